What follows belongs to an exercise in optimizing a design on an open flow for small area, a short achievable clock period and few clock cycles; a production flow would make more cautious choices. Where RTL was checked, it was by simulation tests only, not by an equivalence proof against the original. The runs stand in the order in which they began. Some may have run side by side, so a run need not build on the results above it, and the first need not be the original design. The series may have gaps, and a smaller design here may also do less where the tests do not look. Only the layout flow was run in runs 2 to 14, 17 to 19, 21 and 24 to 35; the RTL was not checked for function there.

===== flow/run.sh =====
#!/bin/bash
# synth_recipe.tcl (not shown) runs the flow's synth.tcl, then flattens the netlist and writes it again
# the make line also repeats each setting of config.mk as NAME=value (left out here)
make -C /OpenROAD-flow-scripts/flow DESIGN_CONFIG=/design/flow/config.mk WORK_HOME=/design/flow/orfs CLKGATE_MAP_FILE= SYNTH_SCRIPT=/design/flow/synth_recipe.tcl finish

===== flow/config.mk =====
export PLATFORM = sky130hd
export DESIGN_NAME = top
export DESIGN_NICKNAME = top
export VERILOG_FILES = /design/flow/design.v
export SDC_FILE = /design/flow/constraint.sdc
export NUM_CORES = 4
export LEC_CHECK = 0
export CAP_MARGIN = 20
export CORE_MARGIN = 2
export CORE_UTILIZATION = 40
export SLEW_MARGIN = 20

===== flow/constraint.sdc =====
create_clock -name core_clock -period 10.0 [get_ports {clk}]
set_input_delay 2.0000 -clock core_clock [delete_from_list [all_inputs] [get_ports {clk}]]
set_output_delay 2.0000 -clock core_clock [all_outputs]
set_load 0.01 [all_outputs]

===== flow/design.v =====
module matrix_mult
    (   input Clock,
        input reset,  
        input Enable,     
        input [71:0] A,
        input [71:0] B,
        output reg [71:0] C,
        output reg done      
    );
reg signed [7:0] matA [2:0][2:0];
reg signed [7:0] matB [2:0][2:0];
reg signed [7:0] matC [2:0][2:0];
integer i,j,k;   
reg first_cycle;     
reg end_of_mult;     
reg signed [15:0] temp;  
always @(posedge Clock or posedge reset)
begin
    if(reset == 1) begin     
        i = 0;
        j = 0;
        k = 0;
        temp = 0;
        first_cycle = 1;
        end_of_mult = 0;
        done = 0;
        for(i=0;i<=2;i=i+1) begin
            for(j=0;j<=2;j=j+1) begin
                matA[i][j] = 8'd0;
                matB[i][j] = 8'd0;
                matC[i][j] = 8'd0;
            end
        end
    end
    else begin   
        if(Enable == 1)      
            if(first_cycle == 1) begin      
                for(i=0;i<=2;i=i+1) begin
                    for(j=0;j<=2;j=j+1) begin
                        matA[i][j] = A[(i*3+j)*8+:8];
                        matB[i][j] = B[(i*3+j)*8+:8];
                        matC[i][j] = 8'd0;
                    end
                end
                first_cycle = 0;
                end_of_mult = 0;
                temp = 0;
                i = 0;
                j = 0;
                k = 0;
            end
            else if(end_of_mult == 0) begin      
                temp = matA[i][k]*matB[k][j];
                matC[i][j] = matC[i][j] + temp[7:0];     
                if(k == 2) begin
                    k = 0;
                    if(j == 2) begin
                        j = 0;
                        if (i == 2) begin
                            i = 0;
                            end_of_mult = 1;
                        end
                        else
                            i = i + 1;
                    end
                    else
                        j = j+1;
                end
                else
                    k = k+1;
            end
            else if(end_of_mult == 1) begin      
                for(i=0;i<=2;i=i+1) begin    
                    for(j=0;j<=2;j=j+1) begin     
                        C[(i*3+j)*8+:8] = matC[i][j];
                    end
                end
                done = 1;    
            end
    end
end
endmodule
module top(
    input clk,              
    input rst,              
    input cyc,              
    input stb,              
    input we,               
	input [3:0] wb_sel,     
    input [31:0] adr,       
    input [31:0] dat_mosi,  
    output reg [31:0] dat_miso,  
    output reg ack,             
    output reg err              
);
parameter A_OFFSET = 0;     
parameter B_OFFSET = 9;     
parameter C_OFFSET = 18;    
parameter MAT_SIZE = 9;     
parameter INT_WIDTH = 8;  
reg [71:0] A, B;
reg Enable;
reg reset_matrix;
wire [71:0] C;
wire done;
matrix_mult mm_inst(
    .Clock(clk),
    .reset(reset_matrix),
    .Enable(Enable),
    .A(A),
    .B(B),
    .C(C),
    .done(done)
);
always @(posedge clk or posedge rst) begin
    if (rst) begin
        dat_miso <= 32'b0;
        ack <= 0;
        err <= 0;
        reset_matrix <= 1;
        Enable <= 0;
        A <= 72'b0;
        B <= 72'b0;
    end else if (cyc && stb) begin
        ack <= 0;
        err <= 0;
        reset_matrix <= 0;
        if (we && wb_sel[0]) begin
            reset_matrix <= 1;
            if (adr < A_OFFSET+MAT_SIZE) begin
                A[((adr-A_OFFSET)*INT_WIDTH)+:INT_WIDTH] <= dat_mosi[7:0];
                ack <= 1;
            end else if (adr >=B_OFFSET && adr < B_OFFSET+MAT_SIZE) begin
                B[((adr-B_OFFSET)*INT_WIDTH)+:INT_WIDTH] <= dat_mosi[7:0];
                ack <= 1;
            end else begin
                err <= 1;
            end
        end else if (!we) begin
            if (adr >= C_OFFSET && adr < C_OFFSET+MAT_SIZE) begin
                Enable <= 1;
                if (done) begin
                    dat_miso[7:0] <= C[(adr-C_OFFSET)*INT_WIDTH+:INT_WIDTH];
                    ack <= 1;
                    Enable <= 0;
                end
            end else begin
                err <= 1;
            end
        end
    end else begin
        ack <= 0;
        err <= 0;
    end
end
endmodule

==> results of run 1 <==
## placed cells by master, fill, tap and decap left out, drive strengths merged, types with 22 or more instances in the layout
cell type	n
nand3	66
clkbuf	80
xnor2	65
nor2	164
inv	58
nor2b	22
or3	24
nand4	30
conb	24
nor4	33
clkdlybuf4s50	54
o21ai	73
xor2	67
nand2	155
dfrtp	465
nor3	48
mux2	358
buf	32
edfxtp	72
ha	45
mux4	28
fa	22
and3	29
a21oi	57
## flip-flops by register name (all words and copies together) (netlist names)
register and flops:
reset_matrix 1, mm_inst.done 1, mm_inst.C 72, dat_miso 8, B 72, mm_inst.j 32
mm_inst.matA 72, ack 1, mm_inst.i 32, A 72, mm_inst.matC 72, mm_inst.first_cycle 1
Enable 1, mm_inst.end_of_mult 1, err 1, mm_inst.k 32, mm_inst.matB 72
## final timing paths
check,from,endpoint,slack [ns]
setup / recovery,mm_inst.k[0],mm_inst.matC[4][7],1.06
hold / removal,reset_matrix,mm_inst.matC[1][6],0.37
setup reg to reg,mm_inst.k[0],mm_inst.matC[4][7],1.06
hold reg to reg,reset_matrix,mm_inst.matC[1][6],0.37
max in group asynchronous,rst,B[6],6.85
min in group core_clock,mm_inst.matC[0][2],mm_inst.C[66],0.47
## metrics by stage
step / std cells / util / hold slack [ns] / setup WS (ns)
4_1_cts: 3243 / 0.4532 / 0.4633 / 1.049
5_1_grt: 3243 / 0.4533 / 0.4814 / 0.5240
3_5_place_dp: 3141 / 0.4260 / 0.4492 / 1.072
2_1_floorplan: 2311 / - / 0.4351 / 0.9486
3_3_place_gp: 3141 / 0.4260 / 0.4459 / 1.191
6_report: 3243 / 0.4533 / 0.3684 / 1.065
## synthesized netlist by cell type, drive strengths merged (5+ instances only)
master,count,area share
nor2,164,0.023
dfrtp,465,0.43
nor4,33,0.0081
nor3b,6,0.0017
or3,24,0.0057
dfstp,6,0.0058
nand3,66,0.012
nand2,155,0.021
mux2i,20,0.0073
buf,44,0.010
or4,10,0.0030
xnor2,65,0.021
or2,8,0.0018
nand4,30,0.0074
o41ai,11,0.0035
nor3,48,0.0088
xor2,67,0.022
o221ai,14,0.0045
edfxtp,72,0.079
o31ai,18,0.0050
o2111ai,10,0.0032
o21ai,73,0.013
clkbuf,85,0.012
a21oi,57,0.011
nor4b,6,0.0019
nand2b,16,0.0037
inv,58,0.0080
mux2,358,0.15
and2,13,0.0030
and3,29,0.0067
nor2b,22,0.0050
a22oi,9,0.0025
ha,45,0.021
o22ai,11,0.0025
a211oi,5,0.0023
and4,7,0.0022
a22o,6,0.0019
a31oi,21,0.0048
o211ai,9,0.0025
fa,22,0.016
xnor3,7,0.0058
nand3b,12,0.0033
mux4,28,0.023
## worst register-to-register path, cell delays in order (launching register included)
cell,delay [ns]
dfrtp_1,0.49
ha_1,0.32
xnor2_1,0.29
inv_1,0.11
ha_1,0.32
fa_1,0.48
inv_1,0.06
fa_1,0.43
xnor3_1,0.35
xor2_1,0.22
xor3_1,0.46
xnor2_1,0.28
buf_4,0.20
o221ai_1,0.22
or2_2,0.37
fa_1,0.47
fa_1,0.55
inv_1,0.05
fa_1,0.48
fa_1,0.49
ha_1,0.32
ha_1,0.33
a21oi_1,0.22
xnor2_1,0.17
xnor2_1,0.14
xnor3_1,0.24
xnor3_1,0.39
o41ai_1,0.37
## cells by family after synthesis
family / Yosys count / share of synthesized area
buffers and inverters: 187 / 0.02993
other: 1 / 0.0001376
XOR/XNOR: 140 / 0.04940
multiplexers: 406 / 0.1784
AO/OA/AOI/OAI: 290 / 0.07300
AND/OR/NAND/NOR: 654 / 0.1202
adder cells (fa/ha/maj): 67 / 0.03682
flip-flops: 543 / 0.5121
## routing by layer
metal  track usage  vias up  part of all wire
met3       0.02509       94             0.044
met2        0.3031      433              0.48
met1        0.2608     9319              0.45
met4       0.05436        0             0.024
li1              -     8331                 -
met5             0        -                 0
## final cells by class
cell class                 count  area [sq um]
clock buffer                  80          1582
clock inverter                22         247.7
fill                        6118         36780
inverter                      58         230.2
multi-input combinational   1581         12590
sequential                   543         13960
tap                          873          1092
timing repair buffer          86         798.3
==> results.txt, run 1 <==
Status:
- The flow ran to the end and the layout has no timing, DRC or antenna violations.

Synth:
- The most common flop cell mapped by yosys is dfrtp_1.
- Synthesis instantiated 85 different standard cells from the library.
- For this run, asynchronously set or reset flops after synthesis account for 0.8674.
- The Yosys step of the flow raised 5 warnings.
- The post-synthesis average cell area is approximately 12 sq um.
- Counting flops and latches in the post-synthesis netlist gives 543.
- The number of flops mapped to enable cells by yosys is 72.
- The post-synthesis cell count is about 2300.
- After synthesis the cells add up to between 20000 and 30000 sq um.
- The share of the Yosys chip area taken by registers is 0.5121.

Clock tree:
- The clock latency on the worst-skew pair is around 0.61 ns.
- Hold repair after CTS inserted 0 buffers.
- The register clock-pin slew on the reported worst setup and hold paths is 0.06 ns.
- The maximum root-to-sink buffer count is 3.
- Once the clock tree was built, the resizer swapped 0 gates to a different size.
- The count of clock tree sinks is roughly 540.
- TritonCTS built the clock tree.
- In this run the number of H-tree levels came out at 2.
- The cell at the root of the clock tree is clkbuf_16.
- The total CTS buffers is between 50 and 60.
- In this run the post-CTS setup repair buffer count came out at 0.

Critical path:
- The most used cell along the critical path is fa_1.
- The cell type group with the largest total delay on the critical path is adder cells.
- The arrival time reported for the critical path endpoint is between 9 and 10 ns.
- Among all stages on the critical path, the largest delay is contributed by fa_1.
- The largest stage delay on the critical path is 0.55 ns.
- For the worst setup path, the data required time is ~10 ns.
- Measured in cells, the most critical reg-to-reg path has a length of 27.
- The kind of end point of the critical path is a flop.
- The startpoint kind of the worst setup timing path is a flop.
- Together, buffers and inverters on the worst path number 4.
- The type of the setup path with the least slack is reg -> reg.
- The number of gates on the worst path with buffers counted is 27.
- The largest fanout on the critical path is 10.

Drt:
- Across all layers, the routed design uses approximately 18000 vias.
- The remaining routing DRC violations is 0.
- The number of design-rule violations left by the first detailed-router iteration is approximately 1500.
- Using the TritonRoute via totals, the vias-per-cell ratio works out to ~5.6.
- The routed wire length per instance is between 20 and 25 um.
- The first TritonRoute pass finished after 5 iterations.
- The wire length reported by the detailed router is approximately 65000 um.
- The count of nets left with antenna violations once routing finished came out at 0.

Finish:
- The final net count is roughly 2500.
- Summing all non-filler instances in the final layout gives an area of 30500 sq um.
- 0 antenna diodes ended up in the layout.
- The post-synthesis to final-layout area growth is 11.90%.
- Of the cells placed in the final design, the portion with a size suffix greater than 1 is 0.2283.

Global route:
- The first global-routing pass estimated about 100000 um of wire.
- The initial antenna violation count came to 0.
- Across every metal layer, demand over resource in global routing totals 0.1862.
- Summed over all layers, the global routing overflow is 0.
- The number of global-route vias before repair came to 18576.
- Entering global routing, the biggest net connects between 100 and 150 pins.

Die:
- In this run the vertical extent of the chip is between 200 and 300 um.
- The initial core utilization is 0.4051.
- The die area is between 70000 and 80000 sq um.
- The row count is 95.
- The total core area is about 67000 sq um.
- The count of pins on the block boundary is between 100 and 150.
- From left edge to right edge, the die measures between 200 and 300 um.

Placement:
- After legalization and detailed placement, the total HPWL measured ~43000 um.
- Input and output buffers added on the ports amount to 55.
- Summing all placed instances gives a cell area of 28660 sq um.
- The routability congestion estimate from global placement is between 0.8 and 0.9.

Timing:
- On the final layout, the worst clock skew is between 0.015 and 0.02 ns.
- The count of final hold-check violations came to 0.
- At the pin with the least slew margin, the transition time is 1.144 ns.
- The count of final setup violators is 0.
- Setup repair after global routing left no endpoint under its margin.
- For the finished layout, the period the worst path requires is 8.935 ns.
- The maximum operating frequency is 0.1119 GHz.
- Headroom to the max-slew limit came out at 0.2351.
- The number of max-slew violations in the final report is 0.
- The final critical-path share of the clock period is 0.8935.
- The post-route setup TNS is 0 ns.

Min path:
- The worst hold path class is reg -> async.

Run:
- Max-cap violations in this run came to 0.
Testbench counts, summed over its fixed seeds: cycles 18,240.
Power of run 1 is not shown: the default activity estimate is doubtful for this run.
==> inputs of run 2 (changes only) <==
==> flow/design.v (replaced) <==
module matrix_mult (
    input  [71:0] A,
    input  [71:0] B,
    input  [2:0]  row,    
    input  [2:0]  col,    
    output [7:0]  c
);
    wire [7:0] a0 = ({8{row[0]}} & A[0*8+:8]) | ({8{row[1]}} & A[3*8+:8]) | ({8{row[2]}} & A[6*8+:8]);
    wire [7:0] a1 = ({8{row[0]}} & A[1*8+:8]) | ({8{row[1]}} & A[4*8+:8]) | ({8{row[2]}} & A[7*8+:8]);
    wire [7:0] a2 = ({8{row[0]}} & A[2*8+:8]) | ({8{row[1]}} & A[5*8+:8]) | ({8{row[2]}} & A[8*8+:8]);
    wire [7:0] b0 = ({8{col[0]}} & B[0*8+:8]) | ({8{col[1]}} & B[1*8+:8]) | ({8{col[2]}} & B[2*8+:8]);
    wire [7:0] b1 = ({8{col[0]}} & B[3*8+:8]) | ({8{col[1]}} & B[4*8+:8]) | ({8{col[2]}} & B[5*8+:8]);
    wire [7:0] b2 = ({8{col[0]}} & B[6*8+:8]) | ({8{col[1]}} & B[7*8+:8]) | ({8{col[2]}} & B[8*8+:8]);
    assign c = a0 * b0 + a1 * b1 + a2 * b2;
endmodule
module top(
    input clk,              
    input rst,              
    input cyc,              
    input stb,              
    input we,               
    input [3:0] wb_sel,     
    input [31:0] adr,       
    input [31:0] dat_mosi,  
    output [31:0] dat_miso,  
    output reg ack,             
    output reg err              
);
reg [71:0] A, B;
reg [7:0] rdata;
reg [2:0] nxt_row, nxt_col;
assign dat_miso = {24'b0, rdata};
wire req      = cyc & stb;
wire adr_hi0  = ~|adr[31:5];
wire [4:0] a5 = adr[4:0];
wire in_ab    = adr_hi0 & (a5 < 5'd18);
wire in_c     = adr_hi0 & (a5 >= 5'd18) & (a5 < 5'd27);
wire wr       = req & we & wb_sel[0];
wire rd       = req & ~we;
reg [2:0] r_row, r_col;
always @(*) begin
    case (a5)
        5'd18: begin r_row = 3'b001; r_col = 3'b001; end
        5'd19: begin r_row = 3'b001; r_col = 3'b010; end
        5'd20: begin r_row = 3'b001; r_col = 3'b100; end
        5'd21: begin r_row = 3'b010; r_col = 3'b001; end
        5'd22: begin r_row = 3'b010; r_col = 3'b010; end
        5'd23: begin r_row = 3'b010; r_col = 3'b100; end
        5'd24: begin r_row = 3'b100; r_col = 3'b001; end
        5'd25: begin r_row = 3'b100; r_col = 3'b010; end
        default: begin r_row = 3'b100; r_col = 3'b100; end
    endcase
end
wire hit = (r_row == nxt_row) & (r_col == nxt_col);
wire [7:0] c;
matrix_mult mm_inst(.A(A), .B(B), .row(nxt_row), .col(nxt_col), .c(c));
always @(posedge clk or posedge rst) begin
    if (rst) begin
        ack <= 1'b0;
        err <= 1'b0;
        nxt_row <= 3'b001;
        nxt_col <= 3'b001;
    end else begin
        ack <= (wr & in_ab) | (rd & in_c & hit);
        err <= (wr & ~in_ab) | (rd & ~in_c);
        if (wr) begin
            nxt_row <= 3'b001;
            nxt_col <= 3'b001;
        end else if (rd & in_c) begin
            if (hit) begin
                nxt_col <= {r_col[1:0], r_col[2]};
                nxt_row <= r_col[2] ? {r_row[1:0], r_row[2]} : r_row;
            end else begin
                nxt_row <= r_row;
                nxt_col <= r_col;
            end
        end
    end
end
always @(posedge clk)
    rdata <= c;
wire [7:0] wdata = rst ? 8'b0 : dat_mosi[7:0];
integer e;
always @(posedge clk) begin
    for (e = 0; e < 9; e = e + 1) begin
        if (rst | (wr & in_ab & (a5 == e)))     A[e*8+:8] <= wdata;
        if (rst | (wr & in_ab & (a5 == e + 9))) B[e*8+:8] <= wdata;
    end
end
endmodule
==> results.txt, run 2 <==
Timing:
- The worst-case hold slack is 0.7801 ns (was 0.3684 ns).
- RSZ-0062 raised after global routing: no (unchanged).
- The shortest clock period the worst path allows after layout came to 7.153 ns (was 8.935 ns).
- The count of final setup violators is 0 (unchanged).
- The clock skew is 0.01918 ns (was 0.01803 ns).
- The pin slew with the least headroom to its limit is 1.045 ns (was 1.144 ns).
- The post-route setup TNS is 0 ns (unchanged).
- The number of max-slew violations in the final report is 0 (unchanged).
- The headroom to the max-slew limit is 0.3036 (was 0.2351).
- The final critical-path share of the clock period is 0.7153 (was 0.8935).
- The count of final hold-check violations is 0 (unchanged).
- The maximum operating frequency is 0.1398 GHz (was 0.1119 GHz).

Drt:
- The routed via count is 5773 (was 18177).
- The wire length reported by the detailed router came to 20570 um (was 65210 um).
- The remaining routing DRC violations came to 0 (unchanged).
- The number of design-rule violations left by the first detailed-router iteration is 512 (was 1505).
- The routed via count divided by cell count was 5.164 (was 5.605).
- The first-pass iteration count of the detailed router is 7 (was 5).
- The routed wire length per instance is 18.40 um (was 20.11 um).
- The number of nets with antenna violations after detailed routing is 0 (unchanged).

Synth:
- The number of warnings issued by yosys came to 1 (was 5).
- The post-synthesis sequential element count is 160 (was 543).
- The distinct cell type count after synthesis is 41 (was 85).
- The mapped cell area was 9235 sq um (was 27250 sq um).
- The post-synthesis cell count is 733 (was 2288).
- The async set-or-reset flop fraction in the synthesized netlist is 0.05000 (was 0.8674).
- The post-synthesis average cell area was 12.60 sq um (was 11.91 sq um).
- Largest cells by area after synthesis: edfxtp_1 47%, fa_1 11%, ha_1 7.5% (was dfrtp_1 43%, mux2_2 15%, edfxtp_1 7.9%).
- The post-synthesis sequential area ratio is 0.5075 (was 0.5121).
- The number of flops mapped to enable cells by yosys is 144 (was 72).
- The cell type with the largest total area after synthesis is edfxtp_1 (was dfrtp_1).
- The most common flop cell mapped by yosys was edfxtp_1 (was dfrtp_1).
- The most instantiated library cell after synthesis is edfxtp_1 (was dfrtp_1).
- The portion of synthesized cell area occupied by the leading cell type is 0.4682 (was 0.4270).
- Most numerous cell types in the synthesized netlist: 144 x edfxtp_1, 85 x inv_1, 78 x nor2_1 (was 465 x dfrtp_1, 358 x mux2_2, 164 x nor2_1).

Finish:
- The utilization after layout is 0.4768 (was 0.4533).
- Leading cell types in the layout, fill and taps excluded: 144 x edfxtp_1, 85 x inv_1, 78 x nor2_1, 55 x ha_1, 55 x clkdlybuf4s50_1 (was 465 x dfrtp_1, 358 x mux2_2, 163 x nor2_1, 153 x nand2_1).
- In the final layout, the registers with the most flip-flops are A (72), B (72), rdata (8).
- The fraction of layout instances using a drive strength above 1 is 0.1236 (was 0.2283).
- The post-synthesis to final-layout area growth came to 16.88% (was 11.90%).
- The count of inserted antenna diode cells is 0 (unchanged).
- The final net count is 1000 (was 2466).
- The cell area after layout came to 10790 sq um (was 30500 sq um).
- The most common cell after layout, fill and taps aside is edfxtp_1 (was dfrtp_1).

Clock tree:
- The buffers inserted during post-CTS setup optimization is 0 (unchanged).
- The number of H-tree levels is 4 (was 2).
- The clock latency on the worst-skew pair was 0.44 ns (was 0.61 ns).
- The number of hold-repair buffers added at the cts stage came to 0 (unchanged).
- The count of clock tree sinks is 160 (was 543).
- The total CTS buffers was 17 (was 56).
- The cell at the root of the clock tree is clkbuf_16 (unchanged).
- The post-cts gate resize count is 0 (unchanged).
- The maximum root-to-sink buffer count is 2 (was 3).
- The clock tree from TritonCTS is yes (unchanged).
- The register clock-pin slew on the reported worst setup and hold paths was 0.08 ns (was 0.06 ns).

Die:
- The total core area is 22640 sq um (was 67280 sq um).
- The initial core utilization is 0.4079 (was 0.4051).
- The die outline height is 155.9 um (was 265.0 um).
- The count of pins on the block boundary is 107 (unchanged).
- The row count is 55 (was 95).
- The die area came to 24320 sq um (was 70240 sq um).
- The overall die width is 155.9 um (was 265.0 um).

Critical path:
- The critical path data required time is 10.36 ns (was 10.48 ns).
- The largest stage delay on the critical path is 1.00 ns (was 0.55 ns).
- The terminus of the critical flop-to-flop path is rdata[7] (was mm_inst.matC[4][7]).
- The type of the setup path with the least slack is reg -> reg (unchanged).
- The worst reg-to-reg setup slack came to 2.85 ns (was 1.06 ns).
- The kind of end point of the critical path is a flop (unchanged).
- The source of the worst register-to-register timing path is nxt_col[1] (was mm_inst.k[0]).
- The critical path goes through a222oi_1, nand2b_1, fa_1, fa_1, fa_1, inv_1, fa_1, fa_1, fa_1, inv_1, fa_1, inv_1, ha_1, a21o_1, a21oi_1, xnor2_1, xnor2_1, xnor2_1, xnor2_1, xnor2_1.
- The number of cells on the worst reg-to-reg path is 20 (was 27).
- The arrival time reported for the critical path endpoint is 7.51 ns (was 9.42 ns).
- The library cell contributing the largest single delay on the critical path is a222oi_1 (was fa_1).
- The largest fanout on the critical path is 15 (was 10).
- The startpoint kind of the worst setup timing path was a flop (unchanged).
- The most used cell along the critical path is fa_1 (unchanged).

Min path:
- The worst hold path begins at nxt_row[2].
- The worst hold path class is reg -> reg (was reg -> async).
- The worst hold path was traced through 2 stages.
- The worst hold endpoint is nxt_row[2].

Global route:
- The overall global routing resource usage came to 0.1760 (was 0.1862).
- The initial antenna violation count is 0 (unchanged).
- The number of global-route vias before repair is 5833 (was 18576).
- The total overflow reported by the global router came to 0 (unchanged).
- The first-pass GRT wire length is 32060 um (was 104500 um).
- The largest net degree at the start of global routing is 29 (was 147).

Status:
- Status: finished clean (unchanged).

Placement:
- The routability congestion estimate from global placement is 0.7897 (was 0.8905).
- The detailed placer's ending HPWL is 14590 um (was 42900 um).
- The number of I/O port buffers is 55 (unchanged).
- The placement-stage cell area is 10180 sq um (was 28660 sq um).

Run:
- The number of max-capacitance violations reported came to 0 (unchanged).
[run 2: worst max path at each step]
| stage | from | cells past startpoint | to | slack (ns) |
|---|---|---|---|---|
| floorplan | nxt_col[0] | 22 | rdata[7] | 3.64 |
| global placement | nxt_row[2] | 20 | rdata[7] | 2.82 |
| detailed placement | nxt_row[2] | 22 | rdata[7] | 2.75 |
| CTS | nxt_row[2] | 22 | rdata[7] | 2.71 |
| global route | nxt_col[1] | 20 | rdata[7] | 2.49 |
| finish | nxt_col[1] | 20 | rdata[7] | 2.85 |
[run 2: final cells by class]
cell class	count	area [sq um]
Fill cell	2045	11850
Sequential cell	160	4687
Multi-Input combinational cell	461	3994
Timing Repair Buffer	95	843.3
Clock buffer	17	425.4
Tap cell	285	356.6
Inverter	85	319.1
Clock inverter	15	168.9
[run 2: cells by family (layout without fill, tap and decap cells)]
family | Yosys count | count (layout) | share of synthesized area
buffers and inverters | 135 | 212 | 0.06964
xor gates and xnor gates | 55 | 55 | 0.05460
and+or+nand+nor | 178 | 178 | 0.09227
DFF | 160 | 160 | 0.5075
AOI/OAI and AO/OA | 85 | 85 | 0.07533
muxes | 12 | 12 | 0.01301
adders and majority gates | 107 | 107 | 0.1872
other | 1 | 24 | 0.0004061
[run 2: stage by stage]
step | setup WS [ns] | instances
final | 2.847 | 1118
after global routing | 2.486 | 1118
after CTS | 2.713 | 1114
after detailed placement | 2.747 | 1082
after global placement | 2.824 | 1082
after floorplan | 3.642 | 756
[run 2: routing by layer]
layer	up-vias	global-route usage	wire length [um]
met4	0	0.04325	243
met3	19	0.03194	1083
met1	2847	0.2400	9383
met2	187	0.2933	9859
met5	-	0	0
li1	2720	-	-
[run 2: critical path: cells and delay by family, from the launching register on]
family | cells | cell delay (ns)
compound gates | 3 | 1.42
xor+xnor | 5 | 0.84
fa+ha+maj | 8 | 3.80
buf+inv | 3 | 0.15
flops | 1 | 0.63
simple gates | 1 | 0.23
Power of run 2 is not shown: the default activity estimate is doubtful for this run.
==> inputs of run 3 (changes only) <==
--- a/flow/config.mk
+++ b/flow/config.mk
@@ -7,2 +7,3 @@
 export LEC_CHECK = 0
+export ABC_CLOCK_PERIOD_IN_PS = 4000
 export CAP_MARGIN = 20
@@ -10,2 +11,3 @@
 export CORE_UTILIZATION = 40
+export SETUP_SLACK_MARGIN = 4
 export SLEW_MARGIN = 20
==> results.txt, run 3 <==
Timing:
- RSZ-0062 raised after global routing: yes (was no).
- The number of max-slew violations in the final report came to 0 (unchanged).
- The pin slew with the least headroom to its limit is 0.9325 ns (was 1.045 ns).
- The headroom to the max-slew limit came to 0.3755 (was 0.3036).
- The clock skew is 0.009299 ns (was 0.01918 ns).
- The count of final setup violators came to 0 (unchanged).
- The shortest clock period the worst path allows after layout is 6.363 ns (was 7.153 ns).
- The final critical-path share of the clock period came to 0.6363 (was 0.7153).
- The maximum operating frequency is 0.1572 GHz (was 0.1398 GHz).
- The count of final hold-check violations was 0 (unchanged).
- The post-route setup TNS is 0 ns (unchanged).

Placement:
- The number of I/O port buffers is 55 (unchanged).
- The detailed placer's ending HPWL was 14260 um (was 14590 um).
- The routability congestion estimate from global placement was 0.7638 (was 0.7897).

Synth:
- The portion of synthesized cell area occupied by the leading cell type is 0.4682 (unchanged).
- The post-synthesis sequential area ratio came to 0.5075 (unchanged).
- The post-synthesis sequential element count is 160 (unchanged).
- Largest cells by area after synthesis: edfxtp_1 47%, fa_1 11%, ha_1 7.5% (unchanged).
- Most numerous cell types in the synthesized netlist: 144 x edfxtp_1, 85 x inv_1, 78 x nor2_1 (unchanged).
- The largest family of logic cells by synthesized area was adder cells (unchanged).
- The distinct cell type count after synthesis is 41 (unchanged).
- The post-synthesis average cell area came to 12.60 sq um (unchanged).
- The simple-gate share of the synthesized area is 0.09226 (unchanged).
- The cell type with the largest total area after synthesis is edfxtp_1 (unchanged).
- The share of the synthesized netlist area taken by xor and xnor gates is 0.05460 (unchanged).
- The most common flop cell mapped by yosys is edfxtp_1 (unchanged).
- The mapped cell area is 9235 sq um (unchanged).
- The post-synthesis cell count is 733 (unchanged).
- The number of warnings issued by yosys came to 1 (unchanged).
- The fraction of synthesized area in multiplexers was 0.01301 (unchanged).
- The post-synthesis compound-gate area fraction was 0.07533 (unchanged).
- The adder and majority gate portion of the synthesized area was 0.1872 (unchanged).
- The number of flops mapped to enable cells by yosys is 144 (unchanged).
- The async set-or-reset flop fraction in the synthesized netlist is 0.05000 (unchanged).
- The most instantiated library cell after synthesis is edfxtp_1 (unchanged).

Die:
- The die outline height is 155.9 um (unchanged).
- The total core area is 22640 sq um (unchanged).
- The count of pins on the block boundary was 107 (unchanged).
- The row count is 55 (unchanged).
- The die area is 24320 sq um (unchanged).
- The initial core utilization came to 0.4079 (unchanged).
- The overall die width is 155.9 um (unchanged).

Drt:
- The routed via count is 6004 (was 5773).
- The first-pass iteration count of the detailed router came to 7 (unchanged).
- The number of nets with antenna violations after detailed routing is 0 (unchanged).
- The number of design-rule violations left by the first detailed-router iteration is 590 (was 512).
- The wire length reported by the detailed router is 21610 um (was 20570 um).
- The routed via count divided by cell count came to 5.140 (was 5.164).
- The remaining routing DRC violations is 0 (unchanged).
- The routed wire length per instance is 18.50 um (was 18.40 um).

Global route:
- The overall global routing resource usage is 0.1902 (was 0.1760).
- The total overflow reported by the global router is 0 (unchanged).
- The number of global-route vias before repair was 6271 (was 5833).
- The first-pass GRT wire length is 34420 um (was 32060 um).
- The largest net degree at the start of global routing is 29 (unchanged).
- The initial antenna violation count is 0 (unchanged).

Min path:
- The instance count along the most critical hold path is 2 (unchanged).
- The start point of the worst min-delay path is nxt_col[2] (was nxt_row[2]).
- The worst hold path class is reg -> reg (unchanged).

Critical path:
- The arrival time reported for the critical path endpoint was 6.70 ns (was 7.51 ns).
- The number of cells on the worst reg-to-reg path is 21 (was 20).
- The most used cell along the critical path is fa_1 (unchanged).
- The number of gates on the worst path with buffers counted is 21 (was 20).
- The startpoint kind of the worst setup timing path was a flop (unchanged).
- The cell type group with the largest total delay on the critical path was adder cells (unchanged).
- The source of the worst register-to-register timing path is nxt_col[0] (was nxt_col[1]).
- The library cell contributing the largest single delay on the critical path is dfstp_4 (was a222oi_1).
- The largest fanout on the critical path is 7 (was 15).
- The combined buffer and inverter count along the critical path came to 5 (was 3).
- The largest stage delay on the critical path is 0.71 ns (was 1.00 ns).
- Worst-path cell chain: a222oi_1, buf_4, buf_4, or2_2, fa_1, fa_1, fa_1, inv_1, fa_1, fa_1, fa_1, inv_1, fa_1, inv_1, ha_4, a21oi_4, xnor2_2, xnor2_1, xnor2_1, xnor2_1, xnor2_1 (was a222oi_1, nand2b_1, fa_1, fa_1, fa_1, inv_1, fa_1, fa_1, fa_1, inv_1, fa_1, inv_1, ha_1, a21o_1, a21oi_1, xnor2_1, xnor2_1, xnor2_1, xnor2_1, xnor2_1).
- The kind of end point of the critical path is a flop (unchanged).
- The first element of the critical path is nxt_col[0] (was nxt_col[1]).
- The type of the setup path with the least slack was reg -> reg (unchanged).
- The critical path data required time came to 10.34 ns (was 10.36 ns).

Clock tree:
- The register clock-pin slew on the reported worst setup and hold paths is 0.07 ns (was 0.08 ns).
- The number of H-tree levels is 4 (unchanged).
- The maximum root-to-sink buffer count is 2 (unchanged).
- The cell at the root of the clock tree was clkbuf_16 (unchanged).
- The count of clock tree sinks is 160 (unchanged).
- The number of hold-repair buffers added at the cts stage is 0 (unchanged).
- The clock latency on the worst-skew pair is 0.43 ns (was 0.44 ns).
- The total CTS buffers came to 17 (unchanged).
- The clock tree from TritonCTS was yes (unchanged).

Finish:
- The fill cell total of the finished layout was 2004 (was 2045).
- The utilization after layout was 0.4988 (was 0.4768).
- The most common cell after layout, fill and taps aside was edfxtp_1 (unchanged).
- Leading cell types in the layout, fill and taps excluded: 144 x edfxtp_1, 83 x inv_1, 80 x buf_4, 78 x nor2_1, 55 x clkdlybuf4s50_1 (was 144 x edfxtp_1, 85 x inv_1, 78 x nor2_1, 55 x ha_1, 55 x clkdlybuf4s50_1).
- The fraction of layout instances using a drive strength above 1 is 0.1880 (was 0.1236).
- The final net count is 1050 (was 1000).
- The count of inserted antenna diode cells is 0 (unchanged).
- The area taken by flip-flops and latches is 4695 sq um (was 4687 sq um).
- The area used by multi-input combinational logic was 4070 sq um (was 3994 sq um).
- Leading registers by flop count: A (72), B (72), rdata (8) (unchanged).
- The post-synthesis to final-layout area growth is 22.29% (was 16.88%).

Status:
- Status: finished clean (unchanged).

Run:
- The number of max-capacitance violations reported is 0 (unchanged).
==> run 3: cell count changes in the layout (fill, tap and decap cells not counted), sizes merged <==
cell	previous run	this run
buf	38	90
clkbuf	19	18
clkinv	8	5
clkinvlp	0	1
inv	92	93
==> run 3: timing repair <==
| action | CTS | global route |
|---|---|---|
| gates resized for setup | 27 | 6 |
| pin swaps | 45 | 10 |
| endpoints found under the hold margin | 0 | 0 |
| buffers inserted | 50 | 4 |
| setup endpoints to repair | 2 | 1 |
==> run 3: tightest hold or removal path, cell delays in order, from the launching register on <==
cell	delay, ns
dfrtp_1	0.45
nand2_1	0.08
mux2i_1	0.06
==> run 3: cell families (layout without fill, tap and decap cells) <==
group                    after synthesis  in the layout
other                                  1             24
adder cells (fa/ha/maj)              107            107
AO/OA/AOI/OAI                         85             85
multiplexers                          12             12
XOR/XNOR                              55             55
flip-flops                           160            160
AND/OR/NAND/NOR                      178            178
buffers and inverters                135            262
==> run 3: final cells by class <==
cell class                 instances  share of cell area
multi-input combinational        461              0.3604
sequential                       160              0.4157
timing repair buffer             145              0.1149
clock inverter                    14             0.01119
tap                              285             0.03158
inverter                          85             0.02825
clock buffer                      18             0.03800
==> run 3: worst paths after layout <==
check	end	slack, ns
worst min-delay path	nxt_col[2]	0.64
worst max-delay path	rdata[7]	3.64
worst min register to register	nxt_col[2]	0.64
min in group asynchronous	ack	2.27
max in group asynchronous	nxt_row[1]	7.27
worst max register to register	rdata[7]	3.64
==> run 3: through the flow <==
stage | std cells | setup slack, ns | hold WS (ns) | instance area [sq um]
2_1_floorplan | 756 | 3.890 | 0.7724 | 9345
3_3_place_gp | 1082 | 3.039 | 0.5690 | 10200
3_5_place_dp | 1082 | 3.055 | 0.5819 | 10200
4_1_cts | 1164 | 3.556 | 0.6048 | 11230
5_1_grt | 1168 | 3.405 | 0.6772 | 11290
6_report | 1168 | 3.637 | 0.6365 | 11290
==> run 3: per-layer routing <==
layer / vias to the layer above / share of wire / global-route usage
met5: - / 0 / 0
met3: 21 / 0.060 / 0.03778
met2: 206 / 0.49 / 0.3194
met1: 2953 / 0.44 / 0.2527
met4: 0 / 0.017 / 0.05242
li1: 2824 / - / -
Power of run 3 is not shown: the default activity estimate is doubtful for this run.
==> inputs of run 4 (changes only) <==
--- a/flow/design.v
+++ b/flow/design.v
@@ -13,3 +13,147 @@
     wire [7:0] b2 = ({8{col[0]}} & B[6*8+:8]) | ({8{col[1]}} & B[7*8+:8]) | ({8{col[2]}} & B[8*8+:8]);
-    assign c = a0 * b0 + a1 * b1 + a2 * b2;
+    wire s1 = (a0[0] & b0[6]) ^ (a0[1] & b0[5]) ^ (a0[2] & b0[4]);
+    wire k2 = ((a0[0] & b0[6]) & (a0[1] & b0[5])) | ((a0[0] & b0[6]) & (a0[2] & b0[4])) | ((a0[1] & b0[5]) & (a0[2] & b0[4]));
+    wire s3 = (a0[0] & b0[7]) ^ (a0[1] & b0[6]) ^ (a0[2] & b0[5]);
+    wire s4 = (a0[3] & b0[4]) ^ (a0[4] & b0[3]) ^ (a0[5] & b0[2]);
+    wire s5 = (a0[6] & b0[1]) ^ (a0[7] & b0[0]) ^ (a1[0] & b1[7]);
+    wire s6 = (a0[0] & b0[4]) ^ (a0[1] & b0[3]) ^ (a0[2] & b0[2]);
+    wire k7 = ((a0[0] & b0[4]) & (a0[1] & b0[3])) | ((a0[0] & b0[4]) & (a0[2] & b0[2])) | ((a0[1] & b0[3]) & (a0[2] & b0[2]));
+    wire s8 = (a0[0] & b0[5]) ^ (a0[1] & b0[4]) ^ (a0[2] & b0[3]);
+    wire k9 = ((a0[0] & b0[5]) & (a0[1] & b0[4])) | ((a0[0] & b0[5]) & (a0[2] & b0[3])) | ((a0[1] & b0[4]) & (a0[2] & b0[3]));
+    wire s10 = (a0[3] & b0[2]) ^ (a0[4] & b0[1]) ^ (a0[5] & b0[0]);
+    wire k11 = ((a0[3] & b0[2]) & (a0[4] & b0[1])) | ((a0[3] & b0[2]) & (a0[5] & b0[0])) | ((a0[4] & b0[1]) & (a0[5] & b0[0]));
+    wire s12 = (a1[0] & b1[5]) ^ (a1[1] & b1[4]) ^ (a1[2] & b1[3]);
+    wire k13 = ((a1[0] & b1[5]) & (a1[1] & b1[4])) | ((a1[0] & b1[5]) & (a1[2] & b1[3])) | ((a1[1] & b1[4]) & (a1[2] & b1[3]));
+    wire s14 = (a0[3] & b0[3]) ^ (a0[4] & b0[2]) ^ (a0[5] & b0[1]);
+    wire k15 = ((a0[3] & b0[3]) & (a0[4] & b0[2])) | ((a0[3] & b0[3]) & (a0[5] & b0[1])) | ((a0[4] & b0[2]) & (a0[5] & b0[1]));
+    wire s16 = (a0[6] & b0[0]) ^ (a1[0] & b1[6]) ^ (a1[1] & b1[5]);
+    wire k17 = ((a0[6] & b0[0]) & (a1[0] & b1[6])) | ((a0[6] & b0[0]) & (a1[1] & b1[5])) | ((a1[0] & b1[6]) & (a1[1] & b1[5]));
+    wire s18 = (a1[2] & b1[4]) ^ (a1[3] & b1[3]) ^ (a1[4] & b1[2]);
+    wire k19 = ((a1[2] & b1[4]) & (a1[3] & b1[3])) | ((a1[2] & b1[4]) & (a1[4] & b1[2])) | ((a1[3] & b1[3]) & (a1[4] & b1[2]));
+    wire s20 = (a1[5] & b1[1]) ^ (a1[6] & b1[0]) ^ (a2[0] & b2[6]);
+    wire k21 = ((a1[5] & b1[1]) & (a1[6] & b1[0])) | ((a1[5] & b1[1]) & (a2[0] & b2[6])) | ((a1[6] & b1[0]) & (a2[0] & b2[6]));
+    wire s22 = (a2[1] & b2[5]) ^ (a2[2] & b2[4]);
+    wire k23 = (a2[1] & b2[5]) & (a2[2] & b2[4]);
+    wire s24 = k2 ^ (a1[1] & b1[6]) ^ (a1[2] & b1[5]);
+    wire s25 = (a1[3] & b1[4]) ^ (a1[4] & b1[3]) ^ (a1[5] & b1[2]);
+    wire s26 = (a1[6] & b1[1]) ^ (a1[7] & b1[0]) ^ (a2[0] & b2[7]);
+    wire s27 = (a2[1] & b2[6]) ^ (a2[2] & b2[5]) ^ (a2[3] & b2[4]);
+    wire s28 = (a2[4] & b2[3]) ^ (a2[5] & b2[2]) ^ (a2[6] & b2[1]);
+    wire s29 = (a2[7] & b2[0]) ^ s3;
+    wire s30 = (a0[0] & b0[3]) ^ (a0[1] & b0[2]) ^ (a0[2] & b0[1]);
+    wire k31 = ((a0[0] & b0[3]) & (a0[1] & b0[2])) | ((a0[0] & b0[3]) & (a0[2] & b0[1])) | ((a0[1] & b0[2]) & (a0[2] & b0[1]));
+    wire s32 = (a0[3] & b0[0]) ^ (a1[0] & b1[3]);
+    wire k33 = (a0[3] & b0[0]) & (a1[0] & b1[3]);
+    wire s34 = (a0[3] & b0[1]) ^ (a0[4] & b0[0]) ^ (a1[0] & b1[4]);
+    wire k35 = ((a0[3] & b0[1]) & (a0[4] & b0[0])) | ((a0[3] & b0[1]) & (a1[0] & b1[4])) | ((a0[4] & b0[0]) & (a1[0] & b1[4]));
+    wire s36 = (a1[1] & b1[3]) ^ (a1[2] & b1[2]) ^ (a1[3] & b1[1]);
+    wire k37 = ((a1[1] & b1[3]) & (a1[2] & b1[2])) | ((a1[1] & b1[3]) & (a1[3] & b1[1])) | ((a1[2] & b1[2]) & (a1[3] & b1[1]));
+    wire s38 = (a1[4] & b1[0]) ^ (a2[0] & b2[4]) ^ (a2[1] & b2[3]);
+    wire k39 = ((a1[4] & b1[0]) & (a2[0] & b2[4])) | ((a1[4] & b1[0]) & (a2[1] & b2[3])) | ((a2[0] & b2[4]) & (a2[1] & b2[3]));
+    wire s40 = k7 ^ (a1[3] & b1[2]) ^ (a1[4] & b1[1]);
+    wire k41 = (k7 & (a1[3] & b1[2])) | (k7 & (a1[4] & b1[1])) | ((a1[3] & b1[2]) & (a1[4] & b1[1]));
+    wire s42 = (a1[5] & b1[0]) ^ (a2[0] & b2[5]) ^ (a2[1] & b2[4]);
+    wire k43 = ((a1[5] & b1[0]) & (a2[0] & b2[5])) | ((a1[5] & b1[0]) & (a2[1] & b2[4])) | ((a2[0] & b2[5]) & (a2[1] & b2[4]));
+    wire s44 = (a2[2] & b2[3]) ^ (a2[3] & b2[2]) ^ (a2[4] & b2[1]);
+    wire k45 = ((a2[2] & b2[3]) & (a2[3] & b2[2])) | ((a2[2] & b2[3]) & (a2[4] & b2[1])) | ((a2[3] & b2[2]) & (a2[4] & b2[1]));
+    wire s46 = (a2[5] & b2[0]) ^ s8;
+    wire k47 = (a2[5] & b2[0]) & s8;
+    wire s48 = k9 ^ k11 ^ k13;
+    wire k49 = (k9 & k11) | (k9 & k13) | (k11 & k13);
+    wire s50 = (a2[3] & b2[3]) ^ (a2[4] & b2[2]) ^ (a2[5] & b2[1]);
+    wire k51 = ((a2[3] & b2[3]) & (a2[4] & b2[2])) | ((a2[3] & b2[3]) & (a2[5] & b2[1])) | ((a2[4] & b2[2]) & (a2[5] & b2[1]));
+    wire s52 = (a2[6] & b2[0]) ^ s1 ^ s14;
+    wire k53 = ((a2[6] & b2[0]) & s1) | ((a2[6] & b2[0]) & s14) | (s1 & s14);
+    wire s54 = s16 ^ s18 ^ s20;
+    wire k55 = (s16 & s18) | (s16 & s20) | (s18 & s20);
+    wire s56 = k15 ^ k17 ^ k19;
+    wire s57 = k21 ^ k23 ^ s4;
+    wire s58 = s5 ^ s24 ^ s25;
+    wire s59 = s26 ^ s27 ^ s28;
+    wire s60 = (a0[0] & b0[2]) ^ (a0[1] & b0[1]) ^ (a0[2] & b0[0]);
+    wire k61 = ((a0[0] & b0[2]) & (a0[1] & b0[1])) | ((a0[0] & b0[2]) & (a0[2] & b0[0])) | ((a0[1] & b0[1]) & (a0[2] & b0[0]));
+    wire s62 = (a1[0] & b1[2]) ^ (a1[1] & b1[1]);
+    wire k63 = (a1[0] & b1[2]) & (a1[1] & b1[1]);
+    wire s64 = (a1[1] & b1[2]) ^ (a1[2] & b1[1]) ^ (a1[3] & b1[0]);
+    wire k65 = ((a1[1] & b1[2]) & (a1[2] & b1[1])) | ((a1[1] & b1[2]) & (a1[3] & b1[0])) | ((a1[2] & b1[1]) & (a1[3] & b1[0]));
+    wire s66 = (a2[0] & b2[3]) ^ (a2[1] & b2[2]) ^ (a2[2] & b2[1]);
+    wire k67 = ((a2[0] & b2[3]) & (a2[1] & b2[2])) | ((a2[0] & b2[3]) & (a2[2] & b2[1])) | ((a2[1] & b2[2]) & (a2[2] & b2[1]));
+    wire s68 = (a2[3] & b2[0]) ^ s30;
+    wire k69 = (a2[3] & b2[0]) & s30;
+    wire s70 = k31 ^ k33 ^ (a2[2] & b2[2]);
+    wire k71 = (k31 & k33) | (k31 & (a2[2] & b2[2])) | (k33 & (a2[2] & b2[2]));
+    wire s72 = (a2[3] & b2[1]) ^ (a2[4] & b2[0]) ^ s6;
+    wire k73 = ((a2[3] & b2[1]) & (a2[4] & b2[0])) | ((a2[3] & b2[1]) & s6) | ((a2[4] & b2[0]) & s6);
+    wire s74 = s34 ^ s36 ^ s38;
+    wire k75 = (s34 & s36) | (s34 & s38) | (s36 & s38);
+    wire s76 = k35 ^ k37 ^ k39;
+    wire k77 = (k35 & k37) | (k35 & k39) | (k37 & k39);
+    wire s78 = s10 ^ s12 ^ s40;
+    wire k79 = (s10 & s12) | (s10 & s40) | (s12 & s40);
+    wire s80 = s42 ^ s44 ^ s46;
+    wire k81 = (s42 & s44) | (s42 & s46) | (s44 & s46);
+    wire s82 = k41 ^ k43 ^ k45;
+    wire k83 = (k41 & k43) | (k41 & k45) | (k43 & k45);
+    wire s84 = k47 ^ s22 ^ s48;
+    wire k85 = (k47 & s22) | (k47 & s48) | (s22 & s48);
+    wire s86 = s50 ^ s52 ^ s54;
+    wire k87 = (s50 & s52) | (s50 & s54) | (s52 & s54);
+    wire s88 = k49 ^ k51 ^ k53;
+    wire s89 = k55 ^ s29 ^ s56;
+    wire s90 = s57 ^ s58 ^ s59;
+    wire s91 = (a0[0] & b0[1]) ^ (a0[1] & b0[0]) ^ (a1[0] & b1[1]);
+    wire k92 = ((a0[0] & b0[1]) & (a0[1] & b0[0])) | ((a0[0] & b0[1]) & (a1[0] & b1[1])) | ((a0[1] & b0[0]) & (a1[0] & b1[1]));
+    wire s93 = (a1[2] & b1[0]) ^ (a2[0] & b2[2]) ^ (a2[1] & b2[1]);
+    wire k94 = ((a1[2] & b1[0]) & (a2[0] & b2[2])) | ((a1[2] & b1[0]) & (a2[1] & b2[1])) | ((a2[0] & b2[2]) & (a2[1] & b2[1]));
+    wire s95 = (a2[2] & b2[0]) ^ s60;
+    wire k96 = (a2[2] & b2[0]) & s60;
+    wire s97 = k61 ^ k63 ^ s32;
+    wire k98 = (k61 & k63) | (k61 & s32) | (k63 & s32);
+    wire s99 = s64 ^ s66 ^ s68;
+    wire k100 = (s64 & s66) | (s64 & s68) | (s66 & s68);
+    wire s101 = k65 ^ k67 ^ k69;
+    wire k102 = (k65 & k67) | (k65 & k69) | (k67 & k69);
+    wire s103 = s70 ^ s72 ^ s74;
+    wire k104 = (s70 & s72) | (s70 & s74) | (s72 & s74);
+    wire s105 = k71 ^ k73 ^ k75;
+    wire k106 = (k71 & k73) | (k71 & k75) | (k73 & k75);
+    wire s107 = s76 ^ s78 ^ s80;
+    wire k108 = (s76 & s78) | (s76 & s80) | (s78 & s80);
+    wire s109 = k77 ^ k79 ^ k81;
+    wire k110 = (k77 & k79) | (k77 & k81) | (k79 & k81);
+    wire s111 = s82 ^ s84 ^ s86;
+    wire k112 = (s82 & s84) | (s82 & s86) | (s84 & s86);
+    wire s113 = k83 ^ k85 ^ k87;
+    wire s114 = s88 ^ s89 ^ s90;
+    wire s115 = (a1[1] & b1[0]) ^ (a2[0] & b2[1]);
+    wire k116 = (a1[1] & b1[0]) & (a2[0] & b2[1]);
+    wire s117 = k92 ^ s62 ^ s93;
+    wire k118 = (k92 & s62) | (k92 & s93) | (s62 & s93);
+    wire s119 = k94 ^ k96 ^ s97;
+    wire k120 = (k94 & k96) | (k94 & s97) | (k96 & s97);
+    wire s121 = k98 ^ k100 ^ s101;
+    wire k122 = (k98 & k100) | (k98 & s101) | (k100 & s101);
+    wire s123 = k102 ^ k104 ^ s105;
+    wire k124 = (k102 & k104) | (k102 & s105) | (k104 & s105);
+    wire s125 = k106 ^ k108 ^ s109;
+    wire k126 = (k106 & k108) | (k106 & s109) | (k108 & s109);
+    wire s127 = k110 ^ k112 ^ s113;
+    wire s128 = (a0[0] & b0[0]) ^ (a1[0] & b1[0]);
+    wire k129 = (a0[0] & b0[0]) & (a1[0] & b1[0]);
+    wire s130 = (a2[1] & b2[0]) ^ s91 ^ s115;
+    wire k131 = ((a2[1] & b2[0]) & s91) | ((a2[1] & b2[0]) & s115) | (s91 & s115);
+    wire s132 = k116 ^ s95 ^ s117;
+    wire k133 = (k116 & s95) | (k116 & s117) | (s95 & s117);
+    wire s134 = k118 ^ s99 ^ s119;
+    wire k135 = (k118 & s99) | (k118 & s119) | (s99 & s119);
+    wire s136 = k120 ^ s103 ^ s121;
+    wire k137 = (k120 & s103) | (k120 & s121) | (s103 & s121);
+    wire s138 = k122 ^ s107 ^ s123;
+    wire k139 = (k122 & s107) | (k122 & s123) | (s107 & s123);
+    wire s140 = k124 ^ s111 ^ s125;
+    wire k141 = (k124 & s111) | (k124 & s125) | (s111 & s125);
+    wire s142 = k126 ^ s114 ^ s127;
+    wire [7:0] x = {k141, k139, k137, k135, k133, k131, k129, (a2[0] & b2[0])};
+    wire [7:0] y = {s142, s140, s138, s136, s134, s132, s130, s128};
+    assign c = x + y;
 endmodule
--- a/flow/config.mk
+++ b/flow/config.mk
@@ -7,3 +7,2 @@
 export LEC_CHECK = 0
-export ABC_CLOCK_PERIOD_IN_PS = 4000
 export CAP_MARGIN = 20
@@ -11,3 +10,2 @@
 export CORE_UTILIZATION = 40
-export SETUP_SLACK_MARGIN = 4
 export SLEW_MARGIN = 20
==> results.txt, run 4 <==
Status:
- Status: finished clean (unchanged).

Finish:
- The most common cell after layout, fill and taps aside is edfxtp_1 (unchanged).
- Leading registers by flop count: A (72), B (72), rdata (8) (unchanged).
- The cell area after layout is 10230 sq um (was 11290 sq um).
- The area taken by flip-flops and latches is 4687 sq um (was 4695 sq um).
- The post-synthesis to final-layout area growth is 17.20% (was 22.29%).
- The final net count was 898 (was 1050).
- Leading cell types in the layout, fill and taps excluded: 144 x edfxtp_1, 84 x nor2_1, 55 x clkdlybuf4s50_1, 54 x inv_1, 53 x fa_1 (was 144 x edfxtp_1, 83 x inv_1, 80 x buf_4, 78 x nor2_1, 55 x clkdlybuf4s50_1).
- The count of inserted antenna diode cells came to 0 (unchanged).
- The fill cell total of the finished layout is 1939 (was 2004).
- The area used by multi-input combinational logic came to 3588 sq um (was 4070 sq um).
- The fraction of layout instances using a drive strength above 1 is 0.1376 (was 0.1880).

Timing:
- The maximum operating frequency came to 0.1645 GHz (was 0.1572 GHz).
- The number of max-slew violations in the final report was 0 (unchanged).
- RSZ-0062 raised after global routing: no (was yes).
- The shortest clock period the worst path allows after layout is 6.078 ns (was 6.363 ns).
- The pin slew with the least headroom to its limit is 1.130 ns (was 0.9325 ns).
- The clock skew was 0.008999 ns (was 0.009299 ns).
- The count of final hold-check violations is 0 (unchanged).
- The post-route setup TNS is 0 ns (unchanged).
- The count of final setup violators is 0 (unchanged).
- The final critical-path share of the clock period is 0.6078 (was 0.6363).
- The headroom to the max-slew limit came to 0.2465 (was 0.3755).

Critical path:
- The combined buffer and inverter count along the critical path is 2 (was 5).
- Worst-path cell chain: a222oi_1, nor2_1, fa_1, inv_1, fa_1, fa_1, fa_1, inv_1, fa_1, xor2_1, xnor2_1, xnor2_1, xnor2_1, xnor2_1, xnor2_1, xnor3_1 (was a222oi_1, buf_4, buf_4, or2_2, fa_1, fa_1, fa_1, inv_1, fa_1, fa_1, fa_1, inv_1, fa_1, inv_1, ha_4, a21oi_4, xnor2_2, xnor2_1, xnor2_1, xnor2_1, xnor2_1).
- The critical path data required time was 10.31 ns (was 10.34 ns).
- The largest stage delay on the critical path is 1.11 ns (was 0.71 ns).
- The arrival time reported for the critical path endpoint is 6.39 ns (was 6.70 ns).
- The largest fanout on the critical path was 26 (was 7).
- The cell type group with the largest total delay on the critical path is adder cells (unchanged).
- The type of the setup path with the least slack is reg -> reg (unchanged).
- The startpoint kind of the worst setup timing path is a flop (unchanged).
- The library cell contributing the largest single delay on the critical path was a222oi_1 (was dfstp_4).
- The kind of end point of the critical path is a flop (unchanged).

Synth:
- The cell type with the largest total area after synthesis is edfxtp_1 (unchanged).
- The mapped cell area is 8727 sq um (was 9235 sq um).
- The post-synthesis average cell area is 13.12 sq um (was 12.60 sq um).
- Largest cells by area after synthesis: edfxtp_1 50%, fa_1 12%, a222oi_1 5.3% (was edfxtp_1 47%, fa_1 11%, ha_1 7.5%).
- The number of warnings issued by yosys is 1 (unchanged).
- The post-synthesis sequential area ratio is 0.5371 (was 0.5075).
- The async set-or-reset flop fraction in the synthesized netlist was 0.05000 (unchanged).
- The number of flops mapped to enable cells by yosys is 144 (unchanged).
- The post-synthesis sequential element count came to 160 (unchanged).
- Most numerous cell types in the synthesized netlist: 144 x edfxtp_1, 84 x nor2_1, 54 x inv_1 (was 144 x edfxtp_1, 85 x inv_1, 78 x nor2_1).
- The most instantiated library cell after synthesis is edfxtp_1 (unchanged).
- The post-synthesis cell count was 665 (was 733).
- The most common flop cell mapped by yosys is edfxtp_1 (unchanged).
- The portion of synthesized cell area occupied by the leading cell type came to 0.4955 (was 0.4682).
- The distinct cell type count after synthesis is 48 (was 41).

Global route:
- The met2 demand-to-capacity share in global routing is 0.3205 (was 0.3194).
- The total overflow reported by the global router is 0 (unchanged).
- The overall global routing resource usage is 0.1914 (was 0.1902).
- The met1 capacity usage during global routing is 0.2458 (was 0.2527).
- The first-pass GRT wire length was 32320 um (was 34420 um).
- The met3 track demand over resource in global routing is 0.03413 (was 0.03778).
- The initial antenna violation count is 0 (unchanged).
- The routing layer with the top usage in global route is met2 (unchanged).
- The number of global-route vias before repair is 5810 (was 6271).
- The largest net degree at the start of global routing came to 28 (was 29).

Min path:
- The worst hold path class was reg -> reg (unchanged).

Die:
- The initial core utilization is 0.4036 (was 0.4079).
- The count of pins on the block boundary is 107 (unchanged).
- The overall die width is 151.7 um (was 155.9 um).
- The row count came to 54 (was 55).
- The total core area was 21620 sq um (was 22640 sq um).
- The die outline height is 151.7 um (was 155.9 um).
- The die area came to 23020 sq um (was 24320 sq um).

Run:
- The number of max-capacitance violations reported is 0 (unchanged).

Clock tree:
- The count of clock tree sinks is 160 (unchanged).
- The clock tree from TritonCTS is yes (unchanged).
- The total CTS buffers is 17 (unchanged).
- The number of hold-repair buffers added at the cts stage is 0 (unchanged).
- The register clock-pin slew on the reported worst setup and hold paths is 0.07 ns (about the same).
- The clock latency on the worst-skew pair is 0.43 ns (about the same).
- The buffers inserted during post-CTS setup optimization is 0 (was 50).
- The maximum root-to-sink buffer count is 2 (unchanged).
- The post-cts gate resize count is 0 (was 27).
- The cell at the root of the clock tree is clkbuf_16 (unchanged).
- The number of H-tree levels came to 4 (unchanged).

Placement:
- The placement-stage cell area came to 9676 sq um (was 10200 sq um).
- The routability congestion estimate from global placement is 0.8881 (was 0.7638).
- The detailed placer's ending HPWL is 14660 um (was 14260 um).
- The number of I/O port buffers is 55 (unchanged).

Drt:
- The routed via count is 5641 (was 6004).
- The first-pass iteration count of the detailed router came to 6 (was 7).
- The routed wire length per instance is 20.10 um (was 18.50 um).
- The number of design-rule violations left by the first detailed-router iteration came to 509 (was 590).
- The remaining routing DRC violations is 0 (unchanged).
- The routed via count divided by cell count is 5.408 (was 5.140).
- The number of nets with antenna violations after detailed routing is 0 (unchanged).
- The wire length reported by the detailed router is 20960 um (was 21610 um).
[run 4: changes by cell type after synthesis, moves of 6 or more]
| cell | delta |
|---|---|
| nand2_1 | -10 |
| ha_1 | -34 |
| xnor2_1 | -8 |
| nor2_1 | +6 |
| a31o_2 | +7 |
| inv_1 | -31 |
[run 4: cell families after synthesis]
logic type	Yosys count	synth area share
other cells	1	0.0004297
buf+inv	105	0.06193
compound gates	97	0.09376
fa+ha+maj	74	0.1517
xor+xnor	51	0.05448
flops	160	0.5371
simple gates	168	0.09032
mux	9	0.01032
[run 4: layout make-up]
cell class | count | area share
Sequential cell | 160 | 0.4582
Multi-Input combinational cell | 423 | 0.3508
Timing Repair Buffer | 94 | 0.08245
Clock buffer | 17 | 0.04159
Tap cell | 280 | 0.03425
Inverter | 55 | 0.02018
Clock inverter | 14 | 0.01248
[run 4: final timing paths]
path / startpoint / slack, ns / depth (start not counted) / end
min: nxt_col[2] / 0.62 / 2 / nxt_col[2]
max in group asynchronous: rst / 7.20 / 2 / nxt_row[1]
min in group asynchronous: rst / 2.39 / 2 / ack
min reg2reg: nxt_col[2] / 0.62 / 2 / nxt_col[2]
max: nxt_col[1] / 3.92 / 16 / rdata[7]
max reg2reg: nxt_col[1] / 3.92 / 16 / rdata[7]
[run 4: metrics by stage]
stage	hold slack (ns)	util	instances	setup WS, ns
2_1_floorplan	0.7130	-	688	4.792
3_3_place_gp	0.6175	0.4475	1012	4.041
3_5_place_dp	0.6139	0.4475	1012	3.982
4_1_cts	0.6229	0.4731	1043	3.973
5_1_grt	0.6330	0.4731	1043	3.644
6_report	0.6167	0.4731	1043	3.922
[run 4: worst min-delay path, stage by stage, from the launching register on]
cell and delay (ns):
dfrtp_1 0.44, nand2_1 0.08, mux2i_1 0.06
[run 4: metal layers]
layer	vias up	wire [um]
met5	-	0
li1	2523	-
met2	269	10210
met1	2800	8679
met4	0	704
met3	49	1362
Power of run 4 is not shown: the default activity estimate is doubtful for this run.
==> inputs of run 5 (changes only) <==
--- a/flow/design.v
+++ b/flow/design.v
@@ -1,2 +1,3 @@
 module matrix_mult (
+    input         clk,
     input  [71:0] A,
@@ -155,4 +156,38 @@
     wire s142 = k126 ^ s114 ^ s127;
-    wire [7:0] x = {k141, k139, k137, k135, k133, k131, k129, (a2[0] & b2[0])};
-    wire [7:0] y = {s142, s140, s138, s136, s134, s132, s130, s128};
+    reg p0_0;
+    reg p0_1;
+    reg p1_0;
+    reg p1_1;
+    reg p2_0;
+    reg p2_1;
+    reg p3_0;
+    reg p3_1;
+    reg p4_0;
+    reg p4_1;
+    reg p5_0;
+    reg p5_1;
+    reg p6_0;
+    reg p6_1;
+    reg p7_0;
+    reg p7_1;
+    always @(posedge clk) begin
+        p0_0 <= (a2[0] & b2[0]);
+        p0_1 <= s128;
+        p1_0 <= k129;
+        p1_1 <= s130;
+        p2_0 <= k131;
+        p2_1 <= s132;
+        p3_0 <= k133;
+        p3_1 <= s134;
+        p4_0 <= k135;
+        p4_1 <= s136;
+        p5_0 <= k137;
+        p5_1 <= s138;
+        p6_0 <= k139;
+        p6_1 <= s140;
+        p7_0 <= k141;
+        p7_1 <= s142;
+    end
+    wire [7:0] x = {p7_0, p6_0, p5_0, p4_0, p3_0, p2_0, p1_0, p0_0};
+    wire [7:0] y = {p7_1, p6_1, p5_1, p4_1, p3_1, p2_1, p1_1, p0_1};
     assign c = x + y;
@@ -174,3 +209,5 @@
 reg [7:0] rdata;
-reg [2:0] nxt_row, nxt_col;
+reg [2:0] tgt_row, tgt_col;    
+reg [4:0] tag;                 
+reg stale;
 assign dat_miso = {24'b0, rdata};
@@ -183,2 +220,19 @@
 wire rd       = req & ~we;
+wire wr_ab    = wr & in_ab;
+wire rd_c     = rd & in_c;
+wire hit = (a5 == tag) & ~stale;
+reg [4:0] tgt_adr;
+always @(*) begin
+    case ({tgt_row, tgt_col})
+        6'b001_001: tgt_adr = 5'd18;
+        6'b001_010: tgt_adr = 5'd19;
+        6'b001_100: tgt_adr = 5'd20;
+        6'b010_001: tgt_adr = 5'd21;
+        6'b010_010: tgt_adr = 5'd22;
+        6'b010_100: tgt_adr = 5'd23;
+        6'b100_001: tgt_adr = 5'd24;
+        6'b100_010: tgt_adr = 5'd25;
+        default:    tgt_adr = 5'd26;
+    endcase
+end
 reg [2:0] r_row, r_col;
@@ -197,5 +251,17 @@
 end
-wire hit = (r_row == nxt_row) & (r_col == nxt_col);
+wire [2:0] n_col = {r_col[1:0], r_col[2]};
+wire [2:0] n_row = r_col[2] ? {r_row[1:0], r_row[2]} : r_row;
+wire [2:0] p_row = hit ? n_row : r_row;
+wire [2:0] p_col = hit ? n_col : r_col;
+wire p_in_stage1 = (p_row == tgt_row) & (p_col == tgt_col);
+wire [2:0] q_col = {p_col[1:0], p_col[2]};
+wire [2:0] q_row = p_col[2] ? {p_row[1:0], p_row[2]} : p_row;
+wire [2:0] w_row = (a5 < 5'd3) ? 3'b001 : (a5 < 5'd6) ? 3'b010 : 3'b100;
+wire [1:0] b_idx = (a5 == 5'd9 || a5 == 5'd12 || a5 == 5'd15) ? 2'd0 :
+                   (a5 == 5'd10 || a5 == 5'd13 || a5 == 5'd16) ? 2'd1 : 2'd2;
+wire [2:0] w_col = 3'b001 << b_idx;
+wire w_is_a = a5 < 5'd9;
+wire touch = w_is_a ? |(w_row & tgt_row) : |(w_col & tgt_col);
 wire [7:0] c;
-matrix_mult mm_inst(.A(A), .B(B), .row(nxt_row), .col(nxt_col), .c(c));
+matrix_mult mm_inst(.clk(clk), .A(A), .B(B), .row(tgt_row), .col(tgt_col), .c(c));
 always @(posedge clk or posedge rst) begin
@@ -204,18 +270,17 @@
         err <= 1'b0;
-        nxt_row <= 3'b001;
-        nxt_col <= 3'b001;
+        tgt_row <= 3'b001;
+        tgt_col <= 3'b001;
+        tag <= 5'd18;
+        stale <= 1'b1;
     end else begin
-        ack <= (wr & in_ab) | (rd & in_c & hit);
+        ack <= wr_ab | (rd_c & hit);
         err <= (wr & ~in_ab) | (rd & ~in_c);
+        tag <= tgt_adr;
+        stale <= wr_ab & touch;
         if (wr) begin
-            nxt_row <= 3'b001;
-            nxt_col <= 3'b001;
-        end else if (rd & in_c) begin
-            if (hit) begin
-                nxt_col <= {r_col[1:0], r_col[2]};
-                nxt_row <= r_col[2] ? {r_row[1:0], r_row[2]} : r_row;
-            end else begin
-                nxt_row <= r_row;
-                nxt_col <= r_col;
-            end
+            tgt_row <= 3'b001;
+            tgt_col <= (a5 == 5'd17) ? 3'b010 : 3'b001;
+        end else if (rd_c) begin
+            tgt_row <= p_in_stage1 ? q_row : p_row;
+            tgt_col <= p_in_stage1 ? q_col : p_col;
         end
@@ -229,4 +294,4 @@
     for (e = 0; e < 9; e = e + 1) begin
-        if (rst | (wr & in_ab & (a5 == e)))     A[e*8+:8] <= wdata;
-        if (rst | (wr & in_ab & (a5 == e + 9))) B[e*8+:8] <= wdata;
+        if (rst | (wr_ab & (a5 == e)))     A[e*8+:8] <= wdata;
+        if (rst | (wr_ab & (a5 == e + 9))) B[e*8+:8] <= wdata;
     end
==> results.txt, run 5 <==
Finish:
- Leading cell types in the layout, fill and taps excluded: 144 x edfxtp_1, 77 x nor2_1, 67 x nand2_1, 55 x clkdlybuf4s50_1, 54 x fa_1 (was 144 x edfxtp_1, 84 x nor2_1, 55 x clkdlybuf4s50_1, 54 x inv_1, 53 x fa_1).
- The most common cell after layout, fill and taps aside is edfxtp_1 (unchanged).
- The post-synthesis to final-layout area growth came to 17.56% (was 17.20%).
- The final net count is 1012 (was 898).
- The area taken by flip-flops and latches is 5135 sq um (was 4687 sq um).
- The area used by multi-input combinational logic is 4053 sq um (was 3588 sq um).
- The count of inserted antenna diode cells is 0 (unchanged).
- The fraction of layout instances using a drive strength above 1 was 0.1207 (was 0.1376).
- Leading registers by flop count: A (72), B (72), rdata (8) (unchanged).
- The fill cell total of the finished layout is 2145 (was 1939).

Synth:
- The number of flops mapped to enable cells by yosys is 144 (unchanged).
- The mapped cell area is 9563 sq um (was 8727 sq um).
- The fraction of synthesized area in multiplexers is 0.01047 (was 0.01032).
- The post-synthesis cell count is 780 (was 665).
- The adder and majority gate portion of the synthesized area is 0.1392 (was 0.1517).
- The distinct cell type count after synthesis is 54 (was 48).
- The most instantiated library cell after synthesis is edfxtp_1 (unchanged).
- The post-synthesis compound-gate area fraction is 0.09826 (was 0.09376).
- Largest cells by area after synthesis: edfxtp_1 45%, fa_1 11%, dfxtp_1 5.0% (was edfxtp_1 50%, fa_1 12%, a222oi_1 5.3%).
- The most common flop cell mapped by yosys is edfxtp_1 (unchanged).
- The post-synthesis sequential area ratio was 0.5370 (was 0.5371).
- The portion of synthesized cell area occupied by the leading cell type is 0.4522 (was 0.4955).
- The simple-gate share of the synthesized area came to 0.1145 (was 0.09032).
- The number of warnings issued by yosys was 2 (was 1).
- Most numerous cell types in the synthesized netlist: 144 x edfxtp_1, 77 x nor2_1, 67 x nand2_1 (was 144 x edfxtp_1, 84 x nor2_1, 54 x inv_1).
- The cell type with the largest total area after synthesis is edfxtp_1 (unchanged).
- The async set-or-reset flop fraction in the synthesized netlist came to 0.07182 (was 0.05000).
- The post-synthesis sequential element count is 181 (was 160).
- The post-synthesis average cell area is 12.26 sq um (was 13.12 sq um).
- The largest family of logic cells by synthesized area is adder cells (unchanged).
- The share of the synthesized netlist area taken by xor and xnor gates is 0.04946 (was 0.05448).

Global route:
- The total overflow reported by the global router is 0 (unchanged).
- The first-pass GRT wire length is 34270 um (was 32320 um).
- The met3 track demand over resource in global routing came to 0.03321 (was 0.03413).
- The met2 demand-to-capacity share in global routing is 0.3210 (was 0.3205).
- The routing layer with the top usage in global route is met2 (unchanged).
- The initial antenna violation count came to 0 (unchanged).
- The met1 capacity usage during global routing came to 0.2482 (was 0.2458).
- The largest net degree at the start of global routing is 35 (was 28).
- The overall global routing resource usage is 0.1868 (was 0.1914).
- The number of global-route vias before repair is 6115 (was 5810).

Timing:
- The count of final hold-check violations came to 0 (unchanged).
- The final critical-path share of the clock period is 0.5277 (was 0.6078).
- The shortest clock period the worst path allows after layout was 5.277 ns (was 6.078 ns).
- The post-route setup TNS was 0 ns (unchanged).
- The pin slew with the least headroom to its limit came to 1.021 ns (was 1.130 ns).
- The number of max-slew violations in the final report came to 0 (unchanged).
- The maximum operating frequency is 0.1895 GHz (was 0.1645 GHz).
- The count of final setup violators is 0 (unchanged).
- The clock skew came to 0.01489 ns (was 0.008999 ns).
- The headroom to the max-slew limit is 0.3147 (was 0.2465).
- RSZ-0062 raised after global routing: no (unchanged).

Critical path:
- The arrival time reported for the critical path endpoint is 5.61 ns (was 6.39 ns).
- The critical path data required time is 10.33 ns (was 10.31 ns).
- The type of the setup path with the least slack is reg -> reg (unchanged).
- The worst reg-to-reg setup slack was 4.72 ns (was 3.92 ns).
- The startpoint kind of the worst setup timing path was a flop (unchanged).
- The number of cells on the worst reg-to-reg path is 18 (was 16).
- The largest fanout on the critical path is 32 (was 26).
- The kind of end point of the critical path is a flop (unchanged).

Die:
- The total core area was 23470 sq um (was 21620 sq um).
- The initial core utilization was 0.4074 (was 0.4036).
- The row count came to 56 (was 54).
- The die outline height is 158.6 um (was 151.7 um).
- The overall die width is 158.6 um (was 151.7 um).
- The count of pins on the block boundary is 107 (unchanged).
- The die area came to 25160 sq um (was 23020 sq um).

Min path:
- The worst hold path class is reg -> reg (unchanged).
- The instance count along the most critical hold path is 1 (was 2).

Placement:
- The detailed placer's ending HPWL is 15470 um (was 14660 um).
- The routability congestion estimate from global placement is 0.9041 (was 0.8881).
- The number of I/O port buffers is 55 (unchanged).

Clock tree:
- The cell at the root of the clock tree was clkbuf_16 (unchanged).
- The clock tree from TritonCTS is yes (unchanged).
- The buffers inserted during post-CTS setup optimization is 0 (unchanged).
- The clock latency on the worst-skew pair was 0.44 ns (was 0.43 ns).
- The number of hold-repair buffers added at the cts stage is 0 (unchanged).
- The count of clock tree sinks was 181 (was 160).
- The register clock-pin slew on the reported worst setup and hold paths came to 0.08 ns (was 0.07 ns).
- The total CTS buffers is 17 (unchanged).
- The number of H-tree levels was 4 (unchanged).
- The maximum root-to-sink buffer count is 2 (unchanged).
- The post-cts gate resize count is 0 (unchanged).

Drt:
- The number of nets with antenna violations after detailed routing is 0 (unchanged).
- The number of design-rule violations left by the first detailed-router iteration is 670 (was 509).
- The routed via count divided by cell count is 5.170 (was 5.408).
- The wire length reported by the detailed router is 22290 um (was 20960 um).
- The routed wire length per instance is 18.62 um (was 20.10 um).
- The remaining routing DRC violations is 0 (unchanged).
- The first-pass iteration count of the detailed router is 6 (unchanged).
- The routed via count was 6188 (was 5641).

Status:
- Status: finished clean (unchanged).

Run:
- The number of max-capacitance violations reported is 0 (unchanged).
run 5: changes by cell type after synthesis, moves of 7 or more:
cell,delta
a31o_2,-7
a222oi_1,-9
dfxtp_1,+16
nand2_1,+47
o21ai_0,+8
clkbuf_1,+14
nand3_1,+9
nor2_1,-7
xnor2_1,+9
a22oi_1,+12
run 5: layout make-up:
class	instances	area share
clock buffers	17	0.03784
clock inverters	15	0.01625
inverters	51	0.01703
multi-input cells	518	0.3605
flip-flops and latches	181	0.4568
well taps	319	0.03550
repair buffers	96	0.07613
run 5: cell families (layout without fill, tap and decap cells):
kind of cell / count (synthesis) / count (layout)
AND/OR/NAND/NOR: 232 / 232
flip-flops: 181 / 181
AO/OA/AOI/OAI: 124 / 124
buffers and inverters: 104 / 179
adder cells (fa/ha/maj): 74 / 74
XOR/XNOR: 54 / 54
multiplexers: 10 / 10
other: 1 / 24
run 5: critical path: stages, from the launching register on:
cell,delay [ns]
dfstp_2,1.01
a222oi_1,0.21
buf_4,0.23
or2_2,0.30
fa_1,0.48
inv_1,0.05
ha_1,0.27
inv_1,0.04
fa_1,0.47
inv_1,0.05
fa_1,0.39
fa_1,0.43
xnor2_1,0.22
xnor2_1,0.16
xnor2_1,0.17
xnor2_1,0.16
xnor2_1,0.15
xnor2_1,0.16
xnor2_1,0.18
run 5: worst paths after layout:
kind	endpoint	startpoint
setup / recovery	mm_inst.p7_1	tgt_col[0]
hold / removal	rdata[0]	mm_inst.p0_0
setup reg to reg	mm_inst.p7_1	tgt_col[0]
hold reg to reg	rdata[0]	mm_inst.p0_0
max in group asynchronous	tag[0]	rst
min in group asynchronous	tgt_col[1]	rst
run 5: routing by layer:
metal,part of all wire,vias to the layer above
met3,0.048,12
met4,0.0070,0
met2,0.51,204
met5,0,-
li1,-,2912
met1,0.44,3060
run 5: metrics by stage:
stage / worst slack, ns / utilization / hold slack, ns / std cells / cell area, sq um
after CTS: 4.712 / 0.4785 / 0.4616 / 1197 / 11230
after global routing: 4.470 / 0.4789 / 0.4760 / 1197 / 11240
after detailed placement: 4.351 / 0.4526 / 0.4401 / 1165 / 10620
after global placement: 4.380 / 0.4523 / 0.4416 / 1164 / 10620
after floorplan: 5.078 / - / 0.4200 / 803 / 9649
final: 4.723 / 0.4789 / 0.4582 / 1197 / 11240
Power of run 5 is not shown: the default activity estimate is doubtful for this run.
==> inputs of run 6 (changes only) <==
--- a/flow/config.mk
+++ b/flow/config.mk
@@ -7,2 +7,3 @@
 export LEC_CHECK = 0
+export ABC_CLOCK_PERIOD_IN_PS = 3000
 export CAP_MARGIN = 20
@@ -10,2 +11,3 @@
 export CORE_UTILIZATION = 40
+export SETUP_SLACK_MARGIN = 5
 export SLEW_MARGIN = 20
==> results.txt, run 6 <==
Drt:
- The total routed wire length on the met1 layer is 9842 um (was 9762 um).
- The routed via count divided by cell count is 5.182 (was 5.170).
- The number of nets with antenna violations after detailed routing is 0 (unchanged).
- The number of design-rule violations left by the first detailed-router iteration came to 663 (was 670).
- The routed wire length per instance is 19.04 um (was 18.62 um).
- The routed via count came to 6224 (was 6188).
- The met2 routed wirelength was 11440 um (was 11290 um).
- The wire length reported by the detailed router came to 22870 um (was 22290 um).
- The first-pass iteration count of the detailed router is 6 (unchanged).
- The remaining routing DRC violations is 0 (unchanged).
- The wire length on met3 is 1326 um (was 1078 um).
- The top routing layer in use was met4 (unchanged).

Timing:
- The final critical-path share of the clock period is 0.4869 (was 0.5277).
- The post-route setup TNS is 0 ns (unchanged).
- RSZ-0062 raised after global routing: yes (was no).
- The maximum operating frequency is 0.2054 GHz (was 0.1895 GHz).
- The count of final setup violators is 0 (unchanged).
- The shortest clock period the worst path allows after layout came to 4.869 ns (was 5.277 ns).
- The clock skew was 0.01556 ns (was 0.01489 ns).
- The headroom to the max-slew limit is 0.3231 (was 0.3147).
- The count of final hold-check violations was 0 (unchanged).
- The number of max-slew violations in the final report is 0 (unchanged).
- The post-layout worst setup margin is 5.131 ns (was 4.723 ns).
- The pin slew with the least headroom to its limit is 1.015 ns (was 1.021 ns).

Synth:
- Most numerous cell types in the synthesized netlist: 144 x edfxtp_1, 77 x nor2_1, 67 x nand2_1 (unchanged).
- The mapped cell area is 9563 sq um (unchanged).
- The post-synthesis average cell area was 12.26 sq um (unchanged).
- The portion of synthesized cell area occupied by the leading cell type is 0.4522 (unchanged).
- The number of flops mapped to enable cells by yosys is 144 (unchanged).
- The distinct cell type count after synthesis is 54 (unchanged).
- The most instantiated library cell after synthesis is edfxtp_1 (unchanged).
- The post-synthesis sequential area ratio was 0.5370 (unchanged).
- The async set-or-reset flop fraction in the synthesized netlist was 0.07182 (unchanged).
- The post-synthesis sequential element count came to 181 (unchanged).
- Largest cells by area after synthesis: edfxtp_1 45%, fa_1 11%, dfxtp_1 5.0% (unchanged).
- The post-synthesis cell count is 780 (unchanged).
- The most common flop cell mapped by yosys was edfxtp_1 (unchanged).
- The number of warnings issued by yosys is 2 (unchanged).
- The cell type with the largest total area after synthesis was edfxtp_1 (unchanged).

Min path:
- The instance count along the most critical hold path is 1 (unchanged).
- The start point of the worst min-delay path is mm_inst.p0_0 (unchanged).
- The worst hold endpoint was rdata[0] (unchanged).
- The worst hold path class was reg -> reg (unchanged).

Die:
- The die outline height is 158.6 um (unchanged).
- The overall die width was 158.6 um (unchanged).
- The total core area is 23470 sq um (unchanged).
- The row count is 56 (unchanged).
- The die area is 25160 sq um (unchanged).
- The initial core utilization was 0.4074 (unchanged).
- The count of pins on the block boundary is 107 (unchanged).

Critical path:
- The library cell contributing the largest single delay on the critical path is dfstp_4 (was dfstp_2).
- The kind of end point of the critical path is a flop (unchanged).
- The startpoint kind of the worst setup timing path was a flop (unchanged).
- The terminus of the critical flop-to-flop path is mm_inst.p7_1 (unchanged).
- The arrival time reported for the critical path endpoint is 5.21 ns (was 5.61 ns).
- The number of gates on the worst path with buffers counted is 18 (unchanged).
- The most used cell along the critical path is xnor2_1 (unchanged).
- The cell type group with the largest total delay on the critical path is adder cells (unchanged).
- The number of cells on the worst reg-to-reg path is 18 (unchanged).
- The largest fanout on the critical path is 13 (was 32).
- The combined buffer and inverter count along the critical path is 4 (unchanged).
- The worst reg-to-reg setup slack came to 5.13 ns (was 4.72 ns).
- Worst-path cell chain: a222oi_1, buf_4, or2_2, fa_1, inv_1, ha_1, inv_1, fa_1, fa_1, inv_1, fa_2, xnor2_2, xnor2_1, xnor2_1, xnor2_1, xnor2_1, xnor2_1, xnor2_1 (was a222oi_1, buf_4, or2_2, fa_1, inv_1, ha_1, inv_1, fa_1, inv_1, fa_1, fa_1, xnor2_1, xnor2_1, xnor2_1, xnor2_1, xnor2_1, xnor2_1, xnor2_1).
- The largest stage delay on the critical path was 0.74 ns (was 1.01 ns).
- The critical path data required time is 10.34 ns (was 10.33 ns).
- The source of the worst register-to-register timing path is tgt_row[0] (was tgt_col[0]).
- The type of the setup path with the least slack is reg -> reg (unchanged).

Clock tree:
- The clock tree from TritonCTS was yes (unchanged).
- The register clock-pin slew on the reported worst setup and hold paths is 0.08 ns (about the same).
- The maximum root-to-sink buffer count is 2 (unchanged).
- The cell at the root of the clock tree is clkbuf_16 (unchanged).
- The total CTS buffers is 17 (unchanged).
- The number of H-tree levels is 4 (unchanged).
- The count of clock tree sinks is 181 (unchanged).
- The clock latency on the worst-skew pair is 0.44 ns (about the same).

Finish:
- Leading cell types in the layout, fill and taps excluded: 144 x edfxtp_1, 77 x nor2_1, 67 x nand2_1, 51 x clkdlybuf4s50_1, 50 x fa_1 (was 144 x edfxtp_1, 77 x nor2_1, 67 x nand2_1, 55 x clkdlybuf4s50_1, 54 x fa_1).
- The fraction of layout instances using a drive strength above 1 came to 0.1349 (was 0.1207).
- The most common cell after layout, fill and taps aside is edfxtp_1 (unchanged).
- The count of inserted antenna diode cells is 0 (unchanged).
- Leading registers by flop count: A (72), B (72), rdata (8) (unchanged).
- The cell area after layout came to 11360 sq um (was 11240 sq um).
- The post-synthesis to final-layout area growth is 18.83% (was 17.56%).
- The fill cell total of the finished layout came to 2129 (was 2145).
- The final net count is 1016 (was 1012).

Global route:
- The first-pass GRT wire length is 34760 um (was 34270 um).
- The number of global-route vias before repair is 6180 (was 6115).
- The largest net degree at the start of global routing is 35 (unchanged).
- The total overflow reported by the global router came to 0 (unchanged).
- The overall global routing resource usage was 0.1899 (was 0.1868).
- The initial antenna violation count came to 0 (unchanged).

Placement:
- The detailed placer's ending HPWL came to 15470 um (unchanged).
- The worst slack at placement is 4.351 ns (unchanged).
- The number of I/O port buffers is 55 (unchanged).
- The placement-stage cell area is 10620 sq um (unchanged).
- The routability congestion estimate from global placement is 0.9041 (unchanged).

Status:
- Status: finished clean (unchanged).

Run:
- The number of max-capacitance violations reported was 0 (unchanged).
[run 6: changes by cell type in the layout (fill, tap and decap cells not counted), sizes merged]
cell,change
bufbuf,+1
clkdlybuf4s15,+1
buf,+3
clkdlybuf4s50,-4
dlymetal6s2s,+2
clkbuf,+1
[run 6: worst max path at each step]
stage | slack [ns] | from | end
after global placement | 4.38 | adr[3] | tgt_row[1]
after CTS | 4.94 | tgt_col[1] | mm_inst.p7_1
final | 5.13 | tgt_row[0] | mm_inst.p7_1
after floorplan | 5.08 | tgt_row[0] | mm_inst.p7_1
after global routing | 4.98 | tgt_row[0] | mm_inst.p7_1
after detailed placement | 4.35 | adr[3] | tgt_row[1]
[run 6: cell families after synthesis]
family / Yosys count / share of synthesized area
XOR/XNOR: 54 / 0.04946
AO/OA/AOI/OAI: 124 / 0.09826
other: 1 / 0.0003921
multiplexers: 10 / 0.01047
AND/OR/NAND/NOR: 232 / 0.1145
flip-flops: 181 / 0.5370
buffers and inverters: 104 / 0.05076
adder cells (fa/ha/maj): 74 / 0.1392
[run 6: area by class of cell]
class,instances,area (sq um),area share
multi-input combinational,518,4075,0.3586
clock buffer,17,425.4,0.03744
clock inverter,15,182.7,0.01608
inverter,51,191.4,0.01685
tap,319,399.1,0.03512
sequential,181,5144,0.4527
timing repair buffer,100,945.9,0.08324
[run 6: worst reg2reg max path, stage by stage (launching register included)]
cell	delay, ns
dfstp_4	0.74
a222oi_1	0.14
buf_4	0.21
or2_2	0.34
fa_1	0.54
inv_1	0.05
ha_1	0.27
inv_1	0.05
fa_1	0.39
fa_1	0.49
inv_1	0.05
fa_2	0.36
xnor2_2	0.15
xnor2_1	0.14
xnor2_1	0.21
xnor2_1	0.16
xnor2_1	0.15
xnor2_1	0.16
xnor2_1	0.18
[run 6: metal layers]
layer	vias up	track usage
li1	2922	-
met1	3051	0.2518
met2	234	0.3261
met3	17	0.03375
met4	0	0.04290
met5	-	0
[run 6: through the flow]
stage	hold WS [ns]	instances	utilization
floorplan	0.4200	803	-
global placement	0.4416	1164	0.4523
detailed placement	0.4401	1165	0.4526
CTS	0.4616	1199	0.4816
global route	0.4760	1201	0.4841
finish	0.4580	1201	0.4841
[run 6: timing repair]
action | CTS | global route
hold endpoints to repair | 0 | 0
cloned | 1 | 0
setup buffers | 1 | 2
hold buffers | 0 | 0
setup endpoints to repair | 7 | 7
pin swaps | 8 | 10
resized for setup | 12 | 13
Power of run 6 is not shown: the default activity estimate is doubtful for this run.
==> inputs of run 7 (changes only) <==
==> flow/design.v: back to that of run 4 <==
==> results.txt, run 7 <==
Timing:
- The count of final hold-check violations came to 0 (unchanged).
- The headroom to the max-slew limit is 0.4484 (was 0.3231).
- The post-route setup TNS is 0 ns (unchanged).
- The worst-case hold slack came to 0.6561 ns (was 0.4580 ns).
- The shortest clock period the worst path allows after layout is 5.318 ns (was 4.869 ns).
- The count of final setup violators is 0 (unchanged).
- The maximum operating frequency is 0.1880 GHz (was 0.2054 GHz).
- The pin slew with the least headroom to its limit is 0.8236 ns (was 1.015 ns).
- The final critical-path share of the clock period is 0.5318 (was 0.4869).
- The clock skew is 0.01087 ns (was 0.01556 ns).
- RSZ-0062 raised after global routing: yes (unchanged).
- The number of max-slew violations in the final report is 0 (unchanged).

Synth:
- The distinct cell type count after synthesis is 48 (was 54).
- The number of flops mapped to enable cells by yosys was 144 (unchanged).
- The most common flop cell mapped by yosys is edfxtp_1 (unchanged).
- The portion of synthesized cell area occupied by the leading cell type is 0.4955 (was 0.4522).
- The number of warnings issued by yosys was 1 (was 2).
- The post-synthesis sequential area ratio was 0.5371 (was 0.5370).
- The post-synthesis sequential element count is 160 (was 181).
- The post-synthesis cell count is 665 (was 780).
- The post-synthesis average cell area is 13.12 sq um (was 12.26 sq um).
- The cell type with the largest total area after synthesis is edfxtp_1 (unchanged).
- The most instantiated library cell after synthesis was edfxtp_1 (unchanged).
- Largest cells by area after synthesis: edfxtp_1 50%, fa_1 12%, a222oi_1 5.3% (was edfxtp_1 45%, fa_1 11%, dfxtp_1 5.0%).
- Most numerous cell types in the synthesized netlist: 144 x edfxtp_1, 84 x nor2_1, 54 x inv_1 (was 144 x edfxtp_1, 77 x nor2_1, 67 x nand2_1).
- The async set-or-reset flop fraction in the synthesized netlist came to 0.05000 (was 0.07182).
- The mapped cell area is 8727 sq um (was 9563 sq um).

Critical path:
- The worst reg-to-reg setup slack came to 4.68 ns (was 5.13 ns).
- The type of the setup path with the least slack is reg -> reg (unchanged).
- The number of cells on the worst reg-to-reg path is 17 (was 18).
- The startpoint kind of the worst setup timing path is a flop (unchanged).
- The arrival time reported for the critical path endpoint is 5.63 ns (was 5.21 ns).
- The critical path data required time is 10.31 ns (was 10.34 ns).
- The largest fanout on the critical path is 8 (was 13).
- The kind of end point of the critical path is a flop (unchanged).

Clock tree:
- The register clock-pin slew on the reported worst setup and hold paths is 0.07 ns (was 0.08 ns).
- The maximum root-to-sink buffer count is 2 (unchanged).
- The clock tree from TritonCTS is yes (unchanged).
- The count of clock tree sinks is 160 (was 181).
- The cell at the root of the clock tree is clkbuf_16 (unchanged).
- The total CTS buffers is 17 (unchanged).
- The number of hold-repair buffers added at the cts stage is 0 (unchanged).
- The number of H-tree levels was 4 (unchanged).
- The clock latency on the worst-skew pair is 0.42 ns (was 0.44 ns).

Die:
- The die area is 23020 sq um (was 25160 sq um).
- The initial core utilization came to 0.4036 (was 0.4074).
- The total core area was 21620 sq um (was 23470 sq um).
- The row count came to 54 (was 56).
- The count of pins on the block boundary is 107 (unchanged).
- The overall die width was 151.7 um (was 158.6 um).
- The die outline height came to 151.7 um (was 158.6 um).

Finish:
- The post-synthesis to final-layout area growth was 24.37% (was 18.83%).
- The fill cell total of the finished layout is 1892 (was 2129).
- Leading cell types in the layout, fill and taps excluded: 144 x edfxtp_1, 82 x nor2_1, 82 x buf_4, 55 x clkdlybuf4s50_1 (was 144 x edfxtp_1, 77 x nor2_1, 67 x nand2_1, 51 x clkdlybuf4s50_1, 50 x fa_1).
- The final net count is 955 (was 1016).
- The count of inserted antenna diode cells was 0 (unchanged).
- The most common cell after layout, fill and taps aside is edfxtp_1 (unchanged).
- The fraction of layout instances using a drive strength above 1 is 0.2302 (was 0.1349).
- Leading registers by flop count: A (72), B (72), rdata (8) (unchanged).

Drt:
- The remaining routing DRC violations is 0 (unchanged).
- The routed wire length per instance is 20.34 um (was 19.04 um).
- The routed via count divided by cell count was 5.422 (was 5.182).
- The wire length reported by the detailed router is 22390 um (was 22870 um).
- The number of nets with antenna violations after detailed routing is 0 (unchanged).
- The routed via count is 5970 (was 6224).
- The number of design-rule violations left by the first detailed-router iteration is 584 (was 663).
- The first-pass iteration count of the detailed router is 6 (unchanged).

Global route:
- The largest net degree at the start of global routing is 21 (was 35).
- The number of global-route vias before repair is 6214 (was 6180).
- The initial antenna violation count came to 0 (unchanged).
- The total overflow reported by the global router is 0 (unchanged).
- The first-pass GRT wire length is 34170 um (was 34760 um).
- The overall global routing resource usage was 0.2032 (was 0.1899).

Status:
- Status: finished clean (unchanged).

Placement:
- The detailed placer's ending HPWL was 14670 um (was 15470 um).
- The routability congestion estimate from global placement was 0.8509 (was 0.9041).
- The number of I/O port buffers is 55 (unchanged).

Min path:
- The worst hold path class was reg -> reg (unchanged).
- The instance count along the most critical hold path is 2 (was 1).

Run:
- The number of max-capacitance violations reported is 0 (unchanged).
run 7: cell count changes in the layout (fill, tap and decap cells not counted), sizes merged, moves of 12 or more:
cell | before | now
a22oi | 14 | 2
buf | 44 | 95
dfxtp | 24 | 8
nand2 | 67 | 20
o21ai | 28 | 15
run 7: through the flow:
step                worst slack [ns]  std cells    util  area [sq um]
global placement               3.958       1008  0.4462          9648
detailed placement             3.947       1009  0.4466          9656
CTS                            4.773       1090  0.4938         10680
floorplan                      4.998        688       -          8828
global route                   4.505       1101  0.5020         10850
finish                         4.682       1101  0.5020         10850
run 7: cell families (layout without fill, tap and decap cells):
family	Yosys count	after routing	share of synthesized area
adders and majority gates	74	74	0.1517
buffers and inverters	105	238	0.06193
xor gates and xnor gates	51	51	0.05448
and+or+nand+nor	168	168	0.09032
other	1	24	0.0004297
AOI/OAI and AO/OA	97	97	0.09376
DFF	160	160	0.5371
muxes	9	9	0.01032
run 7: final cells by class:
class                      instances  area, sq um  share of cell area
multi-input combinational        423         3656              0.3368
timing repair buffer             151         1376              0.1268
tap                              280        350.3             0.03228
clock buffer                      17        425.4             0.03919
clock inverter                    15        132.6             0.01222
sequential                       160         4707              0.4337
inverter                          55        206.4             0.01902
run 7: repair_timing:
action | CTS | global route
setup buffers | 49 | 10
endpoints found under the setup margin | 3 | 1
resized for setup | 20 | 23
pin swaps | 25 | 25
gates cloned | 0 | 1
run 7: worst paths after layout:
path,from,end
worst max-delay path,nxt_row[0],rdata[7]
min in group asynchronous,rst,nxt_col[2]
worst max register to register,nxt_row[0],rdata[7]
worst min register to register,nxt_col[2],nxt_col[2]
max in group asynchronous,rst,nxt_row[2]
worst min-delay path,nxt_col[2],nxt_col[2]
run 7: critical path, cell delays in order, from the launching register on:
cell and delay [ns]:
dfstp_4 0.69, buf_6 0.13, a222oi_1 0.07, buf_4 0.18
or2_2 0.32, fa_1 0.51, fa_1 0.58, fa_1 0.46
fa_1 0.53, inv_2 0.04, fa_2 0.38, xor2_2 0.18
xnor2_1 0.19, xnor2_1 0.11, xnor2_1 0.29, xnor2_1 0.18
xnor2_1 0.15, xnor3_1 0.22
run 7: metal layers:
metal / global-route usage / vias to the layer above / wire [um]
met2: 0.3480 / 284 / 11140
met3: 0.03503 / 45 / 1560
met4: 0.06852 / 0 / 626
li1: - / 2643 / -
met1: 0.2623 / 2998 / 9068
met5: 0 / - / 0
Power of run 7 is not shown: the default activity estimate is doubtful for this run.
==> inputs of run 8 (changes only) <==
--- a/flow/design.v
+++ b/flow/design.v
@@ -1,2 +1,3 @@
 module matrix_mult (
+    input         clk,
     input  [71:0] A,
@@ -103,30 +104,122 @@
     wire s90 = s57 ^ s58 ^ s59;
-    wire s91 = (a0[0] & b0[1]) ^ (a0[1] & b0[0]) ^ (a1[0] & b1[1]);
-    wire k92 = ((a0[0] & b0[1]) & (a0[1] & b0[0])) | ((a0[0] & b0[1]) & (a1[0] & b1[1])) | ((a0[1] & b0[0]) & (a1[0] & b1[1]));
-    wire s93 = (a1[2] & b1[0]) ^ (a2[0] & b2[2]) ^ (a2[1] & b2[1]);
-    wire k94 = ((a1[2] & b1[0]) & (a2[0] & b2[2])) | ((a1[2] & b1[0]) & (a2[1] & b2[1])) | ((a2[0] & b2[2]) & (a2[1] & b2[1]));
-    wire s95 = (a2[2] & b2[0]) ^ s60;
-    wire k96 = (a2[2] & b2[0]) & s60;
-    wire s97 = k61 ^ k63 ^ s32;
-    wire k98 = (k61 & k63) | (k61 & s32) | (k63 & s32);
-    wire s99 = s64 ^ s66 ^ s68;
-    wire k100 = (s64 & s66) | (s64 & s68) | (s66 & s68);
-    wire s101 = k65 ^ k67 ^ k69;
-    wire k102 = (k65 & k67) | (k65 & k69) | (k67 & k69);
-    wire s103 = s70 ^ s72 ^ s74;
-    wire k104 = (s70 & s72) | (s70 & s74) | (s72 & s74);
-    wire s105 = k71 ^ k73 ^ k75;
-    wire k106 = (k71 & k73) | (k71 & k75) | (k73 & k75);
-    wire s107 = s76 ^ s78 ^ s80;
-    wire k108 = (s76 & s78) | (s76 & s80) | (s78 & s80);
-    wire s109 = k77 ^ k79 ^ k81;
-    wire k110 = (k77 & k79) | (k77 & k81) | (k79 & k81);
-    wire s111 = s82 ^ s84 ^ s86;
-    wire k112 = (s82 & s84) | (s82 & s86) | (s84 & s86);
-    wire s113 = k83 ^ k85 ^ k87;
-    wire s114 = s88 ^ s89 ^ s90;
-    wire s115 = (a1[1] & b1[0]) ^ (a2[0] & b2[1]);
-    wire k116 = (a1[1] & b1[0]) & (a2[0] & b2[1]);
-    wire s117 = k92 ^ s62 ^ s93;
-    wire k118 = (k92 & s62) | (k92 & s93) | (s62 & s93);
+    reg p0_0;
+    reg p0_1;
+    reg p0_2;
+    reg p1_0;
+    reg p1_1;
+    reg p1_2;
+    reg p1_3;
+    reg p1_4;
+    reg p1_5;
+    reg p2_0;
+    reg p2_1;
+    reg p2_2;
+    reg p2_3;
+    reg p2_4;
+    reg p2_5;
+    reg p3_0;
+    reg p3_1;
+    reg p3_2;
+    reg p3_3;
+    reg p3_4;
+    reg p3_5;
+    reg p4_0;
+    reg p4_1;
+    reg p4_2;
+    reg p4_3;
+    reg p4_4;
+    reg p4_5;
+    reg p5_0;
+    reg p5_1;
+    reg p5_2;
+    reg p5_3;
+    reg p5_4;
+    reg p5_5;
+    reg p6_0;
+    reg p6_1;
+    reg p6_2;
+    reg p6_3;
+    reg p6_4;
+    reg p6_5;
+    reg p7_0;
+    reg p7_1;
+    reg p7_2;
+    reg p7_3;
+    reg p7_4;
+    reg p7_5;
+    always @(posedge clk) begin
+        p0_0 <= (a0[0] & b0[0]);
+        p0_1 <= (a1[0] & b1[0]);
+        p0_2 <= (a2[0] & b2[0]);
+        p1_0 <= (a0[0] & b0[1]);
+        p1_1 <= (a0[1] & b0[0]);
+        p1_2 <= (a1[0] & b1[1]);
+        p1_3 <= (a1[1] & b1[0]);
+        p1_4 <= (a2[0] & b2[1]);
+        p1_5 <= (a2[1] & b2[0]);
+        p2_0 <= (a1[2] & b1[0]);
+        p2_1 <= (a2[0] & b2[2]);
+        p2_2 <= (a2[1] & b2[1]);
+        p2_3 <= (a2[2] & b2[0]);
+        p2_4 <= s60;
+        p2_5 <= s62;
+        p3_0 <= k61;
+        p3_1 <= k63;
+        p3_2 <= s32;
+        p3_3 <= s64;
+        p3_4 <= s66;
+        p3_5 <= s68;
+        p4_0 <= k65;
+        p4_1 <= k67;
+        p4_2 <= k69;
+        p4_3 <= s70;
+        p4_4 <= s72;
+        p4_5 <= s74;
+        p5_0 <= k71;
+        p5_1 <= k73;
+        p5_2 <= k75;
+        p5_3 <= s76;
+        p5_4 <= s78;
+        p5_5 <= s80;
+        p6_0 <= k77;
+        p6_1 <= k79;
+        p6_2 <= k81;
+        p6_3 <= s82;
+        p6_4 <= s84;
+        p6_5 <= s86;
+        p7_0 <= k83;
+        p7_1 <= k85;
+        p7_2 <= k87;
+        p7_3 <= s88;
+        p7_4 <= s89;
+        p7_5 <= s90;
+    end
+    wire s91 = p1_0 ^ p1_1 ^ p1_2;
+    wire k92 = (p1_0 & p1_1) | (p1_0 & p1_2) | (p1_1 & p1_2);
+    wire s93 = p2_0 ^ p2_1 ^ p2_2;
+    wire k94 = (p2_0 & p2_1) | (p2_0 & p2_2) | (p2_1 & p2_2);
+    wire s95 = p2_3 ^ p2_4;
+    wire k96 = p2_3 & p2_4;
+    wire s97 = p3_0 ^ p3_1 ^ p3_2;
+    wire k98 = (p3_0 & p3_1) | (p3_0 & p3_2) | (p3_1 & p3_2);
+    wire s99 = p3_3 ^ p3_4 ^ p3_5;
+    wire k100 = (p3_3 & p3_4) | (p3_3 & p3_5) | (p3_4 & p3_5);
+    wire s101 = p4_0 ^ p4_1 ^ p4_2;
+    wire k102 = (p4_0 & p4_1) | (p4_0 & p4_2) | (p4_1 & p4_2);
+    wire s103 = p4_3 ^ p4_4 ^ p4_5;
+    wire k104 = (p4_3 & p4_4) | (p4_3 & p4_5) | (p4_4 & p4_5);
+    wire s105 = p5_0 ^ p5_1 ^ p5_2;
+    wire k106 = (p5_0 & p5_1) | (p5_0 & p5_2) | (p5_1 & p5_2);
+    wire s107 = p5_3 ^ p5_4 ^ p5_5;
+    wire k108 = (p5_3 & p5_4) | (p5_3 & p5_5) | (p5_4 & p5_5);
+    wire s109 = p6_0 ^ p6_1 ^ p6_2;
+    wire k110 = (p6_0 & p6_1) | (p6_0 & p6_2) | (p6_1 & p6_2);
+    wire s111 = p6_3 ^ p6_4 ^ p6_5;
+    wire k112 = (p6_3 & p6_4) | (p6_3 & p6_5) | (p6_4 & p6_5);
+    wire s113 = p7_0 ^ p7_1 ^ p7_2;
+    wire s114 = p7_3 ^ p7_4 ^ p7_5;
+    wire s115 = p1_3 ^ p1_4;
+    wire k116 = p1_3 & p1_4;
+    wire s117 = k92 ^ p2_5 ^ s93;
+    wire k118 = (k92 & p2_5) | (k92 & s93) | (p2_5 & s93);
     wire s119 = k94 ^ k96 ^ s97;
@@ -140,6 +233,6 @@
     wire s127 = k110 ^ k112 ^ s113;
-    wire s128 = (a0[0] & b0[0]) ^ (a1[0] & b1[0]);
-    wire k129 = (a0[0] & b0[0]) & (a1[0] & b1[0]);
-    wire s130 = (a2[1] & b2[0]) ^ s91 ^ s115;
-    wire k131 = ((a2[1] & b2[0]) & s91) | ((a2[1] & b2[0]) & s115) | (s91 & s115);
+    wire s128 = p0_0 ^ p0_1;
+    wire k129 = p0_0 & p0_1;
+    wire s130 = p1_5 ^ s91 ^ s115;
+    wire k131 = (p1_5 & s91) | (p1_5 & s115) | (s91 & s115);
     wire s132 = k116 ^ s95 ^ s117;
@@ -155,3 +248,3 @@
     wire s142 = k126 ^ s114 ^ s127;
-    wire [7:0] x = {k141, k139, k137, k135, k133, k131, k129, (a2[0] & b2[0])};
+    wire [7:0] x = {k141, k139, k137, k135, k133, k131, k129, p0_2};
     wire [7:0] y = {s142, s140, s138, s136, s134, s132, s130, s128};
@@ -174,3 +267,6 @@
 reg [7:0] rdata;
-reg [2:0] nxt_row, nxt_col;
+reg [2:0] tgt_row, tgt_col;    
+reg [4:0] tgt_adr;             
+reg [4:0] tag;                 
+reg fresh;                     
 assign dat_miso = {24'b0, rdata};
@@ -183,2 +279,5 @@
 wire rd       = req & ~we;
+wire wr_ab    = wr & in_ab;
+wire rd_c     = rd & in_c;
+wire hit = adr_hi0 & (a5 == tag) & fresh;
 reg [2:0] r_row, r_col;
@@ -197,5 +296,16 @@
 end
-wire hit = (r_row == nxt_row) & (r_col == nxt_col);
+wire [2:0] n_col = {tgt_col[1:0], tgt_col[2]};
+wire [2:0] n_row = tgt_col[2] ? {tgt_row[1:0], tgt_row[2]} : tgt_row;
+wire [4:0] n_adr = (tgt_adr == 5'd26) ? 5'd18 : tgt_adr + 5'd1;
+wire w_is_a = a5 < 5'd9;
+wire w_row0 = a5 < 5'd3;
+wire w_row1 = ~w_row0 & (a5 < 5'd6);
+wire w_row2 = ~w_row0 & ~w_row1;
+wire w_col0 = (a5 == 5'd9) | (a5 == 5'd12) | (a5 == 5'd15);
+wire w_col1 = (a5 == 5'd10) | (a5 == 5'd13) | (a5 == 5'd16);
+wire w_col2 = ~w_col0 & ~w_col1;
+wire touch = w_is_a ? |({w_row2, w_row1, w_row0} & tgt_row)
+                    : |({w_col2, w_col1, w_col0} & tgt_col);
 wire [7:0] c;
-matrix_mult mm_inst(.A(A), .B(B), .row(nxt_row), .col(nxt_col), .c(c));
+matrix_mult mm_inst(.clk(clk), .A(A), .B(B), .row(tgt_row), .col(tgt_col), .c(c));
 always @(posedge clk or posedge rst) begin
@@ -204,18 +314,20 @@
         err <= 1'b0;
-        nxt_row <= 3'b001;
-        nxt_col <= 3'b001;
+        tgt_row <= 3'b000;
+        tgt_col <= 3'b000;
+        tgt_adr <= 5'd0;
+        tag <= 5'd0;
+        fresh <= 1'b0;
     end else begin
-        ack <= (wr & in_ab) | (rd & in_c & hit);
+        ack <= wr_ab | (rd_c & hit);
         err <= (wr & ~in_ab) | (rd & ~in_c);
+        tag <= tgt_adr;
+        fresh <= ~(wr_ab & touch);
         if (wr) begin
-            nxt_row <= 3'b001;
-            nxt_col <= 3'b001;
-        end else if (rd & in_c) begin
-            if (hit) begin
-                nxt_col <= {r_col[1:0], r_col[2]};
-                nxt_row <= r_col[2] ? {r_row[1:0], r_row[2]} : r_row;
-            end else begin
-                nxt_row <= r_row;
-                nxt_col <= r_col;
-            end
+            tgt_row <= 3'b001;
+            tgt_col <= (a5 == 5'd17) ? 3'b010 : 3'b001;
+            tgt_adr <= (a5 == 5'd17) ? 5'd19 : 5'd18;
+        end else if (rd_c) begin
+            tgt_row <= hit ? n_row : r_row;
+            tgt_col <= hit ? n_col : r_col;
+            tgt_adr <= hit ? n_adr : a5;
         end
@@ -229,4 +341,4 @@
     for (e = 0; e < 9; e = e + 1) begin
-        if (rst | (wr & in_ab & (a5 == e)))     A[e*8+:8] <= wdata;
-        if (rst | (wr & in_ab & (a5 == e + 9))) B[e*8+:8] <= wdata;
+        if (rst | (wr_ab & (a5 == e)))     A[e*8+:8] <= wdata;
+        if (rst | (wr_ab & (a5 == e + 9))) B[e*8+:8] <= wdata;
     end
--- a/flow/config.mk
+++ b/flow/config.mk
@@ -7,3 +7,3 @@
 export LEC_CHECK = 0
-export ABC_CLOCK_PERIOD_IN_PS = 3000
+export ABC_CLOCK_PERIOD_IN_PS = 4000
 export CAP_MARGIN = 20
==> results.txt, run 8 <==
Clock tree:
- The clock latency on the worst-skew pair came to 0.52 ns (was 0.42 ns).
- The number of H-tree levels is 1 (was 4).
- The count of clock tree sinks was 216 (was 160).
- The register clock-pin slew on the reported worst setup and hold paths is 0.06 ns (was 0.07 ns).
- The clock tree from TritonCTS is yes (unchanged).
- The maximum root-to-sink buffer count is 3 (was 2).
- The post-cts gate resize count is 0 (was 20).
- The total CTS buffers was 23 (was 17).
- The buffers inserted during post-CTS setup optimization was 0 (was 49).
- The number of hold-repair buffers added at the cts stage came to 0 (unchanged).
- The cell at the root of the clock tree is clkbuf_16 (unchanged).

Critical path:
- The kind of end point of the critical path is a flop (unchanged).
- The source of the worst register-to-register timing path is tgt_col[0] (was nxt_row[0]).
- The startpoint kind of the worst setup timing path is a primary input (was flop).
- The arrival time reported for the critical path endpoint is 4.70 ns (was 5.63 ns).
- The type of the setup path with the least slack was in -> reg (was reg -> reg).
- The critical path data required time is 10.16 ns (was 10.31 ns).
- The first element of the critical path is we (was nxt_row[0]).
- The largest fanout on the critical path came to 10 (was 8).
- The terminus of the critical flop-to-flop path is mm_inst.p7_4 (was rdata[7]).
- The number of cells on the worst reg-to-reg path is 9 (was 17).
- The worst reg-to-reg setup slack was 6.21 ns (was 4.68 ns).

Global route:
- The overall global routing resource usage was 0.1709 (was 0.2032).
- The largest net degree at the start of global routing is 37 (was 21).
- The number of global-route vias before repair is 6187 (was 6214).
- The first-pass GRT wire length is 34980 um (was 34170 um).
- The initial antenna violation count is 0 (unchanged).
- The total overflow reported by the global router was 0 (unchanged).

Timing:
- The shortest clock period the worst path allows after layout is 4.535 ns (was 5.318 ns).
- The post-route setup TNS is 0 ns (unchanged).
- The count of final setup violators came to 0 (unchanged).
- The pin slew with the least headroom to its limit came to 1.055 ns (was 0.8236 ns).
- The headroom to the max-slew limit is 0.2887 (was 0.4484).
- RSZ-0062 raised after global routing: no (was yes).
- The count of final hold-check violations is 0 (unchanged).
- The final critical-path share of the clock period came to 0.4535 (was 0.5318).
- The clock skew is 0.01598 ns (was 0.01087 ns).
- The number of max-slew violations in the final report is 0 (unchanged).
- The maximum operating frequency is 0.2205 GHz (was 0.1880 GHz).

Synth:
- The distinct cell type count after synthesis came to 50 (was 48).
- The portion of synthesized cell area occupied by the leading cell type is 0.4249 (was 0.4955).
- The number of flops mapped to enable cells by yosys came to 144 (unchanged).
- The most common flop cell mapped by yosys is edfxtp_1 (unchanged).
- The post-synthesis sequential element count is 216 (was 160).
- The mapped cell area came to 10180 sq um (was 8727 sq um).
- Largest cells by area after synthesis: edfxtp_1 42%, fa_1 11%, dfxtp_1 10% (was edfxtp_1 50%, fa_1 12%, a222oi_1 5.3%).
- The number of warnings issued by yosys is 2 (was 1).
- The cell type with the largest total area after synthesis is edfxtp_1 (unchanged).
- The post-synthesis average cell area came to 12.96 sq um (was 13.12 sq um).
- The most instantiated library cell after synthesis is edfxtp_1 (unchanged).
- The async set-or-reset flop fraction in the synthesized netlist is 0.08796 (was 0.05000).
- The post-synthesis sequential area ratio is 0.5759 (was 0.5371).
- Most numerous cell types in the synthesized netlist: 144 x edfxtp_1, 103 x nor2_1, 54 x fa_1, 54 x inv_1, 53 x dfxtp_1 (was 144 x edfxtp_1, 84 x nor2_1, 54 x inv_1).
- The post-synthesis cell count was 785 (was 665).

Min path:
- The instance count along the most critical hold path is 1 (was 2).
- The worst hold endpoint was rdata[0] (was nxt_col[2]).
- The start point of the worst min-delay path is mm_inst.p0_2 (was nxt_col[2]).
- The worst hold path class is reg -> reg (unchanged).

Die:
- The overall die width came to 163.5 um (was 151.7 um).
- The count of pins on the block boundary came to 107 (unchanged).
- The row count came to 58 (was 54).
- The die area is 26730 sq um (was 23020 sq um).
- The total core area is 25110 sq um (was 21620 sq um).
- The initial core utilization is 0.4053 (was 0.4036).
- The die outline height is 163.5 um (was 151.7 um).

Drt:
- The routed via count divided by cell count was 5.153 (was 5.422).
- The number of design-rule violations left by the first detailed-router iteration is 598 (was 584).
- The number of nets with antenna violations after detailed routing is 0 (unchanged).
- The wire length reported by the detailed router was 22060 um (was 22390 um).
- The first-pass iteration count of the detailed router was 6 (unchanged).
- The remaining routing DRC violations was 0 (unchanged).
- The routed wire length per instance is 18.19 um (was 20.34 um).
- The routed via count was 6251 (was 5970).

Finish:
- The fraction of layout instances using a drive strength above 1 is 0.1133 (was 0.2302).
- The cell area after layout was 11870 sq um (was 10850 sq um).
- The utilization after layout is 0.4725 (was 0.5020).
- The fill cell total of the finished layout is 2283 (was 1892).
- The count of inserted antenna diode cells is 0 (unchanged).
- Leading registers by flop count: A (72), B (72), rdata (8) (unchanged).
- The most common cell after layout, fill and taps aside is edfxtp_1 (unchanged).
- Leading cell types in the layout, fill and taps excluded: 144 x edfxtp_1, 103 x nor2_1, 55 x clkdlybuf4s50_1, 54 x inv_1, 54 x fa_1 (was 144 x edfxtp_1, 82 x nor2_1, 82 x buf_4, 55 x clkdlybuf4s50_1).
- The post-synthesis to final-layout area growth is 16.60% (was 24.37%).
- The final net count is 1016 (was 955).

Status:
- Status: finished clean (unchanged).

Placement:
- The detailed placer's ending HPWL is 15240 um (was 14670 um).
- The placement-stage cell area is 11150 sq um (was 9656 sq um).
- The routability congestion estimate from global placement is 0.8211 (was 0.8509).
- The number of I/O port buffers is 55 (unchanged).

Run:
- The number of max-capacitance violations reported is 0 (unchanged).
-- run 8: cell types whose count changed in the layout (fill, tap and decap cells not counted), sizes merged, moves of 6 or more --
cell	delta
nand3	+11
a21oi	+6
xnor2	+6
nand2	+12
dfrtp	+13
nor2	+19
o31ai	+6
dfxtp	+45
clkbuf	+11
a31o	-7
buf	-61
-- run 8: area by class of cell --
| class | count | area, sq um | area share |
|---|---|---|---|
| Clock buffer | 28 | 594.3 | 0.05009 |
| Timing Repair Buffer | 90 | 803.3 | 0.06770 |
| Sequential cell | 216 | 5861 | 0.4939 |
| Clock inverter | 13 | 95.09 | 0.008014 |
| Tap cell | 330 | 412.9 | 0.03480 |
| Multi-Input combinational cell | 481 | 3892 | 0.3281 |
| Inverter | 55 | 206.4 | 0.01740 |
-- run 8: routing by layer --
metal | wire [um] | vias to the layer above | global-route usage
met2 | 10900 | 190 | 0.2927
met4 | 400 | 0 | 0.03748
met3 | 1173 | 33 | 0.02489
li1 | - | 2918 | -
met5 | 0 | - | 0
met1 | 9594 | 3110 | 0.2315
-- run 8: worst max path at each step --
stage / to / slack, ns / cells after the start
4_1_cts: A[53] / 5.49 / 6
3_5_place_dp: A[52] / 4.95 / 6
5_1_grt: A[53] / 5.13 / 7
3_3_place_gp: A[52] / 4.93 / 6
2_1_floorplan: A[0] / 5.71 / 5
6_report: A[53] / 5.46 / 6
-- run 8: worst max-delay path: stages --
cell and delay (ns):
clkdlybuf4s50_1 0.50, nand2_1 0.06, nor2_1 0.59, nand2_1 0.43
nor3_1 0.59, a41o_1 0.52
-- run 8: cell families after synthesis --
kind of cell / Yosys count / synth area share
AOI/OAI and AO/OA: 112 / 0.08804
xor gates and xnor gates: 51 / 0.04537
adders and majority gates: 76 / 0.1333
buffers and inverters: 111 / 0.05385
DFF: 216 / 0.5759
muxes: 8 / 0.007869
other: 1 / 0.0003685
and+or+nand+nor: 210 / 0.09529
-- run 8: metrics by stage --
step	cells	hold WS (ns)	worst slack, ns
finish	1213	0.4521	5.465
detailed placement	1170	0.4397	4.951
floorplan	808	0.3519	5.715
global placement	1168	0.4343	4.934
global route	1213	0.4700	5.127
CTS	1211	0.4508	5.489
Power of run 8 is not shown: the default activity estimate is doubtful for this run.
==> inputs of run 9 (changes only) <==
--- a/flow/config.mk
+++ b/flow/config.mk
@@ -7,3 +7,3 @@
 export LEC_CHECK = 0
-export ABC_CLOCK_PERIOD_IN_PS = 4000
+export ABC_CLOCK_PERIOD_IN_PS = 1500
 export CAP_MARGIN = 20
==> results.txt, run 9 <==
Clock tree:
- The clock latency on the worst-skew pair came to 0.52 ns (about the same).
- The maximum root-to-sink buffer count is 3 (unchanged).
- The cell at the root of the clock tree is clkbuf_16 (unchanged).
- The number of H-tree levels came to 1 (unchanged).
- The number of hold-repair buffers added at the cts stage came to 0 (unchanged).
- The post-cts gate resize count came to 0 (unchanged).
- The buffers inserted during post-CTS setup optimization is 0 (unchanged).
- The clock tree from TritonCTS is yes (unchanged).
- The count of clock tree sinks was 216 (unchanged).
- The register clock-pin slew on the reported worst setup and hold paths was 0.06 ns (about the same).
- The total CTS buffers is 23 (unchanged).

Critical path:
- The worst reg-to-reg setup slack is 6.21 ns (about the same).
- The endpoint of the worst setup timing path is A[53] (unchanged).
- The number of cells on the worst reg-to-reg path is 9 (unchanged).
- Worst-path cell chain: clkdlybuf4s50_1, nand2_1, nor2_1, nand2_1, nor3_1, a41o_1 (unchanged).
- The arrival time reported for the critical path endpoint came to 4.70 ns (about the same).
- The most used cell along the critical path is nand2_1 (unchanged).
- The startpoint kind of the worst setup timing path was a primary input (unchanged).
- The largest stage delay on the critical path is 0.59 ns (about the same).
- The critical path data required time is 10.16 ns (about the same).
- The type of the setup path with the least slack was in -> reg (unchanged).
- The largest fanout on the critical path is 10 (unchanged).
- The terminus of the critical flop-to-flop path is mm_inst.p7_4 (unchanged).
- The number of gates on the worst path with buffers counted came to 6 (unchanged).
- The combined buffer and inverter count along the critical path came to 1 (unchanged).
- The library cell contributing the largest single delay on the critical path is nor2_1 (unchanged).
- The source of the worst register-to-register timing path was tgt_col[0] (unchanged).
- The kind of end point of the critical path is a flop (unchanged).
- The first element of the critical path was we (unchanged).
- The cell type group with the largest total delay on the critical path is simple AND/OR/NAND/NOR gates (unchanged).

Synth:
- The cell type with the largest total area after synthesis is edfxtp_1 (unchanged).
- The mapped cell area is 10180 sq um (unchanged).
- The number of flops mapped to enable cells by yosys is 144 (unchanged).
- The distinct cell type count after synthesis was 50 (unchanged).
- The post-synthesis sequential element count was 216 (unchanged).
- The number of warnings issued by yosys was 2 (unchanged).
- The post-synthesis sequential area ratio is 0.5759 (unchanged).
- Largest cells by area after synthesis: edfxtp_1 42%, fa_1 11%, dfxtp_1 10% (unchanged).
- The portion of synthesized cell area occupied by the leading cell type is 0.4249 (unchanged).
- The post-synthesis average cell area was 12.96 sq um (unchanged).
- Most numerous cell types in the synthesized netlist: 144 x edfxtp_1, 103 x nor2_1, 54 x fa_1, 54 x inv_1, 53 x dfxtp_1 (unchanged).
- The most common flop cell mapped by yosys is edfxtp_1 (unchanged).
- The post-synthesis cell count was 785 (unchanged).
- The async set-or-reset flop fraction in the synthesized netlist was 0.08796 (unchanged).
- The most instantiated library cell after synthesis is edfxtp_1 (unchanged).

Global route:
- The total overflow reported by the global router is 0 (unchanged).
- The initial antenna violation count was 0 (unchanged).
- The overall global routing resource usage was 0.1709 (unchanged).
- The largest net degree at the start of global routing came to 37 (unchanged).
- The number of global-route vias before repair is 6187 (unchanged).
- The first-pass GRT wire length was 34980 um (unchanged).

Placement:
- The post-placement cell count is 1170 (unchanged).
- The number of I/O port buffers was 55 (unchanged).
- The detailed placer's ending HPWL is 15240 um (unchanged).
- The routability congestion estimate from global placement came to 0.8211 (unchanged).

Finish:
- The fraction of layout instances using a drive strength above 1 is 0.1133 (unchanged).
- The final net count is 1016 (unchanged).
- Leading registers by flop count: A (72), B (72), rdata (8) (unchanged).
- The most common cell after layout, fill and taps aside is edfxtp_1 (unchanged).
- Leading cell types in the layout, fill and taps excluded: 144 x edfxtp_1, 103 x nor2_1, 55 x clkdlybuf4s50_1, 54 x inv_1, 54 x fa_1 (unchanged).
- The post-synthesis to final-layout area growth came to 16.60% (unchanged).
- The count of inserted antenna diode cells is 0 (unchanged).
- The count of non-filler cells in the finished layout is 1213 (unchanged).

Drt:
- The remaining routing DRC violations is 0 (unchanged).
- The number of nets with antenna violations after detailed routing is 0 (unchanged).
- The routed via count divided by cell count is 5.153 (unchanged).
- The wire length reported by the detailed router is 22060 um (unchanged).
- The number of design-rule violations left by the first detailed-router iteration was 598 (unchanged).
- The routed wire length per instance came to 18.19 um (unchanged).
- The first-pass iteration count of the detailed router is 6 (unchanged).
- The routed via count is 6251 (unchanged).

Min path:
- The start point of the worst min-delay path is mm_inst.p0_2 (unchanged).
- The worst hold path class is reg -> reg (unchanged).

Run:
- The number of max-capacitance violations reported is 0 (unchanged).

Timing:
- The headroom to the max-slew limit is 0.2887 (unchanged).
- The pin slew with the least headroom to its limit is 1.055 ns (unchanged).
- The maximum operating frequency is 0.2205 GHz (unchanged).
- The clock skew is 0.01598 ns (unchanged).
- The count of final hold-check violations was 0 (unchanged).
- The number of max-slew violations in the final report is 0 (unchanged).
- The shortest clock period the worst path allows after layout was 4.535 ns (unchanged).
- The final critical-path share of the clock period came to 0.4535 (unchanged).
- RSZ-0062 raised after global routing: no (unchanged).
- The count of final setup violators is 0 (unchanged).
- The post-route setup TNS is 0 ns (unchanged).

Status:
- Status: finished clean (unchanged).

Die:
- The initial core utilization is 0.4053 (unchanged).
- The overall die width was 163.5 um (unchanged).
- The die outline height was 163.5 um (unchanged).
- The row count was 58 (unchanged).
- The count of pins on the block boundary was 107 (unchanged).
- The total core area is 25110 sq um (unchanged).
- The die area is 26730 sq um (unchanged).
run 9: final cells by class:
| class | instances | area (sq um) |
|---|---|---|
| Fill cell | 2283 | 13240 |
| Timing Repair Buffer | 90 | 803.3 |
| Clock inverter | 13 | 95.09 |
| Inverter | 55 | 206.4 |
| Sequential cell | 216 | 5861 |
| Tap cell | 330 | 412.9 |
| Clock buffer | 28 | 594.3 |
| Multi-Input combinational cell | 481 | 3892 |
run 9: cell families after synthesis:
logic type / share of synthesized area
other: 0.0003685
xor gates and xnor gates: 0.04537
adders and majority gates: 0.1333
DFF: 0.5759
and+or+nand+nor: 0.09529
muxes: 0.007869
AOI/OAI and AO/OA: 0.08804
buffers and inverters: 0.05385
run 9: worst min path at each step:
stage / endpoint / slack [ns] / cells after the start
2_1_floorplan: tag[2] / 0.35 / 0
3_3_place_gp: rdata[0] / 0.43 / 1
3_5_place_dp: tag[4] / 0.44 / 0
4_1_cts: tag[4] / 0.45 / 0
5_1_grt: tag[4] / 0.47 / 0
6_report: rdata[0] / 0.45 / 1
run 9: routing by layer:
layer | part of all wire | up-vias | GRT usage
li1 | - | 2918 | -
met1 | 0.43 | 3110 | 0.2315
met2 | 0.49 | 190 | 0.2927
met3 | 0.053 | 33 | 0.02489
met4 | 0.018 | 0 | 0.03748
met5 | 0 | - | 0
run 9: per-stage QoR:
step / setup slack [ns] / hold WS (ns) / util / cell area (sq um)
5_1_grt: 5.127 / 0.4700 / 0.4725 / 11870
2_1_floorplan: 5.715 / 0.3519 / - / 10260
3_5_place_dp: 4.951 / 0.4397 / 0.4441 / 11150
3_3_place_gp: 4.934 / 0.4343 / 0.4437 / 11140
4_1_cts: 5.489 / 0.4508 / 0.4716 / 11840
6_report: 5.465 / 0.4521 / 0.4725 / 11870
Power of run 9 is not shown: the default activity estimate is doubtful for this run.
==> inputs of run 10 (changes only) <==
--- a/flow/config.mk
+++ b/flow/config.mk
@@ -7,4 +7,3 @@
 export LEC_CHECK = 0
-export ABC_CLOCK_PERIOD_IN_PS = 1500
-export CAP_MARGIN = 20
+export CAP_MARGIN = 50
 export CORE_MARGIN = 2
@@ -12,2 +11,2 @@
 export SETUP_SLACK_MARGIN = 5
-export SLEW_MARGIN = 20
+export SLEW_MARGIN = 70
==> results.txt, run 10 <==
Status:
- Status: finished clean (unchanged).

Synth:
- The fraction of synthesized area in multiplexers is 0.007869 (unchanged).
- The adder and majority gate portion of the synthesized area was 0.1333 (unchanged).
- The share of the synthesized netlist area taken by xor and xnor gates is 0.04537 (unchanged).
- The post-synthesis cell count was 785 (unchanged).
- The mapped cell area is 10180 sq um (unchanged).
- The cell type with the largest total area after synthesis is edfxtp_1 (unchanged).
- The post-synthesis compound-gate area fraction is 0.08804 (unchanged).
- The post-synthesis sequential element count is 216 (unchanged).
- The portion of synthesized cell area occupied by the leading cell type is 0.4249 (unchanged).
- The number of warnings issued by yosys is 2 (unchanged).
- The simple-gate share of the synthesized area is 0.09529 (unchanged).
- Most numerous cell types in the synthesized netlist: 144 x edfxtp_1, 103 x nor2_1, 54 x fa_1, 54 x inv_1, 53 x dfxtp_1 (unchanged).
- The number of flops mapped to enable cells by yosys was 144 (unchanged).
- The most instantiated library cell after synthesis was edfxtp_1 (unchanged).
- The distinct cell type count after synthesis is 50 (unchanged).
- The post-synthesis average cell area is 12.96 sq um (unchanged).
- Largest cells by area after synthesis: edfxtp_1 42%, fa_1 11%, dfxtp_1 10% (unchanged).
- The async set-or-reset flop fraction in the synthesized netlist is 0.08796 (unchanged).
- The most common flop cell mapped by yosys is edfxtp_1 (unchanged).
- The largest family of logic cells by synthesized area is adder cells (unchanged).
- The post-synthesis sequential area ratio came to 0.5759 (unchanged).

Finish:
- Leading cell types in the layout, fill and taps excluded: 144 x edfxtp_1, 101 x nor2_1, 73 x clkdlybuf4s50_1, 54 x inv_1, 54 x fa_1 (was 144 x edfxtp_1, 103 x nor2_1, 55 x clkdlybuf4s50_1, 54 x inv_1, 54 x fa_1).
- The post-synthesis to final-layout area growth is 22.66% (was 16.60%).
- The count of inserted antenna diode cells came to 0 (unchanged).
- The fraction of layout instances using a drive strength above 1 is 0.1306 (was 0.1133).
- The final net count was 1089 (was 1016).
- Leading registers by flop count: A (72), B (72), rdata (8) (unchanged).
- The most common cell after layout, fill and taps aside is edfxtp_1 (unchanged).

Placement:
- The worst slack at placement is 5.038 ns (was 4.951 ns).
- The number of I/O port buffers is 55 (unchanged).
- The detailed placer's ending HPWL is 15710 um (was 15240 um).
- The routability congestion estimate from global placement is 0.8211 (unchanged).

Drt:
- The routed via count came to 6511 (was 6251).
- The routed via count divided by cell count is 5.059 (was 5.153).
- The wire length reported by the detailed router came to 22430 um (was 22060 um).
- The remaining routing DRC violations came to 0 (unchanged).
- The number of nets with antenna violations after detailed routing is 0 (unchanged).
- The routed wire length per instance is 17.43 um (was 18.19 um).
- The number of design-rule violations left by the first detailed-router iteration came to 547 (was 598).
- The first-pass iteration count of the detailed router is 5 (was 6).

Die:
- The initial core utilization is 0.4053 (unchanged).
- The row count is 58 (unchanged).
- The die area is 26730 sq um (unchanged).
- The die outline height is 163.5 um (unchanged).
- The overall die width was 163.5 um (unchanged).
- The count of pins on the block boundary is 107 (unchanged).
- The total core area is 25110 sq um (unchanged).

Clock tree:
- The count of clock tree sinks is 216 (unchanged).
- The cell at the root of the clock tree is clkbuf_16 (unchanged).
- The number of hold-repair buffers added at the cts stage is 0 (unchanged).
- The register clock-pin slew on the reported worst setup and hold paths came to 0.06 ns (about the same).
- The clock latency on the worst-skew pair is 0.52 ns (about the same).
- The clock tree from TritonCTS is yes (unchanged).
- The buffers inserted during post-CTS setup optimization came to 0 (unchanged).
- The number of H-tree levels is 1 (unchanged).
- The post-cts gate resize count is 0 (unchanged).
- The total CTS buffers is 23 (unchanged).
- The maximum root-to-sink buffer count is 3 (unchanged).

Global route:
- The number of global-route vias before repair is 6673 (was 6187).
- The total overflow reported by the global router was 0 (unchanged).
- The first-pass GRT wire length was 36140 um (was 34980 um).
- The overall global routing resource usage is 0.1747 (was 0.1709).
- The initial antenna violation count is 0 (unchanged).
- The largest net degree at the start of global routing was 37 (unchanged).

Critical path:
- The type of the setup path with the least slack is reg -> reg (was in -> reg).
- The kind of end point of the critical path is a flop (unchanged).
- The arrival time reported for the critical path endpoint was 4.71 ns (was 4.70 ns).
- The startpoint kind of the worst setup timing path is a flop (was primary input).
- The largest fanout on the critical path is 27 (was 10).
- The critical path data required time is 10.39 ns (was 10.16 ns).

Timing:
- The final critical-path share of the clock period came to 0.4316 (was 0.4535).
- The post-route setup TNS is 0 ns (unchanged).
- The maximum operating frequency is 0.2317 GHz (was 0.2205 GHz).
- RSZ-0062 raised after global routing: no (unchanged).
- The shortest clock period the worst path allows after layout is 4.316 ns (was 4.535 ns).
- The post-layout worst setup margin is 5.684 ns (was 5.465 ns).
- The clock skew was 0.009088 ns (was 0.01598 ns).
- The worst-case hold slack was 0.4515 ns (was 0.4521 ns).
- The count of final setup violators is 0 (unchanged).
- The number of max-slew violations in the final report is 0 (unchanged).
- The count of final hold-check violations is 0 (unchanged).

Run:
- The number of max-capacitance violations reported came to 0 (unchanged).

Min path:
- The worst hold path class is reg -> reg (unchanged).
==> run 10: critical path, cell delays in order, from the launching register on <==
cell             delay, ns
dfrtp_4               0.63
a222oi_1              0.51
clkdlybuf4s50_1       0.63
clkdlybuf4s25_1       0.32
clkdlybuf4s50_1       0.54
nor2_1                0.07
fa_1                  0.53
fa_1                  0.45
fa_1                  0.49
==> run 10: routing by layer <==
metal | vias to the layer above | part of all wire | routed length [um] | GRT usage
met4 | 0 | 0.018 | 406 | 0.04466
met1 | 3202 | 0.43 | 9751 | 0.2308
li1 | 3068 | - | - | -
met5 | - | 0 | 0 | 0
met3 | 31 | 0.052 | 1166 | 0.02362
met2 | 210 | 0.50 | 11100 | 0.3044
==> run 10: worst paths after layout <==
| kind | startpoint | endpoint | slack [ns] | cells after the start |
|---|---|---|---|---|
| setup / recovery | tgt_col[0] | mm_inst.p6_5 | 5.68 | 8 |
| hold / removal | mm_inst.p0_2 | rdata[0] | 0.45 | 1 |
| setup reg to reg | tgt_col[0] | mm_inst.p6_5 | 5.68 | 8 |
| hold reg to reg | mm_inst.p0_2 | rdata[0] | 0.45 | 1 |
| max in group asynchronous | rst | tgt_col[0] | 8.08 | 3 |
| min in group asynchronous | rst | tgt_row[1] | 1.64 | 3 |
==> run 10: area by class of cell <==
class / instances / area [sq um]
clock inverter: 16 / 167.7
fill: 2231 / 12630
tap: 330 / 412.9
sequential: 216 / 5864
inverter: 55 / 206.4
timing repair buffer: 163 / 1266
clock buffer: 26 / 606.8
multi-input combinational: 481 / 3958
==> run 10: metrics by stage <==
stage / cells / area (sq um) / utilization
global placement: 1168 / 11140 / 0.4437
CTS: 1284 / 12450 / 0.4957
floorplan: 808 / 10260 / -
finish: 1287 / 12480 / 0.4971
detailed placement: 1242 / 11670 / 0.4648
global route: 1287 / 12480 / 0.4971
==> run 10: cells by family after synthesis <==
logic type               Yosys count
multiplexers                       8
buffers and inverters            111
other                              1
AND/OR/NAND/NOR                  210
adder cells (fa/ha/maj)           76
XOR/XNOR                          51
flip-flops                       216
AO/OA/AOI/OAI                    112
Power of run 10 is not shown: the default activity estimate is doubtful for this run.
==> inputs of run 11 (changes only) <==
==> flow/flow/run.sh (new file) <==
#!/bin/bash
bash standard.sh SETUP_SLACK_MARGIN=6.5 finish > standard.log 2>&1
==> flow/standard.sh (new file) <==
#!/bin/bash
# synth_recipe.tcl (not shown) runs the flow's synth.tcl, then flattens the netlist and writes it again
# the make line also repeats each setting of config.mk as NAME=value (left out here)
make -C /OpenROAD-flow-scripts/flow DESIGN_CONFIG=/design/flow/config.mk WORK_HOME=/design/flow/orfs CLKGATE_MAP_FILE= SYNTH_SCRIPT=/design/flow/synth_recipe.tcl "${@:-finish}"
--- a/flow/config.mk
+++ b/flow/config.mk
@@ -7,6 +7,5 @@
 export LEC_CHECK = 0
-export CAP_MARGIN = 50
+export CAP_MARGIN = 20
 export CORE_MARGIN = 2
 export CORE_UTILIZATION = 40
-export SETUP_SLACK_MARGIN = 5
-export SLEW_MARGIN = 70
+export SLEW_MARGIN = 20
removed: flow/run.sh
==> results.txt, run 11 <==
Status:
- Status: finished clean (unchanged).

Critical path:
- The type of the setup path with the least slack is in -> reg (was reg -> reg).
- The worst reg-to-reg setup slack is 6.68 ns (was 5.68 ns).
- The kind of end point of the critical path is a flop (unchanged).
- The startpoint kind of the worst setup timing path is a primary input (was flop).
- The largest fanout on the critical path came to 8 (was 27).
- The arrival time reported for the critical path endpoint is 3.56 ns (was 4.71 ns).
- The critical path data required time is 10.15 ns (was 10.39 ns).

Synth:
- Most numerous cell types in the synthesized netlist: 144 x edfxtp_1, 103 x nor2_1, 54 x fa_1, 54 x inv_1, 53 x dfxtp_1 (unchanged).
- The cell type with the largest total area after synthesis is edfxtp_1 (unchanged).
- The most common flop cell mapped by yosys is edfxtp_1 (unchanged).
- The post-synthesis average cell area is 12.96 sq um (unchanged).
- The portion of synthesized cell area occupied by the leading cell type is 0.4249 (unchanged).
- The distinct cell type count after synthesis is 50 (unchanged).
- The post-synthesis sequential area ratio is 0.5759 (unchanged).
- The post-synthesis cell count is 785 (unchanged).
- The async set-or-reset flop fraction in the synthesized netlist is 0.08796 (unchanged).
- The most instantiated library cell after synthesis was edfxtp_1 (unchanged).
- The post-synthesis sequential element count is 216 (unchanged).
- Largest cells by area after synthesis: edfxtp_1 42%, fa_1 11%, dfxtp_1 10% (unchanged).
- The number of warnings issued by yosys was 2 (unchanged).
- The number of flops mapped to enable cells by yosys was 144 (unchanged).
- The mapped cell area is 10180 sq um (unchanged).

Drt:
- The routed via count divided by cell count was 5.196 (was 5.059).
- The first-pass iteration count of the detailed router is 7 (was 5).
- The routed via count is 6495 (was 6511).
- The wire length reported by the detailed router was 23650 um (was 22430 um).
- The routed wire length per instance is 18.92 um (was 17.43 um).
- The remaining routing DRC violations came to 0 (unchanged).
- The number of nets with antenna violations after detailed routing is 0 (unchanged).
- The number of design-rule violations left by the first detailed-router iteration is 576 (was 547).

Timing:
- The number of max-slew violations in the final report is 0 (unchanged).
- The post-layout worst setup margin was 6.595 ns (was 5.684 ns).
- For the pin with the worst max-slew slack, the measured transition is about 1.1 ns.
- The count of final setup violators came to 0 (unchanged).
- The headroom to the max-slew limit is 0.2550.
- The post-route setup TNS came to 0 ns (unchanged).
- The shortest clock period the worst path allows after layout is 3.405 ns (was 4.316 ns).
- RSZ-0062 raised after global routing: yes (was no).
- The final critical-path share of the clock period was 0.3405 (was 0.4316).
- The maximum operating frequency is 0.2937 GHz (was 0.2317 GHz).
- The clock skew is 0.01269 ns (was 0.009088 ns).
- The count of final hold-check violations is 0 (unchanged).

Run:
- The number of max-capacitance violations reported is 0 (unchanged).

Global route:
- The routing layer with the top usage in global route was met2 (unchanged).
- The first-pass GRT wire length is 37610 um (was 36140 um).
- The initial antenna violation count is 1 (was 0).
- The largest net degree at the start of global routing came to 37 (unchanged).
- The met2 demand-to-capacity share in global routing is 0.3159 (was 0.3044).
- The total overflow reported by the global router came to 0 (unchanged).
- The met3 track demand over resource in global routing is 0.02387 (was 0.02362).
- The overall global routing resource usage is 0.1834 (was 0.1747).
- The met1 capacity usage during global routing was 0.2484 (was 0.2308).
- The number of global-route vias before repair was 6652 (was 6673).

Placement:
- The number of I/O port buffers is 55 (unchanged).
- The placement-stage cell area is 11330 sq um (was 11670 sq um).
- The detailed placer's ending HPWL is 15640 um (was 15710 um).
- The routability congestion estimate from global placement came to 0.8447 (was 0.8211).
- The post-placement cell count is 1166 (was 1242).
- The worst slack at placement is 4.994 ns (was 5.038 ns).

Clock tree:
- The count of clock tree sinks is 216 (unchanged).
- The number of H-tree levels is 1 (unchanged).
- The register clock-pin slew on the reported worst setup and hold paths is 0.06 ns (about the same).
- The total CTS buffers is 24 (was 23).
- The cell at the root of the clock tree is clkbuf_16 (unchanged).
- The clock latency on the worst-skew pair is 0.51 ns (was 0.52 ns).
- The clock tree from TritonCTS was yes (unchanged).
- The number of hold-repair buffers added at the cts stage was 0 (unchanged).
- The maximum root-to-sink buffer count was 3 (unchanged).

Finish:
- The final net count is 1053 (was 1089).
- The fraction of layout instances using a drive strength above 1 is 0.2065 (was 0.1306).
- The fill cell total of the finished layout came to 2237 (was 2231).
- The count of inserted antenna diode cells is 0 (unchanged).
- The count of non-filler cells in the finished layout is 1250 (was 1287).
- The most common cell after layout, fill and taps aside is edfxtp_1 (unchanged).
- The cell area after layout is 12640 sq um (was 12480 sq um).
- Leading cell types in the layout, fill and taps excluded: 144 x edfxtp_1, 100 x nor2_1, 61 x buf_4, 54 x fa_1 (was 144 x edfxtp_1, 101 x nor2_1, 73 x clkdlybuf4s50_1, 54 x inv_1, 54 x fa_1).
- The post-synthesis to final-layout area growth is 24.23% (was 22.66%).
- Leading registers by flop count: A (72), B (72), rdata (8) (unchanged).

Die:
- The die area is 26730 sq um (unchanged).
- The overall die width was 163.5 um (unchanged).
- The initial core utilization is 0.4053 (unchanged).
- The row count is 58 (unchanged).
- The total core area is 25110 sq um (unchanged).
- The die outline height is 163.5 um (unchanged).
- The count of pins on the block boundary came to 107 (unchanged).

Min path:
- The worst hold path class was reg -> reg (unchanged).
[run 11: cell counts after synthesis]
No cell type changed its count.
[run 11: area by class of cell]
type	instances	area, sq um	area share
Inverter	55	219.0	0.01732
Clock buffer	39	730.7	0.05780
Sequential cell	216	5863	0.4638
Tap cell	330	412.9	0.03266
Clock inverter	3	12.51	0.0009897
Multi-Input combinational cell	481	4280	0.3386
Timing Repair Buffer	126	1124	0.08888
[run 11: worst paths after layout]
path / start / endpoint / depth (start not counted)
min in group asynchronous: rst / tgt_row[2] / 2
max in group asynchronous: rst / tgt_col[0] / 2
worst min register to register: mm_inst.p0_2 / rdata[0] / 1
worst max register to register: tgt_row[1] / mm_inst.p6_5 / 5
worst max-delay path: adr[13] / B[24] / 6
worst min-delay path: mm_inst.p0_2 / rdata[0] / 1
[run 11: logic make-up (layout without fill, tap and decap cells)]
kind of cell / Yosys count / count (layout) / synth area share
other: 1 / 24 / 0.0003685
adder cells (fa/ha/maj): 76 / 76 / 0.1333
AO/OA/AOI/OAI: 112 / 112 / 0.08804
buffers and inverters: 111 / 223 / 0.05385
flip-flops: 216 / 216 / 0.5759
AND/OR/NAND/NOR: 210 / 210 / 0.09529
XOR/XNOR: 51 / 51 / 0.04537
multiplexers: 8 / 8 / 0.007869
[run 11: metrics by stage]
step	hold WS, ns	utilization
after global placement	0.4284	0.4511
after CTS	0.4513	0.5008
after global routing	0.4501	0.5035
after detailed placement	0.4377	0.4511
final	0.4428	0.5035
after floorplan	0.3519	-
[run 11: what timing repair did]
action                     4_1_cts  5_1_grt
pin swaps                       29       17
gates resized for setup         76       37
setup endpoints to repair      162      150
cloned                           0        1
buffers inserted                36        4
[run 11: metal layers]
metal / up-vias / share of wire
met4: 0 / 0.023
met5: - / 0
li1: 3001 / -
met1: 3267 / 0.43
met2: 185 / 0.50
met3: 42 / 0.045
[run 11: critical path, stage by stage]
cell,delay [ns]
dlygate4sd2_1,0.24
nor4_2,0.29
nand3_2,0.16
nor2_4,0.20
nand2_8,0.13
o31ai_4,0.53
Power of run 11 is not shown: the default activity estimate is doubtful for this run.
==> inputs of run 12 (changes only) <==
==> flow/flow/run.sh (replaced) <==
#!/bin/bash
bash standard.sh SETUP_SLACK_MARGIN=7 finish > standard.log 2>&1
==> results.txt, run 12 <==
Status:
- Status: finished clean (unchanged).

Drt:
- The number of nets with antenna violations after detailed routing is 0 (unchanged).
- The number of design-rule violations left by the first detailed-router iteration is 673 (was 576).
- The routed via count is 6668 (was 6495).
- The remaining routing DRC violations is 0 (unchanged).
- The routed via count divided by cell count was 5.125 (was 5.196).
- The wire length reported by the detailed router was 23860 um (was 23650 um).
- The routed wire length per instance is 18.34 um (was 18.92 um).
- The first-pass iteration count of the detailed router is 6 (was 7).

Synth:
- The most common flop cell mapped by yosys is edfxtp_1 (unchanged).
- The adder and majority gate portion of the synthesized area is 0.1333 (unchanged).
- The cell type with the largest total area after synthesis is edfxtp_1 (unchanged).
- The distinct cell type count after synthesis is 50 (unchanged).
- The post-synthesis average cell area is 12.96 sq um (unchanged).
- The portion of synthesized cell area occupied by the leading cell type was 0.4249 (unchanged).
- The post-synthesis cell count is 785 (unchanged).
- The post-synthesis sequential area ratio is 0.5759 (unchanged).
- The number of flops mapped to enable cells by yosys is 144 (unchanged).
- The most instantiated library cell after synthesis is edfxtp_1 (unchanged).
- The largest family of logic cells by synthesized area is adder cells (unchanged).
- Largest cells by area after synthesis: edfxtp_1 42%, fa_1 11%, dfxtp_1 10% (unchanged).
- The fraction of synthesized area in multiplexers is 0.007869 (unchanged).
- Most numerous cell types in the synthesized netlist: 144 x edfxtp_1, 103 x nor2_1, 54 x fa_1, 54 x inv_1, 53 x dfxtp_1 (unchanged).
- The simple-gate share of the synthesized area is 0.09529 (unchanged).
- The post-synthesis compound-gate area fraction is 0.08804 (unchanged).
- The number of warnings issued by yosys is 2 (unchanged).
- The async set-or-reset flop fraction in the synthesized netlist is 0.08796 (unchanged).
- The post-synthesis sequential element count was 216 (unchanged).
- The mapped cell area was 10180 sq um (unchanged).
- The share of the synthesized netlist area taken by xor and xnor gates is 0.04537 (unchanged).

Placement:
- The worst slack at placement was 4.964 ns (was 4.994 ns).
- The detailed placer's ending HPWL is 15700 um (was 15640 um).
- The number of I/O port buffers is 55 (unchanged).
- The placement-stage cell area is 11360 sq um (was 11330 sq um).
- The routability congestion estimate from global placement is 0.8292 (was 0.8447).

Die:
- The die outline height was 163.5 um (unchanged).
- The overall die width was 163.5 um (unchanged).
- The row count came to 58 (unchanged).
- The count of pins on the block boundary is 107 (unchanged).
- The initial core utilization is 0.4053 (unchanged).
- The die area is 26730 sq um (unchanged).
- The total core area is 25110 sq um (unchanged).

Global route:
- The largest net degree at the start of global routing was 37 (unchanged).
- The total overflow reported by the global router came to 0 (unchanged).
- The first-pass GRT wire length is 37230 um (was 37610 um).
- The initial antenna violation count is 0 (was 1).
- The number of global-route vias before repair is 6757 (was 6652).
- The overall global routing resource usage is 0.1822 (was 0.1834).

Clock tree:
- The maximum root-to-sink buffer count is 3 (unchanged).
- The register clock-pin slew on the reported worst setup and hold paths is 0.06 ns (about the same).
- The clock tree from TritonCTS is yes (unchanged).
- The count of clock tree sinks came to 216 (unchanged).
- The clock latency on the worst-skew pair is 0.52 ns (was 0.51 ns).
- The number of hold-repair buffers added at the cts stage was 0 (unchanged).
- The total CTS buffers is 24 (unchanged).
- The cell at the root of the clock tree is clkbuf_16 (unchanged).
- The number of H-tree levels is 1 (unchanged).

Critical path:
- The cell type group with the largest total delay on the critical path is simple AND/OR/NAND/NOR gates (unchanged).
- The largest stage delay on the critical path was 0.28 ns (was 0.53 ns).
- The terminus of the critical flop-to-flop path is mm_inst.p6_5 (unchanged).
- The kind of end point of the critical path is a flop (unchanged).
- The critical path data required time is 10.21 ns (was 10.15 ns).
- The worst reg-to-reg setup slack is 6.97 ns (was 6.68 ns).
- The library cell contributing the largest single delay on the critical path is nor4_2 (was o31ai_4).
- The startpoint kind of the worst setup timing path is a primary input (unchanged).
- The type of the setup path with the least slack is in -> reg (unchanged).
- The source of the worst register-to-register timing path is tgt_col[0] (was tgt_row[1]).
- Worst-path cell chain: clkdlybuf4s15_1, nor4_2, nand3_2, nor2_4, nand2_8, nor3_4, buf_6, a41o_4 (was dlygate4sd2_1, nor4_2, nand3_2, nor2_4, nand2_8, o31ai_4).
- The combined buffer and inverter count along the critical path is 2 (was 1).
- The largest fanout on the critical path is 8 (unchanged).
- The number of cells on the worst reg-to-reg path is 9 (was 5).
- The first element of the critical path is adr[12] (was adr[13]).
- The arrival time reported for the critical path endpoint is 3.56 ns (about the same).

Finish:
- The fill cell total of the finished layout is 2146 (was 2237).
- The cell area after layout is 13510 sq um (was 12640 sq um).
- Leading cell types in the layout, fill and taps excluded: 144 x edfxtp_1, 98 x nor2_1, 82 x buf_4, 52 x dfxtp_1 (was 144 x edfxtp_1, 100 x nor2_1, 61 x buf_4, 54 x fa_1).
- The post-synthesis to final-layout area growth is 32.74% (was 24.23%).
- The fraction of layout instances using a drive strength above 1 is 0.3193 (was 0.2065).
- The final net count is 1103 (was 1053).
- The utilization after layout came to 0.5380 (was 0.5035).
- Leading registers by flop count: A (72), B (72), rdata (8) (unchanged).
- The most common cell after layout, fill and taps aside is edfxtp_1 (unchanged).
- The count of inserted antenna diode cells was 0 (unchanged).

Timing:
- The headroom to the max-slew limit is 0.3798 (was 0.2550).
- The clock skew is 0.01805 ns (was 0.01269 ns).
- The pin slew with the least headroom to its limit is 0.9303 ns (was 1.117 ns).
- The final critical-path share of the clock period is 0.3354 (was 0.3405).
- The count of final hold-check violations is 0 (unchanged).
- The post-route setup TNS is 0 ns (unchanged).
- RSZ-0062 raised after global routing: yes (unchanged).
- The shortest clock period the worst path allows after layout came to 3.354 ns (was 3.405 ns).
- The maximum operating frequency is 0.2981 GHz (was 0.2937 GHz).
- The number of max-slew violations in the final report is 0 (unchanged).
- The post-layout worst setup margin was 6.646 ns (was 6.595 ns).
- The count of final setup violators is 0 (unchanged).

Min path:
- The worst hold path class was reg -> reg (unchanged).
- The worst hold endpoint is rdata[0] (unchanged).
- The instance count along the most critical hold path is 1 (unchanged).
- The start point of the worst min-delay path is mm_inst.p0_2 (unchanged).

Run:
- The number of max-capacitance violations reported is 0 (unchanged).
-- run 12: metal layers --
metal,part of all wire,wire [um],up-vias,track usage
met2,0.50,11880,180,0.3126
met3,0.047,1116,34,0.02336
met5,0,0,-,0
li1,-,-,3107,-
met4,0.024,568,0,0.04785
met1,0.43,10300,3347,0.2449
-- run 12: worst reg2reg max path, stage by stage, from the launching register on --
cell and delay [ns]:
dfrtp_2 0.44, buf_4 0.16, buf_6 0.11, buf_4 0.12
a222oi_1 0.31, buf_4 0.18, nor2_1 0.05, fa_1 0.53
fa_1 0.58, fa_2 0.43
-- run 12: area by class of cell --
cell class	instances	area, sq um	area share
multi-input combinational	481	4537	0.3359
tap	330	412.9	0.03057
inverter	55	221.5	0.01639
sequential	216	5871	0.4346
clock buffer	28	636.9	0.04715
timing repair buffer	176	1625	0.1203
clock inverter	15	203.9	0.01510
-- run 12: worst max path at each step --
stage | to | slack, ns | depth (start not counted)
4_1_cts | A[3] | 6.68 | 8
5_1_grt | A[55] | 6.56 | 8
6_report | A[52] | 6.65 | 8
3_5_place_dp | tgt_adr[0] | 4.96 | 8
3_3_place_gp | tgt_adr[0] | 4.96 | 8
2_1_floorplan | A[48] | 6.31 | 6
-- run 12: cells by family (layout without fill, tap and decap cells) --
group	after synthesis	count (layout)
AO/OA/AOI/OAI	112	112
XOR/XNOR	51	51
adder cells (fa/ha/maj)	76	76
buffers and inverters	111	274
flip-flops	216	216
multiplexers	8	8
other	1	24
AND/OR/NAND/NOR	210	210
-- run 12: stage by stage --
stage                     hold WS, ns  std cells
after floorplan                0.3519        808
after global placement         0.4300       1165
after detailed placement       0.4342       1166
after CTS                      0.4481       1283
after global routing           0.4549       1301
final                          0.4430       1301
-- run 12: repair_timing --
| item | 4_1_cts | 5_1_grt |
|---|---|---|
| setup endpoints to repair | 205 | 170 |
| setup buffers | 73 | 16 |
| pin swaps | 63 | 57 |
| cloned | 1 | 1 |
| gates resized for setup | 226 | 67 |
Power of run 12 is not shown: the default activity estimate is doubtful for this run.
==> inputs of run 13 (changes only) <==
--- a/flow/design.v
+++ b/flow/design.v
@@ -271,2 +271,6 @@
 reg fresh;                     
+reg wv;                        
+reg [4:0] wa;
+reg [7:0] wd;
+reg rst_q;
 assign dat_miso = {24'b0, rdata};
@@ -281,3 +285,3 @@
 wire rd_c     = rd & in_c;
-wire hit = adr_hi0 & (a5 == tag) & fresh;
+wire hit = (a5 == tag) & fresh;
 reg [2:0] r_row, r_col;
@@ -299,11 +303,18 @@
 wire [4:0] n_adr = (tgt_adr == 5'd26) ? 5'd18 : tgt_adr + 5'd1;
-wire w_is_a = a5 < 5'd9;
-wire w_row0 = a5 < 5'd3;
-wire w_row1 = ~w_row0 & (a5 < 5'd6);
-wire w_row2 = ~w_row0 & ~w_row1;
-wire w_col0 = (a5 == 5'd9) | (a5 == 5'd12) | (a5 == 5'd15);
-wire w_col1 = (a5 == 5'd10) | (a5 == 5'd13) | (a5 == 5'd16);
-wire w_col2 = ~w_col0 & ~w_col1;
-wire touch = w_is_a ? |({w_row2, w_row1, w_row0} & tgt_row)
-                    : |({w_col2, w_col1, w_col0} & tgt_col);
+function touches;
+    input [4:0] x;
+    input [2:0] row, col;
+    begin
+        if (x < 5'd9)
+            touches = (x < 5'd3) ? row[0] : (x < 5'd6) ? row[1] : row[2];
+        else if (x == 5'd9 || x == 5'd12 || x == 5'd15)
+            touches = col[0];
+        else if (x == 5'd10 || x == 5'd13 || x == 5'd16)
+            touches = col[1];
+        else
+            touches = col[2];
+    end
+endfunction
+wire touch_now = wr_ab & touches(a5, tgt_row, tgt_col);
+wire touch_pend = wv & touches(wa, tgt_row, tgt_col);
 wire [7:0] c;
@@ -319,2 +330,3 @@
         fresh <= 1'b0;
+        wv <= 1'b0;
     end else begin
@@ -323,3 +335,4 @@
         tag <= tgt_adr;
-        fresh <= ~(wr_ab & touch);
+        fresh <= ~(touch_now | touch_pend | rst_q);
+        wv <= wr_ab;
         if (wr) begin
@@ -335,5 +348,15 @@
 end
+always @(posedge clk or posedge rst) begin
+    if (rst)
+        rst_q <= 1'b1;
+    else
+        rst_q <= 1'b0;
+end
+always @(posedge clk) begin
+    wa <= a5;
+    wd <= dat_mosi[7:0];
+end
 always @(posedge clk)
     rdata <= c;
-wire [7:0] wdata = rst ? 8'b0 : dat_mosi[7:0];
+wire [7:0] sdata = rst_q ? 8'b0 : wd;
 integer e;
@@ -341,4 +364,4 @@
     for (e = 0; e < 9; e = e + 1) begin
-        if (rst | (wr_ab & (a5 == e)))     A[e*8+:8] <= wdata;
-        if (rst | (wr_ab & (a5 == e + 9))) B[e*8+:8] <= wdata;
+        if (rst_q | (wv & (wa == e)))     A[e*8+:8] <= sdata;
+        if (rst_q | (wv & (wa == e + 9))) B[e*8+:8] <= sdata;
     end
==> flow/flow/run.sh (replaced) <==
#!/bin/bash
bash standard.sh SETUP_SLACK_MARGIN=6.5 finish > standard.log 2>&1
==> results.txt, run 13 <==
Synth:
- The number of flops mapped to enable cells by yosys is 144 (unchanged).
- Most numerous cell types in the synthesized netlist: 144 x edfxtp_1, 96 x nor2_1, 66 x dfxtp_1 (was 144 x edfxtp_1, 103 x nor2_1, 54 x fa_1, 54 x inv_1, 53 x dfxtp_1).
- The number of warnings issued by yosys is 2 (unchanged).
- The post-synthesis sequential area ratio was 0.5823 (was 0.5759).
- The most common flop cell mapped by yosys is edfxtp_1 (unchanged).
- The async set-or-reset flop fraction in the synthesized netlist came to 0.09091 (was 0.08796).
- The cell type with the largest total area after synthesis is edfxtp_1 (unchanged).
- The post-synthesis sequential element count is 231 (was 216).
- The portion of synthesized cell area occupied by the leading cell type is 0.4079 (was 0.4249).
- The post-synthesis average cell area was 13.15 sq um (was 12.96 sq um).
- The mapped cell area is 10600 sq um (was 10180 sq um).
- The most instantiated library cell after synthesis was edfxtp_1 (unchanged).
- Largest cells by area after synthesis: edfxtp_1 41%, dfxtp_1 12%, fa_1 10% (was edfxtp_1 42%, fa_1 11%, dfxtp_1 10%).
- The distinct cell type count after synthesis is 53 (was 50).
- The post-synthesis cell count is 806 (was 785).

Die:
- The overall die width came to 166.8 um (was 163.5 um).
- The die outline height is 166.8 um (was 163.5 um).
- The initial core utilization is 0.4068 (was 0.4053).
- The row count is 59 (was 58).
- The count of pins on the block boundary is 107 (unchanged).
- The total core area is 26060 sq um (was 25110 sq um).
- The die area is 27820 sq um (was 26730 sq um).

Run:
- The number of max-capacitance violations reported came to 0 (unchanged).

Finish:
- The post-synthesis to final-layout area growth is 18.92% (was 32.74%).
- Leading registers by flop count: A (72), B (72) (was A (72), B (72), rdata (8)).
- The final net count is 1051 (was 1103).
- The fraction of layout instances using a drive strength above 1 is 0.1520 (was 0.3193).
- The count of inserted antenna diode cells is 0 (unchanged).
- The utilization after layout came to 0.4837 (was 0.5380).
- Leading cell types in the layout, fill and taps excluded: 144 x edfxtp_1, 96 x nor2_1, 66 x dfxtp_1, 54 x fa_1, 51 x inv_1 (was 144 x edfxtp_1, 98 x nor2_1, 82 x buf_4, 52 x dfxtp_1).
- The most common cell after layout, fill and taps aside is edfxtp_1 (unchanged).

Timing:
- RSZ-0062 raised after global routing: no (was yes).
- The final critical-path share of the clock period is 0.3401 (was 0.3354).
- The worst-case hold slack came to 0.4477 ns (was 0.4430 ns).
- The clock skew is 0.01984 ns (was 0.01805 ns).
- The shortest clock period the worst path allows after layout came to 3.401 ns (was 3.354 ns).
- The number of max-slew violations in the final report was 0 (unchanged).
- The count of final setup violators is 0 (unchanged).
- The pin slew with the least headroom to its limit is 1.043 ns (was 0.9303 ns).
- The count of final hold-check violations came to 0 (unchanged).
- The headroom to the max-slew limit is 0.3048 (was 0.3798).
- The maximum operating frequency is 0.2941 GHz (was 0.2981 GHz).
- The post-route setup TNS was 0 ns (unchanged).

Clock tree:
- The number of H-tree levels is 1 (unchanged).
- The total CTS buffers came to 25 (was 24).
- The maximum root-to-sink buffer count is 3 (unchanged).
- The register clock-pin slew on the reported worst setup and hold paths came to 0.06 ns (about the same).
- The count of clock tree sinks is 231 (was 216).
- The number of hold-repair buffers added at the cts stage is 0 (unchanged).
- The clock tree from TritonCTS is yes (unchanged).
- The cell at the root of the clock tree is clkbuf_16 (unchanged).
- The clock latency on the worst-skew pair is 0.54 ns (was 0.52 ns).

Critical path:
- The largest fanout on the critical path is 5 (was 8).
- The critical path data required time came to 10.39 ns (was 10.21 ns).
- The type of the setup path with the least slack is in -> reg (unchanged).
- The startpoint kind of the worst setup timing path is a primary input (unchanged).
- The arrival time reported for the critical path endpoint was 3.79 ns (was 3.56 ns).
- The worst reg-to-reg setup slack is 6.65 ns (was 6.97 ns).
- The kind of end point of the critical path is a flop (unchanged).

Drt:
- The routed via count divided by cell count was 5.185 (was 5.125).
- The routed wire length per instance came to 18.12 um (was 18.34 um).
- The number of nets with antenna violations after detailed routing is 0 (unchanged).
- The first-pass iteration count of the detailed router came to 5 (was 6).
- The number of design-rule violations left by the first detailed-router iteration is 671 (was 673).
- The remaining routing DRC violations was 0 (unchanged).
- The routed via count is 6512 (was 6668).
- The wire length reported by the detailed router came to 22750 um (was 23860 um).

Placement:
- The number of I/O port buffers is 55 (unchanged).
- The detailed placer's ending HPWL is 15640 um (was 15700 um).
- The routability congestion estimate from global placement was 0.8423 (was 0.8292).

Global route:
- The initial antenna violation count is 0 (unchanged).
- The overall global routing resource usage was 0.1649 (was 0.1822).
- The number of global-route vias before repair is 6373 (was 6757).
- The largest net degree at the start of global routing is 29 (was 37).
- The first-pass GRT wire length was 35920 um (was 37230 um).
- The total overflow reported by the global router came to 0 (unchanged).

Min path:
- The worst hold path class is reg -> reg (unchanged).

Status:
- Status: finished clean (unchanged).
## run 13: cell families after synthesis
group | count (synthesis) | synth area share
multiplexers | 16 | 0.01534
flip-flops | 231 | 0.5823
AND/OR/NAND/NOR | 191 | 0.08404
adder cells (fa/ha/maj) | 76 | 0.1280
AO/OA/AOI/OAI | 128 | 0.09514
other | 1 | 0.0003538
buffers and inverters | 110 | 0.05040
XOR/XNOR | 53 | 0.04450
## run 13: worst max-delay path, stage by stage
cell	delay, ns
clkdlybuf4s50_1	0.41
nor4_2	0.25
nand4_1	0.20
a2111oi_4	0.28
nand2_2	0.18
a21oi_4	0.23
mux2i_1	0.21
nor2_1	0.05
## run 13: area by class of cell
type	instances	area, sq um
Clock buffer	39	748.2
Timing Repair Buffer	102	889.6
Inverter	53	198.9
Tap cell	335	419.2
Multi-Input combinational cell	489	4095
Sequential cell	231	6173
Clock inverter	7	81.33
Fill cell	2308	13450
## run 13: timing repair
| item | CTS | global route |
|---|---|---|
| cloned | 0 | 0 |
| pin swaps | 11 | 14 |
| gates resized for setup | 29 | 20 |
| setup endpoints to repair | 18 | 14 |
| setup buffers | 9 | 11 |
## run 13: final timing paths
check                                   from            to  cells after the start
worst max-delay path                 adr[18]    tgt_row[2]                      8
worst min-delay path            mm_inst.p0_2      rdata[0]                      1
worst max register to register    tgt_col[0]  mm_inst.p6_5                      6
worst min register to register  mm_inst.p0_2      rdata[0]                      1
max in group asynchronous                rst    tgt_row[2]                      2
min in group asynchronous                rst    tgt_adr[4]                      2
## run 13: metal layers
metal	vias up	wire [um]	global-route usage
met5	-	0	0
met3	30	1418	0.02471
met1	3217	9831	0.2269
li1	3041	-	-
met2	224	11080	0.2760
met4	0	427	0.04160
## run 13: per-stage QoR
step	worst slack, ns	area (sq um)	std cells
finish	6.599	12610	1256
floorplan	6.472	10730	830
global placement	5.119	11550	1189
CTS	6.477	12500	1245
global route	6.499	12610	1256
detailed placement	5.086	11560	1190
Power of run 13 is not shown: the default activity estimate is doubtful for this run.
==> inputs of run 14 (changes only) <==
==> flow/flow/run.sh (replaced) <==
#!/bin/bash
bash standard.sh SETUP_SLACK_MARGIN=7 finish > standard.log 2>&1
==> results.txt, run 14 <==
Placement:
- The detailed placer's ending HPWL is 15460 um (was 15640 um).
- The post-placement cell count came to 1189 (was 1190).
- The routability congestion estimate from global placement is 0.7823 (was 0.8423).
- The placement-stage cell area is 11630 sq um (was 11560 sq um).
- The number of I/O port buffers is 55 (unchanged).

Global route:
- The number of global-route vias before repair was 6761 (was 6373).
- The first-pass GRT wire length was 37530 um (was 35920 um).
- The overall global routing resource usage was 0.1723 (was 0.1649).
- The total overflow reported by the global router is 0 (unchanged).
- The largest net degree at the start of global routing is 30 (was 29).
- The initial antenna violation count came to 0 (unchanged).

Synth:
- The largest family of logic cells by synthesized area is adder cells (unchanged).
- The number of warnings issued by yosys is 2 (unchanged).
- The share of the synthesized netlist area taken by xor and xnor gates is 0.04450 (unchanged).
- The most instantiated library cell after synthesis is edfxtp_1 (unchanged).
- The cell type with the largest total area after synthesis is edfxtp_1 (unchanged).
- The fraction of synthesized area in multiplexers came to 0.01534 (unchanged).
- The adder and majority gate portion of the synthesized area is 0.1280 (unchanged).
- The number of flops mapped to enable cells by yosys was 144 (unchanged).
- The mapped cell area is 10600 sq um (unchanged).
- Largest cells by area after synthesis: edfxtp_1 41%, dfxtp_1 12%, fa_1 10% (unchanged).
- The most common flop cell mapped by yosys is edfxtp_1 (unchanged).
- The portion of synthesized cell area occupied by the leading cell type is 0.4079 (unchanged).
- The post-synthesis sequential area ratio is 0.5823 (unchanged).
- The post-synthesis cell count is 806 (unchanged).
- The distinct cell type count after synthesis came to 53 (unchanged).
- The post-synthesis sequential element count is 231 (unchanged).
- The post-synthesis compound-gate area fraction is 0.09514 (unchanged).
- Most numerous cell types in the synthesized netlist: 144 x edfxtp_1, 96 x nor2_1, 66 x dfxtp_1 (unchanged).
- The async set-or-reset flop fraction in the synthesized netlist is 0.09091 (unchanged).
- The simple-gate share of the synthesized area is 0.08404 (unchanged).
- The post-synthesis average cell area is 13.15 sq um (unchanged).

Die:
- The overall die width is 166.8 um (unchanged).
- The count of pins on the block boundary is 107 (unchanged).
- The total core area is 26060 sq um (unchanged).
- The initial core utilization is 0.4068 (unchanged).
- The die area was 27820 sq um (unchanged).
- The die outline height is 166.8 um (unchanged).
- The row count is 59 (unchanged).

Drt:
- The routed via count came to 6691 (was 6512).
- The number of nets with antenna violations after detailed routing was 0 (unchanged).
- The number of design-rule violations left by the first detailed-router iteration came to 529 (was 671).
- The first-pass iteration count of the detailed router is 6 (was 5).
- The routed via count divided by cell count is 5.159 (was 5.185).
- The wire length reported by the detailed router is 23800 um (was 22750 um).
- The remaining routing DRC violations is 0 (unchanged).
- The routed wire length per instance is 18.35 um (was 18.12 um).

Finish:
- Leading registers by flop count: A (72), B (72) (unchanged).
- The count of non-filler cells in the finished layout is 1297 (was 1256).
- The final net count was 1093 (was 1051).
- The post-synthesis to final-layout area growth is 23.64% (was 18.92%).
- The count of inserted antenna diode cells came to 0 (unchanged).
- Leading cell types in the layout, fill and taps excluded: 144 x edfxtp_1, 94 x nor2_1, 81 x buf_4, 64 x dfxtp_1, 52 x fa_1 (was 144 x edfxtp_1, 96 x nor2_1, 66 x dfxtp_1, 54 x fa_1, 51 x inv_1).
- The most common cell after layout, fill and taps aside is edfxtp_1 (unchanged).
- The cell area after layout came to 13110 sq um (was 12610 sq um).
- The fraction of layout instances using a drive strength above 1 is 0.2484 (was 0.1520).
- The utilization after layout is 0.5030 (was 0.4837).

Timing:
- The count of final setup violators is 0 (unchanged).
- RSZ-0062 raised after global routing: yes (was no).
- The number of max-slew violations in the final report was 0 (unchanged).
- The post-route setup TNS was 0 ns (unchanged).
- The headroom to the max-slew limit is 0.3748 (was 0.3048).
- The final critical-path share of the clock period is 0.3148 (was 0.3401).
- The pin slew with the least headroom to its limit was 0.9358 ns (was 1.043 ns).
- The clock skew is 0.01304 ns (was 0.01984 ns).
- The count of final hold-check violations is 0 (unchanged).
- The shortest clock period the worst path allows after layout is 3.148 ns (was 3.401 ns).
- The maximum operating frequency came to 0.3177 GHz (was 0.2941 GHz).

Clock tree:
- The clock latency on the worst-skew pair is 0.51 ns (was 0.54 ns).
- The total CTS buffers is 25 (unchanged).
- The cell at the root of the clock tree is clkbuf_16 (unchanged).
- The number of H-tree levels was 1 (unchanged).
- The register clock-pin slew on the reported worst setup and hold paths is 0.06 ns (about the same).
- The maximum root-to-sink buffer count was 3 (unchanged).
- The clock tree from TritonCTS is yes (unchanged).
- The count of clock tree sinks is 231 (unchanged).

Run:
- The number of max-capacitance violations reported was 0 (unchanged).

Critical path:
- The arrival time reported for the critical path endpoint is 3.51 ns (was 3.79 ns).
- The type of the setup path with the least slack is in -> reg (unchanged).
- The largest fanout on the critical path is 5 (unchanged).
- The kind of end point of the critical path was a flop (unchanged).
- The startpoint kind of the worst setup timing path was a primary input (unchanged).
- The critical path data required time is 10.37 ns (was 10.39 ns).

Status:
- Status: finished clean (unchanged).

Min path:
- The worst hold path class is reg -> reg (unchanged).
[run 14: through the flow]
stage | setup slack (ns) | hold WS, ns
2_1_floorplan | 6.580 | 0.4059
3_3_place_gp | 5.376 | 0.4292
3_5_place_dp | 5.319 | 0.4324
4_1_cts | 6.844 | 0.4542
5_1_grt | 6.783 | 0.4767
6_report | 6.852 | 0.4563
[run 14: layout make-up]
class,count,area (sq um)
clock buffers,34,683.2
clock inverters,11,185.2
fillers,2262,12950
inverters,53,206.4
multi-input cells,492,4293
flip-flops and latches,231,6182
well taps,335,419.2
repair buffers,141,1137
[run 14: path summary, 6_finish.rpt]
kind,from,cells after the start,to,slack (ns)
setup reg to reg,tgt_row[0],9,mm_inst.p7_4,6.94
max in group asynchronous,rst,2,tgt_col[1],7.42
hold reg to reg,mm_inst.p0_2,1,rdata[0],0.46
setup / recovery,adr[27],8,tgt_row[2],6.85
min in group asynchronous,rst,2,tgt_adr[0],1.97
hold / removal,mm_inst.p0_2,1,rdata[0],0.46
[run 14: timing repair]
action / CTS / global route
hold buffers: 0 / 0
resized for setup: 172 / 40
gates cloned: 2 / 1
pin swaps: 42 / 34
setup buffers: 42 / 18
setup endpoints to repair: 45 / 25
[run 14: worst max-delay path: stages]
cell	delay (ns)
dlygate4sd2_1	0.23
nor3_2	0.18
nand3_2	0.14
a2111oi_4	0.37
nand2_4	0.14
a21oi_4	0.20
mux2i_1	0.20
nor2_1	0.05
[run 14: per-layer routing]
| layer | track usage | wire, um | vias to the layer above |
|---|---|---|---|
| met3 | 0.02662 | 1354 | 28 |
| met4 | 0.04385 | 419 | 0 |
| met1 | 0.2313 | 10600 | 3335 |
| li1 | - | - | 3125 |
| met5 | 0 | 0 | - |
| met2 | 0.2943 | 11430 | 203 |
[run 14: cell families (layout without fill, tap and decap cells)]
logic type,after synthesis,count (layout)
mux,16,16
flops,231,231
other cells,1,25
compound gates,128,128
xor+xnor,53,53
fa+ha+maj,76,76
buf+inv,110,239
simple gates,191,194
Power of run 14 is not shown: the default activity estimate is doubtful for this run.
==> inputs of run 15 (changes only) <==
--- a/flow/design.v
+++ b/flow/design.v
@@ -286,2 +286,3 @@
 wire hit = (a5 == tag) & fresh;
+wire rd_c_lo  = rd & (a5 >= 5'd18) & (a5 < 5'd27);
 reg [2:0] r_row, r_col;
@@ -317,3 +318,3 @@
 endfunction
-wire touch_now = wr_ab & touches(a5, tgt_row, tgt_col);
+wire touch_now = wr & touches(a5, tgt_row, tgt_col);
 wire touch_pend = wv & touches(wa, tgt_row, tgt_col);
@@ -341,3 +342,3 @@
             tgt_adr <= (a5 == 5'd17) ? 5'd19 : 5'd18;
-        end else if (rd_c) begin
+        end else if (rd_c_lo) begin
             tgt_row <= hit ? n_row : r_row;
==> results.txt, run 15 <==
Synth:
- The fraction of synthesized area in multiplexers was 0.01461 (was 0.01534).
- The most common flop cell mapped by yosys is edfxtp_1 (unchanged).
- The cell type with the largest total area after synthesis is edfxtp_1 (unchanged).
- The post-synthesis compound-gate area fraction came to 0.09286 (was 0.09514).
- The number of warnings issued by yosys came to 2 (unchanged).
- Most numerous cell types in the synthesized netlist: 144 x edfxtp_1, 103 x nor2_1, 66 x dfxtp_1 (was 144 x edfxtp_1, 96 x nor2_1, 66 x dfxtp_1).
- The portion of synthesized cell area occupied by the leading cell type is 0.4073 (was 0.4079).
- The mapped cell area came to 10620 sq um (was 10600 sq um).
- The largest family of logic cells by synthesized area was adder cells (unchanged).
- The adder and majority gate portion of the synthesized area was 0.1277 (was 0.1280).
- The post-synthesis sequential area ratio is 0.5813 (was 0.5823).
- The simple-gate share of the synthesized area is 0.08414 (was 0.08404).
- The post-synthesis average cell area came to 13.14 sq um (was 13.15 sq um).
- The most instantiated library cell after synthesis is edfxtp_1 (unchanged).
- The async set-or-reset flop fraction in the synthesized netlist was 0.09091 (unchanged).
- The post-synthesis sequential element count is 231 (unchanged).
- Largest cells by area after synthesis: edfxtp_1 41%, dfxtp_1 12%, fa_1 10% (unchanged).
- The share of the synthesized netlist area taken by xor and xnor gates is 0.04655 (was 0.04450).
- The number of flops mapped to enable cells by yosys is 144 (unchanged).
- The post-synthesis cell count is 808 (was 806).
- The distinct cell type count after synthesis is 54 (was 53).

Critical path:
- The terminus of the critical flop-to-flop path is rdata[7] (was mm_inst.p7_4).
- The source of the worst register-to-register timing path is mm_inst.p2_0 (was tgt_row[0]).
- The type of the setup path with the least slack is in -> reg (unchanged).
- The arrival time reported for the critical path endpoint came to 3.49 ns (was 3.51 ns).
- The kind of end point of the critical path was a flop (unchanged).
- The largest fanout on the critical path is 6 (was 5).
- The worst reg-to-reg setup slack came to 7.00 ns (was 6.94 ns).
- The critical path data required time is 10.39 ns (was 10.37 ns).
- The number of cells on the worst reg-to-reg path is 10 (was 9).
- The startpoint kind of the worst setup timing path is a primary input (unchanged).

Global route:
- The first-pass GRT wire length was 37860 um (was 37530 um).
- The overall global routing resource usage is 0.1730 (was 0.1723).
- The initial antenna violation count is 0 (unchanged).
- The total overflow reported by the global router is 0 (unchanged).
- The number of global-route vias before repair was 6816 (was 6761).
- The largest net degree at the start of global routing is 30 (unchanged).

Drt:
- The wire length reported by the detailed router is 24400 um (was 23800 um).
- The first-pass iteration count of the detailed router was 7 (was 6).
- The routed via count divided by cell count was 5.144 (was 5.159).
- The number of nets with antenna violations after detailed routing came to 0 (unchanged).
- The number of design-rule violations left by the first detailed-router iteration was 736 (was 529).
- The remaining routing DRC violations is 0 (unchanged).
- The routed via count is 6765 (was 6691).
- The routed wire length per instance is 18.56 um (was 18.35 um).

Placement:
- The placement-stage cell area was 11610 sq um (was 11630 sq um).
- The routability congestion estimate from global placement is 0.8329 (was 0.7823).
- The number of I/O port buffers was 55 (unchanged).
- The detailed placer's ending HPWL is 15640 um (was 15460 um).
- The worst slack at placement is 5.026 ns (was 5.319 ns).

Clock tree:
- The total CTS buffers came to 25 (unchanged).
- The number of hold-repair buffers added at the cts stage was 0 (unchanged).
- The clock tree from TritonCTS is yes (unchanged).
- The maximum root-to-sink buffer count is 3 (unchanged).
- The register clock-pin slew on the reported worst setup and hold paths is 0.06 ns (about the same).
- The number of H-tree levels is 1 (unchanged).
- The count of clock tree sinks is 231 (unchanged).
- The clock latency on the worst-skew pair is 0.51 ns (about the same).
- The cell at the root of the clock tree is clkbuf_16 (unchanged).

Finish:
- The count of inserted antenna diode cells was 0 (unchanged).
- Leading cell types in the layout, fill and taps excluded: 144 x edfxtp_1, 100 x nor2_1, 92 x buf_4, 63 x dfxtp_1, 53 x fa_1 (was 144 x edfxtp_1, 94 x nor2_1, 81 x buf_4, 64 x dfxtp_1, 52 x fa_1).
- Leading registers by flop count: A (72), B (72) (unchanged).
- The cell area after layout is 13390 sq um (was 13110 sq um).
- The final net count was 1111 (was 1093).
- The fill cell total of the finished layout is 2213 (was 2262).
- The fraction of layout instances using a drive strength above 1 is 0.2561 (was 0.2484).
- The most common cell after layout, fill and taps aside was edfxtp_1 (unchanged).
- The post-synthesis to final-layout area growth is 26.07% (was 23.64%).

Timing:
- The count of final hold-check violations came to 0 (unchanged).
- The number of max-slew violations in the final report is 0 (unchanged).
- The clock skew was 0.007831 ns (was 0.01304 ns).
- The pin slew with the least headroom to its limit came to 0.9890 ns (was 0.9358 ns).
- The headroom to the max-slew limit is 0.3407 (was 0.3748).
- The count of final setup violators is 0 (unchanged).
- The final critical-path share of the clock period came to 0.3094 (was 0.3148).
- The post-route setup TNS is 0 ns (unchanged).
- The post-layout worst setup margin was 6.906 ns (was 6.852 ns).
- The maximum operating frequency is 0.3233 GHz (was 0.3177 GHz).
- The worst-case hold slack is 0.4389 ns (was 0.4563 ns).
- The shortest clock period the worst path allows after layout is 3.094 ns (was 3.148 ns).
- RSZ-0062 raised after global routing: yes (unchanged).

Die:
- The row count is 59 (unchanged).
- The die area is 27860 sq um (was 27820 sq um).
- The count of pins on the block boundary came to 107 (unchanged).
- The die outline height is 166.9 um (was 166.8 um).
- The total core area came to 26060 sq um (unchanged).
- The initial core utilization is 0.4075 (was 0.4068).
- The overall die width is 166.9 um (was 166.8 um).

Min path:
- The worst hold endpoint is rdata[0] (unchanged).
- The start point of the worst min-delay path is mm_inst.p0_2 (unchanged).
- The instance count along the most critical hold path is 1 (unchanged).
- The worst hold path class is reg -> reg (unchanged).

Run:
- The number of max-capacitance violations reported is 0 (unchanged).

Status:
- Status: finished clean (unchanged).
## run 15: cell types whose count changed after synthesis, moves of 4 or more
cell	before	now
a21oi_1	15	22
inv_1	53	58
nand2_1	23	17
nor2_1	96	103
nor3_1	2	6
o21ai_0	18	8
## run 15: layer usage
metal / wire [um] / vias up / share of wire / GRT usage
li1: - / 3149 / - / -
met1: 10230 / 3360 / 0.42 / 0.2325
met2: 12240 / 227 / 0.50 / 0.2981
met3: 1469 / 29 / 0.060 / 0.02258
met4: 461 / 0 / 0.019 / 0.04348
met5: 0 / - / 0 / 0
## run 15: layout make-up
type / instances / area [sq um] / area share
Clock buffer: 40 / 800.8 / 0.05982
Clock inverter: 5 / 51.30 / 0.003833
Inverter: 58 / 240.2 / 0.01795
Multi-Input combinational cell: 487 / 4228 / 0.3159
Sequential cell: 231 / 6183 / 0.4620
Tap cell: 335 / 419.2 / 0.03131
Timing Repair Buffer: 159 / 1463 / 0.1093
## run 15: how the worst max path moves through the flow
| stage | to | startpoint | slack (ns) |
|---|---|---|---|
| after floorplan | fresh | adr[1] | 6.57 |
| after global routing | tgt_adr[4] | adr[2] | 6.83 |
| after detailed placement | tgt_adr[4] | adr[2] | 5.03 |
| after CTS | rdata[7] | mm_inst.p2_2 | 6.93 |
| final | tgt_adr[4] | adr[1] | 6.91 |
| after global placement | tgt_row[2] | adr[2] | 5.07 |
## run 15: kinds of logic (layout without fill, tap and decap cells)
kind of cell	count (synthesis)	after routing
buffers and inverters	116	262
adders and majority gates	76	76
DFF	231	231
and+or+nand+nor	192	194
muxes	15	15
AOI/OAI and AO/OA	124	124
other	1	25
xor gates and xnor gates	53	53
## run 15: stage by stage
stage,cells,util
2_1_floorplan,832,-
3_3_place_gp,1192,0.4451
3_5_place_dp,1193,0.4454
4_1_cts,1289,0.4972
5_1_grt,1315,0.5137
6_report,1315,0.5137
## run 15: critical path, stage by stage
cell and delay, ns:
buf_12 0.12, xor2_1 0.15, nor4_2 0.31, and3_4 0.31
inv_8 0.06, or3_1 0.37, o21ai_1 0.08, a21oi_1 0.08
## run 15: what timing repair did
action,in CTS,in global routing
pin swaps,32,41
resized for setup,110,42
endpoints found under the setup margin,41,24
cloned,1,5
buffers inserted,50,21
Testbench counts for the RTL of run 15, summed over its fixed seeds: cycles 8,640.
Power of run 15 is not shown: the default activity estimate is doubtful for this run.
==> inputs of run 16 (changes only) <==
==> flow/flow/run.sh (replaced) <==
#!/bin/bash
bash standard.sh SETUP_SLACK_MARGIN=7 "BUFFER_PORTS_ARGS=-buffer_cell sky130_fd_sc_hd__buf_1" finish > standard.log 2>&1
--- a/flow/config.mk
+++ b/flow/config.mk
@@ -10,2 +10,3 @@
 export CORE_UTILIZATION = 40
+export CTS_BUF_LIST = sky130_fd_sc_hd__clkbuf_8
 export SLEW_MARGIN = 20
==> results.txt, run 16 <==
Clock tree:
- The register clock-pin slew on the reported worst setup and hold paths is 0.06 ns (about the same).
- The number of H-tree levels is 2 (was 1).
- The count of clock tree sinks is 231 (unchanged).
- The clock tree from TritonCTS is yes (unchanged).
- The clock latency on the worst-skew pair is 0.54 ns (was 0.51 ns).
- The maximum root-to-sink buffer count is 3 (unchanged).
- The total CTS buffers is 39 (was 25).
- The cell at the root of the clock tree is clkbuf_8 (was clkbuf_16).

Critical path:
- The library cell contributing the largest single delay on the critical path is mux2_4 (was or3_1).
- The arrival time reported for the critical path endpoint was 3.50 ns (was 3.49 ns).
- The worst reg-to-reg setup slack is 6.94 ns (was 7.00 ns).
- The largest fanout on the critical path came to 5 (was 6).
- The critical path data required time is 10.43 ns (was 10.39 ns).
- The type of the setup path with the least slack is in -> reg (unchanged).
- The number of cells on the worst reg-to-reg path was 11 (was 10).
- The largest stage delay on the critical path is 0.28 ns (was 0.37 ns).
- Worst-path cell chain: buf_12, inv_8, ha_4, mux2_4, a2bb2oi_2, mux2i_1, nor2_1, a21oi_1, mux2i_1, a221oi_2 (was buf_12, xor2_1, nor4_2, and3_4, inv_8, or3_1, o21ai_1, a21oi_1).
- Counting stages on the worst path, the most repeated cell is mux2i_1.
- The source of the worst register-to-register timing path is tgt_row[0] (was mm_inst.p2_0).
- The number of gates on the worst path with buffers counted is 10 (was 8).
- The kind of end point of the critical path was a flop (unchanged).
- The cell type group with the largest total delay on the critical path is multiplexers (was simple AND/OR/NAND/NOR gates).
- The terminus of the critical flop-to-flop path is mm_inst.p7_4 (was rdata[7]).
- The startpoint kind of the worst setup timing path is a primary input (unchanged).
- The combined buffer and inverter count along the critical path is 2 (unchanged).

Timing:
- The count of final setup violators came to 0 (unchanged).
- The post-route setup TNS is 0 ns (unchanged).
- The maximum operating frequency is 0.3255 GHz (was 0.3233 GHz).
- The count of final hold-check violations is 0 (unchanged).
- The pin slew with the least headroom to its limit is 1.044 ns (was 0.9890 ns).
- RSZ-0062 raised after global routing: yes (unchanged).
- The clock skew was 0.02608 ns (was 0.007831 ns).
- The worst-case hold slack is 0.4374 ns (was 0.4389 ns).
- The shortest clock period the worst path allows after layout is 3.072 ns (was 3.094 ns).
- The number of max-slew violations in the final report is 0 (unchanged).
- The final critical-path share of the clock period is 0.3072 (was 0.3094).
- The headroom to the max-slew limit is 0.3024 (was 0.3407).

Synth:
- Most numerous cell types in the synthesized netlist: 144 x edfxtp_1, 103 x nor2_1, 66 x dfxtp_1 (unchanged).
- The portion of synthesized cell area occupied by the leading cell type is 0.4073 (unchanged).
- The number of warnings issued by yosys is 2 (unchanged).
- The post-synthesis cell count was 808 (unchanged).
- The post-synthesis average cell area came to 13.14 sq um (unchanged).
- The cell type with the largest total area after synthesis is edfxtp_1 (unchanged).
- The mapped cell area is 10620 sq um (unchanged).
- The most instantiated library cell after synthesis is edfxtp_1 (unchanged).
- The post-synthesis sequential area ratio was 0.5813 (unchanged).
- Largest cells by area after synthesis: edfxtp_1 41%, dfxtp_1 12%, fa_1 10% (unchanged).
- The most common flop cell mapped by yosys is edfxtp_1 (unchanged).
- The number of flops mapped to enable cells by yosys is 144 (unchanged).
- The distinct cell type count after synthesis came to 54 (unchanged).
- The post-synthesis sequential element count is 231 (unchanged).
- The async set-or-reset flop fraction in the synthesized netlist was 0.09091 (unchanged).

Status:
- Status: finished clean (unchanged).

Placement:
- The number of I/O port buffers was 55 (unchanged).
- The detailed placer's ending HPWL is 15270 um (was 15640 um).
- The routability congestion estimate from global placement was 0.8456 (was 0.8329).

Global route:
- The initial antenna violation count is 0 (unchanged).
- The first-pass GRT wire length is 38530 um (was 37860 um).
- The overall global routing resource usage is 0.1786 (was 0.1730).
- The number of global-route vias before repair is 6972 (was 6816).
- The largest net degree at the start of global routing is 28 (was 30).
- The total overflow reported by the global router came to 0 (unchanged).

Min path:
- The worst hold path class is reg -> reg (unchanged).
- The start point of the worst min-delay path is tgt_adr[2] (was mm_inst.p0_2).
- The instance count along the most critical hold path is 0 (was 1).
- The worst hold endpoint is tag[2] (was rdata[0]).

Die:
- The overall die width is 166.9 um (unchanged).
- The die outline height came to 166.9 um (unchanged).
- The die area came to 27860 sq um (unchanged).
- The initial core utilization is 0.4075 (unchanged).
- The count of pins on the block boundary was 107 (unchanged).
- The row count was 59 (unchanged).
- The total core area is 26060 sq um (unchanged).

Run:
- The number of max-capacitance violations reported is 0 (unchanged).

Drt:
- The routed via count divided by cell count is 5.089 (was 5.144).
- The wire length reported by the detailed router is 24880 um (was 24400 um).
- The routed wire length per instance is 18.35 um (was 18.56 um).
- The remaining routing DRC violations is 0 (unchanged).
- The routed via count was 6901 (was 6765).
- The number of nets with antenna violations after detailed routing was 0 (unchanged).
- The first-pass iteration count of the detailed router is 6 (was 7).
- The number of design-rule violations left by the first detailed-router iteration is 630 (was 736).

Finish:
- The fraction of layout instances using a drive strength above 1 is 0.2654 (was 0.2561).
- Leading cell types in the layout, fill and taps excluded: 144 x edfxtp_1, 104 x buf_4, 97 x nor2_1, 65 x dfxtp_1, 64 x inv_1 (was 144 x edfxtp_1, 100 x nor2_1, 92 x buf_4, 63 x dfxtp_1, 53 x fa_1).
- The most common cell after layout, fill and taps aside is edfxtp_1 (unchanged).
- The post-synthesis to final-layout area growth came to 23.83% (was 26.07%).
- The final net count is 1139 (was 1111).
- Leading registers by flop count: A (72), B (72) (unchanged).
- The count of inserted antenna diode cells was 0 (unchanged).
-- run 16: worst register-to-register path, cell delays in order (launching register included) --
cell	delay [ns]
dfrtp_4	0.48
buf_6	0.14
buf_4	0.14
a222oi_1	0.31
buf_4	0.20
nor2_2	0.06
fa_1	0.52
fa_2	0.43
xnor2_2	0.15
xnor2_1	0.15
xnor2_1	0.26
xnor2_1	0.14
-- run 16: what timing repair did --
item / in CTS / in global routing
setup endpoints to repair: 38 / 31
pin swaps: 35 / 38
cloned: 1 / 0
resized for setup: 51 / 54
hold buffers: 0 / 0
buffers inserted: 64 / 30
endpoints found under the hold margin: 0 / 0
-- run 16: through the flow --
stage	utilization	std cells	cell area (sq um)	worst slack (ns)
after floorplan	-	832	10870	6.569
after global placement	0.4311	1189	11230	5.376
after detailed placement	0.4311	1189	11230	5.390
after CTS	0.4881	1326	12720	6.946
after global routing	0.5045	1356	13150	6.846
final	0.5045	1356	13150	6.928
-- run 16: worst max path at each step --
stage	slack, ns	startpoint	end
after floorplan	6.57	adr[1]	fresh
after global placement	5.38	adr[2]	tgt_row[1]
after detailed placement	5.39	adr[2]	tgt_row[1]
after CTS	6.95	adr[0]	fresh
after global routing	6.85	tgt_row[0]	mm_inst.p7_4
final	6.93	adr[0]	fresh
-- run 16: kinds of logic after synthesis --
| logic type | synth area share |
|---|---|
| muxes | 0.01461 |
| other | 0.0003532 |
| AOI/OAI and AO/OA | 0.09286 |
| buffers and inverters | 0.05244 |
| and+or+nand+nor | 0.08414 |
| xor gates and xnor gates | 0.04655 |
| DFF | 0.5813 |
| adders and majority gates | 0.1277 |
-- run 16: layer usage --
metal  global-route usage  up-vias  wire (um)
li1                     -     3205          -
met1               0.2292     3399      10380
met2               0.3122      253      12340
met3              0.03137       44       1557
met4              0.04835        0        606
met5                    0        -          0
-- run 16: layout make-up --
type                            instances  area (sq um)
Clock buffer                           47         646.9
Sequential cell                       231          6188
Inverter                               58         240.2
Timing Repair Buffer                  174          1269
Multi-Input combinational cell        486          4225
Clock inverter                         25         158.9
Fill cell                            2258         12910
Tap cell                              335         419.2
Power of run 16 is not shown: the default activity estimate is doubtful for this run.
==> inputs of run 17 (changes only) <==
--- a/flow/design.v
+++ b/flow/design.v
@@ -285,3 +285,5 @@
 wire rd_c     = rd & in_c;
-wire hit = (a5 == tag) & fresh;
+wire [2:0] tag_row = (tag < 5'd21) ? 3'b001 : (tag < 5'd24) ? 3'b010 : 3'b100;
+wire [2:0] tag_col = (tag == 5'd18 || tag == 5'd21 || tag == 5'd24) ? 3'b001 :
+                     (tag == 5'd19 || tag == 5'd22 || tag == 5'd25) ? 3'b010 : 3'b100;
 wire rd_c_lo  = rd & (a5 >= 5'd18) & (a5 < 5'd27);
@@ -318,4 +320,3 @@
 endfunction
-wire touch_now = wr & touches(a5, tgt_row, tgt_col);
-wire touch_pend = wv & touches(wa, tgt_row, tgt_col);
+wire hit = (a5 == tag) & fresh & ~(wv & touches(wa, tag_row, tag_col));
 wire [7:0] c;
@@ -336,3 +337,3 @@
         tag <= tgt_adr;
-        fresh <= ~(touch_now | touch_pend | rst_q);
+        fresh <= ~((wv & touches(wa, tgt_row, tgt_col)) | rst_q);
         wv <= wr_ab;
==> flow/flow/run.sh (replaced) <==
#!/bin/bash
bash standard.sh SETUP_SLACK_MARGIN=7 \
  "BUFFER_PORTS_ARGS=-buffer_cell sky130_fd_sc_hd__buf_1" \
  "CTS_ARGS=-sink_clustering_enable -repair_clock_nets -buf_list sky130_fd_sc_hd__clkbuf_16 -sink_clustering_size 30 -sink_clustering_max_diameter 150 -dont_use_dummy_load" \
  finish > standard.log 2>&1
--- a/flow/config.mk
+++ b/flow/config.mk
@@ -10,3 +10,2 @@
 export CORE_UTILIZATION = 40
-export CTS_BUF_LIST = sky130_fd_sc_hd__clkbuf_8
 export SLEW_MARGIN = 20
==> results.txt, run 17 <==
Critical path:
- The combined buffer and inverter count along the critical path is 3 (was 2).
- The critical path data required time was 10.33 ns (was 10.43 ns).
- The type of the setup path with the least slack was in -> reg (unchanged).
- The terminus of the critical flop-to-flop path is mm_inst.p7_4 (unchanged).
- The largest fanout on the critical path is 5 (unchanged).
- The cell type group with the largest total delay on the critical path is simple AND/OR/NAND/NOR gates (was multiplexers).
- The startpoint kind of the worst setup timing path is a primary input (unchanged).
- Worst-path cell chain: buf_12, xor2_2, nor4_2, nand3_2, a311oi_4, buf_4, a21oi_4, buf_6, nand4_1, a41oi_2 (was buf_12, inv_8, ha_4, mux2_4, a2bb2oi_2, mux2i_1, nor2_1, a21oi_1, mux2i_1, a221oi_2).
- The kind of end point of the critical path is a flop (unchanged).
- The number of cells on the worst reg-to-reg path is 11 (unchanged).
- The largest stage delay on the critical path is 0.33 ns (was 0.28 ns).
- The source of the worst register-to-register timing path is tgt_col[0] (was tgt_row[0]).
- The library cell contributing the largest single delay on the critical path was nor4_2 (was mux2_4).
- The arrival time reported for the critical path endpoint is 3.72 ns (was 3.50 ns).
- The worst reg-to-reg setup slack is 6.85 ns (was 6.94 ns).

Die:
- The total core area is 26800 sq um (was 26060 sq um).
- The die outline height came to 168.7 um (was 166.9 um).
- The overall die width is 168.7 um (was 166.9 um).
- The count of pins on the block boundary is 107 (unchanged).
- The initial core utilization is 0.4046 (was 0.4075).
- The row count was 60 (was 59).
- The die area is 28440 sq um (was 27860 sq um).

Drt:
- The wire length reported by the detailed router is 24110 um (was 24880 um).
- The first-pass iteration count of the detailed router is 5 (was 6).
- The routed via count divided by cell count was 5.220 (was 5.089).
- The number of nets with antenna violations after detailed routing is 0 (unchanged).
- The routed via count is 6802 (was 6901).
- The remaining routing DRC violations is 0 (unchanged).
- The routed wire length per instance is 18.50 um (was 18.35 um).
- The number of design-rule violations left by the first detailed-router iteration is 629 (was 630).

Timing:
- The clock skew is 0.01462 ns (was 0.02608 ns).
- The headroom to the max-slew limit was 0.2970 (was 0.3024).
- The final critical-path share of the clock period is 0.3387 (was 0.3072).
- The shortest clock period the worst path allows after layout was 3.387 ns (was 3.072 ns).
- The post-route setup TNS was 0 ns (unchanged).
- The number of max-slew violations in the final report came to 0 (unchanged).
- The count of final setup violators is 0 (unchanged).
- The post-layout worst setup margin came to 6.613 ns (was 6.928 ns).
- The maximum operating frequency is 0.2953 GHz (was 0.3255 GHz).
- The pin slew with the least headroom to its limit was 1.052 ns (was 1.044 ns).
- The count of final hold-check violations is 0 (unchanged).
- RSZ-0062 raised after global routing: yes (unchanged).

Finish:
- The fraction of layout instances using a drive strength above 1 was 0.2110 (was 0.2654).
- Leading registers by flop count: A (72), B (72) (unchanged).
- The post-synthesis to final-layout area growth is 15.66% (was 23.83%).
- The most common cell after layout, fill and taps aside is edfxtp_1 (unchanged).
- Leading cell types in the layout, fill and taps excluded: 144 x edfxtp_1, 97 x nor2_1, 85 x buf_4, 65 x dfxtp_1, 51 x inv_1 (was 144 x edfxtp_1, 104 x buf_4, 97 x nor2_1, 65 x dfxtp_1, 64 x inv_1).
- The count of inserted antenna diode cells is 0 (unchanged).
- The final net count is 1113 (was 1139).

Synth:
- The cell type with the largest total area after synthesis is edfxtp_1 (unchanged).
- The post-synthesis average cell area came to 13.00 sq um (was 13.14 sq um).
- The async set-or-reset flop fraction in the synthesized netlist is 0.09091 (unchanged).
- The most common flop cell mapped by yosys is edfxtp_1 (unchanged).
- Largest cells by area after synthesis: edfxtp_1 40%, dfxtp_1 12%, fa_1 10% (was edfxtp_1 41%, dfxtp_1 12%, fa_1 10%).
- The post-synthesis cell count is 834 (was 808).
- The most instantiated library cell after synthesis is edfxtp_1 (unchanged).
- The distinct cell type count after synthesis came to 67 (was 54).
- The portion of synthesized cell area occupied by the leading cell type is 0.3988 (was 0.4073).
- The post-synthesis sequential element count came to 231 (unchanged).
- Most numerous cell types in the synthesized netlist: 144 x edfxtp_1, 101 x nor2_1, 66 x dfxtp_1 (was 144 x edfxtp_1, 103 x nor2_1, 66 x dfxtp_1).
- The number of flops mapped to enable cells by yosys is 144 (unchanged).
- The number of warnings issued by yosys came to 2 (unchanged).
- The mapped cell area was 10840 sq um (was 10620 sq um).
- The post-synthesis sequential area ratio is 0.5692 (was 0.5813).

Global route:
- The total overflow reported by the global router is 0 (unchanged).
- The overall global routing resource usage was 0.1717 (was 0.1786).
- The number of global-route vias before repair is 6634 (was 6972).
- The initial antenna violation count is 0 (unchanged).
- The largest net degree at the start of global routing is 32 (was 28).
- The first-pass GRT wire length came to 37700 um (was 38530 um).

Clock tree:
- The register clock-pin slew on the reported worst setup and hold paths came to 0.11 ns (was 0.06 ns).
- The clock tree from TritonCTS was yes (unchanged).
- The number of H-tree levels came to 1 (was 2).
- The total CTS buffers is 11 (was 39).
- The clock latency on the worst-skew pair is 0.47 ns (was 0.54 ns).
- The maximum root-to-sink buffer count is 3 (unchanged).
- The cell at the root of the clock tree is clkbuf_16 (was clkbuf_8).
- The count of clock tree sinks was 231 (unchanged).

Min path:
- The start point of the worst min-delay path is mm_inst.p0_2 (was tgt_adr[2]).
- The instance count along the most critical hold path is 1 (was 0).
- The worst hold path class is reg -> reg (unchanged).
- The worst hold endpoint is rdata[0] (was tag[2]).

Placement:
- The routability congestion estimate from global placement is 0.8367 (was 0.8456).
- The detailed placer's ending HPWL came to 16040 um (was 15270 um).
- The worst slack at placement was 5.772 ns (was 5.390 ns).
- The number of I/O port buffers was 55 (unchanged).

Run:
- The number of max-capacitance violations reported is 0 (unchanged).

Status:
- Status: finished clean (unchanged).
[run 17: how the worst max path moves through the flow]
stage	from	end	slack (ns)	depth (start not counted)
finish	adr[4]	tgt_col[0]	6.61	10
global route	adr[4]	ack	6.53	10
CTS	adr[4]	tgt_adr[0]	6.66	8
detailed placement	adr[1]	tgt_row[1]	5.77	8
global placement	adr[1]	tgt_row[1]	5.77	8
floorplan	adr[1]	tgt_adr[0]	6.38	8
[run 17: final cells by class]
type / instances / area, sq um
Timing Repair Buffer: 155 / 1077
Tap cell: 341 / 426.7
Multi-Input combinational cell: 509 / 4373
Clock buffer: 11 / 275.3
Inverter: 56 / 210.2
Sequential cell: 231 / 6180
Fill cell: 2402 / 14260
[run 17: logic make-up after synthesis]
family / after synthesis / synth area share
other: 1 / 0.0003458
muxes: 11 / 0.01050
AOI/OAI and AO/OA: 137 / 0.1065
xor gates and xnor gates: 53 / 0.04281
DFF: 231 / 0.5692
buffers and inverters: 119 / 0.05250
and+or+nand+nor: 206 / 0.09311
adders and majority gates: 76 / 0.1251
[run 17: per-layer routing]
metal  wire length (um)  global-route usage
met2              11710              0.2916
met1              10490              0.2386
met4                491             0.04310
met5                  0                   0
met3               1418             0.01660
[run 17: what timing repair did]
item,CTS,global route
pin swaps,43,38
setup endpoints to repair,33,22
buffers inserted,57,16
gates cloned,1,0
resized for setup,43,30
hold buffers,0,0
[run 17: stage by stage]
| step | hold WS [ns] | std cells | utilization | cell area (sq um) |
|---|---|---|---|---|
| 4_1_cts | 0.4670 | 1287 | 0.4591 | 12300 |
| 6_report | 0.4637 | 1303 | 0.4680 | 12540 |
| 2_1_floorplan | 0.3519 | 858 | - | 11000 |
| 5_1_grt | 0.4900 | 1303 | 0.4680 | 12540 |
| 3_3_place_gp | 0.4358 | 1215 | 0.4256 | 11410 |
| 3_5_place_dp | 0.4344 | 1218 | 0.4264 | 11430 |
Power of run 17 is not shown: the default activity estimate is doubtful for this run.
==> inputs of run 18 (changes only) <==
==> flow/flow/run.sh (replaced) <==
#!/bin/bash
bash standard.sh SETUP_SLACK_MARGIN=7 \
  "BUFFER_PORTS_ARGS=-buffer_cell sky130_fd_sc_hd__buf_1" \
  "CTS_ARGS=-sink_clustering_enable -repair_clock_nets -buf_list sky130_fd_sc_hd__clkbuf_16 -sink_clustering_size 24 -sink_clustering_max_diameter 120 -dont_use_dummy_load" \
  finish > standard.log 2>&1
==> results.txt, run 18 <==
Status:
- Status: finished clean (unchanged).

Timing:
- The maximum operating frequency is 0.2972 GHz (was 0.2953 GHz).
- RSZ-0062 raised after global routing: yes (unchanged).
- The final critical-path share of the clock period came to 0.3365 (was 0.3387).
- The post-route setup TNS came to 0 ns (unchanged).
- The shortest clock period the worst path allows after layout is 3.365 ns (was 3.387 ns).
- The count of final setup violators is 0 (unchanged).
- The clock skew came to 0.01623 ns (was 0.01462 ns).
- The count of final hold-check violations was 0 (unchanged).
- The number of max-slew violations in the final report came to 0 (unchanged).
- The pin slew with the least headroom to its limit is 1.190 ns (was 1.052 ns).
- The headroom to the max-slew limit is 0.2066 (was 0.2970).

Clock tree:
- The clock latency on the worst-skew pair came to 0.47 ns (about the same).
- The number of hold-repair buffers added at the cts stage is 0 (unchanged).
- The number of H-tree levels is 1 (unchanged).
- The clock tree from TritonCTS is yes (unchanged).
- The register clock-pin slew on the reported worst setup and hold paths was 0.09 ns (was 0.11 ns).
- The cell at the root of the clock tree is clkbuf_16 (unchanged).
- The count of clock tree sinks is 231 (unchanged).
- The total CTS buffers is 13 (was 11).
- The maximum root-to-sink buffer count is 3 (unchanged).

Drt:
- The routed wire length per instance is 18.56 um (was 18.50 um).
- The routed via count is 6804 (was 6802).
- The routed via count divided by cell count is 5.194 (was 5.220).
- The remaining routing DRC violations is 0 (unchanged).
- The wire length reported by the detailed router came to 24310 um (was 24110 um).
- The number of design-rule violations left by the first detailed-router iteration is 646 (was 629).
- The number of nets with antenna violations after detailed routing is 0 (unchanged).
- The first-pass iteration count of the detailed router was 6 (was 5).

Finish:
- The fraction of layout instances using a drive strength above 1 is 0.2157 (was 0.2110).
- The post-synthesis to final-layout area growth was 16.59% (was 15.66%).
- The count of inserted antenna diode cells came to 0 (unchanged).
- The final net count is 1120 (was 1113).
- Leading cell types in the layout, fill and taps excluded: 144 x edfxtp_1, 96 x nor2_1, 90 x buf_4, 65 x dfxtp_1, 52 x inv_1 (was 144 x edfxtp_1, 97 x nor2_1, 85 x buf_4, 65 x dfxtp_1, 51 x inv_1).
- The most common cell after layout, fill and taps aside is edfxtp_1 (unchanged).
- The cell area after layout was 12640 sq um (was 12540 sq um).
- Leading registers by flop count: A (72), B (72) (unchanged).

Synth:
- Largest cells by area after synthesis: edfxtp_1 40%, dfxtp_1 12%, fa_1 10% (unchanged).
- The number of warnings issued by yosys came to 2 (unchanged).
- The post-synthesis average cell area is 13.00 sq um (unchanged).
- The cell type with the largest total area after synthesis is edfxtp_1 (unchanged).
- The mapped cell area is 10840 sq um (unchanged).
- The post-synthesis sequential area ratio is 0.5692 (unchanged).
- The number of flops mapped to enable cells by yosys is 144 (unchanged).
- Most numerous cell types in the synthesized netlist: 144 x edfxtp_1, 101 x nor2_1, 66 x dfxtp_1 (unchanged).
- The most common flop cell mapped by yosys is edfxtp_1 (unchanged).
- The portion of synthesized cell area occupied by the leading cell type is 0.3988 (unchanged).
- The async set-or-reset flop fraction in the synthesized netlist came to 0.09091 (unchanged).
- The post-synthesis cell count is 834 (unchanged).
- The most instantiated library cell after synthesis is edfxtp_1 (unchanged).
- The post-synthesis sequential element count was 231 (unchanged).
- The distinct cell type count after synthesis was 67 (unchanged).

Die:
- The initial core utilization is 0.4046 (unchanged).
- The total core area came to 26800 sq um (unchanged).
- The overall die width is 168.7 um (unchanged).
- The row count is 60 (unchanged).
- The count of pins on the block boundary came to 107 (unchanged).
- The die area is 28440 sq um (unchanged).
- The die outline height came to 168.7 um (unchanged).

Critical path:
- The worst reg-to-reg setup slack is 6.84 ns (was 6.85 ns).
- The library cell contributing the largest single delay on the critical path is nor4_2 (unchanged).
- Worst-path cell chain: buf_12, xor2_1, nor4_2, nand3_2, a311oi_4, a21oi_4, buf_4, o31ai_4, a22oi_2 (was buf_12, xor2_2, nor4_2, nand3_2, a311oi_4, buf_4, a21oi_4, buf_6, nand4_1, a41oi_2).
- The kind of end point of the critical path is a flop (unchanged).
- The critical path data required time came to 10.34 ns (was 10.33 ns).
- The largest fanout on the critical path is 7 (was 5).
- The startpoint kind of the worst setup timing path is a primary input (unchanged).
- The arrival time reported for the critical path endpoint came to 3.71 ns (was 3.72 ns).
- The type of the setup path with the least slack is in -> reg (unchanged).
- The largest stage delay on the critical path is 0.34 ns (was 0.33 ns).

Global route:
- The met1 capacity usage during global routing is 0.2406 (was 0.2386).
- The routing layer with the top usage in global route is met2 (unchanged).
- The total overflow reported by the global router is 0 (unchanged).
- The initial antenna violation count is 0 (unchanged).
- The largest net degree at the start of global routing came to 32 (unchanged).
- The overall global routing resource usage is 0.1743 (was 0.1717).
- The number of global-route vias before repair is 6763 (was 6634).
- The met3 track demand over resource in global routing is 0.01964 (was 0.01660).
- The met2 demand-to-capacity share in global routing is 0.2965 (was 0.2916).
- The first-pass GRT wire length came to 38270 um (was 37700 um).

Placement:
- The placement-stage cell area is 11430 sq um (unchanged).
- The number of I/O port buffers is 55 (unchanged).
- The detailed placer's ending HPWL is 16040 um (unchanged).
- The routability congestion estimate from global placement is 0.8367 (unchanged).

Min path:
- The worst hold path class is reg -> reg (unchanged).

Run:
- The number of max-capacitance violations reported is 0 (unchanged).
## run 18: final cells by class
cell class,count,area (sq um)
inverters,56,210.2
well taps,341,426.7
fillers,2375,14160
multi-input cells,509,4367
repair buffers,160,1135
clock buffers,13,325.3
flip-flops and latches,231,6180
## run 18: cell families (layout without fill, tap and decap cells)
family | after synthesis | in the layout | share of synthesized area
AOI/OAI and AO/OA | 137 | 138 | 0.1065
xor gates and xnor gates | 53 | 53 | 0.04281
adders and majority gates | 76 | 76 | 0.1251
buffers and inverters | 119 | 229 | 0.05250
DFF | 231 | 231 | 0.5692
muxes | 11 | 11 | 0.01050
other | 1 | 25 | 0.0003458
and+or+nand+nor | 206 | 206 | 0.09311
## run 18: timing repair
item / in CTS / in global routing
setup endpoints to repair: 33 / 23
buffers inserted: 66 / 12
resized for setup: 49 / 27
cloned: 1 / 0
pin swaps: 57 / 34
endpoints found under the hold margin: 0 / 0
## run 18: worst paths after layout
kind                         startpoint            to  cells past startpoint
max in group asynchronous           rst    tgt_col[0]                      2
setup reg to reg             tgt_col[0]  mm_inst.p6_4                     13
hold reg to reg            mm_inst.p0_2      rdata[0]                      1
hold / removal             mm_inst.p0_2      rdata[0]                      1
setup / recovery                 adr[4]    tgt_row[0]                      9
min in group asynchronous           rst    tgt_adr[4]                      2
## run 18: critical path: cells and delay by family
family / cells / cell delay, ns
compound gates: 4 / 0.75
xor+xnor: 1 / 0.16
buf+inv: 2 / 0.27
simple gates: 2 / 0.51
## run 18: metal layers
metal / wire length, um / vias to the layer above
met3: 1408 / 25
met5: 0 / -
met1: 10580 / 3339
li1: - / 3201
met2: 11790 / 239
met4: 535 / 0
## run 18: stage by stage
step / utilization / hold slack [ns] / setup WS (ns) / cells
2_1_floorplan: - / 0.3519 / 6.383 / 858
3_3_place_gp: 0.4256 / 0.4358 / 5.766 / 1215
3_5_place_dp: 0.4264 / 0.4344 / 5.772 / 1218
4_1_cts: 0.4644 / 0.4585 / 6.664 / 1298
5_1_grt: 0.4718 / 0.4801 / 6.567 / 1310
6_report: 0.4718 / 0.4543 / 6.635 / 1310
Power of run 18 is not shown: the default activity estimate is doubtful for this run.
==> inputs of run 19 (changes only) <==
--- a/flow/design.v
+++ b/flow/design.v
@@ -268,5 +268,5 @@
 reg [2:0] tgt_row, tgt_col;    
-reg [4:0] tgt_adr;             
 reg [4:0] tag;                 
 reg fresh;                     
+reg missed;                    
 reg wv;                        
@@ -279,4 +279,6 @@
 wire [4:0] a5 = adr[4:0];
-wire in_ab    = adr_hi0 & (a5 < 5'd18);
-wire in_c     = adr_hi0 & (a5 >= 5'd18) & (a5 < 5'd27);
+wire lo_ab    = a5 < 5'd18;
+wire lo_c     = (a5 >= 5'd18) & (a5 < 5'd27);
+wire in_ab    = adr_hi0 & lo_ab;
+wire in_c     = adr_hi0 & lo_c;
 wire wr       = req & we & wb_sel[0];
@@ -285,6 +287,2 @@
 wire rd_c     = rd & in_c;
-wire [2:0] tag_row = (tag < 5'd21) ? 3'b001 : (tag < 5'd24) ? 3'b010 : 3'b100;
-wire [2:0] tag_col = (tag == 5'd18 || tag == 5'd21 || tag == 5'd24) ? 3'b001 :
-                     (tag == 5'd19 || tag == 5'd22 || tag == 5'd25) ? 3'b010 : 3'b100;
-wire rd_c_lo  = rd & (a5 >= 5'd18) & (a5 < 5'd27);
 reg [2:0] r_row, r_col;
@@ -303,5 +301,22 @@
 end
-wire [2:0] n_col = {tgt_col[1:0], tgt_col[2]};
-wire [2:0] n_row = tgt_col[2] ? {tgt_row[1:0], tgt_row[2]} : tgt_row;
-wire [4:0] n_adr = (tgt_adr == 5'd26) ? 5'd18 : tgt_adr + 5'd1;
+wire [2:0] nn_col = {r_col[0], r_col[2:1]};
+wire [2:0] nn_row = r_col[0] ? r_row : {r_row[1:0], r_row[2]};
+reg [4:0] tgt_adr;
+always @(*) begin
+    case ({tgt_row, tgt_col})
+        6'b001_001: tgt_adr = 5'd18;
+        6'b001_010: tgt_adr = 5'd19;
+        6'b001_100: tgt_adr = 5'd20;
+        6'b010_001: tgt_adr = 5'd21;
+        6'b010_010: tgt_adr = 5'd22;
+        6'b010_100: tgt_adr = 5'd23;
+        6'b100_001: tgt_adr = 5'd24;
+        6'b100_010: tgt_adr = 5'd25;
+        6'b100_100: tgt_adr = 5'd26;
+        default:    tgt_adr = 5'd0;
+    endcase
+end
+wire [2:0] tag_row = (tag < 5'd21) ? 3'b001 : (tag < 5'd24) ? 3'b010 : 3'b100;
+wire [2:0] tag_col = (tag == 5'd18 || tag == 5'd21 || tag == 5'd24) ? 3'b001 :
+                     (tag == 5'd19 || tag == 5'd22 || tag == 5'd25) ? 3'b010 : 3'b100;
 function touches;
@@ -329,5 +344,5 @@
         tgt_col <= 3'b000;
-        tgt_adr <= 5'd0;
         tag <= 5'd0;
         fresh <= 1'b0;
+        missed <= 1'b0;
         wv <= 1'b0;
@@ -338,2 +353,3 @@
         fresh <= ~((wv & touches(wa, tgt_row, tgt_col)) | rst_q);
+        missed <= rd_c & ~hit;
         wv <= wr_ab;
@@ -342,7 +358,5 @@
             tgt_col <= (a5 == 5'd17) ? 3'b010 : 3'b001;
-            tgt_adr <= (a5 == 5'd17) ? 5'd19 : 5'd18;
-        end else if (rd_c_lo) begin
-            tgt_row <= hit ? n_row : r_row;
-            tgt_col <= hit ? n_col : r_col;
-            tgt_adr <= hit ? n_adr : a5;
+        end else if (rd & lo_c) begin
+            tgt_row <= missed ? r_row : nn_row;
+            tgt_col <= missed ? r_col : nn_col;
         end
==> flow/flow/run.sh (replaced) <==
#!/bin/bash
bash standard.sh SETUP_SLACK_MARGIN=7 \
  "BUFFER_PORTS_ARGS=-buffer_cell sky130_fd_sc_hd__buf_1" \
  "CTS_ARGS=-sink_clustering_enable -repair_clock_nets -buf_list sky130_fd_sc_hd__clkbuf_16 -sink_clustering_size 30 -sink_clustering_max_diameter 150 -dont_use_dummy_load" \
  finish > standard.log 2>&1
==> results.txt, run 19 <==
Clock tree:
- The cell at the root of the clock tree is clkbuf_16 (unchanged).
- The clock tree from TritonCTS is yes (unchanged).
- The register clock-pin slew on the reported worst setup and hold paths is 0.11 ns (was 0.09 ns).
- The total CTS buffers is 11 (was 13).
- The clock latency on the worst-skew pair is 0.47 ns (about the same).
- The number of hold-repair buffers added at the cts stage came to 0 (unchanged).
- The count of clock tree sinks is 227 (was 231).
- The maximum root-to-sink buffer count is 3 (unchanged).
- The number of H-tree levels came to 1 (unchanged).

Global route:
- The total overflow reported by the global router was 0 (unchanged).
- The initial antenna violation count was 0 (unchanged).
- The number of global-route vias before repair is 6745 (was 6763).
- The overall global routing resource usage was 0.1687 (was 0.1743).
- The first-pass GRT wire length is 36690 um (was 38270 um).
- The largest net degree at the start of global routing is 36 (was 32).

Synth:
- The post-synthesis sequential area ratio is 0.5722 (was 0.5692).
- The post-synthesis average cell area is 12.73 sq um (was 13.00 sq um).
- The mapped cell area was 10610 sq um (was 10840 sq um).
- Largest cells by area after synthesis: edfxtp_1 41%, dfxtp_1 12%, fa_1 10% (was edfxtp_1 40%, dfxtp_1 12%, fa_1 10%).
- The number of flops mapped to enable cells by yosys is 144 (unchanged).
- The cell type with the largest total area after synthesis is edfxtp_1 (unchanged).
- The post-synthesis sequential element count was 227 (was 231).
- The async set-or-reset flop fraction in the synthesized netlist is 0.07489 (was 0.09091).
- Most numerous cell types in the synthesized netlist: 144 x edfxtp_1, 104 x nor2_1, 66 x dfxtp_1 (was 144 x edfxtp_1, 101 x nor2_1, 66 x dfxtp_1).
- The number of warnings issued by yosys was 2 (unchanged).
- The most common flop cell mapped by yosys is edfxtp_1 (unchanged).
- The portion of synthesized cell area occupied by the leading cell type is 0.4075 (was 0.3988).
- The distinct cell type count after synthesis is 61 (was 67).
- The post-synthesis cell count was 834 (unchanged).
- The most instantiated library cell after synthesis is edfxtp_1 (unchanged).

Die:
- The total core area is 26060 sq um (was 26800 sq um).
- The row count is 59 (was 60).
- The die area is 27850 sq um (was 28440 sq um).
- The die outline height is 166.9 um (was 168.7 um).
- The initial core utilization is 0.4073 (was 0.4046).
- The overall die width was 166.9 um (was 168.7 um).
- The count of pins on the block boundary was 107 (unchanged).

Finish:
- The post-synthesis to final-layout area growth came to 15.39% (was 16.59%).
- The fill cell total of the finished layout was 2353 (was 2375).
- The utilization after layout is 0.4699 (was 0.4718).
- The final net count is 1105 (was 1120).
- The count of inserted antenna diode cells was 0 (unchanged).
- The fraction of layout instances using a drive strength above 1 came to 0.1851 (was 0.2157).
- Leading cell types in the layout, fill and taps excluded: 144 x edfxtp_1, 104 x nor2_1, 78 x buf_4, 63 x dfxtp_1, 52 x inv_1 (was 144 x edfxtp_1, 96 x nor2_1, 90 x buf_4, 65 x dfxtp_1, 52 x inv_1).
- The most common cell after layout, fill and taps aside is edfxtp_1 (unchanged).
- Leading registers by flop count: A (72), B (72) (unchanged).
- The cell area after layout is 12250 sq um (was 12640 sq um).

Critical path:
- The type of the setup path with the least slack is reg -> reg (was in -> reg).
- The number of cells on the worst reg-to-reg path came to 7 (was 13).
- The startpoint kind of the worst setup timing path is a flop (was primary input).
- The kind of end point of the critical path is a flop (unchanged).
- The critical path data required time is 10.36 ns (was 10.34 ns).
- The largest fanout on the critical path is 9 (was 7).
- The arrival time reported for the critical path endpoint is 3.40 ns (was 3.71 ns).

Placement:
- The routability congestion estimate from global placement is 0.8227 (was 0.8367).
- The placement-stage cell area is 11360 sq um (was 11430 sq um).
- The number of I/O port buffers is 55 (unchanged).
- The detailed placer's ending HPWL is 15860 um (was 16040 um).

Timing:
- The final critical-path share of the clock period is 0.3046 (was 0.3365).
- The post-route setup TNS was 0 ns (unchanged).
- The headroom to the max-slew limit is 0.2518 (was 0.2066).
- The shortest clock period the worst path allows after layout came to 3.046 ns (was 3.365 ns).
- The clock skew is 0.04153 ns (was 0.01623 ns).
- The count of final setup violators is 0 (unchanged).
- The number of max-slew violations in the final report came to 0 (unchanged).
- RSZ-0062 raised after global routing: yes (unchanged).
- The pin slew with the least headroom to its limit is 1.122 ns (was 1.190 ns).
- The count of final hold-check violations was 0 (unchanged).
- The maximum operating frequency is 0.3283 GHz (was 0.2972 GHz).

Status:
- Status: finished clean (unchanged).

Drt:
- The met2 routed wirelength is 12000 um (was 11790 um).
- The number of design-rule violations left by the first detailed-router iteration is 643 (was 646).
- The remaining routing DRC violations is 0 (unchanged).
- The first-pass iteration count of the detailed router was 7 (was 6).
- The top routing layer in use is met4 (unchanged).
- The total routed wire length on the met1 layer came to 10130 um (was 10580 um).
- The routed via count is 6728 (was 6804).
- The routed via count divided by cell count is 5.211 (was 5.194).
- The wire length on met3 is 1370 um (was 1408 um).
- The number of nets with antenna violations after detailed routing is 0 (unchanged).
- The wire length reported by the detailed router is 24010 um (was 24310 um).
- The routed wire length per instance is 18.60 um (was 18.56 um).

Min path:
- The worst hold path class was reg -> reg (unchanged).
- The instance count along the most critical hold path is 1 (unchanged).

Run:
- The number of max-capacitance violations reported came to 0 (unchanged).
## run 19: changes by cell type after synthesis, sizes merged, moves of 3 or more
cell	delta
nand2	+23
a31o	-8
nor2	+6
xnor2	+6
mux2i	-5
a21o	-4
buf	-4
clkbuf	-4
dfrtp	-4
o211ai	-3
o21ai	+3
o21bai	-3
## run 19: stage by stage
stage / cells / hold WS (ns) / setup WS [ns]
floorplan: 858 / 0.4200 / 6.869
global placement: 1230 / 0.4363 / 5.898
detailed placement: 1230 / 0.4355 / 5.943
CTS: 1278 / 0.4685 / 6.964
global route: 1291 / 0.4912 / 6.879
finish: 1291 / 0.4621 / 6.954
## run 19: logic make-up (layout without fill, tap and decap cells)
logic type / Yosys count / count (layout) / synth area share
AOI/OAI and AO/OA: 126 / 126 / 0.09396
xor gates and xnor gates: 57 / 57 / 0.04916
adders and majority gates: 74 / 74 / 0.1254
buffers and inverters: 110 / 208 / 0.05081
DFF: 227 / 227 / 0.5722
muxes: 4 / 4 / 0.003891
other: 1 / 25 / 0.0003534
and+or+nand+nor: 235 / 235 / 0.1042
## run 19: final timing paths
path	startpoint	to	slack [ns]
setup / recovery	tgt_row[0]	mm_inst.p6_5	6.95
setup reg to reg	tgt_row[0]	mm_inst.p6_5	6.95
min in group asynchronous	rst	tgt_row[1]	1.58
max in group asynchronous	rst	tgt_row[0]	7.96
hold / removal	mm_inst.p0_2	rdata[0]	0.46
hold reg to reg	mm_inst.p0_2	rdata[0]	0.46
## run 19: final cells by class
type                    instances  area [sq um]  area share
flip-flops and latches        227          6078      0.4964
multi-input cells             521          4259      0.3478
repair buffers                142         982.2     0.08021
well taps                     335         419.2     0.03423
clock buffers                  11         275.3     0.02248
inverters                      55         231.5     0.01890
## run 19: what timing repair did
item / 4_1_cts / 5_1_grt
gates resized for setup: 29 / 23
hold endpoints to repair: 0 / 0
pin swaps: 33 / 32
cloned: 0 / 2
buffers inserted: 37 / 11
endpoints found under the setup margin: 22 / 14
## run 19: critical path: stages (launching register included)
cell and delay, ns:
dfrtp_2 0.44, buf_12 0.15, buf_6 0.14, a222oi_1 0.55, nor2_1 0.15, fa_1 0.48
fa_1 0.56, fa_2 0.45
## run 19: routing by layer
layer,vias to the layer above,track usage
met5,-,0
met4,0,0.04010
li1,3144,-
met1,3337,0.2216
met3,32,0.02448
met2,215,0.2952
Power of run 19 is not shown: the default activity estimate is doubtful for this run.
==> inputs of run 20 (changes only) <==
==> flow/design.v: back to that of run 15 <==
==> results.txt, run 20 <==
Critical path:
- The critical path data required time was 10.35 ns (was 10.36 ns).
- The kind of end point of the critical path is a flop (unchanged).
- The number of cells on the worst reg-to-reg path is 11 (was 7).
- The type of the setup path with the least slack is in -> reg (was reg -> reg).
- The largest fanout on the critical path is 5 (was 9).
- The arrival time reported for the critical path endpoint is 3.52 ns (was 3.40 ns).
- The startpoint kind of the worst setup timing path is a primary input (was flop).

Drt:
- The routed via count is 6600 (was 6728).
- The wire length reported by the detailed router is 23740 um (was 24010 um).
- The remaining routing DRC violations was 0 (unchanged).
- The first-pass iteration count of the detailed router is 5 (was 7).
- The met2 routed wirelength is 11720 um (was 12000 um).
- The number of design-rule violations left by the first detailed-router iteration is 530 (was 643).
- The routed wire length per instance was 18.61 um (was 18.60 um).
- The wire length on met3 is 1519 um (was 1370 um).
- The top routing layer in use is met4 (unchanged).
- The number of nets with antenna violations after detailed routing is 0 (unchanged).
- The routed via count divided by cell count came to 5.172 (was 5.211).
- The total routed wire length on the met1 layer came to 10050 um (was 10130 um).

Die:
- The die area was 27860 sq um (was 27850 sq um).
- The row count is 59 (unchanged).
- The die outline height was 166.9 um (about the same).
- The initial core utilization is 0.4075 (was 0.4073).
- The count of pins on the block boundary was 107 (unchanged).
- The total core area is 26060 sq um (unchanged).
- The overall die width is 166.9 um (about the same).

Synth:
- The post-synthesis sequential area ratio is 0.5813 (was 0.5722).
- The cell type with the largest total area after synthesis is edfxtp_1 (unchanged).
- The post-synthesis sequential element count is 231 (was 227).
- The portion of synthesized cell area occupied by the leading cell type is 0.4073 (was 0.4075).
- Most numerous cell types in the synthesized netlist: 144 x edfxtp_1, 103 x nor2_1, 66 x dfxtp_1 (was 144 x edfxtp_1, 104 x nor2_1, 66 x dfxtp_1).
- The most common flop cell mapped by yosys is edfxtp_1 (unchanged).
- The number of warnings issued by yosys is 2 (unchanged).
- The most instantiated library cell after synthesis is edfxtp_1 (unchanged).
- The number of flops mapped to enable cells by yosys is 144 (unchanged).
- The post-synthesis cell count is 808 (was 834).
- Largest cells by area after synthesis: edfxtp_1 41%, dfxtp_1 12%, fa_1 10% (unchanged).
- The mapped cell area was 10620 sq um (was 10610 sq um).
- The distinct cell type count after synthesis is 54 (was 61).
- The post-synthesis average cell area came to 13.14 sq um (was 12.73 sq um).
- The async set-or-reset flop fraction in the synthesized netlist was 0.09091 (was 0.07489).

Clock tree:
- The total CTS buffers is 11 (unchanged).
- The number of H-tree levels was 1 (unchanged).
- The clock latency on the worst-skew pair is 0.48 ns (was 0.47 ns).
- The clock tree from TritonCTS is yes (unchanged).
- The count of clock tree sinks is 231 (was 227).
- The register clock-pin slew on the reported worst setup and hold paths is 0.09 ns (was 0.11 ns).
- The cell at the root of the clock tree is clkbuf_16 (unchanged).
- The maximum root-to-sink buffer count is 3 (unchanged).

Timing:
- The pin slew with the least headroom to its limit is 1.015 ns (was 1.122 ns).
- The final critical-path share of the clock period is 0.3168 (was 0.3046).
- The worst-case hold slack is 0.4542 ns (was 0.4621 ns).
- The count of final hold-check violations was 0 (unchanged).
- The post-layout worst setup margin came to 6.832 ns (was 6.954 ns).
- The maximum operating frequency is 0.3156 GHz (was 0.3283 GHz).
- The count of final setup violators came to 0 (unchanged).
- The post-route setup TNS is 0 ns (unchanged).
- The number of max-slew violations in the final report is 0 (unchanged).
- The clock skew is 0.02674 ns (was 0.04153 ns).
- RSZ-0062 raised after global routing: yes (unchanged).
- The shortest clock period the worst path allows after layout is 3.168 ns (was 3.046 ns).
- The headroom to the max-slew limit is 0.3218 (was 0.2518).

Global route:
- The total overflow reported by the global router was 0 (unchanged).
- The first-pass GRT wire length came to 37010 um (was 36690 um).
- The largest net degree at the start of global routing is 31 (was 36).
- The number of global-route vias before repair is 6616 (was 6745).
- The initial antenna violation count is 0 (unchanged).
- The overall global routing resource usage is 0.1711 (was 0.1687).

Finish:
- The final net count is 1092 (was 1105).
- Leading registers by flop count: A (72), B (72) (unchanged).
- The fraction of layout instances using a drive strength above 1 is 0.2062 (was 0.1851).
- Leading cell types in the layout, fill and taps excluded: 144 x edfxtp_1, 101 x nor2_1, 89 x buf_4, 65 x dfxtp_1, 52 x inv_1 (was 144 x edfxtp_1, 104 x nor2_1, 78 x buf_4, 63 x dfxtp_1, 52 x inv_1).
- The count of inserted antenna diode cells is 0 (unchanged).
- The most common cell after layout, fill and taps aside was edfxtp_1 (unchanged).
- The post-synthesis to final-layout area growth is 16.39% (was 15.39%).

Min path:
- The worst hold path class is reg -> reg (unchanged).
- The instance count along the most critical hold path is 0 (was 1).

Placement:
- The number of I/O port buffers came to 55 (unchanged).
- The detailed placer's ending HPWL was 15270 um (was 15860 um).
- The routability congestion estimate from global placement came to 0.8456 (was 0.8227).
- The worst slack at placement was 5.390 ns (was 5.943 ns).

Run:
- The number of max-capacitance violations reported is 0 (unchanged).

Status:
- Status: finished clean (unchanged).
[run 20: cell count changes in the layout (fill, tap and decap cells not counted), moves of 9 or more]
cell      change
o21bai_1     +13
nand2_1      -22
o21ai_0      -14
mux2i_1       +9
buf_4        +11
a21oi_1       +9
[run 20: metrics by stage]
step           utilization  cell area (sq um)  cells
3_3_place_gp        0.4311              11230   1189
2_1_floorplan            -              10870    832
6_report            0.4742              12360   1276
5_1_grt             0.4742              12360   1276
4_1_cts             0.4670              12170   1262
3_5_place_dp        0.4311              11230   1189
[run 20: path summary, 6_finish.rpt]
kind / slack [ns] / startpoint / endpoint
min in group asynchronous: 1.64 / rst / tgt_col[2]
worst min register to register: 0.45 / tgt_adr[4] / tag[4]
max in group asynchronous: 7.74 / rst / tgt_row[1]
worst min-delay path: 0.45 / tgt_adr[4] / tag[4]
worst max register to register: 7.00 / tgt_row[0] / mm_inst.p7_4
worst max-delay path: 6.83 / adr[0] / fresh
[run 20: cells by family after synthesis]
group                      share of synthesized area
AOI/OAI and AO/OA                            0.09286
xor gates and xnor gates                     0.04655
adders and majority gates                     0.1277
buffers and inverters                        0.05244
DFF                                           0.5813
muxes                                        0.01461
other                                      0.0003532
and+or+nand+nor                              0.08414
[run 20: routing by layer]
metal,GRT usage,up-vias
li1,-,3078
met1,0.2295,3242
met2,0.2984,254
met3,0.01759,26
met4,0.04310,0
met5,0,-
[run 20: area by class of cell]
class                           count  area, sq um
Clock buffer                       11        275.3
Inverter                           58        237.7
Sequential cell                   231         6188
Fill cell                        2322        13700
Timing Repair Buffer              155         1079
Multi-Input combinational cell    486         4159
Tap cell                          335        419.2
[run 20: worst max-delay path, stage by stage]
cell and delay (ns):
buf_12 0.11, inv_8 0.03, ha_4 0.15, mux2_4 0.28, a2bb2oi_2 0.14, mux2i_1 0.19
nor2_1 0.06, a21oi_1 0.15, mux2i_1 0.11, a221oi_2 0.30
[run 20: repair_timing]
action                                  CTS  global route
pin swaps                                34            32
gates resized for setup                  49            28
cloned                                    1             0
endpoints found under the setup margin   35            21
setup buffers                            61            13
hold buffers                              0             0
Testbench counts for the RTL of run 20, summed over its fixed seeds: cycles 8,640.
Power of run 20 is not shown: the default activity estimate is doubtful for this run.
==> inputs of run 21 (changes only) <==
==> flow/design.v (replaced) <==
module matrix_mult (
    input         clk,
    input  [71:0] A,
    input  [71:0] B,
    input  [2:0]  row,    
    input  [2:0]  col,    
    output [7:0]  c
);
    wire [7:0] a0 = ({8{row[0]}} & A[0*8+:8]) | ({8{row[1]}} & A[3*8+:8]) | ({8{row[2]}} & A[6*8+:8]);
    wire [7:0] a1 = ({8{row[0]}} & A[1*8+:8]) | ({8{row[1]}} & A[4*8+:8]) | ({8{row[2]}} & A[7*8+:8]);
    wire [7:0] a2 = ({8{row[0]}} & A[2*8+:8]) | ({8{row[1]}} & A[5*8+:8]) | ({8{row[2]}} & A[8*8+:8]);
    wire [7:0] b0 = ({8{col[0]}} & B[0*8+:8]) | ({8{col[1]}} & B[1*8+:8]) | ({8{col[2]}} & B[2*8+:8]);
    wire [7:0] b1 = ({8{col[0]}} & B[3*8+:8]) | ({8{col[1]}} & B[4*8+:8]) | ({8{col[2]}} & B[5*8+:8]);
    wire [7:0] b2 = ({8{col[0]}} & B[6*8+:8]) | ({8{col[1]}} & B[7*8+:8]) | ({8{col[2]}} & B[8*8+:8]);
    wire s1 = (a0[0] & b0[0]) ^ (a1[0] & b1[0]) ^ (a2[0] & b2[0]);
    wire k2 = ((a0[0] & b0[0]) & (a1[0] & b1[0])) | ((a0[0] & b0[0]) & (a2[0] & b2[0])) | ((a1[0] & b1[0]) & (a2[0] & b2[0]));
    wire s3 = (a0[0] & b0[1]) ^ (a0[1] & b0[0]) ^ (a1[0] & b1[1]);
    wire k4 = ((a0[0] & b0[1]) & (a0[1] & b0[0])) | ((a0[0] & b0[1]) & (a1[0] & b1[1])) | ((a0[1] & b0[0]) & (a1[0] & b1[1]));
    wire s5 = (a1[1] & b1[0]) ^ (a2[0] & b2[1]) ^ (a2[1] & b2[0]);
    wire k6 = ((a1[1] & b1[0]) & (a2[0] & b2[1])) | ((a1[1] & b1[0]) & (a2[1] & b2[0])) | ((a2[0] & b2[1]) & (a2[1] & b2[0]));
    wire s7 = k2 ^ s3 ^ s5;
    wire k8 = (k2 & s3) | (k2 & s5) | (s3 & s5);
    wire s9 = (a0[0] & b0[2]) ^ (a0[1] & b0[1]) ^ (a0[2] & b0[0]);
    wire k10 = ((a0[0] & b0[2]) & (a0[1] & b0[1])) | ((a0[0] & b0[2]) & (a0[2] & b0[0])) | ((a0[1] & b0[1]) & (a0[2] & b0[0]));
    wire s11 = (a1[0] & b1[2]) ^ (a1[1] & b1[1]) ^ (a1[2] & b1[0]);
    wire k12 = ((a1[0] & b1[2]) & (a1[1] & b1[1])) | ((a1[0] & b1[2]) & (a1[2] & b1[0])) | ((a1[1] & b1[1]) & (a1[2] & b1[0]));
    wire s13 = (a2[0] & b2[2]) ^ (a2[1] & b2[1]) ^ (a2[2] & b2[0]);
    wire k14 = ((a2[0] & b2[2]) & (a2[1] & b2[1])) | ((a2[0] & b2[2]) & (a2[2] & b2[0])) | ((a2[1] & b2[1]) & (a2[2] & b2[0]));
    wire s15 = k4 ^ k6 ^ s9;
    wire k16 = (k4 & k6) | (k4 & s9) | (k6 & s9);
    wire s17 = s11 ^ s13 ^ k8;
    wire k18 = (s11 & s13) | (s11 & k8) | (s13 & k8);
    wire s19 = (a0[0] & b0[3]) ^ (a0[1] & b0[2]) ^ (a0[2] & b0[1]);
    wire k20 = ((a0[0] & b0[3]) & (a0[1] & b0[2])) | ((a0[0] & b0[3]) & (a0[2] & b0[1])) | ((a0[1] & b0[2]) & (a0[2] & b0[1]));
    wire s21 = (a0[3] & b0[0]) ^ (a1[0] & b1[3]) ^ (a1[1] & b1[2]);
    wire k22 = ((a0[3] & b0[0]) & (a1[0] & b1[3])) | ((a0[3] & b0[0]) & (a1[1] & b1[2])) | ((a1[0] & b1[3]) & (a1[1] & b1[2]));
    wire s23 = (a1[2] & b1[1]) ^ (a1[3] & b1[0]) ^ (a2[0] & b2[3]);
    wire k24 = ((a1[2] & b1[1]) & (a1[3] & b1[0])) | ((a1[2] & b1[1]) & (a2[0] & b2[3])) | ((a1[3] & b1[0]) & (a2[0] & b2[3]));
    wire s25 = (a2[1] & b2[2]) ^ (a2[2] & b2[1]) ^ (a2[3] & b2[0]);
    wire k26 = ((a2[1] & b2[2]) & (a2[2] & b2[1])) | ((a2[1] & b2[2]) & (a2[3] & b2[0])) | ((a2[2] & b2[1]) & (a2[3] & b2[0]));
    wire s27 = k10 ^ k12 ^ k14;
    wire k28 = (k10 & k12) | (k10 & k14) | (k12 & k14);
    wire s29 = s19 ^ s21 ^ s23;
    wire k30 = (s19 & s21) | (s19 & s23) | (s21 & s23);
    wire s31 = s25 ^ k16 ^ s27;
    wire k32 = (s25 & k16) | (s25 & s27) | (k16 & s27);
    wire s33 = s29 ^ k18 ^ s31;
    wire k34 = (s29 & k18) | (s29 & s31) | (k18 & s31);
    wire s35 = (a0[0] & b0[4]) ^ (a0[1] & b0[3]) ^ (a0[2] & b0[2]);
    wire k36 = ((a0[0] & b0[4]) & (a0[1] & b0[3])) | ((a0[0] & b0[4]) & (a0[2] & b0[2])) | ((a0[1] & b0[3]) & (a0[2] & b0[2]));
    wire s37 = (a0[3] & b0[1]) ^ (a0[4] & b0[0]) ^ (a1[0] & b1[4]);
    wire k38 = ((a0[3] & b0[1]) & (a0[4] & b0[0])) | ((a0[3] & b0[1]) & (a1[0] & b1[4])) | ((a0[4] & b0[0]) & (a1[0] & b1[4]));
    wire s39 = (a1[1] & b1[3]) ^ (a1[2] & b1[2]) ^ (a1[3] & b1[1]);
    wire k40 = ((a1[1] & b1[3]) & (a1[2] & b1[2])) | ((a1[1] & b1[3]) & (a1[3] & b1[1])) | ((a1[2] & b1[2]) & (a1[3] & b1[1]));
    wire s41 = (a1[4] & b1[0]) ^ (a2[0] & b2[4]) ^ (a2[1] & b2[3]);
    wire k42 = ((a1[4] & b1[0]) & (a2[0] & b2[4])) | ((a1[4] & b1[0]) & (a2[1] & b2[3])) | ((a2[0] & b2[4]) & (a2[1] & b2[3]));
    wire s43 = (a2[2] & b2[2]) ^ (a2[3] & b2[1]) ^ (a2[4] & b2[0]);
    wire k44 = ((a2[2] & b2[2]) & (a2[3] & b2[1])) | ((a2[2] & b2[2]) & (a2[4] & b2[0])) | ((a2[3] & b2[1]) & (a2[4] & b2[0]));
    wire s45 = k20 ^ k22 ^ k24;
    wire k46 = (k20 & k22) | (k20 & k24) | (k22 & k24);
    wire s47 = k26 ^ s35 ^ s37;
    wire k48 = (k26 & s35) | (k26 & s37) | (s35 & s37);
    wire s49 = s39 ^ s41 ^ s43;
    wire k50 = (s39 & s41) | (s39 & s43) | (s41 & s43);
    wire s51 = k28 ^ k30 ^ s45;
    wire k52 = (k28 & k30) | (k28 & s45) | (k30 & s45);
    wire s53 = s47 ^ s49 ^ k32;
    wire k54 = (s47 & s49) | (s47 & k32) | (s49 & k32);
    wire s55 = (a0[0] & b0[5]) ^ (a0[1] & b0[4]) ^ (a0[2] & b0[3]);
    wire k56 = ((a0[0] & b0[5]) & (a0[1] & b0[4])) | ((a0[0] & b0[5]) & (a0[2] & b0[3])) | ((a0[1] & b0[4]) & (a0[2] & b0[3]));
    wire s57 = (a0[3] & b0[2]) ^ (a0[4] & b0[1]) ^ (a0[5] & b0[0]);
    wire k58 = ((a0[3] & b0[2]) & (a0[4] & b0[1])) | ((a0[3] & b0[2]) & (a0[5] & b0[0])) | ((a0[4] & b0[1]) & (a0[5] & b0[0]));
    wire s59 = (a1[0] & b1[5]) ^ (a1[1] & b1[4]) ^ (a1[2] & b1[3]);
    wire k60 = ((a1[0] & b1[5]) & (a1[1] & b1[4])) | ((a1[0] & b1[5]) & (a1[2] & b1[3])) | ((a1[1] & b1[4]) & (a1[2] & b1[3]));
    wire s61 = (a1[3] & b1[2]) ^ (a1[4] & b1[1]) ^ (a1[5] & b1[0]);
    wire k62 = ((a1[3] & b1[2]) & (a1[4] & b1[1])) | ((a1[3] & b1[2]) & (a1[5] & b1[0])) | ((a1[4] & b1[1]) & (a1[5] & b1[0]));
    wire s63 = (a2[0] & b2[5]) ^ (a2[1] & b2[4]) ^ (a2[2] & b2[3]);
    wire k64 = ((a2[0] & b2[5]) & (a2[1] & b2[4])) | ((a2[0] & b2[5]) & (a2[2] & b2[3])) | ((a2[1] & b2[4]) & (a2[2] & b2[3]));
    wire s65 = (a2[3] & b2[2]) ^ (a2[4] & b2[1]) ^ (a2[5] & b2[0]);
    wire k66 = ((a2[3] & b2[2]) & (a2[4] & b2[1])) | ((a2[3] & b2[2]) & (a2[5] & b2[0])) | ((a2[4] & b2[1]) & (a2[5] & b2[0]));
    wire s67 = k36 ^ k38 ^ k40;
    wire k68 = (k36 & k38) | (k36 & k40) | (k38 & k40);
    wire s69 = k42 ^ k44 ^ s55;
    wire k70 = (k42 & k44) | (k42 & s55) | (k44 & s55);
    wire s71 = s57 ^ s59 ^ s61;
    wire k72 = (s57 & s59) | (s57 & s61) | (s59 & s61);
    wire s73 = s63 ^ s65 ^ k46;
    wire k74 = (s63 & s65) | (s63 & k46) | (s65 & k46);
    wire s75 = k48 ^ k50 ^ s67;
    wire k76 = (k48 & k50) | (k48 & s67) | (k50 & s67);
    wire s77 = s69 ^ s71 ^ k52;
    wire k78 = (s69 & s71) | (s69 & k52) | (s71 & k52);
    wire s79 = (a0[0] & b0[6]) ^ (a0[1] & b0[5]) ^ (a0[2] & b0[4]);
    wire k80 = ((a0[0] & b0[6]) & (a0[1] & b0[5])) | ((a0[0] & b0[6]) & (a0[2] & b0[4])) | ((a0[1] & b0[5]) & (a0[2] & b0[4]));
    wire s81 = (a0[3] & b0[3]) ^ (a0[4] & b0[2]) ^ (a0[5] & b0[1]);
    wire k82 = ((a0[3] & b0[3]) & (a0[4] & b0[2])) | ((a0[3] & b0[3]) & (a0[5] & b0[1])) | ((a0[4] & b0[2]) & (a0[5] & b0[1]));
    wire s83 = (a0[6] & b0[0]) ^ (a1[0] & b1[6]) ^ (a1[1] & b1[5]);
    wire k84 = ((a0[6] & b0[0]) & (a1[0] & b1[6])) | ((a0[6] & b0[0]) & (a1[1] & b1[5])) | ((a1[0] & b1[6]) & (a1[1] & b1[5]));
    wire s85 = (a1[2] & b1[4]) ^ (a1[3] & b1[3]) ^ (a1[4] & b1[2]);
    wire k86 = ((a1[2] & b1[4]) & (a1[3] & b1[3])) | ((a1[2] & b1[4]) & (a1[4] & b1[2])) | ((a1[3] & b1[3]) & (a1[4] & b1[2]));
    wire s87 = (a1[5] & b1[1]) ^ (a1[6] & b1[0]) ^ (a2[0] & b2[6]);
    wire k88 = ((a1[5] & b1[1]) & (a1[6] & b1[0])) | ((a1[5] & b1[1]) & (a2[0] & b2[6])) | ((a1[6] & b1[0]) & (a2[0] & b2[6]));
    wire s89 = (a2[1] & b2[5]) ^ (a2[2] & b2[4]) ^ (a2[3] & b2[3]);
    wire k90 = ((a2[1] & b2[5]) & (a2[2] & b2[4])) | ((a2[1] & b2[5]) & (a2[3] & b2[3])) | ((a2[2] & b2[4]) & (a2[3] & b2[3]));
    wire s91 = (a2[4] & b2[2]) ^ (a2[5] & b2[1]) ^ (a2[6] & b2[0]);
    wire k92 = ((a2[4] & b2[2]) & (a2[5] & b2[1])) | ((a2[4] & b2[2]) & (a2[6] & b2[0])) | ((a2[5] & b2[1]) & (a2[6] & b2[0]));
    wire s93 = k56 ^ k58 ^ k60;
    wire k94 = (k56 & k58) | (k56 & k60) | (k58 & k60);
    wire s95 = k62 ^ k64 ^ k66;
    wire k96 = (k62 & k64) | (k62 & k66) | (k64 & k66);
    wire s97 = s79 ^ s81 ^ s83;
    wire k98 = (s79 & s81) | (s79 & s83) | (s81 & s83);
    wire s99 = s85 ^ s87 ^ s89;
    wire k100 = (s85 & s87) | (s85 & s89) | (s87 & s89);
    wire s101 = s91 ^ k68 ^ k70;
    wire k102 = (s91 & k68) | (s91 & k70) | (k68 & k70);
    wire s103 = k72 ^ s93 ^ s95;
    wire k104 = (k72 & s93) | (k72 & s95) | (s93 & s95);
    wire s105 = s97 ^ s99 ^ k74;
    wire k106 = (s97 & s99) | (s97 & k74) | (s99 & k74);
    wire s107 = k76 ^ s101 ^ s103;
    wire k108 = (k76 & s101) | (k76 & s103) | (s101 & s103);
    wire s109 = (a0[0] & b0[7]) ^ (a0[1] & b0[6]) ^ (a0[2] & b0[5]);
    wire s110 = (a0[3] & b0[4]) ^ (a0[4] & b0[3]) ^ (a0[5] & b0[2]);
    wire s111 = (a0[6] & b0[1]) ^ (a0[7] & b0[0]) ^ (a1[0] & b1[7]);
    wire s112 = (a1[1] & b1[6]) ^ (a1[2] & b1[5]) ^ (a1[3] & b1[4]);
    wire s113 = (a1[4] & b1[3]) ^ (a1[5] & b1[2]) ^ (a1[6] & b1[1]);
    wire s114 = (a1[7] & b1[0]) ^ (a2[0] & b2[7]) ^ (a2[1] & b2[6]);
    wire s115 = (a2[2] & b2[5]) ^ (a2[3] & b2[4]) ^ (a2[4] & b2[3]);
    wire s116 = (a2[5] & b2[2]) ^ (a2[6] & b2[1]) ^ (a2[7] & b2[0]);
    wire s117 = k80 ^ k82 ^ k84;
    wire s118 = k86 ^ k88 ^ k90;
    wire s119 = k92 ^ s109 ^ s110;
    wire s120 = s111 ^ s112 ^ s113;
    wire s121 = s114 ^ s115 ^ s116;
    wire s122 = k94 ^ k96 ^ k98;
    wire s123 = k100 ^ s117 ^ s118;
    wire s124 = s119 ^ s120 ^ s121;
    wire s125 = k102 ^ k104 ^ s122;
    reg p0_0;
    reg p1_0;
    reg p2_0;
    reg p2_1;
    reg p3_0;
    reg p4_0;
    reg p4_1;
    reg p4_2;
    reg p5_0;
    reg p5_1;
    reg p5_2;
    reg p5_3;
    reg p6_0;
    reg p6_1;
    reg p6_2;
    reg p7_0;
    reg p7_1;
    reg p7_2;
    reg p7_3;
    reg p7_4;
    always @(posedge clk) begin
        p0_0 <= s1;
        p1_0 <= s7;
        p2_0 <= s15;
        p2_1 <= s17;
        p3_0 <= s33;
        p4_0 <= s51;
        p4_1 <= k34;
        p4_2 <= s53;
        p5_0 <= s73;
        p5_1 <= s75;
        p5_2 <= k54;
        p5_3 <= s77;
        p6_0 <= k78;
        p6_1 <= s105;
        p6_2 <= s107;
        p7_0 <= s123;
        p7_1 <= s124;
        p7_2 <= k106;
        p7_3 <= k108;
        p7_4 <= s125;
    end
    wire s126 = p7_0 ^ p7_1;
    wire s127 = p5_0 ^ p5_1;
    wire k128 = p5_0 & p5_1;
    wire s129 = p6_0 ^ p6_1;
    wire k130 = p6_0 & p6_1;
    wire s131 = p7_2 ^ p7_3 ^ p7_4;
    wire s132 = p4_0 ^ p4_1;
    wire k133 = p4_0 & p4_1;
    wire s134 = p5_2 ^ p5_3 ^ s127;
    wire k135 = (p5_2 & p5_3) | (p5_2 & s127) | (p5_3 & s127);
    wire s136 = k128 ^ p6_2 ^ s129;
    wire k137 = (k128 & p6_2) | (k128 & s129) | (p6_2 & s129);
    wire s138 = k130 ^ s126 ^ s131;
    wire [7:0] x = {k137, k135, k133, p4_2, p3_0, p2_0, p1_0, p0_0};
    wire [7:0] y = {s138, s136, s134, s132, 1'b0, p2_1, 1'b0, 1'b0};
    assign c = x + y;
endmodule
module top(
    input clk,              
    input rst,              
    input cyc,              
    input stb,              
    input we,               
    input [3:0] wb_sel,     
    input [31:0] adr,       
    input [31:0] dat_mosi,  
    output [31:0] dat_miso,  
    output reg ack,             
    output reg err              
);
reg [71:0] A, B;
reg [7:0] rdata;
reg [2:0] tgt_row, tgt_col;    
reg [4:0] tag;                 
reg fresh;                     
reg missed;                    
reg wv;                        
reg [4:0] wa;
reg [7:0] wd;
reg rst_q;
assign dat_miso = {24'b0, rdata};
wire req      = cyc & stb;
wire adr_hi0  = ~|adr[31:5];
wire [4:0] a5 = adr[4:0];
wire lo_ab    = a5 < 5'd18;
wire lo_c     = (a5 >= 5'd18) & (a5 < 5'd27);
wire in_ab    = adr_hi0 & lo_ab;
wire in_c     = adr_hi0 & lo_c;
wire wr       = req & we & wb_sel[0];
wire rd       = req & ~we;
wire wr_ab    = wr & in_ab;
wire rd_c     = rd & in_c;
reg [2:0] r_row, r_col;
always @(*) begin
    case (a5)
        5'd18: begin r_row = 3'b001; r_col = 3'b001; end
        5'd19: begin r_row = 3'b001; r_col = 3'b010; end
        5'd20: begin r_row = 3'b001; r_col = 3'b100; end
        5'd21: begin r_row = 3'b010; r_col = 3'b001; end
        5'd22: begin r_row = 3'b010; r_col = 3'b010; end
        5'd23: begin r_row = 3'b010; r_col = 3'b100; end
        5'd24: begin r_row = 3'b100; r_col = 3'b001; end
        5'd25: begin r_row = 3'b100; r_col = 3'b010; end
        default: begin r_row = 3'b100; r_col = 3'b100; end
    endcase
end
wire [2:0] nn_col = {r_col[0], r_col[2:1]};
wire [2:0] nn_row = r_col[0] ? r_row : {r_row[1:0], r_row[2]};
reg [4:0] tgt_adr;
always @(*) begin
    case ({tgt_row, tgt_col})
        6'b001_001: tgt_adr = 5'd18;
        6'b001_010: tgt_adr = 5'd19;
        6'b001_100: tgt_adr = 5'd20;
        6'b010_001: tgt_adr = 5'd21;
        6'b010_010: tgt_adr = 5'd22;
        6'b010_100: tgt_adr = 5'd23;
        6'b100_001: tgt_adr = 5'd24;
        6'b100_010: tgt_adr = 5'd25;
        6'b100_100: tgt_adr = 5'd26;
        default:    tgt_adr = 5'd0;
    endcase
end
wire [2:0] tag_row = (tag < 5'd21) ? 3'b001 : (tag < 5'd24) ? 3'b010 : 3'b100;
wire [2:0] tag_col = (tag == 5'd18 || tag == 5'd21 || tag == 5'd24) ? 3'b001 :
                     (tag == 5'd19 || tag == 5'd22 || tag == 5'd25) ? 3'b010 : 3'b100;
function touches;
    input [4:0] x;
    input [2:0] row, col;
    begin
        if (x < 5'd9)
            touches = (x < 5'd3) ? row[0] : (x < 5'd6) ? row[1] : row[2];
        else if (x == 5'd9 || x == 5'd12 || x == 5'd15)
            touches = col[0];
        else if (x == 5'd10 || x == 5'd13 || x == 5'd16)
            touches = col[1];
        else
            touches = col[2];
    end
endfunction
wire hit = (a5 == tag) & fresh & ~(wv & touches(wa, tag_row, tag_col));
wire [7:0] c;
matrix_mult mm_inst(.clk(clk), .A(A), .B(B), .row(tgt_row), .col(tgt_col), .c(c));
always @(posedge clk or posedge rst) begin
    if (rst) begin
        ack <= 1'b0;
        err <= 1'b0;
        tgt_row <= 3'b000;
        tgt_col <= 3'b000;
        tag <= 5'd0;
        fresh <= 1'b0;
        missed <= 1'b0;
        wv <= 1'b0;
    end else begin
        ack <= wr_ab | (rd_c & hit);
        err <= (wr & ~in_ab) | (rd & ~in_c);
        tag <= tgt_adr;
        fresh <= ~((wv & touches(wa, tgt_row, tgt_col)) | rst_q);
        missed <= rd_c & ~hit;
        wv <= wr_ab;
        if (wr) begin
            tgt_row <= 3'b001;
            tgt_col <= (a5 == 5'd17) ? 3'b010 : 3'b001;
        end else if (rd & lo_c) begin
            tgt_row <= missed ? r_row : nn_row;
            tgt_col <= missed ? r_col : nn_col;
        end
    end
end
always @(posedge clk or posedge rst) begin
    if (rst)
        rst_q <= 1'b1;
    else
        rst_q <= 1'b0;
end
always @(posedge clk) begin
    wa <= a5;
    wd <= dat_mosi[7:0];
end
always @(posedge clk)
    rdata <= c;
wire [7:0] sdata = rst_q ? 8'b0 : wd;
integer e;
always @(posedge clk) begin
    for (e = 0; e < 9; e = e + 1) begin
        if (rst_q | (wv & (wa == e)))     A[e*8+:8] <= sdata;
        if (rst_q | (wv & (wa == e + 9))) B[e*8+:8] <= sdata;
    end
end
endmodule
==> results.txt, run 21 <==
Status:
- Status: finished clean (unchanged).

Synth:
- The post-synthesis average cell area is 12.74 sq um (was 13.14 sq um).
- Largest cells by area after synthesis: edfxtp_1 43%, fa_1 11%, dfxtp_1 8.2% (was edfxtp_1 41%, dfxtp_1 12%, fa_1 10%).
- The number of warnings issued by yosys was 2 (unchanged).
- The portion of synthesized cell area occupied by the leading cell type is 0.4323 (was 0.4073).
- The number of flops mapped to enable cells by yosys is 144 (unchanged).
- The async set-or-reset flop fraction in the synthesized netlist is 0.08416 (was 0.09091).
- The post-synthesis cell count came to 785 (was 808).
- The most instantiated library cell after synthesis was edfxtp_1 (unchanged).
- The distinct cell type count after synthesis is 58 (was 54).
- The cell type with the largest total area after synthesis is edfxtp_1 (unchanged).
- The most common flop cell mapped by yosys is edfxtp_1 (unchanged).
- The mapped cell area was 10000 sq um (was 10620 sq um).
- The post-synthesis sequential element count is 202 (was 231).
- The post-synthesis sequential area ratio is 0.5570 (was 0.5813).
- Most numerous cell types in the synthesized netlist: 144 x edfxtp_1, 86 x nor2_1, 56 x fa_1, 56 x inv_1, 46 x a222oi_1 (was 144 x edfxtp_1, 103 x nor2_1, 66 x dfxtp_1).

Clock tree:
- The number of hold-repair buffers added at the cts stage came to 0 (unchanged).
- The clock tree from TritonCTS is yes (unchanged).
- The count of clock tree sinks is 202 (was 231).
- The cell at the root of the clock tree is clkbuf_16 (unchanged).
- The register clock-pin slew on the reported worst setup and hold paths is 0.12 ns (was 0.09 ns).
- The number of H-tree levels is 1 (unchanged).
- The maximum root-to-sink buffer count was 3 (unchanged).
- The total CTS buffers is 10 (was 11).
- The clock latency on the worst-skew pair was 0.46 ns (was 0.48 ns).

Timing:
- The final critical-path share of the clock period is 0.3412 (was 0.3168).
- The count of final hold-check violations is 0 (unchanged).
- The post-layout worst setup margin came to 6.588 ns (was 6.832 ns).
- The number of max-slew violations in the final report was 0 (unchanged).
- The post-route setup TNS is 0 ns (unchanged).
- The headroom to the max-slew limit is 0.3597 (was 0.3218).
- The maximum operating frequency is 0.2931 GHz (was 0.3156 GHz).
- The clock skew is 0.02196 ns (was 0.02674 ns).
- The shortest clock period the worst path allows after layout is 3.412 ns (was 3.168 ns).
- The pin slew with the least headroom to its limit is 0.9585 ns (was 1.015 ns).
- RSZ-0062 raised after global routing: yes (unchanged).
- The count of final setup violators is 0 (unchanged).

Finish:
- The count of inserted antenna diode cells came to 0 (unchanged).
- The fill cell total of the finished layout is 2156 (was 2322).
- The most common cell after layout, fill and taps aside is edfxtp_1 (unchanged).
- The fraction of layout instances using a drive strength above 1 is 0.2145 (was 0.2062).
- The final net count is 1053 (was 1092).
- Leading cell types in the layout, fill and taps excluded: 144 x edfxtp_1, 86 x nor2_1, 77 x buf_4, 50 x buf_1, 48 x inv_1 (was 144 x edfxtp_1, 101 x nor2_1, 89 x buf_4, 65 x dfxtp_1, 52 x inv_1).
- The post-synthesis to final-layout area growth is 17.14% (was 16.39%).
- Leading registers by flop count: A (72), B (72) (unchanged).

Drt:
- The wire length reported by the detailed router was 23200 um (was 23740 um).
- The routed wire length per instance is 18.82 um (was 18.61 um).
- The remaining routing DRC violations is 0 (unchanged).
- The number of design-rule violations left by the first detailed-router iteration came to 569 (was 530).
- The first-pass iteration count of the detailed router is 8 (was 5).
- The routed via count divided by cell count was 5.229 (was 5.172).
- The number of nets with antenna violations after detailed routing is 0 (unchanged).
- The routed via count was 6447 (was 6600).

Global route:
- The largest net degree at the start of global routing is 36 (was 31).
- The total overflow reported by the global router was 0 (unchanged).
- The initial antenna violation count is 0 (unchanged).
- The first-pass GRT wire length was 35470 um (was 37010 um).
- The overall global routing resource usage was 0.1754 (was 0.1711).
- The number of global-route vias before repair is 6359 (was 6616).

Min path:
- The worst hold path class is reg -> reg (unchanged).

Placement:
- The number of I/O port buffers was 55 (unchanged).
- The routability congestion estimate from global placement is 0.8402 (was 0.8456).
- The detailed placer's ending HPWL is 14840 um (was 15270 um).
- The worst slack at placement is 5.923 ns (was 5.390 ns).

Run:
- The number of max-capacitance violations reported is 0 (unchanged).

Critical path:
- The arrival time reported for the critical path endpoint is 3.82 ns (was 3.52 ns).
- The critical path data required time is 10.41 ns (was 10.35 ns).
- The startpoint kind of the worst setup timing path was a flop (was primary input).
- The kind of end point of the critical path was a flop (unchanged).
- The largest fanout on the critical path came to 7 (was 5).
- The type of the setup path with the least slack is reg -> reg (was in -> reg).

Die:
- The die area is 26290 sq um (was 27860 sq um).
- The overall die width is 162.1 um (was 166.9 um).
- The initial core utilization is 0.4089 (was 0.4075).
- The row count came to 57 (was 59).
- The die outline height came to 162.1 um (was 166.9 um).
- The total core area is 24460 sq um (was 26060 sq um).
- The count of pins on the block boundary is 107 (unchanged).
run 21: cells by family (layout without fill, tap and decap cells):
logic type	Yosys count	after routing	synth area share
AND/OR/NAND/NOR	209	209	0.1028
flip-flops	202	202	0.5570
AO/OA/AOI/OAI	134	134	0.1058
buffers and inverters	113	213	0.05366
adder cells (fa/ha/maj)	69	69	0.1283
XOR/XNOR	53	53	0.04779
multiplexers	4	4	0.004128
other	1	25	0.0003749
run 21: worst paths after layout:
| path | cells after the start | startpoint | end | slack, ns |
|---|---|---|---|---|
| max in group asynchronous | 2 | rst | tgt_col[0] | 7.93 |
| max | 10 | tgt_row[0] | mm_inst.p6_2 | 6.59 |
| max reg2reg | 10 | tgt_row[0] | mm_inst.p6_2 | 6.59 |
| min in group asynchronous | 2 | rst | ack | 1.61 |
| min | 0 | mm_inst.p1_0 | rdata[1] | 0.34 |
| min reg2reg | 0 | mm_inst.p1_0 | rdata[1] | 0.34 |
run 21: metrics by stage:
stage	instances	cell area (sq um)	hold WS, ns	utilization
floorplan	809	10330	0.3096	-
global placement	1154	10650	0.3132	0.4352
detailed placement	1155	10660	0.3150	0.4356
CTS	1214	11460	0.3417	0.4685
global route	1233	11720	0.3509	0.4790
finish	1233	11720	0.3385	0.4790
run 21: cell type report:
class                      instances  area, sq um  area share
sequential                       202         5575      0.4759
tap                              324        405.4     0.03460
clock buffer                      10        250.2     0.02136
timing repair buffer             147         1095     0.09344
multi-input combinational        494         4169      0.3558
inverter                          56        221.5     0.01890
run 21: timing repair:
| action | in CTS | in global routing |
|---|---|---|
| pin swaps | 36 | 31 |
| setup endpoints to repair | 27 | 21 |
| gates cloned | 1 | 2 |
| buffers inserted | 48 | 17 |
| gates resized for setup | 52 | 21 |
run 21: critical path, stage by stage (launching register included):
cell      delay (ns)
dfrtp_2         0.45
buf_12          0.16
buf_12          0.14
a222oi_1        0.31
buf_4           0.24
or2_4           0.13
fa_1            0.44
fa_2            0.41
fa_1            0.52
inv_1           0.06
fa_2            0.51
run 21: layer usage:
layer / routed length (um) / GRT usage
met1: 9812 / 0.2386
met2: 11630 / 0.3081
met3: 1344 / 0.01711
met4: 415 / 0.03459
met5: 0 / 0
Power of run 21 is not shown: the default activity estimate is doubtful for this run.
==> inputs of run 22 (changes only) <==
--- a/flow/design.v
+++ b/flow/design.v
@@ -46,95 +46,84 @@
     wire k32 = (s25 & k16) | (s25 & s27) | (k16 & s27);
-    wire s33 = s29 ^ k18 ^ s31;
-    wire k34 = (s29 & k18) | (s29 & s31) | (k18 & s31);
-    wire s35 = (a0[0] & b0[4]) ^ (a0[1] & b0[3]) ^ (a0[2] & b0[2]);
-    wire k36 = ((a0[0] & b0[4]) & (a0[1] & b0[3])) | ((a0[0] & b0[4]) & (a0[2] & b0[2])) | ((a0[1] & b0[3]) & (a0[2] & b0[2]));
-    wire s37 = (a0[3] & b0[1]) ^ (a0[4] & b0[0]) ^ (a1[0] & b1[4]);
-    wire k38 = ((a0[3] & b0[1]) & (a0[4] & b0[0])) | ((a0[3] & b0[1]) & (a1[0] & b1[4])) | ((a0[4] & b0[0]) & (a1[0] & b1[4]));
-    wire s39 = (a1[1] & b1[3]) ^ (a1[2] & b1[2]) ^ (a1[3] & b1[1]);
-    wire k40 = ((a1[1] & b1[3]) & (a1[2] & b1[2])) | ((a1[1] & b1[3]) & (a1[3] & b1[1])) | ((a1[2] & b1[2]) & (a1[3] & b1[1]));
-    wire s41 = (a1[4] & b1[0]) ^ (a2[0] & b2[4]) ^ (a2[1] & b2[3]);
-    wire k42 = ((a1[4] & b1[0]) & (a2[0] & b2[4])) | ((a1[4] & b1[0]) & (a2[1] & b2[3])) | ((a2[0] & b2[4]) & (a2[1] & b2[3]));
-    wire s43 = (a2[2] & b2[2]) ^ (a2[3] & b2[1]) ^ (a2[4] & b2[0]);
-    wire k44 = ((a2[2] & b2[2]) & (a2[3] & b2[1])) | ((a2[2] & b2[2]) & (a2[4] & b2[0])) | ((a2[3] & b2[1]) & (a2[4] & b2[0]));
-    wire s45 = k20 ^ k22 ^ k24;
-    wire k46 = (k20 & k22) | (k20 & k24) | (k22 & k24);
-    wire s47 = k26 ^ s35 ^ s37;
-    wire k48 = (k26 & s35) | (k26 & s37) | (s35 & s37);
-    wire s49 = s39 ^ s41 ^ s43;
-    wire k50 = (s39 & s41) | (s39 & s43) | (s41 & s43);
-    wire s51 = k28 ^ k30 ^ s45;
-    wire k52 = (k28 & k30) | (k28 & s45) | (k30 & s45);
-    wire s53 = s47 ^ s49 ^ k32;
-    wire k54 = (s47 & s49) | (s47 & k32) | (s49 & k32);
-    wire s55 = (a0[0] & b0[5]) ^ (a0[1] & b0[4]) ^ (a0[2] & b0[3]);
-    wire k56 = ((a0[0] & b0[5]) & (a0[1] & b0[4])) | ((a0[0] & b0[5]) & (a0[2] & b0[3])) | ((a0[1] & b0[4]) & (a0[2] & b0[3]));
-    wire s57 = (a0[3] & b0[2]) ^ (a0[4] & b0[1]) ^ (a0[5] & b0[0]);
-    wire k58 = ((a0[3] & b0[2]) & (a0[4] & b0[1])) | ((a0[3] & b0[2]) & (a0[5] & b0[0])) | ((a0[4] & b0[1]) & (a0[5] & b0[0]));
-    wire s59 = (a1[0] & b1[5]) ^ (a1[1] & b1[4]) ^ (a1[2] & b1[3]);
-    wire k60 = ((a1[0] & b1[5]) & (a1[1] & b1[4])) | ((a1[0] & b1[5]) & (a1[2] & b1[3])) | ((a1[1] & b1[4]) & (a1[2] & b1[3]));
-    wire s61 = (a1[3] & b1[2]) ^ (a1[4] & b1[1]) ^ (a1[5] & b1[0]);
-    wire k62 = ((a1[3] & b1[2]) & (a1[4] & b1[1])) | ((a1[3] & b1[2]) & (a1[5] & b1[0])) | ((a1[4] & b1[1]) & (a1[5] & b1[0]));
-    wire s63 = (a2[0] & b2[5]) ^ (a2[1] & b2[4]) ^ (a2[2] & b2[3]);
-    wire k64 = ((a2[0] & b2[5]) & (a2[1] & b2[4])) | ((a2[0] & b2[5]) & (a2[2] & b2[3])) | ((a2[1] & b2[4]) & (a2[2] & b2[3]));
-    wire s65 = (a2[3] & b2[2]) ^ (a2[4] & b2[1]) ^ (a2[5] & b2[0]);
-    wire k66 = ((a2[3] & b2[2]) & (a2[4] & b2[1])) | ((a2[3] & b2[2]) & (a2[5] & b2[0])) | ((a2[4] & b2[1]) & (a2[5] & b2[0]));
-    wire s67 = k36 ^ k38 ^ k40;
-    wire k68 = (k36 & k38) | (k36 & k40) | (k38 & k40);
-    wire s69 = k42 ^ k44 ^ s55;
-    wire k70 = (k42 & k44) | (k42 & s55) | (k44 & s55);
-    wire s71 = s57 ^ s59 ^ s61;
-    wire k72 = (s57 & s59) | (s57 & s61) | (s59 & s61);
-    wire s73 = s63 ^ s65 ^ k46;
-    wire k74 = (s63 & s65) | (s63 & k46) | (s65 & k46);
-    wire s75 = k48 ^ k50 ^ s67;
-    wire k76 = (k48 & k50) | (k48 & s67) | (k50 & s67);
-    wire s77 = s69 ^ s71 ^ k52;
-    wire k78 = (s69 & s71) | (s69 & k52) | (s71 & k52);
-    wire s79 = (a0[0] & b0[6]) ^ (a0[1] & b0[5]) ^ (a0[2] & b0[4]);
-    wire k80 = ((a0[0] & b0[6]) & (a0[1] & b0[5])) | ((a0[0] & b0[6]) & (a0[2] & b0[4])) | ((a0[1] & b0[5]) & (a0[2] & b0[4]));
-    wire s81 = (a0[3] & b0[3]) ^ (a0[4] & b0[2]) ^ (a0[5] & b0[1]);
-    wire k82 = ((a0[3] & b0[3]) & (a0[4] & b0[2])) | ((a0[3] & b0[3]) & (a0[5] & b0[1])) | ((a0[4] & b0[2]) & (a0[5] & b0[1]));
-    wire s83 = (a0[6] & b0[0]) ^ (a1[0] & b1[6]) ^ (a1[1] & b1[5]);
-    wire k84 = ((a0[6] & b0[0]) & (a1[0] & b1[6])) | ((a0[6] & b0[0]) & (a1[1] & b1[5])) | ((a1[0] & b1[6]) & (a1[1] & b1[5]));
-    wire s85 = (a1[2] & b1[4]) ^ (a1[3] & b1[3]) ^ (a1[4] & b1[2]);
-    wire k86 = ((a1[2] & b1[4]) & (a1[3] & b1[3])) | ((a1[2] & b1[4]) & (a1[4] & b1[2])) | ((a1[3] & b1[3]) & (a1[4] & b1[2]));
-    wire s87 = (a1[5] & b1[1]) ^ (a1[6] & b1[0]) ^ (a2[0] & b2[6]);
-    wire k88 = ((a1[5] & b1[1]) & (a1[6] & b1[0])) | ((a1[5] & b1[1]) & (a2[0] & b2[6])) | ((a1[6] & b1[0]) & (a2[0] & b2[6]));
-    wire s89 = (a2[1] & b2[5]) ^ (a2[2] & b2[4]) ^ (a2[3] & b2[3]);
-    wire k90 = ((a2[1] & b2[5]) & (a2[2] & b2[4])) | ((a2[1] & b2[5]) & (a2[3] & b2[3])) | ((a2[2] & b2[4]) & (a2[3] & b2[3]));
-    wire s91 = (a2[4] & b2[2]) ^ (a2[5] & b2[1]) ^ (a2[6] & b2[0]);
-    wire k92 = ((a2[4] & b2[2]) & (a2[5] & b2[1])) | ((a2[4] & b2[2]) & (a2[6] & b2[0])) | ((a2[5] & b2[1]) & (a2[6] & b2[0]));
-    wire s93 = k56 ^ k58 ^ k60;
-    wire k94 = (k56 & k58) | (k56 & k60) | (k58 & k60);
-    wire s95 = k62 ^ k64 ^ k66;
-    wire k96 = (k62 & k64) | (k62 & k66) | (k64 & k66);
-    wire s97 = s79 ^ s81 ^ s83;
-    wire k98 = (s79 & s81) | (s79 & s83) | (s81 & s83);
-    wire s99 = s85 ^ s87 ^ s89;
-    wire k100 = (s85 & s87) | (s85 & s89) | (s87 & s89);
-    wire s101 = s91 ^ k68 ^ k70;
-    wire k102 = (s91 & k68) | (s91 & k70) | (k68 & k70);
-    wire s103 = k72 ^ s93 ^ s95;
-    wire k104 = (k72 & s93) | (k72 & s95) | (s93 & s95);
-    wire s105 = s97 ^ s99 ^ k74;
-    wire k106 = (s97 & s99) | (s97 & k74) | (s99 & k74);
-    wire s107 = k76 ^ s101 ^ s103;
-    wire k108 = (k76 & s101) | (k76 & s103) | (s101 & s103);
-    wire s109 = (a0[0] & b0[7]) ^ (a0[1] & b0[6]) ^ (a0[2] & b0[5]);
-    wire s110 = (a0[3] & b0[4]) ^ (a0[4] & b0[3]) ^ (a0[5] & b0[2]);
-    wire s111 = (a0[6] & b0[1]) ^ (a0[7] & b0[0]) ^ (a1[0] & b1[7]);
-    wire s112 = (a1[1] & b1[6]) ^ (a1[2] & b1[5]) ^ (a1[3] & b1[4]);
-    wire s113 = (a1[4] & b1[3]) ^ (a1[5] & b1[2]) ^ (a1[6] & b1[1]);
-    wire s114 = (a1[7] & b1[0]) ^ (a2[0] & b2[7]) ^ (a2[1] & b2[6]);
-    wire s115 = (a2[2] & b2[5]) ^ (a2[3] & b2[4]) ^ (a2[4] & b2[3]);
-    wire s116 = (a2[5] & b2[2]) ^ (a2[6] & b2[1]) ^ (a2[7] & b2[0]);
-    wire s117 = k80 ^ k82 ^ k84;
-    wire s118 = k86 ^ k88 ^ k90;
-    wire s119 = k92 ^ s109 ^ s110;
-    wire s120 = s111 ^ s112 ^ s113;
-    wire s121 = s114 ^ s115 ^ s116;
-    wire s122 = k94 ^ k96 ^ k98;
-    wire s123 = k100 ^ s117 ^ s118;
-    wire s124 = s119 ^ s120 ^ s121;
-    wire s125 = k102 ^ k104 ^ s122;
+    wire s33 = (a0[0] & b0[4]) ^ (a0[1] & b0[3]) ^ (a0[2] & b0[2]);
+    wire k34 = ((a0[0] & b0[4]) & (a0[1] & b0[3])) | ((a0[0] & b0[4]) & (a0[2] & b0[2])) | ((a0[1] & b0[3]) & (a0[2] & b0[2]));
+    wire s35 = (a0[3] & b0[1]) ^ (a0[4] & b0[0]) ^ (a1[0] & b1[4]);
+    wire k36 = ((a0[3] & b0[1]) & (a0[4] & b0[0])) | ((a0[3] & b0[1]) & (a1[0] & b1[4])) | ((a0[4] & b0[0]) & (a1[0] & b1[4]));
+    wire s37 = (a1[1] & b1[3]) ^ (a1[2] & b1[2]) ^ (a1[3] & b1[1]);
+    wire k38 = ((a1[1] & b1[3]) & (a1[2] & b1[2])) | ((a1[1] & b1[3]) & (a1[3] & b1[1])) | ((a1[2] & b1[2]) & (a1[3] & b1[1]));
+    wire s39 = (a1[4] & b1[0]) ^ (a2[0] & b2[4]) ^ (a2[1] & b2[3]);
+    wire k40 = ((a1[4] & b1[0]) & (a2[0] & b2[4])) | ((a1[4] & b1[0]) & (a2[1] & b2[3])) | ((a2[0] & b2[4]) & (a2[1] & b2[3]));
+    wire s41 = (a2[2] & b2[2]) ^ (a2[3] & b2[1]) ^ (a2[4] & b2[0]);
+    wire k42 = ((a2[2] & b2[2]) & (a2[3] & b2[1])) | ((a2[2] & b2[2]) & (a2[4] & b2[0])) | ((a2[3] & b2[1]) & (a2[4] & b2[0]));
+    wire s43 = k20 ^ k22 ^ k24;
+    wire k44 = (k20 & k22) | (k20 & k24) | (k22 & k24);
+    wire s45 = k26 ^ s33 ^ s35;
+    wire k46 = (k26 & s33) | (k26 & s35) | (s33 & s35);
+    wire s47 = s37 ^ s39 ^ s41;
+    wire k48 = (s37 & s39) | (s37 & s41) | (s39 & s41);
+    wire s49 = k28 ^ k30 ^ s43;
+    wire k50 = (k28 & k30) | (k28 & s43) | (k30 & s43);
+    wire s51 = (a0[0] & b0[5]) ^ (a0[1] & b0[4]) ^ (a0[2] & b0[3]);
+    wire k52 = ((a0[0] & b0[5]) & (a0[1] & b0[4])) | ((a0[0] & b0[5]) & (a0[2] & b0[3])) | ((a0[1] & b0[4]) & (a0[2] & b0[3]));
+    wire s53 = (a0[3] & b0[2]) ^ (a0[4] & b0[1]) ^ (a0[5] & b0[0]);
+    wire k54 = ((a0[3] & b0[2]) & (a0[4] & b0[1])) | ((a0[3] & b0[2]) & (a0[5] & b0[0])) | ((a0[4] & b0[1]) & (a0[5] & b0[0]));
+    wire s55 = (a1[0] & b1[5]) ^ (a1[1] & b1[4]) ^ (a1[2] & b1[3]);
+    wire k56 = ((a1[0] & b1[5]) & (a1[1] & b1[4])) | ((a1[0] & b1[5]) & (a1[2] & b1[3])) | ((a1[1] & b1[4]) & (a1[2] & b1[3]));
+    wire s57 = (a1[3] & b1[2]) ^ (a1[4] & b1[1]) ^ (a1[5] & b1[0]);
+    wire k58 = ((a1[3] & b1[2]) & (a1[4] & b1[1])) | ((a1[3] & b1[2]) & (a1[5] & b1[0])) | ((a1[4] & b1[1]) & (a1[5] & b1[0]));
+    wire s59 = (a2[0] & b2[5]) ^ (a2[1] & b2[4]) ^ (a2[2] & b2[3]);
+    wire k60 = ((a2[0] & b2[5]) & (a2[1] & b2[4])) | ((a2[0] & b2[5]) & (a2[2] & b2[3])) | ((a2[1] & b2[4]) & (a2[2] & b2[3]));
+    wire s61 = (a2[3] & b2[2]) ^ (a2[4] & b2[1]) ^ (a2[5] & b2[0]);
+    wire k62 = ((a2[3] & b2[2]) & (a2[4] & b2[1])) | ((a2[3] & b2[2]) & (a2[5] & b2[0])) | ((a2[4] & b2[1]) & (a2[5] & b2[0]));
+    wire s63 = k34 ^ k36 ^ k38;
+    wire k64 = (k34 & k36) | (k34 & k38) | (k36 & k38);
+    wire s65 = k40 ^ k42 ^ s51;
+    wire k66 = (k40 & k42) | (k40 & s51) | (k42 & s51);
+    wire s67 = s53 ^ s55 ^ s57;
+    wire k68 = (s53 & s55) | (s53 & s57) | (s55 & s57);
+    wire s69 = s59 ^ s61 ^ k44;
+    wire k70 = (s59 & s61) | (s59 & k44) | (s61 & k44);
+    wire s71 = k46 ^ k48 ^ s63;
+    wire k72 = (k46 & k48) | (k46 & s63) | (k48 & s63);
+    wire s73 = (a0[0] & b0[6]) ^ (a0[1] & b0[5]) ^ (a0[2] & b0[4]);
+    wire k74 = ((a0[0] & b0[6]) & (a0[1] & b0[5])) | ((a0[0] & b0[6]) & (a0[2] & b0[4])) | ((a0[1] & b0[5]) & (a0[2] & b0[4]));
+    wire s75 = (a0[3] & b0[3]) ^ (a0[4] & b0[2]) ^ (a0[5] & b0[1]);
+    wire k76 = ((a0[3] & b0[3]) & (a0[4] & b0[2])) | ((a0[3] & b0[3]) & (a0[5] & b0[1])) | ((a0[4] & b0[2]) & (a0[5] & b0[1]));
+    wire s77 = (a0[6] & b0[0]) ^ (a1[0] & b1[6]) ^ (a1[1] & b1[5]);
+    wire k78 = ((a0[6] & b0[0]) & (a1[0] & b1[6])) | ((a0[6] & b0[0]) & (a1[1] & b1[5])) | ((a1[0] & b1[6]) & (a1[1] & b1[5]));
+    wire s79 = (a1[2] & b1[4]) ^ (a1[3] & b1[3]) ^ (a1[4] & b1[2]);
+    wire k80 = ((a1[2] & b1[4]) & (a1[3] & b1[3])) | ((a1[2] & b1[4]) & (a1[4] & b1[2])) | ((a1[3] & b1[3]) & (a1[4] & b1[2]));
+    wire s81 = (a1[5] & b1[1]) ^ (a1[6] & b1[0]) ^ (a2[0] & b2[6]);
+    wire k82 = ((a1[5] & b1[1]) & (a1[6] & b1[0])) | ((a1[5] & b1[1]) & (a2[0] & b2[6])) | ((a1[6] & b1[0]) & (a2[0] & b2[6]));
+    wire s83 = (a2[1] & b2[5]) ^ (a2[2] & b2[4]) ^ (a2[3] & b2[3]);
+    wire k84 = ((a2[1] & b2[5]) & (a2[2] & b2[4])) | ((a2[1] & b2[5]) & (a2[3] & b2[3])) | ((a2[2] & b2[4]) & (a2[3] & b2[3]));
+    wire s85 = (a2[4] & b2[2]) ^ (a2[5] & b2[1]) ^ (a2[6] & b2[0]);
+    wire k86 = ((a2[4] & b2[2]) & (a2[5] & b2[1])) | ((a2[4] & b2[2]) & (a2[6] & b2[0])) | ((a2[5] & b2[1]) & (a2[6] & b2[0]));
+    wire s87 = k52 ^ k54 ^ k56;
+    wire k88 = (k52 & k54) | (k52 & k56) | (k54 & k56);
+    wire s89 = k58 ^ k60 ^ k62;
+    wire k90 = (k58 & k60) | (k58 & k62) | (k60 & k62);
+    wire s91 = s73 ^ s75 ^ s77;
+    wire k92 = (s73 & s75) | (s73 & s77) | (s75 & s77);
+    wire s93 = s79 ^ s81 ^ s83;
+    wire k94 = (s79 & s81) | (s79 & s83) | (s81 & s83);
+    wire s95 = s85 ^ k64 ^ k66;
+    wire k96 = (s85 & k64) | (s85 & k66) | (k64 & k66);
+    wire s97 = k68 ^ s87 ^ s89;
+    wire k98 = (k68 & s87) | (k68 & s89) | (s87 & s89);
+    wire s99 = (a0[0] & b0[7]) ^ (a0[1] & b0[6]) ^ (a0[2] & b0[5]);
+    wire s100 = (a0[3] & b0[4]) ^ (a0[4] & b0[3]) ^ (a0[5] & b0[2]);
+    wire s101 = (a0[6] & b0[1]) ^ (a0[7] & b0[0]) ^ (a1[0] & b1[7]);
+    wire s102 = (a1[1] & b1[6]) ^ (a1[2] & b1[5]) ^ (a1[3] & b1[4]);
+    wire s103 = (a1[4] & b1[3]) ^ (a1[5] & b1[2]) ^ (a1[6] & b1[1]);
+    wire s104 = (a1[7] & b1[0]) ^ (a2[0] & b2[7]) ^ (a2[1] & b2[6]);
+    wire s105 = (a2[2] & b2[5]) ^ (a2[3] & b2[4]) ^ (a2[4] & b2[3]);
+    wire s106 = (a2[5] & b2[2]) ^ (a2[6] & b2[1]) ^ (a2[7] & b2[0]);
+    wire s107 = k74 ^ k76 ^ k78;
+    wire s108 = k80 ^ k82 ^ k84;
+    wire s109 = k86 ^ s99 ^ s100;
+    wire s110 = s101 ^ s102 ^ s103;
+    wire s111 = s104 ^ s105 ^ s106;
+    wire s112 = k88 ^ k90 ^ k92;
+    wire s113 = k94 ^ s107 ^ s108;
+    wire s114 = s109 ^ s110 ^ s111;
     reg p0_0;
@@ -144,2 +133,4 @@
     reg p3_0;
+    reg p3_1;
+    reg p3_2;
     reg p4_0;
@@ -147,2 +138,3 @@
     reg p4_2;
+    reg p4_3;
     reg p5_0;
@@ -151,2 +143,3 @@
     reg p5_3;
+    reg p5_4;
     reg p6_0;
@@ -154,2 +147,5 @@
     reg p6_2;
+    reg p6_3;
+    reg p6_4;
+    reg p6_5;
     reg p7_0;
@@ -164,34 +160,52 @@
         p2_1 <= s17;
-        p3_0 <= s33;
-        p4_0 <= s51;
-        p4_1 <= k34;
-        p4_2 <= s53;
-        p5_0 <= s73;
-        p5_1 <= s75;
-        p5_2 <= k54;
-        p5_3 <= s77;
-        p6_0 <= k78;
-        p6_1 <= s105;
-        p6_2 <= s107;
-        p7_0 <= s123;
-        p7_1 <= s124;
-        p7_2 <= k106;
-        p7_3 <= k108;
-        p7_4 <= s125;
+        p3_0 <= s29;
+        p3_1 <= k18;
+        p3_2 <= s31;
+        p4_0 <= s45;
+        p4_1 <= s47;
+        p4_2 <= k32;
+        p4_3 <= s49;
+        p5_0 <= s65;
+        p5_1 <= s67;
+        p5_2 <= k50;
+        p5_3 <= s69;
+        p5_4 <= s71;
+        p6_0 <= s91;
+        p6_1 <= s93;
+        p6_2 <= k70;
+        p6_3 <= k72;
+        p6_4 <= s95;
+        p6_5 <= s97;
+        p7_0 <= k96;
+        p7_1 <= k98;
+        p7_2 <= s112;
+        p7_3 <= s113;
+        p7_4 <= s114;
     end
-    wire s126 = p7_0 ^ p7_1;
-    wire s127 = p5_0 ^ p5_1;
-    wire k128 = p5_0 & p5_1;
-    wire s129 = p6_0 ^ p6_1;
-    wire k130 = p6_0 & p6_1;
-    wire s131 = p7_2 ^ p7_3 ^ p7_4;
-    wire s132 = p4_0 ^ p4_1;
-    wire k133 = p4_0 & p4_1;
-    wire s134 = p5_2 ^ p5_3 ^ s127;
-    wire k135 = (p5_2 & p5_3) | (p5_2 & s127) | (p5_3 & s127);
-    wire s136 = k128 ^ p6_2 ^ s129;
-    wire k137 = (k128 & p6_2) | (k128 & s129) | (p6_2 & s129);
-    wire s138 = k130 ^ s126 ^ s131;
-    wire [7:0] x = {k137, k135, k133, p4_2, p3_0, p2_0, p1_0, p0_0};
-    wire [7:0] y = {s138, s136, s134, s132, 1'b0, p2_1, 1'b0, 1'b0};
+    wire s115 = p5_0 ^ p5_1;
+    wire k116 = p5_0 & p5_1;
+    wire s117 = p6_0 ^ p6_1 ^ p6_2;
+    wire k118 = (p6_0 & p6_1) | (p6_0 & p6_2) | (p6_1 & p6_2);
+    wire s119 = p6_3 ^ p6_4;
+    wire k120 = p6_3 & p6_4;
+    wire s121 = p7_0 ^ p7_1 ^ p7_2;
+    wire s122 = p7_3 ^ p7_4;
+    wire s123 = p4_0 ^ p4_1;
+    wire k124 = p4_0 & p4_1;
+    wire s125 = p5_2 ^ p5_3 ^ p5_4;
+    wire k126 = (p5_2 & p5_3) | (p5_2 & p5_4) | (p5_3 & p5_4);
+    wire s127 = k116 ^ p6_5 ^ s117;
+    wire k128 = (k116 & p6_5) | (k116 & s117) | (p6_5 & s117);
+    wire s129 = k118 ^ k120 ^ s121;
+    wire s130 = p3_0 ^ p3_1;
+    wire k131 = p3_0 & p3_1;
+    wire s132 = p4_2 ^ p4_3 ^ s123;
+    wire k133 = (p4_2 & p4_3) | (p4_2 & s123) | (p4_3 & s123);
+    wire s134 = k124 ^ s115 ^ s125;
+    wire k135 = (k124 & s115) | (k124 & s125) | (s115 & s125);
+    wire s136 = k126 ^ s119 ^ s127;
+    wire k137 = (k126 & s119) | (k126 & s127) | (s119 & s127);
+    wire s138 = k128 ^ s122 ^ s129;
+    wire [7:0] x = {k137, k135, k133, k131, p3_2, p2_0, p1_0, p0_0};
+    wire [7:0] y = {s138, s136, s134, s132, s130, p2_1, 1'b0, 1'b0};
     assign c = x + y;
==> results.txt, run 22 <==
Timing:
- The count of final setup violators was 0 (unchanged).
- The count of final hold-check violations is 0 (unchanged).
- The clock skew was 0.01625 ns (was 0.02196 ns).
- The headroom to the max-slew limit is 0.5082 (was 0.3597).
- The final critical-path share of the clock period is 0.2967 (was 0.3412).
- RSZ-0062 raised after global routing: yes (unchanged).
- The post-route setup TNS is 0 ns (unchanged).
- The maximum operating frequency is 0.3371 GHz (was 0.2931 GHz).
- The pin slew with the least headroom to its limit is 0.7344 ns (was 0.9585 ns).
- The number of max-slew violations in the final report is 0 (unchanged).
- The shortest clock period the worst path allows after layout came to 2.967 ns (was 3.412 ns).

Clock tree:
- The number of H-tree levels is 1 (unchanged).
- The register clock-pin slew on the reported worst setup and hold paths was 0.11 ns (was 0.12 ns).
- The maximum root-to-sink buffer count was 3 (unchanged).
- The count of clock tree sinks was 209 (was 202).
- The cell at the root of the clock tree is clkbuf_16 (unchanged).
- The clock tree from TritonCTS is yes (unchanged).
- The clock latency on the worst-skew pair is 0.47 ns (was 0.46 ns).
- The number of hold-repair buffers added at the cts stage is 0 (unchanged).
- The total CTS buffers is 10 (unchanged).

Synth:
- The post-synthesis cell count is 801 (was 785).
- The number of warnings issued by yosys is 2 (unchanged).
- The post-synthesis sequential element count is 209 (was 202).
- The most instantiated library cell after synthesis is edfxtp_1 (unchanged).
- The cell type with the largest total area after synthesis is edfxtp_1 (unchanged).
- Largest cells by area after synthesis: edfxtp_1 43%, fa_1 11%, dfxtp_1 9.5% (was edfxtp_1 43%, fa_1 11%, dfxtp_1 8.2%).
- The post-synthesis average cell area is 12.69 sq um (was 12.74 sq um).
- The most common flop cell mapped by yosys is edfxtp_1 (unchanged).
- The async set-or-reset flop fraction in the synthesized netlist was 0.08134 (was 0.08416).
- The portion of synthesized cell area occupied by the leading cell type is 0.4255 (was 0.4323).
- Most numerous cell types in the synthesized netlist: 144 x edfxtp_1, 94 x nor2_1, 56 x fa_1 (was 144 x edfxtp_1, 86 x nor2_1, 56 x fa_1, 56 x inv_1, 46 x a222oi_1).
- The number of flops mapped to enable cells by yosys is 144 (unchanged).
- The post-synthesis sequential area ratio is 0.5621 (was 0.5570).
- The distinct cell type count after synthesis is 65 (was 58).
- The mapped cell area is 10160 sq um (was 10000 sq um).

Critical path:
- The largest stage delay on the critical path is 0.38 ns (was 0.52 ns).
- The library cell contributing the largest single delay on the critical path was dfrtp_1 (was fa_1).
- The critical path data required time is 8.00 ns (was 10.41 ns).
- The largest fanout on the critical path is 1 (was 7).
- The kind of end point of the critical path is a primary output (was flop).
- Worst-path cell chain: clkbuf_2 (was buf_12, buf_12, a222oi_1, buf_4, or2_4, fa_1, fa_2, fa_1, inv_1, fa_2).
- The cell type group with the largest total delay on the critical path is flip-flops (was adder cells).
- The startpoint kind of the worst setup timing path is a flop (unchanged).
- The combined buffer and inverter count along the critical path is 1 (was 4).
- The arrival time reported for the critical path endpoint is 0.97 ns (was 3.82 ns).
- The type of the setup path with the least slack is reg -> out (was reg -> reg).

Die:
- The row count came to 58 (was 57).
- The overall die width is 163.4 um (was 162.1 um).
- The total core area is 25040 sq um (was 24460 sq um).
- The die outline height is 163.4 um (was 162.1 um).
- The initial core utilization came to 0.4059 (was 0.4089).
- The count of pins on the block boundary is 107 (unchanged).
- The die area was 26700 sq um (was 26290 sq um).

Min path:
- The worst hold path class was reg -> reg (unchanged).

Drt:
- The routed wire length per instance is 18.06 um (was 18.82 um).
- The wire length reported by the detailed router is 22020 um (was 23200 um).
- The routed via count divided by cell count was 5.155 (was 5.229).
- The routed via count came to 6284 (was 6447).
- The remaining routing DRC violations was 0 (unchanged).
- The number of design-rule violations left by the first detailed-router iteration is 590 (was 569).
- The first-pass iteration count of the detailed router is 5 (was 8).
- The number of nets with antenna violations after detailed routing is 0 (unchanged).

Global route:
- The number of global-route vias before repair is 6306 (was 6359).
- The initial antenna violation count came to 0 (unchanged).
- The total overflow reported by the global router is 0 (unchanged).
- The overall global routing resource usage came to 0.1674 (was 0.1754).
- The first-pass GRT wire length is 34320 um (was 35470 um).
- The largest net degree at the start of global routing is 35 (was 36).

Finish:
- Leading cell types in the layout, fill and taps excluded: 144 x edfxtp_1, 94 x nor2_1, 50 x fa_1, 50 x buf_4 (was 144 x edfxtp_1, 86 x nor2_1, 77 x buf_4, 50 x buf_1, 48 x inv_1).
- The area used by multi-input combinational logic is 4124 sq um (was 4169 sq um).
- The count of inserted antenna diode cells is 0 (unchanged).
- The most common cell after layout, fill and taps aside is edfxtp_1 (unchanged).
- The fraction of layout instances using a drive strength above 1 came to 0.1226 (was 0.2145).
- Leading registers by flop count: A (72), B (72) (unchanged).
- The area taken by flip-flops and latches was 5714 sq um (was 5575 sq um).
- The final net count is 1034 (was 1053).
- The post-synthesis to final-layout area growth is 12.55% (was 17.14%).
- The fill cell total of the finished layout is 2290 (was 2156).

Placement:
- The number of I/O port buffers is 55 (unchanged).
- The detailed placer's ending HPWL is 14950 um (was 14840 um).
- The routability congestion estimate from global placement is 0.8326 (was 0.8402).

Run:
- The number of max-capacitance violations reported is 0 (unchanged).

Status:
- Status: finished clean (unchanged).
-- run 22: cell count changes after synthesis, sizes merged, moves of 6 or more --
cell,previous run,this run
inv,56,50
nand2,27,49
dfxtp,41,48
nor2,86,95
o21bai,15,4
a21o,8,14
or2,34,22
clkbuf,16,24
buf,41,35
-- run 22: worst paths after layout --
| path | depth (start not counted) | endpoint | from | slack, ns |
|---|---|---|---|---|
| min reg2reg | 0 | rdata[1] | mm_inst.p1_0 | 0.34 |
| min | 0 | rdata[1] | mm_inst.p1_0 | 0.34 |
| max reg2reg | 6 | mm_inst.p6_4 | tgt_col[0] | 7.05 |
| max in group asynchronous | 2 | tgt_col[0] | rst | 7.97 |
| min in group asynchronous | 2 | err | rst | 1.58 |
| max | 1 | ack | ack | 7.03 |
-- run 22: logic make-up after synthesis --
| logic type | synth area share |
|---|---|
| buffers and inverters | 0.05183 |
| flip-flops | 0.5621 |
| AO/OA/AOI/OAI | 0.1044 |
| AND/OR/NAND/NOR | 0.1011 |
| adder cells (fa/ha/maj) | 0.1276 |
| XOR/XNOR | 0.04863 |
| other | 0.0003690 |
| multiplexers | 0.004063 |
-- run 22: layout make-up --
class	instances	share of cell area
multi-input cells	507	0.3606
inverters	50	0.01728
flip-flops and latches	209	0.4996
clock buffers	10	0.02188
well taps	330	0.03610
repair buffers	113	0.06454
-- run 22: worst reg2reg max path: stages (launching register included) --
cell	delay, ns
dfrtp_2	0.50
buf_12	0.17
a222oi_1	0.64
nor2_1	0.15
fa_1	0.51
fa_1	0.40
fa_1	0.47
-- run 22: metal layers --
layer  global-route usage  wire length [um]  up-vias
li1                     -                 -     2967
met1               0.2263              9720     3163
met2               0.2946             11130      138
met3              0.01574               843       16
met4              0.03459               323        0
met5                    0                 0        -
-- run 22: metrics by stage --
step | area (sq um) | hold slack (ns) | instances | worst slack, ns | utilization
after floorplan | 10340 | 0.3096 | 825 | 6.745 | -
after global placement | 10740 | 0.3109 | 1172 | 5.887 | 0.4288
after detailed placement | 10740 | 0.3154 | 1172 | 5.886 | 0.4289
after CTS | 11280 | 0.3434 | 1214 | 6.959 | 0.4506
after global routing | 11440 | 0.3527 | 1219 | 6.949 | 0.4568
final | 11440 | 0.3395 | 1219 | 7.033 | 0.4568
-- run 22: repair_timing --
action / in CTS / in global routing
gates resized for setup: 18 / 25
cloned: 0 / 1
setup buffers: 32 / 4
setup endpoints to repair: 33 / 21
pin swaps: 21 / 11
Testbench counts for the RTL of run 22, summed over its fixed seeds: cycles 8,640.
Power of run 22 is not shown: the default activity estimate is doubtful for this run.
==> inputs of run 23 (changes only) <==
--- a/flow/flow/run.sh
+++ b/flow/flow/run.sh
@@ -1,3 +1,3 @@
 #!/bin/bash
-bash standard.sh SETUP_SLACK_MARGIN=7 \
+bash standard.sh SETUP_SLACK_MARGIN=7.3 \
   "BUFFER_PORTS_ARGS=-buffer_cell sky130_fd_sc_hd__buf_1" \
==> results.txt, run 23 <==
Status:
- Status: finished clean (unchanged).

Timing:
- The final critical-path share of the clock period is 0.2975 (was 0.2967).
- The clock skew was 0.01647 ns (was 0.01625 ns).
- The count of final hold-check violations is 0 (unchanged).
- The post-route setup TNS is 0 ns (unchanged).
- The shortest clock period the worst path allows after layout came to 2.975 ns (was 2.967 ns).
- The maximum operating frequency is 0.3361 GHz (was 0.3371 GHz).
- The headroom to the max-slew limit came to 0.3527 (was 0.5082).
- RSZ-0062 raised after global routing: yes (unchanged).
- The number of max-slew violations in the final report is 0 (unchanged).
- The pin slew with the least headroom to its limit is 0.9665 ns (was 0.7344 ns).
- The count of final setup violators is 0 (unchanged).

Die:
- The initial core utilization came to 0.4059 (unchanged).
- The count of pins on the block boundary is 107 (unchanged).
- The overall die width is 163.4 um (unchanged).
- The die outline height is 163.4 um (unchanged).
- The row count is 58 (unchanged).
- The die area is 26700 sq um (unchanged).
- The total core area came to 25040 sq um (unchanged).

Synth:
- The number of flops mapped to enable cells by yosys was 144 (unchanged).
- The portion of synthesized cell area occupied by the leading cell type was 0.4255 (unchanged).
- The mapped cell area was 10160 sq um (unchanged).
- The post-synthesis sequential area ratio was 0.5621 (unchanged).
- Largest cells by area after synthesis: edfxtp_1 43%, fa_1 11%, dfxtp_1 9.5% (unchanged).
- The post-synthesis average cell area is 12.69 sq um (unchanged).
- The post-synthesis sequential element count is 209 (unchanged).
- The async set-or-reset flop fraction in the synthesized netlist was 0.08134 (unchanged).
- The cell type with the largest total area after synthesis is edfxtp_1 (unchanged).
- The most common flop cell mapped by yosys is edfxtp_1 (unchanged).
- The post-synthesis cell count is 801 (unchanged).
- The distinct cell type count after synthesis is 65 (unchanged).
- Most numerous cell types in the synthesized netlist: 144 x edfxtp_1, 94 x nor2_1, 56 x fa_1 (unchanged).
- The most instantiated library cell after synthesis is edfxtp_1 (unchanged).
- The number of warnings issued by yosys came to 2 (unchanged).

Critical path:
- The critical path data required time is 8.00 ns (about the same).
- The largest fanout on the critical path is 1 (unchanged).
- The combined buffer and inverter count along the critical path is 1 (unchanged).
- Worst-path cell chain: clkbuf_2 (unchanged).
- The arrival time reported for the critical path endpoint is 0.98 ns (was 0.97 ns).
- The type of the setup path with the least slack is reg -> out (unchanged).
- The startpoint kind of the worst setup timing path is a flop (unchanged).
- The cell type group with the largest total delay on the critical path is flip-flops (unchanged).
- The kind of end point of the critical path was a primary output (unchanged).
- The largest stage delay on the critical path is 0.38 ns (about the same).
- The library cell contributing the largest single delay on the critical path is dfrtp_1 (unchanged).

Clock tree:
- The clock tree from TritonCTS is yes (unchanged).
- The clock latency on the worst-skew pair is 0.47 ns (about the same).
- The number of H-tree levels is 1 (unchanged).
- The register clock-pin slew on the reported worst setup and hold paths is 0.11 ns (about the same).
- The maximum root-to-sink buffer count is 3 (unchanged).
- The total CTS buffers was 10 (unchanged).
- The cell at the root of the clock tree is clkbuf_16 (unchanged).
- The count of clock tree sinks was 209 (unchanged).
- The number of hold-repair buffers added at the cts stage is 0 (unchanged).

Drt:
- The number of nets with antenna violations after detailed routing was 0 (unchanged).
- The wire length reported by the detailed router is 24840 um (was 22020 um).
- The remaining routing DRC violations is 0 (unchanged).
- The routed via count is 6785 (was 6284).
- The routed via count divided by cell count is 5.280 (was 5.155).
- The number of design-rule violations left by the first detailed-router iteration is 572 (was 590).
- The routed wire length per instance was 19.33 um (was 18.06 um).
- The first-pass iteration count of the detailed router is 6 (was 5).

Run:
- The number of max-capacitance violations reported is 0 (unchanged).

Global route:
- The total overflow reported by the global router is 0 (unchanged).
- The number of global-route vias before repair is 6713 (was 6306).
- The largest net degree at the start of global routing is 36 (was 35).
- The initial antenna violation count is 0 (unchanged).
- The first-pass GRT wire length came to 36800 um (was 34320 um).
- The overall global routing resource usage is 0.1805 (was 0.1674).

Finish:
- The fraction of layout instances using a drive strength above 1 is 0.2733 (was 0.1226).
- The most common cell after layout, fill and taps aside is edfxtp_1 (unchanged).
- Leading registers by flop count: A (72), B (72) (unchanged).
- The final net count is 1100 (was 1034).
- The post-synthesis to final-layout area growth is 23.16% (was 12.55%).
- The count of inserted antenna diode cells is 0 (unchanged).
- Leading cell types in the layout, fill and taps excluded: 144 x edfxtp_1, 93 x buf_4, 84 x nor2_1, 45 x dfxtp_1, 44 x nand2_1 (was 144 x edfxtp_1, 94 x nor2_1, 50 x fa_1, 50 x buf_4).

Placement:
- The number of I/O port buffers is 55 (unchanged).
- The detailed placer's ending HPWL was 15080 um (was 14950 um).
- The routability congestion estimate from global placement was 0.8267 (was 0.8326).

Min path:
- The worst hold path class is reg -> reg (unchanged).
[run 23: cell counts after synthesis]
Identical to the previous run, type by type.
[run 23: final timing paths]
kind | start | end | slack, ns | cells after the start
max | ack | ack | 7.02 | 1
min | mm_inst.p1_0 | rdata[1] | 0.34 | 0
max reg2reg | tgt_col[0] | mm_inst.p3_2 | 7.09 | 10
min reg2reg | mm_inst.p1_0 | rdata[1] | 0.34 | 0
max in group asynchronous | rst | tgt_col[1] | 7.94 | 2
min in group asynchronous | rst | tgt_col[2] | 1.59 | 2
[run 23: final cells by class]
type,count,area [sq um]
fill,2189,12520
clock buffer,10,250.2
tap,330,412.9
sequential,209,5723
timing repair buffer,178,1573
multi-input combinational,508,4354
inverter,50,202.7
[run 23: timing repair]
action | 4_1_cts | 5_1_grt
endpoints found under the setup margin | 45 | 37
resized for setup | 86 | 64
buffers inserted | 66 | 29
gates cloned | 4 | 4
pin swaps | 59 | 63
endpoints found under the hold margin | 0 | 0
[run 23: layer usage]
| layer | vias up | track usage | routed length, um |
|---|---|---|---|
| li1 | 3111 | - | - |
| met1 | 3389 | 0.2387 | 10180 |
| met2 | 238 | 0.3120 | 12460 |
| met3 | 47 | 0.01879 | 1351 |
| met4 | 0 | 0.05873 | 840 |
| met5 | - | 0 | 0 |
[run 23: cells by family (layout without fill, tap and decap cells)]
group | count (synthesis) | in the layout | synth area share
AND/OR/NAND/NOR | 220 | 221 | 0.1011
AO/OA/AOI/OAI | 134 | 134 | 0.1044
other | 1 | 25 | 0.0003690
multiplexers | 4 | 4 | 0.004063
XOR/XNOR | 54 | 54 | 0.04863
adder cells (fa/ha/maj) | 70 | 70 | 0.1276
buffers and inverters | 109 | 238 | 0.05183
flip-flops | 209 | 209 | 0.5621
[run 23: stage by stage]
stage	util	instance area, sq um	instances	hold WS, ns	worst slack [ns]
2_1_floorplan	-	10400	825	0.3096	6.746
3_3_place_gp	0.4306	10780	1172	0.3103	5.878
3_5_place_dp	0.4306	10780	1172	0.3121	5.903
4_1_cts	0.4773	11950	1252	0.3388	7.009
5_1_grt	0.4999	12520	1285	0.3508	6.991
6_report	0.4999	12520	1285	0.3390	7.025
Power of run 23 is not shown: the default activity estimate is doubtful for this run.
==> inputs of run 24 (changes only) <==
--- a/flow/design.v
+++ b/flow/design.v
@@ -232,3 +232,3 @@
 reg wv;                        
-reg [4:0] wa;
+reg [4:0] wa;                  
 reg [7:0] wd;
@@ -247,18 +247,30 @@
 wire rd_c     = rd & in_c;
-reg [2:0] r_row, r_col;
+reg [2:0] nn_row, nn_col;
 always @(*) begin
     case (a5)
-        5'd18: begin r_row = 3'b001; r_col = 3'b001; end
-        5'd19: begin r_row = 3'b001; r_col = 3'b010; end
-        5'd20: begin r_row = 3'b001; r_col = 3'b100; end
-        5'd21: begin r_row = 3'b010; r_col = 3'b001; end
-        5'd22: begin r_row = 3'b010; r_col = 3'b010; end
-        5'd23: begin r_row = 3'b010; r_col = 3'b100; end
-        5'd24: begin r_row = 3'b100; r_col = 3'b001; end
-        5'd25: begin r_row = 3'b100; r_col = 3'b010; end
-        default: begin r_row = 3'b100; r_col = 3'b100; end
+        5'd18: begin nn_row = 3'b001; nn_col = 3'b100; end
+        5'd19: begin nn_row = 3'b010; nn_col = 3'b001; end
+        5'd20: begin nn_row = 3'b010; nn_col = 3'b010; end
+        5'd21: begin nn_row = 3'b010; nn_col = 3'b100; end
+        5'd22: begin nn_row = 3'b100; nn_col = 3'b001; end
+        5'd23: begin nn_row = 3'b100; nn_col = 3'b010; end
+        5'd24: begin nn_row = 3'b100; nn_col = 3'b100; end
+        5'd25: begin nn_row = 3'b001; nn_col = 3'b001; end
+        default: begin nn_row = 3'b001; nn_col = 3'b010; end
+    endcase
+end
+reg [2:0] l_row, l_col;
+always @(*) begin
+    case (wa)
+        5'd18: begin l_row = 3'b001; l_col = 3'b001; end
+        5'd19: begin l_row = 3'b001; l_col = 3'b010; end
+        5'd20: begin l_row = 3'b001; l_col = 3'b100; end
+        5'd21: begin l_row = 3'b010; l_col = 3'b001; end
+        5'd22: begin l_row = 3'b010; l_col = 3'b010; end
+        5'd23: begin l_row = 3'b010; l_col = 3'b100; end
+        5'd24: begin l_row = 3'b100; l_col = 3'b001; end
+        5'd25: begin l_row = 3'b100; l_col = 3'b010; end
+        default: begin l_row = 3'b100; l_col = 3'b100; end
     endcase
 end
-wire [2:0] nn_col = {r_col[0], r_col[2:1]};
-wire [2:0] nn_row = r_col[0] ? r_row : {r_row[1:0], r_row[2]};
 reg [4:0] tgt_adr;
@@ -319,4 +331,4 @@
         end else if (rd & lo_c) begin
-            tgt_row <= missed ? r_row : nn_row;
-            tgt_col <= missed ? r_col : nn_col;
+            tgt_row <= missed ? l_row : nn_row;
+            tgt_col <= missed ? l_col : nn_col;
         end
--- a/flow/flow/run.sh
+++ b/flow/flow/run.sh
@@ -1,3 +1,3 @@
 #!/bin/bash
-bash standard.sh SETUP_SLACK_MARGIN=7.3 \
+bash standard.sh SETUP_SLACK_MARGIN=7 \
   "BUFFER_PORTS_ARGS=-buffer_cell sky130_fd_sc_hd__buf_1" \
==> results.txt, run 24 <==
Placement:
- The number of I/O port buffers is 55 (unchanged).
- The detailed placer's ending HPWL was 15570 um (was 15080 um).
- The post-placement cell count is 1175 (was 1172).
- The routability congestion estimate from global placement is 0.8212 (was 0.8267).

Synth:
- The mapped cell area came to 10340 sq um (was 10160 sq um).
- Most numerous cell types in the synthesized netlist: 144 x edfxtp_1, 85 x nor2_1, 56 x fa_1 (was 144 x edfxtp_1, 94 x nor2_1, 56 x fa_1).
- The post-synthesis average cell area was 12.78 sq um (was 12.69 sq um).
- The post-synthesis sequential area ratio is 0.5639 (was 0.5621).
- The number of warnings issued by yosys is 2 (unchanged).
- The number of flops mapped to enable cells by yosys was 144 (unchanged).
- Largest cells by area after synthesis: edfxtp_1 42%, fa_1 11%, dfxtp_1 10% (was edfxtp_1 43%, fa_1 11%, dfxtp_1 9.5%).
- The async set-or-reset flop fraction in the synthesized netlist is 0.07907 (was 0.08134).
- The post-synthesis cell count is 809 (was 801).
- The most instantiated library cell after synthesis is edfxtp_1 (unchanged).
- The distinct cell type count after synthesis is 64 (was 65).
- The cell type with the largest total area after synthesis is edfxtp_1 (unchanged).
- The post-synthesis sequential element count was 215 (was 209).
- The portion of synthesized cell area occupied by the leading cell type was 0.4181 (was 0.4255).
- The most common flop cell mapped by yosys is edfxtp_1 (unchanged).

Die:
- The total core area is 25250 sq um (was 25040 sq um).
- The overall die width came to 164.8 um (was 163.4 um).
- The die outline height came to 164.8 um (was 163.4 um).
- The die area came to 27160 sq um (was 26700 sq um).
- The initial core utilization is 0.4095 (was 0.4059).
- The count of pins on the block boundary is 107 (unchanged).
- The row count is 58 (unchanged).

Critical path:
- The kind of end point of the critical path is a primary output (unchanged).
- The arrival time reported for the critical path endpoint is 0.98 ns (about the same).
- The largest fanout on the critical path is 1 (unchanged).
- The library cell contributing the largest single delay on the critical path is dfrtp_1 (unchanged).
- The type of the setup path with the least slack is reg -> out (unchanged).
- The startpoint kind of the worst setup timing path is a flop (unchanged).
- The cell type group with the largest total delay on the critical path is flip-flops (unchanged).
- The combined buffer and inverter count along the critical path is 1 (unchanged).
- The worst reg-to-reg setup slack is 7.02 ns (was 7.09 ns).
- Worst-path cell chain: buf_6 (was clkbuf_2).
- The largest stage delay on the critical path is 0.39 ns (was 0.38 ns).
- The critical path data required time is 8.00 ns (about the same).

Timing:
- The headroom to the max-slew limit is 0.3242 (was 0.3527).
- The count of final hold-check violations is 0 (unchanged).
- The number of max-slew violations in the final report is 0 (unchanged).
- The pin slew with the least headroom to its limit was 1.012 ns (was 0.9665 ns).
- RSZ-0062 raised after global routing: yes (unchanged).
- The maximum operating frequency is 0.3352 GHz (was 0.3361 GHz).
- The worst-case hold slack is 0.3378 ns (was 0.3390 ns).
- The clock skew is 0.06354 ns (was 0.01647 ns).
- The shortest clock period the worst path allows after layout is 2.984 ns (was 2.975 ns).
- The post-route setup TNS is 0 ns (unchanged).
- The count of final setup violators is 0 (unchanged).
- The final critical-path share of the clock period was 0.2984 (was 0.2975).

Drt:
- The wire length reported by the detailed router was 23910 um (was 24840 um).
- The routed via count divided by cell count is 5.186 (was 5.280).
- The first-pass iteration count of the detailed router is 7 (was 6).
- The remaining routing DRC violations is 0 (unchanged).
- The routed wire length per instance is 19.14 um (was 19.33 um).
- The number of nets with antenna violations after detailed routing is 0 (unchanged).
- The number of design-rule violations left by the first detailed-router iteration is 659 (was 572).
- The routed via count came to 6477 (was 6785).

Finish:
- Leading registers by flop count: A (72), B (72) (unchanged).
- The post-synthesis to final-layout area growth is 15.34% (was 23.16%).
- The count of inserted antenna diode cells is 0 (unchanged).
- Leading cell types in the layout, fill and taps excluded: 144 x edfxtp_1, 81 x nor2_1, 68 x buf_4, 54 x dfxtp_1, 46 x fa_1 (was 144 x edfxtp_1, 93 x buf_4, 84 x nor2_1, 45 x dfxtp_1, 44 x nand2_1).
- The fill cell total of the finished layout came to 2289 (was 2189).
- The most common cell after layout, fill and taps aside is edfxtp_1 (unchanged).
- The final net count came to 1064 (was 1100).
- The fraction of layout instances using a drive strength above 1 came to 0.1926 (was 0.2733).
- The count of non-filler cells in the finished layout was 1249 (was 1285).
- The utilization after layout is 0.4723 (was 0.4999).

Global route:
- The first-pass GRT wire length is 35860 um (was 36800 um).
- The overall global routing resource usage is 0.1737 (was 0.1805).
- The total overflow reported by the global router came to 0 (unchanged).
- The initial antenna violation count was 0 (unchanged).
- The number of global-route vias before repair is 6420 (was 6713).
- The largest net degree at the start of global routing is 38 (was 36).

Run:
- The number of max-capacitance violations reported came to 0 (unchanged).

Clock tree:
- The number of hold-repair buffers added at the cts stage is 0 (unchanged).
- The cell at the root of the clock tree is clkbuf_16 (unchanged).
- The number of H-tree levels was 1 (unchanged).
- The clock latency on the worst-skew pair is 0.47 ns (about the same).
- The count of clock tree sinks came to 215 (was 209).
- The register clock-pin slew on the reported worst setup and hold paths was 0.11 ns (about the same).
- The total CTS buffers came to 11 (was 10).
- The clock tree from TritonCTS is yes (unchanged).
- The maximum root-to-sink buffer count is 3 (unchanged).

Status:
- Status: finished clean (unchanged).

Min path:
- The worst hold path class is reg -> reg (unchanged).
==> run 24: cell count changes after synthesis, sizes merged, moves of 5 or more <==
cell	previous run	this run
nand2	49	39
nor2	95	85
a21o	14	6
o21bai	4	12
a22oi	11	5
dfxtp	48	54
nand2b	7	12
nand3	2	7
or2	22	27
==> run 24: worst register-to-register path: stages (launching register included) <==
cell       delay [ns]
dfrtp_2          0.51
clkbuf_16        0.21
a222oi_1         0.37
buf_4            0.26
nor2_4           0.05
fa_2             0.57
inv_2            0.04
fa_2             0.38
inv_2            0.06
fa_1             0.39
==> run 24: what timing repair did <==
item,CTS,global route
endpoints found under the setup margin,35,25
gates cloned,0,4
pin swaps,28,30
buffers inserted,42,17
gates resized for setup,41,44
==> run 24: logic make-up (layout without fill, tap and decap cells) <==
logic type,Yosys count,in the layout,synth area share
and+or+nand+nor,224,224,0.1062
DFF,215,215,0.5639
AOI/OAI and AO/OA,127,127,0.09970
buffers and inverters,113,199,0.05384
adders and majority gates,70,70,0.1253
xor gates and xnor gates,55,55,0.04658
muxes,4,4,0.003993
other,1,25,0.0003626
==> run 24: final cells by class <==
class | instances | area, sq um | share of cell area
tap | 330 | 412.9 | 0.03462
timing repair buffer | 137 | 1035 | 0.08675
multi-input combinational | 505 | 4163 | 0.3490
inverter | 51 | 203.9 | 0.01710
sequential | 215 | 5838 | 0.4895
clock buffer | 11 | 275.3 | 0.02308
==> run 24: routing by layer <==
layer	track usage	vias up	routed length, um
met4	0.04783	0	451
li1	-	3052	-
met1	0.2342	3200	10360
met2	0.2990	203	11820
met5	0.003788	-	0
met3	0.01883	22	1282
==> run 24: path summary, 6_finish.rpt <==
check,startpoint,to,depth (start not counted)
max in group asynchronous,rst,tgt_row[2],2
min reg2reg,mm_inst.p1_0,rdata[1],0
max,ack,ack,1
min,mm_inst.p1_0,rdata[1],0
max reg2reg,tgt_col[1],mm_inst.p3_2,9
min in group asynchronous,rst,ack,2
==> run 24: stage by stage <==
step           area [sq um]  setup WS [ns]
3_3_place_gp          10830          5.746
2_1_floorplan         10470          6.585
4_1_cts               11560          6.939
5_1_grt               11930          6.930
6_report              11930          7.016
3_5_place_dp          10830          5.757
Power of run 24 is not shown: the default activity estimate is doubtful for this run.
==> inputs of run 25 (changes only) <==
--- a/flow/design.v
+++ b/flow/design.v
@@ -312,4 +312,2 @@
     if (rst) begin
-        ack <= 1'b0;
-        err <= 1'b0;
         tgt_row <= 3'b000;
@@ -321,4 +319,2 @@
     end else begin
-        ack <= wr_ab | (rd_c & hit);
-        err <= (wr & ~in_ab) | (rd & ~in_c);
         tag <= tgt_adr;
@@ -342,2 +338,6 @@
 end
+always @(posedge clk) begin
+    ack <= wr_ab | (rd_c & hit);
+    err <= (wr & ~in_ab) | (rd & ~in_c);
+end
 always @(posedge clk) begin
==> results.txt, run 25 <==
Status:
- Status: finished clean (unchanged).

Global route:
- The largest net degree at the start of global routing is 39 (was 38).
- The number of global-route vias before repair was 6401 (was 6420).
- The total overflow reported by the global router came to 0 (unchanged).
- The met1 capacity usage during global routing came to 0.2315 (was 0.2342).
- The met2 demand-to-capacity share in global routing is 0.2946 (was 0.2990).
- The routing layer with the top usage in global route is met2 (unchanged).
- The met3 track demand over resource in global routing is 0.01995 (was 0.01883).
- The first-pass GRT wire length is 35160 um (was 35860 um).
- The overall global routing resource usage is 0.1697 (was 0.1737).
- The initial antenna violation count is 0 (unchanged).

Synth:
- The post-synthesis sequential area ratio was 0.5677 (was 0.5639).
- The post-synthesis average cell area is 12.57 sq um (was 12.78 sq um).
- The number of flops mapped to enable cells by yosys is 144 (unchanged).
- The number of warnings issued by yosys is 2 (unchanged).
- The portion of synthesized cell area occupied by the leading cell type was 0.4217 (was 0.4181).
- Largest cells by area after synthesis: edfxtp_1 42%, dfxtp_1 11%, fa_1 11% (was edfxtp_1 42%, fa_1 11%, dfxtp_1 10%).
- Most numerous cell types in the synthesized netlist: 144 x edfxtp_1, 88 x nor2_1, 61 x nand2_1 (was 144 x edfxtp_1, 85 x nor2_1, 56 x fa_1).
- The async set-or-reset flop fraction in the synthesized netlist came to 0.06977 (was 0.07907).
- The most instantiated library cell after synthesis is edfxtp_1 (unchanged).
- The most common flop cell mapped by yosys is edfxtp_1 (unchanged).
- The distinct cell type count after synthesis was 62 (was 64).
- The mapped cell area came to 10250 sq um (was 10340 sq um).
- The post-synthesis cell count came to 816 (was 809).
- The cell type with the largest total area after synthesis is edfxtp_1 (unchanged).
- The post-synthesis sequential element count came to 215 (unchanged).

Finish:
- The post-synthesis to final-layout area growth was 13.59% (was 15.34%).
- Leading registers by flop count: A (72), B (72) (unchanged).
- The most common cell after layout, fill and taps aside is edfxtp_1 (unchanged).
- The final net count is 1063 (was 1064).
- The fraction of layout instances using a drive strength above 1 came to 0.1471 (was 0.1926).
- Leading cell types in the layout, fill and taps excluded: 144 x edfxtp_1, 88 x nor2_1, 61 x nand2_1, 61 x buf_4, 56 x dfxtp_1 (was 144 x edfxtp_1, 81 x nor2_1, 68 x buf_4, 54 x dfxtp_1, 46 x fa_1).
- The count of inserted antenna diode cells came to 0 (unchanged).

Min path:
- The worst hold endpoint is rdata[1] (unchanged).
- The instance count along the most critical hold path is 0 (unchanged).
- The worst hold path class is reg -> reg (unchanged).
- The start point of the worst min-delay path was mm_inst.p1_0 (unchanged).

Critical path:
- The most used cell along the critical path is a21oi_1.
- The largest stage delay on the critical path came to 0.43 ns (was 0.39 ns).
- The type of the setup path with the least slack is in -> reg (was reg -> out).
- The kind of end point of the critical path is a flop (was primary output).
- The combined buffer and inverter count along the critical path came to 2 (was 1).
- The number of cells on the worst reg-to-reg path is 9 (unchanged).
- The startpoint kind of the worst setup timing path is a primary input (was flop).
- The cell type group with the largest total delay on the critical path is simple AND/OR/NAND/NOR gates (was flip-flops).
- The terminus of the critical flop-to-flop path is mm_inst.p5_4 (was mm_inst.p3_2).
- Worst-path cell chain: buf_12, clkinv_8, ha_4, nor4_2, a21oi_1, nand2_1, or3_4, or3_1, a21oi_1 (was buf_6).
- The number of gates on the worst path with buffers counted is 9 (was 1).
- The critical path data required time is 10.42 ns (was 8.00 ns).
- The largest fanout on the critical path is 7 (was 1).
- The source of the worst register-to-register timing path is tgt_col[1] (unchanged).
- The arrival time reported for the critical path endpoint was 3.42 ns (was 0.98 ns).
- The library cell contributing the largest single delay on the critical path is or3_4 (was dfrtp_1).
- The worst reg-to-reg setup slack came to 7.08 ns (was 7.02 ns).

Drt:
- The routed wire length per instance is 18.07 um (was 19.14 um).
- The first-pass iteration count of the detailed router is 7 (unchanged).
- The wire length reported by the detailed router came to 22560 um (was 23910 um).
- The routed via count is 6466 (was 6477).
- The routed via count divided by cell count is 5.181 (was 5.186).
- The remaining routing DRC violations is 0 (unchanged).
- The number of nets with antenna violations after detailed routing is 0 (unchanged).
- The number of design-rule violations left by the first detailed-router iteration came to 556 (was 659).

Die:
- The die area came to 26930 sq um (was 27160 sq um).
- The count of pins on the block boundary was 107 (unchanged).
- The die outline height is 164.1 um (was 164.8 um).
- The row count was 58 (unchanged).
- The initial core utilization is 0.4072 (was 0.4095).
- The total core area is 25180 sq um (was 25250 sq um).
- The overall die width is 164.1 um (was 164.8 um).

Clock tree:
- The cell at the root of the clock tree is clkbuf_16 (unchanged).
- The clock tree from TritonCTS is yes (unchanged).
- The total CTS buffers was 11 (unchanged).
- The number of H-tree levels is 1 (unchanged).
- The clock latency on the worst-skew pair is 0.48 ns (was 0.47 ns).
- The maximum root-to-sink buffer count is 3 (unchanged).
- The register clock-pin slew on the reported worst setup and hold paths is 0.11 ns (about the same).
- The count of clock tree sinks is 215 (unchanged).

Timing:
- The count of final hold-check violations came to 0 (unchanged).
- The clock skew was 0.06656 ns (was 0.06354 ns).
- The final critical-path share of the clock period is 0.3008 (was 0.2984).
- The post-route setup TNS was 0 ns (unchanged).
- RSZ-0062 raised after global routing: yes (unchanged).
- The count of final setup violators is 0 (unchanged).
- The maximum operating frequency is 0.3324 GHz (was 0.3352 GHz).
- The number of max-slew violations in the final report was 0 (unchanged).
- The pin slew with the least headroom to its limit came to 0.9765 ns (was 1.012 ns).
- The shortest clock period the worst path allows after layout is 3.008 ns (was 2.984 ns).
- The headroom to the max-slew limit is 0.3451 (was 0.3242).

Placement:
- The detailed placer's ending HPWL is 15290 um (was 15570 um).
- The routability congestion estimate from global placement is 0.8345 (was 0.8212).
- The number of I/O port buffers came to 55 (unchanged).

Run:
- The number of max-capacitance violations reported is 0 (unchanged).
==> run 25: changes by cell type in the layout (fill, tap and decap cells not counted), sizes merged, moves of 5 or more <==
cell	change
nand2	+22
buf	-12
o21bai	-10
nand2b	-9
a21oi	+5
o21ai	+5
==> run 25: timing repair <==
action / in CTS / in global routing
pin swaps: 23 / 9
setup endpoints to repair: 31 / 25
gates resized for setup: 23 / 28
hold buffers: 0 / 0
cloned: 1 / 1
endpoints found under the hold margin: 0 / 0
buffers inserted: 34 / 6
==> run 25: cell type report <==
cell class	count	area, sq um
inverters	54	215.2
flip-flops and latches	215	5823
fillers	2322	13530
clock buffers	11	275.3
well taps	330	412.9
multi-input cells	512	4051
repair buffers	126	870.8
==> run 25: per-stage QoR <==
| stage | utilization | std cells | instance area (sq um) | hold WS, ns | setup slack (ns) |
|---|---|---|---|---|---|
| 2_1_floorplan | - | 840 | 10380 | 0.3096 | 6.653 |
| 3_3_place_gp | 0.4314 | 1194 | 10860 | 0.3103 | 5.964 |
| 3_5_place_dp | 0.4316 | 1195 | 10870 | 0.3136 | 5.910 |
| 4_1_cts | 0.4562 | 1241 | 11490 | 0.3407 | 6.937 |
| 5_1_grt | 0.4626 | 1248 | 11650 | 0.3436 | 6.927 |
| 6_report | 0.4626 | 1248 | 11650 | 0.3386 | 6.992 |
==> run 25: kinds of logic after synthesis <==
logic type	synth area share
AOI/OAI and AO/OA	0.09114
xor gates and xnor gates	0.04832
adders and majority gates	0.1264
other	0.0003657
DFF	0.5677
and+or+nand+nor	0.1069
buffers and inverters	0.05124
muxes	0.007931
==> run 25: worst max-delay path by stage <==
stage | start | to | slack [ns]
6_report | adr[0] | ack | 6.99
5_1_grt | tgt_col[0] | mm_inst.p6_5 | 6.93
4_1_cts | adr[2] | ack | 6.94
3_5_place_dp | adr[1] | ack | 5.91
3_3_place_gp | adr[1] | ack | 5.96
2_1_floorplan | adr[1] | ack | 6.65
==> run 25: metal layers <==
metal,share of wire,vias to the layer above
li1,-,3043
met1,0.44,3258
met2,0.50,146
met3,0.044,19
met4,0.016,0
met5,0,-
Power of run 25 is not shown: the default activity estimate is doubtful for this run.
==> inputs of run 26 (changes only) <==
--- a/flow/config.mk
+++ b/flow/config.mk
@@ -7,2 +7,3 @@
 export LEC_CHECK = 0
+export ABC_AREA = 1
 export CAP_MARGIN = 20
==> results.txt, run 26 <==
Critical path:
- The combined buffer and inverter count along the critical path is 1 (was 2).
- The largest fanout on the critical path was 1 (was 7).
- The worst reg-to-reg setup slack was 7.11 ns (was 7.08 ns).
- The cell type group with the largest total delay on the critical path was flip-flops (was simple AND/OR/NAND/NOR gates).
- The type of the setup path with the least slack is reg -> out (was in -> reg).
- The largest stage delay on the critical path was 0.34 ns (was 0.43 ns).
- The source of the worst register-to-register timing path was tgt_row[2] (was tgt_col[1]).
- The critical path data required time is 8.00 ns (was 10.42 ns).
- The startpoint kind of the worst setup timing path is a flop (was primary input).
- The arrival time reported for the critical path endpoint is 0.96 ns (was 3.42 ns).
- The library cell contributing the largest single delay on the critical path is dfxtp_1 (was or3_4).
- Worst-path cell chain: buf_1 (was buf_12, clkinv_8, ha_4, nor4_2, a21oi_1, nand2_1, or3_4, or3_1, a21oi_1).
- The terminus of the critical flop-to-flop path is mm_inst.p4_3 (was mm_inst.p5_4).
- The number of cells on the worst reg-to-reg path is 8 (was 9).
- The kind of end point of the critical path was a primary output (was flop).

Timing:
- The post-route setup TNS was 0 ns (unchanged).
- The count of final setup violators came to 0 (unchanged).
- The maximum operating frequency is 0.3382 GHz (was 0.3324 GHz).
- The clock skew came to 0.06903 ns (was 0.06656 ns).
- The count of final hold-check violations is 0 (unchanged).
- RSZ-0062 raised after global routing: no (was yes).
- The number of max-slew violations in the final report was 0 (unchanged).
- The headroom to the max-slew limit came to 0.3110 (was 0.3451).
- The shortest clock period the worst path allows after layout is 2.956 ns (was 3.008 ns).
- The final critical-path share of the clock period came to 0.2956 (was 0.3008).
- The pin slew with the least headroom to its limit was 1.027 ns (was 0.9765 ns).

Finish:
- Leading registers by flop count: A (72), B (72) (unchanged).
- The final net count came to 1296 (was 1063).
- The count of inserted antenna diode cells came to 0 (unchanged).
- The fraction of layout instances using a drive strength above 1 is 0.09470 (was 0.1471).
- The area taken by flip-flops and latches came to 5826 sq um (was 5823 sq um).
- The most common cell after layout, fill and taps aside is nand2_1 (was edfxtp_1).
- The post-synthesis to final-layout area growth is 7.879% (was 13.59%).
- Leading cell types in the layout, fill and taps excluded: 327 x nand2_1, 144 x edfxtp_1, 143 x inv_1, 76 x nand3_1 (was 144 x edfxtp_1, 88 x nor2_1, 61 x nand2_1, 61 x buf_4, 56 x dfxtp_1).
- The fill cell total of the finished layout is 2568 (was 2322).
- The area used by multi-input combinational logic is 4360 sq um (was 4051 sq um).

Synth:
- Most numerous cell types in the synthesized netlist: 329 x nand2_1, 145 x inv_1, 144 x edfxtp_1 (was 144 x edfxtp_1, 88 x nor2_1, 61 x nand2_1).
- The most common flop cell mapped by yosys is edfxtp_1 (unchanged).
- The post-synthesis sequential area ratio is 0.5298 (was 0.5677).
- The distinct cell type count after synthesis was 45 (was 62).
- The cell type with the largest total area after synthesis was edfxtp_1 (unchanged).
- Largest cells by area after synthesis: edfxtp_1 39%, nand2_1 11%, dfxtp_1 10% (was edfxtp_1 42%, dfxtp_1 11%, fa_1 11%).
- The mapped cell area was 10990 sq um (was 10250 sq um).
- The largest family of logic cells by synthesized area is simple AND/OR/NAND/NOR gates (was adder cells).
- The post-synthesis cell count is 1082 (was 816).
- The number of flops mapped to enable cells by yosys is 144 (unchanged).
- The adder and majority gate portion of the synthesized area is 0.1180 (was 0.1264).
- The most instantiated library cell after synthesis is nand2_1 (was edfxtp_1).
- The number of warnings issued by yosys is 2 (unchanged).
- The fraction of synthesized area in multiplexers is 0 (was 0.007931).
- The portion of synthesized cell area occupied by the leading cell type came to 0.3935 (was 0.4217).
- The post-synthesis average cell area came to 10.16 sq um (was 12.57 sq um).
- The post-synthesis compound-gate area fraction is 0.03234 (was 0.09114).
- The share of the synthesized netlist area taken by xor and xnor gates is 0.01822 (was 0.04832).
- The simple-gate share of the synthesized area is 0.2155 (was 0.1069).
- The async set-or-reset flop fraction in the synthesized netlist is 0.06977 (unchanged).
- The post-synthesis sequential element count is 215 (unchanged).

Drt:
- The first-pass iteration count of the detailed router came to 5 (was 7).
- The number of design-rule violations left by the first detailed-router iteration is 425 (was 556).
- The remaining routing DRC violations came to 0 (unchanged).
- The routed via count is 7181 (was 6466).
- The routed via count divided by cell count was 4.813 (was 5.181).
- The number of nets with antenna violations after detailed routing was 0 (unchanged).
- The wire length reported by the detailed router was 23290 um (was 22560 um).
- The routed wire length per instance was 15.61 um (was 18.07 um).

Placement:
- The number of I/O port buffers came to 55 (unchanged).
- The detailed placer's ending HPWL is 16630 um (was 15290 um).
- The routability congestion estimate from global placement came to 0.8782 (was 0.8345).

Clock tree:
- The clock latency on the worst-skew pair is 0.48 ns (about the same).
- The clock tree from TritonCTS is yes (unchanged).
- The maximum root-to-sink buffer count was 3 (unchanged).
- The count of clock tree sinks is 215 (unchanged).
- The number of H-tree levels is 1 (unchanged).
- The register clock-pin slew on the reported worst setup and hold paths is 0.11 ns (about the same).
- The total CTS buffers is 11 (unchanged).
- The buffers inserted during post-CTS setup optimization came to 0 (was 34).
- The cell at the root of the clock tree was clkbuf_16 (unchanged).

Die:
- The count of pins on the block boundary was 107 (unchanged).
- The initial core utilization is 0.4078 (was 0.4072).
- The total core area is 26950 sq um (was 25180 sq um).
- The die area was 28820 sq um (was 26930 sq um).
- The row count is 60 (was 58).
- The overall die width came to 169.8 um (was 164.1 um).
- The die outline height is 169.8 um (was 164.1 um).

Global route:
- The largest net degree at the start of global routing is 31 (was 39).
- The met1 capacity usage during global routing is 0.2204 (was 0.2315).
- The overall global routing resource usage came to 0.1678 (was 0.1697).
- The met2 demand-to-capacity share in global routing came to 0.2921 (was 0.2946).
- The number of global-route vias before repair is 7000 (was 6401).
- The routing layer with the top usage in global route is met2 (unchanged).
- The first-pass GRT wire length is 37250 um (was 35160 um).
- The total overflow reported by the global router is 0 (unchanged).
- The met3 track demand over resource in global routing is 0.02659 (was 0.01995).
- The initial antenna violation count is 0 (unchanged).

Status:
- Status: finished clean (unchanged).

Run:
- The number of max-capacitance violations reported came to 0 (unchanged).

Min path:
- The worst hold path class is reg -> reg (unchanged).
- The start point of the worst min-delay path is mm_inst.p0_0 (was mm_inst.p1_0).
- The worst hold endpoint is rdata[0] (was rdata[1]).
- The instance count along the most critical hold path is 0 (unchanged).
run 26: cell count changes in the layout (fill, tap and decap cells not counted), moves of 10 or more:
cell / change
nand3_2: +22
nor2b_1: -12
o21ai_0: +10
inv_1: +90
nor2_1: -52
nand2_2: +20
xnor2_1: -22
buf_4: -38
nand3_1: +68
a222oi_1: -44
or2_2: -22
nand2_1: +266
run 26: layer usage:
layer,wire (um),share of wire
met1,10380,0.45
met2,11250,0.48
met3,1119,0.048
met4,535,0.023
met5,0,0
run 26: cell families after synthesis:
family                   after synthesis
AND/OR/NAND/NOR                      517
flip-flops                           215
buffers and inverters                195
adder cells (fa/ha/maj)               70
AO/OA/AOI/OAI                         62
XOR/XNOR                              22
other                                  1
run 26: worst reg2reg max path, stage by stage (launching register included):
cell	delay (ns)
dfrtp_4	0.60
buf_6	0.21
nand2_1	0.08
nand3_2	0.25
nand2_1	0.16
inv_1	0.06
fa_1	0.49
fa_1	0.46
fa_1	0.47
run 26: layout make-up:
class / count / area share
flip-flops and latches: 215 / 0.4914
multi-input cells: 696 / 0.3678
inverters: 149 / 0.04718
well taps: 341 / 0.03599
repair buffers: 80 / 0.03441
clock buffers: 11 / 0.02322
run 26: how the worst max path moves through the flow:
stage / startpoint / endpoint / slack (ns) / cells after the start
6_report: err / err / 7.04 / 1
5_1_grt: rdata[5] / dat_miso[5] / 7.00 / 1
4_1_cts: adr[4] / tgt_col[2] / 7.02 / 10
3_5_place_dp: adr[2] / tgt_col[2] / 6.33 / 10
3_3_place_gp: adr[2] / tgt_col[2] / 6.40 / 10
2_1_floorplan: adr[2] / tgt_row[0] / 7.00 / 9
run 26: repair_timing:
| action | CTS | global route |
|---|---|---|
| gates resized for setup | 4 | 10 |
| setup endpoints to repair | 19 | 17 |
| hold buffers | 0 | 0 |
| cloned | 0 | 0 |
| pin swaps | 0 | 0 |
run 26: through the flow:
stage	utilization	hold slack [ns]	cell area, sq um	setup WS [ns]	instances
2_1_floorplan	-	0.3096	11100	7.004	1106
6_report	0.4399	0.3380	11860	7.044	1492
3_3_place_gp	0.4282	0.3123	11540	6.402	1481
3_5_place_dp	0.4284	0.3121	11550	6.330	1481
5_1_grt	0.4399	0.3443	11860	7.003	1492
4_1_cts	0.4388	0.3389	11830	7.018	1492
Power of run 26 is not shown: the default activity estimate is doubtful for this run.
==> inputs of run 27 (changes only) <==
--- a/flow/design.v
+++ b/flow/design.v
@@ -232,3 +232,3 @@
 reg wv;                        
-reg [4:0] wa;                  
+reg [4:0] wa;
 reg [7:0] wd;
@@ -247,30 +247,18 @@
 wire rd_c     = rd & in_c;
-reg [2:0] nn_row, nn_col;
+reg [2:0] r_row, r_col;
 always @(*) begin
     case (a5)
-        5'd18: begin nn_row = 3'b001; nn_col = 3'b100; end
-        5'd19: begin nn_row = 3'b010; nn_col = 3'b001; end
-        5'd20: begin nn_row = 3'b010; nn_col = 3'b010; end
-        5'd21: begin nn_row = 3'b010; nn_col = 3'b100; end
-        5'd22: begin nn_row = 3'b100; nn_col = 3'b001; end
-        5'd23: begin nn_row = 3'b100; nn_col = 3'b010; end
-        5'd24: begin nn_row = 3'b100; nn_col = 3'b100; end
-        5'd25: begin nn_row = 3'b001; nn_col = 3'b001; end
-        default: begin nn_row = 3'b001; nn_col = 3'b010; end
-    endcase
-end
-reg [2:0] l_row, l_col;
-always @(*) begin
-    case (wa)
-        5'd18: begin l_row = 3'b001; l_col = 3'b001; end
-        5'd19: begin l_row = 3'b001; l_col = 3'b010; end
-        5'd20: begin l_row = 3'b001; l_col = 3'b100; end
-        5'd21: begin l_row = 3'b010; l_col = 3'b001; end
-        5'd22: begin l_row = 3'b010; l_col = 3'b010; end
-        5'd23: begin l_row = 3'b010; l_col = 3'b100; end
-        5'd24: begin l_row = 3'b100; l_col = 3'b001; end
-        5'd25: begin l_row = 3'b100; l_col = 3'b010; end
-        default: begin l_row = 3'b100; l_col = 3'b100; end
+        5'd18: begin r_row = 3'b001; r_col = 3'b001; end
+        5'd19: begin r_row = 3'b001; r_col = 3'b010; end
+        5'd20: begin r_row = 3'b001; r_col = 3'b100; end
+        5'd21: begin r_row = 3'b010; r_col = 3'b001; end
+        5'd22: begin r_row = 3'b010; r_col = 3'b010; end
+        5'd23: begin r_row = 3'b010; r_col = 3'b100; end
+        5'd24: begin r_row = 3'b100; r_col = 3'b001; end
+        5'd25: begin r_row = 3'b100; r_col = 3'b010; end
+        default: begin r_row = 3'b100; r_col = 3'b100; end
     endcase
 end
+wire [2:0] nn_col = {r_col[0], r_col[2:1]};
+wire [2:0] nn_row = r_col[0] ? r_row : {r_row[1:0], r_row[2]};
 reg [4:0] tgt_adr;
@@ -327,4 +315,4 @@
         end else if (rd & lo_c) begin
-            tgt_row <= missed ? l_row : nn_row;
-            tgt_col <= missed ? l_col : nn_col;
+            tgt_row <= missed ? r_row : nn_row;
+            tgt_col <= missed ? r_col : nn_col;
         end
==> results.txt, run 27 <==
Synth:
- The cell type with the largest total area after synthesis was edfxtp_1 (unchanged).
- The number of warnings issued by yosys is 2 (unchanged).
- The post-synthesis sequential element count is 209 (was 215).
- The post-synthesis average cell area came to 10.14 sq um (was 10.16 sq um).
- Most numerous cell types in the synthesized netlist: 329 x nand2_1, 144 x edfxtp_1, 140 x inv_1 (was 329 x nand2_1, 145 x inv_1, 144 x edfxtp_1).
- The distinct cell type count after synthesis is 50 (was 45).
- The mapped cell area was 11070 sq um (was 10990 sq um).
- Largest cells by area after synthesis: edfxtp_1 39%, nand2_1 11%, fa_1 10% (was edfxtp_1 39%, nand2_1 11%, dfxtp_1 10%).
- The most instantiated library cell after synthesis is nand2_1 (unchanged).
- The most common flop cell mapped by yosys is edfxtp_1 (unchanged).
- The portion of synthesized cell area occupied by the leading cell type is 0.3905 (was 0.3935).
- The number of flops mapped to enable cells by yosys is 144 (unchanged).
- The async set-or-reset flop fraction in the synthesized netlist is 0.07177 (was 0.06977).
- The post-synthesis cell count was 1092 (was 1082).
- The post-synthesis sequential area ratio is 0.5149 (was 0.5298).

Global route:
- The initial antenna violation count is 0 (unchanged).
- The total overflow reported by the global router is 0 (unchanged).
- The largest net degree at the start of global routing is 31 (unchanged).
- The overall global routing resource usage was 0.1614 (was 0.1678).
- The number of global-route vias before repair was 6953 (was 7000).
- The first-pass GRT wire length is 36400 um (was 37250 um).

Timing:
- The clock skew was 0.02597 ns (was 0.06903 ns).
- The number of max-slew violations in the final report came to 0 (unchanged).
- The count of final setup violators came to 0 (unchanged).
- The maximum operating frequency is 0.3394 GHz (was 0.3382 GHz).
- The pin slew with the least headroom to its limit is 1.005 ns (was 1.027 ns).
- The final critical-path share of the clock period came to 0.2946 (was 0.2956).
- The shortest clock period the worst path allows after layout is 2.946 ns (was 2.956 ns).
- The post-route setup TNS is 0 ns (unchanged).
- The headroom to the max-slew limit is 0.3254 (was 0.3110).
- RSZ-0062 raised after global routing: yes (was no).
- The count of final hold-check violations came to 0 (unchanged).

Clock tree:
- The number of H-tree levels was 1 (unchanged).
- The maximum root-to-sink buffer count is 3 (unchanged).
- The register clock-pin slew on the reported worst setup and hold paths is 0.11 ns (about the same).
- The total CTS buffers is 10 (was 11).
- The clock latency on the worst-skew pair is 0.47 ns (was 0.48 ns).
- The clock tree from TritonCTS was yes (unchanged).
- The cell at the root of the clock tree was clkbuf_16 (unchanged).
- The count of clock tree sinks is 209 (was 215).

Drt:
- The routed wire length per instance was 14.64 um (was 15.61 um).
- The routed via count divided by cell count came to 4.661 (was 4.813).
- The remaining routing DRC violations is 0 (unchanged).
- The number of design-rule violations left by the first detailed-router iteration is 445 (was 425).
- The first-pass iteration count of the detailed router came to 5 (unchanged).
- The wire length reported by the detailed router is 22540 um (was 23290 um).
- The number of nets with antenna violations after detailed routing is 0 (unchanged).
- The routed via count is 7178 (was 7181).

Finish:
- The final net count is 1313 (was 1296).
- The count of non-filler cells in the finished layout is 1540 (was 1492).
- The post-synthesis to final-layout area growth is 8.214% (was 7.879%).
- The fraction of layout instances using a drive strength above 1 is 0.1318 (was 0.09470).
- The count of inserted antenna diode cells is 0 (unchanged).
- The most common cell after layout, fill and taps aside is nand2_1 (unchanged).
- The cell area after layout is 11980 sq um (was 11860 sq um).
- The fill cell total of the finished layout was 2568 (unchanged).
- Leading cell types in the layout, fill and taps excluded: 328 x nand2_1, 144 x edfxtp_1, 139 x inv_1, 56 x fa_1, 52 x nand3_1 (was 327 x nand2_1, 144 x edfxtp_1, 143 x inv_1, 76 x nand3_1).
- Leading registers by flop count: A (72), B (72) (unchanged).

Critical path:
- The library cell contributing the largest single delay on the critical path is dfxtp_1 (unchanged).
- The startpoint kind of the worst setup timing path is a flop (unchanged).
- The largest fanout on the critical path is 1 (unchanged).
- The type of the setup path with the least slack is reg -> out (unchanged).
- The critical path data required time is 8.00 ns (about the same).
- Worst-path cell chain: buf_1 (unchanged).
- The largest stage delay on the critical path is 0.33 ns (was 0.34 ns).
- The number of gates on the worst path with buffers counted is 1 (unchanged).
- The kind of end point of the critical path is a primary output (unchanged).
- The cell type group with the largest total delay on the critical path is flip-flops (unchanged).
- The combined buffer and inverter count along the critical path is 1 (unchanged).
- The arrival time reported for the critical path endpoint came to 0.95 ns (was 0.96 ns).
- The number of cells on the worst reg-to-reg path came to 7 (was 8).

Die:
- The total core area is 27100 sq um (was 26950 sq um).
- The die outline height is 170.4 um (was 169.8 um).
- The initial core utilization is 0.4086 (was 0.4078).
- The row count is 60 (unchanged).
- The overall die width is 170.4 um (was 169.8 um).
- The die area came to 29030 sq um (was 28820 sq um).
- The count of pins on the block boundary is 107 (unchanged).

Placement:
- The routability congestion estimate from global placement is 0.8654 (was 0.8782).
- The placement-stage cell area is 11690 sq um (was 11550 sq um).
- The post-placement cell count is 1528 (was 1481).
- The detailed placer's ending HPWL is 16620 um (was 16630 um).
- The number of I/O port buffers is 55 (unchanged).

Status:
- Status: finished clean (unchanged).

Run:
- The number of max-capacitance violations reported came to 0 (unchanged).

Min path:
- The instance count along the most critical hold path is 0 (unchanged).
- The worst hold path class is reg -> reg (unchanged).
[run 27: layout make-up]
type | instances | area, sq um | share of cell area
tap | 372 | 465.4 | 0.03884
inverter | 157 | 589.3 | 0.04918
clock buffer | 10 | 250.2 | 0.02088
sequential | 209 | 5707 | 0.4762
multi-input combinational | 705 | 4509 | 0.3763
timing repair buffer | 87 | 462.9 | 0.03863
[run 27: cells by family (layout without fill, tap and decap cells)]
group | Yosys count | after routing | synth area share
other | 1 | 25 | 0.0003386
AOI/OAI and AO/OA | 60 | 60 | 0.03254
adders and majority gates | 70 | 70 | 0.1170
and+or+nand+nor | 524 | 524 | 0.2255
DFF | 209 | 209 | 0.5149
xor gates and xnor gates | 26 | 26 | 0.02124
buffers and inverters | 202 | 254 | 0.08846
[run 27: per-layer routing]
| metal | wire length [um] | track usage | part of all wire | up-vias |
|---|---|---|---|---|
| met1 | 10350 | 0.2169 | 0.46 | 3413 |
| met2 | 11000 | 0.2838 | 0.49 | 156 |
| met3 | 789 | 0.01651 | 0.035 | 20 |
| met5 | 0 | 0 | 0 | - |
| li1 | - | - | - | 3589 |
| met4 | 402 | 0.03382 | 0.018 | 0 |
[run 27: path summary, 6_finish.rpt]
path	from	end	slack [ns]
worst max-delay path	err	err	7.05
worst min-delay path	mm_inst.p0_0	rdata[0]	0.34
worst max register to register	tgt_col[2]	mm_inst.p5_4	7.15
worst min register to register	mm_inst.p0_0	rdata[0]	0.34
max in group asynchronous	rst	tgt_row[0]	8.04
min in group asynchronous	rst	wv	1.54
[run 27: stage by stage]
stage,setup WS [ns],utilization,hold WS [ns]
6_report,7.054,0.4422,0.3379
5_1_grt,6.978,0.4422,0.3432
4_1_cts,7.030,0.4410,0.3392
3_5_place_dp,6.417,0.4314,0.3121
3_3_place_gp,6.426,0.4314,0.3125
2_1_floorplan,6.994,-,0.3096
[run 27: repair_timing]
item	in CTS	in global routing
hold buffers	0	0
endpoints found under the setup margin	15	12
gates resized for setup	6	8
pin swaps	0	0
buffers inserted	0	2
Power of run 27 is not shown: the default activity estimate is doubtful for this run.
==> inputs of run 28 (changes only) <==
--- a/flow/config.mk
+++ b/flow/config.mk
@@ -7,3 +7,2 @@
 export LEC_CHECK = 0
-export ABC_AREA = 1
 export CAP_MARGIN = 20
==> results.txt, run 28 <==
Clock tree:
- The clock latency on the worst-skew pair was 0.48 ns (was 0.47 ns).
- The register clock-pin slew on the reported worst setup and hold paths was 0.12 ns (was 0.11 ns).
- The clock tree from TritonCTS is yes (unchanged).
- The cell at the root of the clock tree is clkbuf_16 (unchanged).
- The count of clock tree sinks is 209 (unchanged).
- The number of H-tree levels was 1 (unchanged).
- The total CTS buffers is 10 (unchanged).
- The maximum root-to-sink buffer count is 3 (unchanged).
- The number of hold-repair buffers added at the cts stage is 0 (unchanged).

Drt:
- The routed via count divided by cell count came to 5.253 (was 4.661).
- The wire length reported by the detailed router is 22620 um (was 22540 um).
- The first-pass iteration count of the detailed router is 8 (was 5).
- The number of design-rule violations left by the first detailed-router iteration is 581 (was 445).
- The routed wire length per instance was 18.54 um (was 14.64 um).
- The routed via count is 6409 (was 7178).
- The number of nets with antenna violations after detailed routing is 0 (unchanged).
- The remaining routing DRC violations was 0 (unchanged).

Placement:
- The routability congestion estimate from global placement is 0.8146 (was 0.8654).
- The number of I/O port buffers is 55 (unchanged).
- The detailed placer's ending HPWL is 15310 um (was 16620 um).
- The placement-stage cell area came to 10780 sq um (was 11690 sq um).
- The post-placement cell count is 1177 (was 1528).

Run:
- The number of max-capacitance violations reported came to 0 (unchanged).

Finish:
- The cell area after layout is 11460 sq um (was 11980 sq um).
- The area used by multi-input combinational logic is 4146 sq um (was 4509 sq um).
- The most common cell after layout, fill and taps aside was edfxtp_1 (was nand2_1).
- Leading registers by flop count: A (72), B (72) (unchanged).
- The count of non-filler cells in the finished layout is 1220 (was 1540).
- The final net count is 1035 (was 1313).
- The count of inserted antenna diode cells is 0 (unchanged).
- The fill cell total of the finished layout is 2335 (was 2568).
- Leading cell types in the layout, fill and taps excluded: 144 x edfxtp_1, 83 x nor2_1, 55 x fa_1, 52 x buf_4 (was 328 x nand2_1, 144 x edfxtp_1, 139 x inv_1, 56 x fa_1, 52 x nand3_1).
- The fraction of layout instances using a drive strength above 1 came to 0.1494 (was 0.1318).
- The utilization after layout is 0.4566 (was 0.4422).
- The post-synthesis to final-layout area growth is 12.09% (was 8.214%).
- The area taken by flip-flops and latches was 5704 sq um (was 5707 sq um).

Global route:
- The total overflow reported by the global router was 0 (unchanged).
- The first-pass GRT wire length came to 35160 um (was 36400 um).
- The initial antenna violation count is 0 (unchanged).
- The overall global routing resource usage came to 0.1713 (was 0.1614).
- The number of global-route vias before repair is 6290 (was 6953).
- The largest net degree at the start of global routing is 38 (was 31).

Timing:
- The count of final setup violators is 0 (unchanged).
- The shortest clock period the worst path allows after layout is 3.022 ns (was 2.946 ns).
- The count of final hold-check violations came to 0 (unchanged).
- The post-route setup TNS came to 0 ns (unchanged).
- The maximum operating frequency was 0.3309 GHz (was 0.3394 GHz).
- The headroom to the max-slew limit is 0.3461 (was 0.3254).
- The final critical-path share of the clock period was 0.3022 (was 0.2946).
- RSZ-0062 raised after global routing: yes (unchanged).
- The pin slew with the least headroom to its limit is 0.9788 ns (was 1.005 ns).
- The number of max-slew violations in the final report is 0 (unchanged).
- The clock skew is 0.03335 ns (was 0.02597 ns).

Critical path:
- The arrival time reported for the critical path endpoint came to 3.35 ns (was 0.95 ns).
- The startpoint kind of the worst setup timing path is a primary input (was flop).
- Worst-path cell chain: buf_8, buf_4, ha_1, mux2_2, o211ai_1, o21ai_0, mux2i_1, a21oi_1 (was buf_1).
- The kind of end point of the critical path is a flop (was primary output).
- The largest fanout on the critical path is 4 (was 1).
- The library cell contributing the largest single delay on the critical path is o211ai_1 (was dfxtp_1).
- The type of the setup path with the least slack is in -> reg (was reg -> out).
- The critical path data required time was 10.33 ns (was 8.00 ns).
- The largest stage delay on the critical path is 0.27 ns (was 0.33 ns).

Status:
- Status: finished clean (unchanged).

Synth:
- The number of warnings issued by yosys is 2 (unchanged).
- The post-synthesis sequential area ratio was 0.5574 (was 0.5149).
- The distinct cell type count after synthesis came to 63 (was 50).
- The async set-or-reset flop fraction in the synthesized netlist is 0.07177 (unchanged).
- Most numerous cell types in the synthesized netlist: 144 x edfxtp_1, 83 x nor2_1, 56 x fa_1 (was 329 x nand2_1, 144 x edfxtp_1, 140 x inv_1).
- The cell type with the largest total area after synthesis is edfxtp_1 (unchanged).
- The portion of synthesized cell area occupied by the leading cell type is 0.4228 (was 0.3905).
- Largest cells by area after synthesis: edfxtp_1 42%, fa_1 11%, dfxtp_1 9.8% (was edfxtp_1 39%, nand2_1 11%, fa_1 10%).
- The post-synthesis sequential element count is 209 (unchanged).
- The most common flop cell mapped by yosys is edfxtp_1 (unchanged).
- The post-synthesis cell count is 804 (was 1092).
- The post-synthesis average cell area was 12.72 sq um (was 10.14 sq um).
- The mapped cell area is 10230 sq um (was 11070 sq um).
- The number of flops mapped to enable cells by yosys came to 144 (unchanged).
- The most instantiated library cell after synthesis is edfxtp_1 (was nand2_1).

Die:
- The initial core utilization came to 0.4074 (was 0.4086).
- The die area was 26870 sq um (was 29030 sq um).
- The total core area came to 25110 sq um (was 27100 sq um).
- The count of pins on the block boundary is 107 (unchanged).
- The die outline height came to 163.9 um (was 170.4 um).
- The row count was 58 (was 60).
- The overall die width was 163.9 um (was 170.4 um).

Min path:
- The worst hold path class is reg -> reg (unchanged).
run 28: cell count changes in the layout (fill, tap and decap cells not counted), sizes merged, moves of 7 or more:
cell	before	now
nand2	361	51
inv	157	51
nand3	92	10
a222oi	0	42
nor2	50	86
buf	83	109
or2	0	22
xnor2	14	32
nor2b	0	12
o21ai	25	13
a21o	0	9
a22oi	0	9
xor2	12	20
a31o	0	7
run 28: cell families after synthesis:
| logic type | count (synthesis) | synth area share |
|---|---|---|
| buffers and inverters | 114 | 0.05725 |
| multiplexers | 3 | 0.003058 |
| other | 1 | 0.0003666 |
| AND/OR/NAND/NOR | 221 | 0.1024 |
| flip-flops | 209 | 0.5574 |
| AO/OA/AOI/OAI | 132 | 0.1039 |
| XOR/XNOR | 54 | 0.04893 |
| adder cells (fa/ha/maj) | 70 | 0.1267 |
run 28: path summary, 6_finish.rpt:
path	start	to	slack, ns	cells after the start
min	mm_inst.p0_0	rdata[0]	0.34	0
min reg2reg	mm_inst.p0_0	rdata[0]	0.34	0
min in group asynchronous	rst	tgt_col[1]	1.58	2
max	adr[0]	tgt_col[0]	6.98	8
max in group asynchronous	rst	tgt_row[1]	7.98	2
max reg2reg	tgt_col[0]	mm_inst.p6_5	7.03	8
run 28: final cells by class:
type | instances | share of cell area
inverter | 52 | 0.01779
multi-input combinational | 505 | 0.3617
sequential | 209 | 0.4975
timing repair buffer | 114 | 0.06515
tap | 330 | 0.03601
clock buffer | 10 | 0.02183
run 28: worst max-delay path, delay by kind of cell:
| family | cells | cell delay [ns] |
|---|---|---|
| buffers and inverters | 2 | 0.24 |
| AOI/OAI and AO/OA | 3 | 0.51 |
| muxes | 2 | 0.41 |
| adders and majority gates | 1 | 0.19 |
run 28: layer usage:
layer | global-route usage | part of all wire | vias up
met1 | 0.2363 | 0.43 | 3185
met4 | 0.03788 | 0.016 | 0
met3 | 0.02020 | 0.056 | 24
li1 | - | - | 2996
met5 | 0 | 0 | -
met2 | 0.2920 | 0.49 | 204
run 28: through the flow:
stage          setup WS, ns  hold WS (ns)
6_report              6.978        0.3398
5_1_grt               6.944        0.3484
4_1_cts               6.976        0.3403
3_5_place_dp          5.889        0.3121
3_3_place_gp          5.925        0.3113
2_1_floorplan         6.736        0.3096
run 28: what timing repair did:
item / CTS / global route
buffers inserted: 21 / 11
resized for setup: 24 / 25
pin swaps: 20 / 24
setup endpoints to repair: 31 / 16
cloned: 0 / 1
Power of run 28 is not shown: the default activity estimate is doubtful for this run.
==> inputs of run 29 (changes only) <==
--- a/flow/config.mk
+++ b/flow/config.mk
@@ -9,3 +9,3 @@
 export CORE_MARGIN = 2
-export CORE_UTILIZATION = 40
+export CORE_UTILIZATION = 60
 export SLEW_MARGIN = 20
==> results.txt, run 29 <==
Min path:
- The worst hold path class is reg -> reg (unchanged).

Synth:
- Largest cells by area after synthesis: edfxtp_1 42%, fa_1 11%, dfxtp_1 9.8% (unchanged).
- The post-synthesis average cell area is 12.72 sq um (unchanged).
- The most common flop cell mapped by yosys is edfxtp_1 (unchanged).
- The async set-or-reset flop fraction in the synthesized netlist is 0.07177 (unchanged).
- The distinct cell type count after synthesis is 63 (unchanged).
- The cell type with the largest total area after synthesis is edfxtp_1 (unchanged).
- The post-synthesis sequential element count is 209 (unchanged).
- The number of warnings issued by yosys is 2 (unchanged).
- The most instantiated library cell after synthesis was edfxtp_1 (unchanged).
- The portion of synthesized cell area occupied by the leading cell type was 0.4228 (unchanged).
- The mapped cell area came to 10230 sq um (unchanged).
- The post-synthesis cell count is 804 (unchanged).
- The post-synthesis sequential area ratio is 0.5574 (unchanged).
- Most numerous cell types in the synthesized netlist: 144 x edfxtp_1, 83 x nor2_1, 56 x fa_1 (unchanged).
- The number of flops mapped to enable cells by yosys is 144 (unchanged).

Timing:
- The shortest clock period the worst path allows after layout is 3.110 ns (was 3.022 ns).
- The maximum operating frequency is 0.3215 GHz (was 0.3309 GHz).
- The count of final hold-check violations is 0 (unchanged).
- The headroom to the max-slew limit is 0.3979 (was 0.3461).
- The pin slew with the least headroom to its limit was 0.9013 ns (was 0.9788 ns).
- The count of final setup violators is 0 (unchanged).
- The final critical-path share of the clock period came to 0.3110 (was 0.3022).
- The post-route setup TNS is 0 ns (unchanged).
- The number of max-slew violations in the final report is 0 (unchanged).
- The worst-case hold slack is 0.3401 ns (was 0.3398 ns).
- RSZ-0062 raised after global routing: yes (unchanged).
- The clock skew is 0.02669 ns (was 0.03335 ns).

Finish:
- The fill cell total of the finished layout is 1206 (was 2335).
- Leading cell types in the layout, fill and taps excluded: 144 x edfxtp_1, 81 x nor2_1, 79 x buf_4, 50 x dfxtp_1, 50 x buf_1 (was 144 x edfxtp_1, 83 x nor2_1, 55 x fa_1, 52 x buf_4).
- The post-synthesis to final-layout area growth is 15.34% (was 12.09%).
- The final net count is 1076 (was 1035).
- The fraction of layout instances using a drive strength above 1 came to 0.2073 (was 0.1494).
- The cell area after layout is 11800 sq um (was 11460 sq um).
- The area taken by flip-flops and latches is 5710 sq um (was 5704 sq um).
- The most common cell after layout, fill and taps aside is edfxtp_1 (unchanged).
- The area used by multi-input combinational logic is 4189 sq um (was 4146 sq um).
- Leading registers by flop count: A (72), B (72) (unchanged).
- The count of inserted antenna diode cells is 0 (unchanged).

Placement:
- The detailed placer's ending HPWL is 15980 um (was 15310 um).
- The placement-stage cell area came to 10610 sq um (was 10780 sq um).
- The routability congestion estimate from global placement was 0.9285 (was 0.8146).
- The number of I/O port buffers came to 55 (unchanged).

Clock tree:
- The register clock-pin slew on the reported worst setup and hold paths is 0.11 ns (was 0.12 ns).
- The number of hold-repair buffers added at the cts stage came to 0 (unchanged).
- The cell at the root of the clock tree is clkbuf_16 (unchanged).
- The clock latency on the worst-skew pair is 0.47 ns (was 0.48 ns).
- The count of clock tree sinks is 209 (unchanged).
- The number of H-tree levels came to 1 (unchanged).
- The clock tree from TritonCTS is yes (unchanged).
- The maximum root-to-sink buffer count was 3 (unchanged).
- The total CTS buffers is 10 (unchanged).

Critical path:
- The critical path data required time is 10.32 ns (was 10.33 ns).
- The largest fanout on the critical path is 5 (was 4).
- The type of the setup path with the least slack is in -> reg (unchanged).
- The arrival time reported for the critical path endpoint is 3.43 ns (was 3.35 ns).
- The startpoint kind of the worst setup timing path is a primary input (unchanged).
- The kind of end point of the critical path is a flop (unchanged).

Drt:
- The routed via count divided by cell count is 5.976 (was 5.253).
- The first-pass iteration count of the detailed router is 8 (unchanged).
- The number of nets with antenna violations after detailed routing is 0 (unchanged).
- The routed wire length per instance came to 21.37 um (was 18.54 um).
- The number of design-rule violations left by the first detailed-router iteration was 750 (was 581).
- The wire length reported by the detailed router is 24590 um (was 22620 um).
- The routed via count came to 6878 (was 6409).
- The remaining routing DRC violations is 0 (unchanged).

Die:
- The count of pins on the block boundary is 107 (unchanged).
- The die outline height is 134.6 um (was 163.9 um).
- The total core area came to 16640 sq um (was 25110 sq um).
- The die area was 18110 sq um (was 26870 sq um).
- The initial core utilization came to 0.6146 (was 0.4074).
- The overall die width is 134.6 um (was 163.9 um).
- The row count was 47 (was 58).

Global route:
- The total overflow reported by the global router is 0 (unchanged).
- The largest net degree at the start of global routing was 37 (was 38).
- The first-pass GRT wire length is 36740 um (was 35160 um).
- The initial antenna violation count is 0 (unchanged).
- The number of global-route vias before repair is 6844 (was 6290).
- The overall global routing resource usage is 0.2646 (was 0.1713).

Status:
- Status: finished clean (unchanged).

Run:
- The number of max-capacitance violations reported is 0 (unchanged).
## run 29: cell count changes in the layout (fill, tap and decap cells not counted), moves of 3 or more
| cell | delta |
|---|---|
| inv_2 | +4 |
| clkbuf_16 | +4 |
| fa_2 | +13 |
| buf_2 | +3 |
| buf_4 | +27 |
| fa_1 | -13 |
| buf_6 | +5 |
| dfrtp_1 | -3 |
| buf_12 | +4 |
| inv_1 | -4 |
## run 29: worst paths after layout
path / end / start / cells past startpoint / slack (ns)
min in group asynchronous: tag[3] / rst / 2 / 1.58
min: rdata[1] / mm_inst.p1_0 / 0 / 0.34
max: tgt_col[0] / adr[0] / 11 / 6.89
max reg2reg: mm_inst.p6_5 / tgt_row[0] / 8 / 7.03
min reg2reg: rdata[1] / mm_inst.p1_0 / 0 / 0.34
max in group asynchronous: tgt_col[0] / rst / 2 / 7.94
## run 29: cells by family after synthesis
logic type,after synthesis,synth area share
AND/OR/NAND/NOR,221,0.1024
flip-flops,209,0.5574
AO/OA/AOI/OAI,132,0.1039
buffers and inverters,114,0.05725
adder cells (fa/ha/maj),70,0.1267
XOR/XNOR,54,0.04893
multiplexers,3,0.003058
other,1,0.0003666
## run 29: what timing repair did
item | CTS | global route
setup buffers | 52 | 20
endpoints found under the setup margin | 34 | 19
cloned | 0 | 5
resized for setup | 25 | 54
pin swaps | 33 | 26
## run 29: routing by layer
metal | track usage | wire length [um]
met1 | 0.3454 | 9556
met2 | 0.4889 | 13170
met3 | 0.02928 | 1459
met4 | 0.04211 | 410
met5 | 0 | 0
## run 29: cell type report
type,count,share of cell area
Clock buffer,10,0.02121
Inverter,52,0.01729
Multi-Input combinational cell,505,0.3551
Sequential cell,209,0.4840
Tap cell,220,0.02333
Timing Repair Buffer,155,0.09906
## run 29: worst max-delay path: stages
cell and delay [ns]:
buf_12 0.09, clkinvlp_4 0.13, ha_4 0.20, mux2i_1 0.19, o21ai_2 0.10, buf_4 0.14
buf_4 0.12, nand3_1 0.09, o21ai_0 0.11, mux2i_1 0.16, a21oi_1 0.09
## run 29: through the flow
step,instances,util,setup WS (ns)
4_1_cts,1126,0.6811,6.977
3_3_place_gp,1061,0.6368,6.027
6_report,1151,0.7089,6.890
3_5_place_dp,1064,0.6377,5.963
5_1_grt,1151,0.7089,6.826
2_1_floorplan,828,-,6.736
Power of run 29 is not shown: the default activity estimate is doubtful for this run.
==> inputs of run 30 (changes only) <==
--- a/flow/config.mk
+++ b/flow/config.mk
@@ -7,5 +7,5 @@
 export LEC_CHECK = 0
-export CAP_MARGIN = 20
+export CAP_MARGIN = 5
 export CORE_MARGIN = 2
-export CORE_UTILIZATION = 60
-export SLEW_MARGIN = 20
+export CORE_UTILIZATION = 40
+export SLEW_MARGIN = 5
==> results.txt, run 30 <==
Placement:
- The routability congestion estimate from global placement was 0.8146 (was 0.9285).
- The number of I/O port buffers came to 55 (unchanged).
- The detailed placer's ending HPWL is 15350 um (was 15980 um).
- The worst slack at placement is 5.897 ns (was 5.963 ns).

Global route:
- The routing layer with the top usage in global route was met2 (unchanged).
- The first-pass GRT wire length is 35740 um (was 36740 um).
- The met1 capacity usage during global routing was 0.2361 (was 0.3454).
- The largest net degree at the start of global routing came to 38 (was 37).
- The overall global routing resource usage is 0.1742 (was 0.2646).
- The total overflow reported by the global router came to 0 (unchanged).
- The met2 demand-to-capacity share in global routing is 0.3002 (was 0.4889).
- The met3 track demand over resource in global routing came to 0.02348 (was 0.02928).
- The number of global-route vias before repair is 6374 (was 6844).
- The initial antenna violation count is 0 (unchanged).

Die:
- The total core area is 25110 sq um (was 16640 sq um).
- The overall die width is 163.9 um (was 134.6 um).
- The count of pins on the block boundary is 107 (unchanged).
- The die outline height is 163.9 um (was 134.6 um).
- The initial core utilization was 0.4074 (was 0.6146).
- The die area came to 26870 sq um (was 18110 sq um).
- The row count is 58 (was 47).

Synth:
- The most common flop cell mapped by yosys was edfxtp_1 (unchanged).
- The distinct cell type count after synthesis is 63 (unchanged).
- The most instantiated library cell after synthesis is edfxtp_1 (unchanged).
- The number of warnings issued by yosys is 2 (unchanged).
- The async set-or-reset flop fraction in the synthesized netlist is 0.07177 (unchanged).
- The post-synthesis sequential area ratio is 0.5574 (unchanged).
- The portion of synthesized cell area occupied by the leading cell type is 0.4228 (unchanged).
- The post-synthesis cell count came to 804 (unchanged).
- The post-synthesis sequential element count is 209 (unchanged).
- The number of flops mapped to enable cells by yosys came to 144 (unchanged).
- Largest cells by area after synthesis: edfxtp_1 42%, fa_1 11%, dfxtp_1 9.8% (unchanged).
- Most numerous cell types in the synthesized netlist: 144 x edfxtp_1, 83 x nor2_1, 56 x fa_1 (unchanged).
- The post-synthesis average cell area is 12.72 sq um (unchanged).
- The mapped cell area is 10230 sq um (unchanged).
- The cell type with the largest total area after synthesis is edfxtp_1 (unchanged).

Timing:
- The shortest clock period the worst path allows after layout is 2.997 ns (was 3.110 ns).
- The final critical-path share of the clock period came to 0.2997 (was 0.3110).
- The count of final hold-check violations came to 0 (unchanged).
- RSZ-0062 raised after global routing: yes (unchanged).
- The maximum operating frequency is 0.3337 GHz (was 0.3215 GHz).
- The clock skew was 0.02624 ns (was 0.02669 ns).
- The post-route setup TNS came to 0 ns (unchanged).
- The number of max-slew violations in the final report was 0 (unchanged).
- The count of final setup violators is 0 (unchanged).
- The headroom to the max-slew limit is 0.2110 (was 0.3979).
- The pin slew with the least headroom to its limit is 1.181 ns (was 0.9013 ns).
- The post-layout worst setup margin was 7.003 ns (was 6.890 ns).

Critical path:
- The library cell contributing the largest single delay on the critical path is o311ai_2 (was ha_4).
- The kind of end point of the critical path is a flop (unchanged).
- The arrival time reported for the critical path endpoint is 3.37 ns (was 3.43 ns).
- The startpoint kind of the worst setup timing path was a primary input (unchanged).
- Worst-path cell chain: buf_12, clkinvlp_4, ha_4, and2_1, o311ai_2, nor2_1, a211oi_2, a21oi_1, o21bai_1 (was buf_12, clkinvlp_4, ha_4, mux2i_1, o21ai_2, buf_4, buf_4, nand3_1, o21ai_0, mux2i_1, a21oi_1).
- The critical path data required time was 10.37 ns (was 10.32 ns).
- The number of cells on the worst reg-to-reg path is 11 (was 8).
- The largest fanout on the critical path is 4 (was 5).
- The type of the setup path with the least slack is in -> reg (unchanged).
- The largest stage delay on the critical path is 0.30 ns (was 0.20 ns).

Drt:
- The routed via count is 6436 (was 6878).
- The number of design-rule violations left by the first detailed-router iteration is 566 (was 750).
- The routed via count divided by cell count is 5.275 (was 5.976).
- The remaining routing DRC violations is 0 (unchanged).
- The number of nets with antenna violations after detailed routing was 0 (unchanged).
- The wire length reported by the detailed router is 22800 um (was 24590 um).
- The first-pass iteration count of the detailed router was 7 (was 8).
- The routed wire length per instance is 18.69 um (was 21.37 um).

Clock tree:
- The clock tree from TritonCTS is yes (unchanged).
- The cell at the root of the clock tree is clkbuf_16 (unchanged).
- The register clock-pin slew on the reported worst setup and hold paths is 0.12 ns (was 0.11 ns).
- The count of clock tree sinks is 209 (unchanged).
- The clock latency on the worst-skew pair is 0.47 ns (about the same).
- The maximum root-to-sink buffer count is 3 (unchanged).
- The number of H-tree levels is 1 (unchanged).
- The total CTS buffers is 10 (unchanged).

Finish:
- The fill cell total of the finished layout is 2311 (was 1206).
- The final net count was 1035 (was 1076).
- Leading registers by flop count: A (72), B (72) (unchanged).
- The most common cell after layout, fill and taps aside is edfxtp_1 (unchanged).
- The post-synthesis to final-layout area growth is 12.17% (was 15.34%).
- Leading cell types in the layout, fill and taps excluded: 144 x edfxtp_1, 83 x nor2_1, 55 x fa_1, 51 x buf_4 (was 144 x edfxtp_1, 81 x nor2_1, 79 x buf_4, 50 x dfxtp_1, 50 x buf_1).
- The count of inserted antenna diode cells is 0 (unchanged).
- The fraction of layout instances using a drive strength above 1 is 0.1438 (was 0.2073).

Run:
- The number of max-capacitance violations reported is 0 (unchanged).

Min path:
- The instance count along the most critical hold path is 0 (unchanged).
- The worst hold path class is reg -> reg (unchanged).

Status:
- Status: finished clean (unchanged).
==> run 30: worst max-delay path, delay by kind of cell <==
family / cells / cell delay [ns]
compound gates: 4 / 0.70
fa+ha+maj: 1 / 0.25
buf+inv: 2 / 0.20
simple gates: 2 / 0.21
==> run 30: cell families after synthesis <==
group / synth area share
fa+ha+maj: 0.1267
other cells: 0.0003666
flops: 0.5574
buf+inv: 0.05725
simple gates: 0.1024
xor+xnor: 0.04893
compound gates: 0.1039
mux: 0.003058
==> run 30: what timing repair did <==
item	CTS	global route
buffers inserted	24	9
setup endpoints to repair	33	15
cloned	1	0
gates resized for setup	23	24
hold buffers	0	0
pin swaps	23	19
==> run 30: final timing paths <==
kind	from	to	slack [ns]
min in group asynchronous	rst	tgt_col[1]	1.59
max in group asynchronous	rst	tgt_row[1]	7.97
setup / recovery	adr[0]	tgt_col[1]	7.00
hold reg to reg	mm_inst.p0_0	rdata[0]	0.34
hold / removal	mm_inst.p0_0	rdata[0]	0.34
setup reg to reg	tgt_row[2]	mm_inst.p7_3	7.11
==> run 30: layout make-up <==
cell class                 count  area, sq um  area share
multi-input combinational    505         4121      0.3592
tap                          330        412.9     0.03599
sequential                   209         5704      0.4972
inverter                      52        203.9     0.01778
clock buffer                  10        250.2     0.02181
timing repair buffer         114        780.7     0.06805
==> run 30: through the flow <==
step	hold WS, ns	instance area, sq um	util	instances
6_report	0.3397	11470	0.4569	1220
4_1_cts	0.3406	11310	0.4506	1211
5_1_grt	0.3484	11470	0.4569	1220
3_5_place_dp	0.3121	10770	0.4290	1176
2_1_floorplan	0.3096	10390	-	828
3_3_place_gp	0.3113	10770	0.4290	1176
==> run 30: per-layer routing <==
metal / share of wire / wire (um) / vias up
met5: 0 / 0 / -
met3: 0.057 / 1308 / 26
met2: 0.49 / 11180 / 196
li1: - / - / 2991
met1: 0.43 / 9915 / 3223
met4: 0.018 / 399 / 0
Power of run 30 is not shown: the default activity estimate is doubtful for this run.
==> inputs of run 31 (changes only) <==
--- a/flow/flow/run.sh
+++ b/flow/flow/run.sh
@@ -1,3 +1,3 @@
 #!/bin/bash
-bash standard.sh SETUP_SLACK_MARGIN=7 \
+bash standard.sh SETUP_SLACK_MARGIN=6.85 \
   "BUFFER_PORTS_ARGS=-buffer_cell sky130_fd_sc_hd__buf_1" \
--- a/flow/config.mk
+++ b/flow/config.mk
@@ -7,5 +7,5 @@
 export LEC_CHECK = 0
-export CAP_MARGIN = 5
+export CAP_MARGIN = 20
 export CORE_MARGIN = 2
 export CORE_UTILIZATION = 40
-export SLEW_MARGIN = 5
+export SLEW_MARGIN = 20
==> results.txt, run 31 <==
Status:
- Status: finished clean (unchanged).

Synth:
- The portion of synthesized cell area occupied by the leading cell type is 0.4228 (unchanged).
- The post-synthesis sequential area ratio is 0.5574 (unchanged).
- The most instantiated library cell after synthesis is edfxtp_1 (unchanged).
- The number of flops mapped to enable cells by yosys is 144 (unchanged).
- The post-synthesis sequential element count was 209 (unchanged).
- The distinct cell type count after synthesis is 63 (unchanged).
- Most numerous cell types in the synthesized netlist: 144 x edfxtp_1, 83 x nor2_1, 56 x fa_1 (unchanged).
- The post-synthesis average cell area is 12.72 sq um (unchanged).
- Largest cells by area after synthesis: edfxtp_1 42%, fa_1 11%, dfxtp_1 9.8% (unchanged).
- The number of warnings issued by yosys came to 2 (unchanged).
- The post-synthesis cell count was 804 (unchanged).
- The async set-or-reset flop fraction in the synthesized netlist was 0.07177 (unchanged).
- The cell type with the largest total area after synthesis is edfxtp_1 (unchanged).
- The most common flop cell mapped by yosys is edfxtp_1 (unchanged).
- The mapped cell area came to 10230 sq um (unchanged).

Clock tree:
- The clock latency on the worst-skew pair is 0.47 ns (about the same).
- The clock tree from TritonCTS is yes (unchanged).
- The count of clock tree sinks is 209 (unchanged).
- The cell at the root of the clock tree is clkbuf_16 (unchanged).
- The register clock-pin slew on the reported worst setup and hold paths was 0.12 ns (about the same).
- The maximum root-to-sink buffer count is 3 (unchanged).
- The number of H-tree levels was 1 (unchanged).
- The total CTS buffers is 10 (unchanged).
- The number of hold-repair buffers added at the cts stage was 0 (unchanged).

Finish:
- The post-synthesis to final-layout area growth came to 10.40% (was 12.17%).
- The count of inserted antenna diode cells is 0 (unchanged).
- Leading registers by flop count: A (72), B (72) (unchanged).
- The cell area after layout is 11290 sq um (was 11470 sq um).
- The final net count is 1029 (was 1035).
- Leading cell types in the layout, fill and taps excluded: 144 x edfxtp_1, 83 x nor2_1, 56 x fa_1 (was 144 x edfxtp_1, 83 x nor2_1, 55 x fa_1, 51 x buf_4).
- The fraction of layout instances using a drive strength above 1 is 0.1324 (was 0.1438).
- The most common cell after layout, fill and taps aside was edfxtp_1 (unchanged).

Drt:
- The wire length reported by the detailed router is 22290 um (was 22800 um).
- The number of nets with antenna violations after detailed routing is 0 (unchanged).
- The routed via count is 6325 (was 6436).
- The routed via count divided by cell count is 5.210 (was 5.275).
- The routed wire length per instance is 18.36 um (was 18.69 um).
- The number of design-rule violations left by the first detailed-router iteration is 547 (was 566).
- The remaining routing DRC violations was 0 (unchanged).
- The first-pass iteration count of the detailed router is 7 (unchanged).

Critical path:
- The library cell contributing the largest single delay on the critical path is a222oi_1 (was o311ai_2).
- The critical path data required time is 10.41 ns (was 10.37 ns).
- Worst-path cell chain: buf_6, a222oi_1, nor2_1, fa_1, fa_1, fa_1 (was buf_12, clkinvlp_4, ha_4, and2_1, o311ai_2, nor2_1, a211oi_2, a21oi_1, o21bai_1).
- The kind of end point of the critical path is a flop (unchanged).
- The largest stage delay on the critical path came to 0.69 ns (was 0.30 ns).
- The largest fanout on the critical path is 33 (was 4).
- The startpoint kind of the worst setup timing path is a flop (was primary input).
- The arrival time reported for the critical path endpoint came to 3.47 ns (was 3.37 ns).
- The most used cell along the critical path is fa_1.
- The type of the setup path with the least slack was reg -> reg (was in -> reg).

Placement:
- The placement-stage cell area came to 10790 sq um (was 10770 sq um).
- The routability congestion estimate from global placement was 0.8441 (was 0.8146).
- The detailed placer's ending HPWL is 15180 um (was 15350 um).
- The number of I/O port buffers came to 55 (unchanged).

Global route:
- The largest net degree at the start of global routing is 37 (was 38).
- The first-pass GRT wire length is 34970 um (was 35740 um).
- The initial antenna violation count came to 0 (unchanged).
- The overall global routing resource usage is 0.1711 (was 0.1742).
- The number of global-route vias before repair is 6345 (was 6374).
- The total overflow reported by the global router is 0 (unchanged).

Timing:
- The maximum operating frequency was 0.3264 GHz (was 0.3337 GHz).
- The post-route setup TNS is 0 ns (unchanged).
- The count of final hold-check violations came to 0 (unchanged).
- The number of max-slew violations in the final report came to 0 (unchanged).
- The final critical-path share of the clock period was 0.3064 (was 0.2997).
- The count of final setup violators is 0 (unchanged).
- The clock skew is 0.02332 ns (was 0.02624 ns).
- The pin slew with the least headroom to its limit is 0.8901 ns (was 1.181 ns).
- The headroom to the max-slew limit is 0.4039 (was 0.2110).
- The shortest clock period the worst path allows after layout was 3.064 ns (was 2.997 ns).
- RSZ-0062 raised after global routing: no (was yes).
- The worst-case hold slack was 0.3392 ns (was 0.3397 ns).

Die:
- The row count is 58 (unchanged).
- The overall die width is 163.9 um (unchanged).
- The total core area is 25110 sq um (unchanged).
- The die area is 26870 sq um (unchanged).
- The count of pins on the block boundary was 107 (unchanged).
- The initial core utilization is 0.4074 (unchanged).
- The die outline height is 163.9 um (unchanged).

Min path:
- The worst hold path class is reg -> reg (unchanged).

Run:
- The number of max-capacitance violations reported is 0 (unchanged).
run 31: worst max-delay path: cells and delay by family, from the launching register on:
kind,cells,cell delay [ns]
compound gates,1,0.69
buf+inv,1,0.21
fa+ha+maj,3,1.55
flops,1,0.41
simple gates,1,0.14
run 31: final timing paths:
kind                                 to  depth (start not counted)  slack, ns    startpoint
max in group asynchronous    tgt_row[1]                          2       8.02           rst
min in group asynchronous        missed                          2       1.55           rst
max                        mm_inst.p6_5                          6       6.94    tgt_col[0]
min                            rdata[1]                          0       0.34  mm_inst.p1_0
min reg2reg                    rdata[1]                          0       0.34  mm_inst.p1_0
max reg2reg                mm_inst.p6_5                          6       6.94    tgt_col[0]
run 31: area by class of cell:
type / count / area (sq um)
flip-flops and latches: 209 / 5705
multi-input cells: 505 / 4076
inverters: 52 / 200.2
repair buffers: 108 / 646.9
clock buffers: 10 / 250.2
fillers: 2329 / 13820
well taps: 330 / 412.9
run 31: repair_timing:
item,in CTS,in global routing
setup buffers,19,7
endpoints found under the setup margin,25,13
pin swaps,11,7
resized for setup,12,7
run 31: logic make-up (layout without fill, tap and decap cells):
family | count (synthesis) | after routing | synth area share
compound gates | 132 | 132 | 0.1039
xor+xnor | 54 | 54 | 0.04893
fa+ha+maj | 70 | 70 | 0.1267
buf+inv | 114 | 170 | 0.05725
flops | 209 | 209 | 0.5574
mux | 3 | 3 | 0.003058
other cells | 1 | 25 | 0.0003666
simple gates | 221 | 221 | 0.1024
run 31: metrics by stage:
step | setup WS (ns) | cells | utilization
4_1_cts | 6.857 | 1207 | 0.4469
6_report | 6.936 | 1214 | 0.4497
3_5_place_dp | 5.976 | 1178 | 0.4296
2_1_floorplan | 6.736 | 828 | -
5_1_grt | 6.830 | 1214 | 0.4497
3_3_place_gp | 5.962 | 1176 | 0.4289
run 31: layer usage:
| metal | GRT usage | vias to the layer above | wire, um |
|---|---|---|---|
| li1 | - | 2978 | - |
| met1 | 0.2276 | 3106 | 9565 |
| met2 | 0.2993 | 219 | 11040 |
| met3 | 0.02146 | 22 | 1278 |
| met4 | 0.04067 | 0 | 397 |
| met5 | 0 | - | 0 |
Power of run 31 is not shown: the default activity estimate is doubtful for this run.
==> inputs of run 32 (changes only) <==
==> flow/flow/run.sh (replaced) <==
#!/bin/bash
# The standard layout (standard synthesis unchanged): the floorplan's
# timing repair aims for the standard 5 ns of setup slack, the later repairs
# for 7 ns; the smallest buffer on the ports, and larger clock-tree sink
# clusters without dummy loads.
ARGS=("BUFFER_PORTS_ARGS=-buffer_cell sky130_fd_sc_hd__buf_1"
  "CTS_ARGS=-sink_clustering_enable -repair_clock_nets -buf_list sky130_fd_sc_hd__clkbuf_16 -sink_clustering_size 30 -sink_clustering_max_diameter 150 -dont_use_dummy_load")
bash standard.sh SETUP_SLACK_MARGIN=5 "${ARGS[@]}" floorplan > standard_floorplan.log 2>&1 &&
bash standard.sh SETUP_SLACK_MARGIN=7 "${ARGS[@]}" finish > standard.log 2>&1
==> results.txt, run 32 <==
Synth:
- The portion of synthesized cell area occupied by the leading cell type was 0.4228 (unchanged).
- The number of flops mapped to enable cells by yosys is 144 (unchanged).
- The distinct cell type count after synthesis is 63 (unchanged).
- The post-synthesis sequential element count is 209 (unchanged).
- The post-synthesis cell count is 804 (unchanged).
- The post-synthesis average cell area is 12.72 sq um (unchanged).
- Most numerous cell types in the synthesized netlist: 144 x edfxtp_1, 83 x nor2_1, 56 x fa_1 (unchanged).
- The async set-or-reset flop fraction in the synthesized netlist is 0.07177 (unchanged).
- The most common flop cell mapped by yosys is edfxtp_1 (unchanged).
- The post-synthesis sequential area ratio was 0.5574 (unchanged).
- The number of warnings issued by yosys came to 2 (unchanged).
- The most instantiated library cell after synthesis is edfxtp_1 (unchanged).
- Largest cells by area after synthesis: edfxtp_1 42%, fa_1 11%, dfxtp_1 9.8% (unchanged).
- The cell type with the largest total area after synthesis is edfxtp_1 (unchanged).
- The mapped cell area is 10230 sq um (unchanged).

Timing:
- The maximum operating frequency is 0.3363 GHz (was 0.3264 GHz).
- The pin slew with the least headroom to its limit came to 0.9245 ns (was 0.8901 ns).
- The clock skew is 0.03157 ns (was 0.02332 ns).
- The shortest clock period the worst path allows after layout is 2.973 ns (was 3.064 ns).
- The post-route setup TNS was 0 ns (unchanged).
- The headroom to the max-slew limit is 0.3824 (was 0.4039).
- The count of final setup violators was 0 (unchanged).
- The number of max-slew violations in the final report was 0 (unchanged).
- The post-layout worst setup margin came to 7.027 ns (was 6.936 ns).
- RSZ-0062 raised after global routing: yes (was no).
- The final critical-path share of the clock period is 0.2973 (was 0.3064).
- The count of final hold-check violations is 0 (unchanged).

Clock tree:
- The register clock-pin slew on the reported worst setup and hold paths is 0.11 ns (was 0.12 ns).
- The count of clock tree sinks is 209 (unchanged).
- The total CTS buffers was 10 (unchanged).
- The number of hold-repair buffers added at the cts stage is 0 (unchanged).
- The clock latency on the worst-skew pair is 0.48 ns (was 0.47 ns).
- The maximum root-to-sink buffer count is 3 (unchanged).
- The number of H-tree levels was 1 (unchanged).
- The cell at the root of the clock tree is clkbuf_16 (unchanged).
- The clock tree from TritonCTS is yes (unchanged).

Critical path:
- The cell type group with the largest total delay on the critical path is compound AO/OA/AOI/OAI gates (was adder cells).
- The arrival time reported for the critical path endpoint is 3.37 ns (was 3.47 ns).
- The library cell contributing the largest single delay on the critical path is o31ai_1 (was a222oi_1).
- The type of the setup path with the least slack is in -> reg (was reg -> reg).
- The kind of end point of the critical path is a flop (unchanged).
- The combined buffer and inverter count along the critical path is 3 (was 1).
- The startpoint kind of the worst setup timing path was a primary input (was flop).
- The critical path data required time was 10.40 ns (was 10.41 ns).
- The largest stage delay on the critical path came to 0.25 ns (was 0.69 ns).
- The largest fanout on the critical path was 6 (was 33).
- Worst-path cell chain: buf_6, inv_4, ha_4, mux2i_2, o21ai_2, a21oi_2, buf_4, nand2_1, o21ai_1, a22oi_1, o31ai_1 (was buf_6, a222oi_1, nor2_1, fa_1, fa_1, fa_1).

Finish:
- Leading registers by flop count: A (72), B (72) (unchanged).
- The post-synthesis to final-layout area growth is 13.68% (was 10.40%).
- The final net count is 1044 (was 1029).
- The most common cell after layout, fill and taps aside was edfxtp_1 (unchanged).
- The area used by multi-input combinational logic is 4158 sq um (was 4076 sq um).
- The count of inserted antenna diode cells was 0 (unchanged).
- The fill cell total of the finished layout is 2272 (was 2329).
- Leading cell types in the layout, fill and taps excluded: 144 x edfxtp_1, 80 x nor2_1, 55 x buf_4 (was 144 x edfxtp_1, 83 x nor2_1, 56 x fa_1).
- The fraction of layout instances using a drive strength above 1 is 0.1769 (was 0.1324).
- The area taken by flip-flops and latches is 5705 sq um (unchanged).

Drt:
- The first-pass iteration count of the detailed router is 6 (was 7).
- The wire length reported by the detailed router was 23380 um (was 22290 um).
- The routed via count divided by cell count is 5.325 (was 5.210).
- The routed via count came to 6544 (was 6325).
- The number of nets with antenna violations after detailed routing was 0 (unchanged).
- The remaining routing DRC violations is 0 (unchanged).
- The number of design-rule violations left by the first detailed-router iteration was 561 (was 547).
- The routed wire length per instance is 19.02 um (was 18.36 um).

Die:
- The die area is 26870 sq um (unchanged).
- The total core area was 25110 sq um (unchanged).
- The overall die width was 163.9 um (unchanged).
- The initial core utilization is 0.4074 (unchanged).
- The count of pins on the block boundary is 107 (unchanged).
- The die outline height is 163.9 um (unchanged).
- The row count is 58 (unchanged).

Run:
- The number of max-capacitance violations reported is 0 (unchanged).

Global route:
- The largest net degree at the start of global routing is 38 (was 37).
- The total overflow reported by the global router was 0 (unchanged).
- The number of global-route vias before repair came to 6511 (was 6345).
- The overall global routing resource usage is 0.1752 (was 0.1711).
- The first-pass GRT wire length came to 35780 um (was 34970 um).
- The initial antenna violation count came to 0 (unchanged).

Placement:
- The detailed placer's ending HPWL is 15310 um (was 15180 um).
- The routability congestion estimate from global placement is 0.8309 (was 0.8441).
- The number of I/O port buffers was 55 (unchanged).
- The worst slack at placement is 5.936 ns (was 5.976 ns).

Min path:
- The worst hold path class is reg -> reg (unchanged).

Status:
- Status: finished clean (unchanged).
==> run 32: cell count changes in the layout (fill, tap and decap cells not counted), moves of 7 or more <==
cell,change
buf_12,+7
buf_4,+8
fa_1,-12
fa_2,+12
inv_1,-7
inv_2,+7
==> run 32: cell families (layout without fill, tap and decap cells) <==
| group | after synthesis | count (layout) | synth area share |
|---|---|---|---|
| fa+ha+maj | 70 | 70 | 0.1267 |
| simple gates | 221 | 221 | 0.1024 |
| flops | 209 | 209 | 0.5574 |
| xor+xnor | 54 | 54 | 0.04893 |
| compound gates | 132 | 132 | 0.1039 |
| mux | 3 | 3 | 0.003058 |
| other cells | 1 | 25 | 0.0003666 |
| buf+inv | 114 | 185 | 0.05725 |
==> run 32: final timing paths <==
check,start,to,slack (ns),cells after the start
setup / recovery,adr[0],tgt_row[1],7.03,11
hold / removal,mm_inst.p1_0,rdata[1],0.34,0
setup reg to reg,tgt_row[2],mm_inst.p7_3,7.07,11
hold reg to reg,mm_inst.p1_0,rdata[1],0.34,0
max in group asynchronous,rst,tgt_row[0],8.03,2
min in group asynchronous,rst,missed,1.54,2
==> run 32: layout make-up <==
class,instances,area share
timing repair buffer,123,0.07769
tap,330,0.03551
multi-input combinational,505,0.3576
inverter,52,0.01700
clock buffer,10,0.02152
sequential,209,0.4907
==> run 32: repair_timing <==
| action | 4_1_cts | 5_1_grt |
|---|---|---|
| gates resized for setup | 28 | 57 |
| buffers inserted | 27 | 9 |
| cloned | 1 | 2 |
| hold endpoints to repair | 0 | 0 |
| pin swaps | 16 | 13 |
| endpoints found under the setup margin | 32 | 20 |
==> run 32: routing by layer <==
layer / share of wire / track usage
met1: 0.43 / 0.2312
met3: 0.049 / 0.02222
met5: 0 / 0
met2: 0.50 / 0.3086
met4: 0.019 / 0.04067
==> run 32: through the flow <==
stage	hold WS, ns	utilization	cells	instance area, sq um
final	0.3385	0.4631	1229	11630
after global routing	0.3486	0.4631	1229	11630
after CTS	0.3413	0.4517	1218	11340
after detailed placement	0.3143	0.4288	1180	10770
after global placement	0.3103	0.4281	1178	10750
after floorplan	0.3096	-	828	10320
==> run 32: worst reg2reg max path, delay by kind of cell (launching register included) <==
family,cells,cell delay [ns]
AOI/OAI and AO/OA,1,0.10
xor gates and xnor gates,3,0.53
buffers and inverters,4,0.54
and+or+nand+nor,1,0.30
DFF,1,0.47
adders and majority gates,2,0.88
Power of run 32 is not shown: the default activity estimate is doubtful for this run.
==> inputs of run 33 (changes only) <==
==> flow/flow/run.sh (replaced) <==
#!/bin/bash
bash standard.sh SETUP_SLACK_MARGIN=7 REMOVE_ABC_BUFFERS=1 \
  "BUFFER_PORTS_ARGS=-buffer_cell sky130_fd_sc_hd__buf_1" \
  "CTS_ARGS=-sink_clustering_enable -repair_clock_nets -buf_list sky130_fd_sc_hd__clkbuf_16 -sink_clustering_size 30 -sink_clustering_max_diameter 150 -dont_use_dummy_load" \
  finish > standard.log 2>&1
==> results.txt, run 33 <==
Status:
- Status: finished clean (unchanged).

Timing:
- The post-route setup TNS was 0 ns (unchanged).
- The clock skew is 0.02763 ns (was 0.03157 ns).
- RSZ-0062 raised after global routing: yes (unchanged).
- The number of max-slew violations in the final report is 0 (unchanged).
- The headroom to the max-slew limit is 0.3870 (was 0.3824).
- The final critical-path share of the clock period was 0.2962 (was 0.2973).
- The maximum operating frequency is 0.3376 GHz (was 0.3363 GHz).
- The count of final hold-check violations is 0 (unchanged).
- The count of final setup violators is 0 (unchanged).
- The pin slew with the least headroom to its limit is 0.9176 ns (was 0.9245 ns).
- The shortest clock period the worst path allows after layout came to 2.962 ns (was 2.973 ns).

Clock tree:
- The clock latency on the worst-skew pair was 0.47 ns (was 0.48 ns).
- The clock tree from TritonCTS is yes (unchanged).
- The count of clock tree sinks came to 209 (unchanged).
- The maximum root-to-sink buffer count is 3 (unchanged).
- The number of hold-repair buffers added at the cts stage is 0 (unchanged).
- The number of H-tree levels is 1 (unchanged).
- The total CTS buffers was 10 (unchanged).
- The cell at the root of the clock tree is clkbuf_16 (unchanged).
- The register clock-pin slew on the reported worst setup and hold paths is 0.11 ns (about the same).

Synth:
- The portion of synthesized cell area occupied by the leading cell type is 0.4228 (unchanged).
- The most common flop cell mapped by yosys was edfxtp_1 (unchanged).
- The number of warnings issued by yosys was 2 (unchanged).
- The number of flops mapped to enable cells by yosys is 144 (unchanged).
- The async set-or-reset flop fraction in the synthesized netlist was 0.07177 (unchanged).
- The distinct cell type count after synthesis is 63 (unchanged).
- The post-synthesis sequential area ratio is 0.5574 (unchanged).
- The post-synthesis average cell area was 12.72 sq um (unchanged).
- The post-synthesis sequential element count came to 209 (unchanged).
- Most numerous cell types in the synthesized netlist: 144 x edfxtp_1, 83 x nor2_1, 56 x fa_1 (unchanged).
- The cell type with the largest total area after synthesis is edfxtp_1 (unchanged).
- The mapped cell area is 10230 sq um (unchanged).
- The post-synthesis cell count was 804 (unchanged).
- The most instantiated library cell after synthesis is edfxtp_1 (unchanged).
- Largest cells by area after synthesis: edfxtp_1 42%, fa_1 11%, dfxtp_1 9.8% (unchanged).

Drt:
- The wire length reported by the detailed router is 22840 um (was 23380 um).
- The number of design-rule violations left by the first detailed-router iteration is 631 (was 561).
- The routed via count divided by cell count is 5.301 (was 5.325).
- The routed via count is 6510 (was 6544).
- The number of nets with antenna violations after detailed routing is 0 (unchanged).
- The first-pass iteration count of the detailed router is 6 (unchanged).
- The routed wire length per instance is 18.60 um (was 19.02 um).
- The remaining routing DRC violations is 0 (unchanged).

Placement:
- The detailed placer's ending HPWL is 15660 um (was 15310 um).
- The number of I/O port buffers is 55 (unchanged).
- The routability congestion estimate from global placement is 0.8512 (was 0.8309).

Finish:
- Leading registers by flop count: A (72), B (72) (unchanged).
- The area taken by flip-flops and latches is 5710 sq um (was 5705 sq um).
- Leading cell types in the layout, fill and taps excluded: 144 x edfxtp_1, 80 x nor2_1, 57 x buf_4 (was 144 x edfxtp_1, 80 x nor2_1, 55 x buf_4).
- The fraction of layout instances using a drive strength above 1 was 0.1748 (was 0.1769).
- The final net count is 1043 (was 1044).
- The area used by multi-input combinational logic is 4143 sq um (was 4158 sq um).
- The post-synthesis to final-layout area growth was 12.67% (was 13.68%).
- The fill cell total of the finished layout is 2327 (was 2272).
- The most common cell after layout, fill and taps aside is edfxtp_1 (unchanged).
- The count of inserted antenna diode cells was 0 (unchanged).

Critical path:
- The startpoint kind of the worst setup timing path is a primary input (unchanged).
- The largest fanout on the critical path came to 10 (was 6).
- The type of the setup path with the least slack is in -> reg (unchanged).
- The library cell contributing the largest single delay on the critical path is o31ai_1 (unchanged).
- The arrival time reported for the critical path endpoint came to 3.35 ns (was 3.37 ns).
- The worst reg-to-reg setup slack was 7.05 ns (was 7.07 ns).
- The number of cells on the worst reg-to-reg path came to 9 (was 11).
- The source of the worst register-to-register timing path is tgt_row[0] (was tgt_row[2]).
- Worst-path cell chain: buf_12, inv_2, ha_2, mux2i_1, o21ai_2, a21oi_2, buf_6, nand2_1, o21ai_2, a22oi_2, o31ai_1 (was buf_6, inv_4, ha_4, mux2i_2, o21ai_2, a21oi_2, buf_4, nand2_1, o21ai_1, a22oi_1, o31ai_1).
- The terminus of the critical flop-to-flop path is mm_inst.p6_5 (was mm_inst.p7_3).
- The largest stage delay on the critical path is 0.23 ns (was 0.25 ns).
- The most used cell along the critical path is o21ai_2.
- The critical path data required time is 10.39 ns (was 10.40 ns).
- The kind of end point of the critical path is a flop (unchanged).

Die:
- The die outline height was 163.9 um (unchanged).
- The total core area is 25110 sq um (unchanged).
- The count of pins on the block boundary is 107 (unchanged).
- The initial core utilization is 0.4074 (unchanged).
- The row count was 58 (unchanged).
- The overall die width is 163.9 um (unchanged).
- The die area is 26870 sq um (unchanged).

Min path:
- The worst hold path class is reg -> reg (unchanged).
- The worst hold endpoint is rdata[1] (unchanged).
- The start point of the worst min-delay path is mm_inst.p1_0 (unchanged).
- The instance count along the most critical hold path came to 0 (unchanged).

Run:
- The number of max-capacitance violations reported is 0 (unchanged).

Global route:
- The overall global routing resource usage is 0.1740 (was 0.1752).
- The initial antenna violation count is 0 (unchanged).
- The number of global-route vias before repair is 6374 (was 6511).
- The total overflow reported by the global router is 0 (unchanged).
- The largest net degree at the start of global routing was 31 (was 38).
- The first-pass GRT wire length is 35540 um (was 35780 um).
==> run 33: cell types whose count changed in the layout (fill, tap and decap cells not counted), sizes merged <==
cell    change
clkbuf      -1
bufbuf      -1
buf         +1
==> run 33: logic make-up after synthesis <==
| logic type | synth area share |
|---|---|
| flops | 0.5574 |
| other cells | 0.0003666 |
| fa+ha+maj | 0.1267 |
| simple gates | 0.1024 |
| buf+inv | 0.05725 |
| xor+xnor | 0.04893 |
| mux | 0.003058 |
| compound gates | 0.1039 |
==> run 33: per-layer routing <==
metal / track usage / vias up / part of all wire
met1: 0.2306 / 3259 / 0.43
met3: 0.02197 / 33 / 0.050
met4: 0.03907 / 0 / 0.025
li1: - / 3008 / -
met5: 0 / - / 0
met2: 0.3060 / 210 / 0.49
==> run 33: cell type report <==
class / instances / area share
Inverter: 52 / 0.01694
Sequential cell: 209 / 0.4955
Timing Repair Buffer: 122 / 0.07057
Clock buffer: 10 / 0.02171
Multi-Input combinational cell: 505 / 0.3595
Tap cell: 330 / 0.03583
==> run 33: what timing repair did <==
item / in CTS / in global routing
setup endpoints to repair: 34 / 17
buffers inserted: 33 / 8
cloned: 0 / 1
pin swaps: 20 / 20
resized for setup: 27 / 45
==> run 33: worst max path at each step <==
| stage | startpoint | endpoint | slack, ns |
|---|---|---|---|
| 2_1_floorplan | adr[0] | tgt_col[1] | 6.66 |
| 3_3_place_gp | adr[1] | tgt_row[1] | 5.94 |
| 3_5_place_dp | adr[1] | tgt_row[1] | 5.87 |
| 4_1_cts | tgt_row[1] | mm_inst.p7_3 | 7.00 |
| 5_1_grt | tgt_row[0] | mm_inst.p6_5 | 6.95 |
| 6_report | adr[1] | tgt_row[1] | 7.04 |
==> run 33: metrics by stage <==
step	instance area, sq um	utilization	hold WS [ns]	setup slack, ns	std cells
after global placement	10730	0.4272	0.3100	5.941	1175
after global routing	11520	0.4590	0.3449	6.951	1228
final	11520	0.4590	0.3374	7.038	1228
after floorplan	9928	-	0.3096	6.659	766
after CTS	11300	0.4499	0.3411	7.003	1219
after detailed placement	10740	0.4275	0.3138	5.869	1176
==> run 33: worst max-delay path: cells and delay by family <==
family                   cells  cell delay, ns
AO/OA/AOI/OAI                5            0.62
adder cells (fa/ha/maj)      1            0.17
buffers and inverters        3            0.30
multiplexers                 1            0.19
AND/OR/NAND/NOR              1            0.07
Power of run 33 is not shown: the default activity estimate is doubtful for this run.
==> inputs of run 34 (changes only) <==
==> flow/design.v (replaced) <==
module matrix_mult (
    input         clk,
    input  [71:0] A,
    input  [71:0] B,
    input  [2:0]  row,    
    input  [2:0]  col,    
    output [7:0]  c
);
    wire [7:0] a0 = ({8{row[0]}} & A[0*8+:8]) | ({8{row[1]}} & A[3*8+:8]) | ({8{row[2]}} & A[6*8+:8]);
    wire [7:0] a1 = ({8{row[0]}} & A[1*8+:8]) | ({8{row[1]}} & A[4*8+:8]) | ({8{row[2]}} & A[7*8+:8]);
    wire [7:0] a2 = ({8{row[0]}} & A[2*8+:8]) | ({8{row[1]}} & A[5*8+:8]) | ({8{row[2]}} & A[8*8+:8]);
    wire [7:0] b0 = ({8{col[0]}} & B[0*8+:8]) | ({8{col[1]}} & B[1*8+:8]) | ({8{col[2]}} & B[2*8+:8]);
    wire [7:0] b1 = ({8{col[0]}} & B[3*8+:8]) | ({8{col[1]}} & B[4*8+:8]) | ({8{col[2]}} & B[5*8+:8]);
    wire [7:0] b2 = ({8{col[0]}} & B[6*8+:8]) | ({8{col[1]}} & B[7*8+:8]) | ({8{col[2]}} & B[8*8+:8]);
    wire s1 = (a0[0] & b0[0]) ^ (a1[0] & b1[0]) ^ (a2[0] & b2[0]);
    wire k2 = ((a0[0] & b0[0]) & (a1[0] & b1[0])) | ((a0[0] & b0[0]) & (a2[0] & b2[0])) | ((a1[0] & b1[0]) & (a2[0] & b2[0]));
    wire s3 = (a0[0] & b0[1]) ^ (a0[1] & b0[0]) ^ (a1[0] & b1[1]);
    wire k4 = ((a0[0] & b0[1]) & (a0[1] & b0[0])) | ((a0[0] & b0[1]) & (a1[0] & b1[1])) | ((a0[1] & b0[0]) & (a1[0] & b1[1]));
    wire s5 = (a1[1] & b1[0]) ^ (a2[0] & b2[1]) ^ (a2[1] & b2[0]);
    wire k6 = ((a1[1] & b1[0]) & (a2[0] & b2[1])) | ((a1[1] & b1[0]) & (a2[1] & b2[0])) | ((a2[0] & b2[1]) & (a2[1] & b2[0]));
    wire s7 = k2 ^ s3 ^ s5;
    wire k8 = (k2 & s3) | (k2 & s5) | (s3 & s5);
    wire s9 = (a0[0] & b0[2]) ^ (a0[1] & b0[1]) ^ (a0[2] & b0[0]);
    wire k10 = ((a0[0] & b0[2]) & (a0[1] & b0[1])) | ((a0[0] & b0[2]) & (a0[2] & b0[0])) | ((a0[1] & b0[1]) & (a0[2] & b0[0]));
    wire s11 = (a1[0] & b1[2]) ^ (a1[1] & b1[1]) ^ (a1[2] & b1[0]);
    wire k12 = ((a1[0] & b1[2]) & (a1[1] & b1[1])) | ((a1[0] & b1[2]) & (a1[2] & b1[0])) | ((a1[1] & b1[1]) & (a1[2] & b1[0]));
    wire s13 = (a2[0] & b2[2]) ^ (a2[1] & b2[1]) ^ (a2[2] & b2[0]);
    wire k14 = ((a2[0] & b2[2]) & (a2[1] & b2[1])) | ((a2[0] & b2[2]) & (a2[2] & b2[0])) | ((a2[1] & b2[1]) & (a2[2] & b2[0]));
    wire s15 = k4 ^ k6 ^ s9;
    wire k16 = (k4 & k6) | (k4 & s9) | (k6 & s9);
    wire s17 = (a0[0] & b0[3]) ^ (a0[1] & b0[2]) ^ (a0[2] & b0[1]);
    wire k18 = ((a0[0] & b0[3]) & (a0[1] & b0[2])) | ((a0[0] & b0[3]) & (a0[2] & b0[1])) | ((a0[1] & b0[2]) & (a0[2] & b0[1]));
    wire s19 = (a0[3] & b0[0]) ^ (a1[0] & b1[3]) ^ (a1[1] & b1[2]);
    wire k20 = ((a0[3] & b0[0]) & (a1[0] & b1[3])) | ((a0[3] & b0[0]) & (a1[1] & b1[2])) | ((a1[0] & b1[3]) & (a1[1] & b1[2]));
    wire s21 = (a1[2] & b1[1]) ^ (a1[3] & b1[0]) ^ (a2[0] & b2[3]);
    wire k22 = ((a1[2] & b1[1]) & (a1[3] & b1[0])) | ((a1[2] & b1[1]) & (a2[0] & b2[3])) | ((a1[3] & b1[0]) & (a2[0] & b2[3]));
    wire s23 = (a2[1] & b2[2]) ^ (a2[2] & b2[1]) ^ (a2[3] & b2[0]);
    wire k24 = ((a2[1] & b2[2]) & (a2[2] & b2[1])) | ((a2[1] & b2[2]) & (a2[3] & b2[0])) | ((a2[2] & b2[1]) & (a2[3] & b2[0]));
    wire s25 = k10 ^ k12 ^ k14;
    wire k26 = (k10 & k12) | (k10 & k14) | (k12 & k14);
    wire s27 = s17 ^ s19 ^ s21;
    wire k28 = (s17 & s19) | (s17 & s21) | (s19 & s21);
    wire s29 = (a0[0] & b0[4]) ^ (a0[1] & b0[3]) ^ (a0[2] & b0[2]);
    wire k30 = ((a0[0] & b0[4]) & (a0[1] & b0[3])) | ((a0[0] & b0[4]) & (a0[2] & b0[2])) | ((a0[1] & b0[3]) & (a0[2] & b0[2]));
    wire s31 = (a0[3] & b0[1]) ^ (a0[4] & b0[0]) ^ (a1[0] & b1[4]);
    wire k32 = ((a0[3] & b0[1]) & (a0[4] & b0[0])) | ((a0[3] & b0[1]) & (a1[0] & b1[4])) | ((a0[4] & b0[0]) & (a1[0] & b1[4]));
    wire s33 = (a1[1] & b1[3]) ^ (a1[2] & b1[2]) ^ (a1[3] & b1[1]);
    wire k34 = ((a1[1] & b1[3]) & (a1[2] & b1[2])) | ((a1[1] & b1[3]) & (a1[3] & b1[1])) | ((a1[2] & b1[2]) & (a1[3] & b1[1]));
    wire s35 = (a1[4] & b1[0]) ^ (a2[0] & b2[4]) ^ (a2[1] & b2[3]);
    wire k36 = ((a1[4] & b1[0]) & (a2[0] & b2[4])) | ((a1[4] & b1[0]) & (a2[1] & b2[3])) | ((a2[0] & b2[4]) & (a2[1] & b2[3]));
    wire s37 = (a2[2] & b2[2]) ^ (a2[3] & b2[1]) ^ (a2[4] & b2[0]);
    wire k38 = ((a2[2] & b2[2]) & (a2[3] & b2[1])) | ((a2[2] & b2[2]) & (a2[4] & b2[0])) | ((a2[3] & b2[1]) & (a2[4] & b2[0]));
    wire s39 = k18 ^ k20 ^ k22;
    wire k40 = (k18 & k20) | (k18 & k22) | (k20 & k22);
    wire s41 = k24 ^ s29 ^ s31;
    wire k42 = (k24 & s29) | (k24 & s31) | (s29 & s31);
    wire s43 = s33 ^ s35 ^ s37;
    wire k44 = (s33 & s35) | (s33 & s37) | (s35 & s37);
    wire s45 = (a0[0] & b0[5]) ^ (a0[1] & b0[4]) ^ (a0[2] & b0[3]);
    wire k46 = ((a0[0] & b0[5]) & (a0[1] & b0[4])) | ((a0[0] & b0[5]) & (a0[2] & b0[3])) | ((a0[1] & b0[4]) & (a0[2] & b0[3]));
    wire s47 = (a0[3] & b0[2]) ^ (a0[4] & b0[1]) ^ (a0[5] & b0[0]);
    wire k48 = ((a0[3] & b0[2]) & (a0[4] & b0[1])) | ((a0[3] & b0[2]) & (a0[5] & b0[0])) | ((a0[4] & b0[1]) & (a0[5] & b0[0]));
    wire s49 = (a1[0] & b1[5]) ^ (a1[1] & b1[4]) ^ (a1[2] & b1[3]);
    wire k50 = ((a1[0] & b1[5]) & (a1[1] & b1[4])) | ((a1[0] & b1[5]) & (a1[2] & b1[3])) | ((a1[1] & b1[4]) & (a1[2] & b1[3]));
    wire s51 = (a1[3] & b1[2]) ^ (a1[4] & b1[1]) ^ (a1[5] & b1[0]);
    wire k52 = ((a1[3] & b1[2]) & (a1[4] & b1[1])) | ((a1[3] & b1[2]) & (a1[5] & b1[0])) | ((a1[4] & b1[1]) & (a1[5] & b1[0]));
    wire s53 = (a2[0] & b2[5]) ^ (a2[1] & b2[4]) ^ (a2[2] & b2[3]);
    wire k54 = ((a2[0] & b2[5]) & (a2[1] & b2[4])) | ((a2[0] & b2[5]) & (a2[2] & b2[3])) | ((a2[1] & b2[4]) & (a2[2] & b2[3]));
    wire s55 = (a2[3] & b2[2]) ^ (a2[4] & b2[1]) ^ (a2[5] & b2[0]);
    wire k56 = ((a2[3] & b2[2]) & (a2[4] & b2[1])) | ((a2[3] & b2[2]) & (a2[5] & b2[0])) | ((a2[4] & b2[1]) & (a2[5] & b2[0]));
    wire s57 = k30 ^ k32 ^ k34;
    wire k58 = (k30 & k32) | (k30 & k34) | (k32 & k34);
    wire s59 = k36 ^ k38 ^ s45;
    wire k60 = (k36 & k38) | (k36 & s45) | (k38 & s45);
    wire s61 = s47 ^ s49 ^ s51;
    wire k62 = (s47 & s49) | (s47 & s51) | (s49 & s51);
    wire s63 = (a0[0] & b0[6]) ^ (a0[1] & b0[5]) ^ (a0[2] & b0[4]);
    wire k64 = ((a0[0] & b0[6]) & (a0[1] & b0[5])) | ((a0[0] & b0[6]) & (a0[2] & b0[4])) | ((a0[1] & b0[5]) & (a0[2] & b0[4]));
    wire s65 = (a0[3] & b0[3]) ^ (a0[4] & b0[2]) ^ (a0[5] & b0[1]);
    wire k66 = ((a0[3] & b0[3]) & (a0[4] & b0[2])) | ((a0[3] & b0[3]) & (a0[5] & b0[1])) | ((a0[4] & b0[2]) & (a0[5] & b0[1]));
    wire s67 = (a0[6] & b0[0]) ^ (a1[0] & b1[6]) ^ (a1[1] & b1[5]);
    wire k68 = ((a0[6] & b0[0]) & (a1[0] & b1[6])) | ((a0[6] & b0[0]) & (a1[1] & b1[5])) | ((a1[0] & b1[6]) & (a1[1] & b1[5]));
    wire s69 = (a1[2] & b1[4]) ^ (a1[3] & b1[3]) ^ (a1[4] & b1[2]);
    wire k70 = ((a1[2] & b1[4]) & (a1[3] & b1[3])) | ((a1[2] & b1[4]) & (a1[4] & b1[2])) | ((a1[3] & b1[3]) & (a1[4] & b1[2]));
    wire s71 = (a1[5] & b1[1]) ^ (a1[6] & b1[0]) ^ (a2[0] & b2[6]);
    wire k72 = ((a1[5] & b1[1]) & (a1[6] & b1[0])) | ((a1[5] & b1[1]) & (a2[0] & b2[6])) | ((a1[6] & b1[0]) & (a2[0] & b2[6]));
    wire s73 = (a2[1] & b2[5]) ^ (a2[2] & b2[4]) ^ (a2[3] & b2[3]);
    wire k74 = ((a2[1] & b2[5]) & (a2[2] & b2[4])) | ((a2[1] & b2[5]) & (a2[3] & b2[3])) | ((a2[2] & b2[4]) & (a2[3] & b2[3]));
    wire s75 = (a2[4] & b2[2]) ^ (a2[5] & b2[1]) ^ (a2[6] & b2[0]);
    wire k76 = ((a2[4] & b2[2]) & (a2[5] & b2[1])) | ((a2[4] & b2[2]) & (a2[6] & b2[0])) | ((a2[5] & b2[1]) & (a2[6] & b2[0]));
    wire s77 = k46 ^ k48 ^ k50;
    wire k78 = (k46 & k48) | (k46 & k50) | (k48 & k50);
    wire s79 = k52 ^ k54 ^ k56;
    wire k80 = (k52 & k54) | (k52 & k56) | (k54 & k56);
    wire s81 = s63 ^ s65 ^ s67;
    wire k82 = (s63 & s65) | (s63 & s67) | (s65 & s67);
    wire s83 = s69 ^ s71 ^ s73;
    wire k84 = (s69 & s71) | (s69 & s73) | (s71 & s73);
    wire s85 = (a0[0] & b0[7]) ^ (a0[1] & b0[6]) ^ (a0[2] & b0[5]);
    wire s86 = (a0[3] & b0[4]) ^ (a0[4] & b0[3]) ^ (a0[5] & b0[2]);
    wire s87 = (a0[6] & b0[1]) ^ (a0[7] & b0[0]) ^ (a1[0] & b1[7]);
    wire s88 = (a1[1] & b1[6]) ^ (a1[2] & b1[5]) ^ (a1[3] & b1[4]);
    wire s89 = (a1[4] & b1[3]) ^ (a1[5] & b1[2]) ^ (a1[6] & b1[1]);
    wire s90 = (a1[7] & b1[0]) ^ (a2[0] & b2[7]) ^ (a2[1] & b2[6]);
    wire s91 = (a2[2] & b2[5]) ^ (a2[3] & b2[4]) ^ (a2[4] & b2[3]);
    wire s92 = (a2[5] & b2[2]) ^ (a2[6] & b2[1]) ^ (a2[7] & b2[0]);
    wire s93 = k64 ^ k66 ^ k68;
    wire s94 = k70 ^ k72 ^ k74;
    wire s95 = k76 ^ s85 ^ s86;
    wire s96 = s87 ^ s88 ^ s89;
    wire s97 = s90 ^ s91 ^ s92;
    reg p0_0;
    reg p1_0;
    reg p2_0;
    reg p2_1;
    reg p2_2;
    reg p2_3;
    reg p3_0;
    reg p3_1;
    reg p3_2;
    reg p3_3;
    reg p4_0;
    reg p4_1;
    reg p4_2;
    reg p4_3;
    reg p4_4;
    reg p5_0;
    reg p5_1;
    reg p5_2;
    reg p5_3;
    reg p5_4;
    reg p5_5;
    reg p5_6;
    reg p5_7;
    reg p6_0;
    reg p6_1;
    reg p6_2;
    reg p6_3;
    reg p6_4;
    reg p6_5;
    reg p6_6;
    reg p6_7;
    reg p7_0;
    reg p7_1;
    reg p7_2;
    reg p7_3;
    reg p7_4;
    reg p7_5;
    reg p7_6;
    reg p7_7;
    reg p7_8;
    always @(posedge clk) begin
        p0_0 <= s1;
        p1_0 <= s7;
        p2_0 <= s11;
        p2_1 <= s13;
        p2_2 <= k8;
        p2_3 <= s15;
        p3_0 <= s23;
        p3_1 <= k16;
        p3_2 <= s25;
        p3_3 <= s27;
        p4_0 <= k26;
        p4_1 <= k28;
        p4_2 <= s39;
        p4_3 <= s41;
        p4_4 <= s43;
        p5_0 <= s53;
        p5_1 <= s55;
        p5_2 <= k40;
        p5_3 <= k42;
        p5_4 <= k44;
        p5_5 <= s57;
        p5_6 <= s59;
        p5_7 <= s61;
        p6_0 <= s75;
        p6_1 <= k58;
        p6_2 <= k60;
        p6_3 <= k62;
        p6_4 <= s77;
        p6_5 <= s79;
        p6_6 <= s81;
        p6_7 <= s83;
        p7_0 <= k78;
        p7_1 <= k80;
        p7_2 <= k82;
        p7_3 <= k84;
        p7_4 <= s93;
        p7_5 <= s94;
        p7_6 <= s95;
        p7_7 <= s96;
        p7_8 <= s97;
    end
    wire s98 = p5_0 ^ p5_1 ^ p5_2;
    wire k99 = (p5_0 & p5_1) | (p5_0 & p5_2) | (p5_1 & p5_2);
    wire s100 = p6_0 ^ p6_1 ^ p6_2;
    wire k101 = (p6_0 & p6_1) | (p6_0 & p6_2) | (p6_1 & p6_2);
    wire s102 = p6_3 ^ p6_4;
    wire k103 = p6_3 & p6_4;
    wire s104 = p7_0 ^ p7_1 ^ p7_2;
    wire s105 = p7_3 ^ p7_4 ^ p7_5;
    wire s106 = p7_6 ^ p7_7;
    wire s107 = p4_0 ^ p4_1;
    wire k108 = p4_0 & p4_1;
    wire s109 = p5_3 ^ p5_4 ^ p5_5;
    wire k110 = (p5_3 & p5_4) | (p5_3 & p5_5) | (p5_4 & p5_5);
    wire s111 = p5_6 ^ p5_7;
    wire k112 = p5_6 & p5_7;
    wire s113 = k99 ^ p6_5 ^ p6_6;
    wire k114 = (k99 & p6_5) | (k99 & p6_6) | (p6_5 & p6_6);
    wire s115 = p6_7 ^ s100 ^ s102;
    wire k116 = (p6_7 & s100) | (p6_7 & s102) | (s100 & s102);
    wire s117 = k101 ^ k103 ^ p7_8;
    wire s118 = s104 ^ s105 ^ s106;
    wire s119 = p2_0 ^ p2_1;
    wire k120 = p2_0 & p2_1;
    wire s121 = p3_0 ^ p3_1 ^ p3_2;
    wire k122 = (p3_0 & p3_1) | (p3_0 & p3_2) | (p3_1 & p3_2);
    wire s123 = p4_2 ^ p4_3 ^ p4_4;
    wire k124 = (p4_2 & p4_3) | (p4_2 & p4_4) | (p4_3 & p4_4);
    wire s125 = k108 ^ s98 ^ s109;
    wire k126 = (k108 & s98) | (k108 & s109) | (s98 & s109);
    wire s127 = k110 ^ k112 ^ s113;
    wire k128 = (k110 & k112) | (k110 & s113) | (k112 & s113);
    wire s129 = k114 ^ k116 ^ s117;
    wire s130 = p2_2 ^ p2_3;
    wire k131 = p2_2 & p2_3;
    wire s132 = k120 ^ p3_3 ^ s121;
    wire k133 = (k120 & p3_3) | (k120 & s121) | (p3_3 & s121);
    wire s134 = k122 ^ s107 ^ s123;
    wire k135 = (k122 & s107) | (k122 & s123) | (s107 & s123);
    wire s136 = k124 ^ s111 ^ s125;
    wire k137 = (k124 & s111) | (k124 & s125) | (s111 & s125);
    wire s138 = k126 ^ s115 ^ s127;
    wire k139 = (k126 & s115) | (k126 & s127) | (s115 & s127);
    wire s140 = k128 ^ s118 ^ s129;
    wire [7:0] x = {k139, k137, k135, k133, k131, s119, p1_0, p0_0};
    wire [7:0] y = {s140, s138, s136, s134, s132, s130, 1'b0, 1'b0};
    assign c = x + y;
endmodule
module top(
    input clk,              
    input rst,              
    input cyc,              
    input stb,              
    input we,               
    input [3:0] wb_sel,     
    input [31:0] adr,       
    input [31:0] dat_mosi,  
    output [31:0] dat_miso,  
    output reg ack,             
    output reg err              
);
reg [71:0] A, B;
reg [7:0] rdata;
reg [2:0] tgt_row, tgt_col;    
reg [4:0] tag;                 
reg fresh;                     
reg missed;                    
reg wv;                        
reg [4:0] wa;
reg [7:0] wd;
reg rst_q;
assign dat_miso = {24'b0, rdata};
wire req      = cyc & stb;
wire adr_hi0  = ~|adr[31:5];
wire [4:0] a5 = adr[4:0];
wire lo_ab    = a5 < 5'd18;
wire lo_c     = (a5 >= 5'd18) & (a5 < 5'd27);
wire in_ab    = adr_hi0 & lo_ab;
wire in_c     = adr_hi0 & lo_c;
wire wr       = req & we & wb_sel[0];
wire rd       = req & ~we;
wire wr_ab    = wr & in_ab;
wire rd_c     = rd & in_c;
reg [2:0] r_row, r_col;
always @(*) begin
    case (a5)
        5'd18: begin r_row = 3'b001; r_col = 3'b001; end
        5'd19: begin r_row = 3'b001; r_col = 3'b010; end
        5'd20: begin r_row = 3'b001; r_col = 3'b100; end
        5'd21: begin r_row = 3'b010; r_col = 3'b001; end
        5'd22: begin r_row = 3'b010; r_col = 3'b010; end
        5'd23: begin r_row = 3'b010; r_col = 3'b100; end
        5'd24: begin r_row = 3'b100; r_col = 3'b001; end
        5'd25: begin r_row = 3'b100; r_col = 3'b010; end
        default: begin r_row = 3'b100; r_col = 3'b100; end
    endcase
end
wire [2:0] nn_col = {r_col[0], r_col[2:1]};
wire [2:0] nn_row = r_col[0] ? r_row : {r_row[1:0], r_row[2]};
reg [4:0] tgt_adr;
always @(*) begin
    case ({tgt_row, tgt_col})
        6'b001_001: tgt_adr = 5'd18;
        6'b001_010: tgt_adr = 5'd19;
        6'b001_100: tgt_adr = 5'd20;
        6'b010_001: tgt_adr = 5'd21;
        6'b010_010: tgt_adr = 5'd22;
        6'b010_100: tgt_adr = 5'd23;
        6'b100_001: tgt_adr = 5'd24;
        6'b100_010: tgt_adr = 5'd25;
        6'b100_100: tgt_adr = 5'd26;
        default:    tgt_adr = 5'd0;
    endcase
end
wire [2:0] tag_row = (tag < 5'd21) ? 3'b001 : (tag < 5'd24) ? 3'b010 : 3'b100;
wire [2:0] tag_col = (tag == 5'd18 || tag == 5'd21 || tag == 5'd24) ? 3'b001 :
                     (tag == 5'd19 || tag == 5'd22 || tag == 5'd25) ? 3'b010 : 3'b100;
function touches;
    input [4:0] x;
    input [2:0] row, col;
    begin
        if (x < 5'd9)
            touches = (x < 5'd3) ? row[0] : (x < 5'd6) ? row[1] : row[2];
        else if (x == 5'd9 || x == 5'd12 || x == 5'd15)
            touches = col[0];
        else if (x == 5'd10 || x == 5'd13 || x == 5'd16)
            touches = col[1];
        else
            touches = col[2];
    end
endfunction
wire hit = (a5 == tag) & fresh & ~(wv & touches(wa, tag_row, tag_col));
wire [7:0] c;
matrix_mult mm_inst(.clk(clk), .A(A), .B(B), .row(tgt_row), .col(tgt_col), .c(c));
always @(posedge clk or posedge rst) begin
    if (rst) begin
        tgt_row <= 3'b000;
        tgt_col <= 3'b000;
        tag <= 5'd0;
        fresh <= 1'b0;
        missed <= 1'b0;
        wv <= 1'b0;
    end else begin
        tag <= tgt_adr;
        fresh <= ~((wv & touches(wa, tgt_row, tgt_col)) | rst_q);
        missed <= rd_c & ~hit;
        wv <= wr_ab;
        if (wr) begin
            tgt_row <= 3'b001;
            tgt_col <= (a5 == 5'd17) ? 3'b010 : 3'b001;
        end else if (rd & lo_c) begin
            tgt_row <= missed ? r_row : nn_row;
            tgt_col <= missed ? r_col : nn_col;
        end
    end
end
always @(posedge clk or posedge rst) begin
    if (rst)
        rst_q <= 1'b1;
    else
        rst_q <= 1'b0;
end
always @(posedge clk) begin
    ack <= wr_ab | (rd_c & hit);
    err <= (wr & ~in_ab) | (rd & ~in_c);
end
always @(posedge clk) begin
    wa <= a5;
    wd <= dat_mosi[7:0];
end
always @(posedge clk)
    rdata <= c;
wire [7:0] sdata = rst_q ? 8'b0 : wd;
integer e;
always @(posedge clk) begin
    for (e = 0; e < 9; e = e + 1) begin
        if (rst_q | (wv & (wa == e)))     A[e*8+:8] <= sdata;
        if (rst_q | (wv & (wa == e + 9))) B[e*8+:8] <= sdata;
    end
end
endmodule
--- a/flow/flow/run.sh
+++ b/flow/flow/run.sh
@@ -1,3 +1,3 @@
 #!/bin/bash
-bash standard.sh SETUP_SLACK_MARGIN=7 REMOVE_ABC_BUFFERS=1 \
+bash standard.sh SETUP_SLACK_MARGIN=7 \
   "BUFFER_PORTS_ARGS=-buffer_cell sky130_fd_sc_hd__buf_1" \
==> results.txt, run 34 <==
Timing:
- The shortest clock period the worst path allows after layout is 3.108 ns (was 2.962 ns).
- The post-layout worst setup margin is 6.892 ns (was 7.038 ns).
- The count of final setup violators is 0 (unchanged).
- The pin slew with the least headroom to its limit was 1.026 ns (was 0.9176 ns).
- RSZ-0062 raised after global routing: yes (unchanged).
- The final critical-path share of the clock period was 0.3108 (was 0.2962).
- The headroom to the max-slew limit is 0.3162 (was 0.3870).
- The maximum operating frequency is 0.3218 GHz (was 0.3376 GHz).
- The post-route setup TNS came to 0 ns (unchanged).
- The clock skew is 0.04889 ns (was 0.02763 ns).
- The count of final hold-check violations is 0 (unchanged).
- The number of max-slew violations in the final report is 0 (unchanged).

Die:
- The overall die width came to 167.2 um (was 163.9 um).
- The die outline height was 167.2 um (was 163.9 um).
- The die area was 27940 sq um (was 26870 sq um).
- The row count is 59 (was 58).
- The initial core utilization came to 0.4075 (was 0.4074).
- The count of pins on the block boundary came to 107 (unchanged).
- The total core area was 26130 sq um (was 25110 sq um).

Critical path:
- The arrival time reported for the critical path endpoint is 3.41 ns (was 3.35 ns).
- The type of the setup path with the least slack is in -> reg (unchanged).
- The startpoint kind of the worst setup timing path is a primary input (unchanged).
- The kind of end point of the critical path is a flop (unchanged).
- The largest fanout on the critical path is 4 (was 10).
- The critical path data required time is 10.30 ns (was 10.39 ns).

Finish:
- The post-synthesis to final-layout area growth is 10.42% (was 12.67%).
- The cell area after layout is 11760 sq um (was 11520 sq um).
- The fraction of layout instances using a drive strength above 1 is 0.1245 (was 0.1748).
- The utilization after layout was 0.4500 (was 0.4590).
- The final net count is 1070 (was 1043).
- The count of inserted antenna diode cells is 0 (unchanged).
- Leading cell types in the layout, fill and taps excluded: 144 x edfxtp_1, 79 x nor2_1, 63 x inv_1, 60 x dfxtp_1, 58 x nand2_1 (was 144 x edfxtp_1, 80 x nor2_1, 57 x buf_4).
- Leading registers by flop count: A (72), B (72) (unchanged).
- The most common cell after layout, fill and taps aside is edfxtp_1 (unchanged).

Global route:
- The number of global-route vias before repair is 6430 (was 6374).
- The total overflow reported by the global router is 0 (unchanged).
- The initial antenna violation count is 0 (unchanged).
- The largest net degree at the start of global routing was 37 (was 31).
- The first-pass GRT wire length is 35150 um (was 35540 um).
- The overall global routing resource usage is 0.1600 (was 0.1740).

Synth:
- The post-synthesis average cell area is 12.43 sq um (was 12.72 sq um).
- Largest cells by area after synthesis: edfxtp_1 41%, dfxtp_1 12%, fa_1 11% (was edfxtp_1 42%, fa_1 11%, dfxtp_1 9.8%).
- The distinct cell type count after synthesis is 62 (was 63).
- The post-synthesis sequential area ratio is 0.5599 (was 0.5574).
- The most common flop cell mapped by yosys is edfxtp_1 (unchanged).
- The cell type with the largest total area after synthesis was edfxtp_1 (unchanged).
- The most instantiated library cell after synthesis is edfxtp_1 (unchanged).
- The async set-or-reset flop fraction in the synthesized netlist came to 0.06757 (was 0.07177).
- Most numerous cell types in the synthesized netlist: 144 x edfxtp_1, 79 x nor2_1, 67 x inv_1 (was 144 x edfxtp_1, 83 x nor2_1, 56 x fa_1).
- The number of warnings issued by yosys is 2 (unchanged).
- The number of flops mapped to enable cells by yosys is 144 (unchanged).
- The post-synthesis cell count came to 857 (was 804).
- The mapped cell area is 10650 sq um (was 10230 sq um).
- The post-synthesis sequential element count was 222 (was 209).
- The portion of synthesized cell area occupied by the leading cell type is 0.4061 (was 0.4228).

Clock tree:
- The register clock-pin slew on the reported worst setup and hold paths is 0.11 ns (about the same).
- The maximum root-to-sink buffer count was 3 (unchanged).
- The clock latency on the worst-skew pair is 0.48 ns (was 0.47 ns).
- The clock tree from TritonCTS is yes (unchanged).
- The total CTS buffers is 11 (was 10).
- The count of clock tree sinks came to 222 (was 209).
- The number of hold-repair buffers added at the cts stage is 0 (unchanged).
- The number of H-tree levels is 1 (unchanged).
- The cell at the root of the clock tree is clkbuf_16 (unchanged).

Status:
- Status: finished clean (unchanged).

Placement:
- The routability congestion estimate from global placement is 0.7815 (was 0.8512).
- The placement-stage cell area is 11170 sq um (was 10740 sq um).
- The number of I/O port buffers is 55 (unchanged).
- The worst slack at placement was 5.751 ns (was 5.869 ns).
- The detailed placer's ending HPWL is 15830 um (was 15660 um).

Drt:
- The remaining routing DRC violations is 0 (unchanged).
- The number of nets with antenna violations after detailed routing is 0 (unchanged).
- The number of design-rule violations left by the first detailed-router iteration is 637 (was 631).
- The routed via count divided by cell count was 5.180 (was 5.301).
- The routed wire length per instance is 17.69 um (was 18.60 um).
- The routed via count is 6522 (was 6510).
- The first-pass iteration count of the detailed router was 19 (was 6).
- The wire length reported by the detailed router was 22270 um (was 22840 um).

Min path:
- The worst hold path class is reg -> reg (unchanged).

Run:
- The number of max-capacitance violations reported is 0 (unchanged).
run 34: cell type report:
type / count / area, sq um
repair buffers: 94 / 538.0
flip-flops and latches: 222 / 5966
inverters: 67 / 261.5
multi-input cells: 530 / 4299
well taps: 335 / 419.2
clock buffers: 11 / 275.3
fillers: 2425 / 14370
run 34: per-stage QoR:
step                      hold slack [ns]  instances
final                              0.3399       1259
after global routing               0.3466       1259
after CTS                          0.3434       1244
after detailed placement           0.3165       1225
after global placement             0.3113       1225
after floorplan                    0.3096        881
run 34: cell families (layout without fill, tap and decap cells):
kind of cell               Yosys count  in the layout  synth area share
adders and majority gates           71             71            0.1229
xor gates and xnor gates            55             55           0.04594
DFF                                222            222            0.5599
AOI/OAI and AO/OA                  137            137            0.1025
and+or+nand+nor                    235            236            0.1065
buffers and inverters              130            172           0.05628
muxes                                6              6          0.005757
other                                1             25         0.0003521
run 34: critical path, stage by stage:
cell and delay, ns:
buf_12 0.11, inv_6 0.06, ha_4 0.14, mux2i_4 0.06
o21ai_2 0.23, a21oi_4 0.10, buf_4 0.15, mux2i_2 0.15
a2111oi_4 0.31, o21ai_1 0.11
run 34: worst paths after layout:
kind	from	to	slack (ns)	cells after the start
worst max-delay path	adr[0]	tgt_row[0]	6.89	10
worst min-delay path	mm_inst.p0_0	rdata[0]	0.34	0
worst max register to register	mm_inst.p5_1	rdata[7]	7.03	12
worst min register to register	mm_inst.p0_0	rdata[0]	0.34	0
max in group asynchronous	rst	wv	8.01	2
min in group asynchronous	rst	tag[3]	1.56	2
run 34: timing repair:
action,4_1_cts,5_1_grt
endpoints found under the setup margin,12,17
gates resized for setup,30,15
pin swaps,9,23
gates cloned,0,1
buffers inserted,8,11
run 34: routing by layer:
| metal | up-vias | track usage | part of all wire |
|---|---|---|---|
| li1 | 3096 | - | - |
| met1 | 3240 | 0.2281 | 0.46 |
| met2 | 170 | 0.2706 | 0.48 |
| met3 | 16 | 0.01489 | 0.042 |
| met4 | 0 | 0.02987 | 0.013 |
| met5 | - | 0 | 0 |
Power of run 34 is not shown: the default activity estimate is doubtful for this run.
==> inputs of run 35 (changes only) <==
==> flow/design.v (replaced) <==
module matrix_mult (
    input         clk,
    input  [71:0] A,
    input  [71:0] B,
    input  [2:0]  row,    
    input  [2:0]  col,    
    output [7:0]  c
);
    wire [7:0] a0 = ({8{row[0]}} & A[0*8+:8]) | ({8{row[1]}} & A[3*8+:8]) | ({8{row[2]}} & A[6*8+:8]);
    wire [7:0] a1 = ({8{row[0]}} & A[1*8+:8]) | ({8{row[1]}} & A[4*8+:8]) | ({8{row[2]}} & A[7*8+:8]);
    wire [7:0] a2 = ({8{row[0]}} & A[2*8+:8]) | ({8{row[1]}} & A[5*8+:8]) | ({8{row[2]}} & A[8*8+:8]);
    wire [7:0] b0 = ({8{col[0]}} & B[0*8+:8]) | ({8{col[1]}} & B[1*8+:8]) | ({8{col[2]}} & B[2*8+:8]);
    wire [7:0] b1 = ({8{col[0]}} & B[3*8+:8]) | ({8{col[1]}} & B[4*8+:8]) | ({8{col[2]}} & B[5*8+:8]);
    wire [7:0] b2 = ({8{col[0]}} & B[6*8+:8]) | ({8{col[1]}} & B[7*8+:8]) | ({8{col[2]}} & B[8*8+:8]);
    wire s1 = (a0[0] & b0[0]) ^ (a1[0] & b1[0]) ^ (a2[0] & b2[0]);
    wire k2 = ((a0[0] & b0[0]) & (a1[0] & b1[0])) | ((a0[0] & b0[0]) & (a2[0] & b2[0])) | ((a1[0] & b1[0]) & (a2[0] & b2[0]));
    wire s3 = (a0[0] & b0[1]) ^ (a0[1] & b0[0]) ^ (a1[0] & b1[1]);
    wire k4 = ((a0[0] & b0[1]) & (a0[1] & b0[0])) | ((a0[0] & b0[1]) & (a1[0] & b1[1])) | ((a0[1] & b0[0]) & (a1[0] & b1[1]));
    wire s5 = (a1[1] & b1[0]) ^ (a2[0] & b2[1]) ^ (a2[1] & b2[0]);
    wire k6 = ((a1[1] & b1[0]) & (a2[0] & b2[1])) | ((a1[1] & b1[0]) & (a2[1] & b2[0])) | ((a2[0] & b2[1]) & (a2[1] & b2[0]));
    wire s7 = k2 ^ s3 ^ s5;
    wire k8 = (k2 & s3) | (k2 & s5) | (s3 & s5);
    wire s9 = (a0[0] & b0[2]) ^ (a0[1] & b0[1]) ^ (a0[2] & b0[0]);
    wire k10 = ((a0[0] & b0[2]) & (a0[1] & b0[1])) | ((a0[0] & b0[2]) & (a0[2] & b0[0])) | ((a0[1] & b0[1]) & (a0[2] & b0[0]));
    wire s11 = (a1[0] & b1[2]) ^ (a1[1] & b1[1]) ^ (a1[2] & b1[0]);
    wire k12 = ((a1[0] & b1[2]) & (a1[1] & b1[1])) | ((a1[0] & b1[2]) & (a1[2] & b1[0])) | ((a1[1] & b1[1]) & (a1[2] & b1[0]));
    wire s13 = (a2[0] & b2[2]) ^ (a2[1] & b2[1]) ^ (a2[2] & b2[0]);
    wire k14 = ((a2[0] & b2[2]) & (a2[1] & b2[1])) | ((a2[0] & b2[2]) & (a2[2] & b2[0])) | ((a2[1] & b2[1]) & (a2[2] & b2[0]));
    wire s15 = k4 ^ k6 ^ s9;
    wire k16 = (k4 & k6) | (k4 & s9) | (k6 & s9);
    wire s17 = s11 ^ s13 ^ k8;
    wire k18 = (s11 & s13) | (s11 & k8) | (s13 & k8);
    wire s19 = (a0[0] & b0[3]) ^ (a0[1] & b0[2]) ^ (a0[2] & b0[1]);
    wire k20 = ((a0[0] & b0[3]) & (a0[1] & b0[2])) | ((a0[0] & b0[3]) & (a0[2] & b0[1])) | ((a0[1] & b0[2]) & (a0[2] & b0[1]));
    wire s21 = (a0[3] & b0[0]) ^ (a1[0] & b1[3]) ^ (a1[1] & b1[2]);
    wire k22 = ((a0[3] & b0[0]) & (a1[0] & b1[3])) | ((a0[3] & b0[0]) & (a1[1] & b1[2])) | ((a1[0] & b1[3]) & (a1[1] & b1[2]));
    wire s23 = (a1[2] & b1[1]) ^ (a1[3] & b1[0]) ^ (a2[0] & b2[3]);
    wire k24 = ((a1[2] & b1[1]) & (a1[3] & b1[0])) | ((a1[2] & b1[1]) & (a2[0] & b2[3])) | ((a1[3] & b1[0]) & (a2[0] & b2[3]));
    wire s25 = (a2[1] & b2[2]) ^ (a2[2] & b2[1]) ^ (a2[3] & b2[0]);
    wire k26 = ((a2[1] & b2[2]) & (a2[2] & b2[1])) | ((a2[1] & b2[2]) & (a2[3] & b2[0])) | ((a2[2] & b2[1]) & (a2[3] & b2[0]));
    wire s27 = k10 ^ k12 ^ k14;
    wire k28 = (k10 & k12) | (k10 & k14) | (k12 & k14);
    wire s29 = s19 ^ s21 ^ s23;
    wire k30 = (s19 & s21) | (s19 & s23) | (s21 & s23);
    wire s31 = s25 ^ k16 ^ s27;
    wire k32 = (s25 & k16) | (s25 & s27) | (k16 & s27);
    wire s33 = (a0[0] & b0[4]) ^ (a0[1] & b0[3]) ^ (a0[2] & b0[2]);
    wire k34 = ((a0[0] & b0[4]) & (a0[1] & b0[3])) | ((a0[0] & b0[4]) & (a0[2] & b0[2])) | ((a0[1] & b0[3]) & (a0[2] & b0[2]));
    wire s35 = (a0[3] & b0[1]) ^ (a0[4] & b0[0]) ^ (a1[0] & b1[4]);
    wire k36 = ((a0[3] & b0[1]) & (a0[4] & b0[0])) | ((a0[3] & b0[1]) & (a1[0] & b1[4])) | ((a0[4] & b0[0]) & (a1[0] & b1[4]));
    wire s37 = (a1[1] & b1[3]) ^ (a1[2] & b1[2]) ^ (a1[3] & b1[1]);
    wire k38 = ((a1[1] & b1[3]) & (a1[2] & b1[2])) | ((a1[1] & b1[3]) & (a1[3] & b1[1])) | ((a1[2] & b1[2]) & (a1[3] & b1[1]));
    wire s39 = (a1[4] & b1[0]) ^ (a2[0] & b2[4]) ^ (a2[1] & b2[3]);
    wire k40 = ((a1[4] & b1[0]) & (a2[0] & b2[4])) | ((a1[4] & b1[0]) & (a2[1] & b2[3])) | ((a2[0] & b2[4]) & (a2[1] & b2[3]));
    wire s41 = (a2[2] & b2[2]) ^ (a2[3] & b2[1]) ^ (a2[4] & b2[0]);
    wire k42 = ((a2[2] & b2[2]) & (a2[3] & b2[1])) | ((a2[2] & b2[2]) & (a2[4] & b2[0])) | ((a2[3] & b2[1]) & (a2[4] & b2[0]));
    wire s43 = k20 ^ k22 ^ k24;
    wire k44 = (k20 & k22) | (k20 & k24) | (k22 & k24);
    wire s45 = k26 ^ s33 ^ s35;
    wire k46 = (k26 & s33) | (k26 & s35) | (s33 & s35);
    wire s47 = s37 ^ s39 ^ s41;
    wire k48 = (s37 & s39) | (s37 & s41) | (s39 & s41);
    wire s49 = k28 ^ k30 ^ s43;
    wire k50 = (k28 & k30) | (k28 & s43) | (k30 & s43);
    wire s51 = (a0[0] & b0[5]) ^ (a0[1] & b0[4]) ^ (a0[2] & b0[3]);
    wire k52 = ((a0[0] & b0[5]) & (a0[1] & b0[4])) | ((a0[0] & b0[5]) & (a0[2] & b0[3])) | ((a0[1] & b0[4]) & (a0[2] & b0[3]));
    wire s53 = (a0[3] & b0[2]) ^ (a0[4] & b0[1]) ^ (a0[5] & b0[0]);
    wire k54 = ((a0[3] & b0[2]) & (a0[4] & b0[1])) | ((a0[3] & b0[2]) & (a0[5] & b0[0])) | ((a0[4] & b0[1]) & (a0[5] & b0[0]));
    wire s55 = (a1[0] & b1[5]) ^ (a1[1] & b1[4]) ^ (a1[2] & b1[3]);
    wire k56 = ((a1[0] & b1[5]) & (a1[1] & b1[4])) | ((a1[0] & b1[5]) & (a1[2] & b1[3])) | ((a1[1] & b1[4]) & (a1[2] & b1[3]));
    wire s57 = (a1[3] & b1[2]) ^ (a1[4] & b1[1]) ^ (a1[5] & b1[0]);
    wire k58 = ((a1[3] & b1[2]) & (a1[4] & b1[1])) | ((a1[3] & b1[2]) & (a1[5] & b1[0])) | ((a1[4] & b1[1]) & (a1[5] & b1[0]));
    wire s59 = (a2[0] & b2[5]) ^ (a2[1] & b2[4]) ^ (a2[2] & b2[3]);
    wire k60 = ((a2[0] & b2[5]) & (a2[1] & b2[4])) | ((a2[0] & b2[5]) & (a2[2] & b2[3])) | ((a2[1] & b2[4]) & (a2[2] & b2[3]));
    wire s61 = (a2[3] & b2[2]) ^ (a2[4] & b2[1]) ^ (a2[5] & b2[0]);
    wire k62 = ((a2[3] & b2[2]) & (a2[4] & b2[1])) | ((a2[3] & b2[2]) & (a2[5] & b2[0])) | ((a2[4] & b2[1]) & (a2[5] & b2[0]));
    wire s63 = k34 ^ k36 ^ k38;
    wire k64 = (k34 & k36) | (k34 & k38) | (k36 & k38);
    wire s65 = k40 ^ k42 ^ s51;
    wire k66 = (k40 & k42) | (k40 & s51) | (k42 & s51);
    wire s67 = s53 ^ s55 ^ s57;
    wire k68 = (s53 & s55) | (s53 & s57) | (s55 & s57);
    wire s69 = s59 ^ s61 ^ k44;
    wire k70 = (s59 & s61) | (s59 & k44) | (s61 & k44);
    wire s71 = k46 ^ k48 ^ s63;
    wire k72 = (k46 & k48) | (k46 & s63) | (k48 & s63);
    wire s73 = (a0[0] & b0[6]) ^ (a0[1] & b0[5]) ^ (a0[2] & b0[4]);
    wire k74 = ((a0[0] & b0[6]) & (a0[1] & b0[5])) | ((a0[0] & b0[6]) & (a0[2] & b0[4])) | ((a0[1] & b0[5]) & (a0[2] & b0[4]));
    wire s75 = (a0[3] & b0[3]) ^ (a0[4] & b0[2]) ^ (a0[5] & b0[1]);
    wire k76 = ((a0[3] & b0[3]) & (a0[4] & b0[2])) | ((a0[3] & b0[3]) & (a0[5] & b0[1])) | ((a0[4] & b0[2]) & (a0[5] & b0[1]));
    wire s77 = (a0[6] & b0[0]) ^ (a1[0] & b1[6]) ^ (a1[1] & b1[5]);
    wire k78 = ((a0[6] & b0[0]) & (a1[0] & b1[6])) | ((a0[6] & b0[0]) & (a1[1] & b1[5])) | ((a1[0] & b1[6]) & (a1[1] & b1[5]));
    wire s79 = (a1[2] & b1[4]) ^ (a1[3] & b1[3]) ^ (a1[4] & b1[2]);
    wire k80 = ((a1[2] & b1[4]) & (a1[3] & b1[3])) | ((a1[2] & b1[4]) & (a1[4] & b1[2])) | ((a1[3] & b1[3]) & (a1[4] & b1[2]));
    wire s81 = (a1[5] & b1[1]) ^ (a1[6] & b1[0]) ^ (a2[0] & b2[6]);
    wire k82 = ((a1[5] & b1[1]) & (a1[6] & b1[0])) | ((a1[5] & b1[1]) & (a2[0] & b2[6])) | ((a1[6] & b1[0]) & (a2[0] & b2[6]));
    wire s83 = (a2[1] & b2[5]) ^ (a2[2] & b2[4]) ^ (a2[3] & b2[3]);
    wire k84 = ((a2[1] & b2[5]) & (a2[2] & b2[4])) | ((a2[1] & b2[5]) & (a2[3] & b2[3])) | ((a2[2] & b2[4]) & (a2[3] & b2[3]));
    wire s85 = (a2[4] & b2[2]) ^ (a2[5] & b2[1]) ^ (a2[6] & b2[0]);
    wire k86 = ((a2[4] & b2[2]) & (a2[5] & b2[1])) | ((a2[4] & b2[2]) & (a2[6] & b2[0])) | ((a2[5] & b2[1]) & (a2[6] & b2[0]));
    wire s87 = k52 ^ k54 ^ k56;
    wire k88 = (k52 & k54) | (k52 & k56) | (k54 & k56);
    wire s89 = k58 ^ k60 ^ k62;
    wire k90 = (k58 & k60) | (k58 & k62) | (k60 & k62);
    wire s91 = s73 ^ s75 ^ s77;
    wire k92 = (s73 & s75) | (s73 & s77) | (s75 & s77);
    wire s93 = s79 ^ s81 ^ s83;
    wire k94 = (s79 & s81) | (s79 & s83) | (s81 & s83);
    wire s95 = s85 ^ k64 ^ k66;
    wire k96 = (s85 & k64) | (s85 & k66) | (k64 & k66);
    wire s97 = k68 ^ s87 ^ s89;
    wire k98 = (k68 & s87) | (k68 & s89) | (s87 & s89);
    wire s99 = (a0[0] & b0[7]) ^ (a0[1] & b0[6]) ^ (a0[2] & b0[5]);
    wire s100 = (a0[3] & b0[4]) ^ (a0[4] & b0[3]) ^ (a0[5] & b0[2]);
    wire s101 = (a0[6] & b0[1]) ^ (a0[7] & b0[0]) ^ (a1[0] & b1[7]);
    wire s102 = (a1[1] & b1[6]) ^ (a1[2] & b1[5]) ^ (a1[3] & b1[4]);
    wire s103 = (a1[4] & b1[3]) ^ (a1[5] & b1[2]) ^ (a1[6] & b1[1]);
    wire s104 = (a1[7] & b1[0]) ^ (a2[0] & b2[7]) ^ (a2[1] & b2[6]);
    wire s105 = (a2[2] & b2[5]) ^ (a2[3] & b2[4]) ^ (a2[4] & b2[3]);
    wire s106 = (a2[5] & b2[2]) ^ (a2[6] & b2[1]) ^ (a2[7] & b2[0]);
    wire s107 = k74 ^ k76 ^ k78;
    wire s108 = k80 ^ k82 ^ k84;
    wire s109 = k86 ^ s99 ^ s100;
    wire s110 = s101 ^ s102 ^ s103;
    wire s111 = s104 ^ s105 ^ s106;
    wire s112 = k88 ^ k90 ^ k92;
    wire s113 = k94 ^ s107 ^ s108;
    wire s114 = s109 ^ s110 ^ s111;
    reg p0_0;
    reg p1_0;
    reg p2_0;
    reg p2_1;
    reg p3_0;
    reg p3_1;
    reg p3_2;
    reg p4_0;
    reg p4_1;
    reg p4_2;
    reg p4_3;
    reg p5_0;
    reg p5_1;
    reg p5_2;
    reg p5_3;
    reg p5_4;
    reg p6_0;
    reg p6_1;
    reg p6_2;
    reg p6_3;
    reg p6_4;
    reg p6_5;
    reg p7_0;
    reg p7_1;
    reg p7_2;
    reg p7_3;
    reg p7_4;
    always @(posedge clk) begin
        p0_0 <= s1;
        p1_0 <= s7;
        p2_0 <= s15;
        p2_1 <= s17;
        p3_0 <= s29;
        p3_1 <= k18;
        p3_2 <= s31;
        p4_0 <= s45;
        p4_1 <= s47;
        p4_2 <= k32;
        p4_3 <= s49;
        p5_0 <= s65;
        p5_1 <= s67;
        p5_2 <= k50;
        p5_3 <= s69;
        p5_4 <= s71;
        p6_0 <= s91;
        p6_1 <= s93;
        p6_2 <= k70;
        p6_3 <= k72;
        p6_4 <= s95;
        p6_5 <= s97;
        p7_0 <= k96;
        p7_1 <= k98;
        p7_2 <= s112;
        p7_3 <= s113;
        p7_4 <= s114;
    end
    wire s115 = p5_0 ^ p5_1;
    wire k116 = p5_0 & p5_1;
    wire s117 = p6_0 ^ p6_1 ^ p6_2;
    wire k118 = (p6_0 & p6_1) | (p6_0 & p6_2) | (p6_1 & p6_2);
    wire s119 = p6_3 ^ p6_4;
    wire k120 = p6_3 & p6_4;
    wire s121 = p7_0 ^ p7_1 ^ p7_2;
    wire s122 = p7_3 ^ p7_4;
    wire s123 = p4_0 ^ p4_1;
    wire k124 = p4_0 & p4_1;
    wire s125 = p5_2 ^ p5_3 ^ p5_4;
    wire k126 = (p5_2 & p5_3) | (p5_2 & p5_4) | (p5_3 & p5_4);
    wire s127 = k116 ^ p6_5 ^ s117;
    wire k128 = (k116 & p6_5) | (k116 & s117) | (p6_5 & s117);
    wire s129 = k118 ^ k120 ^ s121;
    wire s130 = p3_0 ^ p3_1;
    wire k131 = p3_0 & p3_1;
    wire s132 = p4_2 ^ p4_3 ^ s123;
    wire k133 = (p4_2 & p4_3) | (p4_2 & s123) | (p4_3 & s123);
    wire s134 = k124 ^ s115 ^ s125;
    wire k135 = (k124 & s115) | (k124 & s125) | (s115 & s125);
    wire s136 = k126 ^ s119 ^ s127;
    wire k137 = (k126 & s119) | (k126 & s127) | (s119 & s127);
    wire s138 = k128 ^ s122 ^ s129;
    wire [7:0] x = {k137, k135, k133, k131, p3_2, p2_0, p1_0, p0_0};
    wire [7:0] y = {s138, s136, s134, s132, s130, p2_1, 1'b0, 1'b0};
    assign c = x + y;
endmodule
module top(
    input clk,              
    input rst,              
    input cyc,              
    input stb,              
    input we,               
    input [3:0] wb_sel,     
    input [31:0] adr,       
    input [31:0] dat_mosi,  
    output [31:0] dat_miso,  
    output reg ack,             
    output reg err              
);
reg [71:0] A, B;
reg [7:0] rdata;
reg [2:0] tgt_row, tgt_col;    
reg [2:0] tag_row, tag_col;    
reg fresh;                     
reg missed;                    
reg wv;                        
reg [4:0] wa;
reg [7:0] wd;
reg rst_q;
assign dat_miso = {24'b0, rdata};
wire req      = cyc & stb;
wire adr_hi0  = ~|adr[31:5];
wire [4:0] a5 = adr[4:0];
wire lo_ab    = a5 < 5'd18;
wire lo_c     = (a5 >= 5'd18) & (a5 < 5'd27);
wire in_ab    = adr_hi0 & lo_ab;
wire in_c     = adr_hi0 & lo_c;
wire wr       = req & we & wb_sel[0];
wire rd       = req & ~we;
wire wr_ab    = wr & in_ab;
wire rd_c     = rd & in_c;
reg [2:0] r_row, r_col;
always @(*) begin
    case (a5)
        5'd18: begin r_row = 3'b001; r_col = 3'b001; end
        5'd19: begin r_row = 3'b001; r_col = 3'b010; end
        5'd20: begin r_row = 3'b001; r_col = 3'b100; end
        5'd21: begin r_row = 3'b010; r_col = 3'b001; end
        5'd22: begin r_row = 3'b010; r_col = 3'b010; end
        5'd23: begin r_row = 3'b010; r_col = 3'b100; end
        5'd24: begin r_row = 3'b100; r_col = 3'b001; end
        5'd25: begin r_row = 3'b100; r_col = 3'b010; end
        default: begin r_row = 3'b100; r_col = 3'b100; end
    endcase
end
wire [2:0] n_col = {tgt_col[1:0], tgt_col[2]};
wire [2:0] n_row = tgt_col[2] ? {tgt_row[1:0], tgt_row[2]} : tgt_row;
function touches;
    input [4:0] x;
    input [2:0] row, col;
    begin
        if (x < 5'd9)
            touches = (x < 5'd3) ? row[0] : (x < 5'd6) ? row[1] : row[2];
        else if (x == 5'd9 || x == 5'd12 || x == 5'd15)
            touches = col[0];
        else if (x == 5'd10 || x == 5'd13 || x == 5'd16)
            touches = col[1];
        else
            touches = col[2];
    end
endfunction
wire hit = |(r_row & tag_row) & |(r_col & tag_col) & fresh &
           ~(wv & touches(wa, tag_row, tag_col));
wire [7:0] c;
matrix_mult mm_inst(.clk(clk), .A(A), .B(B), .row(tgt_row), .col(tgt_col), .c(c));
always @(posedge clk or posedge rst) begin
    if (rst) begin
        tgt_row <= 3'b000;
        tgt_col <= 3'b000;
        fresh <= 1'b0;
        missed <= 1'b0;
        wv <= 1'b0;
    end else begin
        fresh <= ~((wv & touches(wa, tgt_row, tgt_col)) | rst_q);
        missed <= rd_c & ~hit;
        wv <= wr_ab;
        if (wr) begin
            tgt_row <= 3'b001;
            tgt_col <= (a5 == 5'd17) ? 3'b010 : 3'b001;
        end else if (rd & lo_c) begin
            tgt_row <= missed ? r_row : n_row;
            tgt_col <= missed ? r_col : n_col;
        end
    end
end
always @(posedge clk or posedge rst) begin
    if (rst)
        rst_q <= 1'b1;
    else
        rst_q <= 1'b0;
end
always @(posedge clk) begin
    ack <= wr_ab | (rd_c & hit);
    err <= (wr & ~in_ab) | (rd & ~in_c);
end
always @(posedge clk) begin
    tag_row <= tgt_row;
    tag_col <= tgt_col;
end
always @(posedge clk) begin
    wa <= a5;
    wd <= dat_mosi[7:0];
end
always @(posedge clk)
    rdata <= c;
wire [7:0] sdata = rst_q ? 8'b0 : wd;
integer e;
always @(posedge clk) begin
    for (e = 0; e < 9; e = e + 1) begin
        if (rst_q | (wv & (wa == e)))     A[e*8+:8] <= sdata;
        if (rst_q | (wv & (wa == e + 9))) B[e*8+:8] <= sdata;
    end
end
endmodule
==> results.txt, run 35 <==
Timing:
- The post-route setup TNS is 0 ns (unchanged).
- The pin slew with the least headroom to its limit is 1.006 ns (was 1.026 ns).
- RSZ-0062 raised after global routing: yes (unchanged).
- The clock skew is 0.04920 ns (was 0.04889 ns).
- The count of final setup violators is 0 (unchanged).
- The count of final hold-check violations is 0 (unchanged).
- The final critical-path share of the clock period is 0.3150 (was 0.3108).
- The maximum operating frequency is 0.3175 GHz (was 0.3218 GHz).
- The headroom to the max-slew limit was 0.3279 (was 0.3162).
- The post-layout worst setup margin is 6.850 ns (was 6.892 ns).
- The shortest clock period the worst path allows after layout came to 3.150 ns (was 3.108 ns).
- The number of max-slew violations in the final report is 0 (unchanged).
- The worst-case hold slack is 0.3369 ns (was 0.3399 ns).

Status:
- Status: finished clean (unchanged).

Synth:
- The post-synthesis sequential area ratio is 0.5738 (was 0.5599).
- The number of flops mapped to enable cells by yosys is 144 (unchanged).
- The post-synthesis cell count came to 740 (was 857).
- The most instantiated library cell after synthesis is edfxtp_1 (unchanged).
- The post-synthesis average cell area is 13.42 sq um (was 12.43 sq um).
- The portion of synthesized cell area occupied by the leading cell type is 0.4355 (was 0.4061).
- The number of warnings issued by yosys was 2 (unchanged).
- The mapped cell area is 9928 sq um (was 10650 sq um).
- Largest cells by area after synthesis: edfxtp_1 44%, dfxtp_1 11%, fa_1 11% (was edfxtp_1 41%, dfxtp_1 12%, fa_1 11%).
- The most common flop cell mapped by yosys is edfxtp_1 (unchanged).
- The async set-or-reset flop fraction in the synthesized netlist is 0.04762 (was 0.06757).
- The cell type with the largest total area after synthesis was edfxtp_1 (unchanged).
- Most numerous cell types in the synthesized netlist: 144 x edfxtp_1, 84 x nor2_1, 56 x dfxtp_1, 56 x fa_1, 48 x inv_1 (was 144 x edfxtp_1, 79 x nor2_1, 67 x inv_1).
- The distinct cell type count after synthesis came to 58 (was 62).
- The post-synthesis sequential element count is 210 (was 222).

Critical path:
- Worst-path cell chain: buf_8, inv_6, buf_6, ha_4, o2bb2ai_2, a21bo_2, a311oi_2, nand4b_1, a21oi_2 (was buf_12, inv_6, ha_4, mux2i_4, o21ai_2, a21oi_4, buf_4, mux2i_2, a2111oi_4, o21ai_1).
- The library cell contributing the largest single delay on the critical path is a311oi_2 (was a2111oi_4).
- The largest fanout on the critical path is 3 (was 4).
- The startpoint kind of the worst setup timing path is a primary input (unchanged).
- The arrival time reported for the critical path endpoint is 3.55 ns (was 3.41 ns).
- The critical path data required time was 10.40 ns (was 10.30 ns).
- The type of the setup path with the least slack is in -> reg (unchanged).
- The kind of end point of the critical path is a flop (unchanged).
- The largest stage delay on the critical path was 0.33 ns (was 0.31 ns).

Drt:
- The remaining routing DRC violations was 0 (unchanged).
- The first-pass iteration count of the detailed router is 7 (was 19).
- The routed wire length per instance is 19.25 um (was 17.69 um).
- The routed via count divided by cell count is 5.316 (was 5.180).
- The number of design-rule violations left by the first detailed-router iteration is 658 (was 637).
- The number of nets with antenna violations after detailed routing is 0 (unchanged).
- The wire length reported by the detailed router came to 22940 um (was 22270 um).
- The routed via count is 6337 (was 6522).

Die:
- The overall die width is 161.5 um (was 167.2 um).
- The die area came to 26100 sq um (was 27940 sq um).
- The total core area is 24320 sq um (was 26130 sq um).
- The count of pins on the block boundary is 107 (unchanged).
- The row count was 57 (was 59).
- The die outline height is 161.5 um (was 167.2 um).
- The initial core utilization is 0.4082 (was 0.4075).

Placement:
- The detailed placer's ending HPWL is 14460 um (was 15830 um).
- The routability congestion estimate from global placement is 0.8525 (was 0.7815).
- The number of I/O port buffers is 55 (unchanged).
- The worst slack at placement is 5.987 ns (was 5.751 ns).

Global route:
- The total overflow reported by the global router was 0 (unchanged).
- The overall global routing resource usage was 0.1635 (was 0.1600).
- The first-pass GRT wire length came to 32890 um (was 35150 um).
- The initial antenna violation count was 0 (unchanged).
- The largest net degree at the start of global routing is 31 (was 37).
- The number of global-route vias before repair was 6059 (was 6430).

Finish:
- The count of inserted antenna diode cells came to 0 (unchanged).
- Leading cell types in the layout, fill and taps excluded: 144 x edfxtp_1, 79 x nor2_1, 75 x buf_4, 56 x dfxtp_1, 49 x buf_1 (was 144 x edfxtp_1, 79 x nor2_1, 63 x inv_1, 60 x dfxtp_1, 58 x nand2_1).
- The area taken by flip-flops and latches is 5703 sq um (was 5966 sq um).
- The fill cell total of the finished layout was 2142 (was 2425).
- The final net count came to 1013 (was 1070).
- The most common cell after layout, fill and taps aside is edfxtp_1 (unchanged).
- The fraction of layout instances using a drive strength above 1 is 0.2419 (was 0.1245).
- The post-synthesis to final-layout area growth is 17.69% (was 10.42%).
- Leading registers by flop count: A (72), B (72) (unchanged).
- The area used by multi-input combinational logic came to 3980 sq um (was 4299 sq um).

Clock tree:
- The number of hold-repair buffers added at the cts stage is 0 (unchanged).
- The register clock-pin slew on the reported worst setup and hold paths is 0.11 ns (about the same).
- The clock latency on the worst-skew pair was 0.48 ns (about the same).
- The count of clock tree sinks is 210 (was 222).
- The number of H-tree levels is 1 (unchanged).
- The total CTS buffers is 10 (was 11).
- The clock tree from TritonCTS is yes (unchanged).
- The maximum root-to-sink buffer count was 3 (unchanged).
- The cell at the root of the clock tree is clkbuf_16 (unchanged).

Run:
- The number of max-capacitance violations reported is 0 (unchanged).

Min path:
- The worst hold path class is reg -> reg (unchanged).
==> run 35: cell count changes in the layout (fill, tap and decap cells not counted), sizes merged, moves of 8 or more <==
cell and delta:
and2 -10, xnor2 -8, inv -19, nand2 -38
a22oi -10, buf +48
==> run 35: worst paths after layout <==
check / start / to / cells after the start / slack [ns]
min in group asynchronous: rst / tgt_col[1] / 2 / 1.49
max in group asynchronous: rst / tgt_col[2] / 2 / 8.18
min: mm_inst.p1_0 / rdata[1] / 0 / 0.34
min reg2reg: mm_inst.p1_0 / rdata[1] / 0 / 0.34
max: adr[0] / ack / 9 / 6.85
max reg2reg: tgt_col[0] / mm_inst.p6_5 / 10 / 6.98
==> run 35: cells by family after synthesis <==
logic type,count (synthesis),share of synthesized area
multiplexers,8,0.008192
buffers and inverters,103,0.05368
XOR/XNOR,44,0.04386
flip-flops,210,0.5738
adder cells (fa/ha/maj),70,0.1306
AND/OR/NAND/NOR,190,0.09364
AO/OA/AOI/OAI,114,0.09590
other,1,0.0003777
==> run 35: routing by layer <==
layer,up-vias,GRT usage,share of wire
li1,2872,-,-
met1,3168,0.2157,0.41
met2,262,0.2852,0.50
met3,35,0.02157,0.062
met4,0,0.04343,0.027
met5,-,0,0
==> run 35: cell type report <==
| class | instances | area share |
|---|---|---|
| sequential | 210 | 0.4881 |
| tap | 324 | 0.03469 |
| inverter | 48 | 0.01585 |
| timing repair buffer | 148 | 0.09937 |
| multi-input combinational | 452 | 0.3406 |
| clock buffer | 10 | 0.02142 |
==> run 35: stage by stage <==
step / instances / utilization / cell area, sq um
3_3_place_gp: 1108 / 0.4301 / 10460
4_1_cts: 1157 / 0.4574 / 11120
2_1_floorplan: 764 / - / 10090
6_report: 1192 / 0.4805 / 11690
3_5_place_dp: 1111 / 0.4307 / 10480
5_1_grt: 1192 / 0.4805 / 11690
==> run 35: critical path, delay by kind of cell <==
kind                     cells  cell delay (ns)
adder cells (fa/ha/maj)      1             0.22
AO/OA/AOI/OAI                4             0.89
buffers and inverters        3             0.23
AND/OR/NAND/NOR              1             0.21
==> run 35: timing repair <==
| action | 4_1_cts | 5_1_grt |
|---|---|---|
| buffers inserted | 35 | 29 |
| cloned | 1 | 6 |
| setup endpoints to repair | 34 | 21 |
| pin swaps | 30 | 45 |
| resized for setup | 37 | 60 |
Power of run 35 is not shown: the default activity estimate is doubtful for this run.
==> inputs of run 36 (changes only) <==
--- a/flow/design.v
+++ b/flow/design.v
@@ -261,4 +261,4 @@
 end
-wire [2:0] n_col = {tgt_col[1:0], tgt_col[2]};
-wire [2:0] n_row = tgt_col[2] ? {tgt_row[1:0], tgt_row[2]} : tgt_row;
+wire [2:0] nn_col = {r_col[0], r_col[2:1]};
+wire [2:0] nn_row = r_col[0] ? r_row : {r_row[1:0], r_row[2]};
 function touches;
@@ -296,4 +296,4 @@
         end else if (rd & lo_c) begin
-            tgt_row <= missed ? r_row : n_row;
-            tgt_col <= missed ? r_col : n_col;
+            tgt_row <= missed ? r_row : nn_row;
+            tgt_col <= missed ? r_col : nn_col;
         end
==> results.txt, run 36 <==
Status:
- Status: finished clean (unchanged).

Finish:
- The final net count came to 1004 (was 1013).
- Leading cell types in the layout, fill and taps excluded: 144 x edfxtp_1, 78 x nor2_1, 60 x buf_4, 56 x dfxtp_1, 49 x buf_1 (was 144 x edfxtp_1, 79 x nor2_1, 75 x buf_4, 56 x dfxtp_1, 49 x buf_1).
- The post-synthesis to final-layout area growth is 14.90% (was 17.69%).
- The fraction of layout instances using a drive strength above 1 was 0.1769 (was 0.2419).
- The most common cell after layout, fill and taps aside is edfxtp_1 (unchanged).
- The count of inserted antenna diode cells came to 0 (unchanged).
- Leading registers by flop count: A (72), B (72) (unchanged).
- The fill cell total of the finished layout is 2204 (was 2142).

Global route:
- The overall global routing resource usage is 0.1729 (was 0.1635).
- The number of global-route vias before repair is 6159 (was 6059).
- The total overflow reported by the global router is 0 (unchanged).
- The first-pass GRT wire length was 34550 um (was 32890 um).
- The initial antenna violation count is 0 (unchanged).
- The largest net degree at the start of global routing is 31 (unchanged).

Critical path:
- The worst reg-to-reg setup slack is 7.04 ns (was 6.98 ns).
- The source of the worst register-to-register timing path was tgt_col[0] (unchanged).
- The library cell contributing the largest single delay on the critical path is a211oi_2 (was a311oi_2).
- The first element of the critical path was adr[1] (was adr[0]).
- The startpoint kind of the worst setup timing path is a primary input (unchanged).
- The critical path data required time is 10.43 ns (was 10.40 ns).
- The largest stage delay on the critical path is 0.28 ns (was 0.33 ns).
- Worst-path cell chain: buf_12, inv_12, ha_4, and2_4, o311ai_4, a32oi_1, a211oi_2, nand3b_1, a21oi_1 (was buf_8, inv_6, buf_6, ha_4, o2bb2ai_2, a21bo_2, a311oi_2, nand4b_1, a21oi_2).
- The arrival time reported for the critical path endpoint is 3.39 ns (was 3.55 ns).
- The largest fanout on the critical path is 6 (was 3).
- The type of the setup path with the least slack is in -> reg (unchanged).
- The kind of end point of the critical path is a flop (unchanged).

Die:
- The total core area was 24320 sq um (unchanged).
- The overall die width came to 161.3 um (was 161.5 um).
- The row count is 57 (unchanged).
- The die area was 26030 sq um (was 26100 sq um).
- The die outline height is 161.3 um (was 161.5 um).
- The count of pins on the block boundary came to 107 (unchanged).
- The initial core utilization came to 0.4072 (was 0.4082).

Run:
- The number of max-capacitance violations reported is 0 (unchanged).

Drt:
- The wire length reported by the detailed router came to 21960 um (was 22940 um).
- The first-pass iteration count of the detailed router is 8 (was 7).
- The routed wire length per instance was 18.56 um (was 19.25 um).
- The routed via count is 6101 (was 6337).
- The routed via count divided by cell count is 5.157 (was 5.316).
- The number of design-rule violations left by the first detailed-router iteration was 618 (was 658).
- The number of nets with antenna violations after detailed routing is 0 (unchanged).
- The remaining routing DRC violations is 0 (unchanged).

Clock tree:
- The number of H-tree levels was 1 (unchanged).
- The number of hold-repair buffers added at the cts stage is 0 (unchanged).
- The count of clock tree sinks is 210 (unchanged).
- The cell at the root of the clock tree is clkbuf_16 (unchanged).
- The clock tree from TritonCTS is yes (unchanged).
- The register clock-pin slew on the reported worst setup and hold paths was 0.11 ns (about the same).
- The clock latency on the worst-skew pair came to 0.49 ns (was 0.48 ns).
- The maximum root-to-sink buffer count is 3 (unchanged).
- The total CTS buffers is 10 (unchanged).

Synth:
- The post-synthesis sequential element count is 210 (unchanged).
- The number of warnings issued by yosys is 2 (unchanged).
- The cell type with the largest total area after synthesis was edfxtp_1 (unchanged).
- The number of flops mapped to enable cells by yosys is 144 (unchanged).
- The distinct cell type count after synthesis is 56 (was 58).
- Largest cells by area after synthesis: edfxtp_1 44%, dfxtp_1 11%, fa_1 11% (unchanged).
- The most instantiated library cell after synthesis was edfxtp_1 (unchanged).
- The post-synthesis average cell area is 13.15 sq um (was 13.42 sq um).
- The post-synthesis cell count came to 753 (was 740).
- Most numerous cell types in the synthesized netlist: 144 x edfxtp_1, 79 x nor2_1, 56 x dfxtp_1, 56 x fa_1, 49 x inv_1 (was 144 x edfxtp_1, 84 x nor2_1, 56 x dfxtp_1, 56 x fa_1, 48 x inv_1).
- The portion of synthesized cell area occupied by the leading cell type is 0.4367 (was 0.4355).
- The async set-or-reset flop fraction in the synthesized netlist came to 0.04762 (unchanged).
- The most common flop cell mapped by yosys is edfxtp_1 (unchanged).
- The mapped cell area is 9902 sq um (was 9928 sq um).
- The post-synthesis sequential area ratio is 0.5753 (was 0.5738).

Min path:
- The start point of the worst min-delay path was mm_inst.p1_0 (unchanged).
- The worst hold path class is reg -> reg (unchanged).

Timing:
- The headroom to the max-slew limit is 0.2829 (was 0.3279).
- The pin slew with the least headroom to its limit is 1.073 ns (was 1.006 ns).
- The clock skew is 0.05190 ns (was 0.04920 ns).
- The number of max-slew violations in the final report is 0 (unchanged).
- The count of final hold-check violations was 0 (unchanged).
- The count of final setup violators came to 0 (unchanged).
- The maximum operating frequency was 0.3373 GHz (was 0.3175 GHz).
- The post-route setup TNS is 0 ns (unchanged).
- RSZ-0062 raised after global routing: yes (unchanged).
- The shortest clock period the worst path allows after layout came to 2.964 ns (was 3.150 ns).
- The final critical-path share of the clock period came to 0.2964 (was 0.3150).

Placement:
- The routability congestion estimate from global placement is 0.8477 (was 0.8525).
- The number of I/O port buffers was 55 (unchanged).
- The detailed placer's ending HPWL is 15070 um (was 14460 um).
run 36: changes by cell type in the layout (fill, tap and decap cells not counted), sizes merged, moves of 5 or more:
| cell | change |
|---|---|
| nand2 | +18 |
| buf | -17 |
| nor2 | -7 |
| a22oi | +5 |
| clkbuf | -5 |
| o21bai | +5 |
| or2 | -5 |
run 36: worst max-delay path: cells and delay by family:
kind                     cells  cell delay, ns
AND/OR/NAND/NOR              2            0.24
AO/OA/AOI/OAI                4            0.78
adder cells (fa/ha/maj)      1            0.19
buffers and inverters        2            0.18
run 36: cells by family after synthesis:
group / count (synthesis) / synth area share
buf+inv: 103 / 0.05105
mux: 7 / 0.007203
simple gates: 198 / 0.09527
xor+xnor: 42 / 0.04132
other cells: 1 / 0.0003787
fa+ha+maj: 70 / 0.1309
compound gates: 122 / 0.09856
flops: 210 / 0.5753
run 36: metal layers:
layer  up-vias  GRT usage  share of wire
li1       2852          -              -
met1      3036     0.2254           0.42
met2       184     0.3026           0.50
met3        29    0.02876          0.054
met4         0    0.04140          0.020
met5         -          0              0
run 36: worst paths after layout:
check | endpoint | depth (start not counted)
worst max-delay path | ack | 9
worst min-delay path | rdata[1] | 0
worst max register to register | mm_inst.p5_4 | 8
worst min register to register | rdata[1] | 0
max in group asynchronous | rst_q | 2
min in group asynchronous | tgt_col[2] | 2
run 36: final cells by class:
cell class | count | area, sq um | share of cell area
flip-flops and latches | 210 | 5703 | 0.5013
multi-input cells | 464 | 3958 | 0.3478
inverters | 49 | 203.9 | 0.01793
repair buffers | 126 | 857.1 | 0.07533
clock buffers | 10 | 250.2 | 0.02199
well taps | 324 | 405.4 | 0.03563
run 36: stage by stage:
step	instance area [sq um]	utilization	worst slack (ns)	cells	hold slack (ns)
after detailed placement	10570	0.4346	5.875	1128	0.3144
after floorplan	10110	-	6.758	777	0.3096
after CTS	11150	0.4585	6.991	1168	0.3405
final	11380	0.4678	7.036	1183	0.3386
after global routing	11380	0.4678	6.938	1183	0.3550
after global placement	10560	0.4341	5.857	1126	0.3123
run 36: timing repair:
item / 4_1_cts / 5_1_grt
gates resized for setup: 26 / 36
pin swaps: 26 / 19
setup buffers: 30 / 15
setup endpoints to repair: 35 / 17
Testbench counts for the RTL of run 36, summed over its fixed seeds: cycles 8,640.
Power of run 36 is not shown: the default activity estimate is doubtful for this run.
==> inputs of run 37 (changes only) <==
--- a/flow/config.mk
+++ b/flow/config.mk
@@ -9,3 +9,3 @@
 export CORE_MARGIN = 2
-export CORE_UTILIZATION = 40
+export CORE_UTILIZATION = 30
 export SLEW_MARGIN = 20
==> results.txt, run 37 <==
Placement:
- The detailed placer's ending HPWL was 15070 um (about the same).
- The placement-stage cell area came to 10680 sq um (was 10570 sq um).
- The number of I/O port buffers came to 55 (unchanged).
- The routability congestion estimate from global placement is 0.8145 (was 0.8477).

Drt:
- The wire length reported by the detailed router is 21130 um (was 21960 um).
- The first-pass iteration count of the detailed router is 5 (was 8).
- The routed via count is 6066 (was 6101).
- The remaining routing DRC violations is 0 (unchanged).
- The routed via count divided by cell count was 4.724 (was 5.157).
- The number of design-rule violations left by the first detailed-router iteration is 505 (was 618).
- The routed wire length per instance came to 16.45 um (was 18.56 um).
- The number of nets with antenna violations after detailed routing is 0 (unchanged).

Global route:
- The met3 track demand over resource in global routing is 0.01917 (was 0.02876).
- The initial antenna violation count is 0 (unchanged).
- The first-pass GRT wire length is 33180 um (was 34550 um).
- The overall global routing resource usage came to 0.1247 (was 0.1729).
- The met1 capacity usage during global routing is 0.1642 (was 0.2254).
- The number of global-route vias before repair is 6057 (was 6159).
- The largest net degree at the start of global routing came to 31 (unchanged).
- The total overflow reported by the global router is 0 (unchanged).
- The routing layer with the top usage in global route is met2 (unchanged).
- The met2 demand-to-capacity share in global routing is 0.2166 (was 0.3026).

Die:
- The total core area is 32540 sq um (was 24320 sq um).
- The overall die width came to 185.7 um (was 161.3 um).
- The die outline height came to 185.7 um (was 161.3 um).
- The die area came to 34480 sq um (was 26030 sq um).
- The initial core utilization came to 0.3043 (was 0.4072).
- The row count is 66 (was 57).
- The count of pins on the block boundary came to 107 (unchanged).

Clock tree:
- The clock latency on the worst-skew pair is 0.46 ns (was 0.49 ns).
- The maximum root-to-sink buffer count is 3 (unchanged).
- The register clock-pin slew on the reported worst setup and hold paths is 0.12 ns (was 0.11 ns).
- The number of H-tree levels is 1 (unchanged).
- The total CTS buffers is 10 (unchanged).
- The cell at the root of the clock tree is clkbuf_16 (unchanged).
- The clock tree from TritonCTS was yes (unchanged).
- The count of clock tree sinks is 210 (unchanged).
- The number of hold-repair buffers added at the cts stage was 0 (unchanged).

Finish:
- The cell area after layout is 11330 sq um (was 11380 sq um).
- The area used by multi-input combinational logic was 3939 sq um (was 3958 sq um).
- The count of inserted antenna diode cells is 0 (unchanged).
- The area taken by flip-flops and latches is 5700 sq um (was 5703 sq um).
- Leading cell types in the layout, fill and taps excluded: 144 x edfxtp_1, 79 x nor2_1, 56 x dfxtp_1, 51 x fa_1 (was 144 x edfxtp_1, 78 x nor2_1, 60 x buf_4, 56 x dfxtp_1, 49 x buf_1).
- The post-synthesis to final-layout area growth is 14.44% (was 14.90%).
- Leading registers by flop count: A (72), B (72) (unchanged).
- The most common cell after layout, fill and taps aside is edfxtp_1 (unchanged).
- The fraction of layout instances using a drive strength above 1 is 0.1496 (was 0.1769).
- The final net count is 987 (was 1004).
- The fill cell total of the finished layout is 3232 (was 2204).

Min path:
- The worst hold path class is reg -> reg (unchanged).
- The start point of the worst min-delay path was mm_inst.p1_0 (unchanged).

Timing:
- The pin slew with the least headroom to its limit is 0.9394 ns (was 1.073 ns).
- The count of final setup violators is 0 (unchanged).
- The number of max-slew violations in the final report is 0 (unchanged).
- The post-route setup TNS was 0 ns (unchanged).
- The count of final hold-check violations is 0 (unchanged).
- The shortest clock period the worst path allows after layout came to 2.991 ns (was 2.964 ns).
- The maximum operating frequency is 0.3343 GHz (was 0.3373 GHz).
- RSZ-0062 raised after global routing: yes (unchanged).
- The headroom to the max-slew limit is 0.3724 (was 0.2829).
- The clock skew is 0.01976 ns (was 0.05190 ns).
- The final critical-path share of the clock period is 0.2991 (was 0.2964).

Synth:
- Largest cells by area after synthesis: edfxtp_1 44%, dfxtp_1 11%, fa_1 11% (unchanged).
- The post-synthesis cell count came to 753 (unchanged).
- The mapped cell area was 9902 sq um (unchanged).
- The post-synthesis sequential element count is 210 (unchanged).
- The distinct cell type count after synthesis came to 56 (unchanged).
- The post-synthesis sequential area ratio is 0.5753 (unchanged).
- The cell type with the largest total area after synthesis is edfxtp_1 (unchanged).
- The number of flops mapped to enable cells by yosys is 144 (unchanged).
- The most common flop cell mapped by yosys is edfxtp_1 (unchanged).
- The async set-or-reset flop fraction in the synthesized netlist came to 0.04762 (unchanged).
- Most numerous cell types in the synthesized netlist: 144 x edfxtp_1, 79 x nor2_1, 56 x dfxtp_1, 56 x fa_1, 49 x inv_1 (unchanged).
- The post-synthesis average cell area is 13.15 sq um (unchanged).
- The portion of synthesized cell area occupied by the leading cell type is 0.4367 (unchanged).
- The most instantiated library cell after synthesis is edfxtp_1 (unchanged).
- The number of warnings issued by yosys is 2 (unchanged).

Critical path:
- The critical path data required time is 10.41 ns (was 10.43 ns).
- The kind of end point of the critical path is a flop (unchanged).
- The cell type group with the largest total delay on the critical path is compound AO/OA/AOI/OAI gates (unchanged).
- The startpoint kind of the worst setup timing path is a primary input (unchanged).
- The arrival time reported for the critical path endpoint was 3.40 ns (was 3.39 ns).
- Worst-path cell chain: buf_12, inv_12, ha_4, and2_4, o311ai_4, a32oi_1, a211oi_2, nand3b_1, a21oi_2 (was buf_12, inv_12, ha_4, and2_4, o311ai_4, a32oi_1, a211oi_2, nand3b_1, a21oi_1).
- The type of the setup path with the least slack is in -> reg (unchanged).
- The source of the worst register-to-register timing path was tgt_col[0] (unchanged).
- The first element of the critical path is adr[1] (unchanged).
- The largest fanout on the critical path is 10 (was 6).
- The combined buffer and inverter count along the critical path is 2 (unchanged).
- The largest stage delay on the critical path is 0.29 ns (was 0.28 ns).
- The library cell contributing the largest single delay on the critical path is a211oi_2 (unchanged).

Run:
- The number of max-capacitance violations reported is 0 (unchanged).

Status:
- Status: finished clean (unchanged).
## run 37: what timing repair did
action                     CTS  global route
resized for setup           22            18
buffers inserted            26             8
pin swaps                   27            14
setup endpoints to repair   34            23
## run 37: area by class of cell
type,count,share of cell area
inverter,49,0.01800
timing repair buffer,109,0.06051
clock buffer,10,0.02208
sequential,210,0.5030
multi-input combinational,464,0.3476
tap,442,0.04880
## run 37: path summary, 6_finish.rpt
| check | to | depth (start not counted) | slack [ns] |
|---|---|---|---|
| max in group asynchronous | tgt_row[0] | 2 | 8.20 |
| worst max register to register | mm_inst.p5_4 | 9 | 7.05 |
| worst min-delay path | rdata[1] | 0 | 0.34 |
| min in group asynchronous | tgt_col[0] | 2 | 1.48 |
| worst max-delay path | ack | 9 | 7.01 |
| worst min register to register | rdata[1] | 0 | 0.34 |
## run 37: cells by family after synthesis
logic type,Yosys count,synth area share
buffers and inverters,103,0.05105
DFF,210,0.5753
adders and majority gates,70,0.1309
xor gates and xnor gates,42,0.04132
and+or+nand+nor,198,0.09527
other,1,0.0003787
AOI/OAI and AO/OA,122,0.09856
muxes,7,0.007203
## run 37: metrics by stage
stage / hold slack (ns) / worst slack (ns) / std cells / util
finish: 0.3402 / 7.009 / 1284 / 0.3483
global placement: 0.3150 / 5.916 / 1239 / 0.3278
CTS: 0.3393 / 6.985 / 1276 / 0.3441
detailed placement: 0.3121 / 5.874 / 1240 / 0.3281
floorplan: 0.3096 / 6.758 / 777 / -
global route: 0.3495 / 6.942 / 1284 / 0.3483
## run 37: layer usage
metal / part of all wire / routed length (um)
met1: 0.44 / 9253
met2: 0.49 / 10320
met3: 0.054 / 1132
met4: 0.020 / 426
met5: 0 / 0
Power of run 37 is not shown: the default activity estimate is doubtful for this run.
==> inputs of run 38 (changes only) <==
--- a/flow/config.mk
+++ b/flow/config.mk
@@ -9,3 +9,4 @@
 export CORE_MARGIN = 2
-export CORE_UTILIZATION = 30
+export CORE_UTILIZATION = 40
+export PLACE_DENSITY = 0.5
 export SLEW_MARGIN = 20
==> results.txt, run 38 <==
Synth:
- The number of warnings issued by yosys is 2 (unchanged).
- The number of flops mapped to enable cells by yosys is 144 (unchanged).
- Largest cells by area after synthesis: edfxtp_1 44%, dfxtp_1 11%, fa_1 11% (unchanged).
- Most numerous cell types in the synthesized netlist: 144 x edfxtp_1, 79 x nor2_1, 56 x dfxtp_1, 56 x fa_1, 49 x inv_1 (unchanged).
- The distinct cell type count after synthesis is 56 (unchanged).
- The most instantiated library cell after synthesis is edfxtp_1 (unchanged).
- The post-synthesis cell count is 753 (unchanged).
- The post-synthesis sequential element count was 210 (unchanged).
- The post-synthesis sequential area ratio came to 0.5753 (unchanged).
- The cell type with the largest total area after synthesis is edfxtp_1 (unchanged).
- The most common flop cell mapped by yosys is edfxtp_1 (unchanged).
- The portion of synthesized cell area occupied by the leading cell type was 0.4367 (unchanged).
- The mapped cell area is 9902 sq um (unchanged).
- The post-synthesis average cell area was 13.15 sq um (unchanged).
- The async set-or-reset flop fraction in the synthesized netlist is 0.04762 (unchanged).

Drt:
- The routed wire length per instance is 19.26 um (was 16.45 um).
- The total routed wire length on the met1 layer was 9552 um (was 9253 um).
- The wire length on met3 was 909 um (was 1132 um).
- The met2 routed wirelength is 11620 um (was 10320 um).
- The number of nets with antenna violations after detailed routing is 0 (unchanged).
- The wire length reported by the detailed router is 22600 um (was 21130 um).
- The top routing layer in use is met4 (unchanged).
- The routed via count divided by cell count is 5.160 (was 4.724).
- The remaining routing DRC violations was 0 (unchanged).
- The first-pass iteration count of the detailed router came to 6 (was 5).
- The routed via count is 6053 (was 6066).
- The number of design-rule violations left by the first detailed-router iteration is 457 (was 505).

Global route:
- The first-pass GRT wire length is 35090 um (was 33180 um).
- The initial antenna violation count is 0 (unchanged).
- The number of global-route vias before repair came to 6347 (was 6057).
- The largest net degree at the start of global routing was 31 (unchanged).
- The total overflow reported by the global router was 0 (unchanged).
- The overall global routing resource usage is 0.1757 (was 0.1247).

Finish:
- Leading registers by flop count: A (72), B (72) (unchanged).
- The count of inserted antenna diode cells is 0 (unchanged).
- The final net count is 994 (was 987).
- The post-synthesis to final-layout area growth came to 14.33% (was 14.44%).
- Leading cell types in the layout, fill and taps excluded: 144 x edfxtp_1, 77 x nor2_1, 56 x dfxtp_1, 53 x buf_4, 49 x buf_1 (was 144 x edfxtp_1, 79 x nor2_1, 56 x dfxtp_1, 51 x fa_1).
- The most common cell after layout, fill and taps aside is edfxtp_1 (unchanged).
- The fraction of layout instances using a drive strength above 1 was 0.1720 (was 0.1496).
- The cell area after layout is 11320 sq um (was 11330 sq um).

Timing:
- The maximum operating frequency is 0.3341 GHz (was 0.3343 GHz).
- The shortest clock period the worst path allows after layout is 2.993 ns (was 2.991 ns).
- The post-route setup TNS is 0 ns (unchanged).
- The count of final hold-check violations is 0 (unchanged).
- The headroom to the max-slew limit is 0.3670 (was 0.3724).
- The pin slew with the least headroom to its limit was 0.9475 ns (was 0.9394 ns).
- The number of max-slew violations in the final report was 0 (unchanged).
- The clock skew was 0.02905 ns (was 0.01976 ns).
- The count of final setup violators is 0 (unchanged).
- The final critical-path share of the clock period is 0.2993 (was 0.2991).
- RSZ-0062 raised after global routing: yes (unchanged).

Clock tree:
- The clock tree from TritonCTS is yes (unchanged).
- The count of clock tree sinks is 210 (unchanged).
- The number of H-tree levels came to 1 (unchanged).
- The maximum root-to-sink buffer count is 3 (unchanged).
- The cell at the root of the clock tree was clkbuf_16 (unchanged).
- The clock latency on the worst-skew pair is 0.48 ns (was 0.46 ns).
- The total CTS buffers came to 10 (unchanged).
- The register clock-pin slew on the reported worst setup and hold paths is 0.12 ns (about the same).
- The number of hold-repair buffers added at the cts stage is 0 (unchanged).

Critical path:
- The kind of end point of the critical path is a flop (unchanged).
- The arrival time reported for the critical path endpoint is 3.41 ns (was 3.40 ns).
- The critical path data required time is 10.42 ns (was 10.41 ns).
- The library cell contributing the largest single delay on the critical path was a211oi_2 (unchanged).
- The worst reg-to-reg setup slack is 7.11 ns (was 7.05 ns).
- The number of cells on the worst reg-to-reg path is 9 (unchanged).
- The source of the worst register-to-register timing path is tgt_col[0] (unchanged).
- Worst-path cell chain: buf_12, inv_12, ha_4, and2_4, o311ai_4, a32oi_1, a211oi_2, nand3b_1, a21oi_1 (was buf_12, inv_12, ha_4, and2_4, o311ai_4, a32oi_1, a211oi_2, nand3b_1, a21oi_2).
- The startpoint kind of the worst setup timing path is a primary input (unchanged).
- The cell type group with the largest total delay on the critical path was compound AO/OA/AOI/OAI gates (unchanged).
- The terminus of the critical flop-to-flop path was mm_inst.p5_4 (unchanged).
- The first element of the critical path is adr[1] (unchanged).
- The largest fanout on the critical path is 6 (was 10).
- The type of the setup path with the least slack was in -> reg (unchanged).
- The endpoint of the worst setup timing path was ack (unchanged).
- The largest stage delay on the critical path is 0.29 ns (about the same).
- The number of gates on the worst path with buffers counted came to 9 (unchanged).
- The combined buffer and inverter count along the critical path is 2 (unchanged).

Status:
- Status: finished clean (unchanged).

Die:
- The overall die width came to 161.3 um (was 185.7 um).
- The die area is 26030 sq um (was 34480 sq um).
- The initial core utilization is 0.4072 (was 0.3043).
- The row count came to 57 (was 66).
- The die outline height came to 161.3 um (was 185.7 um).
- The count of pins on the block boundary is 107 (unchanged).
- The total core area is 24320 sq um (was 32540 sq um).

Placement:
- The placement-stage cell area is 10520 sq um (was 10680 sq um).
- The routability congestion estimate from global placement is 0.8286 (was 0.8145).
- The number of I/O port buffers is 55 (unchanged).
- The detailed placer's ending HPWL came to 15840 um (was 15070 um).

Run:
- The number of max-capacitance violations reported is 0 (unchanged).

Min path:
- The worst hold path class was reg -> reg (unchanged).
run 38: cell counts after synthesis:
Identical to the previous run, type by type.
run 38: through the flow:
step	hold WS, ns	util	setup WS [ns]	cells
global placement	0.3144	0.4327	5.912	1121
floorplan	0.3096	-	6.758	777
finish	0.3374	0.4655	7.007	1173
global route	0.3519	0.4655	6.941	1173
detailed placement	0.3143	0.4327	5.884	1121
CTS	0.3406	0.4558	6.996	1157
run 38: cells by family (layout without fill, tap and decap cells):
| kind of cell | count (synthesis) | after routing | synth area share |
|---|---|---|---|
| buffers and inverters | 103 | 175 | 0.05105 |
| adder cells (fa/ha/maj) | 70 | 70 | 0.1309 |
| flip-flops | 210 | 210 | 0.5753 |
| other | 1 | 25 | 0.0003787 |
| AO/OA/AOI/OAI | 122 | 122 | 0.09856 |
| XOR/XNOR | 42 | 42 | 0.04132 |
| AND/OR/NAND/NOR | 198 | 198 | 0.09527 |
| multiplexers | 7 | 7 | 0.007203 |
run 38: final cells by class:
| class | count | area, sq um |
|---|---|---|
| fill | 2207 | 13000 |
| sequential | 210 | 5699 |
| multi-input combinational | 464 | 3970 |
| timing repair buffer | 116 | 792.0 |
| tap | 324 | 405.4 |
| clock buffer | 10 | 250.2 |
| inverter | 49 | 203.9 |
run 38: what timing repair did:
| action | 4_1_cts | 5_1_grt |
|---|---|---|
| cloned | 0 | 1 |
| pin swaps | 26 | 22 |
| resized for setup | 32 | 27 |
| setup endpoints to repair | 31 | 23 |
| buffers inserted | 26 | 15 |
run 38: worst min-delay path by stage:
stage	cells after the start	start	slack, ns	to
after detailed placement	0	mm_inst.p0_0	0.31	rdata[0]
after global routing	0	mm_inst.p0_0	0.35	rdata[0]
final	0	mm_inst.p0_0	0.34	rdata[0]
after CTS	0	mm_inst.p0_0	0.34	rdata[0]
after floorplan	0	mm_inst.p0_0	0.31	rdata[0]
after global placement	0	mm_inst.p0_0	0.31	rdata[0]
run 38: per-layer routing:
| layer | GRT usage | up-vias |
|---|---|---|
| li1 | - | 2828 |
| met1 | 0.2243 | 3044 |
| met2 | 0.3139 | 154 |
| met3 | 0.02363 | 27 |
| met4 | 0.04830 | 0 |
| met5 | 0 | - |
Power of run 38 is not shown: the default activity estimate is doubtful for this run.
==> inputs of run 39 (changes only) <==
--- a/flow/config.mk
+++ b/flow/config.mk
@@ -9,4 +9,3 @@
 export CORE_MARGIN = 2
-export CORE_UTILIZATION = 40
-export PLACE_DENSITY = 0.5
+export CORE_UTILIZATION = 25
 export SLEW_MARGIN = 20
==> results.txt, run 39 <==
Finish:
- The count of inserted antenna diode cells came to 0 (unchanged).
- The fraction of layout instances using a drive strength above 1 is 0.1713 (was 0.1720).
- The area used by multi-input combinational logic is 3925 sq um (was 3970 sq um).
- The post-synthesis to final-layout area growth came to 16.73% (was 14.33%).
- The most common cell after layout, fill and taps aside is edfxtp_1 (unchanged).
- Leading cell types in the layout, fill and taps excluded: 144 x edfxtp_1, 78 x nor2_1, 58 x buf_4, 56 x dfxtp_1, 51 x fa_1 (was 144 x edfxtp_1, 77 x nor2_1, 56 x dfxtp_1, 53 x buf_4, 49 x buf_1).
- The fill cell total of the finished layout is 3898 (was 2207).
- The final net count is 1003 (was 994).
- The area taken by flip-flops and latches was 5708 sq um (was 5699 sq um).
- Leading registers by flop count: A (72), B (72) (unchanged).

Synth:
- The post-synthesis compound-gate area fraction is 0.09856 (unchanged).
- Most numerous cell types in the synthesized netlist: 144 x edfxtp_1, 79 x nor2_1, 56 x dfxtp_1, 56 x fa_1, 49 x inv_1 (unchanged).
- The post-synthesis average cell area came to 13.15 sq um (unchanged).
- The most common flop cell mapped by yosys is edfxtp_1 (unchanged).
- The async set-or-reset flop fraction in the synthesized netlist was 0.04762 (unchanged).
- The number of warnings issued by yosys is 2 (unchanged).
- The post-synthesis sequential element count was 210 (unchanged).
- The distinct cell type count after synthesis is 56 (unchanged).
- The cell type with the largest total area after synthesis is edfxtp_1 (unchanged).
- The post-synthesis sequential area ratio is 0.5753 (unchanged).
- The most instantiated library cell after synthesis is edfxtp_1 (unchanged).
- The post-synthesis cell count is 753 (unchanged).
- The adder and majority gate portion of the synthesized area is 0.1309 (unchanged).
- The share of the synthesized netlist area taken by xor and xnor gates was 0.04132 (unchanged).
- The fraction of synthesized area in multiplexers came to 0.007202 (unchanged).
- The number of flops mapped to enable cells by yosys was 144 (unchanged).
- The mapped cell area was 9902 sq um (unchanged).
- The largest family of logic cells by synthesized area was adder cells (unchanged).
- The simple-gate share of the synthesized area is 0.09527 (unchanged).
- Largest cells by area after synthesis: edfxtp_1 44%, dfxtp_1 11%, fa_1 11% (unchanged).
- The portion of synthesized cell area occupied by the leading cell type is 0.4367 (unchanged).

Placement:
- The number of I/O port buffers is 55 (unchanged).
- The detailed placer's ending HPWL came to 15090 um (was 15840 um).
- The routability congestion estimate from global placement is 0.8024 (was 0.8286).

Critical path:
- The terminus of the critical flop-to-flop path is mm_inst.p3_2 (was mm_inst.p5_4).
- The arrival time reported for the critical path endpoint was 3.42 ns (was 3.41 ns).
- The largest fanout on the critical path is 5 (was 6).
- The startpoint kind of the worst setup timing path is a primary input (unchanged).
- The worst reg-to-reg setup slack is 7.02 ns (was 7.11 ns).
- The source of the worst register-to-register timing path is tgt_row[1] (was tgt_col[0]).
- The number of cells on the worst reg-to-reg path is 7 (was 9).
- The critical path data required time is 10.41 ns (was 10.42 ns).
- The type of the setup path with the least slack is in -> reg (unchanged).
- The kind of end point of the critical path is a flop (unchanged).

Timing:
- The headroom to the max-slew limit is 0.3741 (was 0.3670).
- The number of max-slew violations in the final report is 0 (unchanged).
- The maximum operating frequency was 0.3328 GHz (was 0.3341 GHz).
- RSZ-0062 raised after global routing: yes (unchanged).
- The post-route setup TNS was 0 ns (unchanged).
- The shortest clock period the worst path allows after layout is 3.004 ns (was 2.993 ns).
- The count of final setup violators came to 0 (unchanged).
- The final critical-path share of the clock period is 0.3004 (was 0.2993).
- The pin slew with the least headroom to its limit was 0.9370 ns (was 0.9475 ns).
- The count of final hold-check violations is 0 (unchanged).
- The clock skew is 0.02083 ns (was 0.02905 ns).

Global route:
- The number of global-route vias before repair was 6002 (was 6347).
- The overall global routing resource usage is 0.1047 (was 0.1757).
- The initial antenna violation count is 0 (unchanged).
- The largest net degree at the start of global routing is 31 (unchanged).
- The first-pass GRT wire length is 33620 um (was 35090 um).
- The total overflow reported by the global router was 0 (unchanged).

Status:
- Status: finished clean (unchanged).

Die:
- The count of pins on the block boundary was 107 (unchanged).
- The row count was 72 (was 57).
- The total core area came to 38830 sq um (was 24320 sq um).
- The overall die width is 203.0 um (was 161.3 um).
- The initial core utilization is 0.2550 (was 0.4072).
- The die area was 41220 sq um (was 26030 sq um).
- The die outline height came to 203.0 um (was 161.3 um).

Min path:
- The start point of the worst min-delay path is mm_inst.p0_0 (unchanged).
- The worst hold endpoint is rdata[0] (unchanged).
- The instance count along the most critical hold path was 0 (unchanged).
- The worst hold path class was reg -> reg (unchanged).

Clock tree:
- The clock latency on the worst-skew pair is 0.47 ns (was 0.48 ns).
- The register clock-pin slew on the reported worst setup and hold paths is 0.11 ns (was 0.12 ns).
- The number of H-tree levels is 1 (unchanged).
- The count of clock tree sinks was 210 (unchanged).
- The maximum root-to-sink buffer count came to 3 (unchanged).
- The cell at the root of the clock tree is clkbuf_16 (unchanged).
- The total CTS buffers is 10 (unchanged).
- The clock tree from TritonCTS is yes (unchanged).
- The number of hold-repair buffers added at the cts stage came to 0 (unchanged).

Drt:
- The routed via count divided by cell count is 4.493 (was 5.160).
- The number of design-rule violations left by the first detailed-router iteration was 620 (was 457).
- The routed wire length per instance came to 16.01 um (was 19.26 um).
- The remaining routing DRC violations is 0 (unchanged).
- The wire length reported by the detailed router came to 22020 um (was 22600 um).
- The first-pass iteration count of the detailed router is 8 (was 6).
- The routed via count is 6183 (was 6053).
- The number of nets with antenna violations after detailed routing is 0 (unchanged).

Run:
- The number of max-capacitance violations reported is 0 (unchanged).
==> run 39: cell types whose count changed in the layout (fill, tap and decap cells not counted), sizes merged <==
| cell | change |
|---|---|
| buf | +8 |
| clkbuf | +1 |
==> run 39: how the worst max path moves through the flow <==
stage | start | to | slack, ns
finish | adr[1] | ack | 7.00
global route | adr[1] | ack | 6.93
CTS | tgt_row[2] | mm_inst.p7_3 | 7.00
detailed placement | adr[1] | ack | 5.89
global placement | adr[1] | ack | 5.90
floorplan | adr[1] | ack | 6.76
==> run 39: cell type report <==
class | instances | share of cell area
flip-flops and latches | 210 | 0.4938
repair buffers | 125 | 0.07123
multi-input cells | 464 | 0.3396
clock buffers | 10 | 0.02165
well taps | 518 | 0.05607
inverters | 49 | 0.01764
==> run 39: worst max-delay path, stage by stage <==
cell	delay (ns)
buf_12	0.12
inv_12	0.05
ha_4	0.19
and2_4	0.14
o311ai_4	0.29
a32oi_1	0.11
a211oi_2	0.26
nand3b_1	0.13
a21oi_2	0.13
==> run 39: what timing repair did <==
action                     in CTS  in global routing
setup endpoints to repair      34                 19
buffers inserted               36                 14
pin swaps                      26                 21
resized for setup              25                 23
==> run 39: kinds of logic (layout without fill, tap and decap cells) <==
| family | count (synthesis) | count (layout) |
|---|---|---|
| DFF | 210 | 210 |
| and+or+nand+nor | 198 | 198 |
| AOI/OAI and AO/OA | 122 | 122 |
| buffers and inverters | 103 | 184 |
| adders and majority gates | 70 | 70 |
| xor gates and xnor gates | 42 | 42 |
| muxes | 7 | 7 |
| other | 1 | 25 |
==> run 39: layer usage <==
layer | part of all wire | up-vias | global-route usage | wire length, um
li1 | - | 2852 | - | -
met1 | 0.45 | 3095 | 0.1439 | 9878
met2 | 0.48 | 222 | 0.1780 | 10570
met3 | 0.061 | 14 | 0.01445 | 1352
met4 | 0.010 | 0 | 0.01799 | 222
met5 | 0 | - | 0 | 0
==> run 39: through the flow <==
step	area (sq um)	cells	hold WS [ns]	utilization	setup slack (ns)
4_1_cts	11370	1362	0.3493	0.2929	7.002
3_5_place_dp	10770	1316	0.3219	0.2774	5.888
3_3_place_gp	10770	1316	0.3219	0.2774	5.897
6_report	11560	1376	0.3426	0.2977	6.996
2_1_floorplan	10110	777	0.3096	-	6.758
5_1_grt	11560	1376	0.3532	0.2977	6.933
Power of run 39 is not shown: the default activity estimate is doubtful for this run.
==> inputs of run 40 (changes only) <==
--- a/flow/config.mk
+++ b/flow/config.mk
@@ -9,3 +9,3 @@
 export CORE_MARGIN = 2
-export CORE_UTILIZATION = 25
+export CORE_UTILIZATION = 20
 export SLEW_MARGIN = 20
==> results.txt, run 40 <==
Timing:
- The count of final hold-check violations came to 0 (unchanged).
- The post-route setup TNS is 0 ns (unchanged).
- The count of final setup violators is 0 (unchanged).
- The clock skew is 0.02548 ns (was 0.02083 ns).
- The shortest clock period the worst path allows after layout is 3.093 ns (was 3.004 ns).
- The maximum operating frequency is 0.3233 GHz (was 0.3328 GHz).
- The number of max-slew violations in the final report came to 0 (unchanged).
- RSZ-0062 raised after global routing: yes (unchanged).
- The pin slew with the least headroom to its limit was 1.081 ns (was 0.9370 ns).
- The headroom to the max-slew limit is 0.2779 (was 0.3741).
- The final critical-path share of the clock period is 0.3093 (was 0.3004).

Critical path:
- The largest fanout on the critical path came to 4 (was 5).
- The arrival time reported for the critical path endpoint is 3.44 ns (was 3.42 ns).
- The critical path data required time is 10.35 ns (was 10.41 ns).
- The type of the setup path with the least slack was reg -> reg (was in -> reg).
- The startpoint kind of the worst setup timing path is a flop (was primary input).
- The kind of end point of the critical path is a flop (unchanged).

Placement:
- The routability congestion estimate from global placement is 0.7973 (was 0.8024).
- The detailed placer's ending HPWL is 15480 um (was 15090 um).
- The number of I/O port buffers came to 55 (unchanged).

Drt:
- The first-pass iteration count of the detailed router is 6 (was 8).
- The routed via count divided by cell count is 4.062 (was 4.493).
- The routed via count is 6183 (unchanged).
- The number of nets with antenna violations after detailed routing is 0 (unchanged).
- The number of design-rule violations left by the first detailed-router iteration came to 639 (was 620).
- The routed wire length per instance is 14.74 um (was 16.01 um).
- The wire length reported by the detailed router was 22430 um (was 22020 um).
- The remaining routing DRC violations was 0 (unchanged).

Synth:
- The post-synthesis average cell area came to 13.15 sq um (unchanged).
- The cell type with the largest total area after synthesis was edfxtp_1 (unchanged).
- The async set-or-reset flop fraction in the synthesized netlist is 0.04762 (unchanged).
- Most numerous cell types in the synthesized netlist: 144 x edfxtp_1, 79 x nor2_1, 56 x dfxtp_1, 56 x fa_1, 49 x inv_1 (unchanged).
- The distinct cell type count after synthesis was 56 (unchanged).
- The number of flops mapped to enable cells by yosys came to 144 (unchanged).
- The post-synthesis sequential area ratio came to 0.5753 (unchanged).
- Largest cells by area after synthesis: edfxtp_1 44%, dfxtp_1 11%, fa_1 11% (unchanged).
- The number of warnings issued by yosys is 2 (unchanged).
- The post-synthesis cell count is 753 (unchanged).
- The post-synthesis sequential element count came to 210 (unchanged).
- The most common flop cell mapped by yosys was edfxtp_1 (unchanged).
- The most instantiated library cell after synthesis is edfxtp_1 (unchanged).
- The portion of synthesized cell area occupied by the leading cell type is 0.4367 (unchanged).
- The mapped cell area is 9902 sq um (unchanged).

Finish:
- Leading registers by flop count: A (72), B (72) (unchanged).
- The final net count came to 1003 (unchanged).
- The fraction of layout instances using a drive strength above 1 is 0.1760 (was 0.1713).
- The most common cell after layout, fill and taps aside was edfxtp_1 (unchanged).
- The count of inserted antenna diode cells came to 0 (unchanged).
- Leading cell types in the layout, fill and taps excluded: 144 x edfxtp_1, 77 x nor2_1, 60 x buf_4, 56 x dfxtp_1, 47 x buf_1 (was 144 x edfxtp_1, 78 x nor2_1, 58 x buf_4, 56 x dfxtp_1, 51 x fa_1).
- The post-synthesis to final-layout area growth is 19.14% (was 16.73%).

Clock tree:
- The maximum root-to-sink buffer count was 3 (unchanged).
- The total CTS buffers is 10 (unchanged).
- The cell at the root of the clock tree is clkbuf_16 (unchanged).
- The number of hold-repair buffers added at the cts stage was 0 (unchanged).
- The clock tree from TritonCTS is yes (unchanged).
- The number of H-tree levels is 1 (unchanged).
- The clock latency on the worst-skew pair is 0.48 ns (was 0.47 ns).
- The register clock-pin slew on the reported worst setup and hold paths is 0.12 ns (was 0.11 ns).
- The count of clock tree sinks is 210 (unchanged).

Global route:
- The met3 track demand over resource in global routing is 0.01477 (was 0.01445).
- The met2 demand-to-capacity share in global routing is 0.1419 (was 0.1780).
- The met1 capacity usage during global routing is 0.1202 (was 0.1439).
- The first-pass GRT wire length is 34580 um (was 33620 um).
- The total overflow reported by the global router is 0 (unchanged).
- The routing layer with the top usage in global route is met2 (unchanged).
- The overall global routing resource usage came to 0.08675 (was 0.1047).
- The number of global-route vias before repair came to 6176 (was 6002).
- The largest net degree at the start of global routing is 31 (unchanged).
- The initial antenna violation count is 0 (unchanged).

Run:
- The number of max-capacitance violations reported is 0 (unchanged).

Die:
- The initial core utilization is 0.2023 (was 0.2550).
- The overall die width is 226.5 um (was 203.0 um).
- The total core area is 48950 sq um (was 38830 sq um).
- The die area is 51310 sq um (was 41220 sq um).
- The count of pins on the block boundary is 107 (unchanged).
- The row count is 81 (was 72).
- The die outline height is 226.5 um (was 203.0 um).

Status:
- Status: finished clean (unchanged).

Min path:
- The worst hold path class is reg -> reg (unchanged).
==> run 40: what timing repair did <==
| action | 4_1_cts | 5_1_grt |
|---|---|---|
| buffers inserted | 30 | 16 |
| gates cloned | 0 | 1 |
| gates resized for setup | 26 | 23 |
| pin swaps | 17 | 29 |
| hold endpoints to repair | 0 | 0 |
| setup endpoints to repair | 32 | 21 |
==> run 40: layout make-up <==
class	count	area, sq um
Fill cell	5111	37150
Sequential cell	210	5699
Multi-Input combinational cell	464	3941
Timing Repair Buffer	125	872.1
Tap cell	664	830.8
Clock buffer	10	250.2
Inverter	49	203.9
==> run 40: cell families after synthesis <==
group / after synthesis / share of synthesized area
muxes: 7 / 0.007203
DFF: 210 / 0.5753
and+or+nand+nor: 198 / 0.09527
other: 1 / 0.0003787
xor gates and xnor gates: 42 / 0.04132
buffers and inverters: 103 / 0.05105
adders and majority gates: 70 / 0.1309
AOI/OAI and AO/OA: 122 / 0.09856
==> run 40: worst paths after layout <==
check,startpoint,to,slack (ns),depth (start not counted)
worst min register to register,mm_inst.p1_0,rdata[1],0.35,0
worst min-delay path,mm_inst.p1_0,rdata[1],0.35,0
max in group asynchronous,rst,rst_q,8.23,2
min in group asynchronous,rst,tgt_row[1],1.45,2
worst max-delay path,tgt_row[0],mm_inst.p3_2,6.91,8
worst max register to register,tgt_row[0],mm_inst.p3_2,6.91,8
==> run 40: per-stage QoR <==
stage | utilization | instances | area (sq um) | hold WS [ns] | setup slack (ns)
floorplan | - | 777 | 10110 | 0.3096 | 6.758
global placement | 0.2240 | 1464 | 10970 | 0.3177 | 5.913
detailed placement | 0.2241 | 1465 | 10970 | 0.3274 | 5.860
CTS | 0.2357 | 1505 | 11540 | 0.3531 | 6.911
global route | 0.2410 | 1522 | 11800 | 0.3580 | 6.834
finish | 0.2410 | 1522 | 11800 | 0.3490 | 6.907
==> run 40: routing by layer <==
layer / share of wire / vias to the layer above
met5: 0 / -
met4: 0.017 / 0
met3: 0.070 / 26
met2: 0.46 / 249
met1: 0.46 / 3058
li1: - / 2850
==> run 40: critical path, stage by stage, from the launching register on <==
cell      delay, ns
dfrtp_2        0.47
buf_12         0.14
a222oi_1       0.63
buf_4          0.26
buf_12         0.11
nor2_4         0.03
fa_2           0.34
fa_1           0.56
fa_1           0.41
Power of run 40 is not shown: the default activity estimate is doubtful for this run.
==> inputs of run 41 (changes only) <==
==> flow/run.sh (new file) <==
#!/bin/bash
# synth_recipe.tcl (not shown) runs the flow's synth.tcl, then flattens the netlist and writes it again
# the make line also repeats each setting of config.mk as NAME=value (left out here)
make -C /OpenROAD-flow-scripts/flow DESIGN_CONFIG=/design/flow/config.mk WORK_HOME=/design/flow/orfs CLKGATE_MAP_FILE= SYNTH_SCRIPT=/design/flow/synth_recipe.tcl finish
--- a/flow/config.mk
+++ b/flow/config.mk
@@ -9,3 +9,6 @@
 export CORE_MARGIN = 2
-export CORE_UTILIZATION = 20
+export CORE_UTILIZATION = 40
+export CTS_CLUSTER_DIAMETER = 150
+export CTS_CLUSTER_SIZE = 30
+export SETUP_SLACK_MARGIN = 5
 export SLEW_MARGIN = 20
removed: flow/flow/run.sh
removed: flow/standard.sh
==> results.txt, run 41 <==
Drt:
- The remaining routing DRC violations is 0 (unchanged).
- The routed wire length per instance is 18.80 um (was 14.74 um).
- The routed via count divided by cell count is 5.285 (was 4.062).
- The routed via count is 6025 (was 6183).
- The number of nets with antenna violations after detailed routing was 0 (unchanged).
- The number of design-rule violations left by the first detailed-router iteration came to 666 (was 639).
- The wire length reported by the detailed router is 21440 um (was 22430 um).
- The first-pass iteration count of the detailed router is 5 (was 6).

Clock tree:
- The number of hold-repair buffers added at the cts stage is 0 (unchanged).
- The number of H-tree levels is 1 (unchanged).
- The clock tree from TritonCTS is yes (unchanged).
- The count of clock tree sinks came to 210 (unchanged).
- The maximum root-to-sink buffer count was 3 (unchanged).
- The register clock-pin slew on the reported worst setup and hold paths was 0.12 ns (about the same).
- The clock latency on the worst-skew pair is 0.49 ns (was 0.48 ns).
- The total CTS buffers is 10 (unchanged).
- The cell at the root of the clock tree is clkbuf_16 (unchanged).
- The buffers inserted during post-CTS setup optimization is 0 (was 30).
- The post-cts gate resize count came to 0 (was 26).

Global route:
- The largest net degree at the start of global routing is 32 (was 31).
- The overall global routing resource usage is 0.1698 (was 0.08675).
- The total overflow reported by the global router was 0 (unchanged).
- The first-pass GRT wire length is 34160 um (was 34580 um).
- The initial antenna violation count was 0 (unchanged).
- The number of global-route vias before repair is 6052 (was 6176).

Finish:
- The area used by multi-input combinational logic was 3797 sq um (was 3941 sq um).
- The area taken by flip-flops and latches came to 5697 sq um (was 5699 sq um).
- The final net count is 955 (was 1003).
- The fill cell total of the finished layout is 2203 (was 5111).
- The most common cell after layout, fill and taps aside was edfxtp_1 (unchanged).
- The count of inserted antenna diode cells is 0 (unchanged).
- The fraction of layout instances using a drive strength above 1 was 0.07966 (was 0.1760).
- Leading cell types in the layout, fill and taps excluded: 144 x edfxtp_1, 79 x nor2_1, 56 x fa_1, 56 x dfxtp_1, 55 x clkdlybuf4s50_1 (was 144 x edfxtp_1, 77 x nor2_1, 60 x buf_4, 56 x dfxtp_1, 47 x buf_1).
- The cell area after layout was 11070 sq um (was 11800 sq um).
- The utilization after layout is 0.4553 (was 0.2410).
- Leading registers by flop count: A (72), B (72) (unchanged).
- The post-synthesis to final-layout area growth is 11.81% (was 19.14%).

Timing:
- RSZ-0062 raised after global routing: no (was yes).
- The post-route setup TNS is 0 ns (unchanged).
- The pin slew with the least headroom to its limit is 1.141 ns (was 1.081 ns).
- The clock skew is 0.03783 ns (was 0.02548 ns).
- The final critical-path share of the clock period is 0.4202 (was 0.3093).
- The count of final hold-check violations was 0 (unchanged).
- The shortest clock period the worst path allows after layout is 4.202 ns (was 3.093 ns).
- The number of max-slew violations in the final report is 0 (unchanged).
- The headroom to the max-slew limit is 0.2394 (was 0.2779).
- The count of final setup violators is 0 (unchanged).
- The maximum operating frequency is 0.2380 GHz (was 0.3233 GHz).

Critical path:
- The critical path data required time is 10.43 ns (was 10.35 ns).
- The arrival time reported for the critical path endpoint was 4.63 ns (was 3.44 ns).
- The type of the setup path with the least slack is in -> reg (was reg -> reg).
- The startpoint kind of the worst setup timing path is a primary input (was flop).
- The kind of end point of the critical path was a flop (unchanged).
- The number of cells on the worst reg-to-reg path is 7 (was 8).
- The largest fanout on the critical path is 10 (was 4).

Placement:
- The routability congestion estimate from global placement is 0.8708 (was 0.7973).
- The number of I/O port buffers is 55 (unchanged).
- The detailed placer's ending HPWL is 15120 um (was 15480 um).
- The placement-stage cell area came to 10760 sq um (was 10970 sq um).

Synth:
- The post-synthesis sequential area ratio is 0.5753 (unchanged).
- The most instantiated library cell after synthesis is edfxtp_1 (unchanged).
- The post-synthesis sequential element count was 210 (unchanged).
- The post-synthesis cell count is 753 (unchanged).
- The async set-or-reset flop fraction in the synthesized netlist is 0.04762 (unchanged).
- The mapped cell area is 9902 sq um (unchanged).
- Most numerous cell types in the synthesized netlist: 144 x edfxtp_1, 79 x nor2_1, 56 x dfxtp_1, 56 x fa_1, 49 x inv_1 (unchanged).
- The cell type with the largest total area after synthesis is edfxtp_1 (unchanged).
- The post-synthesis average cell area is 13.15 sq um (unchanged).
- The most common flop cell mapped by yosys is edfxtp_1 (unchanged).
- The distinct cell type count after synthesis came to 56 (unchanged).
- The number of warnings issued by yosys is 2 (unchanged).
- The portion of synthesized cell area occupied by the leading cell type is 0.4367 (unchanged).
- Largest cells by area after synthesis: edfxtp_1 44%, dfxtp_1 11%, fa_1 11% (unchanged).
- The number of flops mapped to enable cells by yosys is 144 (unchanged).

Die:
- The die outline height is 161.3 um (was 226.5 um).
- The total core area is 24320 sq um (was 48950 sq um).
- The count of pins on the block boundary is 107 (unchanged).
- The overall die width was 161.3 um (was 226.5 um).
- The initial core utilization is 0.4072 (was 0.2023).
- The die area is 26030 sq um (was 51310 sq um).
- The row count is 57 (was 81).

Min path:
- The instance count along the most critical hold path came to 0 (unchanged).
- The worst hold path class is reg -> reg (unchanged).

Status:
- Status: finished clean (unchanged).

Run:
- The number of max-capacitance violations reported came to 0 (unchanged).
[run 41: kinds of logic after synthesis]
| family | count (synthesis) | synth area share |
|---|---|---|
| xor+xnor | 42 | 0.04132 |
| buf+inv | 103 | 0.05105 |
| simple gates | 198 | 0.09527 |
| fa+ha+maj | 70 | 0.1309 |
| other cells | 1 | 0.0003787 |
| mux | 7 | 0.007203 |
| flops | 210 | 0.5753 |
| compound gates | 122 | 0.09856 |
[run 41: metal layers]
layer  GRT usage  part of all wire  vias up
li1            -                 -     2766
met1      0.2354              0.43     2983
met2      0.2828              0.48      250
met3     0.02440             0.063       26
met4     0.04302             0.022        0
met5           0                 0        -
[run 41: stage by stage]
stage               cells  worst slack, ns  hold WS, ns
floorplan             777            6.447       0.3096
global placement     1118            5.301       0.3116
detailed placement   1120            5.312       0.3161
CTS                  1136            5.839       0.3440
global route         1140            5.570       0.3554
finish               1140            5.798       0.3415
[run 41: final cells by class]
cell class                 count  area share
sequential                   210      0.5145
multi-input combinational    464      0.3430
timing repair buffer          77     0.06351
tap                          324     0.03661
clock buffer                  15     0.02430
inverter                      49     0.01661
clock inverter                 1    0.001469
[run 41: worst max-delay path: stages]
cell and delay (ns):
clkdlybuf4s50_1 0.64, inv_1 0.13, ha_1 0.28, and2_1 0.15, o311ai_0 0.64, a32oi_1 0.11
a211oi_1 0.42, nand3b_1 0.12, a21oi_1 0.14
[run 41: final timing paths]
kind / start / to / slack [ns]
worst max-delay path: adr[1] / ack / 5.80
worst max register to register: tgt_row[0] / mm_inst.p7_4 / 6.18
worst min register to register: mm_inst.p0_0 / rdata[0] / 0.34
worst min-delay path: mm_inst.p0_0 / rdata[0] / 0.34
max in group asynchronous: rst / rst_q / 7.93
min in group asynchronous: rst / tgt_col[2] / 1.76
Power of run 41 is not shown: the default activity estimate is doubtful for this run.

[re-timing with driven ports]
Ports are ideal in the flow. The routed layouts listed here were re-timed in OpenROAD. Step 1 (the two cells are an assumption about what drives the block):
set clk [get_ports {clk}]
set_driving_cell -lib_cell sky130_fd_sc_hd__clkbuf_16 $clk
set_driving_cell -lib_cell sky130_fd_sc_hd__buf_2 [delete_from_list [all_inputs] $clk]
Step 2, shift: input delay + t, output delay - t, t = (earliest + latest rising clock arrival at the registers) / 2. This alone moves slack from input paths to output paths. Slacks: ideal / step 1 / step 2; pairs: ideal / step 1.
run | shift t [ns] | setup slack, ns | worst register clock-pin slew, ns | worst slew at a driven data input, ns
run 1 | 0.663 | 1.065 / 1.065 / 1.065 | 0.06 / 0.06 | 0.05
run 2 | 0.470 | 2.847 / 2.847 / 2.847 | 0.08 / 0.08 | 0.04
run 3 | 0.466 | 3.637 / 3.637 / 3.637 | 0.07 / 0.07 | 0.04
run 4 | 0.466 | 3.922 / 3.922 / 3.922 | 0.07 / 0.07 | 0.04
run 5 | 0.478 | 4.723 / 4.723 / 4.342 | 0.08 / 0.08 | 0.03
run 6 | 0.480 | 5.131 / 5.131 / 4.750 | 0.08 / 0.08 | 0.03
run 7 | 0.466 | 4.682 / 4.682 / 4.682 | 0.07 / 0.07 | 0.04
run 8 | 0.551 | 5.465 / 5.485 / 4.934 | 0.06 / 0.06 | 0.04
run 9 | 0.551 | 5.465 / 5.485 / 4.934 | 0.06 / 0.06 | 0.04
run 10 | 0.564 | 5.684 / 5.684 / 5.244 | 0.06 / 0.06 | 0.04
run 11 | 0.550 | 6.595 / 6.578 / 6.065 | 0.06 / 0.06 | 0.04
run 12 | 0.553 | 6.646 / 6.665 / 6.112 | 0.06 / 0.06 | 0.05
run 13 | 0.571 | 6.599 / 6.559 / 6.050 | 0.06 / 0.06 | 0.03
run 14 | 0.548 | 6.852 / 6.867 / 6.319 | 0.06 / 0.06 | 0.07
run 15 | 0.558 | 6.906 / 6.901 / 6.343 | 0.06 / 0.06 | 0.08
run 16 | 0.573 | 6.928 / 6.909 / 6.337 | 0.06 / 0.06 | 0.10
run 17 | 0.508 | 6.613 / 6.611 / 6.103 | 0.11 / 0.11 | 0.06
run 18 | 0.512 | 6.635 / 6.632 / 6.121 | 0.09 / 0.09 | 0.06
run 19 | 0.505 | 6.954 / 6.954 / 6.618 | 0.11 / 0.11 | 0.05
run 20 | 0.509 | 6.832 / 6.812 / 6.303 | 0.11 / 0.11 | 0.07
run 21 | 0.495 | 6.588 / 6.588 / 6.531 | 0.12 / 0.12 | 0.06
run 22 | 0.507 | 7.033 / 6.985 / 6.593 | 0.11 / 0.11 | 0.05
run 23 | 0.512 | 7.025 / 6.976 / 6.573 | 0.11 / 0.11 | 0.06
run 24 | 0.490 | 7.016 / 6.968 / 6.543 | 0.11 / 0.11 | 0.06
run 25 | 0.491 | 6.992 / 6.986 / 6.495 | 0.11 / 0.11 | 0.06
run 26 | 0.492 | 7.044 / 6.997 / 6.673 | 0.12 / 0.12 | 0.04
run 27 | 0.506 | 7.054 / 7.009 / 6.600 | 0.12 / 0.12 | 0.03
run 28 | 0.510 | 6.978 / 6.989 / 6.480 | 0.12 / 0.12 | 0.05
run 29 | 0.502 | 6.890 / 6.876 / 6.373 | 0.11 / 0.11 | 0.06
run 30 | 0.506 | 7.003 / 6.992 / 6.486 | 0.12 / 0.12 | 0.06
run 31 | 0.503 | 6.936 / 6.936 / 6.490 | 0.12 / 0.12 | 0.03
run 32 | 0.513 | 7.027 / 7.007 / 6.502 | 0.12 / 0.12 | 0.06
run 33 | 0.502 | 7.038 / 7.016 / 6.519 | 0.12 / 0.12 | 0.06
run 34 | 0.494 | 6.892 / 6.889 / 6.394 | 0.12 / 0.12 | 0.06
run 35 | 0.496 | 6.850 / 6.845 / 6.349 | 0.11 / 0.11 | 0.06
run 36 | 0.506 | 7.036 / 7.006 / 6.510 | 0.11 / 0.11 | 0.06
run 37 | 0.502 | 7.009 / 6.995 / 6.493 | 0.12 / 0.12 | 0.06
run 38 | 0.510 | 7.007 / 6.990 / 6.480 | 0.12 / 0.12 | 0.06
run 39 | 0.512 | 6.996 / 6.989 / 6.478 | 0.11 / 0.11 | 0.06
run 40 | 0.518 | 6.907 / 6.907 / 6.451 | 0.12 / 0.12 | 0.06
run 41 | 0.520 | 5.798 / 5.819 / 5.299 | 0.12 / 0.12 | 0.04
After both steps every run listed still meets setup and hold. The setup slack of run 16, which loses most, moves by -0.019 ns with the drivers and by -0.591 ns with both steps.
